Context: an optimization exercise on an open-source flow, tuned for small area and a short achievable clock period. The choices shown serve that exercise and are no tape-out recipe. At most, simulation tests tie the RTL to the original design; equivalence was not proved. The runs stand in the order in which they began. Some may have run side by side, so a run need not build on the results above it, and the first need not be the original design. Not every run is shown, and edits may drop behaviour that the tests do not exercise. Function not checked in run 4: the RTL went through the layout flow alone.

===== flow/run.sh =====
#!/bin/bash
# synth_recipe.tcl (not shown) runs the flow's synth.tcl, then flattens the netlist and writes it again
# the make line also repeats each setting of config.mk as NAME=value (left out here)
make -C /OpenROAD-flow-scripts/flow DESIGN_CONFIG=/design/flow/config.mk WORK_HOME=/design/flow/orfs CLKGATE_MAP_FILE= SYNTH_SCRIPT=/design/flow/synth_recipe.tcl finish

===== flow/config.mk =====
export PLATFORM = sky130hd
export DESIGN_NAME = main32
export DESIGN_NICKNAME = main32
export VERILOG_FILES = /design/flow/design.v
export SDC_FILE = /design/flow/constraint.sdc
export NUM_CORES = 8
export LEC_CHECK = 0
export CAP_MARGIN = 20
export CORE_MARGIN = 2
export CORE_UTILIZATION = 30
export SLEW_MARGIN = 20

===== flow/constraint.sdc =====
create_clock -name core_clock -period 560.0 [get_ports {clk}]
set_input_delay 112.0000 -clock core_clock [delete_from_list [all_inputs] [get_ports {clk}]]
set_output_delay 112.0000 -clock core_clock [all_outputs]
set_load 0.01 [all_outputs]

===== flow/design.v =====
`timescale 1ns / 1ps
module select_term (
    input x,      
    input c,      
    output y      
);
assign y = c & x;
endmodule
module halfAdder(
    input A, B,
    output C, S
);
    xor G1 (S, A, B);
    and G2 (C, A, B);
endmodule
module fullAdder(
    input Ci, A, B,
    output Co, S
);
    wire w1, w2, w3;
    or (Co, w1, w3);
    halfAdder HA1 (
        .A(Ci),
        .B(A),
        .C(w1),
        .S(w2)
    );
    halfAdder HA2 (
        .A(w2),
        .B(B),
        .C(w3),
        .S(S)
    );
endmodule
module and32M(
    input [31:0] A,
    input B,
    output [31:0] Y
    );
    generate
        for (genvar i = 0; i < 32; i = i + 1) begin
            and (Y[i], A[i], B);
        end
    endgenerate
endmodule
module and32(
    input [31:0] A, B,
    output [31:0] Y
    );
    generate
        for (genvar i = 0; i < 32; i = i + 1) begin
            and N (Y[i], A[i], B[i]);
        end
    endgenerate
endmodule
module or32(
    input [31:0] A, B,
    output [31:0] Y
    );
    generate
        for (genvar i = 0; i < 32; i = i + 1) begin
            or N (Y[i], A[i], B[i]);
        end
    endgenerate
endmodule
module xor32(
    input [31:0] A, B,
    output [31:0] Y
    );
    generate
        for (genvar i = 0; i < 32; i = i + 1) begin
            xor N (Y[i], A[i], B[i]);
        end
    endgenerate
endmodule
module xor32A(
    input [31:0] A,
    input B,
    output [31:0] Y
    );
    generate
        for (genvar i = 0; i < 32; i = i + 1) begin
            xor N (Y[i], A[i], B);
        end
    endgenerate
endmodule
module not32(
    input [31:0] X,
    output [31:0] Y
    );
    generate
        for (genvar i = 0; i < 32; i = i + 1) begin
            not N (Y[i], X[i]);
        end
    endgenerate
endmodule
module negate32(
    input [31:0] X,
    output [31:0] Y
);
    wire [31:0] nx;
    not32 N32 (
        .X(X),
        .Y(nx)
    );
    add32 A32 (
        .A(nx),
        .B(32'h0000_0001),
        .Ci(32'h0000_0000),
        .S(Y)
    );
endmodule
module mux2_1_32(
    input [31:0] X0, X1,
    input select,
    output reg [31:0] Y
);
    always @(*) begin
        case (select)
            1'b0 : Y = X0;
            1'b1 : Y = X1;
        endcase
    end
endmodule
module mux4_1_32(
    input [31:0] X0, X1, X2, X3,
    input [1:0] select,
    output reg [31:0] Y
);
    always @(*) begin
        case (select)
            2'b00 : Y = X0;
            2'b01 : Y = X1;
            2'b10 : Y = X2;
            2'b11 : Y = X3;
        endcase
    end
endmodule
module mux8_1_32(
    input [31:0] X0, X1, X2, X3, X4, X5, X6, X7,
    input [2:0] select,
    output reg [31:0] Y
);
    always @(*) begin
        case (select)
            3'b000 : Y = X0;
            3'b001 : Y = X1;
            3'b010 : Y = X2;
            3'b011 : Y = X3;
            3'b100 : Y = X4;
            3'b101 : Y = X5;
            3'b110 : Y = X6;
            3'b111 : Y = X7;
        endcase
    end
endmodule
module mux16_1_32(
    input [511:0] X,
    input [3:0] select,
    input clk,
    output reg [31:0] Y
);
    always @(*) begin
        case (select)
            4'b0000 : Y <= X[31:0];
            4'b0001 : Y <= X[63:32];
            4'b0010 : Y <= X[95:64];
            4'b0011 : Y <= X[127:96];
            4'b0100 : Y <= X[159:128];
            4'b0101 : Y <= X[191:160];
            4'b0110 : Y <= X[223:192];
            4'b0111 : Y <= X[255:224];
            4'b1000 : Y <= X[287:256];
            4'b1001 : Y <= X[319:288];
            4'b1010 : Y <= X[351:320];
            4'b1011 : Y <= X[383:352];
            4'b1100 : Y <= X[415:384];
            4'b1101 : Y <= X[447:416];
            4'b1110 : Y <= X[479:448];
            4'b1111 : Y <= X[511:480];
        endcase
    end
endmodule
module mux2_1_4(
    input [3:0] X0, X1,
    input select,
    output reg [3:0] Y
);
    always @(*) begin
        case (select)
            1'b0 : Y = X0;
            1'b1 : Y = X1;
        endcase
    end
endmodule
module mux2_1_1(
    input X0, X1,
    input select,
    output reg Y
);
    always @(*) begin
        case (select)
            1'b0 : Y = X0;
            1'b1 : Y = X1;
        endcase
    end
endmodule
module decoder32(
    input [4:0] X,
    output [31:0] Y
);
    wire [4:0] n;
    not (n[0], X[0]);
    not (n[1], X[1]);
    not (n[2], X[2]);
    not (n[3], X[3]);
    not (n[4], X[4]);
    and (Y[00], n[4], n[3], n[2], n[1], n[0]);
    and (Y[01], n[4], n[3], n[2], n[1], X[0]);
    and (Y[02], n[4], n[3], n[2], X[1], n[0]);
    and (Y[03], n[4], n[3], n[2], X[1], X[0]);
    and (Y[04], n[4], n[3], X[2], n[1], n[0]);
    and (Y[05], n[4], n[3], X[2], n[1], X[0]);
    and (Y[06], n[4], n[3], X[2], X[1], n[0]);
    and (Y[07], n[4], n[3], X[2], X[1], X[0]);
    and (Y[08], n[4], X[3], n[2], n[1], n[0]);
    and (Y[09], n[4], X[3], n[2], n[1], X[0]);
    and (Y[10], n[4], X[3], n[2], X[1], n[0]);
    and (Y[11], n[4], X[3], n[2], X[1], X[0]);
    and (Y[12], n[4], X[3], X[2], n[1], n[0]);
    and (Y[13], n[4], X[3], X[2], n[1], X[0]);
    and (Y[14], n[4], X[3], X[2], X[1], n[0]);
    and (Y[15], n[4], X[3], X[2], X[1], X[0]);
    and (Y[16], X[4], n[3], n[2], n[1], n[0]);
    and (Y[17], X[4], n[3], n[2], n[1], X[0]);
    and (Y[18], X[4], n[3], n[2], X[1], n[0]);
    and (Y[19], X[4], n[3], n[2], X[1], X[0]);
    and (Y[20], X[4], n[3], X[2], n[1], n[0]);
    and (Y[21], X[4], n[3], X[2], n[1], X[0]);
    and (Y[22], X[4], n[3], X[2], X[1], n[0]);
    and (Y[23], X[4], n[3], X[2], X[1], X[0]);
    and (Y[24], X[4], X[3], n[2], n[1], n[0]);
    and (Y[25], X[4], X[3], n[2], n[1], X[0]);
    and (Y[26], X[4], X[3], n[2], X[1], n[0]);
    and (Y[27], X[4], X[3], n[2], X[1], X[0]);
    and (Y[28], X[4], X[3], X[2], n[1], n[0]);
    and (Y[29], X[4], X[3], X[2], n[1], X[0]);
    and (Y[30], X[4], X[3], X[2], X[1], n[0]);
    and (Y[31], X[4], X[3], X[2], X[1], X[0]);
endmodule
module decoder16(
    input [3:0] X,
    input enable,
    output [15:0] Y
);
    wire [3:0] n;
    not (n[0], X[0]);
    not (n[1], X[1]);
    not (n[2], X[2]);
    not (n[3], X[3]);
    and (Y[00], n[3], n[2], n[1], n[0], enable);
    and (Y[01], n[3], n[2], n[1], X[0], enable);
    and (Y[02], n[3], n[2], X[1], n[0], enable);
    and (Y[03], n[3], n[2], X[1], X[0], enable);
    and (Y[04], n[3], X[2], n[1], n[0], enable);
    and (Y[05], n[3], X[2], n[1], X[0], enable);
    and (Y[06], n[3], X[2], X[1], n[0], enable);
    and (Y[07], n[3], X[2], X[1], X[0], enable);
    and (Y[08], X[3], n[2], n[1], n[0], enable);
    and (Y[09], X[3], n[2], n[1], X[0], enable);
    and (Y[10], X[3], n[2], X[1], n[0], enable);
    and (Y[11], X[3], n[2], X[1], X[0], enable);
    and (Y[12], X[3], X[2], n[1], n[0], enable);
    and (Y[13], X[3], X[2], n[1], X[0], enable);
    and (Y[14], X[3], X[2], X[1], n[0], enable);
    and (Y[15], X[3], X[2], X[1], X[0], enable);
endmodule
module lShift(
    input [31:0] X,
    input [4:0] shiftAmt,
    input SR,  
    output [31:0] Y
);
    wire [31:0] controlSig;
    wire [1023:0] terms;  
    decoder32 d32 (
        .X (shiftAmt),
        .Y(controlSig)
    );
    generate
        for (genvar i = 0; i < 32; i = i + 1) begin  
            for (genvar j = 0; j < 32; j = j + 1) begin  
                if (j - i < 0) begin
                    wire muxConnect;
                    mux2_1_1 M (
                        .X0(1'b0),
                        .X1(X[j - i + 32]),
                        .select(SR),
                        .Y(muxConnect)
                    );
                    select_term tsb (
                        .x(muxConnect),
                        .y(terms[j*32 + i]),
                        .c(controlSig[i])
                    );
                end else begin
                    select_term tsb (
                        .x(X[j - i]),
                        .y(terms[j*32 + i]),
                        .c(controlSig[i])
                    );
                end
            end
        end
        for (genvar j = 0; j < 32; j = j + 1) begin
            assign Y[j] = |terms[j*32 +: 32];
        end
    endgenerate
endmodule
module rShift(
    input [31:0] X,
    input [4:0] shiftAmt,
    input SR,  
    input LA,  
    output [31:0] Y
);
    wire [31:0] controlSig;
    wire [1023:0] terms;  
    decoder32 d32 (
        .X (shiftAmt),
        .Y(controlSig)
    );
    generate
        for (genvar i = 0; i < 32; i = i + 1) begin  
            for (genvar j = 0; j < 32; j = j + 1) begin  
                if (j + i >= 32) begin
                    wire newBit, muxConnect;
                    mux2_1_1 M_LA (
                        .X0(1'b0),
                        .X1(X[31]),
                        .select(LA),
                        .Y(newBit)
                    );
                    mux2_1_1 M_SR (
                        .X0(newBit),
                        .X1(X[j + i - 32]),
                        .select(SR),
                        .Y(muxConnect)
                    );
                    select_term tsb (
                        .x(muxConnect),
                        .y(terms[j*32 + i]),
                        .c(controlSig[i])
                    );
                end else begin
                    select_term tsb (
                        .x(X[j + i]),
                        .y(terms[j*32 + i]),
                        .c(controlSig[i])
                    );
                end
            end
        end
        for (genvar j = 0; j < 32; j = j + 1) begin
            assign Y[j] = |terms[j*32 +: 32];
        end
    endgenerate
endmodule
`timescale 1ns / 1ps
module add32(      
    input [31:0] A, B,
    input Ci,
    output [31:0] S,
    output Co
);
    wire [31:0] cBus;
    assign Co = cBus[31];
    generate
        for (genvar i = 0; i < 32; i = i + 1) begin
            if (i == 0) begin
                fullAdder FAi (
                    .A(A[i]),
                    .B(B[i]),
                    .Ci(Ci),
                    .S(S[i]),
                    .Co(cBus[i])
                );
            end else begin
                fullAdder FAi (
                    .A(A[i]),
                    .B(B[i]),
                    .Ci(cBus[i-1]),
                    .S(S[i]),
                    .Co(cBus[i])
                );
            end
        end
    endgenerate
endmodule
module add4(      
    input [3:0] A, B,
    input Ci,
    output [3:0] S,
    output Co
);
    wire [3:0] cBus;
    assign Co = cBus[3];
    generate
        for (genvar i = 0; i < 4; i = i + 1) begin
            if (i == 0) begin
                fullAdder FAi (
                    .A(A[i]),
                    .B(B[i]),
                    .Ci(Ci),
                    .S(S[i]),
                    .Co(cBus[i])
                );
            end else begin
                fullAdder FAi (
                    .A(A[i]),
                    .B(B[i]),
                    .Ci(cBus[i-1]),
                    .S(S[i]),
                    .Co(cBus[i])
                );
            end
        end
    endgenerate
endmodule
module addSub32(       
    input [31:0] A, B,
    input control,  
    output [31:0] S,
    output Co
);
    wire [31:0] fB;  
    xor32A XA(
        .A(B),
        .B(control),
        .Y(fB)
    );
    add32 a32 (
        .Ci(control),
        .A(A),
        .B(fB),
        .S(S),
        .Co(Co)
    );
endmodule
`timescale 1ns / 1ps
module d_FF4(
    input [3:0] D,
    input clk,
    output reg [3:0] Q
    );
    always @(posedge clk) begin
        Q <= D;
    end
endmodule
module reg4(
    input [3:0] D,
    input clk, enable,
    output [3:0] Q
);
    wire [3:0] out, in;
    mux2_1_4 M1 (
        .X0(out),
        .X1(D),
        .select(enable),
        .Y(in)
    );
    d_FF4 R_main (
        .D(in),
        .clk(clk),
        .Q(out)
    );
    assign Q = out;
endmodule
module d_FF(
    input [31:0] D,
    input clk,
    output reg [31:0] Q
    );
    always @(posedge clk) begin
        Q <= D;
    end
endmodule
module reg32(
    input [31:0] D,
    input clk, enable,
    output [31:0] Q
);
    wire [31:0] out, in;
    mux2_1_32 M1 (
        .X0(out),
        .X1(D),
        .select(enable),
        .Y(in)
    );
    d_FF R_main (
        .D(in),
        .clk(clk),
        .Q(out)
    );
    assign Q = out;
endmodule
module regCell(
    input [31:0] D0, D1,
    input S0, S1, clk,
    output [31:0] Q
);
    wire enable;
    wire [31:0] writeData;
    assign enable = S0 ^ S1;
    mux2_1_32 M1(
        .X0(D0), .X1(D1),
        .select(S1),
        .Y(writeData)
    );
    reg32 R32 (
        .D(writeData),
        .clk(clk), .enable(enable),
        .Q(Q)
    );
endmodule
module regFile(
    input [31:0] inp0, inp1,
    input [4:0] inSelect0, inSelect1,  
    input [3:0] outSelect0, outSelect1, outSelect2,
    input clk,
    output [31:0] out0, out1, out2
);
    wire [15:0] S0Arr, S1Arr;
    wire [511:0] rFileStatus;
    decoder16 D1(
        .X(inSelect0[3:0]),
        .enable(inSelect0[4]),
        .Y(S0Arr)
    );
    decoder16 D2(
        .X(inSelect1[3:0]),
        .enable(inSelect1[4]),
        .Y(S1Arr)
    );
    generate
        for (genvar i = 0; i < 16; i = i + 1) begin
            regCell rC(
                .D0(inp0), 
                .D1(inp1),
                .S0(S0Arr[i]), 
                .S1(S1Arr[i]), 
                .clk(clk),
                .Q(rFileStatus[(i+1)*32 - 1:i*32])
            );
        end
    endgenerate
    mux16_1_32 M0(
        .X(rFileStatus),
        .select(outSelect0),
        .clk(clk),
        .Y(out0)
    );
    mux16_1_32 M1(
        .X(rFileStatus),
        .select(outSelect1),
        .clk(clk),
        .Y(out1)
    );
    mux16_1_32 M2(
        .X(rFileStatus),
        .select(outSelect2),
        .clk(clk),
        .Y(out2)
    );
endmodule
`timescale 1ns / 1ps
module multiplierBase(
    input [31:0] A, B,
    output [31:0] OH, OL
    );
    wire [31:0] prodArr [31:0];
    wire [30:0] carryBus;
    wire [31:0] sumArr [30:0];
    wire [64:0] finalProd;
    generate
        for (genvar i = 0; i < 32; i = i + 1) begin
            and32M G1 (
                .A(A),
                .B(B[i]),
                .Y(prodArr[i])
            );
        end
    endgenerate
    generate
        for (genvar i = 0; i < 31; i = i + 1) begin
            if (i == 0) begin
                add32 G2 (
                    .A({1'b0, prodArr[0][31:1]}),
                    .B(prodArr[1]),
                    .Ci(1'b0),
                    .S(sumArr[0]),
                    .Co(carryBus[0])
                );
            end else begin
                add32 G3 (
                    .A({carryBus[i-1], sumArr[i-1][31:1]}),
                    .B(prodArr[i+1]),
                    .Ci(1'b0),
                    .S(sumArr[i]),
                    .Co(carryBus[i])
                );
            end
        end
    endgenerate
    assign OL[0] = prodArr[0][0];
    assign OH = {carryBus[30] ,sumArr[30][31:1]};
    generate
        for (genvar i = 0; i < 31; i = i + 1) begin
            assign OL[i+1] = sumArr[i][0];
        end
    endgenerate
endmodule
module intMul(
    input [31:0] A, B,
    input us,  
    output [31:0] OH, OL
);
    wire xBit, fMux;
    xor G1 (xBit, A[31], B[31]);
    and G2 (fMux, xBit, us);
    wire [31:0] mag1, mag2;
    wire [31:0] oM1, oM2;
    wire muxA, muxB;
    assign muxA = A[31] & us;
    assign muxB = B[31] & us;
    negate32 N1 (
        .X(A),
        .Y(mag1)
    );
    negate32 N2 (
        .X(B),
        .Y(mag2)
    );
    mux2_1_32 M1 (
        .X0(A),
        .X1(mag1),
        .select(muxA),
        .Y(oM1)
    );
    mux2_1_32 M2 (
        .X0(B),
        .X1(mag2),
        .select(muxB),
        .Y(oM2)
    );
    wire [31:0] OHm, OLm;
    multiplierBase MB (
        .A(oM1),
        .B(oM2),
        .OH(OHm),
        .OL(OLm)
    );
    wire [31:0] OHn, OLn;
    not32 NT1 (
        .X(OHm),
        .Y(OHn)
    );
    not32 NT2 (
        .X(OLm),
        .Y(OLn)
    );
    wire [31:0] OHn2, OLn2;
    wire t;
    add32 A1 (
        .A(OLn),
        .B(32'h0000_0001),
        .Ci(1'b0),
        .S(OLn2),
        .Co(t)
    );
    add32 A2 (
        .A(OHn),
        .B(32'h0000_0000),
        .Ci(t),
        .S(OHn2)
    );
    mux2_1_32 M5 (
        .X0(OHm),
        .X1(OHn2),
        .select(fMux),
        .Y(OH)
    );
    mux2_1_32 M6 (
        .X0(OLm),
        .X1(OLn2),
        .select(fMux),
        .Y(OL)
    );
endmodule
`timescale 1ns / 1ps
module dividerCell(
    input nxtBit,
    input [31:0] prevAns, invDivider,
    output Q,
    output [31:0] R
    );
    wire [31:0] subRes;
    wire muxCont;
    wire temp;
    add32 S1 (
        .A({prevAns[30:0], nxtBit}),
        .B(invDivider),
        .Ci(1'b1),
        .S(subRes),
        .Co(temp)
    );
    mux2_1_32 M1 (
        .X0(subRes),
        .X1({prevAns[30:0], nxtBit}),
        .select(subRes[31]),
        .Y(R)
    );
    assign Q = ~subRes[31];
endmodule
module division(
    input [31:0] A, B, prevR,
    output [31:0] Q, R
);
    wire [31:0] invB;
    wire t;
    wire [31:0] subArr [31:0];
    generate
        for (genvar i = 0; i < 32; i = i + 1) begin
            not N (invB[i], B[i]);
        end
    endgenerate
    generate
        for (genvar i = 31; i >= 0; i = i - 1) begin
            if (i == 31) begin
                dividerCell dC1 (
                    .nxtBit(A[31]),
                    .prevAns(prevR),
                    .invDivider(invB),
                    .Q(Q[31]),
                    .R(subArr[31])
                );
            end else begin
                dividerCell dC2 (
                    .nxtBit(A[i]),
                    .prevAns(subArr[i+1]),
                    .invDivider(invB),
                    .Q(Q[i]),
                    .R(subArr[i])
                );
            end
        end
    endgenerate
    assign R = subArr[31];
endmodule
module intDiv(
    input [31:0] A, B,
    input us,
    output [31:0] Q, R
);
    wire fSign;
    xor G1 (fSign, A[31], B[31]);
    wire [31:0] absA, absB, negA, negB, baseQ, baseR;
    wire muxA, muxB;
    negate32 N1 (
        .X(A),
        .Y(negA)
    );
    negate32 N2 (
        .X(B),
        .Y(negB)
    );
    assign muxA = A[31] & us;
    assign muxB = B[31] & us;
    mux2_1_32 M1 (
        .X0(A),
        .X1(negA),
        .select(muxA),
        .Y(absA)
    );
    mux2_1_32 M2 (
        .X0(B),
        .X1(negB),
        .select(muxB),
        .Y(absB)
    );
    division DMain (
        .A(absA), 
        .B(absB), 
        .prevR(32'b0000_0000),
        .Q(baseQ),
        .R(baseR)
    ); 
    wire [31:0] negQ, negR;
    negate32 N3 (
        .X(baseQ),
        .Y(negQ)
    );
    negate32 N4 (
        .X(baseR),
        .Y(negR)
    );
    wire fMux;
    and (fMux, us, fSign);
    mux2_1_32 M5 (
        .X0(baseQ),
        .X1(negQ),
        .select(fMux),
        .Y(Q)
    );
    mux2_1_32 M6 (
        .X0(baseR),
        .X1(negR),
        .select(fMux),
        .Y(R)
    );
endmodule
`timescale 1ns / 1ps
module iJump (
    input jmpEnable, misc,  
    input [31:0] inst,
    input [3:0] flag,
    output [31:0] newPC,
    output jumpValid
);
    reg outMux;
    always @(*) begin
        case (inst[28:26])
            3'b000: outMux <= flag[3];
            3'b001: outMux <= ~flag[3];
            3'b010: outMux <= flag[1];
            3'b011: outMux <= ~flag[1];
            3'b100: outMux <= flag[0];
            3'b101: outMux <= flag[1] | flag[0];
            3'b110: outMux <= flag[2];
            3'b111: outMux <= flag[2] | flag[1];
        endcase
    end
    assign ucJmp = misc & ~(inst[28] | inst[27] | inst[26]);
    assign newPC = {16'h0000, inst[15:0]};
    assign jumpValid = (outMux & jmpEnable) | ucJmp;
endmodule
module opDecoder(
    input [31:0] inst,
    input clk,
    output [7:0] opType
);
    wire n2, n1, n0, i2, i1, i0;
    assign {i2, i1, i0} = inst[31:29];
    assign {n2, n1, n0} = {~i2, ~i1, ~i0};
    assign opType[0] = n2 & n1 & n0;
    assign opType[1] = n2 & n1 & i0;
    assign opType[2] = n2 & i1 & n0;
    assign opType[3] = n2 & i1 & i0;
    assign opType[4] = i2 & n1 & n0;
    assign opType[5] = i2 & n1 & i0;
    assign opType[6] = i2 & i1 & n0;
    assign opType[7] = i2 & i1 & i0;
endmodule
module Bin1 (
    input [31:0] R0, R1,
    input [2:0] spCode,
    output [31:0] res
);
    wire [31:0] a32, o32, x32, aox, neAox, naox, lastMux0;
    and32 A1 (
        .A(R0), .B(R1),
        .Y(a32)
    );
    or32 O1 (
        .A(R0), .B(R1),
        .Y(o32)
    );
    xor32 X1 (
        .A(R0), .B(R1),
        .Y(x32)
    );
    mux4_1_32 M1 (
        .X0(a32), .X1(o32), .X2(x32), .X3(R0),
        .select(spCode[1:0]),
        .Y(aox)
    );
    negate32 N1(
        .X(aox),
        .Y(neAox)
    );
    not32 N2 (
        .X(aox),
        .Y(naox)
    );
    mux2_1_32 M2 (
        .X0(aox), .X1(neAox),
        .select(spCode[1] & spCode[0]),
        .Y(lastMux0)
    );
    mux2_1_32 M3 (
        .X0(lastMux0), .X1(naox),
        .select(spCode[2]),
        .Y(res)
    );
endmodule
module Bin2 (
    input [31:0] R0, R1,  
    input [2:0] spCode,
    output [31:0] res
);
    wire [31:0] L, R;
    lShift LS(
        .X(R0),
        .shiftAmt(R1[4:0]),
        .SR(spCode[1]),  
        .Y(L)
    );
    rShift RS(
        .X(R0),
        .shiftAmt(R1[4:0]),
        .SR(spCode[1]),  
        .LA(spCode[0]),  
        .Y(R)
    );
    mux2_1_32 M1 (
        .X0(L), .X1(R),
        .select(spCode[2]),
        .Y(res)
   );
endmodule
module arithCmp (
    input [31:0] R0, R1,
    input [2:0] spCode,
    input cmp,
    output [31:0] Rd1, Rd2,
    output usMSB, sMSB
);
    wire ctrl, bit33;
    wire [31:0] addSubOut, mul1, mul0, divQ, divR, filteredR1;
    assign ctrl = spCode[1] | spCode[0] | cmp;
    addSub32 addSub(       
        .A(R0), .B(R1),
        .control(ctrl),  
        .S(addSubOut),
        .Co(bit33)
    );
    assign usMSB = ~bit33;
    assign sMSB = addSubOut[31];
    intMul multiplier(
        .A(R0), .B(R1),
        .us(spCode[2]),  
        .OH(mul1), .OL(mul0)
    );
    intDiv divider(
        .A(R0), .B(R1),
        .us(spCode[2]),
        .Q(divQ), .R(divR)
    );
    mux2_1_32 M1 (
        .X0(mul1), .X1(divR),
        .select(spCode[0]),
        .Y(Rd2)
    );
    mux4_1_32 M2(
        .X0(addSubOut), .X1(addSubOut), .X2(mul0), .X3(divQ),
        .select(spCode[1:0]),
        .Y(Rd1)
    );
endmodule
module writes(
    input [31:0] regVal,
    input [15:0] inVal,
    input [2:0] spCode,
    output [31:0] newVal
);
    mux2_1_32 M1 (
        .X0({regVal[31:16], inVal}), .X1({inVal, regVal[15:0]}),
        .select(spCode[0]),
        .Y(newVal)
    );
endmodule
module loadStore #(
    parameter addWidth = 8
) (
    input [31:0] memAddress, R1val, memReadVal,
    output [addWidth - 1:0] memReadAdd,
    output [31:0] R0val, memWriteVal,
    output [addWidth - 1:0] memWriteAdd
);
    assign memReadAdd = memAddress[addWidth-1:0];
    assign R0val = memReadVal;
    assign memWriteAdd = memAddress[addWidth-1:0];
    assign memWriteVal = R1val;
endmodule
module comparator(
    input [31:0] Rd1, Rd2,
    input [2:0] spCode, inst,
    input sMSB, usMSB,
    output [3:0] flag
);
    wire iM, finalV2, finalOR, MSBbit;
    wire v1, v2;
    assign iM = inst[2] & ~inst[1] & ~inst[0] & spCode[1] & ~spCode[0];
    assign isMul = iM;
    assign v1 = |Rd1;
    assign v2 = |Rd2;
    assign finalV2 = v2 & iM;
    assign finalOR = v1 | finalV2;
    assign flag[3] = ~finalOR;
    assign flag[1] = ~finalOR;
    mux2_1_1 M1 (
        .X0(sMSB), .X1(usMSB),
        .select(spCode[0]),
        .Y(MSBbit)
    );
    assign flag[2] = MSBbit;
    assign flag[0] = ~MSBbit;
endmodule
module main32 #(
    parameter ramDepth = 8
) (
    input rst, clk,
    input [3:0] rSelect,
    output [31:0] regOut, PCOut,
    output [3:0] flagOut,
    input [31:0] instIn,
    output [ramDepth-1:0] memAddr,
    output [31:0] memWData,
    output memWE,
    input [31:0] memRData
);
   wire [3:0] flag;  
   wire [31:0] inst;
   wire [7:0] hotInst;
   wire [31:0] setPC, readPC, nxtPC, incPC, jmpPC, writeB, readB;
   wire jmpValid, memWriteEnable, flagWriteEnable;
   wire [ramDepth-1:0] W_loc, R_loc;
   wire [3:0] newFlag;
   wire [31:0] regWData0, regWData1, R1Read, R2Read;
   wire [4:0] regWAdd1;
   wire [31:0] val1, val2;
   wire [31:0] bin1Out, bin2Out, arithOut1, arithOut2;
   wire [31:0] writesOut;
   wire [31:0] loadRegVal;
   wire sMSB, usMSB, regWrite1enable;
   assign PCOut = readPC;
   assign flagOut = flag;
   assign inst = instIn;
   assign readB = memRData;
   assign memAddr = R_loc;
   assign memWData = writeB;
   assign memWE = memWriteEnable;
   assign memWriteEnable = hotInst[5] & inst[28];  
   reg4 Flag (
        .D(newFlag),
        .clk(clk), .enable(flagWriteEnable),
        .Q(flag)
    );
   reg32 PC ( 
        .D(setPC),
        .clk(clk), 
        .enable(1'b1),
        .Q(readPC)
   );
   mux2_1_32 M1 (
        .X0(nxtPC), .X1(32'h0000_0000),
        .select(rst),
        .Y(setPC)
   );
   add32 INC_PC(
        .A(readPC), .B(32'h0000_0001),
        .Ci(1'b0),
        .S(incPC)
    );
   mux2_1_32 M2 (
        .X0(incPC), .X1(jmpPC),
        .select(jmpValid),
        .Y(nxtPC)
   );
   iJump JMP (
        .jmpEnable(hotInst[7]),
        .misc(hotInst[3]),
        .inst(inst),
        .flag(flag),
        .newPC(jmpPC),
        .jumpValid(jmpValid)
    );
    opDecoder OD (
        .inst(inst),
        .clk(clk),
        .opType(hotInst)
    );
    assign flagWriteEnable = hotInst[4] | hotInst[2] | hotInst[1] | hotInst[0];
    assign regWAdd1[4] = hotInst[4] & inst[27];  
    assign regWrite1enable = hotInst[0] | hotInst[1] | hotInst[4] | hotInst[6] | (hotInst[5] & ~inst[28]);
    assign regWData1 = arithOut2;
    add4 RPP (
        .A(inst[23:20]), .B(4'b0001),
        .Ci(1'b0),
        .S(regWAdd1[3:0])
    );
    regFile RF(
        .inp0(regWData0), .inp1(regWData1),
        .inSelect0({regWrite1enable, inst[23:20]}), .inSelect1(regWAdd1),  
        .outSelect0(inst[19:16]), .outSelect1(inst[15:12]), .outSelect2(rSelect),
        .clk(clk),
        .out0(R1Read), .out1(R2Read), .out2(regOut)
    );
    mux4_1_32 M3 (
        .X0(R2Read), .X1(R2Read), .X2({16'h0000, inst[15:0]}), .X3({24'h0000_00, inst[15:8]}),
        .select(inst[25:24]),
        .Y(val2)
    );
    mux4_1_32 M4 (
        .X0(R1Read), .X1({16'h0000, inst[15:0]}), .X2(R1Read), .X3({24'h0000_00, inst[7:0]}),
        .select(inst[25:24]),
        .Y(val1)
    );
    Bin1 binary1 (
        .R0(val1), .R1(val2),
        .spCode(inst[28:26]),
        .res(bin1Out)
    );
    Bin2 binary2 (
        .R0(val1), .R1(val2),
        .spCode(inst[28:26]),
        .res(bin2Out)
    );
    arithCmp AC (
        .R0(val1), .R1(val2),
        .spCode(inst[28:26]),
        .cmp(hotInst[2]),
        .Rd1(arithOut1), .Rd2(arithOut2),
        .usMSB(usMSB), .sMSB(sMSB)
    );
    comparator comp(
        .Rd1(regWData0), .Rd2(arithOut2),
        .spCode(inst[28:26]), .inst(inst[31:29]),
        .sMSB(sMSB), .usMSB(usMSB),
        .flag(newFlag)
    );
    mux8_1_32 R0_combined (
        .X0(bin1Out), .X1(bin2Out), .X2(32'h0000_0000), .X3(32'h0000_0000),
        .X4(arithOut1), .X5(loadRegVal), .X6(writesOut), .X7(32'h0000_0000),
        .select(inst[31:29]),
        .Y(regWData0)
    );
    writes W (
        .regVal(val1),
        .inVal(inst[15:0]),
        .spCode(inst[28:26]),
        .newVal(writesOut)
    );
    loadStore #(
        .addWidth(ramDepth)
    ) LS (
        .memAddress(val2), .R1val(val1), .memReadVal(readB),
        .memReadAdd(R_loc),
        .R0val(loadRegVal), .memWriteVal(writeB),
        .memWriteAdd(W_loc)
    );
endmodule

==> flow_metrics.py, run 1 <==
metrics = {
    "critical_path": {
        "path_buf_inv": 18,
        "worstSetupEndpoint": "Flag.R_main.Q[1]",
        "worst-path-stages": 825,
        "reg2reg_slack_ns": 127.70,
        "r2r_end": "Flag.R_main.Q[1]",
        "cp_slowest_cell": "mux4_2",
        "max_stage_delay_ns": 0.53,
        "cp_max_fo": 12,
        "r2r_start": "RF.genblk1[13].rC.R32.R_main.Q[1]",
        "arrival_ns": 544.87,
        "cp-startpoint": "instIn[19]",
        "end_kind": "register",
        "critPathMostFrequentCell": "fa_1",
        "rr_worst_depth": 1235,
        "worstSetupPathType": "in -> reg",
        "start_kind": "input pin",
        "crit_required_ns": 560.51,
        "critPathTopFamily": "adder cells",
    },
    "routing": {
        "dr.first_iter.drc_count": 19480,
        "post_drt_via_cell_ratio": 6.489,
        "vias": 117900,
        "wl_per_cell_um": 36.00,
        "wirelength_mm": 654.1,
        "firstDrtPassIters": 21,
        "postRouteAntennaNets": 0,
        "drcViolationCount": 0,
    },
    "grt": {
        "busiest_layer": "met2",
        "grt_max_degree": 96,
        "met3_usage_pct": 14.75,
        "overflow": 0,
        "grt_pass1_vias": 112900,
        "grtUsageTotal_pct": 33.64,
        "grt_pass1_wl_mm": 909.3,
        "met2_usage_pct": 46.59,
        "antenna_found_initial": 61,
        "use_met1_pct": 42.22,
    },
    "synth": {
        "ys_top_cells_by_count": "nor2_1, fa_1, nand2_1",
        "async_reset_ff_share_pct": 0,
        "synth_ff_type": "edfxtp_1",
        "synth_cells": 12860,
        "netlist_area_um2": 113200,
        "avgSynthCellArea_um2": 8.802,
        "ys_ff_latch": 547,
        "synth-edff-count": 515,
        "synth.distinct_cells": 111,
        "yosys.area.top_type": "fa_1",
        "seq_area_frac_synth_pct": 14.23,
        "yosysTopAreaCellShare_pct": 33.45,
        "yosysWarnings": 13,
        "synth.most_common_cell": "nor2_1",
        "synth_area_leaders": "fa_1, edfxtp_1, nor2_1, ha_1, nand2_1",
    },
    "sta": {
        "skew_ns": 0.03888,
        "tightest_slew_ns": 1.282,
        "period_minus_slack_ns": 544.35,
        "setup-violations-final": 0,
        "hold_ws_ns": 0.5736,
        "relSlewSlack_pct": 12.30,
        "maxSlewViolCount": 0,
        "finalHoldViolCount": 0,
        "fmax_mhz": 1.837,
        "period_share_pct": 97.21,
    },
    "floorplan": {
        "ios": 179,
        "coreArea_um2": 375500,
        "die_x_um": 618.2,
        "start_util_pct": 30.14,
        "dieArea_um2": 382200,
        "die_h_um": 618.2,
        "rows": 225,
    },
    "cells_and_area": {
        "area_growth_pct": 15.88,
        "instances_no_fill": 18170,
        "fillers": 38540,
        "drive_gt1_share_pct": 17.44,
        "final_cell_area_um2": 131200,
        "final_nets": 15500,
    },
    "place": {
        "io_buffers": 178,
        "placed_area_um2": 127300,
        "dp.cells": 17960,
        "place.gp.congestion": 1.095,
        "hpwl_mm": 455.9,
    },
    "clock_network": {
        "htree_levels": 3,
        "path_clk_slew_ns": 0.07,
        "clockRootBuffer": "clkbuf_16",
        "clock-sinks": 547,
        "clock_path_buffers": 3,
        "insertion_delay_ns": 0.67,
        "cts_buffers": 67,
        "cts_tree": "done",
    },
    "hold_path": {
        "hold_class": "reg -> reg",
        "hp-start": "PC.R_main.Q[0]",
        "holdPathEnd": "PC.R_main.Q[0]",
        "whs_path_depth": 1,
    },
    "run": {
        "max_cap_viol_count": 0,
    },
    "outcome": {
        "status": "finished clean",
    },
}
cell families after synthesis:
group,Yosys count,share of synthesized area [%]
AND/OR/NAND/NOR,4426,16.24
AO/OA/AOI/OAI,3230,19.10
adder cells (fa/ha/maj),2354,38.56
buffers and inverters,1741,6.072
flip-flops,547,14.23
multiplexers,436,4.792
XOR/XNOR,125,1.007
flip-flops by register name (all words and copies together), names as in the netlist:
name and flops:
RF.genblk1.rC.R32.R_main.Q 512, PC.R_main.Q 32, Flag.R_main.Q 3
repair_timing:
action | CTS | global route
resized for setup | 80 | 267
setup endpoints to repair | 216 | 513
setup buffers | 16 | 6
hold buffers | 0 | 0
pin swaps | 42 | 54
stage by stage:
stage,TNS (ns),utilization (%),setup WS [ns]
floorplan,-0.07611,-,-0.07611
finish,0,34.93,15.65
global placement,0,33.90,0.2055
detailed placement,-265.19,33.90,-3.950
global route,-0.06395,34.89,-0.06395
CTS,0,34.62,0.05360
layer usage:
layer | vias up | wire, um
met4 | 26 | 57300
met5 | - | 402
li1 | 45840 | -
met1 | 58690 | 241100
met2 | 10180 | 257500
met3 | 3168 | 97830
placed cells by master, fill, tap and decap left out, drive strengths merged, types with 184 or more instances in the layout:
master / synthesis / routed
a21oi: 811 / 811
a22oi: 544 / 544
buf: 246 / 1141
edfxtp: 515 / 515
fa: 1891 / 1891
ha: 463 / 463
inv: 546 / 546
mux2: 277 / 277
nand2: 1497 / 1497
nand4: 184 / 184
nor2: 2183 / 2183
o21ai: 392 / 392
o22ai: 535 / 535
final cells by class:
cell class	count	area (um2)	share of cell area, %
multi-input combinational	10570	93670	71.42
timing repair buffer	1319	10520	8.020
sequential	547	16110	12.28
clock buffer	80	1852	1.412
clock inverter	42	498.0	0.3797
inverter	566	2137	1.629
antenna	52	130.1	0.09921
tap	4994	6248	4.764
Power of run 1 is not shown: the default activity estimate is doubtful for this run.
==> inputs of run 2 (changes only) <==
==> flow/design.v (replaced) <==
module main32 (
    input rst, clk,
    input [3:0] rSelect,
    output [31:0] regOut, PCOut,
    output [3:0] flagOut,
    input [31:0] instIn,
    output [7:0] memAddr,
    output [31:0] memWData,
    output memWE,
    input [31:0] memRData
);
  wire [31:0] inst = instIn;
  wire [2:0] op = inst[31:29];
  wire [2:0] sp = inst[28:26];
  wire [1:0] ip = inst[25:24];
  wire [3:0] rd = inst[23:20];
  wire [3:0] ra = inst[19:16];
  wire [3:0] rb = inst[15:12];
  wire [15:0] imm = inst[15:0];
  wire isB0 = (op == 3'd0);
  wire isB1 = (op == 3'd1);
  wire isCMP = (op == 3'd2);
  wire isMISC = (op == 3'd3);
  wire isAR = (op == 3'd4);
  wire isLS = (op == 3'd5);
  wire isWR = (op == 3'd6);
  wire isJMP = (op == 3'd7);
  wire [511:0] rfq;
  wire [31:0] RA, RB;
  mc_rport u_ra (.q(rfq), .s(ra), .y(RA));
  mc_rport u_rb (.q(rfq), .s(rb), .y(RB));
  mc_rport u_ro (.q(rfq), .s(rSelect), .y(regOut));
  wire [31:0] A = (ip == 2'b01) ? {16'h0, imm} : (ip == 2'b11) ? {24'h0, inst[7:0]} : RA;
  wire [31:0] B = (ip == 2'b10) ? {16'h0, imm} : (ip == 2'b11) ? {24'h0, inst[15:8]} : RB;
  wire us = sp[2];
  wire [31:0] am, bm;
  wire isSRA = (sp == 3'b101);
  wire sgnA = isB1 ? isSRA : us;
  wire [31:0] bn;
  mc_cneg u_na (.x(A), .neg(isB0 | (sgnA & A[31])), .y(am));
  mc_cneg u_nb (.x(B), .neg(us & B[31]), .y(bn));
  wire fneg = isB1 ? (isSRA & A[31]) : (us & (A[31] ^ B[31]));
  wire [4:0] shn = B[4:0];
  wire [4:0] shk = sp[2] ? (5'd0 - shn) : shn;
  wire [31:0] shoh = 32'd1 << shk;
  assign bm = isB1 ? shoh : bn;
  wire cadd = (sp[1:0] != 2'b00) | isCMP;
  wire [31:0] S, b0res, b1res;
  wire co;
  mc_alu u_alu (.A(A), .B(B), .negA(am), .sp(sp), .cadd(cadd), .S(S), .b0res(b0res), .b1res(b1res), .co(co));
  wire div = sp[0] & isAR;
  wire [31:0] u = div ? ~bn : am;
  wire [31:0] sel, hy;
  wire [31:0] hx;
  wire [31:0] rr [0:31];
  mc_row0 u_row31 (.u(u), .lsb(div & am[31]), .div(div), .bi(bm[31]), .r(rr[31]), .sel(sel[31]), .y(hy[31]));
  assign hx[31] = 1'b0;
  genvar i;
  generate for (i = 30; i >= 0; i = i - 1) begin : ar
    mc_row u_row (.prev(rr[i+1]), .u(u), .lsb(div & am[i]), .div(div), .bi(bm[i]), .r(rr[i]), .sel(sel[i]), .y(hy[i]));
    assign hx[i] = rr[i+1][31];
  end endgenerate
  wire [31:0] qv = ~sel;
  wire [31:0] hsum;
  mc_hadd u_hadd (.x(hx), .y(hy), .s(hsum));
  wire [31:0] lo0 = div ? qv : rr[0];
  wire [31:0] lo;
  mc_cneg u_nlo (.x(lo0), .neg(fneg), .y(lo));
  wire lz = ~(|rr[0]);
  wire [31:0] hi0 = (div ? rr[31] : hsum) ^ {32{fneg}};
  wire [31:0] hi;
  mc_cinc u_nhi (.x(hi0), .inc(fneg & (div | lz)), .y(hi));
  reg [31:0] res;
  always @(*) case (op)
    3'd0: res = b0res;
    3'd1: res = (sp[2:1] == 2'b00) ? lo : sp[1] ? (lo | hi) : (shn == 5'd0) ? lo : hi;
    3'd4: res = sp[1] ? lo : S;
    3'd5: res = memRData;
    3'd6: res = sp[0] ? {imm, A[15:0]} : {A[31:16], imm};
    default: res = 32'h0;
  endcase
  wire zmul = ~(|A) | ~(|B);
  wire zdiv = ~(|qv);
  wire zres = ~(|res);
  wire nZ = isCMP ? 1'b1 : (isAR & sp[1]) ? (div ? zdiv : zmul) : zres;
  wire nLT = sp[0] ? ~co : S[31];
  wire fwe = isB0 | isB1 | isCMP | isAR;
  reg fZ, fLT;
  always @(posedge clk) if (fwe) begin fZ <= nZ; fLT <= nLT; end
  assign flagOut = {fZ, fLT, fZ, ~fLT};
  wire we0 = isB0 | isB1 | isAR | isWR | (isLS & ~inst[28]);
  wire we1 = isAR & sp[1];
  wire [3:0] rd1 = rd + 4'd1;
  wire [31:0] busE = rd[0] ? hi : res;
  wire [31:0] busO = rd[0] ? res : hi;
  genvar k;
  generate for (k = 0; k < 16; k = k + 1) begin : rf
    wire en = (we0 & (rd == k)) | (we1 & (rd1 == k));
    reg [31:0] q;
    always @(posedge clk) if (en) q <= (k % 2) ? busO : busE;
    assign rfq[k*32 +: 32] = q;
  end endgenerate
  assign memAddr = B[7:0];
  assign memWData = A;
  assign memWE = isLS & inst[28];
  reg [31:0] pc;
  wire jc = sp[2] ? ((sp[1] ? fLT : ~fLT) | (sp[0] & fZ)) : (fZ ^ sp[0]);
  wire jmp = (isJMP & jc) | (isMISC & (sp == 3'b000));
  always @(posedge clk) pc <= rst ? 32'h0 : jmp ? {16'h0, imm} : pc + 32'd1;
  assign PCOut = pc;
endmodule
module mc_cneg (
    input [31:0] x,
    input neg,
    output [31:0] y
);
  wire og1 = x[1] | x[0];
  wire og2 = x[3] | x[2];
  wire og3 = x[5] | x[4];
  wire og4 = x[7] | x[6];
  wire og5 = x[9] | x[8];
  wire og6 = x[11] | x[10];
  wire og7 = x[13] | x[12];
  wire og8 = x[15] | x[14];
  wire og9 = x[17] | x[16];
  wire og10 = x[19] | x[18];
  wire og11 = x[21] | x[20];
  wire og12 = x[23] | x[22];
  wire og13 = x[25] | x[24];
  wire og14 = x[27] | x[26];
  wire og15 = x[29] | x[28];
  wire og16 = og2 | og1;
  wire og17 = og4 | og3;
  wire og18 = og6 | og5;
  wire og19 = og8 | og7;
  wire og20 = og10 | og9;
  wire og21 = og12 | og11;
  wire og22 = og14 | og13;
  wire og23 = og17 | og16;
  wire og24 = og19 | og18;
  wire og25 = og21 | og20;
  wire og26 = og24 | og23;
  wire og27 = og25 | og26;
  wire og28 = og18 | og23;
  wire og29 = og20 | og26;
  wire og30 = og22 | og27;
  wire og31 = og3 | og16;
  wire og32 = og5 | og23;
  wire og33 = og7 | og28;
  wire og34 = og9 | og26;
  wire og35 = og11 | og29;
  wire og36 = og13 | og27;
  wire og37 = og15 | og30;
  wire og38 = x[2] | og1;
  wire og39 = x[4] | og16;
  wire og40 = x[6] | og31;
  wire og41 = x[8] | og23;
  wire og42 = x[10] | og32;
  wire og43 = x[12] | og28;
  wire og44 = x[14] | og33;
  wire og45 = x[16] | og26;
  wire og46 = x[18] | og34;
  wire og47 = x[20] | og29;
  wire og48 = x[22] | og35;
  wire og49 = x[24] | og27;
  wire og50 = x[26] | og36;
  wire og51 = x[28] | og30;
  wire og52 = x[30] | og37;
  assign y[0] = x[0];
  assign y[1] = x[1] ^ (neg & x[0]);
  assign y[2] = x[2] ^ (neg & og1);
  assign y[3] = x[3] ^ (neg & og38);
  assign y[4] = x[4] ^ (neg & og16);
  assign y[5] = x[5] ^ (neg & og39);
  assign y[6] = x[6] ^ (neg & og31);
  assign y[7] = x[7] ^ (neg & og40);
  assign y[8] = x[8] ^ (neg & og23);
  assign y[9] = x[9] ^ (neg & og41);
  assign y[10] = x[10] ^ (neg & og32);
  assign y[11] = x[11] ^ (neg & og42);
  assign y[12] = x[12] ^ (neg & og28);
  assign y[13] = x[13] ^ (neg & og43);
  assign y[14] = x[14] ^ (neg & og33);
  assign y[15] = x[15] ^ (neg & og44);
  assign y[16] = x[16] ^ (neg & og26);
  assign y[17] = x[17] ^ (neg & og45);
  assign y[18] = x[18] ^ (neg & og34);
  assign y[19] = x[19] ^ (neg & og46);
  assign y[20] = x[20] ^ (neg & og29);
  assign y[21] = x[21] ^ (neg & og47);
  assign y[22] = x[22] ^ (neg & og35);
  assign y[23] = x[23] ^ (neg & og48);
  assign y[24] = x[24] ^ (neg & og27);
  assign y[25] = x[25] ^ (neg & og49);
  assign y[26] = x[26] ^ (neg & og36);
  assign y[27] = x[27] ^ (neg & og50);
  assign y[28] = x[28] ^ (neg & og30);
  assign y[29] = x[29] ^ (neg & og51);
  assign y[30] = x[30] ^ (neg & og37);
  assign y[31] = x[31] ^ (neg & og52);
endmodule
module mc_cinc (
    input [31:0] x,
    input inc,
    output [31:0] y
);
  wire og53 = x[1] & x[0];
  wire og54 = x[3] & x[2];
  wire og55 = x[5] & x[4];
  wire og56 = x[7] & x[6];
  wire og57 = x[9] & x[8];
  wire og58 = x[11] & x[10];
  wire og59 = x[13] & x[12];
  wire og60 = x[15] & x[14];
  wire og61 = x[17] & x[16];
  wire og62 = x[19] & x[18];
  wire og63 = x[21] & x[20];
  wire og64 = x[23] & x[22];
  wire og65 = x[25] & x[24];
  wire og66 = x[27] & x[26];
  wire og67 = x[29] & x[28];
  wire og68 = og54 & og53;
  wire og69 = og56 & og55;
  wire og70 = og58 & og57;
  wire og71 = og60 & og59;
  wire og72 = og62 & og61;
  wire og73 = og64 & og63;
  wire og74 = og66 & og65;
  wire og75 = og69 & og68;
  wire og76 = og71 & og70;
  wire og77 = og73 & og72;
  wire og78 = og76 & og75;
  wire og79 = og77 & og78;
  wire og80 = og70 & og75;
  wire og81 = og72 & og78;
  wire og82 = og74 & og79;
  wire og83 = og55 & og68;
  wire og84 = og57 & og75;
  wire og85 = og59 & og80;
  wire og86 = og61 & og78;
  wire og87 = og63 & og81;
  wire og88 = og65 & og79;
  wire og89 = og67 & og82;
  wire og90 = x[2] & og53;
  wire og91 = x[4] & og68;
  wire og92 = x[6] & og83;
  wire og93 = x[8] & og75;
  wire og94 = x[10] & og84;
  wire og95 = x[12] & og80;
  wire og96 = x[14] & og85;
  wire og97 = x[16] & og78;
  wire og98 = x[18] & og86;
  wire og99 = x[20] & og81;
  wire og100 = x[22] & og87;
  wire og101 = x[24] & og79;
  wire og102 = x[26] & og88;
  wire og103 = x[28] & og82;
  wire og104 = x[30] & og89;
  assign y[0] = x[0] ^ inc;
  assign y[1] = x[1] ^ (inc & x[0]);
  assign y[2] = x[2] ^ (inc & og53);
  assign y[3] = x[3] ^ (inc & og90);
  assign y[4] = x[4] ^ (inc & og68);
  assign y[5] = x[5] ^ (inc & og91);
  assign y[6] = x[6] ^ (inc & og83);
  assign y[7] = x[7] ^ (inc & og92);
  assign y[8] = x[8] ^ (inc & og75);
  assign y[9] = x[9] ^ (inc & og93);
  assign y[10] = x[10] ^ (inc & og84);
  assign y[11] = x[11] ^ (inc & og94);
  assign y[12] = x[12] ^ (inc & og80);
  assign y[13] = x[13] ^ (inc & og95);
  assign y[14] = x[14] ^ (inc & og85);
  assign y[15] = x[15] ^ (inc & og96);
  assign y[16] = x[16] ^ (inc & og78);
  assign y[17] = x[17] ^ (inc & og97);
  assign y[18] = x[18] ^ (inc & og86);
  assign y[19] = x[19] ^ (inc & og98);
  assign y[20] = x[20] ^ (inc & og81);
  assign y[21] = x[21] ^ (inc & og99);
  assign y[22] = x[22] ^ (inc & og87);
  assign y[23] = x[23] ^ (inc & og100);
  assign y[24] = x[24] ^ (inc & og79);
  assign y[25] = x[25] ^ (inc & og101);
  assign y[26] = x[26] ^ (inc & og88);
  assign y[27] = x[27] ^ (inc & og102);
  assign y[28] = x[28] ^ (inc & og82);
  assign y[29] = x[29] ^ (inc & og103);
  assign y[30] = x[30] ^ (inc & og89);
  assign y[31] = x[31] ^ (inc & og104);
endmodule
module mc_rport (
    input [511:0] q,
    input [3:0] s,
    output [31:0] y
);
  assign y = q[s*32 +: 32];
endmodule
module mc_alu (
    input [31:0] A, B, negA,
    input [2:0] sp,
    input cadd,
    output [31:0] S, b0res, b1res,
    output co
);
  wire [31:0] Bx = B ^ {32{cadd}};
  wire [32:0] ads_c;
  wire [31:0] ads_s;
  assign ads_c[0] = cadd;
  assign ads_s[0] = A[0] ^ Bx[0] ^ ads_c[0];
  assign ads_c[1] = (A[0] & Bx[0]) | (A[0] & ads_c[0]) | (Bx[0] & ads_c[0]);
  assign ads_s[1] = A[1] ^ Bx[1] ^ ads_c[1];
  assign ads_c[2] = (A[1] & Bx[1]) | (A[1] & ads_c[1]) | (Bx[1] & ads_c[1]);
  assign ads_s[2] = A[2] ^ Bx[2] ^ ads_c[2];
  assign ads_c[3] = (A[2] & Bx[2]) | (A[2] & ads_c[2]) | (Bx[2] & ads_c[2]);
  assign ads_s[3] = A[3] ^ Bx[3] ^ ads_c[3];
  assign ads_c[4] = (A[3] & Bx[3]) | (A[3] & ads_c[3]) | (Bx[3] & ads_c[3]);
  assign ads_s[4] = A[4] ^ Bx[4] ^ ads_c[4];
  assign ads_c[5] = (A[4] & Bx[4]) | (A[4] & ads_c[4]) | (Bx[4] & ads_c[4]);
  assign ads_s[5] = A[5] ^ Bx[5] ^ ads_c[5];
  assign ads_c[6] = (A[5] & Bx[5]) | (A[5] & ads_c[5]) | (Bx[5] & ads_c[5]);
  assign ads_s[6] = A[6] ^ Bx[6] ^ ads_c[6];
  assign ads_c[7] = (A[6] & Bx[6]) | (A[6] & ads_c[6]) | (Bx[6] & ads_c[6]);
  assign ads_s[7] = A[7] ^ Bx[7] ^ ads_c[7];
  assign ads_c[8] = (A[7] & Bx[7]) | (A[7] & ads_c[7]) | (Bx[7] & ads_c[7]);
  assign ads_s[8] = A[8] ^ Bx[8] ^ ads_c[8];
  assign ads_c[9] = (A[8] & Bx[8]) | (A[8] & ads_c[8]) | (Bx[8] & ads_c[8]);
  assign ads_s[9] = A[9] ^ Bx[9] ^ ads_c[9];
  assign ads_c[10] = (A[9] & Bx[9]) | (A[9] & ads_c[9]) | (Bx[9] & ads_c[9]);
  assign ads_s[10] = A[10] ^ Bx[10] ^ ads_c[10];
  assign ads_c[11] = (A[10] & Bx[10]) | (A[10] & ads_c[10]) | (Bx[10] & ads_c[10]);
  assign ads_s[11] = A[11] ^ Bx[11] ^ ads_c[11];
  assign ads_c[12] = (A[11] & Bx[11]) | (A[11] & ads_c[11]) | (Bx[11] & ads_c[11]);
  assign ads_s[12] = A[12] ^ Bx[12] ^ ads_c[12];
  assign ads_c[13] = (A[12] & Bx[12]) | (A[12] & ads_c[12]) | (Bx[12] & ads_c[12]);
  assign ads_s[13] = A[13] ^ Bx[13] ^ ads_c[13];
  assign ads_c[14] = (A[13] & Bx[13]) | (A[13] & ads_c[13]) | (Bx[13] & ads_c[13]);
  assign ads_s[14] = A[14] ^ Bx[14] ^ ads_c[14];
  assign ads_c[15] = (A[14] & Bx[14]) | (A[14] & ads_c[14]) | (Bx[14] & ads_c[14]);
  assign ads_s[15] = A[15] ^ Bx[15] ^ ads_c[15];
  assign ads_c[16] = (A[15] & Bx[15]) | (A[15] & ads_c[15]) | (Bx[15] & ads_c[15]);
  assign ads_s[16] = A[16] ^ Bx[16] ^ ads_c[16];
  assign ads_c[17] = (A[16] & Bx[16]) | (A[16] & ads_c[16]) | (Bx[16] & ads_c[16]);
  assign ads_s[17] = A[17] ^ Bx[17] ^ ads_c[17];
  assign ads_c[18] = (A[17] & Bx[17]) | (A[17] & ads_c[17]) | (Bx[17] & ads_c[17]);
  assign ads_s[18] = A[18] ^ Bx[18] ^ ads_c[18];
  assign ads_c[19] = (A[18] & Bx[18]) | (A[18] & ads_c[18]) | (Bx[18] & ads_c[18]);
  assign ads_s[19] = A[19] ^ Bx[19] ^ ads_c[19];
  assign ads_c[20] = (A[19] & Bx[19]) | (A[19] & ads_c[19]) | (Bx[19] & ads_c[19]);
  assign ads_s[20] = A[20] ^ Bx[20] ^ ads_c[20];
  assign ads_c[21] = (A[20] & Bx[20]) | (A[20] & ads_c[20]) | (Bx[20] & ads_c[20]);
  assign ads_s[21] = A[21] ^ Bx[21] ^ ads_c[21];
  assign ads_c[22] = (A[21] & Bx[21]) | (A[21] & ads_c[21]) | (Bx[21] & ads_c[21]);
  assign ads_s[22] = A[22] ^ Bx[22] ^ ads_c[22];
  assign ads_c[23] = (A[22] & Bx[22]) | (A[22] & ads_c[22]) | (Bx[22] & ads_c[22]);
  assign ads_s[23] = A[23] ^ Bx[23] ^ ads_c[23];
  assign ads_c[24] = (A[23] & Bx[23]) | (A[23] & ads_c[23]) | (Bx[23] & ads_c[23]);
  assign ads_s[24] = A[24] ^ Bx[24] ^ ads_c[24];
  assign ads_c[25] = (A[24] & Bx[24]) | (A[24] & ads_c[24]) | (Bx[24] & ads_c[24]);
  assign ads_s[25] = A[25] ^ Bx[25] ^ ads_c[25];
  assign ads_c[26] = (A[25] & Bx[25]) | (A[25] & ads_c[25]) | (Bx[25] & ads_c[25]);
  assign ads_s[26] = A[26] ^ Bx[26] ^ ads_c[26];
  assign ads_c[27] = (A[26] & Bx[26]) | (A[26] & ads_c[26]) | (Bx[26] & ads_c[26]);
  assign ads_s[27] = A[27] ^ Bx[27] ^ ads_c[27];
  assign ads_c[28] = (A[27] & Bx[27]) | (A[27] & ads_c[27]) | (Bx[27] & ads_c[27]);
  assign ads_s[28] = A[28] ^ Bx[28] ^ ads_c[28];
  assign ads_c[29] = (A[28] & Bx[28]) | (A[28] & ads_c[28]) | (Bx[28] & ads_c[28]);
  assign ads_s[29] = A[29] ^ Bx[29] ^ ads_c[29];
  assign ads_c[30] = (A[29] & Bx[29]) | (A[29] & ads_c[29]) | (Bx[29] & ads_c[29]);
  assign ads_s[30] = A[30] ^ Bx[30] ^ ads_c[30];
  assign ads_c[31] = (A[30] & Bx[30]) | (A[30] & ads_c[30]) | (Bx[30] & ads_c[30]);
  assign ads_s[31] = A[31] ^ Bx[31] ^ ads_c[31];
  assign ads_c[32] = (A[31] & Bx[31]) | (A[31] & ads_c[31]) | (Bx[31] & ads_c[31]);
  assign S = ads_s;
  assign co = ads_c[32];
  reg [31:0] X0;
  always @(*) case (sp[1:0])
    2'b00: X0 = A & B;
    2'b01: X0 = A | B;
    2'b10: X0 = A ^ B;
    default: X0 = A;
  endcase
  assign b0res = sp[2] ? ~X0 : (sp[1:0] == 2'b11) ? negA : X0;
  assign b1res = 32'h0;
endmodule
module mc_row (
    input [31:0] prev, u,
    input lsb, div, bi,
    output [31:0] r,
    output sel, y
);
  wire [31:0] t = {prev[30:0], lsb};
  wire [31:0] a_g, a_p, a_s;
  assign a_p[0] = t[0] ^ u[0];
  assign a_g[0] = (t[0] & u[0]) | (a_p[0] & div);
  assign a_p[1] = t[1] ^ u[1];
  assign a_g[1] = t[1] & u[1];
  assign a_p[2] = t[2] ^ u[2];
  assign a_g[2] = t[2] & u[2];
  assign a_p[3] = t[3] ^ u[3];
  assign a_g[3] = t[3] & u[3];
  assign a_p[4] = t[4] ^ u[4];
  assign a_g[4] = t[4] & u[4];
  assign a_p[5] = t[5] ^ u[5];
  assign a_g[5] = t[5] & u[5];
  assign a_p[6] = t[6] ^ u[6];
  assign a_g[6] = t[6] & u[6];
  assign a_p[7] = t[7] ^ u[7];
  assign a_g[7] = t[7] & u[7];
  assign a_p[8] = t[8] ^ u[8];
  assign a_g[8] = t[8] & u[8];
  assign a_p[9] = t[9] ^ u[9];
  assign a_g[9] = t[9] & u[9];
  assign a_p[10] = t[10] ^ u[10];
  assign a_g[10] = t[10] & u[10];
  assign a_p[11] = t[11] ^ u[11];
  assign a_g[11] = t[11] & u[11];
  assign a_p[12] = t[12] ^ u[12];
  assign a_g[12] = t[12] & u[12];
  assign a_p[13] = t[13] ^ u[13];
  assign a_g[13] = t[13] & u[13];
  assign a_p[14] = t[14] ^ u[14];
  assign a_g[14] = t[14] & u[14];
  assign a_p[15] = t[15] ^ u[15];
  assign a_g[15] = t[15] & u[15];
  assign a_p[16] = t[16] ^ u[16];
  assign a_g[16] = t[16] & u[16];
  assign a_p[17] = t[17] ^ u[17];
  assign a_g[17] = t[17] & u[17];
  assign a_p[18] = t[18] ^ u[18];
  assign a_g[18] = t[18] & u[18];
  assign a_p[19] = t[19] ^ u[19];
  assign a_g[19] = t[19] & u[19];
  assign a_p[20] = t[20] ^ u[20];
  assign a_g[20] = t[20] & u[20];
  assign a_p[21] = t[21] ^ u[21];
  assign a_g[21] = t[21] & u[21];
  assign a_p[22] = t[22] ^ u[22];
  assign a_g[22] = t[22] & u[22];
  assign a_p[23] = t[23] ^ u[23];
  assign a_g[23] = t[23] & u[23];
  assign a_p[24] = t[24] ^ u[24];
  assign a_g[24] = t[24] & u[24];
  assign a_p[25] = t[25] ^ u[25];
  assign a_g[25] = t[25] & u[25];
  assign a_p[26] = t[26] ^ u[26];
  assign a_g[26] = t[26] & u[26];
  assign a_p[27] = t[27] ^ u[27];
  assign a_g[27] = t[27] & u[27];
  assign a_p[28] = t[28] ^ u[28];
  assign a_g[28] = t[28] & u[28];
  assign a_p[29] = t[29] ^ u[29];
  assign a_g[29] = t[29] & u[29];
  assign a_p[30] = t[30] ^ u[30];
  assign a_g[30] = t[30] & u[30];
  assign a_p[31] = t[31] ^ u[31];
  assign a_g[31] = t[31] & u[31];
  wire ag105 = a_g[1] | (a_p[1] & a_g[0]);
  wire ag106 = a_g[3] | (a_p[3] & a_g[2]);
  wire ap107 = a_p[3] & a_p[2];
  wire ag108 = a_g[5] | (a_p[5] & a_g[4]);
  wire ap109 = a_p[5] & a_p[4];
  wire ag110 = a_g[7] | (a_p[7] & a_g[6]);
  wire ap111 = a_p[7] & a_p[6];
  wire ag112 = a_g[9] | (a_p[9] & a_g[8]);
  wire ap113 = a_p[9] & a_p[8];
  wire ag114 = a_g[11] | (a_p[11] & a_g[10]);
  wire ap115 = a_p[11] & a_p[10];
  wire ag116 = a_g[13] | (a_p[13] & a_g[12]);
  wire ap117 = a_p[13] & a_p[12];
  wire ag118 = a_g[15] | (a_p[15] & a_g[14]);
  wire ap119 = a_p[15] & a_p[14];
  wire ag120 = a_g[17] | (a_p[17] & a_g[16]);
  wire ap121 = a_p[17] & a_p[16];
  wire ag122 = a_g[19] | (a_p[19] & a_g[18]);
  wire ap123 = a_p[19] & a_p[18];
  wire ag124 = a_g[21] | (a_p[21] & a_g[20]);
  wire ap125 = a_p[21] & a_p[20];
  wire ag126 = a_g[23] | (a_p[23] & a_g[22]);
  wire ap127 = a_p[23] & a_p[22];
  wire ag128 = a_g[25] | (a_p[25] & a_g[24]);
  wire ap129 = a_p[25] & a_p[24];
  wire ag130 = a_g[27] | (a_p[27] & a_g[26]);
  wire ap131 = a_p[27] & a_p[26];
  wire ag132 = a_g[29] | (a_p[29] & a_g[28]);
  wire ap133 = a_p[29] & a_p[28];
  wire ag134 = a_g[31] | (a_p[31] & a_g[30]);
  wire ap135 = a_p[31] & a_p[30];
  wire ag136 = ag106 | (ap107 & ag105);
  wire ag137 = ag110 | (ap111 & ag108);
  wire ap138 = ap111 & ap109;
  wire ag139 = ag114 | (ap115 & ag112);
  wire ap140 = ap115 & ap113;
  wire ag141 = ag118 | (ap119 & ag116);
  wire ap142 = ap119 & ap117;
  wire ag143 = ag122 | (ap123 & ag120);
  wire ap144 = ap123 & ap121;
  wire ag145 = ag126 | (ap127 & ag124);
  wire ap146 = ap127 & ap125;
  wire ag147 = ag130 | (ap131 & ag128);
  wire ap148 = ap131 & ap129;
  wire ag149 = ag134 | (ap135 & ag132);
  wire ap150 = ap135 & ap133;
  wire ag151 = ag137 | (ap138 & ag136);
  wire ag152 = ag141 | (ap142 & ag139);
  wire ap153 = ap142 & ap140;
  wire ag154 = ag145 | (ap146 & ag143);
  wire ap155 = ap146 & ap144;
  wire ag156 = ag149 | (ap150 & ag147);
  wire ap157 = ap150 & ap148;
  wire ag158 = ag152 | (ap153 & ag151);
  wire ag159 = ag156 | (ap157 & ag154);
  wire ap160 = ap157 & ap155;
  wire ag161 = ag159 | (ap160 & ag158);
  wire ag162 = ag154 | (ap155 & ag158);
  wire ag163 = ag139 | (ap140 & ag151);
  wire ag164 = ag143 | (ap144 & ag158);
  wire ag165 = ag147 | (ap148 & ag162);
  wire ag166 = ag108 | (ap109 & ag136);
  wire ag167 = ag112 | (ap113 & ag151);
  wire ag168 = ag116 | (ap117 & ag163);
  wire ag169 = ag120 | (ap121 & ag158);
  wire ag170 = ag124 | (ap125 & ag164);
  wire ag171 = ag128 | (ap129 & ag162);
  wire ag172 = ag132 | (ap133 & ag165);
  wire ag173 = a_g[2] | (a_p[2] & ag105);
  wire ag174 = a_g[4] | (a_p[4] & ag136);
  wire ag175 = a_g[6] | (a_p[6] & ag166);
  wire ag176 = a_g[8] | (a_p[8] & ag151);
  wire ag177 = a_g[10] | (a_p[10] & ag167);
  wire ag178 = a_g[12] | (a_p[12] & ag163);
  wire ag179 = a_g[14] | (a_p[14] & ag168);
  wire ag180 = a_g[16] | (a_p[16] & ag158);
  wire ag181 = a_g[18] | (a_p[18] & ag169);
  wire ag182 = a_g[20] | (a_p[20] & ag164);
  wire ag183 = a_g[22] | (a_p[22] & ag170);
  wire ag184 = a_g[24] | (a_p[24] & ag162);
  wire ag185 = a_g[26] | (a_p[26] & ag171);
  wire ag186 = a_g[28] | (a_p[28] & ag165);
  wire ag187 = a_g[30] | (a_p[30] & ag172);
  assign a_s[0] = a_p[0] ^ div;
  assign a_s[1] = a_p[1] ^ a_g[0];
  assign a_s[2] = a_p[2] ^ ag105;
  assign a_s[3] = a_p[3] ^ ag173;
  assign a_s[4] = a_p[4] ^ ag136;
  assign a_s[5] = a_p[5] ^ ag174;
  assign a_s[6] = a_p[6] ^ ag166;
  assign a_s[7] = a_p[7] ^ ag175;
  assign a_s[8] = a_p[8] ^ ag151;
  assign a_s[9] = a_p[9] ^ ag176;
  assign a_s[10] = a_p[10] ^ ag167;
  assign a_s[11] = a_p[11] ^ ag177;
  assign a_s[12] = a_p[12] ^ ag163;
  assign a_s[13] = a_p[13] ^ ag178;
  assign a_s[14] = a_p[14] ^ ag168;
  assign a_s[15] = a_p[15] ^ ag179;
  assign a_s[16] = a_p[16] ^ ag158;
  assign a_s[17] = a_p[17] ^ ag180;
  assign a_s[18] = a_p[18] ^ ag169;
  assign a_s[19] = a_p[19] ^ ag181;
  assign a_s[20] = a_p[20] ^ ag164;
  assign a_s[21] = a_p[21] ^ ag182;
  assign a_s[22] = a_p[22] ^ ag170;
  assign a_s[23] = a_p[23] ^ ag183;
  assign a_s[24] = a_p[24] ^ ag162;
  assign a_s[25] = a_p[25] ^ ag184;
  assign a_s[26] = a_p[26] ^ ag171;
  assign a_s[27] = a_p[27] ^ ag185;
  assign a_s[28] = a_p[28] ^ ag165;
  assign a_s[29] = a_p[29] ^ ag186;
  assign a_s[30] = a_p[30] ^ ag172;
  assign a_s[31] = a_p[31] ^ ag187;
  assign sel = div ? a_s[31] : ~bi;
  assign y = bi & ag161;
  assign r = sel ? t : a_s;
endmodule
module mc_row0 (
    input [31:0] u,
    input lsb, div, bi,
    output [31:0] r,
    output sel, y
);
  wire [31:0] t = {31'h0, lsb};
  wire [31:0] a_g, a_p, a_s;
  assign a_p[0] = t[0] ^ u[0];
  assign a_g[0] = (t[0] & u[0]) | (a_p[0] & div);
  assign a_p[1] = t[1] ^ u[1];
  assign a_g[1] = t[1] & u[1];
  assign a_p[2] = t[2] ^ u[2];
  assign a_g[2] = t[2] & u[2];
  assign a_p[3] = t[3] ^ u[3];
  assign a_g[3] = t[3] & u[3];
  assign a_p[4] = t[4] ^ u[4];
  assign a_g[4] = t[4] & u[4];
  assign a_p[5] = t[5] ^ u[5];
  assign a_g[5] = t[5] & u[5];
  assign a_p[6] = t[6] ^ u[6];
  assign a_g[6] = t[6] & u[6];
  assign a_p[7] = t[7] ^ u[7];
  assign a_g[7] = t[7] & u[7];
  assign a_p[8] = t[8] ^ u[8];
  assign a_g[8] = t[8] & u[8];
  assign a_p[9] = t[9] ^ u[9];
  assign a_g[9] = t[9] & u[9];
  assign a_p[10] = t[10] ^ u[10];
  assign a_g[10] = t[10] & u[10];
  assign a_p[11] = t[11] ^ u[11];
  assign a_g[11] = t[11] & u[11];
  assign a_p[12] = t[12] ^ u[12];
  assign a_g[12] = t[12] & u[12];
  assign a_p[13] = t[13] ^ u[13];
  assign a_g[13] = t[13] & u[13];
  assign a_p[14] = t[14] ^ u[14];
  assign a_g[14] = t[14] & u[14];
  assign a_p[15] = t[15] ^ u[15];
  assign a_g[15] = t[15] & u[15];
  assign a_p[16] = t[16] ^ u[16];
  assign a_g[16] = t[16] & u[16];
  assign a_p[17] = t[17] ^ u[17];
  assign a_g[17] = t[17] & u[17];
  assign a_p[18] = t[18] ^ u[18];
  assign a_g[18] = t[18] & u[18];
  assign a_p[19] = t[19] ^ u[19];
  assign a_g[19] = t[19] & u[19];
  assign a_p[20] = t[20] ^ u[20];
  assign a_g[20] = t[20] & u[20];
  assign a_p[21] = t[21] ^ u[21];
  assign a_g[21] = t[21] & u[21];
  assign a_p[22] = t[22] ^ u[22];
  assign a_g[22] = t[22] & u[22];
  assign a_p[23] = t[23] ^ u[23];
  assign a_g[23] = t[23] & u[23];
  assign a_p[24] = t[24] ^ u[24];
  assign a_g[24] = t[24] & u[24];
  assign a_p[25] = t[25] ^ u[25];
  assign a_g[25] = t[25] & u[25];
  assign a_p[26] = t[26] ^ u[26];
  assign a_g[26] = t[26] & u[26];
  assign a_p[27] = t[27] ^ u[27];
  assign a_g[27] = t[27] & u[27];
  assign a_p[28] = t[28] ^ u[28];
  assign a_g[28] = t[28] & u[28];
  assign a_p[29] = t[29] ^ u[29];
  assign a_g[29] = t[29] & u[29];
  assign a_p[30] = t[30] ^ u[30];
  assign a_g[30] = t[30] & u[30];
  assign a_p[31] = t[31] ^ u[31];
  assign a_g[31] = t[31] & u[31];
  wire ag188 = a_g[1] | (a_p[1] & a_g[0]);
  wire ag189 = a_g[3] | (a_p[3] & a_g[2]);
  wire ap190 = a_p[3] & a_p[2];
  wire ag191 = a_g[5] | (a_p[5] & a_g[4]);
  wire ap192 = a_p[5] & a_p[4];
  wire ag193 = a_g[7] | (a_p[7] & a_g[6]);
  wire ap194 = a_p[7] & a_p[6];
  wire ag195 = a_g[9] | (a_p[9] & a_g[8]);
  wire ap196 = a_p[9] & a_p[8];
  wire ag197 = a_g[11] | (a_p[11] & a_g[10]);
  wire ap198 = a_p[11] & a_p[10];
  wire ag199 = a_g[13] | (a_p[13] & a_g[12]);
  wire ap200 = a_p[13] & a_p[12];
  wire ag201 = a_g[15] | (a_p[15] & a_g[14]);
  wire ap202 = a_p[15] & a_p[14];
  wire ag203 = a_g[17] | (a_p[17] & a_g[16]);
  wire ap204 = a_p[17] & a_p[16];
  wire ag205 = a_g[19] | (a_p[19] & a_g[18]);
  wire ap206 = a_p[19] & a_p[18];
  wire ag207 = a_g[21] | (a_p[21] & a_g[20]);
  wire ap208 = a_p[21] & a_p[20];
  wire ag209 = a_g[23] | (a_p[23] & a_g[22]);
  wire ap210 = a_p[23] & a_p[22];
  wire ag211 = a_g[25] | (a_p[25] & a_g[24]);
  wire ap212 = a_p[25] & a_p[24];
  wire ag213 = a_g[27] | (a_p[27] & a_g[26]);
  wire ap214 = a_p[27] & a_p[26];
  wire ag215 = a_g[29] | (a_p[29] & a_g[28]);
  wire ap216 = a_p[29] & a_p[28];
  wire ag217 = a_g[31] | (a_p[31] & a_g[30]);
  wire ap218 = a_p[31] & a_p[30];
  wire ag219 = ag189 | (ap190 & ag188);
  wire ag220 = ag193 | (ap194 & ag191);
  wire ap221 = ap194 & ap192;
  wire ag222 = ag197 | (ap198 & ag195);
  wire ap223 = ap198 & ap196;
  wire ag224 = ag201 | (ap202 & ag199);
  wire ap225 = ap202 & ap200;
  wire ag226 = ag205 | (ap206 & ag203);
  wire ap227 = ap206 & ap204;
  wire ag228 = ag209 | (ap210 & ag207);
  wire ap229 = ap210 & ap208;
  wire ag230 = ag213 | (ap214 & ag211);
  wire ap231 = ap214 & ap212;
  wire ag232 = ag217 | (ap218 & ag215);
  wire ap233 = ap218 & ap216;
  wire ag234 = ag220 | (ap221 & ag219);
  wire ag235 = ag224 | (ap225 & ag222);
  wire ap236 = ap225 & ap223;
  wire ag237 = ag228 | (ap229 & ag226);
  wire ap238 = ap229 & ap227;
  wire ag239 = ag232 | (ap233 & ag230);
  wire ap240 = ap233 & ap231;
  wire ag241 = ag235 | (ap236 & ag234);
  wire ag242 = ag239 | (ap240 & ag237);
  wire ap243 = ap240 & ap238;
  wire ag244 = ag242 | (ap243 & ag241);
  wire ag245 = ag237 | (ap238 & ag241);
  wire ag246 = ag222 | (ap223 & ag234);
  wire ag247 = ag226 | (ap227 & ag241);
  wire ag248 = ag230 | (ap231 & ag245);
  wire ag249 = ag191 | (ap192 & ag219);
  wire ag250 = ag195 | (ap196 & ag234);
  wire ag251 = ag199 | (ap200 & ag246);
  wire ag252 = ag203 | (ap204 & ag241);
  wire ag253 = ag207 | (ap208 & ag247);
  wire ag254 = ag211 | (ap212 & ag245);
  wire ag255 = ag215 | (ap216 & ag248);
  wire ag256 = a_g[2] | (a_p[2] & ag188);
  wire ag257 = a_g[4] | (a_p[4] & ag219);
  wire ag258 = a_g[6] | (a_p[6] & ag249);
  wire ag259 = a_g[8] | (a_p[8] & ag234);
  wire ag260 = a_g[10] | (a_p[10] & ag250);
  wire ag261 = a_g[12] | (a_p[12] & ag246);
  wire ag262 = a_g[14] | (a_p[14] & ag251);
  wire ag263 = a_g[16] | (a_p[16] & ag241);
  wire ag264 = a_g[18] | (a_p[18] & ag252);
  wire ag265 = a_g[20] | (a_p[20] & ag247);
  wire ag266 = a_g[22] | (a_p[22] & ag253);
  wire ag267 = a_g[24] | (a_p[24] & ag245);
  wire ag268 = a_g[26] | (a_p[26] & ag254);
  wire ag269 = a_g[28] | (a_p[28] & ag248);
  wire ag270 = a_g[30] | (a_p[30] & ag255);
  assign a_s[0] = a_p[0] ^ div;
  assign a_s[1] = a_p[1] ^ a_g[0];
  assign a_s[2] = a_p[2] ^ ag188;
  assign a_s[3] = a_p[3] ^ ag256;
  assign a_s[4] = a_p[4] ^ ag219;
  assign a_s[5] = a_p[5] ^ ag257;
  assign a_s[6] = a_p[6] ^ ag249;
  assign a_s[7] = a_p[7] ^ ag258;
  assign a_s[8] = a_p[8] ^ ag234;
  assign a_s[9] = a_p[9] ^ ag259;
  assign a_s[10] = a_p[10] ^ ag250;
  assign a_s[11] = a_p[11] ^ ag260;
  assign a_s[12] = a_p[12] ^ ag246;
  assign a_s[13] = a_p[13] ^ ag261;
  assign a_s[14] = a_p[14] ^ ag251;
  assign a_s[15] = a_p[15] ^ ag262;
  assign a_s[16] = a_p[16] ^ ag241;
  assign a_s[17] = a_p[17] ^ ag263;
  assign a_s[18] = a_p[18] ^ ag252;
  assign a_s[19] = a_p[19] ^ ag264;
  assign a_s[20] = a_p[20] ^ ag247;
  assign a_s[21] = a_p[21] ^ ag265;
  assign a_s[22] = a_p[22] ^ ag253;
  assign a_s[23] = a_p[23] ^ ag266;
  assign a_s[24] = a_p[24] ^ ag245;
  assign a_s[25] = a_p[25] ^ ag267;
  assign a_s[26] = a_p[26] ^ ag254;
  assign a_s[27] = a_p[27] ^ ag268;
  assign a_s[28] = a_p[28] ^ ag248;
  assign a_s[29] = a_p[29] ^ ag269;
  assign a_s[30] = a_p[30] ^ ag255;
  assign a_s[31] = a_p[31] ^ ag270;
  assign sel = div ? a_s[31] : ~bi;
  assign y = bi & ag244;
  assign r = sel ? t : a_s;
endmodule
module mc_hadd (
    input [31:0] x, y,
    output [31:0] s
);
  wire [31:0] h_g, h_p, h_s;
  assign h_p[0] = x[0] ^ y[0];
  assign h_g[0] = x[0] & y[0];
  assign h_p[1] = x[1] ^ y[1];
  assign h_g[1] = x[1] & y[1];
  assign h_p[2] = x[2] ^ y[2];
  assign h_g[2] = x[2] & y[2];
  assign h_p[3] = x[3] ^ y[3];
  assign h_g[3] = x[3] & y[3];
  assign h_p[4] = x[4] ^ y[4];
  assign h_g[4] = x[4] & y[4];
  assign h_p[5] = x[5] ^ y[5];
  assign h_g[5] = x[5] & y[5];
  assign h_p[6] = x[6] ^ y[6];
  assign h_g[6] = x[6] & y[6];
  assign h_p[7] = x[7] ^ y[7];
  assign h_g[7] = x[7] & y[7];
  assign h_p[8] = x[8] ^ y[8];
  assign h_g[8] = x[8] & y[8];
  assign h_p[9] = x[9] ^ y[9];
  assign h_g[9] = x[9] & y[9];
  assign h_p[10] = x[10] ^ y[10];
  assign h_g[10] = x[10] & y[10];
  assign h_p[11] = x[11] ^ y[11];
  assign h_g[11] = x[11] & y[11];
  assign h_p[12] = x[12] ^ y[12];
  assign h_g[12] = x[12] & y[12];
  assign h_p[13] = x[13] ^ y[13];
  assign h_g[13] = x[13] & y[13];
  assign h_p[14] = x[14] ^ y[14];
  assign h_g[14] = x[14] & y[14];
  assign h_p[15] = x[15] ^ y[15];
  assign h_g[15] = x[15] & y[15];
  assign h_p[16] = x[16] ^ y[16];
  assign h_g[16] = x[16] & y[16];
  assign h_p[17] = x[17] ^ y[17];
  assign h_g[17] = x[17] & y[17];
  assign h_p[18] = x[18] ^ y[18];
  assign h_g[18] = x[18] & y[18];
  assign h_p[19] = x[19] ^ y[19];
  assign h_g[19] = x[19] & y[19];
  assign h_p[20] = x[20] ^ y[20];
  assign h_g[20] = x[20] & y[20];
  assign h_p[21] = x[21] ^ y[21];
  assign h_g[21] = x[21] & y[21];
  assign h_p[22] = x[22] ^ y[22];
  assign h_g[22] = x[22] & y[22];
  assign h_p[23] = x[23] ^ y[23];
  assign h_g[23] = x[23] & y[23];
  assign h_p[24] = x[24] ^ y[24];
  assign h_g[24] = x[24] & y[24];
  assign h_p[25] = x[25] ^ y[25];
  assign h_g[25] = x[25] & y[25];
  assign h_p[26] = x[26] ^ y[26];
  assign h_g[26] = x[26] & y[26];
  assign h_p[27] = x[27] ^ y[27];
  assign h_g[27] = x[27] & y[27];
  assign h_p[28] = x[28] ^ y[28];
  assign h_g[28] = x[28] & y[28];
  assign h_p[29] = x[29] ^ y[29];
  assign h_g[29] = x[29] & y[29];
  assign h_p[30] = x[30] ^ y[30];
  assign h_g[30] = x[30] & y[30];
  assign h_p[31] = x[31] ^ y[31];
  assign h_g[31] = x[31] & y[31];
  wire hg271 = h_g[1] | (h_p[1] & h_g[0]);
  wire hg272 = h_g[3] | (h_p[3] & h_g[2]);
  wire hp273 = h_p[3] & h_p[2];
  wire hg274 = h_g[5] | (h_p[5] & h_g[4]);
  wire hp275 = h_p[5] & h_p[4];
  wire hg276 = h_g[7] | (h_p[7] & h_g[6]);
  wire hp277 = h_p[7] & h_p[6];
  wire hg278 = h_g[9] | (h_p[9] & h_g[8]);
  wire hp279 = h_p[9] & h_p[8];
  wire hg280 = h_g[11] | (h_p[11] & h_g[10]);
  wire hp281 = h_p[11] & h_p[10];
  wire hg282 = h_g[13] | (h_p[13] & h_g[12]);
  wire hp283 = h_p[13] & h_p[12];
  wire hg284 = h_g[15] | (h_p[15] & h_g[14]);
  wire hp285 = h_p[15] & h_p[14];
  wire hg286 = h_g[17] | (h_p[17] & h_g[16]);
  wire hp287 = h_p[17] & h_p[16];
  wire hg288 = h_g[19] | (h_p[19] & h_g[18]);
  wire hp289 = h_p[19] & h_p[18];
  wire hg290 = h_g[21] | (h_p[21] & h_g[20]);
  wire hp291 = h_p[21] & h_p[20];
  wire hg292 = h_g[23] | (h_p[23] & h_g[22]);
  wire hp293 = h_p[23] & h_p[22];
  wire hg294 = h_g[25] | (h_p[25] & h_g[24]);
  wire hp295 = h_p[25] & h_p[24];
  wire hg296 = h_g[27] | (h_p[27] & h_g[26]);
  wire hp297 = h_p[27] & h_p[26];
  wire hg298 = h_g[29] | (h_p[29] & h_g[28]);
  wire hp299 = h_p[29] & h_p[28];
  wire hg300 = h_g[31] | (h_p[31] & h_g[30]);
  wire hp301 = h_p[31] & h_p[30];
  wire hg302 = hg272 | (hp273 & hg271);
  wire hg303 = hg276 | (hp277 & hg274);
  wire hp304 = hp277 & hp275;
  wire hg305 = hg280 | (hp281 & hg278);
  wire hp306 = hp281 & hp279;
  wire hg307 = hg284 | (hp285 & hg282);
  wire hp308 = hp285 & hp283;
  wire hg309 = hg288 | (hp289 & hg286);
  wire hp310 = hp289 & hp287;
  wire hg311 = hg292 | (hp293 & hg290);
  wire hp312 = hp293 & hp291;
  wire hg313 = hg296 | (hp297 & hg294);
  wire hp314 = hp297 & hp295;
  wire hg315 = hg300 | (hp301 & hg298);
  wire hp316 = hp301 & hp299;
  wire hg317 = hg303 | (hp304 & hg302);
  wire hg318 = hg307 | (hp308 & hg305);
  wire hp319 = hp308 & hp306;
  wire hg320 = hg311 | (hp312 & hg309);
  wire hp321 = hp312 & hp310;
  wire hg322 = hg315 | (hp316 & hg313);
  wire hp323 = hp316 & hp314;
  wire hg324 = hg318 | (hp319 & hg317);
  wire hg325 = hg322 | (hp323 & hg320);
  wire hp326 = hp323 & hp321;
  wire hg327 = hg325 | (hp326 & hg324);
  wire hg328 = hg320 | (hp321 & hg324);
  wire hg329 = hg305 | (hp306 & hg317);
  wire hg330 = hg309 | (hp310 & hg324);
  wire hg331 = hg313 | (hp314 & hg328);
  wire hg332 = hg274 | (hp275 & hg302);
  wire hg333 = hg278 | (hp279 & hg317);
  wire hg334 = hg282 | (hp283 & hg329);
  wire hg335 = hg286 | (hp287 & hg324);
  wire hg336 = hg290 | (hp291 & hg330);
  wire hg337 = hg294 | (hp295 & hg328);
  wire hg338 = hg298 | (hp299 & hg331);
  wire hg339 = h_g[2] | (h_p[2] & hg271);
  wire hg340 = h_g[4] | (h_p[4] & hg302);
  wire hg341 = h_g[6] | (h_p[6] & hg332);
  wire hg342 = h_g[8] | (h_p[8] & hg317);
  wire hg343 = h_g[10] | (h_p[10] & hg333);
  wire hg344 = h_g[12] | (h_p[12] & hg329);
  wire hg345 = h_g[14] | (h_p[14] & hg334);
  wire hg346 = h_g[16] | (h_p[16] & hg324);
  wire hg347 = h_g[18] | (h_p[18] & hg335);
  wire hg348 = h_g[20] | (h_p[20] & hg330);
  wire hg349 = h_g[22] | (h_p[22] & hg336);
  wire hg350 = h_g[24] | (h_p[24] & hg328);
  wire hg351 = h_g[26] | (h_p[26] & hg337);
  wire hg352 = h_g[28] | (h_p[28] & hg331);
  wire hg353 = h_g[30] | (h_p[30] & hg338);
  assign h_s[0] = h_p[0] ^ 1'b0;
  assign h_s[1] = h_p[1] ^ h_g[0];
  assign h_s[2] = h_p[2] ^ hg271;
  assign h_s[3] = h_p[3] ^ hg339;
  assign h_s[4] = h_p[4] ^ hg302;
  assign h_s[5] = h_p[5] ^ hg340;
  assign h_s[6] = h_p[6] ^ hg332;
  assign h_s[7] = h_p[7] ^ hg341;
  assign h_s[8] = h_p[8] ^ hg317;
  assign h_s[9] = h_p[9] ^ hg342;
  assign h_s[10] = h_p[10] ^ hg333;
  assign h_s[11] = h_p[11] ^ hg343;
  assign h_s[12] = h_p[12] ^ hg329;
  assign h_s[13] = h_p[13] ^ hg344;
  assign h_s[14] = h_p[14] ^ hg334;
  assign h_s[15] = h_p[15] ^ hg345;
  assign h_s[16] = h_p[16] ^ hg324;
  assign h_s[17] = h_p[17] ^ hg346;
  assign h_s[18] = h_p[18] ^ hg335;
  assign h_s[19] = h_p[19] ^ hg347;
  assign h_s[20] = h_p[20] ^ hg330;
  assign h_s[21] = h_p[21] ^ hg348;
  assign h_s[22] = h_p[22] ^ hg336;
  assign h_s[23] = h_p[23] ^ hg349;
  assign h_s[24] = h_p[24] ^ hg328;
  assign h_s[25] = h_p[25] ^ hg350;
  assign h_s[26] = h_p[26] ^ hg337;
  assign h_s[27] = h_p[27] ^ hg351;
  assign h_s[28] = h_p[28] ^ hg331;
  assign h_s[29] = h_p[29] ^ hg352;
  assign h_s[30] = h_p[30] ^ hg338;
  assign h_s[31] = h_p[31] ^ hg353;
  assign s = h_s;
endmodule
--- a/flow/config.mk
+++ b/flow/config.mk
@@ -10,2 +10,3 @@
 export CORE_UTILIZATION = 30
-export SLEW_MARGIN = 20
+export SLEW_MARGIN = 50
+export SYNTH_HIERARCHICAL = 1
==> run 2 against run 1 <==
- die area is 15% lower
- first-iteration DRC count shrank 48%
- routed wire length decreased by 41%
- register-to-register slack better by 320 ns
- clock-buffer cell count down 21
- worst setup slack improved by 320 ns
- synthesized cell count decreased by 14%
- critical endpoint is now memAddr[2]
- highest routed layer unchanged
==> flow_metrics.py, run 2 <==
metrics = {
    "outcome": {
        "status": "finished clean",
    },
    "critical_path": {
        "crit_required_ns": 448.00,
        "worstSetupPathType": "in -> out",
        "start_kind": "input pin",
        "end_kind": "output port",
        "arrival_ns": 115.86,
        "cp_max_fo": 21,
    },
    "routing": {
        "wl_per_cell_um": 24.87,
        "drcViolationCount": 0,
        "vias": 87390,
        "firstDrtPassIters": 7,
        "wirelength_mm": 382.8,
        "postRouteAntennaNets": 0,
        "post_drt_via_cell_ratio": 5.677,
        "dr.first_iter.drc_count": 10190,
    },
    "cells_and_area": {
        "largest_register_ffs": 512,
        "mostFrequentLayoutCells": "nand2_1, ha_1, a21oi_1",
        "area_growth_pct": 10.40,
        "drive_gt1_share_pct": 12.48,
        "top_register": "rf.q",
        "final_common_cell": "nand2_1",
        "top_regs": "rf.q (512), pc (32)",
        "final_nets": 12730,
        "fin_util_pct": 33.26,
    },
    "grt": {
        "overflow": 0,
        "grtUsageTotal_pct": 22.76,
        "antenna_found_initial": 28,
        "grt_max_degree": 66,
        "grt_pass1_wl_mm": 554.7,
        "grt_pass1_vias": 82320,
    },
    "clock_network": {
        "clock-sinks": 546,
        "insertion_delay_ns": 0.62,
        "path_clk_slew_ns": 0.06,
        "postCtsSetupBuffers": 0,
        "cts_buffers": 51,
        "clock_path_buffers": 3,
        "clockRootBuffer": "clkbuf_16",
        "htree_levels": 2,
        "cts-resized-gates": 0,
        "cts_hold_buf": 0,
        "cts_tree": "done",
    },
    "sta": {
        "setup-violations-final": 0,
        "rsz0062_at_grt": "no",
        "skew_ns": 0.02900,
        "maxSlewViolCount": 0,
        "period_share_pct": 40.69,
        "fmax_mhz": 4.389,
        "finalHoldViolCount": 0,
        "tightest_slew_ns": 0.8766,
        "relSlewSlack_pct": 41.56,
        "finalSetupTns_ns": 0,
        "period_minus_slack_ns": 227.86,
    },
    "synth": {
        "avgSynthCellArea_um2": 8.751,
        "yosysWarnings": 8,
        "synth_cells": 11050,
        "netlist_area_um2": 96660,
    },
    "place": {
        "hpwl_mm": 294.1,
        "io_buffers": 178,
        "place.gp.congestion": 0.9954,
    },
    "floorplan": {
        "dieArea_um2": 326800,
        "die_x_um": 571.6,
        "coreArea_um2": 320900,
        "rows": 208,
        "start_util_pct": 30.12,
        "die_h_um": 571.6,
        "ios": 179,
    },
    "run": {
        "max_cap_viol_count": 0,
    },
    "hold_path": {
        "hold_class": "reg -> reg",
    },
}
==> run 2: path summary, 6_finish.rpt <==
| check | slack [ns] | from | end | depth (start not counted) |
|---|---|---|---|---|
| worst max-delay path | 332.15 | instIn[15] | memAddr[2] | 10 |
| worst min-delay path | 0.51 | pc[31] | pc[31] | 2 |
| worst max register to register | 447.55 | rf[11].q[6] | rf[5].q[27] | 490 |
| worst min register to register | 0.51 | pc[31] | pc[31] | 2 |
==> run 2: critical path, stage by stage <==
cell and delay (ns):
clkdlybuf4s50_1 0.46, buf_4 0.34, and2_2 0.48, buf_4 0.50, a22oi_1 0.18, nand2_1 0.22
nor2_1 0.07, a21o_1 0.30, inv_1 0.49, clkdlybuf4s50_1 0.79
==> run 2: area by class of cell <==
cell class              count  area [um2]
repair buffers            456        4179
multi-input cells        9203       76340
diodes                     10       25.02
fillers                 33110      214200
well taps                4305        5386
flip-flops and latches    546       16080
inverters                 778        2928
clock buffers              59        1328
clock inverters            36       454.2
==> run 2: per-stage QoR <==
step,instances,hold WS (ns),setup slack [ns],cell area (um2)
2_1_floorplan,11050,0.5151,334.26,96660
3_3_place_gp,15270,0.4947,328.53,104000
3_5_place_dp,15280,0.5034,332.27,104600
4_1_cts,15380,0.5160,332.25,106400
5_1_grt,15380,0.5493,326.27,106700
6_report,15390,0.5095,332.15,106700
==> run 2: routing by layer <==
layer  vias up  GRT usage [%]  wire [um]
met4        18          11.73      23890
met5         -              0        123
met2      4353          35.44     167000
met1     42760          29.44     151500
met3       930          5.109      40290
li1      39330              -          -
Power of run 2 is left out: the tool's default activity adds up to more than one toggle a clock period on the data nets, which glitch-free logic cannot reach.
--- run 3: outline of the changes from run 2 ---
flow/design.v: 953 -> 1923 lines; modules unchanged: 2
  main32: edited, 111 -> 173 lines, not shown
  mc_dec16: new, 10 lines
  mc_sel16: new, 22 lines
  mc_sel17: new, 22 lines
  mc_sel18: new, 22 lines
  mc_rport: edited, 7 -> 12 lines
  mc_rporta: new, 43 lines
  mc_rportb: new, 43 lines, not shown
  mc_alu: edited, 87 -> 89 lines
  mc_rowp: new, 441 lines, not shown
  mc_rown: new, 446 lines, shown in part
  mc_rowf: new, 191 lines, not shown
  mc_hadd: edited, 186 -> 186 lines, not shown
  g_a21oi: new, 3 lines
  g_a222oi: new, 3 lines
  g_a22oi: new, 3 lines
  g_inv: new, 3 lines
  g_mux2i: new, 3 lines
  g_nand2: new, 3 lines
  g_nand3: new, 3 lines
  g_nor2: new, 3 lines
  g_o21ai: new, 3 lines
  g_o22ai: new, 3 lines
  g_or2: new, 3 lines
  g_xnor2: new, 3 lines
  g_xor2: new, 3 lines
  g_ha: new, 4 lines
  removed: mc_row, mc_row0
==> module mc_dec16 as of run 3 <==
module mc_dec16 (
    input [3:0] s,
    input en,
    output [15:0] oh
);
  genvar k;
  generate for (k = 0; k < 16; k = k + 1) begin : d
    assign oh[k] = en & (s == k);
  end endgenerate
endmodule
==> module mc_sel16 as of run 3 <==
module mc_sel16 (
    input [15:0] oh, d,
    output y
);
  wire w105;
  g_a222oi g106 (.a1(oh[0]), .a2(d[0]), .b1(oh[1]), .b2(d[1]), .c1(oh[2]), .c2(d[2]), .y(w105));
  wire w107;
  g_a222oi g108 (.a1(oh[3]), .a2(d[3]), .b1(oh[4]), .b2(d[4]), .c1(oh[5]), .c2(d[5]), .y(w107));
  wire w109;
  g_a222oi g110 (.a1(oh[6]), .a2(d[6]), .b1(oh[7]), .b2(d[7]), .c1(oh[8]), .c2(d[8]), .y(w109));
  wire w111;
  g_a222oi g112 (.a1(oh[9]), .a2(d[9]), .b1(oh[10]), .b2(d[10]), .c1(oh[11]), .c2(d[11]), .y(w111));
  wire w113;
  g_a222oi g114 (.a1(oh[12]), .a2(d[12]), .b1(oh[13]), .b2(d[13]), .c1(oh[14]), .c2(d[14]), .y(w113));
  wire w115;
  g_nand2 g116 (.a(oh[15]), .b(d[15]), .y(w115));
  wire w117;
  g_nand3 g118 (.a(w105), .b(w107), .c(w109), .y(w117));
  wire w119;
  g_nand3 g120 (.a(w111), .b(w113), .c(w115), .y(w119));
  g_or2 g121 (.a(w117), .b(w119), .y(y));
endmodule
==> module mc_sel17 as of run 3 <==
module mc_sel17 (
    input [16:0] oh, d,
    output y
);
  wire w122;
  g_a222oi g123 (.a1(oh[0]), .a2(d[0]), .b1(oh[1]), .b2(d[1]), .c1(oh[2]), .c2(d[2]), .y(w122));
  wire w124;
  g_a222oi g125 (.a1(oh[3]), .a2(d[3]), .b1(oh[4]), .b2(d[4]), .c1(oh[5]), .c2(d[5]), .y(w124));
  wire w126;
  g_a222oi g127 (.a1(oh[6]), .a2(d[6]), .b1(oh[7]), .b2(d[7]), .c1(oh[8]), .c2(d[8]), .y(w126));
  wire w128;
  g_a222oi g129 (.a1(oh[9]), .a2(d[9]), .b1(oh[10]), .b2(d[10]), .c1(oh[11]), .c2(d[11]), .y(w128));
  wire w130;
  g_a222oi g131 (.a1(oh[12]), .a2(d[12]), .b1(oh[13]), .b2(d[13]), .c1(oh[14]), .c2(d[14]), .y(w130));
  wire w132;
  g_a22oi g133 (.a1(oh[15]), .a2(d[15]), .b1(oh[16]), .b2(d[16]), .y(w132));
  wire w134;
  g_nand3 g135 (.a(w122), .b(w124), .c(w126), .y(w134));
  wire w136;
  g_nand3 g137 (.a(w128), .b(w130), .c(w132), .y(w136));
  g_or2 g138 (.a(w134), .b(w136), .y(y));
endmodule
==> module mc_sel18 as of run 3 <==
module mc_sel18 (
    input [17:0] oh, d,
    output y
);
  wire w139;
  g_a222oi g140 (.a1(oh[0]), .a2(d[0]), .b1(oh[1]), .b2(d[1]), .c1(oh[2]), .c2(d[2]), .y(w139));
  wire w141;
  g_a222oi g142 (.a1(oh[3]), .a2(d[3]), .b1(oh[4]), .b2(d[4]), .c1(oh[5]), .c2(d[5]), .y(w141));
  wire w143;
  g_a222oi g144 (.a1(oh[6]), .a2(d[6]), .b1(oh[7]), .b2(d[7]), .c1(oh[8]), .c2(d[8]), .y(w143));
  wire w145;
  g_a222oi g146 (.a1(oh[9]), .a2(d[9]), .b1(oh[10]), .b2(d[10]), .c1(oh[11]), .c2(d[11]), .y(w145));
  wire w147;
  g_a222oi g148 (.a1(oh[12]), .a2(d[12]), .b1(oh[13]), .b2(d[13]), .c1(oh[14]), .c2(d[14]), .y(w147));
  wire w149;
  g_a222oi g150 (.a1(oh[15]), .a2(d[15]), .b1(oh[16]), .b2(d[16]), .c1(oh[17]), .c2(d[17]), .y(w149));
  wire w151;
  g_nand3 g152 (.a(w139), .b(w141), .c(w143), .y(w151));
  wire w153;
  g_nand3 g154 (.a(w145), .b(w147), .c(w149), .y(w153));
  g_or2 g155 (.a(w151), .b(w153), .y(y));
endmodule
==> module mc_rport as of run 3 <==
module mc_rport (
    input [511:0] q,
    input [3:0] s,
    output [31:0] y
);
  wire [15:0] oh;
  mc_dec16 u_dec (.s(s), .en(1'b1), .oh(oh));
  genvar k;
  generate for (k = 0; k < 32; k = k + 1) begin : b
    mc_sel16 u_b (.oh(oh), .d({q[480+k], q[448+k], q[416+k], q[384+k], q[352+k], q[320+k], q[288+k], q[256+k], q[224+k], q[192+k], q[160+k], q[128+k], q[96+k], q[64+k], q[32+k], q[0+k]}), .y(y[k]));
  end endgenerate
endmodule
==> module mc_rporta as of run 3 <==
module mc_rporta (
    input [511:0] q,
    input [31:0] inst,
    output [31:0] y
);
  wire [1:0] ip = inst[25:24];
  wire [15:0] oh;
  mc_dec16 u_dec (.s(inst[19:16]), .en(~ip[0]), .oh(oh));
  wire xl = ip[0];
  wire xh = ip[0] & ~ip[1];
  mc_sel17 u_b0 (.oh({xl, oh}), .d({inst[0], q[480], q[448], q[416], q[384], q[352], q[320], q[288], q[256], q[224], q[192], q[160], q[128], q[96], q[64], q[32], q[0]}), .y(y[0]));
  mc_sel17 u_b1 (.oh({xl, oh}), .d({inst[1], q[481], q[449], q[417], q[385], q[353], q[321], q[289], q[257], q[225], q[193], q[161], q[129], q[97], q[65], q[33], q[1]}), .y(y[1]));
  mc_sel17 u_b2 (.oh({xl, oh}), .d({inst[2], q[482], q[450], q[418], q[386], q[354], q[322], q[290], q[258], q[226], q[194], q[162], q[130], q[98], q[66], q[34], q[2]}), .y(y[2]));
  mc_sel17 u_b3 (.oh({xl, oh}), .d({inst[3], q[483], q[451], q[419], q[387], q[355], q[323], q[291], q[259], q[227], q[195], q[163], q[131], q[99], q[67], q[35], q[3]}), .y(y[3]));
  mc_sel17 u_b4 (.oh({xl, oh}), .d({inst[4], q[484], q[452], q[420], q[388], q[356], q[324], q[292], q[260], q[228], q[196], q[164], q[132], q[100], q[68], q[36], q[4]}), .y(y[4]));
  mc_sel17 u_b5 (.oh({xl, oh}), .d({inst[5], q[485], q[453], q[421], q[389], q[357], q[325], q[293], q[261], q[229], q[197], q[165], q[133], q[101], q[69], q[37], q[5]}), .y(y[5]));
  mc_sel17 u_b6 (.oh({xl, oh}), .d({inst[6], q[486], q[454], q[422], q[390], q[358], q[326], q[294], q[262], q[230], q[198], q[166], q[134], q[102], q[70], q[38], q[6]}), .y(y[6]));
  mc_sel17 u_b7 (.oh({xl, oh}), .d({inst[7], q[487], q[455], q[423], q[391], q[359], q[327], q[295], q[263], q[231], q[199], q[167], q[135], q[103], q[71], q[39], q[7]}), .y(y[7]));
  mc_sel17 u_b8 (.oh({xh, oh}), .d({inst[8], q[488], q[456], q[424], q[392], q[360], q[328], q[296], q[264], q[232], q[200], q[168], q[136], q[104], q[72], q[40], q[8]}), .y(y[8]));
  mc_sel17 u_b9 (.oh({xh, oh}), .d({inst[9], q[489], q[457], q[425], q[393], q[361], q[329], q[297], q[265], q[233], q[201], q[169], q[137], q[105], q[73], q[41], q[9]}), .y(y[9]));
  mc_sel17 u_b10 (.oh({xh, oh}), .d({inst[10], q[490], q[458], q[426], q[394], q[362], q[330], q[298], q[266], q[234], q[202], q[170], q[138], q[106], q[74], q[42], q[10]}), .y(y[10]));
  mc_sel17 u_b11 (.oh({xh, oh}), .d({inst[11], q[491], q[459], q[427], q[395], q[363], q[331], q[299], q[267], q[235], q[203], q[171], q[139], q[107], q[75], q[43], q[11]}), .y(y[11]));
  mc_sel17 u_b12 (.oh({xh, oh}), .d({inst[12], q[492], q[460], q[428], q[396], q[364], q[332], q[300], q[268], q[236], q[204], q[172], q[140], q[108], q[76], q[44], q[12]}), .y(y[12]));
  mc_sel17 u_b13 (.oh({xh, oh}), .d({inst[13], q[493], q[461], q[429], q[397], q[365], q[333], q[301], q[269], q[237], q[205], q[173], q[141], q[109], q[77], q[45], q[13]}), .y(y[13]));
  mc_sel17 u_b14 (.oh({xh, oh}), .d({inst[14], q[494], q[462], q[430], q[398], q[366], q[334], q[302], q[270], q[238], q[206], q[174], q[142], q[110], q[78], q[46], q[14]}), .y(y[14]));
  mc_sel17 u_b15 (.oh({xh, oh}), .d({inst[15], q[495], q[463], q[431], q[399], q[367], q[335], q[303], q[271], q[239], q[207], q[175], q[143], q[111], q[79], q[47], q[15]}), .y(y[15]));
  mc_sel16 u_b16 (.oh(oh), .d({q[496], q[464], q[432], q[400], q[368], q[336], q[304], q[272], q[240], q[208], q[176], q[144], q[112], q[80], q[48], q[16]}), .y(y[16]));
  mc_sel16 u_b17 (.oh(oh), .d({q[497], q[465], q[433], q[401], q[369], q[337], q[305], q[273], q[241], q[209], q[177], q[145], q[113], q[81], q[49], q[17]}), .y(y[17]));
  mc_sel16 u_b18 (.oh(oh), .d({q[498], q[466], q[434], q[402], q[370], q[338], q[306], q[274], q[242], q[210], q[178], q[146], q[114], q[82], q[50], q[18]}), .y(y[18]));
  mc_sel16 u_b19 (.oh(oh), .d({q[499], q[467], q[435], q[403], q[371], q[339], q[307], q[275], q[243], q[211], q[179], q[147], q[115], q[83], q[51], q[19]}), .y(y[19]));
  mc_sel16 u_b20 (.oh(oh), .d({q[500], q[468], q[436], q[404], q[372], q[340], q[308], q[276], q[244], q[212], q[180], q[148], q[116], q[84], q[52], q[20]}), .y(y[20]));
  mc_sel16 u_b21 (.oh(oh), .d({q[501], q[469], q[437], q[405], q[373], q[341], q[309], q[277], q[245], q[213], q[181], q[149], q[117], q[85], q[53], q[21]}), .y(y[21]));
  mc_sel16 u_b22 (.oh(oh), .d({q[502], q[470], q[438], q[406], q[374], q[342], q[310], q[278], q[246], q[214], q[182], q[150], q[118], q[86], q[54], q[22]}), .y(y[22]));
  mc_sel16 u_b23 (.oh(oh), .d({q[503], q[471], q[439], q[407], q[375], q[343], q[311], q[279], q[247], q[215], q[183], q[151], q[119], q[87], q[55], q[23]}), .y(y[23]));
  mc_sel16 u_b24 (.oh(oh), .d({q[504], q[472], q[440], q[408], q[376], q[344], q[312], q[280], q[248], q[216], q[184], q[152], q[120], q[88], q[56], q[24]}), .y(y[24]));
  mc_sel16 u_b25 (.oh(oh), .d({q[505], q[473], q[441], q[409], q[377], q[345], q[313], q[281], q[249], q[217], q[185], q[153], q[121], q[89], q[57], q[25]}), .y(y[25]));
  mc_sel16 u_b26 (.oh(oh), .d({q[506], q[474], q[442], q[410], q[378], q[346], q[314], q[282], q[250], q[218], q[186], q[154], q[122], q[90], q[58], q[26]}), .y(y[26]));
  mc_sel16 u_b27 (.oh(oh), .d({q[507], q[475], q[443], q[411], q[379], q[347], q[315], q[283], q[251], q[219], q[187], q[155], q[123], q[91], q[59], q[27]}), .y(y[27]));
  mc_sel16 u_b28 (.oh(oh), .d({q[508], q[476], q[444], q[412], q[380], q[348], q[316], q[284], q[252], q[220], q[188], q[156], q[124], q[92], q[60], q[28]}), .y(y[28]));
  mc_sel16 u_b29 (.oh(oh), .d({q[509], q[477], q[445], q[413], q[381], q[349], q[317], q[285], q[253], q[221], q[189], q[157], q[125], q[93], q[61], q[29]}), .y(y[29]));
  mc_sel16 u_b30 (.oh(oh), .d({q[510], q[478], q[446], q[414], q[382], q[350], q[318], q[286], q[254], q[222], q[190], q[158], q[126], q[94], q[62], q[30]}), .y(y[30]));
  mc_sel16 u_b31 (.oh(oh), .d({q[511], q[479], q[447], q[415], q[383], q[351], q[319], q[287], q[255], q[223], q[191], q[159], q[127], q[95], q[63], q[31]}), .y(y[31]));
endmodule
==> module mc_alu, changes in run 3 <==
@@ -4,3 +4,3 @@
     input cadd,
-    output [31:0] S, b0res, b1res,
+    output [31:0] S, b0res,
     output co
@@ -77,11 +77,13 @@
   assign co = ads_c[32];
-  reg [31:0] X0;
-  always @(*) case (sp[1:0])
-    2'b00: X0 = A & B;
-    2'b01: X0 = A | B;
-    2'b10: X0 = A ^ B;
-    default: X0 = A;
-  endcase
-  assign b0res = sp[2] ? ~X0 : (sp[1:0] == 2'b11) ? negA : X0;
-  assign b1res = 32'h0;
+  wire isand = (sp[1:0] == 2'b00), isor = (sp[1:0] == 2'b01), isxor = (sp[1:0] == 2'b10);
+  wire k11 = ~isxor ^ sp[2];
+  wire k10 = ~isand ^ sp[2];
+  wire k01 = (isor | isxor) ^ sp[2];
+  wire k00 = sp[2];
+  wire neg = (sp == 3'b011);
+  genvar k;
+  generate for (k = 0; k < 32; k = k + 1) begin : b0
+    wire x = A[k] ? (B[k] ? k11 : k10) : (B[k] ? k01 : k00);
+    assign b0res[k] = neg ? negA[k] : x;
+  end endgenerate
 endmodule
==> module mc_rown as of run 3, first 61 of 446 lines <==
module mc_rown (
    input [31:0] t, u, un,
    input div, divn, nb, nbn, bi,
    output [31:0] r,
    output q, y
);
  wire w589;
  g_xnor2 g590 (.a(t[0]), .b(u[0]), .y(w589));
  wire w591;
  g_nor2 g592 (.a(t[0]), .b(un[0]), .y(w591));
  wire w593;
  g_xnor2 g594 (.a(t[1]), .b(u[1]), .y(w593));
  wire w595;
  g_nor2 g596 (.a(t[1]), .b(un[1]), .y(w595));
  wire w597;
  g_xnor2 g598 (.a(t[2]), .b(u[2]), .y(w597));
  wire w599;
  g_nor2 g600 (.a(t[2]), .b(un[2]), .y(w599));
  wire w601;
  g_xnor2 g602 (.a(t[3]), .b(u[3]), .y(w601));
  wire w603;
  g_nor2 g604 (.a(t[3]), .b(un[3]), .y(w603));
  wire w605;
  g_xnor2 g606 (.a(t[4]), .b(u[4]), .y(w605));
  wire w607;
  g_nor2 g608 (.a(t[4]), .b(un[4]), .y(w607));
  wire w609;
  g_xnor2 g610 (.a(t[5]), .b(u[5]), .y(w609));
  wire w611;
  g_nor2 g612 (.a(t[5]), .b(un[5]), .y(w611));
  wire w613;
  g_xnor2 g614 (.a(t[6]), .b(u[6]), .y(w613));
  wire w615;
  g_nor2 g616 (.a(t[6]), .b(un[6]), .y(w615));
  wire w617;
  g_xnor2 g618 (.a(t[7]), .b(u[7]), .y(w617));
  wire w619;
  g_nor2 g620 (.a(t[7]), .b(un[7]), .y(w619));
  wire w621;
  g_xnor2 g622 (.a(t[8]), .b(u[8]), .y(w621));
  wire w623;
  g_nor2 g624 (.a(t[8]), .b(un[8]), .y(w623));
  wire w625;
  g_xnor2 g626 (.a(t[9]), .b(u[9]), .y(w625));
  wire w627;
  g_nor2 g628 (.a(t[9]), .b(un[9]), .y(w627));
  wire w629;
  g_xnor2 g630 (.a(t[10]), .b(u[10]), .y(w629));
  wire w631;
  g_nor2 g632 (.a(t[10]), .b(un[10]), .y(w631));
  wire w633;
  g_xnor2 g634 (.a(t[11]), .b(u[11]), .y(w633));
  wire w635;
  g_nor2 g636 (.a(t[11]), .b(un[11]), .y(w635));
  wire w637;
  g_xnor2 g638 (.a(t[12]), .b(u[12]), .y(w637));
  wire w639;
  g_nor2 g640 (.a(t[12]), .b(un[12]), .y(w639));
  wire w641;
  g_xnor2 g642 (.a(t[13]), .b(u[13]), .y(w641));
  wire w643;
==> module g_a21oi as of run 3 <==
module g_a21oi (input a1, a2, b1, output y);
  assign y = ~((a1 & a2) | b1);
endmodule
==> module g_a222oi as of run 3 <==
module g_a222oi (input a1, a2, b1, b2, c1, c2, output y);
  assign y = ~((a1 & a2) | (b1 & b2) | (c1 & c2));
endmodule
==> module g_a22oi as of run 3 <==
module g_a22oi (input a1, a2, b1, b2, output y);
  assign y = ~((a1 & a2) | (b1 & b2));
endmodule
==> module g_inv as of run 3 <==
module g_inv (input a, output y);
  assign y = ~a;
endmodule
==> module g_mux2i as of run 3 <==
module g_mux2i (input a0, a1, s, output y);
  assign y = ~(s ? a1 : a0);
endmodule
==> module g_nand2 as of run 3 <==
module g_nand2 (input a, b, output y);
  assign y = ~(a & b);
endmodule
==> module g_nand3 as of run 3 <==
module g_nand3 (input a, b, c, output y);
  assign y = ~(a & b & c);
endmodule
==> module g_nor2 as of run 3 <==
module g_nor2 (input a, b, output y);
  assign y = ~(a | b);
endmodule
==> module g_o21ai as of run 3 <==
module g_o21ai (input a1, a2, b1, output y);
  assign y = ~((a1 | a2) & b1);
endmodule
==> module g_o22ai as of run 3 <==
module g_o22ai (input a1, a2, b1, b2, output y);
  assign y = ~((a1 | a2) & (b1 | b2));
endmodule
==> module g_or2 as of run 3 <==
module g_or2 (input a, b, output y);
  assign y = a | b;
endmodule
==> module g_xnor2 as of run 3 <==
module g_xnor2 (input a, b, output y);
  assign y = ~(a ^ b);
endmodule
==> module g_xor2 as of run 3 <==
module g_xor2 (input a, b, output y);
  assign y = a ^ b;
endmodule
==> module g_ha as of run 3 <==
module g_ha (input a, b, output s, c);
  assign s = a ^ b;
  assign c = a & b;
endmodule
--- a/flow/config.mk
+++ b/flow/config.mk
@@ -10,3 +10,3 @@
 export CORE_UTILIZATION = 30
-export SLEW_MARGIN = 50
+export SLEW_MARGIN = 20
 export SYNTH_HIERARCHICAL = 1
==> run 3 against run 2 <==
- flip-flop and latch count is the same
- cell count fell by 2.1%
- die area shrank 12%
- critical path depth fell by 3
- non-clock buffer count grew 40
- via count increased by 4.0%
- area after synthesis fell by 12%
- highest routed layer unchanged
- worst hold slack got worse by 0.038 ns
- largest cell class unchanged
- clock-buffer cell count fell by 3
- final area fell by 9.4%
- register-to-register slack got worse by 2.0 ns
- first-iteration DRC count grew 51%
==> flow_metrics.py, run 3 <==
metrics = {
    "outcome": {
        "status": "finished clean",
    },
    "critical_path": {
        "r2r_end": "rf[13].q[23]",
        "path_buf_inv": 2,
        "path_cells": "clkdlybuf4s50_1 > nand3b_1 > nor2_4 > a222oi_1 > nand3_1 > or2_1 > clkdlybuf4s50_1",
        "arrival_ns": 116.82,
        "reg2reg_slack_ns": 445.58,
        "cp_slowest_cell": "nor2_4",
        "max_stage_delay_ns": 1.13,
        "end_kind": "output port",
        "r2r_start": "rf[9].q[0]",
        "rr_worst_depth": 366,
        "cp_max_fo": 32,
        "crit_required_ns": 448.00,
        "worstSetupPathType": "in -> out",
        "worst-path-stages": 7,
        "critPathMostFrequentCell": "clkdlybuf4s50_1",
        "start_kind": "input pin",
        "critPathTopFamily": "simple AND/OR/NAND/NOR gates",
    },
    "clock_network": {
        "clock-sinks": 546,
        "htree_levels": 2,
        "path_clk_slew_ns": 0.07,
        "clock_path_buffers": 3,
        "cts_hold_buf": 0,
        "cts_buffers": 48,
        "postCtsSetupBuffers": 0,
        "clockRootBuffer": "clkbuf_16",
        "cts-resized-gates": 0,
        "cts_tree": "done",
        "insertion_delay_ns": 0.67,
    },
    "routing": {
        "post_drt_via_cell_ratio": 6.030,
        "vias": 90870,
        "dr_wl_met3_mm": 48.27,
        "wl_met1_mm": 151.2,
        "topRoutingLayerUsed": "met5",
        "drcViolationCount": 0,
        "firstDrtPassIters": 19,
        "postRouteAntennaNets": 0,
        "wl_per_cell_um": 25.85,
        "wirelength_mm": 389.6,
        "wl_met2_mm": 165.5,
        "dr.first_iter.drc_count": 15420,
    },
    "cells_and_area": {
        "final_cell_area_um2": 96710,
        "area_growth_pct": 13.22,
        "mostFrequentLayoutCells": "xnor2_1, nand2_1, mux2i_1",
        "top_regs": "rf.q (512), pc (32)",
        "top_register": "rf.q",
        "fillers": 29560,
        "largest_register_ffs": 512,
        "multi_input_area_um2": 67350,
        "regArea_um2": 16080,
        "final_common_cell": "xnor2_1",
        "drive_gt1_share_pct": 6.053,
        "final_nets": 11470,
    },
    "hold_path": {
        "whs_path_depth": 1,
        "hold_class": "reg -> reg",
        "holdPathEnd": "pc[0]",
        "hp-start": "pc[0]",
    },
    "sta": {
        "period_share_pct": 40.86,
        "setup-violations-final": 0,
        "rsz0062_at_grt": "no",
        "tightest_slew_ns": 1.362,
        "period_minus_slack_ns": 228.82,
        "relSlewSlack_pct": 8.996,
        "maxSlewViolCount": 0,
        "fmax_mhz": 4.370,
        "finalHoldViolCount": 0,
        "finalSetupTns_ns": 0,
        "skew_ns": 0.07607,
    },
    "grt": {
        "overflow": 0,
        "grtUsageTotal_pct": 25.52,
        "grt_pass1_wl_mm": 556.2,
        "grt_max_degree": 111,
        "grt_pass1_vias": 81380,
        "antenna_found_initial": 33,
    },
    "floorplan": {
        "rows": 195,
        "die_x_um": 537.6,
        "start_util_pct": 30.21,
        "coreArea_um2": 282800,
        "dieArea_um2": 289000,
        "die_h_um": 537.6,
        "ios": 179,
    },
    "synth": {
        "netlist_area_um2": 85420,
        "yosysWarnings": 8,
        "avgSynthCellArea_um2": 7.865,
        "synth_cells": 10860,
    },
    "place": {
        "io_buffers": 178,
        "place.gp.congestion": 1.028,
        "placed_area_um2": 94850,
        "hpwl_mm": 292.1,
    },
    "run": {
        "max_cap_viol_count": 0,
    },
}
==> run 3: how the worst max path moves through the flow <==
stage / from / end / slack, ns
3_5_place_dp: instIn[14] / memAddr[0] / 331.61
3_3_place_gp: instIn[14] / memAddr[0] / 331.56
5_1_grt: instIn[24] / rf[13].q[31] / 328.40
2_1_floorplan: instIn[25] / fZ / 315.15
6_report: instIn[14] / memAddr[0] / 331.18
4_1_cts: instIn[14] / memAddr[0] / 331.60
==> run 3: stage by stage <==
stage	instances	worst slack, ns	hold WS, ns	utilization, %
finish	15070	331.18	0.4714	34.20
global route	15050	328.40	0.5144	34.18
CTS	15040	331.60	0.4791	34.12
detailed placement	14950	331.61	0.4691	33.54
global placement	14950	331.56	0.4746	33.49
floorplan	10860	315.15	0.5100	-
==> run 3: area by class of cell <==
type | count | area share, %
multi-input combinational | 9491 | 69.64
sequential | 546 | 16.62
tap | 3743 | 4.842
timing repair buffer | 496 | 4.485
inverter | 680 | 2.644
clock buffer | 56 | 1.273
clock inverter | 31 | 0.4256
antenna | 27 | 0.06986
==> run 3: layer usage <==
| layer | GRT usage (%) | up-vias |
|---|---|---|
| met3 | 7.034 | 1157 |
| met1 | 32.31 | 42730 |
| met4 | 13.80 | 22 |
| met2 | 39.10 | 5765 |
| met5 | 0.3618 | - |
| li1 | - | 41200 |
Power of run 3 is left out for the same reason.
==> inputs of run 4 (changes only) <==
--- a/flow/design.v
+++ b/flow/design.v
@@ -909,148 +909,146 @@
   wire w442;
-  g_inv g443 (.a(w394), .y(w442));
+  g_o22ai g443 (.a1(w318), .a2(w320), .b1(w318), .b2(w422), .y(w442));
   wire w444;
-  g_o22ai g445 (.a1(w318), .a2(w320), .b1(w318), .b2(w442), .y(w444));
+  g_o22ai g445 (.a1(w326), .a2(w328), .b1(w326), .b2(w430), .y(w444));
   wire w446;
-  g_o22ai g447 (.a1(w326), .a2(w328), .b1(w326), .b2(w430), .y(w446));
+  g_inv g447 (.a(w424), .y(w446));
   wire w448;
-  g_inv g449 (.a(w424), .y(w448));
+  g_o22ai g449 (.a1(w334), .a2(w336), .b1(w334), .b2(w446), .y(w448));
   wire w450;
-  g_o22ai g451 (.a1(w334), .a2(w336), .b1(w334), .b2(w448), .y(w450));
+  g_o22ai g451 (.a1(w342), .a2(w344), .b1(w342), .b2(w432), .y(w450));
   wire w452;
-  g_o22ai g453 (.a1(w342), .a2(w344), .b1(w342), .b2(w432), .y(w452));
+  g_inv g453 (.a(w288), .y(w452));
   wire w454;
-  g_inv g455 (.a(w288), .y(w454));
+  g_o21ai g455 (.a1(w164), .a2(w452), .b1(w166), .y(w454));
   wire w456;
-  g_o21ai g457 (.a1(w164), .a2(w454), .b1(w166), .y(w456));
+  g_o21ai g457 (.a1(w172), .a2(w350), .b1(w174), .y(w456));
   wire w458;
-  g_o21ai g459 (.a1(w172), .a2(w350), .b1(w174), .y(w458));
+  g_o21ai g459 (.a1(w180), .a2(w436), .b1(w182), .y(w458));
   wire w460;
-  g_o21ai g461 (.a1(w180), .a2(w436), .b1(w182), .y(w460));
+  g_o21ai g461 (.a1(w188), .a2(w426), .b1(w190), .y(w460));
   wire w462;
-  g_inv g463 (.a(w380), .y(w462));
+  g_o21ai g463 (.a1(w196), .a2(w438), .b1(w198), .y(w462));
   wire w464;
-  g_o21ai g465 (.a1(w188), .a2(w462), .b1(w190), .y(w464));
+  g_inv g465 (.a(w428), .y(w464));
   wire w466;
-  g_o21ai g467 (.a1(w196), .a2(w438), .b1(w198), .y(w466));
+  g_o21ai g467 (.a1(w204), .a2(w464), .b1(w206), .y(w466));
   wire w468;
-  g_inv g469 (.a(w428), .y(w468));
+  g_o21ai g469 (.a1(w212), .a2(w440), .b1(w214), .y(w468));
   wire w470;
-  g_o21ai g471 (.a1(w204), .a2(w468), .b1(w206), .y(w470));
+  g_o21ai g471 (.a1(w220), .a2(w394), .b1(w222), .y(w470));
   wire w472;
-  g_o21ai g473 (.a1(w212), .a2(w440), .b1(w214), .y(w472));
+  g_o21ai g473 (.a1(w228), .a2(w442), .b1(w230), .y(w472));
   wire w474;
-  g_o21ai g475 (.a1(w220), .a2(w394), .b1(w222), .y(w474));
+  g_inv g475 (.a(w430), .y(w474));
   wire w476;
-  g_o21ai g477 (.a1(w228), .a2(w444), .b1(w230), .y(w476));
+  g_o21ai g477 (.a1(w236), .a2(w474), .b1(w238), .y(w476));
   wire w478;
-  g_inv g479 (.a(w430), .y(w478));
+  g_o21ai g479 (.a1(w244), .a2(w444), .b1(w246), .y(w478));
   wire w480;
-  g_o21ai g481 (.a1(w236), .a2(w478), .b1(w238), .y(w480));
+  g_o21ai g481 (.a1(w252), .a2(w424), .b1(w254), .y(w480));
   wire w482;
-  g_o21ai g483 (.a1(w244), .a2(w446), .b1(w246), .y(w482));
+  g_o21ai g483 (.a1(w260), .a2(w448), .b1(w262), .y(w482));
   wire w484;
-  g_o21ai g485 (.a1(w252), .a2(w424), .b1(w254), .y(w484));
+  g_inv g485 (.a(w432), .y(w484));
   wire w486;
-  g_o21ai g487 (.a1(w260), .a2(w450), .b1(w262), .y(w486));
+  g_o21ai g487 (.a1(w268), .a2(w484), .b1(w270), .y(w486));
   wire w488;
-  g_inv g489 (.a(w432), .y(w488));
+  g_xnor2 g489 (.a(w156), .b(div), .y(w488));
   wire w490;
-  g_o21ai g491 (.a1(w268), .a2(w488), .b1(w270), .y(w490));
+  g_xnor2 g491 (.a(w160), .b(w284), .y(w490));
   wire w492;
-  g_xnor2 g493 (.a(w156), .b(div), .y(w492));
+  g_xnor2 g493 (.a(w164), .b(w288), .y(w492));
   wire w494;
-  g_xnor2 g495 (.a(w160), .b(w284), .y(w494));
+  g_xnor2 g495 (.a(w168), .b(w454), .y(w494));
   wire w496;
-  g_xnor2 g497 (.a(w164), .b(w288), .y(w496));
+  g_xor2 g497 (.a(w172), .b(w350), .y(w496));
   wire w498;
-  g_xnor2 g499 (.a(w168), .b(w456), .y(w498));
+  g_xnor2 g499 (.a(w176), .b(w456), .y(w498));
   wire w500;
-  g_xor2 g501 (.a(w172), .b(w350), .y(w500));
+  g_xor2 g501 (.a(w180), .b(w436), .y(w500));
   wire w502;
-  g_xnor2 g503 (.a(w176), .b(w458), .y(w502));
+  g_xnor2 g503 (.a(w184), .b(w458), .y(w502));
   wire w504;
-  g_xor2 g505 (.a(w180), .b(w436), .y(w504));
+  g_xnor2 g505 (.a(w188), .b(w380), .y(w504));
   wire w506;
-  g_xnor2 g507 (.a(w184), .b(w460), .y(w506));
+  g_xnor2 g507 (.a(w192), .b(w460), .y(w506));
   wire w508;
-  g_xnor2 g509 (.a(w188), .b(w380), .y(w508));
+  g_xor2 g509 (.a(w196), .b(w438), .y(w508));
   wire w510;
-  g_xnor2 g511 (.a(w192), .b(w464), .y(w510));
+  g_xnor2 g511 (.a(w200), .b(w462), .y(w510));
   wire w512;
-  g_xor2 g513 (.a(w196), .b(w438), .y(w512));
+  g_xnor2 g513 (.a(w204), .b(w428), .y(w512));
   wire w514;
-  g_xnor2 g515 (.a(w200), .b(w466), .y(w514));
+  g_xnor2 g515 (.a(w208), .b(w466), .y(w514));
   wire w516;
-  g_xnor2 g517 (.a(w204), .b(w428), .y(w516));
+  g_xor2 g517 (.a(w212), .b(w440), .y(w516));
   wire w518;
-  g_xnor2 g519 (.a(w208), .b(w470), .y(w518));
+  g_xnor2 g519 (.a(w216), .b(w468), .y(w518));
   wire w520;
-  g_xor2 g521 (.a(w212), .b(w440), .y(w520));
+  g_xor2 g521 (.a(w220), .b(w394), .y(w520));
   wire w522;
-  g_xnor2 g523 (.a(w216), .b(w472), .y(w522));
+  g_xnor2 g523 (.a(w224), .b(w470), .y(w522));
   wire w524;
-  g_xor2 g525 (.a(w220), .b(w394), .y(w524));
+  g_xor2 g525 (.a(w228), .b(w442), .y(w524));
   wire w526;
-  g_xnor2 g527 (.a(w224), .b(w474), .y(w526));
+  g_xnor2 g527 (.a(w232), .b(w472), .y(w526));
   wire w528;
-  g_xor2 g529 (.a(w228), .b(w444), .y(w528));
+  g_xnor2 g529 (.a(w236), .b(w430), .y(w528));
   wire w530;
-  g_xnor2 g531 (.a(w232), .b(w476), .y(w530));
+  g_xnor2 g531 (.a(w240), .b(w476), .y(w530));
   wire w532;
-  g_xnor2 g533 (.a(w236), .b(w430), .y(w532));
+  g_xor2 g533 (.a(w244), .b(w444), .y(w532));
   wire w534;
-  g_xnor2 g535 (.a(w240), .b(w480), .y(w534));
+  g_xnor2 g535 (.a(w248), .b(w478), .y(w534));
   wire w536;
-  g_xor2 g537 (.a(w244), .b(w446), .y(w536));
+  g_xor2 g537 (.a(w252), .b(w424), .y(w536));
   wire w538;
-  g_xnor2 g539 (.a(w248), .b(w482), .y(w538));
+  g_xnor2 g539 (.a(w256), .b(w480), .y(w538));
   wire w540;
-  g_xor2 g541 (.a(w252), .b(w424), .y(w540));
+  g_xor2 g541 (.a(w260), .b(w448), .y(w540));
   wire w542;
-  g_xnor2 g543 (.a(w256), .b(w484), .y(w542));
+  g_xnor2 g543 (.a(w264), .b(w482), .y(w542));
   wire w544;
-  g_xor2 g545 (.a(w260), .b(w450), .y(w544));
+  g_xnor2 g545 (.a(w268), .b(w432), .y(w544));
   wire w546;
-  g_xnor2 g547 (.a(w264), .b(w486), .y(w546));
+  g_xnor2 g547 (.a(w272), .b(w486), .y(w546));
   wire w548;
-  g_xnor2 g549 (.a(w268), .b(w432), .y(w548));
+  g_xor2 g549 (.a(w276), .b(w450), .y(w548));
   wire w550;
-  g_xnor2 g551 (.a(w272), .b(w490), .y(w550));
-  wire w552;
-  g_xor2 g553 (.a(w276), .b(w452), .y(w552));
-  wire w554;
-  g_xnor2 g555 (.a(w280), .b(w420), .y(w554));
-  g_a21oi g556 (.a1(div), .a2(w554), .b1(nb), .y(q));
-  g_mux2i g557 (.a0(t[0]), .a1(w492), .s(q), .y(r[0]));
-  g_mux2i g558 (.a0(t[1]), .a1(w494), .s(q), .y(r[1]));
-  g_mux2i g559 (.a0(t[2]), .a1(w496), .s(q), .y(r[2]));
-  g_mux2i g560 (.a0(t[3]), .a1(w498), .s(q), .y(r[3]));
-  g_mux2i g561 (.a0(t[4]), .a1(w500), .s(q), .y(r[4]));
-  g_mux2i g562 (.a0(t[5]), .a1(w502), .s(q), .y(r[5]));
-  g_mux2i g563 (.a0(t[6]), .a1(w504), .s(q), .y(r[6]));
-  g_mux2i g564 (.a0(t[7]), .a1(w506), .s(q), .y(r[7]));
-  g_mux2i g565 (.a0(t[8]), .a1(w508), .s(q), .y(r[8]));
-  g_mux2i g566 (.a0(t[9]), .a1(w510), .s(q), .y(r[9]));
-  g_mux2i g567 (.a0(t[10]), .a1(w512), .s(q), .y(r[10]));
-  g_mux2i g568 (.a0(t[11]), .a1(w514), .s(q), .y(r[11]));
-  g_mux2i g569 (.a0(t[12]), .a1(w516), .s(q), .y(r[12]));
-  g_mux2i g570 (.a0(t[13]), .a1(w518), .s(q), .y(r[13]));
-  g_mux2i g571 (.a0(t[14]), .a1(w520), .s(q), .y(r[14]));
-  g_mux2i g572 (.a0(t[15]), .a1(w522), .s(q), .y(r[15]));
-  g_mux2i g573 (.a0(t[16]), .a1(w524), .s(q), .y(r[16]));
-  g_mux2i g574 (.a0(t[17]), .a1(w526), .s(q), .y(r[17]));
-  g_mux2i g575 (.a0(t[18]), .a1(w528), .s(q), .y(r[18]));
-  g_mux2i g576 (.a0(t[19]), .a1(w530), .s(q), .y(r[19]));
-  g_mux2i g577 (.a0(t[20]), .a1(w532), .s(q), .y(r[20]));
-  g_mux2i g578 (.a0(t[21]), .a1(w534), .s(q), .y(r[21]));
-  g_mux2i g579 (.a0(t[22]), .a1(w536), .s(q), .y(r[22]));
-  g_mux2i g580 (.a0(t[23]), .a1(w538), .s(q), .y(r[23]));
-  g_mux2i g581 (.a0(t[24]), .a1(w540), .s(q), .y(r[24]));
-  g_mux2i g582 (.a0(t[25]), .a1(w542), .s(q), .y(r[25]));
-  g_mux2i g583 (.a0(t[26]), .a1(w544), .s(q), .y(r[26]));
-  g_mux2i g584 (.a0(t[27]), .a1(w546), .s(q), .y(r[27]));
-  g_mux2i g585 (.a0(t[28]), .a1(w548), .s(q), .y(r[28]));
-  g_mux2i g586 (.a0(t[29]), .a1(w550), .s(q), .y(r[29]));
-  g_mux2i g587 (.a0(t[30]), .a1(w552), .s(q), .y(r[30]));
-  g_mux2i g588 (.a0(t[31]), .a1(w554), .s(q), .y(r[31]));
+  g_xnor2 g551 (.a(w280), .b(w420), .y(w550));
+  g_a21oi g552 (.a1(div), .a2(w550), .b1(nb), .y(q));
+  wire w553;
+  g_a21oi g554 (.a1(div), .a2(w550), .b1(nb), .y(w553));
+  g_mux2i g555 (.a0(t[0]), .a1(w488), .s(q), .y(r[0]));
+  g_mux2i g556 (.a0(t[1]), .a1(w490), .s(q), .y(r[1]));
+  g_mux2i g557 (.a0(t[2]), .a1(w492), .s(q), .y(r[2]));
+  g_mux2i g558 (.a0(t[3]), .a1(w494), .s(q), .y(r[3]));
+  g_mux2i g559 (.a0(t[4]), .a1(w496), .s(q), .y(r[4]));
+  g_mux2i g560 (.a0(t[5]), .a1(w498), .s(q), .y(r[5]));
+  g_mux2i g561 (.a0(t[6]), .a1(w500), .s(q), .y(r[6]));
+  g_mux2i g562 (.a0(t[7]), .a1(w502), .s(q), .y(r[7]));
+  g_mux2i g563 (.a0(t[8]), .a1(w504), .s(q), .y(r[8]));
+  g_mux2i g564 (.a0(t[9]), .a1(w506), .s(q), .y(r[9]));
+  g_mux2i g565 (.a0(t[10]), .a1(w508), .s(q), .y(r[10]));
+  g_mux2i g566 (.a0(t[11]), .a1(w510), .s(q), .y(r[11]));
+  g_mux2i g567 (.a0(t[12]), .a1(w512), .s(q), .y(r[12]));
+  g_mux2i g568 (.a0(t[13]), .a1(w514), .s(q), .y(r[13]));
+  g_mux2i g569 (.a0(t[14]), .a1(w516), .s(q), .y(r[14]));
+  g_mux2i g570 (.a0(t[15]), .a1(w518), .s(q), .y(r[15]));
+  g_mux2i g571 (.a0(t[16]), .a1(w520), .s(w553), .y(r[16]));
+  g_mux2i g572 (.a0(t[17]), .a1(w522), .s(w553), .y(r[17]));
+  g_mux2i g573 (.a0(t[18]), .a1(w524), .s(w553), .y(r[18]));
+  g_mux2i g574 (.a0(t[19]), .a1(w526), .s(w553), .y(r[19]));
+  g_mux2i g575 (.a0(t[20]), .a1(w528), .s(w553), .y(r[20]));
+  g_mux2i g576 (.a0(t[21]), .a1(w530), .s(w553), .y(r[21]));
+  g_mux2i g577 (.a0(t[22]), .a1(w532), .s(w553), .y(r[22]));
+  g_mux2i g578 (.a0(t[23]), .a1(w534), .s(w553), .y(r[23]));
+  g_mux2i g579 (.a0(t[24]), .a1(w536), .s(w553), .y(r[24]));
+  g_mux2i g580 (.a0(t[25]), .a1(w538), .s(w553), .y(r[25]));
+  g_mux2i g581 (.a0(t[26]), .a1(w540), .s(w553), .y(r[26]));
+  g_mux2i g582 (.a0(t[27]), .a1(w542), .s(w553), .y(r[27]));
+  g_mux2i g583 (.a0(t[28]), .a1(w544), .s(w553), .y(r[28]));
+  g_mux2i g584 (.a0(t[29]), .a1(w546), .s(w553), .y(r[29]));
+  g_mux2i g585 (.a0(t[30]), .a1(w548), .s(w553), .y(r[30]));
+  g_mux2i g586 (.a0(t[31]), .a1(w550), .s(w553), .y(r[31]));
   assign y = bi & w400;
@@ -1063,441 +1061,439 @@
 );
+  wire w587;
+  g_xnor2 g588 (.a(t[0]), .b(u[0]), .y(w587));
   wire w589;
-  g_xnor2 g590 (.a(t[0]), .b(u[0]), .y(w589));
+  g_nor2 g590 (.a(t[0]), .b(un[0]), .y(w589));
   wire w591;
-  g_nor2 g592 (.a(t[0]), .b(un[0]), .y(w591));
+  g_xnor2 g592 (.a(t[1]), .b(u[1]), .y(w591));
   wire w593;
-  g_xnor2 g594 (.a(t[1]), .b(u[1]), .y(w593));
+  g_nor2 g594 (.a(t[1]), .b(un[1]), .y(w593));
   wire w595;
-  g_nor2 g596 (.a(t[1]), .b(un[1]), .y(w595));
+  g_xnor2 g596 (.a(t[2]), .b(u[2]), .y(w595));
   wire w597;
-  g_xnor2 g598 (.a(t[2]), .b(u[2]), .y(w597));
+  g_nor2 g598 (.a(t[2]), .b(un[2]), .y(w597));
   wire w599;
-  g_nor2 g600 (.a(t[2]), .b(un[2]), .y(w599));
+  g_xnor2 g600 (.a(t[3]), .b(u[3]), .y(w599));
   wire w601;
-  g_xnor2 g602 (.a(t[3]), .b(u[3]), .y(w601));
+  g_nor2 g602 (.a(t[3]), .b(un[3]), .y(w601));
   wire w603;
-  g_nor2 g604 (.a(t[3]), .b(un[3]), .y(w603));
+  g_xnor2 g604 (.a(t[4]), .b(u[4]), .y(w603));
   wire w605;
-  g_xnor2 g606 (.a(t[4]), .b(u[4]), .y(w605));
+  g_nor2 g606 (.a(t[4]), .b(un[4]), .y(w605));
   wire w607;
-  g_nor2 g608 (.a(t[4]), .b(un[4]), .y(w607));
+  g_xnor2 g608 (.a(t[5]), .b(u[5]), .y(w607));
   wire w609;
-  g_xnor2 g610 (.a(t[5]), .b(u[5]), .y(w609));
+  g_nor2 g610 (.a(t[5]), .b(un[5]), .y(w609));
   wire w611;
-  g_nor2 g612 (.a(t[5]), .b(un[5]), .y(w611));
+  g_xnor2 g612 (.a(t[6]), .b(u[6]), .y(w611));
   wire w613;
-  g_xnor2 g614 (.a(t[6]), .b(u[6]), .y(w613));
+  g_nor2 g614 (.a(t[6]), .b(un[6]), .y(w613));
   wire w615;
-  g_nor2 g616 (.a(t[6]), .b(un[6]), .y(w615));
+  g_xnor2 g616 (.a(t[7]), .b(u[7]), .y(w615));
   wire w617;
-  g_xnor2 g618 (.a(t[7]), .b(u[7]), .y(w617));
+  g_nor2 g618 (.a(t[7]), .b(un[7]), .y(w617));
   wire w619;
-  g_nor2 g620 (.a(t[7]), .b(un[7]), .y(w619));
+  g_xnor2 g620 (.a(t[8]), .b(u[8]), .y(w619));
   wire w621;
-  g_xnor2 g622 (.a(t[8]), .b(u[8]), .y(w621));
+  g_nor2 g622 (.a(t[8]), .b(un[8]), .y(w621));
   wire w623;
-  g_nor2 g624 (.a(t[8]), .b(un[8]), .y(w623));
+  g_xnor2 g624 (.a(t[9]), .b(u[9]), .y(w623));
   wire w625;
-  g_xnor2 g626 (.a(t[9]), .b(u[9]), .y(w625));
+  g_nor2 g626 (.a(t[9]), .b(un[9]), .y(w625));
   wire w627;
-  g_nor2 g628 (.a(t[9]), .b(un[9]), .y(w627));
+  g_xnor2 g628 (.a(t[10]), .b(u[10]), .y(w627));
   wire w629;
-  g_xnor2 g630 (.a(t[10]), .b(u[10]), .y(w629));
+  g_nor2 g630 (.a(t[10]), .b(un[10]), .y(w629));
   wire w631;
-  g_nor2 g632 (.a(t[10]), .b(un[10]), .y(w631));
+  g_xnor2 g632 (.a(t[11]), .b(u[11]), .y(w631));
   wire w633;
-  g_xnor2 g634 (.a(t[11]), .b(u[11]), .y(w633));
+  g_nor2 g634 (.a(t[11]), .b(un[11]), .y(w633));
   wire w635;
-  g_nor2 g636 (.a(t[11]), .b(un[11]), .y(w635));
+  g_xnor2 g636 (.a(t[12]), .b(u[12]), .y(w635));
   wire w637;
-  g_xnor2 g638 (.a(t[12]), .b(u[12]), .y(w637));
+  g_nor2 g638 (.a(t[12]), .b(un[12]), .y(w637));
   wire w639;
-  g_nor2 g640 (.a(t[12]), .b(un[12]), .y(w639));
+  g_xnor2 g640 (.a(t[13]), .b(u[13]), .y(w639));
   wire w641;
-  g_xnor2 g642 (.a(t[13]), .b(u[13]), .y(w641));
+  g_nor2 g642 (.a(t[13]), .b(un[13]), .y(w641));
   wire w643;
-  g_nor2 g644 (.a(t[13]), .b(un[13]), .y(w643));
+  g_xnor2 g644 (.a(t[14]), .b(u[14]), .y(w643));
   wire w645;
-  g_xnor2 g646 (.a(t[14]), .b(u[14]), .y(w645));
+  g_nor2 g646 (.a(t[14]), .b(un[14]), .y(w645));
   wire w647;
-  g_nor2 g648 (.a(t[14]), .b(un[14]), .y(w647));
+  g_xnor2 g648 (.a(t[15]), .b(u[15]), .y(w647));
   wire w649;
-  g_xnor2 g650 (.a(t[15]), .b(u[15]), .y(w649));
+  g_nor2 g650 (.a(t[15]), .b(un[15]), .y(w649));
   wire w651;
-  g_nor2 g652 (.a(t[15]), .b(un[15]), .y(w651));
+  g_xnor2 g652 (.a(t[16]), .b(u[16]), .y(w651));
   wire w653;
-  g_xnor2 g654 (.a(t[16]), .b(u[16]), .y(w653));
+  g_nor2 g654 (.a(t[16]), .b(un[16]), .y(w653));
   wire w655;
-  g_nor2 g656 (.a(t[16]), .b(un[16]), .y(w655));
+  g_xnor2 g656 (.a(t[17]), .b(u[17]), .y(w655));
   wire w657;
-  g_xnor2 g658 (.a(t[17]), .b(u[17]), .y(w657));
+  g_nor2 g658 (.a(t[17]), .b(un[17]), .y(w657));
   wire w659;
-  g_nor2 g660 (.a(t[17]), .b(un[17]), .y(w659));
+  g_xnor2 g660 (.a(t[18]), .b(u[18]), .y(w659));
   wire w661;
-  g_xnor2 g662 (.a(t[18]), .b(u[18]), .y(w661));
+  g_nor2 g662 (.a(t[18]), .b(un[18]), .y(w661));
   wire w663;
-  g_nor2 g664 (.a(t[18]), .b(un[18]), .y(w663));
+  g_xnor2 g664 (.a(t[19]), .b(u[19]), .y(w663));
   wire w665;
-  g_xnor2 g666 (.a(t[19]), .b(u[19]), .y(w665));
+  g_nor2 g666 (.a(t[19]), .b(un[19]), .y(w665));
   wire w667;
-  g_nor2 g668 (.a(t[19]), .b(un[19]), .y(w667));
+  g_xnor2 g668 (.a(t[20]), .b(u[20]), .y(w667));
   wire w669;
-  g_xnor2 g670 (.a(t[20]), .b(u[20]), .y(w669));
+  g_nor2 g670 (.a(t[20]), .b(un[20]), .y(w669));
   wire w671;
-  g_nor2 g672 (.a(t[20]), .b(un[20]), .y(w671));
+  g_xnor2 g672 (.a(t[21]), .b(u[21]), .y(w671));
   wire w673;
-  g_xnor2 g674 (.a(t[21]), .b(u[21]), .y(w673));
+  g_nor2 g674 (.a(t[21]), .b(un[21]), .y(w673));
   wire w675;
-  g_nor2 g676 (.a(t[21]), .b(un[21]), .y(w675));
+  g_xnor2 g676 (.a(t[22]), .b(u[22]), .y(w675));
   wire w677;
-  g_xnor2 g678 (.a(t[22]), .b(u[22]), .y(w677));
+  g_nor2 g678 (.a(t[22]), .b(un[22]), .y(w677));
   wire w679;
-  g_nor2 g680 (.a(t[22]), .b(un[22]), .y(w679));
+  g_xnor2 g680 (.a(t[23]), .b(u[23]), .y(w679));
   wire w681;
-  g_xnor2 g682 (.a(t[23]), .b(u[23]), .y(w681));
+  g_nor2 g682 (.a(t[23]), .b(un[23]), .y(w681));
   wire w683;
-  g_nor2 g684 (.a(t[23]), .b(un[23]), .y(w683));
+  g_xnor2 g684 (.a(t[24]), .b(u[24]), .y(w683));
   wire w685;
-  g_xnor2 g686 (.a(t[24]), .b(u[24]), .y(w685));
+  g_nor2 g686 (.a(t[24]), .b(un[24]), .y(w685));
   wire w687;
-  g_nor2 g688 (.a(t[24]), .b(un[24]), .y(w687));
+  g_xnor2 g688 (.a(t[25]), .b(u[25]), .y(w687));
   wire w689;
-  g_xnor2 g690 (.a(t[25]), .b(u[25]), .y(w689));
+  g_nor2 g690 (.a(t[25]), .b(un[25]), .y(w689));
   wire w691;
-  g_nor2 g692 (.a(t[25]), .b(un[25]), .y(w691));
+  g_xnor2 g692 (.a(t[26]), .b(u[26]), .y(w691));
   wire w693;
-  g_xnor2 g694 (.a(t[26]), .b(u[26]), .y(w693));
+  g_nor2 g694 (.a(t[26]), .b(un[26]), .y(w693));
   wire w695;
-  g_nor2 g696 (.a(t[26]), .b(un[26]), .y(w695));
+  g_xnor2 g696 (.a(t[27]), .b(u[27]), .y(w695));
   wire w697;
-  g_xnor2 g698 (.a(t[27]), .b(u[27]), .y(w697));
+  g_nor2 g698 (.a(t[27]), .b(un[27]), .y(w697));
   wire w699;
-  g_nor2 g700 (.a(t[27]), .b(un[27]), .y(w699));
+  g_xnor2 g700 (.a(t[28]), .b(u[28]), .y(w699));
   wire w701;
-  g_xnor2 g702 (.a(t[28]), .b(u[28]), .y(w701));
+  g_nor2 g702 (.a(t[28]), .b(un[28]), .y(w701));
   wire w703;
-  g_nor2 g704 (.a(t[28]), .b(un[28]), .y(w703));
+  g_xnor2 g704 (.a(t[29]), .b(u[29]), .y(w703));
   wire w705;
-  g_xnor2 g706 (.a(t[29]), .b(u[29]), .y(w705));
+  g_nor2 g706 (.a(t[29]), .b(un[29]), .y(w705));
   wire w707;
-  g_nor2 g708 (.a(t[29]), .b(un[29]), .y(w707));
+  g_xnor2 g708 (.a(t[30]), .b(u[30]), .y(w707));
   wire w709;
-  g_xnor2 g710 (.a(t[30]), .b(u[30]), .y(w709));
+  g_nor2 g710 (.a(t[30]), .b(un[30]), .y(w709));
   wire w711;
-  g_nor2 g712 (.a(t[30]), .b(un[30]), .y(w711));
+  g_xnor2 g712 (.a(t[31]), .b(u[31]), .y(w711));
   wire w713;
-  g_xnor2 g714 (.a(t[31]), .b(u[31]), .y(w713));
+  g_nor2 g714 (.a(t[31]), .b(un[31]), .y(w713));
   wire w715;
-  g_nor2 g716 (.a(t[31]), .b(un[31]), .y(w715));
+  g_o22ai g716 (.a1(w589), .a2(w587), .b1(w589), .b2(div), .y(w715));
   wire w717;
-  g_o22ai g718 (.a1(w591), .a2(w589), .b1(w591), .b2(div), .y(w717));
+  g_inv g718 (.a(w715), .y(w717));
   wire w719;
-  g_inv g720 (.a(w717), .y(w719));
+  g_o22ai g720 (.a1(w593), .a2(w591), .b1(w593), .b2(w717), .y(w719));
   wire w721;
-  g_o22ai g722 (.a1(w595), .a2(w593), .b1(w595), .b2(w719), .y(w721));
+  g_o22ai g722 (.a1(w601), .a2(w599), .b1(w601), .b2(w597), .y(w721));
   wire w723;
-  g_o22ai g724 (.a1(w603), .a2(w601), .b1(w603), .b2(w599), .y(w723));
+  g_nand2 g724 (.a(w599), .b(w595), .y(w723));
   wire w725;
-  g_nand2 g726 (.a(w601), .b(w597), .y(w725));
+  g_o22ai g726 (.a1(w609), .a2(w607), .b1(w609), .b2(w605), .y(w725));
   wire w727;
-  g_o22ai g728 (.a1(w611), .a2(w609), .b1(w611), .b2(w607), .y(w727));
+  g_nand2 g728 (.a(w607), .b(w603), .y(w727));
   wire w729;
-  g_nand2 g730 (.a(w609), .b(w605), .y(w729));
+  g_o22ai g730 (.a1(w617), .a2(w615), .b1(w617), .b2(w613), .y(w729));
   wire w731;
-  g_o22ai g732 (.a1(w619), .a2(w617), .b1(w619), .b2(w615), .y(w731));
+  g_nand2 g732 (.a(w615), .b(w611), .y(w731));
   wire w733;
-  g_nand2 g734 (.a(w617), .b(w613), .y(w733));
+  g_o22ai g734 (.a1(w625), .a2(w623), .b1(w625), .b2(w621), .y(w733));
   wire w735;
-  g_o22ai g736 (.a1(w627), .a2(w625), .b1(w627), .b2(w623), .y(w735));
+  g_nand2 g736 (.a(w623), .b(w619), .y(w735));
   wire w737;
-  g_nand2 g738 (.a(w625), .b(w621), .y(w737));
+  g_o22ai g738 (.a1(w633), .a2(w631), .b1(w633), .b2(w629), .y(w737));
   wire w739;
-  g_o22ai g740 (.a1(w635), .a2(w633), .b1(w635), .b2(w631), .y(w739));
+  g_nand2 g740 (.a(w631), .b(w627), .y(w739));
   wire w741;
-  g_nand2 g742 (.a(w633), .b(w629), .y(w741));
+  g_o22ai g742 (.a1(w641), .a2(w639), .b1(w641), .b2(w637), .y(w741));
   wire w743;
-  g_o22ai g744 (.a1(w643), .a2(w641), .b1(w643), .b2(w639), .y(w743));
+  g_nand2 g744 (.a(w639), .b(w635), .y(w743));
   wire w745;
-  g_nand2 g746 (.a(w641), .b(w637), .y(w745));
+  g_o22ai g746 (.a1(w649), .a2(w647), .b1(w649), .b2(w645), .y(w745));
   wire w747;
-  g_o22ai g748 (.a1(w651), .a2(w649), .b1(w651), .b2(w647), .y(w747));
+  g_nand2 g748 (.a(w647), .b(w643), .y(w747));
   wire w749;
-  g_nand2 g750 (.a(w649), .b(w645), .y(w749));
+  g_o22ai g750 (.a1(w657), .a2(w655), .b1(w657), .b2(w653), .y(w749));
   wire w751;
-  g_o22ai g752 (.a1(w659), .a2(w657), .b1(w659), .b2(w655), .y(w751));
+  g_nand2 g752 (.a(w655), .b(w651), .y(w751));
   wire w753;
-  g_nand2 g754 (.a(w657), .b(w653), .y(w753));
+  g_o22ai g754 (.a1(w665), .a2(w663), .b1(w665), .b2(w661), .y(w753));
   wire w755;
-  g_o22ai g756 (.a1(w667), .a2(w665), .b1(w667), .b2(w663), .y(w755));
+  g_nand2 g756 (.a(w663), .b(w659), .y(w755));
   wire w757;
-  g_nand2 g758 (.a(w665), .b(w661), .y(w757));
+  g_o22ai g758 (.a1(w673), .a2(w671), .b1(w673), .b2(w669), .y(w757));
   wire w759;
-  g_o22ai g760 (.a1(w675), .a2(w673), .b1(w675), .b2(w671), .y(w759));
+  g_nand2 g760 (.a(w671), .b(w667), .y(w759));
   wire w761;
-  g_nand2 g762 (.a(w673), .b(w669), .y(w761));
+  g_o22ai g762 (.a1(w681), .a2(w679), .b1(w681), .b2(w677), .y(w761));
   wire w763;
-  g_o22ai g764 (.a1(w683), .a2(w681), .b1(w683), .b2(w679), .y(w763));
+  g_nand2 g764 (.a(w679), .b(w675), .y(w763));
   wire w765;
-  g_nand2 g766 (.a(w681), .b(w677), .y(w765));
+  g_o22ai g766 (.a1(w689), .a2(w687), .b1(w689), .b2(w685), .y(w765));
   wire w767;
-  g_o22ai g768 (.a1(w691), .a2(w689), .b1(w691), .b2(w687), .y(w767));
+  g_nand2 g768 (.a(w687), .b(w683), .y(w767));
   wire w769;
-  g_nand2 g770 (.a(w689), .b(w685), .y(w769));
+  g_o22ai g770 (.a1(w697), .a2(w695), .b1(w697), .b2(w693), .y(w769));
   wire w771;
-  g_o22ai g772 (.a1(w699), .a2(w697), .b1(w699), .b2(w695), .y(w771));
+  g_nand2 g772 (.a(w695), .b(w691), .y(w771));
   wire w773;
-  g_nand2 g774 (.a(w697), .b(w693), .y(w773));
+  g_o22ai g774 (.a1(w705), .a2(w703), .b1(w705), .b2(w701), .y(w773));
   wire w775;
-  g_o22ai g776 (.a1(w707), .a2(w705), .b1(w707), .b2(w703), .y(w775));
+  g_nand2 g776 (.a(w703), .b(w699), .y(w775));
   wire w777;
-  g_nand2 g778 (.a(w705), .b(w701), .y(w777));
+  g_o22ai g778 (.a1(w713), .a2(w711), .b1(w713), .b2(w709), .y(w777));
   wire w779;
-  g_o22ai g780 (.a1(w715), .a2(w713), .b1(w715), .b2(w711), .y(w779));
+  g_nand2 g780 (.a(w711), .b(w707), .y(w779));
   wire w781;
-  g_nand2 g782 (.a(w713), .b(w709), .y(w781));
+  g_o21ai g782 (.a1(w723), .a2(w719), .b1(w721), .y(w781));
   wire w783;
-  g_o21ai g784 (.a1(w725), .a2(w721), .b1(w723), .y(w783));
+  g_o21ai g784 (.a1(w731), .a2(w725), .b1(w729), .y(w783));
   wire w785;
-  g_o21ai g786 (.a1(w733), .a2(w727), .b1(w731), .y(w785));
+  g_nor2 g786 (.a(w731), .b(w727), .y(w785));
   wire w787;
-  g_nor2 g788 (.a(w733), .b(w729), .y(w787));
+  g_o21ai g788 (.a1(w739), .a2(w733), .b1(w737), .y(w787));
   wire w789;
-  g_o21ai g790 (.a1(w741), .a2(w735), .b1(w739), .y(w789));
+  g_nor2 g790 (.a(w739), .b(w735), .y(w789));
   wire w791;
-  g_nor2 g792 (.a(w741), .b(w737), .y(w791));
+  g_o21ai g792 (.a1(w747), .a2(w741), .b1(w745), .y(w791));
   wire w793;
-  g_o21ai g794 (.a1(w749), .a2(w743), .b1(w747), .y(w793));
+  g_nor2 g794 (.a(w747), .b(w743), .y(w793));
   wire w795;
-  g_nor2 g796 (.a(w749), .b(w745), .y(w795));
+  g_o21ai g796 (.a1(w755), .a2(w749), .b1(w753), .y(w795));
   wire w797;
-  g_o21ai g798 (.a1(w757), .a2(w751), .b1(w755), .y(w797));
+  g_nor2 g798 (.a(w755), .b(w751), .y(w797));
   wire w799;
-  g_nor2 g800 (.a(w757), .b(w753), .y(w799));
+  g_o21ai g800 (.a1(w763), .a2(w757), .b1(w761), .y(w799));
   wire w801;
-  g_o21ai g802 (.a1(w765), .a2(w759), .b1(w763), .y(w801));
+  g_nor2 g802 (.a(w763), .b(w759), .y(w801));
   wire w803;
-  g_nor2 g804 (.a(w765), .b(w761), .y(w803));
+  g_o21ai g804 (.a1(w771), .a2(w765), .b1(w769), .y(w803));
   wire w805;
-  g_o21ai g806 (.a1(w773), .a2(w767), .b1(w771), .y(w805));
+  g_nor2 g806 (.a(w771), .b(w767), .y(w805));
   wire w807;
-  g_nor2 g808 (.a(w773), .b(w769), .y(w807));
+  g_o21ai g808 (.a1(w779), .a2(w773), .b1(w777), .y(w807));
   wire w809;
-  g_o21ai g810 (.a1(w781), .a2(w775), .b1(w779), .y(w809));
+  g_nor2 g810 (.a(w779), .b(w775), .y(w809));
   wire w811;
-  g_nor2 g812 (.a(w781), .b(w777), .y(w811));
+  g_o22ai g812 (.a1(w783), .a2(w785), .b1(w783), .b2(w781), .y(w811));
   wire w813;
-  g_o22ai g814 (.a1(w785), .a2(w787), .b1(w785), .b2(w783), .y(w813));
+  g_o22ai g814 (.a1(w791), .a2(w793), .b1(w791), .b2(w787), .y(w813));
   wire w815;
-  g_o22ai g816 (.a1(w793), .a2(w795), .b1(w793), .b2(w789), .y(w815));
+  g_nand2 g816 (.a(w793), .b(w789), .y(w815));
   wire w817;
-  g_nand2 g818 (.a(w795), .b(w791), .y(w817));
+  g_o22ai g818 (.a1(w799), .a2(w801), .b1(w799), .b2(w795), .y(w817));
   wire w819;
-  g_o22ai g820 (.a1(w801), .a2(w803), .b1(w801), .b2(w797), .y(w819));
+  g_nand2 g820 (.a(w801), .b(w797), .y(w819));
   wire w821;
-  g_nand2 g822 (.a(w803), .b(w799), .y(w821));
+  g_o22ai g822 (.a1(w807), .a2(w809), .b1(w807), .b2(w803), .y(w821));
   wire w823;
-  g_o22ai g824 (.a1(w809), .a2(w811), .b1(w809), .b2(w805), .y(w823));
+  g_nand2 g824 (.a(w809), .b(w805), .y(w823));
   wire w825;
-  g_nand2 g826 (.a(w811), .b(w807), .y(w825));
+  g_o21ai g826 (.a1(w815), .a2(w811), .b1(w813), .y(w825));
   wire w827;
-  g_o21ai g828 (.a1(w817), .a2(w813), .b1(w815), .y(w827));
+  g_o21ai g828 (.a1(w823), .a2(w817), .b1(w821), .y(w827));
   wire w829;
-  g_o21ai g830 (.a1(w825), .a2(w819), .b1(w823), .y(w829));
+  g_nor2 g830 (.a(w823), .b(w819), .y(w829));
   wire w831;
-  g_nor2 g832 (.a(w825), .b(w821), .y(w831));
+  g_o22ai g832 (.a1(w827), .a2(w829), .b1(w827), .b2(w825), .y(w831));
   wire w833;
-  g_o22ai g834 (.a1(w829), .a2(w831), .b1(w829), .b2(w827), .y(w833));
+  g_inv g834 (.a(w773), .y(w833));
   wire w835;
-  g_inv g836 (.a(w775), .y(w835));
+  g_o22ai g836 (.a1(w709), .a2(w707), .b1(w709), .b2(w833), .y(w835));
   wire w837;
-  g_o22ai g838 (.a1(w711), .a2(w709), .b1(w711), .b2(w835), .y(w837));
+  g_inv g838 (.a(w775), .y(w837));
   wire w839;
-  g_inv g840 (.a(w777), .y(w839));
+  g_nand2 g840 (.a(w707), .b(w837), .y(w839));
   wire w841;
-  g_nand2 g842 (.a(w709), .b(w839), .y(w841));
+  g_inv g842 (.a(w803), .y(w841));
   wire w843;
-  g_inv g844 (.a(w805), .y(w843));
+  g_o21ai g844 (.a1(w839), .a2(w841), .b1(w835), .y(w843));
   wire w845;
-  g_o21ai g846 (.a1(w841), .a2(w843), .b1(w837), .y(w845));
+  g_inv g846 (.a(w839), .y(w845));
   wire w847;
-  g_inv g848 (.a(w841), .y(w847));
+  g_nand2 g848 (.a(w845), .b(w805), .y(w847));
   wire w849;
-  g_nand2 g850 (.a(w847), .b(w807), .y(w849));
+  g_inv g850 (.a(w843), .y(w849));
   wire w851;
-  g_inv g852 (.a(w845), .y(w851));
+  g_o21ai g852 (.a1(w847), .a2(w817), .b1(w849), .y(w851));
   wire w853;
-  g_o21ai g854 (.a1(w849), .a2(w819), .b1(w851), .y(w853));
+  g_nor2 g854 (.a(w847), .b(w819), .y(w853));
   wire w855;
-  g_nor2 g856 (.a(w849), .b(w821), .y(w855));
+  g_o22ai g856 (.a1(w851), .a2(w853), .b1(w851), .b2(w825), .y(w855));
   wire w857;
-  g_o22ai g858 (.a1(w853), .a2(w855), .b1(w853), .b2(w827), .y(w857));
+  g_inv g858 (.a(w825), .y(w857));
   wire w859;
-  g_inv g860 (.a(w827), .y(w859));
+  g_o21ai g860 (.a1(w819), .a2(w857), .b1(w817), .y(w859));
   wire w861;
-  g_o21ai g862 (.a1(w821), .a2(w859), .b1(w819), .y(w861));
+  g_inv g862 (.a(w811), .y(w861));
   wire w863;
-  g_inv g864 (.a(w813), .y(w863));
+  g_o22ai g864 (.a1(w787), .a2(w789), .b1(w787), .b2(w861), .y(w863));
   wire w865;
-  g_o22ai g866 (.a1(w789), .a2(w791), .b1(w789), .b2(w863), .y(w865));
+  g_o22ai g866 (.a1(w795), .a2(w797), .b1(w795), .b2(w825), .y(w865));
   wire w867;
-  g_o22ai g868 (.a1(w797), .a2(w799), .b1(w797), .b2(w827), .y(w867));
+  g_o22ai g868 (.a1(w803), .a2(w805), .b1(w803), .b2(w859), .y(w867));
   wire w869;
-  g_o22ai g870 (.a1(w805), .a2(w807), .b1(w805), .b2(w861), .y(w869));
+  g_inv g870 (.a(w781), .y(w869));
   wire w871;
-  g_inv g872 (.a(w783), .y(w871));
+  g_o21ai g872 (.a1(w727), .a2(w869), .b1(w725), .y(w871));
   wire w873;
-  g_o21ai g874 (.a1(w729), .a2(w871), .b1(w727), .y(w873));
+  g_o21ai g874 (.a1(w735), .a2(w811), .b1(w733), .y(w873));
   wire w875;
-  g_o21ai g876 (.a1(w737), .a2(w813), .b1(w735), .y(w875));
+  g_o21ai g876 (.a1(w743), .a2(w863), .b1(w741), .y(w875));
   wire w877;
-  g_o21ai g878 (.a1(w745), .a2(w865), .b1(w743), .y(w877));
+  g_o21ai g878 (.a1(w751), .a2(w857), .b1(w749), .y(w877));
   wire w879;
-  g_inv g880 (.a(w827), .y(w879));
+  g_o21ai g880 (.a1(w759), .a2(w865), .b1(w757), .y(w879));
   wire w881;
-  g_o21ai g882 (.a1(w753), .a2(w879), .b1(w751), .y(w881));
+  g_inv g882 (.a(w859), .y(w881));
   wire w883;
-  g_o21ai g884 (.a1(w761), .a2(w867), .b1(w759), .y(w883));
+  g_o21ai g884 (.a1(w767), .a2(w881), .b1(w765), .y(w883));
   wire w885;
-  g_inv g886 (.a(w861), .y(w885));
+  g_o21ai g886 (.a1(w775), .a2(w867), .b1(w773), .y(w885));
   wire w887;
-  g_o21ai g888 (.a1(w769), .a2(w885), .b1(w767), .y(w887));
+  g_inv g888 (.a(w719), .y(w887));
   wire w889;
-  g_o21ai g890 (.a1(w777), .a2(w869), .b1(w775), .y(w889));
+  g_o22ai g890 (.a1(w597), .a2(w595), .b1(w597), .b2(w887), .y(w889));
   wire w891;
-  g_inv g892 (.a(w721), .y(w891));
+  g_o22ai g892 (.a1(w605), .a2(w603), .b1(w605), .b2(w781), .y(w891));
   wire w893;
-  g_o22ai g894 (.a1(w599), .a2(w597), .b1(w599), .b2(w891), .y(w893));
+  g_o22ai g894 (.a1(w613), .a2(w611), .b1(w613), .b2(w871), .y(w893));
   wire w895;
-  g_o22ai g896 (.a1(w607), .a2(w605), .b1(w607), .b2(w783), .y(w895));
+  g_o22ai g896 (.a1(w621), .a2(w619), .b1(w621), .b2(w861), .y(w895));
   wire w897;
-  g_o22ai g898 (.a1(w615), .a2(w613), .b1(w615), .b2(w873), .y(w897));
+  g_o22ai g898 (.a1(w629), .a2(w627), .b1(w629), .b2(w873), .y(w897));
   wire w899;
-  g_inv g900 (.a(w813), .y(w899));
+  g_inv g900 (.a(w863), .y(w899));
   wire w901;
-  g_o22ai g902 (.a1(w623), .a2(w621), .b1(w623), .b2(w899), .y(w901));
+  g_o22ai g902 (.a1(w637), .a2(w635), .b1(w637), .b2(w899), .y(w901));
   wire w903;
-  g_o22ai g904 (.a1(w631), .a2(w629), .b1(w631), .b2(w875), .y(w903));
+  g_o22ai g904 (.a1(w645), .a2(w643), .b1(w645), .b2(w875), .y(w903));
   wire w905;
-  g_inv g906 (.a(w865), .y(w905));
+  g_o22ai g906 (.a1(w653), .a2(w651), .b1(w653), .b2(w825), .y(w905));
   wire w907;
-  g_o22ai g908 (.a1(w639), .a2(w637), .b1(w639), .b2(w905), .y(w907));
+  g_o22ai g908 (.a1(w661), .a2(w659), .b1(w661), .b2(w877), .y(w907));
   wire w909;
-  g_o22ai g910 (.a1(w647), .a2(w645), .b1(w647), .b2(w877), .y(w909));
+  g_inv g910 (.a(w865), .y(w909));
   wire w911;
-  g_o22ai g912 (.a1(w655), .a2(w653), .b1(w655), .b2(w827), .y(w911));
+  g_o22ai g912 (.a1(w669), .a2(w667), .b1(w669), .b2(w909), .y(w911));
   wire w913;
-  g_o22ai g914 (.a1(w663), .a2(w661), .b1(w663), .b2(w881), .y(w913));
+  g_o22ai g914 (.a1(w677), .a2(w675), .b1(w677), .b2(w879), .y(w913));
   wire w915;
-  g_inv g916 (.a(w867), .y(w915));
+  g_o22ai g916 (.a1(w685), .a2(w683), .b1(w685), .b2(w859), .y(w915));
   wire w917;
-  g_o22ai g918 (.a1(w671), .a2(w669), .b1(w671), .b2(w915), .y(w917));
+  g_o22ai g918 (.a1(w693), .a2(w691), .b1(w693), .b2(w883), .y(w917));
   wire w919;
-  g_o22ai g920 (.a1(w679), .a2(w677), .b1(w679), .b2(w883), .y(w919));
+  g_inv g920 (.a(w867), .y(w919));
   wire w921;
-  g_o22ai g922 (.a1(w687), .a2(w685), .b1(w687), .b2(w861), .y(w921));
+  g_o22ai g922 (.a1(w701), .a2(w699), .b1(w701), .b2(w919), .y(w921));
   wire w923;
-  g_o22ai g924 (.a1(w695), .a2(w693), .b1(w695), .b2(w887), .y(w923));
+  g_xnor2 g924 (.a(w587), .b(div), .y(w923));
   wire w925;
-  g_inv g926 (.a(w869), .y(w925));
+  g_xor2 g926 (.a(w591), .b(w715), .y(w925));
   wire w927;
-  g_o22ai g928 (.a1(w703), .a2(w701), .b1(w703), .b2(w925), .y(w927));
+  g_xor2 g928 (.a(w595), .b(w719), .y(w927));
   wire w929;
-  g_xnor2 g930 (.a(w589), .b(div), .y(w929));
+  g_xor2 g930 (.a(w599), .b(w889), .y(w929));
   wire w931;
-  g_xor2 g932 (.a(w593), .b(w717), .y(w931));
+  g_xnor2 g932 (.a(w603), .b(w781), .y(w931));
   wire w933;
-  g_xor2 g934 (.a(w597), .b(w721), .y(w933));
+  g_xor2 g934 (.a(w607), .b(w891), .y(w933));
   wire w935;
-  g_xor2 g936 (.a(w601), .b(w893), .y(w935));
+  g_xnor2 g936 (.a(w611), .b(w871), .y(w935));
   wire w937;
-  g_xnor2 g938 (.a(w605), .b(w783), .y(w937));
+  g_xor2 g938 (.a(w615), .b(w893), .y(w937));
   wire w939;
-  g_xor2 g940 (.a(w609), .b(w895), .y(w939));
+  g_xor2 g940 (.a(w619), .b(w811), .y(w939));
   wire w941;
-  g_xnor2 g942 (.a(w613), .b(w873), .y(w941));
+  g_xor2 g942 (.a(w623), .b(w895), .y(w941));
   wire w943;
-  g_xor2 g944 (.a(w617), .b(w897), .y(w943));
+  g_xnor2 g944 (.a(w627), .b(w873), .y(w943));
   wire w945;
-  g_xor2 g946 (.a(w621), .b(w813), .y(w945));
+  g_xor2 g946 (.a(w631), .b(w897), .y(w945));
   wire w947;
-  g_xor2 g948 (.a(w625), .b(w901), .y(w947));
+  g_xor2 g948 (.a(w635), .b(w863), .y(w947));
   wire w949;
-  g_xnor2 g950 (.a(w629), .b(w875), .y(w949));
+  g_xor2 g950 (.a(w639), .b(w901), .y(w949));
   wire w951;
-  g_xor2 g952 (.a(w633), .b(w903), .y(w951));
+  g_xnor2 g952 (.a(w643), .b(w875), .y(w951));
   wire w953;
-  g_xor2 g954 (.a(w637), .b(w865), .y(w953));
+  g_xor2 g954 (.a(w647), .b(w903), .y(w953));
   wire w955;
-  g_xor2 g956 (.a(w641), .b(w907), .y(w955));
+  g_xnor2 g956 (.a(w651), .b(w825), .y(w955));
   wire w957;
-  g_xnor2 g958 (.a(w645), .b(w877), .y(w957));
+  g_xor2 g958 (.a(w655), .b(w905), .y(w957));
   wire w959;
-  g_xor2 g960 (.a(w649), .b(w909), .y(w959));
+  g_xnor2 g960 (.a(w659), .b(w877), .y(w959));
   wire w961;
-  g_xnor2 g962 (.a(w653), .b(w827), .y(w961));
+  g_xor2 g962 (.a(w663), .b(w907), .y(w961));
   wire w963;
-  g_xor2 g964 (.a(w657), .b(w911), .y(w963));
+  g_xor2 g964 (.a(w667), .b(w865), .y(w963));
   wire w965;
-  g_xnor2 g966 (.a(w661), .b(w881), .y(w965));
+  g_xor2 g966 (.a(w671), .b(w911), .y(w965));
   wire w967;
-  g_xor2 g968 (.a(w665), .b(w913), .y(w967));
+  g_xnor2 g968 (.a(w675), .b(w879), .y(w967));
   wire w969;
-  g_xor2 g970 (.a(w669), .b(w867), .y(w969));
+  g_xor2 g970 (.a(w679), .b(w913), .y(w969));
   wire w971;
-  g_xor2 g972 (.a(w673), .b(w917), .y(w971));
+  g_xnor2 g972 (.a(w683), .b(w859), .y(w971));
   wire w973;
-  g_xnor2 g974 (.a(w677), .b(w883), .y(w973));
+  g_xor2 g974 (.a(w687), .b(w915), .y(w973));
   wire w975;
-  g_xor2 g976 (.a(w681), .b(w919), .y(w975));
+  g_xnor2 g976 (.a(w691), .b(w883), .y(w975));
   wire w977;
-  g_xnor2 g978 (.a(w685), .b(w861), .y(w977));
+  g_xor2 g978 (.a(w695), .b(w917), .y(w977));
   wire w979;
-  g_xor2 g980 (.a(w689), .b(w921), .y(w979));
+  g_xor2 g980 (.a(w699), .b(w867), .y(w979));
   wire w981;
-  g_xnor2 g982 (.a(w693), .b(w887), .y(w981));
+  g_xor2 g982 (.a(w703), .b(w921), .y(w981));
   wire w983;
-  g_xor2 g984 (.a(w697), .b(w923), .y(w983));
+  g_xnor2 g984 (.a(w707), .b(w885), .y(w983));
   wire w985;
-  g_xor2 g986 (.a(w701), .b(w869), .y(w985));
-  wire w987;
-  g_xor2 g988 (.a(w705), .b(w927), .y(w987));
-  wire w989;
-  g_xnor2 g990 (.a(w709), .b(w889), .y(w989));
-  wire w991;
-  g_xor2 g992 (.a(w713), .b(w857), .y(w991));
-  g_o21ai g993 (.a1(divn), .a2(w991), .b1(nbn), .y(seli));
+  g_xor2 g986 (.a(w711), .b(w855), .y(w985));
+  g_o21ai g987 (.a1(divn), .a2(w985), .b1(nbn), .y(seli));
+  wire w988;
+  g_o21ai g989 (.a1(divn), .a2(w985), .b1(nbn), .y(w988));
   assign q = ~seli;
-  g_mux2i g994 (.a0(w929), .a1(t[0]), .s(seli), .y(r[0]));
-  g_mux2i g995 (.a0(w931), .a1(t[1]), .s(seli), .y(r[1]));
-  g_mux2i g996 (.a0(w933), .a1(t[2]), .s(seli), .y(r[2]));
-  g_mux2i g997 (.a0(w935), .a1(t[3]), .s(seli), .y(r[3]));
-  g_mux2i g998 (.a0(w937), .a1(t[4]), .s(seli), .y(r[4]));
-  g_mux2i g999 (.a0(w939), .a1(t[5]), .s(seli), .y(r[5]));
-  g_mux2i g1000 (.a0(w941), .a1(t[6]), .s(seli), .y(r[6]));
-  g_mux2i g1001 (.a0(w943), .a1(t[7]), .s(seli), .y(r[7]));
-  g_mux2i g1002 (.a0(w945), .a1(t[8]), .s(seli), .y(r[8]));
-  g_mux2i g1003 (.a0(w947), .a1(t[9]), .s(seli), .y(r[9]));
-  g_mux2i g1004 (.a0(w949), .a1(t[10]), .s(seli), .y(r[10]));
-  g_mux2i g1005 (.a0(w951), .a1(t[11]), .s(seli), .y(r[11]));
-  g_mux2i g1006 (.a0(w953), .a1(t[12]), .s(seli), .y(r[12]));
-  g_mux2i g1007 (.a0(w955), .a1(t[13]), .s(seli), .y(r[13]));
-  g_mux2i g1008 (.a0(w957), .a1(t[14]), .s(seli), .y(r[14]));
-  g_mux2i g1009 (.a0(w959), .a1(t[15]), .s(seli), .y(r[15]));
-  g_mux2i g1010 (.a0(w961), .a1(t[16]), .s(seli), .y(r[16]));
-  g_mux2i g1011 (.a0(w963), .a1(t[17]), .s(seli), .y(r[17]));
-  g_mux2i g1012 (.a0(w965), .a1(t[18]), .s(seli), .y(r[18]));
-  g_mux2i g1013 (.a0(w967), .a1(t[19]), .s(seli), .y(r[19]));
-  g_mux2i g1014 (.a0(w969), .a1(t[20]), .s(seli), .y(r[20]));
-  g_mux2i g1015 (.a0(w971), .a1(t[21]), .s(seli), .y(r[21]));
-  g_mux2i g1016 (.a0(w973), .a1(t[22]), .s(seli), .y(r[22]));
-  g_mux2i g1017 (.a0(w975), .a1(t[23]), .s(seli), .y(r[23]));
-  g_mux2i g1018 (.a0(w977), .a1(t[24]), .s(seli), .y(r[24]));
-  g_mux2i g1019 (.a0(w979), .a1(t[25]), .s(seli), .y(r[25]));
-  g_mux2i g1020 (.a0(w981), .a1(t[26]), .s(seli), .y(r[26]));
-  g_mux2i g1021 (.a0(w983), .a1(t[27]), .s(seli), .y(r[27]));
-  g_mux2i g1022 (.a0(w985), .a1(t[28]), .s(seli), .y(r[28]));
-  g_mux2i g1023 (.a0(w987), .a1(t[29]), .s(seli), .y(r[29]));
-  g_mux2i g1024 (.a0(w989), .a1(t[30]), .s(seli), .y(r[30]));
-  g_mux2i g1025 (.a0(w991), .a1(t[31]), .s(seli), .y(r[31]));
-  assign y = bi & ~w833;
+  g_mux2i g990 (.a0(w923), .a1(t[0]), .s(seli), .y(r[0]));
+  g_mux2i g991 (.a0(w925), .a1(t[1]), .s(seli), .y(r[1]));
+  g_mux2i g992 (.a0(w927), .a1(t[2]), .s(seli), .y(r[2]));
+  g_mux2i g993 (.a0(w929), .a1(t[3]), .s(seli), .y(r[3]));
+  g_mux2i g994 (.a0(w931), .a1(t[4]), .s(seli), .y(r[4]));
+  g_mux2i g995 (.a0(w933), .a1(t[5]), .s(seli), .y(r[5]));
+  g_mux2i g996 (.a0(w935), .a1(t[6]), .s(seli), .y(r[6]));
+  g_mux2i g997 (.a0(w937), .a1(t[7]), .s(seli), .y(r[7]));
+  g_mux2i g998 (.a0(w939), .a1(t[8]), .s(seli), .y(r[8]));
+  g_mux2i g999 (.a0(w941), .a1(t[9]), .s(seli), .y(r[9]));
+  g_mux2i g1000 (.a0(w943), .a1(t[10]), .s(seli), .y(r[10]));
+  g_mux2i g1001 (.a0(w945), .a1(t[11]), .s(seli), .y(r[11]));
+  g_mux2i g1002 (.a0(w947), .a1(t[12]), .s(seli), .y(r[12]));
+  g_mux2i g1003 (.a0(w949), .a1(t[13]), .s(seli), .y(r[13]));
+  g_mux2i g1004 (.a0(w951), .a1(t[14]), .s(seli), .y(r[14]));
+  g_mux2i g1005 (.a0(w953), .a1(t[15]), .s(seli), .y(r[15]));
+  g_mux2i g1006 (.a0(w955), .a1(t[16]), .s(w988), .y(r[16]));
+  g_mux2i g1007 (.a0(w957), .a1(t[17]), .s(w988), .y(r[17]));
+  g_mux2i g1008 (.a0(w959), .a1(t[18]), .s(w988), .y(r[18]));
+  g_mux2i g1009 (.a0(w961), .a1(t[19]), .s(w988), .y(r[19]));
+  g_mux2i g1010 (.a0(w963), .a1(t[20]), .s(w988), .y(r[20]));
+  g_mux2i g1011 (.a0(w965), .a1(t[21]), .s(w988), .y(r[21]));
+  g_mux2i g1012 (.a0(w967), .a1(t[22]), .s(w988), .y(r[22]));
+  g_mux2i g1013 (.a0(w969), .a1(t[23]), .s(w988), .y(r[23]));
+  g_mux2i g1014 (.a0(w971), .a1(t[24]), .s(w988), .y(r[24]));
+  g_mux2i g1015 (.a0(w973), .a1(t[25]), .s(w988), .y(r[25]));
+  g_mux2i g1016 (.a0(w975), .a1(t[26]), .s(w988), .y(r[26]));
+  g_mux2i g1017 (.a0(w977), .a1(t[27]), .s(w988), .y(r[27]));
+  g_mux2i g1018 (.a0(w979), .a1(t[28]), .s(w988), .y(r[28]));
+  g_mux2i g1019 (.a0(w981), .a1(t[29]), .s(w988), .y(r[29]));
+  g_mux2i g1020 (.a0(w983), .a1(t[30]), .s(w988), .y(r[30]));
+  g_mux2i g1021 (.a0(w985), .a1(t[31]), .s(w988), .y(r[31]));
+  assign y = bi & ~w831;
 endmodule
@@ -1575,117 +1571,117 @@
   assign a_g[31] = t[31] & u[31];
-  wire ag1026 = a_g[1] | (a_p[1] & a_g[0]);
-  wire ag1027 = a_g[3] | (a_p[3] & a_g[2]);
-  wire ap1028 = a_p[3] & a_p[2];
-  wire ag1029 = a_g[5] | (a_p[5] & a_g[4]);
-  wire ap1030 = a_p[5] & a_p[4];
-  wire ag1031 = a_g[7] | (a_p[7] & a_g[6]);
-  wire ap1032 = a_p[7] & a_p[6];
-  wire ag1033 = a_g[9] | (a_p[9] & a_g[8]);
-  wire ap1034 = a_p[9] & a_p[8];
-  wire ag1035 = a_g[11] | (a_p[11] & a_g[10]);
-  wire ap1036 = a_p[11] & a_p[10];
-  wire ag1037 = a_g[13] | (a_p[13] & a_g[12]);
-  wire ap1038 = a_p[13] & a_p[12];
-  wire ag1039 = a_g[15] | (a_p[15] & a_g[14]);
-  wire ap1040 = a_p[15] & a_p[14];
-  wire ag1041 = a_g[17] | (a_p[17] & a_g[16]);
-  wire ap1042 = a_p[17] & a_p[16];
-  wire ag1043 = a_g[19] | (a_p[19] & a_g[18]);
-  wire ap1044 = a_p[19] & a_p[18];
-  wire ag1045 = a_g[21] | (a_p[21] & a_g[20]);
-  wire ap1046 = a_p[21] & a_p[20];
-  wire ag1047 = a_g[23] | (a_p[23] & a_g[22]);
-  wire ap1048 = a_p[23] & a_p[22];
-  wire ag1049 = a_g[25] | (a_p[25] & a_g[24]);
-  wire ap1050 = a_p[25] & a_p[24];
-  wire ag1051 = a_g[27] | (a_p[27] & a_g[26]);
-  wire ap1052 = a_p[27] & a_p[26];
-  wire ag1053 = a_g[29] | (a_p[29] & a_g[28]);
-  wire ap1054 = a_p[29] & a_p[28];
-  wire ag1055 = a_g[31] | (a_p[31] & a_g[30]);
-  wire ap1056 = a_p[31] & a_p[30];
-  wire ag1057 = ag1027 | (ap1028 & ag1026);
-  wire ag1058 = ag1031 | (ap1032 & ag1029);
-  wire ap1059 = ap1032 & ap1030;
-  wire ag1060 = ag1035 | (ap1036 & ag1033);
-  wire ap1061 = ap1036 & ap1034;
-  wire ag1062 = ag1039 | (ap1040 & ag1037);
-  wire ap1063 = ap1040 & ap1038;
-  wire ag1064 = ag1043 | (ap1044 & ag1041);
-  wire ap1065 = ap1044 & ap1042;
-  wire ag1066 = ag1047 | (ap1048 & ag1045);
-  wire ap1067 = ap1048 & ap1046;
-  wire ag1068 = ag1051 | (ap1052 & ag1049);
-  wire ap1069 = ap1052 & ap1050;
-  wire ag1070 = ag1055 | (ap1056 & ag1053);
-  wire ap1071 = ap1056 & ap1054;
-  wire ag1072 = ag1058 | (ap1059 & ag1057);
-  wire ag1073 = ag1062 | (ap1063 & ag1060);
-  wire ap1074 = ap1063 & ap1061;
-  wire ag1075 = ag1066 | (ap1067 & ag1064);
-  wire ap1076 = ap1067 & ap1065;
-  wire ag1077 = ag1070 | (ap1071 & ag1068);
-  wire ap1078 = ap1071 & ap1069;
-  wire ag1079 = ag1073 | (ap1074 & ag1072);
-  wire ag1080 = ag1077 | (ap1078 & ag1075);
-  wire ap1081 = ap1078 & ap1076;
-  wire ag1082 = ag1080 | (ap1081 & ag1079);
-  wire ag1083 = ag1075 | (ap1076 & ag1079);
-  wire ag1084 = ag1060 | (ap1061 & ag1072);
-  wire ag1085 = ag1064 | (ap1065 & ag1079);
-  wire ag1086 = ag1068 | (ap1069 & ag1083);
-  wire ag1087 = ag1029 | (ap1030 & ag1057);
-  wire ag1088 = ag1033 | (ap1034 & ag1072);
-  wire ag1089 = ag1037 | (ap1038 & ag1084);
-  wire ag1090 = ag1041 | (ap1042 & ag1079);
-  wire ag1091 = ag1045 | (ap1046 & ag1085);
-  wire ag1092 = ag1049 | (ap1050 & ag1083);
-  wire ag1093 = ag1053 | (ap1054 & ag1086);
-  wire ag1094 = a_g[2] | (a_p[2] & ag1026);
-  wire ag1095 = a_g[4] | (a_p[4] & ag1057);
-  wire ag1096 = a_g[6] | (a_p[6] & ag1087);
-  wire ag1097 = a_g[8] | (a_p[8] & ag1072);
-  wire ag1098 = a_g[10] | (a_p[10] & ag1088);
-  wire ag1099 = a_g[12] | (a_p[12] & ag1084);
-  wire ag1100 = a_g[14] | (a_p[14] & ag1089);
-  wire ag1101 = a_g[16] | (a_p[16] & ag1079);
-  wire ag1102 = a_g[18] | (a_p[18] & ag1090);
-  wire ag1103 = a_g[20] | (a_p[20] & ag1085);
-  wire ag1104 = a_g[22] | (a_p[22] & ag1091);
-  wire ag1105 = a_g[24] | (a_p[24] & ag1083);
-  wire ag1106 = a_g[26] | (a_p[26] & ag1092);
-  wire ag1107 = a_g[28] | (a_p[28] & ag1086);
-  wire ag1108 = a_g[30] | (a_p[30] & ag1093);
+  wire ag1022 = a_g[1] | (a_p[1] & a_g[0]);
+  wire ag1023 = a_g[3] | (a_p[3] & a_g[2]);
+  wire ap1024 = a_p[3] & a_p[2];
+  wire ag1025 = a_g[5] | (a_p[5] & a_g[4]);
+  wire ap1026 = a_p[5] & a_p[4];
+  wire ag1027 = a_g[7] | (a_p[7] & a_g[6]);
+  wire ap1028 = a_p[7] & a_p[6];
+  wire ag1029 = a_g[9] | (a_p[9] & a_g[8]);
+  wire ap1030 = a_p[9] & a_p[8];
+  wire ag1031 = a_g[11] | (a_p[11] & a_g[10]);
+  wire ap1032 = a_p[11] & a_p[10];
+  wire ag1033 = a_g[13] | (a_p[13] & a_g[12]);
+  wire ap1034 = a_p[13] & a_p[12];
+  wire ag1035 = a_g[15] | (a_p[15] & a_g[14]);
+  wire ap1036 = a_p[15] & a_p[14];
+  wire ag1037 = a_g[17] | (a_p[17] & a_g[16]);
+  wire ap1038 = a_p[17] & a_p[16];
+  wire ag1039 = a_g[19] | (a_p[19] & a_g[18]);
+  wire ap1040 = a_p[19] & a_p[18];
+  wire ag1041 = a_g[21] | (a_p[21] & a_g[20]);
+  wire ap1042 = a_p[21] & a_p[20];
+  wire ag1043 = a_g[23] | (a_p[23] & a_g[22]);
+  wire ap1044 = a_p[23] & a_p[22];
+  wire ag1045 = a_g[25] | (a_p[25] & a_g[24]);
+  wire ap1046 = a_p[25] & a_p[24];
+  wire ag1047 = a_g[27] | (a_p[27] & a_g[26]);
+  wire ap1048 = a_p[27] & a_p[26];
+  wire ag1049 = a_g[29] | (a_p[29] & a_g[28]);
+  wire ap1050 = a_p[29] & a_p[28];
+  wire ag1051 = a_g[31] | (a_p[31] & a_g[30]);
+  wire ap1052 = a_p[31] & a_p[30];
+  wire ag1053 = ag1023 | (ap1024 & ag1022);
+  wire ag1054 = ag1027 | (ap1028 & ag1025);
+  wire ap1055 = ap1028 & ap1026;
+  wire ag1056 = ag1031 | (ap1032 & ag1029);
+  wire ap1057 = ap1032 & ap1030;
+  wire ag1058 = ag1035 | (ap1036 & ag1033);
+  wire ap1059 = ap1036 & ap1034;
+  wire ag1060 = ag1039 | (ap1040 & ag1037);
+  wire ap1061 = ap1040 & ap1038;
+  wire ag1062 = ag1043 | (ap1044 & ag1041);
+  wire ap1063 = ap1044 & ap1042;
+  wire ag1064 = ag1047 | (ap1048 & ag1045);
+  wire ap1065 = ap1048 & ap1046;
+  wire ag1066 = ag1051 | (ap1052 & ag1049);
+  wire ap1067 = ap1052 & ap1050;
+  wire ag1068 = ag1054 | (ap1055 & ag1053);
+  wire ag1069 = ag1058 | (ap1059 & ag1056);
+  wire ap1070 = ap1059 & ap1057;
+  wire ag1071 = ag1062 | (ap1063 & ag1060);
+  wire ap1072 = ap1063 & ap1061;
+  wire ag1073 = ag1066 | (ap1067 & ag1064);
+  wire ap1074 = ap1067 & ap1065;
+  wire ag1075 = ag1069 | (ap1070 & ag1068);
+  wire ag1076 = ag1073 | (ap1074 & ag1071);
+  wire ap1077 = ap1074 & ap1072;
+  wire ag1078 = ag1076 | (ap1077 & ag1075);
+  wire ag1079 = ag1071 | (ap1072 & ag1075);
+  wire ag1080 = ag1056 | (ap1057 & ag1068);
+  wire ag1081 = ag1060 | (ap1061 & ag1075);
+  wire ag1082 = ag1064 | (ap1065 & ag1079);
+  wire ag1083 = ag1025 | (ap1026 & ag1053);
+  wire ag1084 = ag1029 | (ap1030 & ag1068);
+  wire ag1085 = ag1033 | (ap1034 & ag1080);
+  wire ag1086 = ag1037 | (ap1038 & ag1075);
+  wire ag1087 = ag1041 | (ap1042 & ag1081);
+  wire ag1088 = ag1045 | (ap1046 & ag1079);
+  wire ag1089 = ag1049 | (ap1050 & ag1082);
+  wire ag1090 = a_g[2] | (a_p[2] & ag1022);
+  wire ag1091 = a_g[4] | (a_p[4] & ag1053);
+  wire ag1092 = a_g[6] | (a_p[6] & ag1083);
+  wire ag1093 = a_g[8] | (a_p[8] & ag1068);
+  wire ag1094 = a_g[10] | (a_p[10] & ag1084);
+  wire ag1095 = a_g[12] | (a_p[12] & ag1080);
+  wire ag1096 = a_g[14] | (a_p[14] & ag1085);
+  wire ag1097 = a_g[16] | (a_p[16] & ag1075);
+  wire ag1098 = a_g[18] | (a_p[18] & ag1086);
+  wire ag1099 = a_g[20] | (a_p[20] & ag1081);
+  wire ag1100 = a_g[22] | (a_p[22] & ag1087);
+  wire ag1101 = a_g[24] | (a_p[24] & ag1079);
+  wire ag1102 = a_g[26] | (a_p[26] & ag1088);
+  wire ag1103 = a_g[28] | (a_p[28] & ag1082);
+  wire ag1104 = a_g[30] | (a_p[30] & ag1089);
   assign a_s[0] = a_p[0] ^ div;
   assign a_s[1] = a_p[1] ^ a_g[0];
-  assign a_s[2] = a_p[2] ^ ag1026;
-  assign a_s[3] = a_p[3] ^ ag1094;
-  assign a_s[4] = a_p[4] ^ ag1057;
-  assign a_s[5] = a_p[5] ^ ag1095;
-  assign a_s[6] = a_p[6] ^ ag1087;
-  assign a_s[7] = a_p[7] ^ ag1096;
-  assign a_s[8] = a_p[8] ^ ag1072;
-  assign a_s[9] = a_p[9] ^ ag1097;
-  assign a_s[10] = a_p[10] ^ ag1088;
-  assign a_s[11] = a_p[11] ^ ag1098;
-  assign a_s[12] = a_p[12] ^ ag1084;
-  assign a_s[13] = a_p[13] ^ ag1099;
-  assign a_s[14] = a_p[14] ^ ag1089;
-  assign a_s[15] = a_p[15] ^ ag1100;
-  assign a_s[16] = a_p[16] ^ ag1079;
-  assign a_s[17] = a_p[17] ^ ag1101;
-  assign a_s[18] = a_p[18] ^ ag1090;
-  assign a_s[19] = a_p[19] ^ ag1102;
-  assign a_s[20] = a_p[20] ^ ag1085;
-  assign a_s[21] = a_p[21] ^ ag1103;
-  assign a_s[22] = a_p[22] ^ ag1091;
-  assign a_s[23] = a_p[23] ^ ag1104;
-  assign a_s[24] = a_p[24] ^ ag1083;
-  assign a_s[25] = a_p[25] ^ ag1105;
-  assign a_s[26] = a_p[26] ^ ag1092;
-  assign a_s[27] = a_p[27] ^ ag1106;
-  assign a_s[28] = a_p[28] ^ ag1086;
-  assign a_s[29] = a_p[29] ^ ag1107;
-  assign a_s[30] = a_p[30] ^ ag1093;
-  assign a_s[31] = a_p[31] ^ ag1108;
+  assign a_s[2] = a_p[2] ^ ag1022;
+  assign a_s[3] = a_p[3] ^ ag1090;
+  assign a_s[4] = a_p[4] ^ ag1053;
+  assign a_s[5] = a_p[5] ^ ag1091;
+  assign a_s[6] = a_p[6] ^ ag1083;
+  assign a_s[7] = a_p[7] ^ ag1092;
+  assign a_s[8] = a_p[8] ^ ag1068;
+  assign a_s[9] = a_p[9] ^ ag1093;
+  assign a_s[10] = a_p[10] ^ ag1084;
+  assign a_s[11] = a_p[11] ^ ag1094;
+  assign a_s[12] = a_p[12] ^ ag1080;
+  assign a_s[13] = a_p[13] ^ ag1095;
+  assign a_s[14] = a_p[14] ^ ag1085;
+  assign a_s[15] = a_p[15] ^ ag1096;
+  assign a_s[16] = a_p[16] ^ ag1075;
+  assign a_s[17] = a_p[17] ^ ag1097;
+  assign a_s[18] = a_p[18] ^ ag1086;
+  assign a_s[19] = a_p[19] ^ ag1098;
+  assign a_s[20] = a_p[20] ^ ag1081;
+  assign a_s[21] = a_p[21] ^ ag1099;
+  assign a_s[22] = a_p[22] ^ ag1087;
+  assign a_s[23] = a_p[23] ^ ag1100;
+  assign a_s[24] = a_p[24] ^ ag1079;
+  assign a_s[25] = a_p[25] ^ ag1101;
+  assign a_s[26] = a_p[26] ^ ag1088;
+  assign a_s[27] = a_p[27] ^ ag1102;
+  assign a_s[28] = a_p[28] ^ ag1082;
+  assign a_s[29] = a_p[29] ^ ag1103;
+  assign a_s[30] = a_p[30] ^ ag1089;
+  assign a_s[31] = a_p[31] ^ ag1104;
   wire sel = (div & a_s[31]) | nb;
@@ -1763,117 +1759,117 @@
   assign h_g[31] = x[31] & y[31];
-  wire hg1109 = h_g[1] | (h_p[1] & h_g[0]);
-  wire hg1110 = h_g[3] | (h_p[3] & h_g[2]);
-  wire hp1111 = h_p[3] & h_p[2];
-  wire hg1112 = h_g[5] | (h_p[5] & h_g[4]);
-  wire hp1113 = h_p[5] & h_p[4];
-  wire hg1114 = h_g[7] | (h_p[7] & h_g[6]);
-  wire hp1115 = h_p[7] & h_p[6];
-  wire hg1116 = h_g[9] | (h_p[9] & h_g[8]);
-  wire hp1117 = h_p[9] & h_p[8];
-  wire hg1118 = h_g[11] | (h_p[11] & h_g[10]);
-  wire hp1119 = h_p[11] & h_p[10];
-  wire hg1120 = h_g[13] | (h_p[13] & h_g[12]);
-  wire hp1121 = h_p[13] & h_p[12];
-  wire hg1122 = h_g[15] | (h_p[15] & h_g[14]);
-  wire hp1123 = h_p[15] & h_p[14];
-  wire hg1124 = h_g[17] | (h_p[17] & h_g[16]);
-  wire hp1125 = h_p[17] & h_p[16];
-  wire hg1126 = h_g[19] | (h_p[19] & h_g[18]);
-  wire hp1127 = h_p[19] & h_p[18];
-  wire hg1128 = h_g[21] | (h_p[21] & h_g[20]);
-  wire hp1129 = h_p[21] & h_p[20];
-  wire hg1130 = h_g[23] | (h_p[23] & h_g[22]);
-  wire hp1131 = h_p[23] & h_p[22];
-  wire hg1132 = h_g[25] | (h_p[25] & h_g[24]);
-  wire hp1133 = h_p[25] & h_p[24];
-  wire hg1134 = h_g[27] | (h_p[27] & h_g[26]);
-  wire hp1135 = h_p[27] & h_p[26];
-  wire hg1136 = h_g[29] | (h_p[29] & h_g[28]);
-  wire hp1137 = h_p[29] & h_p[28];
-  wire hg1138 = h_g[31] | (h_p[31] & h_g[30]);
-  wire hp1139 = h_p[31] & h_p[30];
-  wire hg1140 = hg1110 | (hp1111 & hg1109);
-  wire hg1141 = hg1114 | (hp1115 & hg1112);
-  wire hp1142 = hp1115 & hp1113;
-  wire hg1143 = hg1118 | (hp1119 & hg1116);
-  wire hp1144 = hp1119 & hp1117;
-  wire hg1145 = hg1122 | (hp1123 & hg1120);
-  wire hp1146 = hp1123 & hp1121;
-  wire hg1147 = hg1126 | (hp1127 & hg1124);
-  wire hp1148 = hp1127 & hp1125;
-  wire hg1149 = hg1130 | (hp1131 & hg1128);
-  wire hp1150 = hp1131 & hp1129;
-  wire hg1151 = hg1134 | (hp1135 & hg1132);
-  wire hp1152 = hp1135 & hp1133;
-  wire hg1153 = hg1138 | (hp1139 & hg1136);
-  wire hp1154 = hp1139 & hp1137;
-  wire hg1155 = hg1141 | (hp1142 & hg1140);
-  wire hg1156 = hg1145 | (hp1146 & hg1143);
-  wire hp1157 = hp1146 & hp1144;
-  wire hg1158 = hg1149 | (hp1150 & hg1147);
-  wire hp1159 = hp1150 & hp1148;
-  wire hg1160 = hg1153 | (hp1154 & hg1151);
-  wire hp1161 = hp1154 & hp1152;
-  wire hg1162 = hg1156 | (hp1157 & hg1155);
-  wire hg1163 = hg1160 | (hp1161 & hg1158);
-  wire hp1164 = hp1161 & hp1159;
-  wire hg1165 = hg1163 | (hp1164 & hg1162);
-  wire hg1166 = hg1158 | (hp1159 & hg1162);
-  wire hg1167 = hg1143 | (hp1144 & hg1155);
-  wire hg1168 = hg1147 | (hp1148 & hg1162);
-  wire hg1169 = hg1151 | (hp1152 & hg1166);
-  wire hg1170 = hg1112 | (hp1113 & hg1140);
-  wire hg1171 = hg1116 | (hp1117 & hg1155);
-  wire hg1172 = hg1120 | (hp1121 & hg1167);
-  wire hg1173 = hg1124 | (hp1125 & hg1162);
-  wire hg1174 = hg1128 | (hp1129 & hg1168);
-  wire hg1175 = hg1132 | (hp1133 & hg1166);
-  wire hg1176 = hg1136 | (hp1137 & hg1169);
-  wire hg1177 = h_g[2] | (h_p[2] & hg1109);
-  wire hg1178 = h_g[4] | (h_p[4] & hg1140);
-  wire hg1179 = h_g[6] | (h_p[6] & hg1170);
-  wire hg1180 = h_g[8] | (h_p[8] & hg1155);
-  wire hg1181 = h_g[10] | (h_p[10] & hg1171);
-  wire hg1182 = h_g[12] | (h_p[12] & hg1167);
-  wire hg1183 = h_g[14] | (h_p[14] & hg1172);
-  wire hg1184 = h_g[16] | (h_p[16] & hg1162);
-  wire hg1185 = h_g[18] | (h_p[18] & hg1173);
-  wire hg1186 = h_g[20] | (h_p[20] & hg1168);
-  wire hg1187 = h_g[22] | (h_p[22] & hg1174);
-  wire hg1188 = h_g[24] | (h_p[24] & hg1166);
-  wire hg1189 = h_g[26] | (h_p[26] & hg1175);
-  wire hg1190 = h_g[28] | (h_p[28] & hg1169);
-  wire hg1191 = h_g[30] | (h_p[30] & hg1176);
+  wire hg1105 = h_g[1] | (h_p[1] & h_g[0]);
+  wire hg1106 = h_g[3] | (h_p[3] & h_g[2]);
+  wire hp1107 = h_p[3] & h_p[2];
+  wire hg1108 = h_g[5] | (h_p[5] & h_g[4]);
+  wire hp1109 = h_p[5] & h_p[4];
+  wire hg1110 = h_g[7] | (h_p[7] & h_g[6]);
+  wire hp1111 = h_p[7] & h_p[6];
+  wire hg1112 = h_g[9] | (h_p[9] & h_g[8]);
+  wire hp1113 = h_p[9] & h_p[8];
+  wire hg1114 = h_g[11] | (h_p[11] & h_g[10]);
+  wire hp1115 = h_p[11] & h_p[10];
+  wire hg1116 = h_g[13] | (h_p[13] & h_g[12]);
+  wire hp1117 = h_p[13] & h_p[12];
+  wire hg1118 = h_g[15] | (h_p[15] & h_g[14]);
+  wire hp1119 = h_p[15] & h_p[14];
+  wire hg1120 = h_g[17] | (h_p[17] & h_g[16]);
+  wire hp1121 = h_p[17] & h_p[16];
+  wire hg1122 = h_g[19] | (h_p[19] & h_g[18]);
+  wire hp1123 = h_p[19] & h_p[18];
+  wire hg1124 = h_g[21] | (h_p[21] & h_g[20]);
+  wire hp1125 = h_p[21] & h_p[20];
+  wire hg1126 = h_g[23] | (h_p[23] & h_g[22]);
+  wire hp1127 = h_p[23] & h_p[22];
+  wire hg1128 = h_g[25] | (h_p[25] & h_g[24]);
+  wire hp1129 = h_p[25] & h_p[24];
+  wire hg1130 = h_g[27] | (h_p[27] & h_g[26]);
+  wire hp1131 = h_p[27] & h_p[26];
+  wire hg1132 = h_g[29] | (h_p[29] & h_g[28]);
+  wire hp1133 = h_p[29] & h_p[28];
+  wire hg1134 = h_g[31] | (h_p[31] & h_g[30]);
+  wire hp1135 = h_p[31] & h_p[30];
+  wire hg1136 = hg1106 | (hp1107 & hg1105);
+  wire hg1137 = hg1110 | (hp1111 & hg1108);
+  wire hp1138 = hp1111 & hp1109;
+  wire hg1139 = hg1114 | (hp1115 & hg1112);
+  wire hp1140 = hp1115 & hp1113;
+  wire hg1141 = hg1118 | (hp1119 & hg1116);
+  wire hp1142 = hp1119 & hp1117;
+  wire hg1143 = hg1122 | (hp1123 & hg1120);
+  wire hp1144 = hp1123 & hp1121;
+  wire hg1145 = hg1126 | (hp1127 & hg1124);
+  wire hp1146 = hp1127 & hp1125;
+  wire hg1147 = hg1130 | (hp1131 & hg1128);
+  wire hp1148 = hp1131 & hp1129;
+  wire hg1149 = hg1134 | (hp1135 & hg1132);
+  wire hp1150 = hp1135 & hp1133;
+  wire hg1151 = hg1137 | (hp1138 & hg1136);
+  wire hg1152 = hg1141 | (hp1142 & hg1139);
+  wire hp1153 = hp1142 & hp1140;
+  wire hg1154 = hg1145 | (hp1146 & hg1143);
+  wire hp1155 = hp1146 & hp1144;
+  wire hg1156 = hg1149 | (hp1150 & hg1147);
+  wire hp1157 = hp1150 & hp1148;
+  wire hg1158 = hg1152 | (hp1153 & hg1151);
+  wire hg1159 = hg1156 | (hp1157 & hg1154);
+  wire hp1160 = hp1157 & hp1155;
+  wire hg1161 = hg1159 | (hp1160 & hg1158);
+  wire hg1162 = hg1154 | (hp1155 & hg1158);
+  wire hg1163 = hg1139 | (hp1140 & hg1151);
+  wire hg1164 = hg1143 | (hp1144 & hg1158);
+  wire hg1165 = hg1147 | (hp1148 & hg1162);
+  wire hg1166 = hg1108 | (hp1109 & hg1136);
+  wire hg1167 = hg1112 | (hp1113 & hg1151);
+  wire hg1168 = hg1116 | (hp1117 & hg1163);
+  wire hg1169 = hg1120 | (hp1121 & hg1158);
+  wire hg1170 = hg1124 | (hp1125 & hg1164);
+  wire hg1171 = hg1128 | (hp1129 & hg1162);
+  wire hg1172 = hg1132 | (hp1133 & hg1165);
+  wire hg1173 = h_g[2] | (h_p[2] & hg1105);
+  wire hg1174 = h_g[4] | (h_p[4] & hg1136);
+  wire hg1175 = h_g[6] | (h_p[6] & hg1166);
+  wire hg1176 = h_g[8] | (h_p[8] & hg1151);
+  wire hg1177 = h_g[10] | (h_p[10] & hg1167);
+  wire hg1178 = h_g[12] | (h_p[12] & hg1163);
+  wire hg1179 = h_g[14] | (h_p[14] & hg1168);
+  wire hg1180 = h_g[16] | (h_p[16] & hg1158);
+  wire hg1181 = h_g[18] | (h_p[18] & hg1169);
+  wire hg1182 = h_g[20] | (h_p[20] & hg1164);
+  wire hg1183 = h_g[22] | (h_p[22] & hg1170);
+  wire hg1184 = h_g[24] | (h_p[24] & hg1162);
+  wire hg1185 = h_g[26] | (h_p[26] & hg1171);
+  wire hg1186 = h_g[28] | (h_p[28] & hg1165);
+  wire hg1187 = h_g[30] | (h_p[30] & hg1172);
   assign h_s[0] = h_p[0] ^ 1'b0;
   assign h_s[1] = h_p[1] ^ h_g[0];
-  assign h_s[2] = h_p[2] ^ hg1109;
-  assign h_s[3] = h_p[3] ^ hg1177;
-  assign h_s[4] = h_p[4] ^ hg1140;
-  assign h_s[5] = h_p[5] ^ hg1178;
-  assign h_s[6] = h_p[6] ^ hg1170;
-  assign h_s[7] = h_p[7] ^ hg1179;
-  assign h_s[8] = h_p[8] ^ hg1155;
-  assign h_s[9] = h_p[9] ^ hg1180;
-  assign h_s[10] = h_p[10] ^ hg1171;
-  assign h_s[11] = h_p[11] ^ hg1181;
-  assign h_s[12] = h_p[12] ^ hg1167;
-  assign h_s[13] = h_p[13] ^ hg1182;
-  assign h_s[14] = h_p[14] ^ hg1172;
-  assign h_s[15] = h_p[15] ^ hg1183;
-  assign h_s[16] = h_p[16] ^ hg1162;
-  assign h_s[17] = h_p[17] ^ hg1184;
-  assign h_s[18] = h_p[18] ^ hg1173;
-  assign h_s[19] = h_p[19] ^ hg1185;
-  assign h_s[20] = h_p[20] ^ hg1168;
-  assign h_s[21] = h_p[21] ^ hg1186;
-  assign h_s[22] = h_p[22] ^ hg1174;
-  assign h_s[23] = h_p[23] ^ hg1187;
-  assign h_s[24] = h_p[24] ^ hg1166;
-  assign h_s[25] = h_p[25] ^ hg1188;
-  assign h_s[26] = h_p[26] ^ hg1175;
-  assign h_s[27] = h_p[27] ^ hg1189;
-  assign h_s[28] = h_p[28] ^ hg1169;
-  assign h_s[29] = h_p[29] ^ hg1190;
-  assign h_s[30] = h_p[30] ^ hg1176;
-  assign h_s[31] = h_p[31] ^ hg1191;
+  assign h_s[2] = h_p[2] ^ hg1105;
+  assign h_s[3] = h_p[3] ^ hg1173;
+  assign h_s[4] = h_p[4] ^ hg1136;
+  assign h_s[5] = h_p[5] ^ hg1174;
+  assign h_s[6] = h_p[6] ^ hg1166;
+  assign h_s[7] = h_p[7] ^ hg1175;
+  assign h_s[8] = h_p[8] ^ hg1151;
+  assign h_s[9] = h_p[9] ^ hg1176;
+  assign h_s[10] = h_p[10] ^ hg1167;
+  assign h_s[11] = h_p[11] ^ hg1177;
+  assign h_s[12] = h_p[12] ^ hg1163;
+  assign h_s[13] = h_p[13] ^ hg1178;
+  assign h_s[14] = h_p[14] ^ hg1168;
+  assign h_s[15] = h_p[15] ^ hg1179;
+  assign h_s[16] = h_p[16] ^ hg1158;
+  assign h_s[17] = h_p[17] ^ hg1180;
+  assign h_s[18] = h_p[18] ^ hg1169;
+  assign h_s[19] = h_p[19] ^ hg1181;
+  assign h_s[20] = h_p[20] ^ hg1164;
+  assign h_s[21] = h_p[21] ^ hg1182;
+  assign h_s[22] = h_p[22] ^ hg1170;
+  assign h_s[23] = h_p[23] ^ hg1183;
+  assign h_s[24] = h_p[24] ^ hg1162;
+  assign h_s[25] = h_p[25] ^ hg1184;
+  assign h_s[26] = h_p[26] ^ hg1171;
+  assign h_s[27] = h_p[27] ^ hg1185;
+  assign h_s[28] = h_p[28] ^ hg1165;
+  assign h_s[29] = h_p[29] ^ hg1186;
+  assign h_s[30] = h_p[30] ^ hg1172;
+  assign h_s[31] = h_p[31] ^ hg1187;
   assign s = h_s;
==> flow/flow/run.sh (new file) <==
#!/bin/bash
# Own layout flow: the standard synthesis, then the standard ORFS layout with the
# port buffers set to buf_2 (the default picks the weakest buffer, a delay cell).
set -euo pipefail
bash standard.sh synth > synth.log 2>&1
bash standard.sh "BUFFER_PORTS_ARGS=-buffer_cell sky130_fd_sc_hd__buf_2" finish > layout.log 2>&1
==> flow/standard.sh (new file) <==
#!/bin/bash
# synth_recipe.tcl (not shown) runs the flow's synth.tcl, then flattens the netlist and writes it again
# the make line also repeats each setting of config.mk as NAME=value (left out here)
make -C /OpenROAD-flow-scripts/flow DESIGN_CONFIG=/design/flow/config.mk WORK_HOME=/design/flow/orfs CLKGATE_MAP_FILE= SYNTH_SCRIPT=/design/flow/synth_recipe.tcl "${@:-finish}"
removed: flow/run.sh
==> run 4 against run 3 <==
- register-to-register slack improved by 8.1 ns
- via count fell by 0.91%
- critical path depth rose by 1
- area after synthesis barely moved
- final area fell by 0.85%
- still clean on timing, DRC and antenna
- first-iteration DRC count fell by 1.3%
- non-clock buffer count rose by 17
- die area barely moved
- cell count fell by 0.12%
- flip-flop and latch count did not move
- global-route usage rose by 0.40 points
- clock-buffer cell count rose by 2
- critical path type unchanged
==> flow_metrics.py, run 4 <==
metrics = {
    "hold_path": {
        "hold_class": "reg -> reg",
    },
    "cells_and_area": {
        "largest_register_ffs": 512,
        "fin_util_pct": 33.91,
        "area_growth_pct": 12.28,
        "mostFrequentLayoutCells": "xnor2_1, nand2_1, mux2i_1",
        "final_common_cell": "xnor2_1",
        "top_register": "rf.q",
        "drive_gt1_share_pct": 8.226,
        "top_regs": "rf.q (512), pc (32)",
        "final_nets": 11460,
    },
    "floorplan": {
        "coreArea_um2": 282800,
        "start_util_pct": 30.20,
        "die_x_um": 537.5,
        "die_h_um": 537.5,
        "rows": 195,
        "ios": 179,
        "dieArea_um2": 288900,
    },
    "grt": {
        "grtUsageTotal_pct": 25.92,
        "met3_usage_pct": 8.501,
        "grt_pass1_wl_mm": 559.3,
        "use_met1_pct": 32.62,
        "antenna_found_initial": 29,
        "met2_usage_pct": 39.18,
        "overflow": 0,
        "grt_max_degree": 87,
        "busiest_layer": "met2",
        "grt_pass1_vias": 81660,
    },
    "sta": {
        "rsz0062_at_grt": "no",
        "period_minus_slack_ns": 227.70,
        "finalHoldViolCount": 0,
        "setup-violations-final": 0,
        "finalSetupTns_ns": 0,
        "period_share_pct": 40.66,
        "maxSlewViolCount": 0,
        "skew_ns": 0.05230,
        "tightest_slew_ns": 1.265,
        "hold_ws_ns": 0.5070,
        "layout_setup_ws_ns": 332.30,
        "relSlewSlack_pct": 15.05,
        "fmax_mhz": 4.392,
    },
    "outcome": {
        "status": "finished clean",
    },
    "place": {
        "place_ws_ns": 332.72,
        "io_buffers": 178,
        "place.gp.congestion": 1.043,
        "hpwl_mm": 296.5,
    },
    "clock_network": {
        "cts_hold_buf": 0,
        "cts_buffers": 52,
        "clock_path_buffers": 3,
        "cts_tree": "done",
        "clock-sinks": 546,
        "path_clk_slew_ns": 0.07,
        "insertion_delay_ns": 0.67,
        "htree_levels": 2,
        "postCtsSetupBuffers": 0,
        "cts-resized-gates": 0,
        "clockRootBuffer": "clkbuf_16",
    },
    "routing": {
        "vias": 90050,
        "drcViolationCount": 0,
        "wirelength_mm": 395.5,
        "post_drt_via_cell_ratio": 5.982,
        "dr.first_iter.drc_count": 15220,
        "postRouteAntennaNets": 0,
        "wl_per_cell_um": 26.28,
        "firstDrtPassIters": 21,
    },
    "synth": {
        "netlist_area_um2": 85400,
        "avgSynthCellArea_um2": 7.886,
        "yosysWarnings": 8,
        "synth_cells": 10830,
    },
    "critical_path": {
        "crit_required_ns": 448.00,
        "cp_max_fo": 22,
        "path_cells": "buf_2 > nand3_1 > nor3_2 > buf_4 > a222oi_1 > nand3_1 > or2_1 > buf_2",
        "start_kind": "input pin",
        "end_kind": "output port",
        "arrival_ns": 115.70,
        "max_stage_delay_ns": 0.96,
        "reg2reg_slack_ns": 453.69,
        "cp_slowest_cell": "nor3_2",
        "worstSetupPathType": "in -> out",
    },
    "run": {
        "max_cap_viol_count": 0,
    },
}
## run 4: layer usage
layer	vias to the layer above	share of wire, %
met5	-	0.15
met4	30	6.1
met3	1112	12
met2	5178	42
met1	42440	40
li1	41290	-
## run 4: metrics by stage
step	cell area, um2	std cells
floorplan	85410	10830
global placement	93950	14940
detailed placement	94000	14940
CTS	95710	15030
global route	95860	15040
finish	95890	15050
## run 4: layout make-up
cell class | count | area (um2)
tap | 3743 | 4683
fill | 29660 | 186900
clock buffer | 58 | 1358
timing repair buffer | 513 | 3503
multi-input combinational | 9522 | 67540
inverter | 618 | 2327
sequential | 546 | 16080
clock inverter | 37 | 357.8
antenna | 15 | 37.54
## run 4: worst paths after layout
kind | cells past startpoint | end | from
hold reg to reg | 1 | pc[0] | pc[0]
setup reg to reg | 372 | fZ | rf[3].q[2]
hold / removal | 1 | pc[0] | pc[0]
setup / recovery | 8 | memAddr[4] | instIn[15]
## run 4: worst max-delay path: cells and delay by family
family / cells / cell delay (ns)
compound gates: 1 / 0.18
simple gates: 4 / 2.33
buf+inv: 3 / 1.17
Power of run 4 is left out for the same reason.
==> inputs of run 5 (changes only) <==
--- a/flow/design.v
+++ b/flow/design.v
@@ -1021,34 +1021,38 @@
   g_a21oi g554 (.a1(div), .a2(w550), .b1(nb), .y(w553));
-  g_mux2i g555 (.a0(t[0]), .a1(w488), .s(q), .y(r[0]));
-  g_mux2i g556 (.a0(t[1]), .a1(w490), .s(q), .y(r[1]));
-  g_mux2i g557 (.a0(t[2]), .a1(w492), .s(q), .y(r[2]));
-  g_mux2i g558 (.a0(t[3]), .a1(w494), .s(q), .y(r[3]));
-  g_mux2i g559 (.a0(t[4]), .a1(w496), .s(q), .y(r[4]));
-  g_mux2i g560 (.a0(t[5]), .a1(w498), .s(q), .y(r[5]));
-  g_mux2i g561 (.a0(t[6]), .a1(w500), .s(q), .y(r[6]));
-  g_mux2i g562 (.a0(t[7]), .a1(w502), .s(q), .y(r[7]));
-  g_mux2i g563 (.a0(t[8]), .a1(w504), .s(q), .y(r[8]));
-  g_mux2i g564 (.a0(t[9]), .a1(w506), .s(q), .y(r[9]));
-  g_mux2i g565 (.a0(t[10]), .a1(w508), .s(q), .y(r[10]));
-  g_mux2i g566 (.a0(t[11]), .a1(w510), .s(q), .y(r[11]));
-  g_mux2i g567 (.a0(t[12]), .a1(w512), .s(q), .y(r[12]));
-  g_mux2i g568 (.a0(t[13]), .a1(w514), .s(q), .y(r[13]));
-  g_mux2i g569 (.a0(t[14]), .a1(w516), .s(q), .y(r[14]));
-  g_mux2i g570 (.a0(t[15]), .a1(w518), .s(q), .y(r[15]));
-  g_mux2i g571 (.a0(t[16]), .a1(w520), .s(w553), .y(r[16]));
-  g_mux2i g572 (.a0(t[17]), .a1(w522), .s(w553), .y(r[17]));
-  g_mux2i g573 (.a0(t[18]), .a1(w524), .s(w553), .y(r[18]));
-  g_mux2i g574 (.a0(t[19]), .a1(w526), .s(w553), .y(r[19]));
-  g_mux2i g575 (.a0(t[20]), .a1(w528), .s(w553), .y(r[20]));
-  g_mux2i g576 (.a0(t[21]), .a1(w530), .s(w553), .y(r[21]));
-  g_mux2i g577 (.a0(t[22]), .a1(w532), .s(w553), .y(r[22]));
-  g_mux2i g578 (.a0(t[23]), .a1(w534), .s(w553), .y(r[23]));
-  g_mux2i g579 (.a0(t[24]), .a1(w536), .s(w553), .y(r[24]));
-  g_mux2i g580 (.a0(t[25]), .a1(w538), .s(w553), .y(r[25]));
-  g_mux2i g581 (.a0(t[26]), .a1(w540), .s(w553), .y(r[26]));
-  g_mux2i g582 (.a0(t[27]), .a1(w542), .s(w553), .y(r[27]));
-  g_mux2i g583 (.a0(t[28]), .a1(w544), .s(w553), .y(r[28]));
-  g_mux2i g584 (.a0(t[29]), .a1(w546), .s(w553), .y(r[29]));
-  g_mux2i g585 (.a0(t[30]), .a1(w548), .s(w553), .y(r[30]));
-  g_mux2i g586 (.a0(t[31]), .a1(w550), .s(w553), .y(r[31]));
+  wire w555;
+  g_a21o g556 (.a1(div), .a2(w550), .b1(nb), .y(w555));
+  wire w557;
+  g_a21o g558 (.a1(div), .a2(w550), .b1(nb), .y(w557));
+  g_o22ai g559 (.a1(q), .a2(t[0]), .b1(w555), .b2(w488), .y(r[0]));
+  g_o22ai g560 (.a1(q), .a2(t[1]), .b1(w555), .b2(w490), .y(r[1]));
+  g_o22ai g561 (.a1(q), .a2(t[2]), .b1(w555), .b2(w492), .y(r[2]));
+  g_o22ai g562 (.a1(q), .a2(t[3]), .b1(w555), .b2(w494), .y(r[3]));
+  g_o22ai g563 (.a1(q), .a2(t[4]), .b1(w555), .b2(w496), .y(r[4]));
+  g_o22ai g564 (.a1(q), .a2(t[5]), .b1(w555), .b2(w498), .y(r[5]));
+  g_o22ai g565 (.a1(q), .a2(t[6]), .b1(w555), .b2(w500), .y(r[6]));
+  g_o22ai g566 (.a1(q), .a2(t[7]), .b1(w555), .b2(w502), .y(r[7]));
+  g_o22ai g567 (.a1(q), .a2(t[8]), .b1(w555), .b2(w504), .y(r[8]));
+  g_o22ai g568 (.a1(q), .a2(t[9]), .b1(w555), .b2(w506), .y(r[9]));
+  g_o22ai g569 (.a1(q), .a2(t[10]), .b1(w555), .b2(w508), .y(r[10]));
+  g_o22ai g570 (.a1(q), .a2(t[11]), .b1(w555), .b2(w510), .y(r[11]));
+  g_o22ai g571 (.a1(q), .a2(t[12]), .b1(w555), .b2(w512), .y(r[12]));
+  g_o22ai g572 (.a1(q), .a2(t[13]), .b1(w555), .b2(w514), .y(r[13]));
+  g_o22ai g573 (.a1(q), .a2(t[14]), .b1(w555), .b2(w516), .y(r[14]));
+  g_o22ai g574 (.a1(q), .a2(t[15]), .b1(w555), .b2(w518), .y(r[15]));
+  g_o22ai g575 (.a1(w553), .a2(t[16]), .b1(w557), .b2(w520), .y(r[16]));
+  g_o22ai g576 (.a1(w553), .a2(t[17]), .b1(w557), .b2(w522), .y(r[17]));
+  g_o22ai g577 (.a1(w553), .a2(t[18]), .b1(w557), .b2(w524), .y(r[18]));
+  g_o22ai g578 (.a1(w553), .a2(t[19]), .b1(w557), .b2(w526), .y(r[19]));
+  g_o22ai g579 (.a1(w553), .a2(t[20]), .b1(w557), .b2(w528), .y(r[20]));
+  g_o22ai g580 (.a1(w553), .a2(t[21]), .b1(w557), .b2(w530), .y(r[21]));
+  g_o22ai g581 (.a1(w553), .a2(t[22]), .b1(w557), .b2(w532), .y(r[22]));
+  g_o22ai g582 (.a1(w553), .a2(t[23]), .b1(w557), .b2(w534), .y(r[23]));
+  g_o22ai g583 (.a1(w553), .a2(t[24]), .b1(w557), .b2(w536), .y(r[24]));
+  g_o22ai g584 (.a1(w553), .a2(t[25]), .b1(w557), .b2(w538), .y(r[25]));
+  g_o22ai g585 (.a1(w553), .a2(t[26]), .b1(w557), .b2(w540), .y(r[26]));
+  g_o22ai g586 (.a1(w553), .a2(t[27]), .b1(w557), .b2(w542), .y(r[27]));
+  g_o22ai g587 (.a1(w553), .a2(t[28]), .b1(w557), .b2(w544), .y(r[28]));
+  g_o22ai g588 (.a1(w553), .a2(t[29]), .b1(w557), .b2(w546), .y(r[29]));
+  g_o22ai g589 (.a1(w553), .a2(t[30]), .b1(w557), .b2(w548), .y(r[30]));
+  g_o22ai g590 (.a1(w553), .a2(t[31]), .b1(w557), .b2(w550), .y(r[31]));
   assign y = bi & w400;
@@ -1061,264 +1065,260 @@
 );
-  wire w587;
-  g_xnor2 g588 (.a(t[0]), .b(u[0]), .y(w587));
-  wire w589;
-  g_nor2 g590 (.a(t[0]), .b(un[0]), .y(w589));
   wire w591;
-  g_xnor2 g592 (.a(t[1]), .b(u[1]), .y(w591));
+  g_xnor2 g592 (.a(t[0]), .b(u[0]), .y(w591));
   wire w593;
-  g_nor2 g594 (.a(t[1]), .b(un[1]), .y(w593));
+  g_nor2 g594 (.a(t[0]), .b(un[0]), .y(w593));
   wire w595;
-  g_xnor2 g596 (.a(t[2]), .b(u[2]), .y(w595));
+  g_xnor2 g596 (.a(t[1]), .b(u[1]), .y(w595));
   wire w597;
-  g_nor2 g598 (.a(t[2]), .b(un[2]), .y(w597));
+  g_nor2 g598 (.a(t[1]), .b(un[1]), .y(w597));
   wire w599;
-  g_xnor2 g600 (.a(t[3]), .b(u[3]), .y(w599));
+  g_xnor2 g600 (.a(t[2]), .b(u[2]), .y(w599));
   wire w601;
-  g_nor2 g602 (.a(t[3]), .b(un[3]), .y(w601));
+  g_nor2 g602 (.a(t[2]), .b(un[2]), .y(w601));
   wire w603;
-  g_xnor2 g604 (.a(t[4]), .b(u[4]), .y(w603));
+  g_xnor2 g604 (.a(t[3]), .b(u[3]), .y(w603));
   wire w605;
-  g_nor2 g606 (.a(t[4]), .b(un[4]), .y(w605));
+  g_nor2 g606 (.a(t[3]), .b(un[3]), .y(w605));
   wire w607;
-  g_xnor2 g608 (.a(t[5]), .b(u[5]), .y(w607));
+  g_xnor2 g608 (.a(t[4]), .b(u[4]), .y(w607));
   wire w609;
-  g_nor2 g610 (.a(t[5]), .b(un[5]), .y(w609));
+  g_nor2 g610 (.a(t[4]), .b(un[4]), .y(w609));
   wire w611;
-  g_xnor2 g612 (.a(t[6]), .b(u[6]), .y(w611));
+  g_xnor2 g612 (.a(t[5]), .b(u[5]), .y(w611));
   wire w613;
-  g_nor2 g614 (.a(t[6]), .b(un[6]), .y(w613));
+  g_nor2 g614 (.a(t[5]), .b(un[5]), .y(w613));
   wire w615;
-  g_xnor2 g616 (.a(t[7]), .b(u[7]), .y(w615));
+  g_xnor2 g616 (.a(t[6]), .b(u[6]), .y(w615));
   wire w617;
-  g_nor2 g618 (.a(t[7]), .b(un[7]), .y(w617));
+  g_nor2 g618 (.a(t[6]), .b(un[6]), .y(w617));
   wire w619;
-  g_xnor2 g620 (.a(t[8]), .b(u[8]), .y(w619));
+  g_xnor2 g620 (.a(t[7]), .b(u[7]), .y(w619));
   wire w621;
-  g_nor2 g622 (.a(t[8]), .b(un[8]), .y(w621));
+  g_nor2 g622 (.a(t[7]), .b(un[7]), .y(w621));
   wire w623;
-  g_xnor2 g624 (.a(t[9]), .b(u[9]), .y(w623));
+  g_xnor2 g624 (.a(t[8]), .b(u[8]), .y(w623));
   wire w625;
-  g_nor2 g626 (.a(t[9]), .b(un[9]), .y(w625));
+  g_nor2 g626 (.a(t[8]), .b(un[8]), .y(w625));
   wire w627;
-  g_xnor2 g628 (.a(t[10]), .b(u[10]), .y(w627));
+  g_xnor2 g628 (.a(t[9]), .b(u[9]), .y(w627));
   wire w629;
-  g_nor2 g630 (.a(t[10]), .b(un[10]), .y(w629));
+  g_nor2 g630 (.a(t[9]), .b(un[9]), .y(w629));
   wire w631;
-  g_xnor2 g632 (.a(t[11]), .b(u[11]), .y(w631));
+  g_xnor2 g632 (.a(t[10]), .b(u[10]), .y(w631));
   wire w633;
-  g_nor2 g634 (.a(t[11]), .b(un[11]), .y(w633));
+  g_nor2 g634 (.a(t[10]), .b(un[10]), .y(w633));
   wire w635;
-  g_xnor2 g636 (.a(t[12]), .b(u[12]), .y(w635));
+  g_xnor2 g636 (.a(t[11]), .b(u[11]), .y(w635));
   wire w637;
-  g_nor2 g638 (.a(t[12]), .b(un[12]), .y(w637));
+  g_nor2 g638 (.a(t[11]), .b(un[11]), .y(w637));
   wire w639;
-  g_xnor2 g640 (.a(t[13]), .b(u[13]), .y(w639));
+  g_xnor2 g640 (.a(t[12]), .b(u[12]), .y(w639));
   wire w641;
-  g_nor2 g642 (.a(t[13]), .b(un[13]), .y(w641));
+  g_nor2 g642 (.a(t[12]), .b(un[12]), .y(w641));
   wire w643;
-  g_xnor2 g644 (.a(t[14]), .b(u[14]), .y(w643));
+  g_xnor2 g644 (.a(t[13]), .b(u[13]), .y(w643));
   wire w645;
-  g_nor2 g646 (.a(t[14]), .b(un[14]), .y(w645));
+  g_nor2 g646 (.a(t[13]), .b(un[13]), .y(w645));
   wire w647;
-  g_xnor2 g648 (.a(t[15]), .b(u[15]), .y(w647));
+  g_xnor2 g648 (.a(t[14]), .b(u[14]), .y(w647));
   wire w649;
-  g_nor2 g650 (.a(t[15]), .b(un[15]), .y(w649));
+  g_nor2 g650 (.a(t[14]), .b(un[14]), .y(w649));
   wire w651;
-  g_xnor2 g652 (.a(t[16]), .b(u[16]), .y(w651));
+  g_xnor2 g652 (.a(t[15]), .b(u[15]), .y(w651));
   wire w653;
-  g_nor2 g654 (.a(t[16]), .b(un[16]), .y(w653));
+  g_nor2 g654 (.a(t[15]), .b(un[15]), .y(w653));
   wire w655;
-  g_xnor2 g656 (.a(t[17]), .b(u[17]), .y(w655));
+  g_xnor2 g656 (.a(t[16]), .b(u[16]), .y(w655));
   wire w657;
-  g_nor2 g658 (.a(t[17]), .b(un[17]), .y(w657));
+  g_nor2 g658 (.a(t[16]), .b(un[16]), .y(w657));
   wire w659;
-  g_xnor2 g660 (.a(t[18]), .b(u[18]), .y(w659));
+  g_xnor2 g660 (.a(t[17]), .b(u[17]), .y(w659));
   wire w661;
-  g_nor2 g662 (.a(t[18]), .b(un[18]), .y(w661));
+  g_nor2 g662 (.a(t[17]), .b(un[17]), .y(w661));
   wire w663;
-  g_xnor2 g664 (.a(t[19]), .b(u[19]), .y(w663));
+  g_xnor2 g664 (.a(t[18]), .b(u[18]), .y(w663));
   wire w665;
-  g_nor2 g666 (.a(t[19]), .b(un[19]), .y(w665));
+  g_nor2 g666 (.a(t[18]), .b(un[18]), .y(w665));
   wire w667;
-  g_xnor2 g668 (.a(t[20]), .b(u[20]), .y(w667));
+  g_xnor2 g668 (.a(t[19]), .b(u[19]), .y(w667));
   wire w669;
-  g_nor2 g670 (.a(t[20]), .b(un[20]), .y(w669));
+  g_nor2 g670 (.a(t[19]), .b(un[19]), .y(w669));
   wire w671;
-  g_xnor2 g672 (.a(t[21]), .b(u[21]), .y(w671));
+  g_xnor2 g672 (.a(t[20]), .b(u[20]), .y(w671));
   wire w673;
-  g_nor2 g674 (.a(t[21]), .b(un[21]), .y(w673));
+  g_nor2 g674 (.a(t[20]), .b(un[20]), .y(w673));
   wire w675;
-  g_xnor2 g676 (.a(t[22]), .b(u[22]), .y(w675));
+  g_xnor2 g676 (.a(t[21]), .b(u[21]), .y(w675));
   wire w677;
-  g_nor2 g678 (.a(t[22]), .b(un[22]), .y(w677));
+  g_nor2 g678 (.a(t[21]), .b(un[21]), .y(w677));
   wire w679;
-  g_xnor2 g680 (.a(t[23]), .b(u[23]), .y(w679));
+  g_xnor2 g680 (.a(t[22]), .b(u[22]), .y(w679));
   wire w681;
-  g_nor2 g682 (.a(t[23]), .b(un[23]), .y(w681));
+  g_nor2 g682 (.a(t[22]), .b(un[22]), .y(w681));
   wire w683;
-  g_xnor2 g684 (.a(t[24]), .b(u[24]), .y(w683));
+  g_xnor2 g684 (.a(t[23]), .b(u[23]), .y(w683));
   wire w685;
-  g_nor2 g686 (.a(t[24]), .b(un[24]), .y(w685));
+  g_nor2 g686 (.a(t[23]), .b(un[23]), .y(w685));
   wire w687;
-  g_xnor2 g688 (.a(t[25]), .b(u[25]), .y(w687));
+  g_xnor2 g688 (.a(t[24]), .b(u[24]), .y(w687));
   wire w689;
-  g_nor2 g690 (.a(t[25]), .b(un[25]), .y(w689));
+  g_nor2 g690 (.a(t[24]), .b(un[24]), .y(w689));
   wire w691;
-  g_xnor2 g692 (.a(t[26]), .b(u[26]), .y(w691));
+  g_xnor2 g692 (.a(t[25]), .b(u[25]), .y(w691));
   wire w693;
-  g_nor2 g694 (.a(t[26]), .b(un[26]), .y(w693));
+  g_nor2 g694 (.a(t[25]), .b(un[25]), .y(w693));
   wire w695;
-  g_xnor2 g696 (.a(t[27]), .b(u[27]), .y(w695));
+  g_xnor2 g696 (.a(t[26]), .b(u[26]), .y(w695));
   wire w697;
-  g_nor2 g698 (.a(t[27]), .b(un[27]), .y(w697));
+  g_nor2 g698 (.a(t[26]), .b(un[26]), .y(w697));
   wire w699;
-  g_xnor2 g700 (.a(t[28]), .b(u[28]), .y(w699));
+  g_xnor2 g700 (.a(t[27]), .b(u[27]), .y(w699));
   wire w701;
-  g_nor2 g702 (.a(t[28]), .b(un[28]), .y(w701));
+  g_nor2 g702 (.a(t[27]), .b(un[27]), .y(w701));
   wire w703;
-  g_xnor2 g704 (.a(t[29]), .b(u[29]), .y(w703));
+  g_xnor2 g704 (.a(t[28]), .b(u[28]), .y(w703));
   wire w705;
-  g_nor2 g706 (.a(t[29]), .b(un[29]), .y(w705));
+  g_nor2 g706 (.a(t[28]), .b(un[28]), .y(w705));
   wire w707;
-  g_xnor2 g708 (.a(t[30]), .b(u[30]), .y(w707));
+  g_xnor2 g708 (.a(t[29]), .b(u[29]), .y(w707));
   wire w709;
-  g_nor2 g710 (.a(t[30]), .b(un[30]), .y(w709));
+  g_nor2 g710 (.a(t[29]), .b(un[29]), .y(w709));
   wire w711;
-  g_xnor2 g712 (.a(t[31]), .b(u[31]), .y(w711));
+  g_xnor2 g712 (.a(t[30]), .b(u[30]), .y(w711));
   wire w713;
-  g_nor2 g714 (.a(t[31]), .b(un[31]), .y(w713));
+  g_nor2 g714 (.a(t[30]), .b(un[30]), .y(w713));
   wire w715;
-  g_o22ai g716 (.a1(w589), .a2(w587), .b1(w589), .b2(div), .y(w715));
+  g_xnor2 g716 (.a(t[31]), .b(u[31]), .y(w715));
   wire w717;
-  g_inv g718 (.a(w715), .y(w717));
+  g_nor2 g718 (.a(t[31]), .b(un[31]), .y(w717));
   wire w719;
-  g_o22ai g720 (.a1(w593), .a2(w591), .b1(w593), .b2(w717), .y(w719));
+  g_o22ai g720 (.a1(w593), .a2(w591), .b1(w593), .b2(div), .y(w719));
   wire w721;
-  g_o22ai g722 (.a1(w601), .a2(w599), .b1(w601), .b2(w597), .y(w721));
+  g_inv g722 (.a(w719), .y(w721));
   wire w723;
-  g_nand2 g724 (.a(w599), .b(w595), .y(w723));
+  g_o22ai g724 (.a1(w597), .a2(w595), .b1(w597), .b2(w721), .y(w723));
   wire w725;
-  g_o22ai g726 (.a1(w609), .a2(w607), .b1(w609), .b2(w605), .y(w725));
+  g_o22ai g726 (.a1(w605), .a2(w603), .b1(w605), .b2(w601), .y(w725));
   wire w727;
-  g_nand2 g728 (.a(w607), .b(w603), .y(w727));
+  g_nand2 g728 (.a(w603), .b(w599), .y(w727));
   wire w729;
-  g_o22ai g730 (.a1(w617), .a2(w615), .b1(w617), .b2(w613), .y(w729));
+  g_o22ai g730 (.a1(w613), .a2(w611), .b1(w613), .b2(w609), .y(w729));
   wire w731;
-  g_nand2 g732 (.a(w615), .b(w611), .y(w731));
+  g_nand2 g732 (.a(w611), .b(w607), .y(w731));
   wire w733;
-  g_o22ai g734 (.a1(w625), .a2(w623), .b1(w625), .b2(w621), .y(w733));
+  g_o22ai g734 (.a1(w621), .a2(w619), .b1(w621), .b2(w617), .y(w733));
   wire w735;
-  g_nand2 g736 (.a(w623), .b(w619), .y(w735));
+  g_nand2 g736 (.a(w619), .b(w615), .y(w735));
   wire w737;
-  g_o22ai g738 (.a1(w633), .a2(w631), .b1(w633), .b2(w629), .y(w737));
+  g_o22ai g738 (.a1(w629), .a2(w627), .b1(w629), .b2(w625), .y(w737));
   wire w739;
-  g_nand2 g740 (.a(w631), .b(w627), .y(w739));
+  g_nand2 g740 (.a(w627), .b(w623), .y(w739));
   wire w741;
-  g_o22ai g742 (.a1(w641), .a2(w639), .b1(w641), .b2(w637), .y(w741));
+  g_o22ai g742 (.a1(w637), .a2(w635), .b1(w637), .b2(w633), .y(w741));
   wire w743;
-  g_nand2 g744 (.a(w639), .b(w635), .y(w743));
+  g_nand2 g744 (.a(w635), .b(w631), .y(w743));
   wire w745;
-  g_o22ai g746 (.a1(w649), .a2(w647), .b1(w649), .b2(w645), .y(w745));
+  g_o22ai g746 (.a1(w645), .a2(w643), .b1(w645), .b2(w641), .y(w745));
   wire w747;
-  g_nand2 g748 (.a(w647), .b(w643), .y(w747));
+  g_nand2 g748 (.a(w643), .b(w639), .y(w747));
   wire w749;
-  g_o22ai g750 (.a1(w657), .a2(w655), .b1(w657), .b2(w653), .y(w749));
+  g_o22ai g750 (.a1(w653), .a2(w651), .b1(w653), .b2(w649), .y(w749));
   wire w751;
-  g_nand2 g752 (.a(w655), .b(w651), .y(w751));
+  g_nand2 g752 (.a(w651), .b(w647), .y(w751));
   wire w753;
-  g_o22ai g754 (.a1(w665), .a2(w663), .b1(w665), .b2(w661), .y(w753));
+  g_o22ai g754 (.a1(w661), .a2(w659), .b1(w661), .b2(w657), .y(w753));
   wire w755;
-  g_nand2 g756 (.a(w663), .b(w659), .y(w755));
+  g_nand2 g756 (.a(w659), .b(w655), .y(w755));
   wire w757;
-  g_o22ai g758 (.a1(w673), .a2(w671), .b1(w673), .b2(w669), .y(w757));
+  g_o22ai g758 (.a1(w669), .a2(w667), .b1(w669), .b2(w665), .y(w757));
   wire w759;
-  g_nand2 g760 (.a(w671), .b(w667), .y(w759));
+  g_nand2 g760 (.a(w667), .b(w663), .y(w759));
   wire w761;
-  g_o22ai g762 (.a1(w681), .a2(w679), .b1(w681), .b2(w677), .y(w761));
+  g_o22ai g762 (.a1(w677), .a2(w675), .b1(w677), .b2(w673), .y(w761));
   wire w763;
-  g_nand2 g764 (.a(w679), .b(w675), .y(w763));
+  g_nand2 g764 (.a(w675), .b(w671), .y(w763));
   wire w765;
-  g_o22ai g766 (.a1(w689), .a2(w687), .b1(w689), .b2(w685), .y(w765));
+  g_o22ai g766 (.a1(w685), .a2(w683), .b1(w685), .b2(w681), .y(w765));
   wire w767;
-  g_nand2 g768 (.a(w687), .b(w683), .y(w767));
+  g_nand2 g768 (.a(w683), .b(w679), .y(w767));
   wire w769;
-  g_o22ai g770 (.a1(w697), .a2(w695), .b1(w697), .b2(w693), .y(w769));
+  g_o22ai g770 (.a1(w693), .a2(w691), .b1(w693), .b2(w689), .y(w769));
   wire w771;
-  g_nand2 g772 (.a(w695), .b(w691), .y(w771));
+  g_nand2 g772 (.a(w691), .b(w687), .y(w771));
   wire w773;
-  g_o22ai g774 (.a1(w705), .a2(w703), .b1(w705), .b2(w701), .y(w773));
+  g_o22ai g774 (.a1(w701), .a2(w699), .b1(w701), .b2(w697), .y(w773));
   wire w775;
-  g_nand2 g776 (.a(w703), .b(w699), .y(w775));
+  g_nand2 g776 (.a(w699), .b(w695), .y(w775));
   wire w777;
-  g_o22ai g778 (.a1(w713), .a2(w711), .b1(w713), .b2(w709), .y(w777));
+  g_o22ai g778 (.a1(w709), .a2(w707), .b1(w709), .b2(w705), .y(w777));
   wire w779;
-  g_nand2 g780 (.a(w711), .b(w707), .y(w779));
+  g_nand2 g780 (.a(w707), .b(w703), .y(w779));
   wire w781;
-  g_o21ai g782 (.a1(w723), .a2(w719), .b1(w721), .y(w781));
+  g_o22ai g782 (.a1(w717), .a2(w715), .b1(w717), .b2(w713), .y(w781));
   wire w783;
-  g_o21ai g784 (.a1(w731), .a2(w725), .b1(w729), .y(w783));
+  g_nand2 g784 (.a(w715), .b(w711), .y(w783));
   wire w785;
-  g_nor2 g786 (.a(w731), .b(w727), .y(w785));
+  g_o21ai g786 (.a1(w727), .a2(w723), .b1(w725), .y(w785));
   wire w787;
-  g_o21ai g788 (.a1(w739), .a2(w733), .b1(w737), .y(w787));
+  g_o21ai g788 (.a1(w735), .a2(w729), .b1(w733), .y(w787));
   wire w789;
-  g_nor2 g790 (.a(w739), .b(w735), .y(w789));
+  g_nor2 g790 (.a(w735), .b(w731), .y(w789));
   wire w791;
-  g_o21ai g792 (.a1(w747), .a2(w741), .b1(w745), .y(w791));
+  g_o21ai g792 (.a1(w743), .a2(w737), .b1(w741), .y(w791));
   wire w793;
-  g_nor2 g794 (.a(w747), .b(w743), .y(w793));
+  g_nor2 g794 (.a(w743), .b(w739), .y(w793));
   wire w795;
-  g_o21ai g796 (.a1(w755), .a2(w749), .b1(w753), .y(w795));
+  g_o21ai g796 (.a1(w751), .a2(w745), .b1(w749), .y(w795));
   wire w797;
-  g_nor2 g798 (.a(w755), .b(w751), .y(w797));
+  g_nor2 g798 (.a(w751), .b(w747), .y(w797));
   wire w799;
-  g_o21ai g800 (.a1(w763), .a2(w757), .b1(w761), .y(w799));
+  g_o21ai g800 (.a1(w759), .a2(w753), .b1(w757), .y(w799));
   wire w801;
-  g_nor2 g802 (.a(w763), .b(w759), .y(w801));
+  g_nor2 g802 (.a(w759), .b(w755), .y(w801));
   wire w803;
-  g_o21ai g804 (.a1(w771), .a2(w765), .b1(w769), .y(w803));
+  g_o21ai g804 (.a1(w767), .a2(w761), .b1(w765), .y(w803));
   wire w805;
-  g_nor2 g806 (.a(w771), .b(w767), .y(w805));
+  g_nor2 g806 (.a(w767), .b(w763), .y(w805));
   wire w807;
-  g_o21ai g808 (.a1(w779), .a2(w773), .b1(w777), .y(w807));
+  g_o21ai g808 (.a1(w775), .a2(w769), .b1(w773), .y(w807));
   wire w809;
-  g_nor2 g810 (.a(w779), .b(w775), .y(w809));
+  g_nor2 g810 (.a(w775), .b(w771), .y(w809));
   wire w811;
-  g_o22ai g812 (.a1(w783), .a2(w785), .b1(w783), .b2(w781), .y(w811));
+  g_o21ai g812 (.a1(w783), .a2(w777), .b1(w781), .y(w811));
   wire w813;
-  g_o22ai g814 (.a1(w791), .a2(w793), .b1(w791), .b2(w787), .y(w813));
+  g_nor2 g814 (.a(w783), .b(w779), .y(w813));
   wire w815;
-  g_nand2 g816 (.a(w793), .b(w789), .y(w815));
+  g_o22ai g816 (.a1(w787), .a2(w789), .b1(w787), .b2(w785), .y(w815));
   wire w817;
-  g_o22ai g818 (.a1(w799), .a2(w801), .b1(w799), .b2(w795), .y(w817));
+  g_o22ai g818 (.a1(w795), .a2(w797), .b1(w795), .b2(w791), .y(w817));
   wire w819;
-  g_nand2 g820 (.a(w801), .b(w797), .y(w819));
+  g_nand2 g820 (.a(w797), .b(w793), .y(w819));
   wire w821;
-  g_o22ai g822 (.a1(w807), .a2(w809), .b1(w807), .b2(w803), .y(w821));
+  g_o22ai g822 (.a1(w803), .a2(w805), .b1(w803), .b2(w799), .y(w821));
   wire w823;
-  g_nand2 g824 (.a(w809), .b(w805), .y(w823));
+  g_nand2 g824 (.a(w805), .b(w801), .y(w823));
   wire w825;
-  g_o21ai g826 (.a1(w815), .a2(w811), .b1(w813), .y(w825));
+  g_o22ai g826 (.a1(w811), .a2(w813), .b1(w811), .b2(w807), .y(w825));
   wire w827;
-  g_o21ai g828 (.a1(w823), .a2(w817), .b1(w821), .y(w827));
+  g_nand2 g828 (.a(w813), .b(w809), .y(w827));
   wire w829;
-  g_nor2 g830 (.a(w823), .b(w819), .y(w829));
+  g_o21ai g830 (.a1(w819), .a2(w815), .b1(w817), .y(w829));
   wire w831;
-  g_o22ai g832 (.a1(w827), .a2(w829), .b1(w827), .b2(w825), .y(w831));
+  g_o21ai g832 (.a1(w827), .a2(w821), .b1(w825), .y(w831));
   wire w833;
-  g_inv g834 (.a(w773), .y(w833));
+  g_nor2 g834 (.a(w827), .b(w823), .y(w833));
   wire w835;
-  g_o22ai g836 (.a1(w709), .a2(w707), .b1(w709), .b2(w833), .y(w835));
+  g_o22ai g836 (.a1(w831), .a2(w833), .b1(w831), .b2(w829), .y(w835));
   wire w837;
-  g_inv g838 (.a(w775), .y(w837));
+  g_inv g838 (.a(w777), .y(w837));
   wire w839;
-  g_nand2 g840 (.a(w707), .b(w837), .y(w839));
+  g_o22ai g840 (.a1(w713), .a2(w711), .b1(w713), .b2(w837), .y(w839));
   wire w841;
-  g_inv g842 (.a(w803), .y(w841));
+  g_inv g842 (.a(w779), .y(w841));
   wire w843;
-  g_o21ai g844 (.a1(w839), .a2(w841), .b1(w835), .y(w843));
+  g_nand2 g844 (.a(w711), .b(w841), .y(w843));
   wire w845;
-  g_inv g846 (.a(w839), .y(w845));
+  g_inv g846 (.a(w807), .y(w845));
   wire w847;
-  g_nand2 g848 (.a(w845), .b(w805), .y(w847));
+  g_o21ai g848 (.a1(w843), .a2(w845), .b1(w839), .y(w847));
   wire w849;
@@ -1326,174 +1326,180 @@
   wire w851;
-  g_o21ai g852 (.a1(w847), .a2(w817), .b1(w849), .y(w851));
+  g_nand2 g852 (.a(w849), .b(w809), .y(w851));
   wire w853;
-  g_nor2 g854 (.a(w847), .b(w819), .y(w853));
+  g_inv g854 (.a(w847), .y(w853));
   wire w855;
-  g_o22ai g856 (.a1(w851), .a2(w853), .b1(w851), .b2(w825), .y(w855));
+  g_o21ai g856 (.a1(w851), .a2(w821), .b1(w853), .y(w855));
   wire w857;
-  g_inv g858 (.a(w825), .y(w857));
+  g_nor2 g858 (.a(w851), .b(w823), .y(w857));
   wire w859;
-  g_o21ai g860 (.a1(w819), .a2(w857), .b1(w817), .y(w859));
+  g_o22ai g860 (.a1(w855), .a2(w857), .b1(w855), .b2(w829), .y(w859));
   wire w861;
-  g_inv g862 (.a(w811), .y(w861));
+  g_inv g862 (.a(w829), .y(w861));
   wire w863;
-  g_o22ai g864 (.a1(w787), .a2(w789), .b1(w787), .b2(w861), .y(w863));
+  g_o21ai g864 (.a1(w823), .a2(w861), .b1(w821), .y(w863));
   wire w865;
-  g_o22ai g866 (.a1(w795), .a2(w797), .b1(w795), .b2(w825), .y(w865));
+  g_inv g866 (.a(w815), .y(w865));
   wire w867;
-  g_o22ai g868 (.a1(w803), .a2(w805), .b1(w803), .b2(w859), .y(w867));
+  g_o22ai g868 (.a1(w791), .a2(w793), .b1(w791), .b2(w865), .y(w867));
   wire w869;
-  g_inv g870 (.a(w781), .y(w869));
+  g_o22ai g870 (.a1(w799), .a2(w801), .b1(w799), .b2(w829), .y(w869));
   wire w871;
-  g_o21ai g872 (.a1(w727), .a2(w869), .b1(w725), .y(w871));
+  g_o22ai g872 (.a1(w807), .a2(w809), .b1(w807), .b2(w863), .y(w871));
   wire w873;
-  g_o21ai g874 (.a1(w735), .a2(w811), .b1(w733), .y(w873));
+  g_inv g874 (.a(w785), .y(w873));
   wire w875;
-  g_o21ai g876 (.a1(w743), .a2(w863), .b1(w741), .y(w875));
+  g_o21ai g876 (.a1(w731), .a2(w873), .b1(w729), .y(w875));
   wire w877;
-  g_o21ai g878 (.a1(w751), .a2(w857), .b1(w749), .y(w877));
+  g_o21ai g878 (.a1(w739), .a2(w815), .b1(w737), .y(w877));
   wire w879;
-  g_o21ai g880 (.a1(w759), .a2(w865), .b1(w757), .y(w879));
+  g_o21ai g880 (.a1(w747), .a2(w867), .b1(w745), .y(w879));
   wire w881;
-  g_inv g882 (.a(w859), .y(w881));
+  g_o21ai g882 (.a1(w755), .a2(w861), .b1(w753), .y(w881));
   wire w883;
-  g_o21ai g884 (.a1(w767), .a2(w881), .b1(w765), .y(w883));
+  g_o21ai g884 (.a1(w763), .a2(w869), .b1(w761), .y(w883));
   wire w885;
-  g_o21ai g886 (.a1(w775), .a2(w867), .b1(w773), .y(w885));
+  g_inv g886 (.a(w863), .y(w885));
   wire w887;
-  g_inv g888 (.a(w719), .y(w887));
+  g_o21ai g888 (.a1(w771), .a2(w885), .b1(w769), .y(w887));
   wire w889;
-  g_o22ai g890 (.a1(w597), .a2(w595), .b1(w597), .b2(w887), .y(w889));
+  g_o21ai g890 (.a1(w779), .a2(w871), .b1(w777), .y(w889));
   wire w891;
-  g_o22ai g892 (.a1(w605), .a2(w603), .b1(w605), .b2(w781), .y(w891));
+  g_inv g892 (.a(w723), .y(w891));
   wire w893;
-  g_o22ai g894 (.a1(w613), .a2(w611), .b1(w613), .b2(w871), .y(w893));
+  g_o22ai g894 (.a1(w601), .a2(w599), .b1(w601), .b2(w891), .y(w893));
   wire w895;
-  g_o22ai g896 (.a1(w621), .a2(w619), .b1(w621), .b2(w861), .y(w895));
+  g_o22ai g896 (.a1(w609), .a2(w607), .b1(w609), .b2(w785), .y(w895));
   wire w897;
-  g_o22ai g898 (.a1(w629), .a2(w627), .b1(w629), .b2(w873), .y(w897));
+  g_o22ai g898 (.a1(w617), .a2(w615), .b1(w617), .b2(w875), .y(w897));
   wire w899;
-  g_inv g900 (.a(w863), .y(w899));
+  g_o22ai g900 (.a1(w625), .a2(w623), .b1(w625), .b2(w865), .y(w899));
   wire w901;
-  g_o22ai g902 (.a1(w637), .a2(w635), .b1(w637), .b2(w899), .y(w901));
+  g_o22ai g902 (.a1(w633), .a2(w631), .b1(w633), .b2(w877), .y(w901));
   wire w903;
-  g_o22ai g904 (.a1(w645), .a2(w643), .b1(w645), .b2(w875), .y(w903));
+  g_inv g904 (.a(w867), .y(w903));
   wire w905;
-  g_o22ai g906 (.a1(w653), .a2(w651), .b1(w653), .b2(w825), .y(w905));
+  g_o22ai g906 (.a1(w641), .a2(w639), .b1(w641), .b2(w903), .y(w905));
   wire w907;
-  g_o22ai g908 (.a1(w661), .a2(w659), .b1(w661), .b2(w877), .y(w907));
+  g_o22ai g908 (.a1(w649), .a2(w647), .b1(w649), .b2(w879), .y(w907));
   wire w909;
-  g_inv g910 (.a(w865), .y(w909));
+  g_o22ai g910 (.a1(w657), .a2(w655), .b1(w657), .b2(w829), .y(w909));
   wire w911;
-  g_o22ai g912 (.a1(w669), .a2(w667), .b1(w669), .b2(w909), .y(w911));
+  g_o22ai g912 (.a1(w665), .a2(w663), .b1(w665), .b2(w881), .y(w911));
   wire w913;
-  g_o22ai g914 (.a1(w677), .a2(w675), .b1(w677), .b2(w879), .y(w913));
+  g_inv g914 (.a(w869), .y(w913));
   wire w915;
-  g_o22ai g916 (.a1(w685), .a2(w683), .b1(w685), .b2(w859), .y(w915));
+  g_o22ai g916 (.a1(w673), .a2(w671), .b1(w673), .b2(w913), .y(w915));
   wire w917;
-  g_o22ai g918 (.a1(w693), .a2(w691), .b1(w693), .b2(w883), .y(w917));
+  g_o22ai g918 (.a1(w681), .a2(w679), .b1(w681), .b2(w883), .y(w917));
   wire w919;
-  g_inv g920 (.a(w867), .y(w919));
+  g_o22ai g920 (.a1(w689), .a2(w687), .b1(w689), .b2(w863), .y(w919));
   wire w921;
-  g_o22ai g922 (.a1(w701), .a2(w699), .b1(w701), .b2(w919), .y(w921));
+  g_o22ai g922 (.a1(w697), .a2(w695), .b1(w697), .b2(w887), .y(w921));
   wire w923;
-  g_xnor2 g924 (.a(w587), .b(div), .y(w923));
+  g_inv g924 (.a(w871), .y(w923));
   wire w925;
-  g_xor2 g926 (.a(w591), .b(w715), .y(w925));
+  g_o22ai g926 (.a1(w705), .a2(w703), .b1(w705), .b2(w923), .y(w925));
   wire w927;
-  g_xor2 g928 (.a(w595), .b(w719), .y(w927));
+  g_xnor2 g928 (.a(w591), .b(div), .y(w927));
   wire w929;
-  g_xor2 g930 (.a(w599), .b(w889), .y(w929));
+  g_xor2 g930 (.a(w595), .b(w719), .y(w929));
   wire w931;
-  g_xnor2 g932 (.a(w603), .b(w781), .y(w931));
+  g_xor2 g932 (.a(w599), .b(w723), .y(w931));
   wire w933;
-  g_xor2 g934 (.a(w607), .b(w891), .y(w933));
+  g_xor2 g934 (.a(w603), .b(w893), .y(w933));
   wire w935;
-  g_xnor2 g936 (.a(w611), .b(w871), .y(w935));
+  g_xnor2 g936 (.a(w607), .b(w785), .y(w935));
   wire w937;
-  g_xor2 g938 (.a(w615), .b(w893), .y(w937));
+  g_xor2 g938 (.a(w611), .b(w895), .y(w937));
   wire w939;
-  g_xor2 g940 (.a(w619), .b(w811), .y(w939));
+  g_xnor2 g940 (.a(w615), .b(w875), .y(w939));
   wire w941;
-  g_xor2 g942 (.a(w623), .b(w895), .y(w941));
+  g_xor2 g942 (.a(w619), .b(w897), .y(w941));
   wire w943;
-  g_xnor2 g944 (.a(w627), .b(w873), .y(w943));
+  g_xor2 g944 (.a(w623), .b(w815), .y(w943));
   wire w945;
-  g_xor2 g946 (.a(w631), .b(w897), .y(w945));
+  g_xor2 g946 (.a(w627), .b(w899), .y(w945));
   wire w947;
-  g_xor2 g948 (.a(w635), .b(w863), .y(w947));
+  g_xnor2 g948 (.a(w631), .b(w877), .y(w947));
   wire w949;
-  g_xor2 g950 (.a(w639), .b(w901), .y(w949));
+  g_xor2 g950 (.a(w635), .b(w901), .y(w949));
   wire w951;
-  g_xnor2 g952 (.a(w643), .b(w875), .y(w951));
+  g_xor2 g952 (.a(w639), .b(w867), .y(w951));
   wire w953;
-  g_xor2 g954 (.a(w647), .b(w903), .y(w953));
+  g_xor2 g954 (.a(w643), .b(w905), .y(w953));
   wire w955;
-  g_xnor2 g956 (.a(w651), .b(w825), .y(w955));
+  g_xnor2 g956 (.a(w647), .b(w879), .y(w955));
   wire w957;
-  g_xor2 g958 (.a(w655), .b(w905), .y(w957));
+  g_xor2 g958 (.a(w651), .b(w907), .y(w957));
   wire w959;
-  g_xnor2 g960 (.a(w659), .b(w877), .y(w959));
+  g_xnor2 g960 (.a(w655), .b(w829), .y(w959));
   wire w961;
-  g_xor2 g962 (.a(w663), .b(w907), .y(w961));
+  g_xor2 g962 (.a(w659), .b(w909), .y(w961));
   wire w963;
-  g_xor2 g964 (.a(w667), .b(w865), .y(w963));
+  g_xnor2 g964 (.a(w663), .b(w881), .y(w963));
   wire w965;
-  g_xor2 g966 (.a(w671), .b(w911), .y(w965));
+  g_xor2 g966 (.a(w667), .b(w911), .y(w965));
   wire w967;
-  g_xnor2 g968 (.a(w675), .b(w879), .y(w967));
+  g_xor2 g968 (.a(w671), .b(w869), .y(w967));
   wire w969;
-  g_xor2 g970 (.a(w679), .b(w913), .y(w969));
+  g_xor2 g970 (.a(w675), .b(w915), .y(w969));
   wire w971;
-  g_xnor2 g972 (.a(w683), .b(w859), .y(w971));
+  g_xnor2 g972 (.a(w679), .b(w883), .y(w971));
   wire w973;
-  g_xor2 g974 (.a(w687), .b(w915), .y(w973));
+  g_xor2 g974 (.a(w683), .b(w917), .y(w973));
   wire w975;
-  g_xnor2 g976 (.a(w691), .b(w883), .y(w975));
+  g_xnor2 g976 (.a(w687), .b(w863), .y(w975));
   wire w977;
-  g_xor2 g978 (.a(w695), .b(w917), .y(w977));
+  g_xor2 g978 (.a(w691), .b(w919), .y(w977));
   wire w979;
-  g_xor2 g980 (.a(w699), .b(w867), .y(w979));
+  g_xnor2 g980 (.a(w695), .b(w887), .y(w979));
   wire w981;
-  g_xor2 g982 (.a(w703), .b(w921), .y(w981));
+  g_xor2 g982 (.a(w699), .b(w921), .y(w981));
   wire w983;
-  g_xnor2 g984 (.a(w707), .b(w885), .y(w983));
+  g_xor2 g984 (.a(w703), .b(w871), .y(w983));
   wire w985;
-  g_xor2 g986 (.a(w711), .b(w855), .y(w985));
-  g_o21ai g987 (.a1(divn), .a2(w985), .b1(nbn), .y(seli));
-  wire w988;
-  g_o21ai g989 (.a1(divn), .a2(w985), .b1(nbn), .y(w988));
-  assign q = ~seli;
-  g_mux2i g990 (.a0(w923), .a1(t[0]), .s(seli), .y(r[0]));
-  g_mux2i g991 (.a0(w925), .a1(t[1]), .s(seli), .y(r[1]));
-  g_mux2i g992 (.a0(w927), .a1(t[2]), .s(seli), .y(r[2]));
-  g_mux2i g993 (.a0(w929), .a1(t[3]), .s(seli), .y(r[3]));
-  g_mux2i g994 (.a0(w931), .a1(t[4]), .s(seli), .y(r[4]));
-  g_mux2i g995 (.a0(w933), .a1(t[5]), .s(seli), .y(r[5]));
-  g_mux2i g996 (.a0(w935), .a1(t[6]), .s(seli), .y(r[6]));
-  g_mux2i g997 (.a0(w937), .a1(t[7]), .s(seli), .y(r[7]));
-  g_mux2i g998 (.a0(w939), .a1(t[8]), .s(seli), .y(r[8]));
-  g_mux2i g999 (.a0(w941), .a1(t[9]), .s(seli), .y(r[9]));
-  g_mux2i g1000 (.a0(w943), .a1(t[10]), .s(seli), .y(r[10]));
-  g_mux2i g1001 (.a0(w945), .a1(t[11]), .s(seli), .y(r[11]));
-  g_mux2i g1002 (.a0(w947), .a1(t[12]), .s(seli), .y(r[12]));
-  g_mux2i g1003 (.a0(w949), .a1(t[13]), .s(seli), .y(r[13]));
-  g_mux2i g1004 (.a0(w951), .a1(t[14]), .s(seli), .y(r[14]));
-  g_mux2i g1005 (.a0(w953), .a1(t[15]), .s(seli), .y(r[15]));
-  g_mux2i g1006 (.a0(w955), .a1(t[16]), .s(w988), .y(r[16]));
-  g_mux2i g1007 (.a0(w957), .a1(t[17]), .s(w988), .y(r[17]));
-  g_mux2i g1008 (.a0(w959), .a1(t[18]), .s(w988), .y(r[18]));
-  g_mux2i g1009 (.a0(w961), .a1(t[19]), .s(w988), .y(r[19]));
-  g_mux2i g1010 (.a0(w963), .a1(t[20]), .s(w988), .y(r[20]));
-  g_mux2i g1011 (.a0(w965), .a1(t[21]), .s(w988), .y(r[21]));
-  g_mux2i g1012 (.a0(w967), .a1(t[22]), .s(w988), .y(r[22]));
-  g_mux2i g1013 (.a0(w969), .a1(t[23]), .s(w988), .y(r[23]));
-  g_mux2i g1014 (.a0(w971), .a1(t[24]), .s(w988), .y(r[24]));
-  g_mux2i g1015 (.a0(w973), .a1(t[25]), .s(w988), .y(r[25]));
-  g_mux2i g1016 (.a0(w975), .a1(t[26]), .s(w988), .y(r[26]));
-  g_mux2i g1017 (.a0(w977), .a1(t[27]), .s(w988), .y(r[27]));
-  g_mux2i g1018 (.a0(w979), .a1(t[28]), .s(w988), .y(r[28]));
-  g_mux2i g1019 (.a0(w981), .a1(t[29]), .s(w988), .y(r[29]));
-  g_mux2i g1020 (.a0(w983), .a1(t[30]), .s(w988), .y(r[30]));
-  g_mux2i g1021 (.a0(w985), .a1(t[31]), .s(w988), .y(r[31]));
-  assign y = bi & ~w831;
+  g_xor2 g986 (.a(w707), .b(w925), .y(w985));
+  wire w987;
+  g_xnor2 g988 (.a(w711), .b(w889), .y(w987));
+  wire w989;
+  g_xor2 g990 (.a(w715), .b(w859), .y(w989));
+  g_o21ai g991 (.a1(divn), .a2(w989), .b1(nbn), .y(seli));
+  wire w992;
+  g_o21ai g993 (.a1(divn), .a2(w989), .b1(nbn), .y(w992));
+  g_o21a g994 (.a1(divn), .a2(w989), .b1(nbn), .y(q));
+  wire w995;
+  g_o21a g996 (.a1(divn), .a2(w989), .b1(nbn), .y(w995));
+  g_o22ai g997 (.a1(q), .a2(t[0]), .b1(seli), .b2(w927), .y(r[0]));
+  g_o22ai g998 (.a1(q), .a2(t[1]), .b1(seli), .b2(w929), .y(r[1]));
+  g_o22ai g999 (.a1(q), .a2(t[2]), .b1(seli), .b2(w931), .y(r[2]));
+  g_o22ai g1000 (.a1(q), .a2(t[3]), .b1(seli), .b2(w933), .y(r[3]));
+  g_o22ai g1001 (.a1(q), .a2(t[4]), .b1(seli), .b2(w935), .y(r[4]));
+  g_o22ai g1002 (.a1(q), .a2(t[5]), .b1(seli), .b2(w937), .y(r[5]));
+  g_o22ai g1003 (.a1(q), .a2(t[6]), .b1(seli), .b2(w939), .y(r[6]));
+  g_o22ai g1004 (.a1(q), .a2(t[7]), .b1(seli), .b2(w941), .y(r[7]));
+  g_o22ai g1005 (.a1(q), .a2(t[8]), .b1(seli), .b2(w943), .y(r[8]));
+  g_o22ai g1006 (.a1(q), .a2(t[9]), .b1(seli), .b2(w945), .y(r[9]));
+  g_o22ai g1007 (.a1(q), .a2(t[10]), .b1(seli), .b2(w947), .y(r[10]));
+  g_o22ai g1008 (.a1(q), .a2(t[11]), .b1(seli), .b2(w949), .y(r[11]));
+  g_o22ai g1009 (.a1(q), .a2(t[12]), .b1(seli), .b2(w951), .y(r[12]));
+  g_o22ai g1010 (.a1(q), .a2(t[13]), .b1(seli), .b2(w953), .y(r[13]));
+  g_o22ai g1011 (.a1(q), .a2(t[14]), .b1(seli), .b2(w955), .y(r[14]));
+  g_o22ai g1012 (.a1(q), .a2(t[15]), .b1(seli), .b2(w957), .y(r[15]));
+  g_o22ai g1013 (.a1(w995), .a2(t[16]), .b1(w992), .b2(w959), .y(r[16]));
+  g_o22ai g1014 (.a1(w995), .a2(t[17]), .b1(w992), .b2(w961), .y(r[17]));
+  g_o22ai g1015 (.a1(w995), .a2(t[18]), .b1(w992), .b2(w963), .y(r[18]));
+  g_o22ai g1016 (.a1(w995), .a2(t[19]), .b1(w992), .b2(w965), .y(r[19]));
+  g_o22ai g1017 (.a1(w995), .a2(t[20]), .b1(w992), .b2(w967), .y(r[20]));
+  g_o22ai g1018 (.a1(w995), .a2(t[21]), .b1(w992), .b2(w969), .y(r[21]));
+  g_o22ai g1019 (.a1(w995), .a2(t[22]), .b1(w992), .b2(w971), .y(r[22]));
+  g_o22ai g1020 (.a1(w995), .a2(t[23]), .b1(w992), .b2(w973), .y(r[23]));
+  g_o22ai g1021 (.a1(w995), .a2(t[24]), .b1(w992), .b2(w975), .y(r[24]));
+  g_o22ai g1022 (.a1(w995), .a2(t[25]), .b1(w992), .b2(w977), .y(r[25]));
+  g_o22ai g1023 (.a1(w995), .a2(t[26]), .b1(w992), .b2(w979), .y(r[26]));
+  g_o22ai g1024 (.a1(w995), .a2(t[27]), .b1(w992), .b2(w981), .y(r[27]));
+  g_o22ai g1025 (.a1(w995), .a2(t[28]), .b1(w992), .b2(w983), .y(r[28]));
+  g_o22ai g1026 (.a1(w995), .a2(t[29]), .b1(w992), .b2(w985), .y(r[29]));
+  g_o22ai g1027 (.a1(w995), .a2(t[30]), .b1(w992), .b2(w987), .y(r[30]));
+  g_o22ai g1028 (.a1(w995), .a2(t[31]), .b1(w992), .b2(w989), .y(r[31]));
+  assign y = bi & ~w835;
 endmodule
@@ -1571,117 +1577,117 @@
   assign a_g[31] = t[31] & u[31];
-  wire ag1022 = a_g[1] | (a_p[1] & a_g[0]);
-  wire ag1023 = a_g[3] | (a_p[3] & a_g[2]);
-  wire ap1024 = a_p[3] & a_p[2];
-  wire ag1025 = a_g[5] | (a_p[5] & a_g[4]);
-  wire ap1026 = a_p[5] & a_p[4];
-  wire ag1027 = a_g[7] | (a_p[7] & a_g[6]);
-  wire ap1028 = a_p[7] & a_p[6];
-  wire ag1029 = a_g[9] | (a_p[9] & a_g[8]);
-  wire ap1030 = a_p[9] & a_p[8];
-  wire ag1031 = a_g[11] | (a_p[11] & a_g[10]);
-  wire ap1032 = a_p[11] & a_p[10];
-  wire ag1033 = a_g[13] | (a_p[13] & a_g[12]);
-  wire ap1034 = a_p[13] & a_p[12];
-  wire ag1035 = a_g[15] | (a_p[15] & a_g[14]);
-  wire ap1036 = a_p[15] & a_p[14];
-  wire ag1037 = a_g[17] | (a_p[17] & a_g[16]);
-  wire ap1038 = a_p[17] & a_p[16];
-  wire ag1039 = a_g[19] | (a_p[19] & a_g[18]);
-  wire ap1040 = a_p[19] & a_p[18];
-  wire ag1041 = a_g[21] | (a_p[21] & a_g[20]);
-  wire ap1042 = a_p[21] & a_p[20];
-  wire ag1043 = a_g[23] | (a_p[23] & a_g[22]);
-  wire ap1044 = a_p[23] & a_p[22];
-  wire ag1045 = a_g[25] | (a_p[25] & a_g[24]);
-  wire ap1046 = a_p[25] & a_p[24];
-  wire ag1047 = a_g[27] | (a_p[27] & a_g[26]);
-  wire ap1048 = a_p[27] & a_p[26];
-  wire ag1049 = a_g[29] | (a_p[29] & a_g[28]);
-  wire ap1050 = a_p[29] & a_p[28];
-  wire ag1051 = a_g[31] | (a_p[31] & a_g[30]);
-  wire ap1052 = a_p[31] & a_p[30];
-  wire ag1053 = ag1023 | (ap1024 & ag1022);
-  wire ag1054 = ag1027 | (ap1028 & ag1025);
-  wire ap1055 = ap1028 & ap1026;
-  wire ag1056 = ag1031 | (ap1032 & ag1029);
-  wire ap1057 = ap1032 & ap1030;
-  wire ag1058 = ag1035 | (ap1036 & ag1033);
-  wire ap1059 = ap1036 & ap1034;
-  wire ag1060 = ag1039 | (ap1040 & ag1037);
-  wire ap1061 = ap1040 & ap1038;
-  wire ag1062 = ag1043 | (ap1044 & ag1041);
-  wire ap1063 = ap1044 & ap1042;
-  wire ag1064 = ag1047 | (ap1048 & ag1045);
-  wire ap1065 = ap1048 & ap1046;
-  wire ag1066 = ag1051 | (ap1052 & ag1049);
-  wire ap1067 = ap1052 & ap1050;
-  wire ag1068 = ag1054 | (ap1055 & ag1053);
-  wire ag1069 = ag1058 | (ap1059 & ag1056);
-  wire ap1070 = ap1059 & ap1057;
-  wire ag1071 = ag1062 | (ap1063 & ag1060);
-  wire ap1072 = ap1063 & ap1061;
-  wire ag1073 = ag1066 | (ap1067 & ag1064);
-  wire ap1074 = ap1067 & ap1065;
-  wire ag1075 = ag1069 | (ap1070 & ag1068);
-  wire ag1076 = ag1073 | (ap1074 & ag1071);
-  wire ap1077 = ap1074 & ap1072;
-  wire ag1078 = ag1076 | (ap1077 & ag1075);
-  wire ag1079 = ag1071 | (ap1072 & ag1075);
-  wire ag1080 = ag1056 | (ap1057 & ag1068);
-  wire ag1081 = ag1060 | (ap1061 & ag1075);
-  wire ag1082 = ag1064 | (ap1065 & ag1079);
-  wire ag1083 = ag1025 | (ap1026 & ag1053);
-  wire ag1084 = ag1029 | (ap1030 & ag1068);
-  wire ag1085 = ag1033 | (ap1034 & ag1080);
-  wire ag1086 = ag1037 | (ap1038 & ag1075);
-  wire ag1087 = ag1041 | (ap1042 & ag1081);
-  wire ag1088 = ag1045 | (ap1046 & ag1079);
-  wire ag1089 = ag1049 | (ap1050 & ag1082);
-  wire ag1090 = a_g[2] | (a_p[2] & ag1022);
-  wire ag1091 = a_g[4] | (a_p[4] & ag1053);
-  wire ag1092 = a_g[6] | (a_p[6] & ag1083);
-  wire ag1093 = a_g[8] | (a_p[8] & ag1068);
-  wire ag1094 = a_g[10] | (a_p[10] & ag1084);
-  wire ag1095 = a_g[12] | (a_p[12] & ag1080);
-  wire ag1096 = a_g[14] | (a_p[14] & ag1085);
-  wire ag1097 = a_g[16] | (a_p[16] & ag1075);
-  wire ag1098 = a_g[18] | (a_p[18] & ag1086);
-  wire ag1099 = a_g[20] | (a_p[20] & ag1081);
-  wire ag1100 = a_g[22] | (a_p[22] & ag1087);
-  wire ag1101 = a_g[24] | (a_p[24] & ag1079);
-  wire ag1102 = a_g[26] | (a_p[26] & ag1088);
-  wire ag1103 = a_g[28] | (a_p[28] & ag1082);
-  wire ag1104 = a_g[30] | (a_p[30] & ag1089);
+  wire ag1029 = a_g[1] | (a_p[1] & a_g[0]);
+  wire ag1030 = a_g[3] | (a_p[3] & a_g[2]);
+  wire ap1031 = a_p[3] & a_p[2];
+  wire ag1032 = a_g[5] | (a_p[5] & a_g[4]);
+  wire ap1033 = a_p[5] & a_p[4];
+  wire ag1034 = a_g[7] | (a_p[7] & a_g[6]);
+  wire ap1035 = a_p[7] & a_p[6];
+  wire ag1036 = a_g[9] | (a_p[9] & a_g[8]);
+  wire ap1037 = a_p[9] & a_p[8];
+  wire ag1038 = a_g[11] | (a_p[11] & a_g[10]);
+  wire ap1039 = a_p[11] & a_p[10];
+  wire ag1040 = a_g[13] | (a_p[13] & a_g[12]);
+  wire ap1041 = a_p[13] & a_p[12];
+  wire ag1042 = a_g[15] | (a_p[15] & a_g[14]);
+  wire ap1043 = a_p[15] & a_p[14];
+  wire ag1044 = a_g[17] | (a_p[17] & a_g[16]);
+  wire ap1045 = a_p[17] & a_p[16];
+  wire ag1046 = a_g[19] | (a_p[19] & a_g[18]);
+  wire ap1047 = a_p[19] & a_p[18];
+  wire ag1048 = a_g[21] | (a_p[21] & a_g[20]);
+  wire ap1049 = a_p[21] & a_p[20];
+  wire ag1050 = a_g[23] | (a_p[23] & a_g[22]);
+  wire ap1051 = a_p[23] & a_p[22];
+  wire ag1052 = a_g[25] | (a_p[25] & a_g[24]);
+  wire ap1053 = a_p[25] & a_p[24];
+  wire ag1054 = a_g[27] | (a_p[27] & a_g[26]);
+  wire ap1055 = a_p[27] & a_p[26];
+  wire ag1056 = a_g[29] | (a_p[29] & a_g[28]);
+  wire ap1057 = a_p[29] & a_p[28];
+  wire ag1058 = a_g[31] | (a_p[31] & a_g[30]);
+  wire ap1059 = a_p[31] & a_p[30];
+  wire ag1060 = ag1030 | (ap1031 & ag1029);
+  wire ag1061 = ag1034 | (ap1035 & ag1032);
+  wire ap1062 = ap1035 & ap1033;
+  wire ag1063 = ag1038 | (ap1039 & ag1036);
+  wire ap1064 = ap1039 & ap1037;
+  wire ag1065 = ag1042 | (ap1043 & ag1040);
+  wire ap1066 = ap1043 & ap1041;
+  wire ag1067 = ag1046 | (ap1047 & ag1044);
+  wire ap1068 = ap1047 & ap1045;
+  wire ag1069 = ag1050 | (ap1051 & ag1048);
+  wire ap1070 = ap1051 & ap1049;
+  wire ag1071 = ag1054 | (ap1055 & ag1052);
+  wire ap1072 = ap1055 & ap1053;
+  wire ag1073 = ag1058 | (ap1059 & ag1056);
+  wire ap1074 = ap1059 & ap1057;
+  wire ag1075 = ag1061 | (ap1062 & ag1060);
+  wire ag1076 = ag1065 | (ap1066 & ag1063);
+  wire ap1077 = ap1066 & ap1064;
+  wire ag1078 = ag1069 | (ap1070 & ag1067);
+  wire ap1079 = ap1070 & ap1068;
+  wire ag1080 = ag1073 | (ap1074 & ag1071);
+  wire ap1081 = ap1074 & ap1072;
+  wire ag1082 = ag1076 | (ap1077 & ag1075);
+  wire ag1083 = ag1080 | (ap1081 & ag1078);
+  wire ap1084 = ap1081 & ap1079;
+  wire ag1085 = ag1083 | (ap1084 & ag1082);
+  wire ag1086 = ag1078 | (ap1079 & ag1082);
+  wire ag1087 = ag1063 | (ap1064 & ag1075);
+  wire ag1088 = ag1067 | (ap1068 & ag1082);
+  wire ag1089 = ag1071 | (ap1072 & ag1086);
+  wire ag1090 = ag1032 | (ap1033 & ag1060);
+  wire ag1091 = ag1036 | (ap1037 & ag1075);
+  wire ag1092 = ag1040 | (ap1041 & ag1087);
+  wire ag1093 = ag1044 | (ap1045 & ag1082);
+  wire ag1094 = ag1048 | (ap1049 & ag1088);
+  wire ag1095 = ag1052 | (ap1053 & ag1086);
+  wire ag1096 = ag1056 | (ap1057 & ag1089);
+  wire ag1097 = a_g[2] | (a_p[2] & ag1029);
+  wire ag1098 = a_g[4] | (a_p[4] & ag1060);
+  wire ag1099 = a_g[6] | (a_p[6] & ag1090);
+  wire ag1100 = a_g[8] | (a_p[8] & ag1075);
+  wire ag1101 = a_g[10] | (a_p[10] & ag1091);
+  wire ag1102 = a_g[12] | (a_p[12] & ag1087);
+  wire ag1103 = a_g[14] | (a_p[14] & ag1092);
+  wire ag1104 = a_g[16] | (a_p[16] & ag1082);
+  wire ag1105 = a_g[18] | (a_p[18] & ag1093);
+  wire ag1106 = a_g[20] | (a_p[20] & ag1088);
+  wire ag1107 = a_g[22] | (a_p[22] & ag1094);
+  wire ag1108 = a_g[24] | (a_p[24] & ag1086);
+  wire ag1109 = a_g[26] | (a_p[26] & ag1095);
+  wire ag1110 = a_g[28] | (a_p[28] & ag1089);
+  wire ag1111 = a_g[30] | (a_p[30] & ag1096);
   assign a_s[0] = a_p[0] ^ div;
   assign a_s[1] = a_p[1] ^ a_g[0];
-  assign a_s[2] = a_p[2] ^ ag1022;
-  assign a_s[3] = a_p[3] ^ ag1090;
-  assign a_s[4] = a_p[4] ^ ag1053;
-  assign a_s[5] = a_p[5] ^ ag1091;
-  assign a_s[6] = a_p[6] ^ ag1083;
-  assign a_s[7] = a_p[7] ^ ag1092;
-  assign a_s[8] = a_p[8] ^ ag1068;
-  assign a_s[9] = a_p[9] ^ ag1093;
-  assign a_s[10] = a_p[10] ^ ag1084;
-  assign a_s[11] = a_p[11] ^ ag1094;
-  assign a_s[12] = a_p[12] ^ ag1080;
-  assign a_s[13] = a_p[13] ^ ag1095;
-  assign a_s[14] = a_p[14] ^ ag1085;
-  assign a_s[15] = a_p[15] ^ ag1096;
-  assign a_s[16] = a_p[16] ^ ag1075;
-  assign a_s[17] = a_p[17] ^ ag1097;
-  assign a_s[18] = a_p[18] ^ ag1086;
-  assign a_s[19] = a_p[19] ^ ag1098;
-  assign a_s[20] = a_p[20] ^ ag1081;
-  assign a_s[21] = a_p[21] ^ ag1099;
-  assign a_s[22] = a_p[22] ^ ag1087;
-  assign a_s[23] = a_p[23] ^ ag1100;
-  assign a_s[24] = a_p[24] ^ ag1079;
-  assign a_s[25] = a_p[25] ^ ag1101;
-  assign a_s[26] = a_p[26] ^ ag1088;
-  assign a_s[27] = a_p[27] ^ ag1102;
-  assign a_s[28] = a_p[28] ^ ag1082;
-  assign a_s[29] = a_p[29] ^ ag1103;
-  assign a_s[30] = a_p[30] ^ ag1089;
-  assign a_s[31] = a_p[31] ^ ag1104;
+  assign a_s[2] = a_p[2] ^ ag1029;
+  assign a_s[3] = a_p[3] ^ ag1097;
+  assign a_s[4] = a_p[4] ^ ag1060;
+  assign a_s[5] = a_p[5] ^ ag1098;
+  assign a_s[6] = a_p[6] ^ ag1090;
+  assign a_s[7] = a_p[7] ^ ag1099;
+  assign a_s[8] = a_p[8] ^ ag1075;
+  assign a_s[9] = a_p[9] ^ ag1100;
+  assign a_s[10] = a_p[10] ^ ag1091;
+  assign a_s[11] = a_p[11] ^ ag1101;
+  assign a_s[12] = a_p[12] ^ ag1087;
+  assign a_s[13] = a_p[13] ^ ag1102;
+  assign a_s[14] = a_p[14] ^ ag1092;
+  assign a_s[15] = a_p[15] ^ ag1103;
+  assign a_s[16] = a_p[16] ^ ag1082;
+  assign a_s[17] = a_p[17] ^ ag1104;
+  assign a_s[18] = a_p[18] ^ ag1093;
+  assign a_s[19] = a_p[19] ^ ag1105;
+  assign a_s[20] = a_p[20] ^ ag1088;
+  assign a_s[21] = a_p[21] ^ ag1106;
+  assign a_s[22] = a_p[22] ^ ag1094;
+  assign a_s[23] = a_p[23] ^ ag1107;
+  assign a_s[24] = a_p[24] ^ ag1086;
+  assign a_s[25] = a_p[25] ^ ag1108;
+  assign a_s[26] = a_p[26] ^ ag1095;
+  assign a_s[27] = a_p[27] ^ ag1109;
+  assign a_s[28] = a_p[28] ^ ag1089;
+  assign a_s[29] = a_p[29] ^ ag1110;
+  assign a_s[30] = a_p[30] ^ ag1096;
+  assign a_s[31] = a_p[31] ^ ag1111;
   wire sel = (div & a_s[31]) | nb;
@@ -1759,119 +1765,122 @@
   assign h_g[31] = x[31] & y[31];
-  wire hg1105 = h_g[1] | (h_p[1] & h_g[0]);
-  wire hg1106 = h_g[3] | (h_p[3] & h_g[2]);
-  wire hp1107 = h_p[3] & h_p[2];
-  wire hg1108 = h_g[5] | (h_p[5] & h_g[4]);
-  wire hp1109 = h_p[5] & h_p[4];
-  wire hg1110 = h_g[7] | (h_p[7] & h_g[6]);
-  wire hp1111 = h_p[7] & h_p[6];
-  wire hg1112 = h_g[9] | (h_p[9] & h_g[8]);
-  wire hp1113 = h_p[9] & h_p[8];
-  wire hg1114 = h_g[11] | (h_p[11] & h_g[10]);
-  wire hp1115 = h_p[11] & h_p[10];
-  wire hg1116 = h_g[13] | (h_p[13] & h_g[12]);
-  wire hp1117 = h_p[13] & h_p[12];
-  wire hg1118 = h_g[15] | (h_p[15] & h_g[14]);
-  wire hp1119 = h_p[15] & h_p[14];
-  wire hg1120 = h_g[17] | (h_p[17] & h_g[16]);
-  wire hp1121 = h_p[17] & h_p[16];
-  wire hg1122 = h_g[19] | (h_p[19] & h_g[18]);
-  wire hp1123 = h_p[19] & h_p[18];
-  wire hg1124 = h_g[21] | (h_p[21] & h_g[20]);
-  wire hp1125 = h_p[21] & h_p[20];
-  wire hg1126 = h_g[23] | (h_p[23] & h_g[22]);
-  wire hp1127 = h_p[23] & h_p[22];
-  wire hg1128 = h_g[25] | (h_p[25] & h_g[24]);
-  wire hp1129 = h_p[25] & h_p[24];
-  wire hg1130 = h_g[27] | (h_p[27] & h_g[26]);
-  wire hp1131 = h_p[27] & h_p[26];
-  wire hg1132 = h_g[29] | (h_p[29] & h_g[28]);
-  wire hp1133 = h_p[29] & h_p[28];
-  wire hg1134 = h_g[31] | (h_p[31] & h_g[30]);
-  wire hp1135 = h_p[31] & h_p[30];
-  wire hg1136 = hg1106 | (hp1107 & hg1105);
-  wire hg1137 = hg1110 | (hp1111 & hg1108);
-  wire hp1138 = hp1111 & hp1109;
-  wire hg1139 = hg1114 | (hp1115 & hg1112);
-  wire hp1140 = hp1115 & hp1113;
-  wire hg1141 = hg1118 | (hp1119 & hg1116);
-  wire hp1142 = hp1119 & hp1117;
-  wire hg1143 = hg1122 | (hp1123 & hg1120);
-  wire hp1144 = hp1123 & hp1121;
-  wire hg1145 = hg1126 | (hp1127 & hg1124);
-  wire hp1146 = hp1127 & hp1125;
-  wire hg1147 = hg1130 | (hp1131 & hg1128);
-  wire hp1148 = hp1131 & hp1129;
-  wire hg1149 = hg1134 | (hp1135 & hg1132);
-  wire hp1150 = hp1135 & hp1133;
-  wire hg1151 = hg1137 | (hp1138 & hg1136);
-  wire hg1152 = hg1141 | (hp1142 & hg1139);
-  wire hp1153 = hp1142 & hp1140;
-  wire hg1154 = hg1145 | (hp1146 & hg1143);
-  wire hp1155 = hp1146 & hp1144;
-  wire hg1156 = hg1149 | (hp1150 & hg1147);
-  wire hp1157 = hp1150 & hp1148;
-  wire hg1158 = hg1152 | (hp1153 & hg1151);
-  wire hg1159 = hg1156 | (hp1157 & hg1154);
-  wire hp1160 = hp1157 & hp1155;
-  wire hg1161 = hg1159 | (hp1160 & hg1158);
-  wire hg1162 = hg1154 | (hp1155 & hg1158);
-  wire hg1163 = hg1139 | (hp1140 & hg1151);
-  wire hg1164 = hg1143 | (hp1144 & hg1158);
-  wire hg1165 = hg1147 | (hp1148 & hg1162);
-  wire hg1166 = hg1108 | (hp1109 & hg1136);
-  wire hg1167 = hg1112 | (hp1113 & hg1151);
-  wire hg1168 = hg1116 | (hp1117 & hg1163);
-  wire hg1169 = hg1120 | (hp1121 & hg1158);
-  wire hg1170 = hg1124 | (hp1125 & hg1164);
-  wire hg1171 = hg1128 | (hp1129 & hg1162);
-  wire hg1172 = hg1132 | (hp1133 & hg1165);
-  wire hg1173 = h_g[2] | (h_p[2] & hg1105);
-  wire hg1174 = h_g[4] | (h_p[4] & hg1136);
-  wire hg1175 = h_g[6] | (h_p[6] & hg1166);
-  wire hg1176 = h_g[8] | (h_p[8] & hg1151);
-  wire hg1177 = h_g[10] | (h_p[10] & hg1167);
-  wire hg1178 = h_g[12] | (h_p[12] & hg1163);
-  wire hg1179 = h_g[14] | (h_p[14] & hg1168);
-  wire hg1180 = h_g[16] | (h_p[16] & hg1158);
-  wire hg1181 = h_g[18] | (h_p[18] & hg1169);
-  wire hg1182 = h_g[20] | (h_p[20] & hg1164);
-  wire hg1183 = h_g[22] | (h_p[22] & hg1170);
-  wire hg1184 = h_g[24] | (h_p[24] & hg1162);
-  wire hg1185 = h_g[26] | (h_p[26] & hg1171);
-  wire hg1186 = h_g[28] | (h_p[28] & hg1165);
-  wire hg1187 = h_g[30] | (h_p[30] & hg1172);
+  wire hg1112 = h_g[1] | (h_p[1] & h_g[0]);
+  wire hg1113 = h_g[3] | (h_p[3] & h_g[2]);
+  wire hp1114 = h_p[3] & h_p[2];
+  wire hg1115 = h_g[5] | (h_p[5] & h_g[4]);
+  wire hp1116 = h_p[5] & h_p[4];
+  wire hg1117 = h_g[7] | (h_p[7] & h_g[6]);
+  wire hp1118 = h_p[7] & h_p[6];
+  wire hg1119 = h_g[9] | (h_p[9] & h_g[8]);
+  wire hp1120 = h_p[9] & h_p[8];
+  wire hg1121 = h_g[11] | (h_p[11] & h_g[10]);
+  wire hp1122 = h_p[11] & h_p[10];
+  wire hg1123 = h_g[13] | (h_p[13] & h_g[12]);
+  wire hp1124 = h_p[13] & h_p[12];
+  wire hg1125 = h_g[15] | (h_p[15] & h_g[14]);
+  wire hp1126 = h_p[15] & h_p[14];
+  wire hg1127 = h_g[17] | (h_p[17] & h_g[16]);
+  wire hp1128 = h_p[17] & h_p[16];
+  wire hg1129 = h_g[19] | (h_p[19] & h_g[18]);
+  wire hp1130 = h_p[19] & h_p[18];
+  wire hg1131 = h_g[21] | (h_p[21] & h_g[20]);
+  wire hp1132 = h_p[21] & h_p[20];
+  wire hg1133 = h_g[23] | (h_p[23] & h_g[22]);
+  wire hp1134 = h_p[23] & h_p[22];
+  wire hg1135 = h_g[25] | (h_p[25] & h_g[24]);
+  wire hp1136 = h_p[25] & h_p[24];
+  wire hg1137 = h_g[27] | (h_p[27] & h_g[26]);
+  wire hp1138 = h_p[27] & h_p[26];
+  wire hg1139 = h_g[29] | (h_p[29] & h_g[28]);
+  wire hp1140 = h_p[29] & h_p[28];
+  wire hg1141 = h_g[31] | (h_p[31] & h_g[30]);
+  wire hp1142 = h_p[31] & h_p[30];
+  wire hg1143 = hg1113 | (hp1114 & hg1112);
+  wire hg1144 = hg1117 | (hp1118 & hg1115);
+  wire hp1145 = hp1118 & hp1116;
+  wire hg1146 = hg1121 | (hp1122 & hg1119);
+  wire hp1147 = hp1122 & hp1120;
+  wire hg1148 = hg1125 | (hp1126 & hg1123);
+  wire hp1149 = hp1126 & hp1124;
+  wire hg1150 = hg1129 | (hp1130 & hg1127);
+  wire hp1151 = hp1130 & hp1128;
+  wire hg1152 = hg1133 | (hp1134 & hg1131);
+  wire hp1153 = hp1134 & hp1132;
+  wire hg1154 = hg1137 | (hp1138 & hg1135);
+  wire hp1155 = hp1138 & hp1136;
+  wire hg1156 = hg1141 | (hp1142 & hg1139);
+  wire hp1157 = hp1142 & hp1140;
+  wire hg1158 = hg1144 | (hp1145 & hg1143);
+  wire hg1159 = hg1148 | (hp1149 & hg1146);
+  wire hp1160 = hp1149 & hp1147;
+  wire hg1161 = hg1152 | (hp1153 & hg1150);
+  wire hp1162 = hp1153 & hp1151;
+  wire hg1163 = hg1156 | (hp1157 & hg1154);
+  wire hp1164 = hp1157 & hp1155;
+  wire hg1165 = hg1159 | (hp1160 & hg1158);
+  wire hg1166 = hg1163 | (hp1164 & hg1161);
+  wire hp1167 = hp1164 & hp1162;
+  wire hg1168 = hg1166 | (hp1167 & hg1165);
+  wire hg1169 = hg1161 | (hp1162 & hg1165);
+  wire hg1170 = hg1146 | (hp1147 & hg1158);
+  wire hg1171 = hg1150 | (hp1151 & hg1165);
+  wire hg1172 = hg1154 | (hp1155 & hg1169);
+  wire hg1173 = hg1115 | (hp1116 & hg1143);
+  wire hg1174 = hg1119 | (hp1120 & hg1158);
+  wire hg1175 = hg1123 | (hp1124 & hg1170);
+  wire hg1176 = hg1127 | (hp1128 & hg1165);
+  wire hg1177 = hg1131 | (hp1132 & hg1171);
+  wire hg1178 = hg1135 | (hp1136 & hg1169);
+  wire hg1179 = hg1139 | (hp1140 & hg1172);
+  wire hg1180 = h_g[2] | (h_p[2] & hg1112);
+  wire hg1181 = h_g[4] | (h_p[4] & hg1143);
+  wire hg1182 = h_g[6] | (h_p[6] & hg1173);
+  wire hg1183 = h_g[8] | (h_p[8] & hg1158);
+  wire hg1184 = h_g[10] | (h_p[10] & hg1174);
+  wire hg1185 = h_g[12] | (h_p[12] & hg1170);
+  wire hg1186 = h_g[14] | (h_p[14] & hg1175);
+  wire hg1187 = h_g[16] | (h_p[16] & hg1165);
+  wire hg1188 = h_g[18] | (h_p[18] & hg1176);
+  wire hg1189 = h_g[20] | (h_p[20] & hg1171);
+  wire hg1190 = h_g[22] | (h_p[22] & hg1177);
+  wire hg1191 = h_g[24] | (h_p[24] & hg1169);
+  wire hg1192 = h_g[26] | (h_p[26] & hg1178);
+  wire hg1193 = h_g[28] | (h_p[28] & hg1172);
+  wire hg1194 = h_g[30] | (h_p[30] & hg1179);
   assign h_s[0] = h_p[0] ^ 1'b0;
   assign h_s[1] = h_p[1] ^ h_g[0];
-  assign h_s[2] = h_p[2] ^ hg1105;
-  assign h_s[3] = h_p[3] ^ hg1173;
-  assign h_s[4] = h_p[4] ^ hg1136;
-  assign h_s[5] = h_p[5] ^ hg1174;
-  assign h_s[6] = h_p[6] ^ hg1166;
-  assign h_s[7] = h_p[7] ^ hg1175;
-  assign h_s[8] = h_p[8] ^ hg1151;
-  assign h_s[9] = h_p[9] ^ hg1176;
-  assign h_s[10] = h_p[10] ^ hg1167;
-  assign h_s[11] = h_p[11] ^ hg1177;
-  assign h_s[12] = h_p[12] ^ hg1163;
-  assign h_s[13] = h_p[13] ^ hg1178;
-  assign h_s[14] = h_p[14] ^ hg1168;
-  assign h_s[15] = h_p[15] ^ hg1179;
-  assign h_s[16] = h_p[16] ^ hg1158;
-  assign h_s[17] = h_p[17] ^ hg1180;
-  assign h_s[18] = h_p[18] ^ hg1169;
-  assign h_s[19] = h_p[19] ^ hg1181;
-  assign h_s[20] = h_p[20] ^ hg1164;
-  assign h_s[21] = h_p[21] ^ hg1182;
-  assign h_s[22] = h_p[22] ^ hg1170;
-  assign h_s[23] = h_p[23] ^ hg1183;
-  assign h_s[24] = h_p[24] ^ hg1162;
-  assign h_s[25] = h_p[25] ^ hg1184;
-  assign h_s[26] = h_p[26] ^ hg1171;
-  assign h_s[27] = h_p[27] ^ hg1185;
-  assign h_s[28] = h_p[28] ^ hg1165;
-  assign h_s[29] = h_p[29] ^ hg1186;
-  assign h_s[30] = h_p[30] ^ hg1172;
-  assign h_s[31] = h_p[31] ^ hg1187;
+  assign h_s[2] = h_p[2] ^ hg1112;
+  assign h_s[3] = h_p[3] ^ hg1180;
+  assign h_s[4] = h_p[4] ^ hg1143;
+  assign h_s[5] = h_p[5] ^ hg1181;
+  assign h_s[6] = h_p[6] ^ hg1173;
+  assign h_s[7] = h_p[7] ^ hg1182;
+  assign h_s[8] = h_p[8] ^ hg1158;
+  assign h_s[9] = h_p[9] ^ hg1183;
+  assign h_s[10] = h_p[10] ^ hg1174;
+  assign h_s[11] = h_p[11] ^ hg1184;
+  assign h_s[12] = h_p[12] ^ hg1170;
+  assign h_s[13] = h_p[13] ^ hg1185;
+  assign h_s[14] = h_p[14] ^ hg1175;
+  assign h_s[15] = h_p[15] ^ hg1186;
+  assign h_s[16] = h_p[16] ^ hg1165;
+  assign h_s[17] = h_p[17] ^ hg1187;
+  assign h_s[18] = h_p[18] ^ hg1176;
+  assign h_s[19] = h_p[19] ^ hg1188;
+  assign h_s[20] = h_p[20] ^ hg1171;
+  assign h_s[21] = h_p[21] ^ hg1189;
+  assign h_s[22] = h_p[22] ^ hg1177;
+  assign h_s[23] = h_p[23] ^ hg1190;
+  assign h_s[24] = h_p[24] ^ hg1169;
+  assign h_s[25] = h_p[25] ^ hg1191;
+  assign h_s[26] = h_p[26] ^ hg1178;
+  assign h_s[27] = h_p[27] ^ hg1192;
+  assign h_s[28] = h_p[28] ^ hg1172;
+  assign h_s[29] = h_p[29] ^ hg1193;
+  assign h_s[30] = h_p[30] ^ hg1179;
+  assign h_s[31] = h_p[31] ^ hg1194;
   assign s = h_s;
 endmodule
+module g_a21o (input a1, a2, b1, output y);
+  assign y = (a1 & a2) | b1;
+endmodule
 module g_a21oi (input a1, a2, b1, output y);
@@ -1888,5 +1897,2 @@
 endmodule
-module g_mux2i (input a0, a1, s, output y);
-  assign y = ~(s ? a1 : a0);
-endmodule
 module g_nand2 (input a, b, output y);
@@ -1900,2 +1906,5 @@
 endmodule
+module g_o21a (input a1, a2, b1, output y);
+  assign y = (a1 | a2) & b1;
+endmodule
 module g_o21ai (input a1, a2, b1, output y);
==> run 5 against run 4 <==
- die area decreased by 3.8%
- first-iteration DRC count increased by 19%
- final area decreased by 4.4%
- utilization decreased by 0.33 points
- still clean
- critical path type unchanged
- non-clock buffer count decreased by 24
==> flow_metrics.py, run 5 <==
metrics = {
    "routing": {
        "wirelength_mm": 381.3,
        "drcViolationCount": 0,
        "wl_per_cell_um": 25.55,
        "postRouteAntennaNets": 0,
        "dr.first_iter.drc_count": 18060,
        "firstDrtPassIters": 22,
        "vias": 93210,
        "post_drt_via_cell_ratio": 6.247,
    },
    "critical_path": {
        "crit_required_ns": 448.00,
        "end_kind": "output port",
        "max_stage_delay_ns": 0.79,
        "critPathMostFrequentCell": "buf_2",
        "rr_worst_depth": 362,
        "critPathTopFamily": "simple AND/OR/NAND/NOR gates",
        "path_buf_inv": 4,
        "r2r_end": "fZ",
        "cp_slowest_cell": "or2_1",
        "path_cells": "buf_2 > inv_1 > or3b_4 > nor3_4 > buf_4 > a222oi_1 > nand3_1 > or2_1 > buf_2",
        "reg2reg_slack_ns": 448.84,
        "start_kind": "input pin",
        "worst-path-stages": 9,
        "arrival_ns": 115.19,
        "r2r_start": "rf[0].q[7]",
        "worstSetupPathType": "in -> out",
        "cp_max_fo": 32,
    },
    "grt": {
        "grt_pass1_wl_mm": 547.0,
        "overflow": 0,
        "grt_pass1_vias": 83480,
        "grt_max_degree": 108,
        "grtUsageTotal_pct": 25.61,
        "antenna_found_initial": 34,
    },
    "sta": {
        "finalHoldViolCount": 0,
        "period_minus_slack_ns": 227.19,
        "relSlewSlack_pct": 8.177,
        "setup-violations-final": 0,
        "tightest_slew_ns": 1.339,
        "fmax_mhz": 4.402,
        "period_share_pct": 40.57,
        "finalSetupTns_ns": 0,
        "skew_ns": 0.04617,
        "maxSlewViolCount": 0,
        "rsz0062_at_grt": "no",
    },
    "floorplan": {
        "die_h_um": 527.1,
        "coreArea_um2": 272900,
        "ios": 179,
        "dieArea_um2": 277800,
        "start_util_pct": 30.08,
        "rows": 192,
        "die_x_um": 527.1,
    },
    "clock_network": {
        "cts_tree": "done",
        "clock_path_buffers": 3,
        "insertion_delay_ns": 0.63,
        "cts_hold_buf": 0,
        "cts-resized-gates": 0,
        "postCtsSetupBuffers": 0,
        "cts_buffers": 46,
        "clockRootBuffer": "clkbuf_16",
        "htree_levels": 2,
        "path_clk_slew_ns": 0.07,
        "clock-sinks": 546,
    },
    "synth": {
        "avgSynthCellArea_um2": 7.546,
        "netlist_area_um2": 82090,
        "yosysWarnings": 8,
        "synth_cells": 10880,
    },
    "place": {
        "hpwl_mm": 276.5,
        "io_buffers": 178,
        "placed_area_um2": 90020,
        "place.gp.congestion": 1.011,
        "dp.cells": 14810,
    },
    "cells_and_area": {
        "instances_no_fill": 14920,
        "area_growth_pct": 11.62,
        "top_register": "rf.q",
        "mostFrequentLayoutCells": "o22ai_1, xnor2_1, nand2_1",
        "fin_util_pct": 33.58,
        "drive_gt1_share_pct": 7.446,
        "multi_input_area_um2": 63960,
        "final_cell_area_um2": 91630,
        "fillers": 28880,
        "regArea_um2": 16080,
        "largest_register_ffs": 512,
        "final_common_cell": "o22ai_1",
        "final_nets": 11470,
        "top_regs": "rf.q (512), pc (32)",
    },
    "hold_path": {
        "hp-start": "pc[31]",
        "holdPathEnd": "pc[31]",
        "whs_path_depth": 2,
        "hold_class": "reg -> reg",
    },
    "outcome": {
        "status": "finished clean",
    },
    "run": {
        "max_cap_viol_count": 0,
    },
}
==> run 5: worst max path at each step <==
stage | from | endpoint | slack, ns
global route | instIn[24] | fZ | 332.47
CTS | instIn[24] | memWData[7] | 333.03
detailed placement | instIn[24] | memWData[7] | 333.03
global placement | instIn[24] | memWData[7] | 333.06
floorplan | instIn[25] | memAddr[1] | 333.30
finish | instIn[24] | memWData[7] | 332.81
==> run 5: layer usage <==
layer | wire (um) | part of all wire (%) | global-route usage (%)
met2 | 158900 | 42 | 38.96
met1 | 146400 | 38 | 32.00
met5 | 767 | 0.20 | 1.229
met3 | 50800 | 13 | 8.539
met4 | 24480 | 6.4 | 12.91
==> run 5: layout make-up <==
class	instances	share of cell area [%]
timing repair buffer	489	3.556
clock inverter	33	0.3509
tap	3589	4.901
sequential	546	17.54
multi-input combinational	9585	69.80
antenna	25	0.06827
clock buffer	51	1.300
inverter	604	2.482
==> run 5: stage by stage <==
step	setup WS, ns	hold WS (ns)
floorplan	333.30	0.5100
global placement	333.06	0.5563
detailed placement	333.03	0.5668
CTS	333.03	0.5830
global route	332.47	0.6102
finish	332.81	0.5774
==> run 5: worst min-delay path, cell delays in order, from the launching register on <==
cell and delay, ns:
dfxtp_1 0.32, xor2_1 0.11, and2_1 0.12
Power of run 5 is left out for the same reason.
## Run 6: large edit since run 5, in outline
flow/design.v: 1928 -> 1955 lines; modules unchanged: 19
  main32: edited, 173 -> 173 lines
  mc_rport: edited, 12 -> 40 lines
  mc_rporta: edited, 43 -> 43 lines
  mc_rportb: edited, 43 -> 43 lines, not shown
  mc_alu: edited, 89 -> 89 lines
  mc_rowp: edited, 443 -> 445 lines, not shown
  mc_rown: edited, 446 -> 449 lines, shown in part
  mc_rowf: edited, 191 -> 191 lines, not shown
  mc_hadd: edited, 186 -> 186 lines, not shown
  removed: g_a21o, g_o21a
==> module main32, changes in run 6 <==
@@ -130,3 +130,3 @@
   always @(*) case (op)
-    3'd0: res = b0res;
+    3'd0: res = (sp == 3'b011) ? am : b0res;
     3'd1: res = (sp[2:1] == 2'b00) ? lo : sp[1] ? (lo | hi) : (shn == 5'd0) ? lo : hi;
==> module mc_rport as of run 6 <==
module mc_rport (
    input [511:0] q,
    input [3:0] s,
    output [31:0] y
);
  wire [15:0] oh0;
  mc_dec16 u_dec0 (.s(s), .en(1'b1), .oh(oh0));
  mc_sel16 u_b0 (.oh(oh0), .d({q[480], q[448], q[416], q[384], q[352], q[320], q[288], q[256], q[224], q[192], q[160], q[128], q[96], q[64], q[32], q[0]}), .y(y[0]));
  mc_sel16 u_b1 (.oh(oh0), .d({q[481], q[449], q[417], q[385], q[353], q[321], q[289], q[257], q[225], q[193], q[161], q[129], q[97], q[65], q[33], q[1]}), .y(y[1]));
  mc_sel16 u_b2 (.oh(oh0), .d({q[482], q[450], q[418], q[386], q[354], q[322], q[290], q[258], q[226], q[194], q[162], q[130], q[98], q[66], q[34], q[2]}), .y(y[2]));
  mc_sel16 u_b3 (.oh(oh0), .d({q[483], q[451], q[419], q[387], q[355], q[323], q[291], q[259], q[227], q[195], q[163], q[131], q[99], q[67], q[35], q[3]}), .y(y[3]));
  mc_sel16 u_b4 (.oh(oh0), .d({q[484], q[452], q[420], q[388], q[356], q[324], q[292], q[260], q[228], q[196], q[164], q[132], q[100], q[68], q[36], q[4]}), .y(y[4]));
  mc_sel16 u_b5 (.oh(oh0), .d({q[485], q[453], q[421], q[389], q[357], q[325], q[293], q[261], q[229], q[197], q[165], q[133], q[101], q[69], q[37], q[5]}), .y(y[5]));
  mc_sel16 u_b6 (.oh(oh0), .d({q[486], q[454], q[422], q[390], q[358], q[326], q[294], q[262], q[230], q[198], q[166], q[134], q[102], q[70], q[38], q[6]}), .y(y[6]));
  mc_sel16 u_b7 (.oh(oh0), .d({q[487], q[455], q[423], q[391], q[359], q[327], q[295], q[263], q[231], q[199], q[167], q[135], q[103], q[71], q[39], q[7]}), .y(y[7]));
  mc_sel16 u_b8 (.oh(oh0), .d({q[488], q[456], q[424], q[392], q[360], q[328], q[296], q[264], q[232], q[200], q[168], q[136], q[104], q[72], q[40], q[8]}), .y(y[8]));
  mc_sel16 u_b9 (.oh(oh0), .d({q[489], q[457], q[425], q[393], q[361], q[329], q[297], q[265], q[233], q[201], q[169], q[137], q[105], q[73], q[41], q[9]}), .y(y[9]));
  mc_sel16 u_b10 (.oh(oh0), .d({q[490], q[458], q[426], q[394], q[362], q[330], q[298], q[266], q[234], q[202], q[170], q[138], q[106], q[74], q[42], q[10]}), .y(y[10]));
  mc_sel16 u_b11 (.oh(oh0), .d({q[491], q[459], q[427], q[395], q[363], q[331], q[299], q[267], q[235], q[203], q[171], q[139], q[107], q[75], q[43], q[11]}), .y(y[11]));
  mc_sel16 u_b12 (.oh(oh0), .d({q[492], q[460], q[428], q[396], q[364], q[332], q[300], q[268], q[236], q[204], q[172], q[140], q[108], q[76], q[44], q[12]}), .y(y[12]));
  mc_sel16 u_b13 (.oh(oh0), .d({q[493], q[461], q[429], q[397], q[365], q[333], q[301], q[269], q[237], q[205], q[173], q[141], q[109], q[77], q[45], q[13]}), .y(y[13]));
  mc_sel16 u_b14 (.oh(oh0), .d({q[494], q[462], q[430], q[398], q[366], q[334], q[302], q[270], q[238], q[206], q[174], q[142], q[110], q[78], q[46], q[14]}), .y(y[14]));
  mc_sel16 u_b15 (.oh(oh0), .d({q[495], q[463], q[431], q[399], q[367], q[335], q[303], q[271], q[239], q[207], q[175], q[143], q[111], q[79], q[47], q[15]}), .y(y[15]));
  mc_sel16 u_b16 (.oh(oh0), .d({q[496], q[464], q[432], q[400], q[368], q[336], q[304], q[272], q[240], q[208], q[176], q[144], q[112], q[80], q[48], q[16]}), .y(y[16]));
  mc_sel16 u_b17 (.oh(oh0), .d({q[497], q[465], q[433], q[401], q[369], q[337], q[305], q[273], q[241], q[209], q[177], q[145], q[113], q[81], q[49], q[17]}), .y(y[17]));
  mc_sel16 u_b18 (.oh(oh0), .d({q[498], q[466], q[434], q[402], q[370], q[338], q[306], q[274], q[242], q[210], q[178], q[146], q[114], q[82], q[50], q[18]}), .y(y[18]));
  mc_sel16 u_b19 (.oh(oh0), .d({q[499], q[467], q[435], q[403], q[371], q[339], q[307], q[275], q[243], q[211], q[179], q[147], q[115], q[83], q[51], q[19]}), .y(y[19]));
  mc_sel16 u_b20 (.oh(oh0), .d({q[500], q[468], q[436], q[404], q[372], q[340], q[308], q[276], q[244], q[212], q[180], q[148], q[116], q[84], q[52], q[20]}), .y(y[20]));
  mc_sel16 u_b21 (.oh(oh0), .d({q[501], q[469], q[437], q[405], q[373], q[341], q[309], q[277], q[245], q[213], q[181], q[149], q[117], q[85], q[53], q[21]}), .y(y[21]));
  mc_sel16 u_b22 (.oh(oh0), .d({q[502], q[470], q[438], q[406], q[374], q[342], q[310], q[278], q[246], q[214], q[182], q[150], q[118], q[86], q[54], q[22]}), .y(y[22]));
  mc_sel16 u_b23 (.oh(oh0), .d({q[503], q[471], q[439], q[407], q[375], q[343], q[311], q[279], q[247], q[215], q[183], q[151], q[119], q[87], q[55], q[23]}), .y(y[23]));
  mc_sel16 u_b24 (.oh(oh0), .d({q[504], q[472], q[440], q[408], q[376], q[344], q[312], q[280], q[248], q[216], q[184], q[152], q[120], q[88], q[56], q[24]}), .y(y[24]));
  mc_sel16 u_b25 (.oh(oh0), .d({q[505], q[473], q[441], q[409], q[377], q[345], q[313], q[281], q[249], q[217], q[185], q[153], q[121], q[89], q[57], q[25]}), .y(y[25]));
  mc_sel16 u_b26 (.oh(oh0), .d({q[506], q[474], q[442], q[410], q[378], q[346], q[314], q[282], q[250], q[218], q[186], q[154], q[122], q[90], q[58], q[26]}), .y(y[26]));
  mc_sel16 u_b27 (.oh(oh0), .d({q[507], q[475], q[443], q[411], q[379], q[347], q[315], q[283], q[251], q[219], q[187], q[155], q[123], q[91], q[59], q[27]}), .y(y[27]));
  mc_sel16 u_b28 (.oh(oh0), .d({q[508], q[476], q[444], q[412], q[380], q[348], q[316], q[284], q[252], q[220], q[188], q[156], q[124], q[92], q[60], q[28]}), .y(y[28]));
  mc_sel16 u_b29 (.oh(oh0), .d({q[509], q[477], q[445], q[413], q[381], q[349], q[317], q[285], q[253], q[221], q[189], q[157], q[125], q[93], q[61], q[29]}), .y(y[29]));
  mc_sel16 u_b30 (.oh(oh0), .d({q[510], q[478], q[446], q[414], q[382], q[350], q[318], q[286], q[254], q[222], q[190], q[158], q[126], q[94], q[62], q[30]}), .y(y[30]));
  mc_sel16 u_b31 (.oh(oh0), .d({q[511], q[479], q[447], q[415], q[383], q[351], q[319], q[287], q[255], q[223], q[191], q[159], q[127], q[95], q[63], q[31]}), .y(y[31]));
endmodule
==> module mc_rporta as of run 6 <==
module mc_rporta (
    input [511:0] q,
    input [31:0] inst,
    output [31:0] y
);
  wire [1:0] ip = inst[25:24];
  wire [15:0] oh0;
  mc_dec16 u_dec0 (.s(inst[19:16]), .en(~ip[0]), .oh(oh0));
  wire xl = ip[0];
  wire xh = ip[0] & ~ip[1];
  mc_sel17 u_b0 (.oh({xl, oh0}), .d({inst[0], q[480], q[448], q[416], q[384], q[352], q[320], q[288], q[256], q[224], q[192], q[160], q[128], q[96], q[64], q[32], q[0]}), .y(y[0]));
  mc_sel17 u_b1 (.oh({xl, oh0}), .d({inst[1], q[481], q[449], q[417], q[385], q[353], q[321], q[289], q[257], q[225], q[193], q[161], q[129], q[97], q[65], q[33], q[1]}), .y(y[1]));
  mc_sel17 u_b2 (.oh({xl, oh0}), .d({inst[2], q[482], q[450], q[418], q[386], q[354], q[322], q[290], q[258], q[226], q[194], q[162], q[130], q[98], q[66], q[34], q[2]}), .y(y[2]));
  mc_sel17 u_b3 (.oh({xl, oh0}), .d({inst[3], q[483], q[451], q[419], q[387], q[355], q[323], q[291], q[259], q[227], q[195], q[163], q[131], q[99], q[67], q[35], q[3]}), .y(y[3]));
  mc_sel17 u_b4 (.oh({xl, oh0}), .d({inst[4], q[484], q[452], q[420], q[388], q[356], q[324], q[292], q[260], q[228], q[196], q[164], q[132], q[100], q[68], q[36], q[4]}), .y(y[4]));
  mc_sel17 u_b5 (.oh({xl, oh0}), .d({inst[5], q[485], q[453], q[421], q[389], q[357], q[325], q[293], q[261], q[229], q[197], q[165], q[133], q[101], q[69], q[37], q[5]}), .y(y[5]));
  mc_sel17 u_b6 (.oh({xl, oh0}), .d({inst[6], q[486], q[454], q[422], q[390], q[358], q[326], q[294], q[262], q[230], q[198], q[166], q[134], q[102], q[70], q[38], q[6]}), .y(y[6]));
  mc_sel17 u_b7 (.oh({xl, oh0}), .d({inst[7], q[487], q[455], q[423], q[391], q[359], q[327], q[295], q[263], q[231], q[199], q[167], q[135], q[103], q[71], q[39], q[7]}), .y(y[7]));
  mc_sel17 u_b8 (.oh({xh, oh0}), .d({inst[8], q[488], q[456], q[424], q[392], q[360], q[328], q[296], q[264], q[232], q[200], q[168], q[136], q[104], q[72], q[40], q[8]}), .y(y[8]));
  mc_sel17 u_b9 (.oh({xh, oh0}), .d({inst[9], q[489], q[457], q[425], q[393], q[361], q[329], q[297], q[265], q[233], q[201], q[169], q[137], q[105], q[73], q[41], q[9]}), .y(y[9]));
  mc_sel17 u_b10 (.oh({xh, oh0}), .d({inst[10], q[490], q[458], q[426], q[394], q[362], q[330], q[298], q[266], q[234], q[202], q[170], q[138], q[106], q[74], q[42], q[10]}), .y(y[10]));
  mc_sel17 u_b11 (.oh({xh, oh0}), .d({inst[11], q[491], q[459], q[427], q[395], q[363], q[331], q[299], q[267], q[235], q[203], q[171], q[139], q[107], q[75], q[43], q[11]}), .y(y[11]));
  mc_sel17 u_b12 (.oh({xh, oh0}), .d({inst[12], q[492], q[460], q[428], q[396], q[364], q[332], q[300], q[268], q[236], q[204], q[172], q[140], q[108], q[76], q[44], q[12]}), .y(y[12]));
  mc_sel17 u_b13 (.oh({xh, oh0}), .d({inst[13], q[493], q[461], q[429], q[397], q[365], q[333], q[301], q[269], q[237], q[205], q[173], q[141], q[109], q[77], q[45], q[13]}), .y(y[13]));
  mc_sel17 u_b14 (.oh({xh, oh0}), .d({inst[14], q[494], q[462], q[430], q[398], q[366], q[334], q[302], q[270], q[238], q[206], q[174], q[142], q[110], q[78], q[46], q[14]}), .y(y[14]));
  mc_sel17 u_b15 (.oh({xh, oh0}), .d({inst[15], q[495], q[463], q[431], q[399], q[367], q[335], q[303], q[271], q[239], q[207], q[175], q[143], q[111], q[79], q[47], q[15]}), .y(y[15]));
  mc_sel16 u_b16 (.oh(oh0), .d({q[496], q[464], q[432], q[400], q[368], q[336], q[304], q[272], q[240], q[208], q[176], q[144], q[112], q[80], q[48], q[16]}), .y(y[16]));
  mc_sel16 u_b17 (.oh(oh0), .d({q[497], q[465], q[433], q[401], q[369], q[337], q[305], q[273], q[241], q[209], q[177], q[145], q[113], q[81], q[49], q[17]}), .y(y[17]));
  mc_sel16 u_b18 (.oh(oh0), .d({q[498], q[466], q[434], q[402], q[370], q[338], q[306], q[274], q[242], q[210], q[178], q[146], q[114], q[82], q[50], q[18]}), .y(y[18]));
  mc_sel16 u_b19 (.oh(oh0), .d({q[499], q[467], q[435], q[403], q[371], q[339], q[307], q[275], q[243], q[211], q[179], q[147], q[115], q[83], q[51], q[19]}), .y(y[19]));
  mc_sel16 u_b20 (.oh(oh0), .d({q[500], q[468], q[436], q[404], q[372], q[340], q[308], q[276], q[244], q[212], q[180], q[148], q[116], q[84], q[52], q[20]}), .y(y[20]));
  mc_sel16 u_b21 (.oh(oh0), .d({q[501], q[469], q[437], q[405], q[373], q[341], q[309], q[277], q[245], q[213], q[181], q[149], q[117], q[85], q[53], q[21]}), .y(y[21]));
  mc_sel16 u_b22 (.oh(oh0), .d({q[502], q[470], q[438], q[406], q[374], q[342], q[310], q[278], q[246], q[214], q[182], q[150], q[118], q[86], q[54], q[22]}), .y(y[22]));
  mc_sel16 u_b23 (.oh(oh0), .d({q[503], q[471], q[439], q[407], q[375], q[343], q[311], q[279], q[247], q[215], q[183], q[151], q[119], q[87], q[55], q[23]}), .y(y[23]));
  mc_sel16 u_b24 (.oh(oh0), .d({q[504], q[472], q[440], q[408], q[376], q[344], q[312], q[280], q[248], q[216], q[184], q[152], q[120], q[88], q[56], q[24]}), .y(y[24]));
  mc_sel16 u_b25 (.oh(oh0), .d({q[505], q[473], q[441], q[409], q[377], q[345], q[313], q[281], q[249], q[217], q[185], q[153], q[121], q[89], q[57], q[25]}), .y(y[25]));
  mc_sel16 u_b26 (.oh(oh0), .d({q[506], q[474], q[442], q[410], q[378], q[346], q[314], q[282], q[250], q[218], q[186], q[154], q[122], q[90], q[58], q[26]}), .y(y[26]));
  mc_sel16 u_b27 (.oh(oh0), .d({q[507], q[475], q[443], q[411], q[379], q[347], q[315], q[283], q[251], q[219], q[187], q[155], q[123], q[91], q[59], q[27]}), .y(y[27]));
  mc_sel16 u_b28 (.oh(oh0), .d({q[508], q[476], q[444], q[412], q[380], q[348], q[316], q[284], q[252], q[220], q[188], q[156], q[124], q[92], q[60], q[28]}), .y(y[28]));
  mc_sel16 u_b29 (.oh(oh0), .d({q[509], q[477], q[445], q[413], q[381], q[349], q[317], q[285], q[253], q[221], q[189], q[157], q[125], q[93], q[61], q[29]}), .y(y[29]));
  mc_sel16 u_b30 (.oh(oh0), .d({q[510], q[478], q[446], q[414], q[382], q[350], q[318], q[286], q[254], q[222], q[190], q[158], q[126], q[94], q[62], q[30]}), .y(y[30]));
  mc_sel16 u_b31 (.oh(oh0), .d({q[511], q[479], q[447], q[415], q[383], q[351], q[319], q[287], q[255], q[223], q[191], q[159], q[127], q[95], q[63], q[31]}), .y(y[31]));
endmodule
==> module mc_alu, changes in run 6 <==
@@ -77,12 +77,12 @@
   assign co = ads_c[32];
-  wire isand = (sp[1:0] == 2'b00), isor = (sp[1:0] == 2'b01), isxor = (sp[1:0] == 2'b10);
-  wire k11 = ~isxor ^ sp[2];
-  wire k10 = ~isand ^ sp[2];
-  wire k01 = (isor | isxor) ^ sp[2];
-  wire k00 = sp[2];
-  wire neg = (sp == 3'b011);
+  wire cand = (sp[1:0] == 2'b00) | (sp[1:0] == 2'b01);
+  wire cxor = sp[1] ^ sp[0];
+  wire cpass = (sp[1:0] == 2'b11);
+  wire nsp2 = ~sp[2];
   genvar k;
   generate for (k = 0; k < 32; k = k + 1) begin : b0
-    wire x = A[k] ? (B[k] ? k11 : k10) : (B[k] ? k01 : k00);
-    assign b0res[k] = neg ? negA[k] : x;
+    wire hg, hp, xn;
+    g_ha u_h (.a(A[k]), .b(B[k]), .s(hp), .c(hg));
+    g_a222oi u_x (.a1(hg), .a2(cand), .b1(hp), .b2(cxor), .c1(A[k]), .c2(cpass), .y(xn));
+    g_xor2 u_o (.a(xn), .b(nsp2), .y(b0res[k]));
   end endgenerate
==> module mc_rown, changes in run 6, first 57 of 653 lines <==
@@ -6,4 +6,2 @@
 );
-  wire w591;
-  g_xnor2 g592 (.a(t[0]), .b(u[0]), .y(w591));
   wire w593;
@@ -11,3 +9,3 @@
   wire w595;
-  g_xnor2 g596 (.a(t[1]), .b(u[1]), .y(w595));
+  g_o22ai g596 (.a1(t[0]), .a2(w593), .b1(un[0]), .b2(w593), .y(w595));
   wire w597;
@@ -15,3 +13,3 @@
   wire w599;
-  g_xnor2 g600 (.a(t[2]), .b(u[2]), .y(w599));
+  g_o22ai g600 (.a1(t[1]), .a2(w597), .b1(un[1]), .b2(w597), .y(w599));
   wire w601;
@@ -19,3 +17,3 @@
   wire w603;
-  g_xnor2 g604 (.a(t[3]), .b(u[3]), .y(w603));
+  g_o22ai g604 (.a1(t[2]), .a2(w601), .b1(un[2]), .b2(w601), .y(w603));
   wire w605;
@@ -23,3 +21,3 @@
   wire w607;
-  g_xnor2 g608 (.a(t[4]), .b(u[4]), .y(w607));
+  g_o22ai g608 (.a1(t[3]), .a2(w605), .b1(un[3]), .b2(w605), .y(w607));
   wire w609;
@@ -27,3 +25,3 @@
   wire w611;
-  g_xnor2 g612 (.a(t[5]), .b(u[5]), .y(w611));
+  g_o22ai g612 (.a1(t[4]), .a2(w609), .b1(un[4]), .b2(w609), .y(w611));
   wire w613;
@@ -31,3 +29,3 @@
   wire w615;
-  g_xnor2 g616 (.a(t[6]), .b(u[6]), .y(w615));
+  g_o22ai g616 (.a1(t[5]), .a2(w613), .b1(un[5]), .b2(w613), .y(w615));
   wire w617;
@@ -35,3 +33,3 @@
   wire w619;
-  g_xnor2 g620 (.a(t[7]), .b(u[7]), .y(w619));
+  g_o22ai g620 (.a1(t[6]), .a2(w617), .b1(un[6]), .b2(w617), .y(w619));
   wire w621;
@@ -39,3 +37,3 @@
   wire w623;
-  g_xnor2 g624 (.a(t[8]), .b(u[8]), .y(w623));
+  g_o22ai g624 (.a1(t[7]), .a2(w621), .b1(un[7]), .b2(w621), .y(w623));
   wire w625;
@@ -43,3 +41,3 @@
   wire w627;
-  g_xnor2 g628 (.a(t[9]), .b(u[9]), .y(w627));
+  g_o22ai g628 (.a1(t[8]), .a2(w625), .b1(un[8]), .b2(w625), .y(w627));
   wire w629;
@@ -47,3 +45,3 @@
   wire w631;
-  g_xnor2 g632 (.a(t[10]), .b(u[10]), .y(w631));
+  g_o22ai g632 (.a1(t[9]), .a2(w629), .b1(un[9]), .b2(w629), .y(w631));
   wire w633;
@@ -51,3 +49,3 @@
   wire w635;
==> run 6 against run 5 <==
- synthesized cell count down 0.27%
- global-route usage up 5.6 points
- sequential share of layout area up 0.50 points
- via count up 3.2%
- highest routed layer unchanged
- area after synthesis down 3.7%
- routed wire length up 16%
- utilization up 0.39 points
- clock-buffer cell count up 8
- critical endpoint is now memAddr[5]
- first-iteration DRC count down 1.2%
- critical path depth down 1
- still clean on timing, DRC and antenna
==> flow_metrics.py, run 6 <==
metrics = {
    "outcome": {
        "status": "finished clean",
    },
    "cells_and_area": {
        "largest_register_ffs": 512,
        "top_regs": "rf.q (512), pc (32)",
        "final_nets": 11540,
        "final_common_cell": "o22ai_1",
        "area_growth_pct": 12.64,
        "top_register": "rf.q",
        "drive_gt1_share_pct": 8.179,
        "mostFrequentLayoutCells": "o22ai_1, o21ai_1, nand2_1",
    },
    "synth": {
        "yosysWarnings": 7,
        "ys_top_cells_by_count": "o22ai_1, o21ai_1, nand2_1",
        "synth_cells": 10850,
        "synth_ff_type": "edfxtp_1",
        "netlist_area_um2": 79080,
        "avgSynthCellArea_um2": 7.289,
        "synth-edff-count": 514,
        "ys_ff_latch": 546,
        "synth_area_leaders": "edfxtp_1, o22ai_1, o21ai_1, xnor2_1, a222oi_1",
        "synth.most_common_cell": "o22ai_1",
        "seq_area_frac_synth_pct": 20.33,
        "synth.distinct_cells": 92,
        "yosys.area.top_type": "edfxtp_1",
        "yosysTopAreaCellShare_pct": 19.52,
        "async_reset_ff_share_pct": 0,
    },
    "sta": {
        "tightest_slew_ns": 1.412,
        "setup-violations-final": 0,
        "fmax_mhz": 4.399,
        "skew_ns": 0.05544,
        "period_share_pct": 40.60,
        "relSlewSlack_pct": 5.895,
        "finalSetupTns_ns": 0,
        "layout_setup_ws_ns": 332.65,
        "maxSlewViolCount": 0,
        "period_minus_slack_ns": 227.35,
        "rsz0062_at_grt": "no",
        "finalHoldViolCount": 0,
    },
    "floorplan": {
        "dieArea_um2": 267700,
        "rows": 188,
        "die_x_um": 517.4,
        "start_util_pct": 30.15,
        "coreArea_um2": 262300,
        "ios": 179,
        "die_h_um": 517.4,
    },
    "routing": {
        "drcViolationCount": 0,
        "vias": 96150,
        "dr.first_iter.drc_count": 17840,
        "post_drt_via_cell_ratio": 6.463,
        "postRouteAntennaNets": 0,
        "firstDrtPassIters": 22,
        "wirelength_mm": 442.7,
        "wl_per_cell_um": 29.75,
    },
    "grt": {
        "grt_pass1_wl_mm": 610.3,
        "busiest_layer": "met2",
        "grt_max_degree": 89,
        "antenna_found_initial": 36,
        "grtUsageTotal_pct": 31.23,
        "met2_usage_pct": 47.21,
        "overflow": 0,
        "use_met1_pct": 39.41,
        "grt_pass1_vias": 82810,
        "met3_usage_pct": 9.870,
    },
    "place": {
        "hpwl_mm": 330.5,
        "place.gp.congestion": 1.053,
        "place_ws_ns": 332.75,
        "io_buffers": 178,
    },
    "clock_network": {
        "clock_path_buffers": 3,
        "cts_hold_buf": 0,
        "clock-sinks": 546,
        "htree_levels": 2,
        "postCtsSetupBuffers": 0,
        "clockRootBuffer": "clkbuf_16",
        "cts_tree": "done",
        "cts_buffers": 53,
        "insertion_delay_ns": 0.66,
        "cts-resized-gates": 0,
        "path_clk_slew_ns": 0.06,
    },
    "critical_path": {
        "start_kind": "input pin",
        "worstSetupPathType": "in -> out",
        "cp-startpoint": "instIn[14]",
        "cp_max_fo": 20,
        "end_kind": "output port",
        "crit_required_ns": 448.00,
        "arrival_ns": 115.35,
        "r2r_start": "rf[6].q[4]",
    },
    "hold_path": {
        "hold_class": "reg -> reg",
        "hp-start": "pc[31]",
    },
    "run": {
        "max_cap_viol_count": 0,
    },
}
## run 6: modules after synthesis (local to each module, per instance), a selection
module / flip-flops and latches / area, um2 / times used / cells
mc_rport: 0 / 3.754 / 1 / 1
mc_rowf: 0 / 734.5 / 1 / 106
g_nor2: 0 / 3.754 / 919 / 1
mc_cneg: 0 / 708.2 / 3 / 91
g_o22ai: 0 / 6.256 / 2391 / 1
mc_rowp: 0 / 13.76 / 16 / 1
mc_rown: 0 / 13.76 / 15 / 1
g_xor2: 0 / 8.758 / 523 / 1
mc_hadd: 0 / 1334 / 1 / 144
g_ha: 0 / 12.51 / 32 / 1
mc_rporta: 0 / 17.52 / 1 / 2
g_a222oi: 0 / 10.01 / 520 / 1
mc_cinc: 0 / 659.4 / 1 / 91
g_inv: 0 / 3.754 / 402 / 1
## run 6: final timing paths
kind | cells past startpoint | slack [ns] | to
worst min-delay path | 2 | 0.53 | pc[31]
worst min register to register | 2 | 0.53 | pc[31]
worst max register to register | 388 | 456.13 | rf[5].q[25]
worst max-delay path | 8 | 332.65 | memAddr[5]
## run 6: layer usage
layer  routed length, um  part of all wire, %
met5                 446                 0.10
met3               55400                   13
met2              184600                   42
met4               28740                  6.5
met1              173500                   39
## run 6: kinds of logic after synthesis
logic type	after synthesis	synth area share [%]
buffers and inverters	736	3.742
AND/OR/NAND/NOR	3006	16.66
AO/OA/AOI/OAI	4946	39.86
multiplexers	170	2.187
XOR/XNOR	1279	14.17
other	2	0.009497
adder cells (fa/ha/maj)	164	3.050
flip-flops	546	20.33
## run 6: area by class of cell
class                   instances  area (um2)
inverters                     612        2305
well taps                    3515        4398
diodes                         16       40.04
flip-flops and latches        546       16080
clock inverters                37       369.1
clock buffers                  59        1370
fillers                     27980      173200
repair buffers                521        3505
multi-input cells            9571       61010
## run 6: critical path: stages
cell and delay [ns]:
buf_2 0.35, nand3_1 0.37, nor3_2 0.90, buf_4 0.48, a222oi_1 0.17, nand3_1 0.21
or2_1 0.51, buf_2 0.31
## run 6: per-stage QoR
stage | utilization (%) | hold WS [ns] | instance area, um2 | cells
3_3_place_gp | 33.23 | 0.5113 | 87160 | 14760
6_report | 33.96 | 0.5310 | 89080 | 14880
5_1_grt | 33.95 | 0.5516 | 89050 | 14870
2_1_floorplan | - | 0.5426 | 79100 | 10850
4_1_cts | 33.92 | 0.5277 | 88960 | 14860
3_5_place_dp | 33.25 | 0.5147 | 87220 | 14760
Power of run 6 is left out for the same reason.
==> run 7: too many edits to list; what changed since run 6 <==
flow/design.v: 1955 -> 2688 lines; modules unchanged: 18
  main32: edited, 173 -> 244 lines
  mc_cneg: edited, 90 -> 227 lines, not shown
  mc_cincn: new, 227 lines, not shown
  mc_cinc: edited, 90 -> 227 lines, not shown
  mc_sel16: edited, 22 -> 22 lines
  mc_sel17: edited, 22 -> 22 lines
  mc_sel18: edited, 22 -> 22 lines
  mc_rowp: edited, 445 -> 445 lines, not shown
  mc_rown: edited, 449 -> 449 lines, shown in part
  mc_rowf: edited, 191 -> 191 lines, not shown
  mc_hadd: edited, 186 -> 347 lines, not shown
==> module main32, changes in run 7 <==
@@ -127,3 +127,5 @@
   wire [31:0] hi;
-  mc_cinc u_nhi (.x(hi0), .inc(fneg & (div | lz)), .y(hi));
+  wire [31:0] hin;
+  mc_cincn u_nhi (.x(hi0), .inc(fneg & (div | lz)), .yn(hin));
+  assign hi = ~hin;
   reg [31:0] res;
@@ -137,6 +139,10 @@
   endcase
-  wire zmul = ~(|A) | ~(|B);
+  wire zA = ~(|A);
+  wire zmul = zA | ~(|B);
   wire zdiv = ~(|qv);
-  wire zres = ~(|res);
-  wire nZ = isCMP ? 1'b1 : (isAR & sp[1]) ? (div ? zdiv : zmul) : zres;
+  wire zS = ~(|S);
+  wire zB0 = (sp == 3'b011) ? zA : ~(|b0res);
+  wire zXY = ~(|hx) & ~(|hy);
+  wire zB1 = (sp[2:1] == 2'b00) ? lz : sp[1] ? zA : (shn == 5'd0) ? zA : (~(sp[0] & A[31]) & zXY);
+  wire nZ = isCMP ? 1'b1 : isAR ? (sp[1] ? (div ? zdiv : zmul) : zS) : isB0 ? zB0 : zB1;
   wire nLT = sp[0] ? ~co : S[31];
@@ -149,4 +155,69 @@
   wire [3:0] rd1 = rd + 4'd1;
-  wire [31:0] busE = rd[0] ? hi : res;
-  wire [31:0] busO = rd[0] ? res : hi;
+  wire [31:0] resn = ~res;
+  wire rd0n = ~rd[0];
+  wire [31:0] busE, busO;
+  g_o22ai g1 (.a1(rd[0]), .a2(resn[0]), .b1(rd0n), .b2(hin[0]), .y(busE[0]));
+  g_o22ai g2 (.a1(rd0n), .a2(resn[0]), .b1(rd[0]), .b2(hin[0]), .y(busO[0]));
+  g_o22ai g3 (.a1(rd[0]), .a2(resn[1]), .b1(rd0n), .b2(hin[1]), .y(busE[1]));
+  g_o22ai g4 (.a1(rd0n), .a2(resn[1]), .b1(rd[0]), .b2(hin[1]), .y(busO[1]));
+  g_o22ai g5 (.a1(rd[0]), .a2(resn[2]), .b1(rd0n), .b2(hin[2]), .y(busE[2]));
+  g_o22ai g6 (.a1(rd0n), .a2(resn[2]), .b1(rd[0]), .b2(hin[2]), .y(busO[2]));
+  g_o22ai g7 (.a1(rd[0]), .a2(resn[3]), .b1(rd0n), .b2(hin[3]), .y(busE[3]));
+  g_o22ai g8 (.a1(rd0n), .a2(resn[3]), .b1(rd[0]), .b2(hin[3]), .y(busO[3]));
+  g_o22ai g9 (.a1(rd[0]), .a2(resn[4]), .b1(rd0n), .b2(hin[4]), .y(busE[4]));
+  g_o22ai g10 (.a1(rd0n), .a2(resn[4]), .b1(rd[0]), .b2(hin[4]), .y(busO[4]));
+  g_o22ai g11 (.a1(rd[0]), .a2(resn[5]), .b1(rd0n), .b2(hin[5]), .y(busE[5]));
+  g_o22ai g12 (.a1(rd0n), .a2(resn[5]), .b1(rd[0]), .b2(hin[5]), .y(busO[5]));
+  g_o22ai g13 (.a1(rd[0]), .a2(resn[6]), .b1(rd0n), .b2(hin[6]), .y(busE[6]));
+  g_o22ai g14 (.a1(rd0n), .a2(resn[6]), .b1(rd[0]), .b2(hin[6]), .y(busO[6]));
+  g_o22ai g15 (.a1(rd[0]), .a2(resn[7]), .b1(rd0n), .b2(hin[7]), .y(busE[7]));
+  g_o22ai g16 (.a1(rd0n), .a2(resn[7]), .b1(rd[0]), .b2(hin[7]), .y(busO[7]));
+  g_o22ai g17 (.a1(rd[0]), .a2(resn[8]), .b1(rd0n), .b2(hin[8]), .y(busE[8]));
+  g_o22ai g18 (.a1(rd0n), .a2(resn[8]), .b1(rd[0]), .b2(hin[8]), .y(busO[8]));
+  g_o22ai g19 (.a1(rd[0]), .a2(resn[9]), .b1(rd0n), .b2(hin[9]), .y(busE[9]));
+  g_o22ai g20 (.a1(rd0n), .a2(resn[9]), .b1(rd[0]), .b2(hin[9]), .y(busO[9]));
+  g_o22ai g21 (.a1(rd[0]), .a2(resn[10]), .b1(rd0n), .b2(hin[10]), .y(busE[10]));
+  g_o22ai g22 (.a1(rd0n), .a2(resn[10]), .b1(rd[0]), .b2(hin[10]), .y(busO[10]));
+  g_o22ai g23 (.a1(rd[0]), .a2(resn[11]), .b1(rd0n), .b2(hin[11]), .y(busE[11]));
+  g_o22ai g24 (.a1(rd0n), .a2(resn[11]), .b1(rd[0]), .b2(hin[11]), .y(busO[11]));
+  g_o22ai g25 (.a1(rd[0]), .a2(resn[12]), .b1(rd0n), .b2(hin[12]), .y(busE[12]));
+  g_o22ai g26 (.a1(rd0n), .a2(resn[12]), .b1(rd[0]), .b2(hin[12]), .y(busO[12]));
+  g_o22ai g27 (.a1(rd[0]), .a2(resn[13]), .b1(rd0n), .b2(hin[13]), .y(busE[13]));
+  g_o22ai g28 (.a1(rd0n), .a2(resn[13]), .b1(rd[0]), .b2(hin[13]), .y(busO[13]));
+  g_o22ai g29 (.a1(rd[0]), .a2(resn[14]), .b1(rd0n), .b2(hin[14]), .y(busE[14]));
+  g_o22ai g30 (.a1(rd0n), .a2(resn[14]), .b1(rd[0]), .b2(hin[14]), .y(busO[14]));
+  g_o22ai g31 (.a1(rd[0]), .a2(resn[15]), .b1(rd0n), .b2(hin[15]), .y(busE[15]));
+  g_o22ai g32 (.a1(rd0n), .a2(resn[15]), .b1(rd[0]), .b2(hin[15]), .y(busO[15]));
+  g_o22ai g33 (.a1(rd[0]), .a2(resn[16]), .b1(rd0n), .b2(hin[16]), .y(busE[16]));
+  g_o22ai g34 (.a1(rd0n), .a2(resn[16]), .b1(rd[0]), .b2(hin[16]), .y(busO[16]));
+  g_o22ai g35 (.a1(rd[0]), .a2(resn[17]), .b1(rd0n), .b2(hin[17]), .y(busE[17]));
+  g_o22ai g36 (.a1(rd0n), .a2(resn[17]), .b1(rd[0]), .b2(hin[17]), .y(busO[17]));
+  g_o22ai g37 (.a1(rd[0]), .a2(resn[18]), .b1(rd0n), .b2(hin[18]), .y(busE[18]));
+  g_o22ai g38 (.a1(rd0n), .a2(resn[18]), .b1(rd[0]), .b2(hin[18]), .y(busO[18]));
+  g_o22ai g39 (.a1(rd[0]), .a2(resn[19]), .b1(rd0n), .b2(hin[19]), .y(busE[19]));
+  g_o22ai g40 (.a1(rd0n), .a2(resn[19]), .b1(rd[0]), .b2(hin[19]), .y(busO[19]));
+  g_o22ai g41 (.a1(rd[0]), .a2(resn[20]), .b1(rd0n), .b2(hin[20]), .y(busE[20]));
+  g_o22ai g42 (.a1(rd0n), .a2(resn[20]), .b1(rd[0]), .b2(hin[20]), .y(busO[20]));
+  g_o22ai g43 (.a1(rd[0]), .a2(resn[21]), .b1(rd0n), .b2(hin[21]), .y(busE[21]));
+  g_o22ai g44 (.a1(rd0n), .a2(resn[21]), .b1(rd[0]), .b2(hin[21]), .y(busO[21]));
+  g_o22ai g45 (.a1(rd[0]), .a2(resn[22]), .b1(rd0n), .b2(hin[22]), .y(busE[22]));
+  g_o22ai g46 (.a1(rd0n), .a2(resn[22]), .b1(rd[0]), .b2(hin[22]), .y(busO[22]));
+  g_o22ai g47 (.a1(rd[0]), .a2(resn[23]), .b1(rd0n), .b2(hin[23]), .y(busE[23]));
+  g_o22ai g48 (.a1(rd0n), .a2(resn[23]), .b1(rd[0]), .b2(hin[23]), .y(busO[23]));
+  g_o22ai g49 (.a1(rd[0]), .a2(resn[24]), .b1(rd0n), .b2(hin[24]), .y(busE[24]));
+  g_o22ai g50 (.a1(rd0n), .a2(resn[24]), .b1(rd[0]), .b2(hin[24]), .y(busO[24]));
+  g_o22ai g51 (.a1(rd[0]), .a2(resn[25]), .b1(rd0n), .b2(hin[25]), .y(busE[25]));
+  g_o22ai g52 (.a1(rd0n), .a2(resn[25]), .b1(rd[0]), .b2(hin[25]), .y(busO[25]));
+  g_o22ai g53 (.a1(rd[0]), .a2(resn[26]), .b1(rd0n), .b2(hin[26]), .y(busE[26]));
+  g_o22ai g54 (.a1(rd0n), .a2(resn[26]), .b1(rd[0]), .b2(hin[26]), .y(busO[26]));
+  g_o22ai g55 (.a1(rd[0]), .a2(resn[27]), .b1(rd0n), .b2(hin[27]), .y(busE[27]));
+  g_o22ai g56 (.a1(rd0n), .a2(resn[27]), .b1(rd[0]), .b2(hin[27]), .y(busO[27]));
+  g_o22ai g57 (.a1(rd[0]), .a2(resn[28]), .b1(rd0n), .b2(hin[28]), .y(busE[28]));
+  g_o22ai g58 (.a1(rd0n), .a2(resn[28]), .b1(rd[0]), .b2(hin[28]), .y(busO[28]));
+  g_o22ai g59 (.a1(rd[0]), .a2(resn[29]), .b1(rd0n), .b2(hin[29]), .y(busE[29]));
+  g_o22ai g60 (.a1(rd0n), .a2(resn[29]), .b1(rd[0]), .b2(hin[29]), .y(busO[29]));
+  g_o22ai g61 (.a1(rd[0]), .a2(resn[30]), .b1(rd0n), .b2(hin[30]), .y(busE[30]));
+  g_o22ai g62 (.a1(rd0n), .a2(resn[30]), .b1(rd[0]), .b2(hin[30]), .y(busO[30]));
+  g_o22ai g63 (.a1(rd[0]), .a2(resn[31]), .b1(rd0n), .b2(hin[31]), .y(busE[31]));
+  g_o22ai g64 (.a1(rd0n), .a2(resn[31]), .b1(rd[0]), .b2(hin[31]), .y(busO[31]));
   genvar k;
==> module mc_sel16 as of run 7 <==
module mc_sel16 (
    input [15:0] oh, d,
    output y
);
  wire w722;
  g_a222oi g723 (.a1(oh[0]), .a2(d[0]), .b1(oh[1]), .b2(d[1]), .c1(oh[2]), .c2(d[2]), .y(w722));
  wire w724;
  g_a222oi g725 (.a1(oh[3]), .a2(d[3]), .b1(oh[4]), .b2(d[4]), .c1(oh[5]), .c2(d[5]), .y(w724));
  wire w726;
  g_a222oi g727 (.a1(oh[6]), .a2(d[6]), .b1(oh[7]), .b2(d[7]), .c1(oh[8]), .c2(d[8]), .y(w726));
  wire w728;
  g_a222oi g729 (.a1(oh[9]), .a2(d[9]), .b1(oh[10]), .b2(d[10]), .c1(oh[11]), .c2(d[11]), .y(w728));
  wire w730;
  g_a222oi g731 (.a1(oh[12]), .a2(d[12]), .b1(oh[13]), .b2(d[13]), .c1(oh[14]), .c2(d[14]), .y(w730));
  wire w732;
  g_nand2 g733 (.a(oh[15]), .b(d[15]), .y(w732));
  wire w734;
  g_nand3 g735 (.a(w722), .b(w724), .c(w726), .y(w734));
  wire w736;
  g_nand3 g737 (.a(w728), .b(w730), .c(w732), .y(w736));
  g_or2 g738 (.a(w734), .b(w736), .y(y));
endmodule
==> module mc_sel17 as of run 7 <==
module mc_sel17 (
    input [16:0] oh, d,
    output y
);
  wire w739;
  g_a222oi g740 (.a1(oh[0]), .a2(d[0]), .b1(oh[1]), .b2(d[1]), .c1(oh[2]), .c2(d[2]), .y(w739));
  wire w741;
  g_a222oi g742 (.a1(oh[3]), .a2(d[3]), .b1(oh[4]), .b2(d[4]), .c1(oh[5]), .c2(d[5]), .y(w741));
  wire w743;
  g_a222oi g744 (.a1(oh[6]), .a2(d[6]), .b1(oh[7]), .b2(d[7]), .c1(oh[8]), .c2(d[8]), .y(w743));
  wire w745;
  g_a222oi g746 (.a1(oh[9]), .a2(d[9]), .b1(oh[10]), .b2(d[10]), .c1(oh[11]), .c2(d[11]), .y(w745));
  wire w747;
  g_a222oi g748 (.a1(oh[12]), .a2(d[12]), .b1(oh[13]), .b2(d[13]), .c1(oh[14]), .c2(d[14]), .y(w747));
  wire w749;
  g_a22oi g750 (.a1(oh[15]), .a2(d[15]), .b1(oh[16]), .b2(d[16]), .y(w749));
  wire w751;
  g_nand3 g752 (.a(w739), .b(w741), .c(w743), .y(w751));
  wire w753;
  g_nand3 g754 (.a(w745), .b(w747), .c(w749), .y(w753));
  g_or2 g755 (.a(w751), .b(w753), .y(y));
endmodule
==> module mc_sel18 as of run 7 <==
module mc_sel18 (
    input [17:0] oh, d,
    output y
);
  wire w756;
  g_a222oi g757 (.a1(oh[0]), .a2(d[0]), .b1(oh[1]), .b2(d[1]), .c1(oh[2]), .c2(d[2]), .y(w756));
  wire w758;
  g_a222oi g759 (.a1(oh[3]), .a2(d[3]), .b1(oh[4]), .b2(d[4]), .c1(oh[5]), .c2(d[5]), .y(w758));
  wire w760;
  g_a222oi g761 (.a1(oh[6]), .a2(d[6]), .b1(oh[7]), .b2(d[7]), .c1(oh[8]), .c2(d[8]), .y(w760));
  wire w762;
  g_a222oi g763 (.a1(oh[9]), .a2(d[9]), .b1(oh[10]), .b2(d[10]), .c1(oh[11]), .c2(d[11]), .y(w762));
  wire w764;
  g_a222oi g765 (.a1(oh[12]), .a2(d[12]), .b1(oh[13]), .b2(d[13]), .c1(oh[14]), .c2(d[14]), .y(w764));
  wire w766;
  g_a222oi g767 (.a1(oh[15]), .a2(d[15]), .b1(oh[16]), .b2(d[16]), .c1(oh[17]), .c2(d[17]), .y(w766));
  wire w768;
  g_nand3 g769 (.a(w756), .b(w758), .c(w760), .y(w768));
  wire w770;
  g_nand3 g771 (.a(w762), .b(w764), .c(w766), .y(w770));
  g_or2 g772 (.a(w768), .b(w770), .y(y));
endmodule
==> module mc_rown as of run 7, first 49 of 449 lines <==
module mc_rown (
    input [31:0] t, u, un,
    input div, divn, nb, nbn, bi,
    output [31:0] r,
    output q, y
);
  wire w1210;
  g_nor2 g1211 (.a(t[0]), .b(un[0]), .y(w1210));
  wire w1212;
  g_o22ai g1213 (.a1(t[0]), .a2(w1210), .b1(un[0]), .b2(w1210), .y(w1212));
  wire w1214;
  g_nor2 g1215 (.a(t[1]), .b(un[1]), .y(w1214));
  wire w1216;
  g_o22ai g1217 (.a1(t[1]), .a2(w1214), .b1(un[1]), .b2(w1214), .y(w1216));
  wire w1218;
  g_nor2 g1219 (.a(t[2]), .b(un[2]), .y(w1218));
  wire w1220;
  g_o22ai g1221 (.a1(t[2]), .a2(w1218), .b1(un[2]), .b2(w1218), .y(w1220));
  wire w1222;
  g_nor2 g1223 (.a(t[3]), .b(un[3]), .y(w1222));
  wire w1224;
  g_o22ai g1225 (.a1(t[3]), .a2(w1222), .b1(un[3]), .b2(w1222), .y(w1224));
  wire w1226;
  g_nor2 g1227 (.a(t[4]), .b(un[4]), .y(w1226));
  wire w1228;
  g_o22ai g1229 (.a1(t[4]), .a2(w1226), .b1(un[4]), .b2(w1226), .y(w1228));
  wire w1230;
  g_nor2 g1231 (.a(t[5]), .b(un[5]), .y(w1230));
  wire w1232;
  g_o22ai g1233 (.a1(t[5]), .a2(w1230), .b1(un[5]), .b2(w1230), .y(w1232));
  wire w1234;
  g_nor2 g1235 (.a(t[6]), .b(un[6]), .y(w1234));
  wire w1236;
  g_o22ai g1237 (.a1(t[6]), .a2(w1234), .b1(un[6]), .b2(w1234), .y(w1236));
  wire w1238;
  g_nor2 g1239 (.a(t[7]), .b(un[7]), .y(w1238));
  wire w1240;
  g_o22ai g1241 (.a1(t[7]), .a2(w1238), .b1(un[7]), .b2(w1238), .y(w1240));
  wire w1242;
  g_nor2 g1243 (.a(t[8]), .b(un[8]), .y(w1242));
  wire w1244;
  g_o22ai g1245 (.a1(t[8]), .a2(w1242), .b1(un[8]), .b2(w1242), .y(w1244));
  wire w1246;
  g_nor2 g1247 (.a(t[9]), .b(un[9]), .y(w1246));
  wire w1248;
  g_o22ai g1249 (.a1(t[9]), .a2(w1246), .b1(un[9]), .b2(w1246), .y(w1248));
  wire w1250;
  g_nor2 g1251 (.a(t[10]), .b(un[10]), .y(w1250));
  wire w1252;
==> run 7 against run 6 <==
- still clean
- final area decreased by 1.2%
- register-to-register slack got worse by 3.0 ns
- clock skew decreased by 0.016 ns
- die area decreased by 0.87%
- critical path type unchanged
==> flow_metrics.py, run 7 <==
metrics = {
    "grt": {
        "antenna_found_initial": 34,
        "met2_usage_pct": 42.48,
        "grt_pass1_vias": 82780,
        "grtUsageTotal_pct": 28.22,
        "grt_pass1_wl_mm": 561.2,
        "use_met1_pct": 35.63,
        "grt_max_degree": 87,
        "met3_usage_pct": 9.536,
        "busiest_layer": "met2",
        "overflow": 0,
    },
    "place": {
        "place.gp.congestion": 1.041,
        "hpwl_mm": 300.7,
        "io_buffers": 178,
    },
    "critical_path": {
        "start_kind": "input pin",
        "arrival_ns": 115.39,
        "crit_required_ns": 448.00,
        "path_buf_inv": 2,
        "max_stage_delay_ns": 0.97,
        "cp-startpoint": "instIn[12]",
        "worst-path-stages": 7,
        "r2r_start": "rf[6].q[1]",
        "rr_worst_depth": 411,
        "r2r_end": "rf[0].q[31]",
        "cp_slowest_cell": "nor2_4",
        "worstSetupEndpoint": "memAddr[0]",
        "critPathMostFrequentCell": "buf_2",
        "worstSetupPathType": "in -> out",
        "reg2reg_slack_ns": 453.10,
        "path_cells": "buf_2 > nand2_1 > nor2_4 > a222oi_1 > nand3_1 > or2_1 > buf_2",
        "cp_max_fo": 32,
        "critPathTopFamily": "simple AND/OR/NAND/NOR gates",
        "end_kind": "output port",
    },
    "routing": {
        "drcViolationCount": 0,
        "postRouteAntennaNets": 0,
        "dr.first_iter.drc_count": 17120,
        "post_drt_via_cell_ratio": 6.387,
        "wl_per_cell_um": 26.77,
        "firstDrtPassIters": 31,
        "vias": 95100,
        "wirelength_mm": 398.6,
    },
    "cells_and_area": {
        "final_nets": 11620,
        "fin_util_pct": 33.87,
        "top_regs": "rf.q (512), pc (32)",
        "top_register": "rf.q",
        "mostFrequentLayoutCells": "o22ai_1, o21ai_1, nand2_1",
        "final_common_cell": "o22ai_1",
        "largest_register_ffs": 512,
        "fillers": 27660,
        "area_growth_pct": 12.23,
        "drive_gt1_share_pct": 7.251,
    },
    "clock_network": {
        "cts-resized-gates": 0,
        "cts_buffers": 54,
        "postCtsSetupBuffers": 0,
        "cts_hold_buf": 0,
        "insertion_delay_ns": 0.67,
        "clock-sinks": 546,
        "htree_levels": 2,
        "path_clk_slew_ns": 0.07,
        "clockRootBuffer": "clkbuf_16",
        "clock_path_buffers": 3,
        "cts_tree": "done",
    },
    "sta": {
        "finalHoldViolCount": 0,
        "tightest_slew_ns": 1.348,
        "period_minus_slack_ns": 227.39,
        "finalSetupTns_ns": 0,
        "setup-violations-final": 0,
        "fmax_mhz": 4.398,
        "relSlewSlack_pct": 9.374,
        "rsz0062_at_grt": "no",
        "period_share_pct": 40.61,
        "skew_ns": 0.03948,
        "maxSlewViolCount": 0,
    },
    "synth": {
        "yosys.area.top_type": "o22ai_1",
        "seq_area_frac_synth_pct": 20.51,
        "ys_ff_latch": 546,
        "yosysTopAreaCellShare_pct": 19.98,
        "netlist_area_um2": 78390,
        "async_reset_ff_share_pct": 0,
        "synth.most_common_cell": "o22ai_1",
        "synth_ff_type": "edfxtp_1",
        "synth-edff-count": 514,
        "avgSynthCellArea_um2": 7.129,
        "synth_cells": 11000,
        "synth.distinct_cells": 69,
        "ys_top_cells_by_count": "o22ai_1, o21ai_1, nor2_1",
        "yosysWarnings": 7,
        "synth_area_leaders": "o22ai_1, edfxtp_1, o21ai_1, xor2_1, xnor2_1",
    },
    "hold_path": {
        "whs_path_depth": 1,
        "hold_class": "reg -> reg",
    },
    "floorplan": {
        "die_h_um": 515.2,
        "ios": 179,
        "rows": 187,
        "dieArea_um2": 265400,
        "coreArea_um2": 259700,
        "die_x_um": 515.2,
        "start_util_pct": 30.18,
    },
    "outcome": {
        "status": "finished clean",
    },
    "run": {
        "max_cap_viol_count": 0,
    },
}
-- run 7: changes by cell type after synthesis, sizes merged, moves of 25 or more --
cell,change
nor2,+186
o21ai,+32
xnor2,-46
xor2,+62
o22ai,+92
o31ai,-26
ha,-30
nand2,+136
o41ai,-25
a32o,+30
-- run 7: worst min-delay path by stage --
| stage | from | endpoint | slack (ns) |
|---|---|---|---|
| floorplan | pc[0] | pc[0] | 0.51 |
| global placement | pc[0] | pc[0] | 0.47 |
| detailed placement | pc[0] | pc[0] | 0.48 |
| CTS | pc[0] | pc[0] | 0.48 |
| global route | pc[0] | pc[0] | 0.50 |
| finish | pc[0] | pc[0] | 0.48 |
-- run 7: Yosys stat by module (local to each module, per instance), a selection --
module / cells inside / flip-flops and latches / cell area, um2 / times used
main32: 1626 / 546 / 22900 / 1
mc_alu: 133 / 0 / 1246 / 1
mc_rportb: 3 / 0 / 20.02 / 1
mc_rporta: 2 / 0 / 17.52 / 1
mc_rown: 1 / 0 / 13.76 / 15
mc_rowp: 1 / 0 / 13.76 / 16
g_a22oi: 1 / 0 / 12.51 / 24
mc_cincn: 2 / 0 / 12.51 / 1
g_ha: 1 / 0 / 12.51 / 32
g_a222oi: 1 / 0 / 10.01 / 520
g_a21oi: 1 / 0 / 8.758 / 62
g_o22ai: 1 / 0 / 6.256 / 2471
g_or2: 1 / 0 / 6.256 / 96
g_nand3: 1 / 0 / 5.005 / 192
mc_hadd: 1 / 0 / 3.754 / 1
g_nand2: 1 / 0 / 3.754 / 1184
-- run 7: per-stage QoR --
step	setup slack (ns)	instances	hold slack [ns]	instance area [um2]
finish	332.61	14890	0.4815	87970
global route	332.69	14880	0.5047	87950
CTS	332.89	14880	0.4848	87890
detailed placement	332.90	14780	0.4755	86080
global placement	332.94	14780	0.4688	86060
floorplan	333.38	11000	0.5100	78410
-- run 7: area by class of cell --
cell class,instances,area (um2),share of cell area (%)
antenna,11,27.53,0.03129
clock buffer,60,1374,1.562
clock inverter,40,439.2,0.4992
inverter,612,2305,2.620
multi-input combinational,9742,60380,68.63
sequential,546,16080,18.27
tap,3402,4257,4.839
timing repair buffer,475,3118,3.544
-- run 7: per-layer routing --
metal / up-vias / routed length, um
met5: - / 1058
met4: 52 / 23590
met3: 1123 / 51840
met2: 5703 / 165200
met1: 43820 / 156900
li1: 44390 / -
-- run 7: worst reg2reg max path, delay by kind of cell, from the launching register on --
family | cells | cell delay, ns
xor gates and xnor gates | 35 | 9.60
and+or+nand+nor | 59 | 12.41
muxes | 1 | 0.24
buffers and inverters | 60 | 14.69
AOI/OAI and AO/OA | 253 | 68.39
adders and majority gates | 3 | 0.76
DFF | 1 | 0.44
-- run 7: cells by family (layout without fill, tap and decap cells) --
family	after synthesis	in the layout	share of synthesized area [%]
buffers and inverters	714	1187	3.665
adders and majority gates	118	118	2.190
and+or+nand+nor	3227	3227	17.43
xor gates and xnor gates	1295	1295	14.47
AOI/OAI and AO/OA	4948	4948	39.86
DFF	546	546	20.51
muxes	146	146	1.868
other	2	19	0.009581
Power of run 7 is left out for the same reason.
## Run 8: large edit since run 7, in outline
flow/design.v: 2688 -> 2676 lines; modules unchanged: 25
  mc_rowp: edited, 445 -> 441 lines
  mc_rown: edited, 449 -> 441 lines, shown in part
  mc_rowf: edited, 191 -> 191 lines
  mc_hadd: edited, 347 -> 347 lines, not shown
==> module mc_rowp, changes in run 8 <==
@@ -406,39 +406,35 @@
   wire w1172;
-  g_a21oi g1173 (.a1(div), .a2(w1167), .b1(nb), .y(w1172));
-  wire w1174;
-  g_o21ai g1175 (.a1(divn), .a2(w1169), .b1(nbn), .y(w1174));
-  wire w1176;
-  g_o21ai g1177 (.a1(divn), .a2(w1169), .b1(nbn), .y(w1176));
-  g_o22ai g1178 (.a1(q), .a2(t[0]), .b1(w1174), .b2(w1105), .y(r[0]));
-  g_o22ai g1179 (.a1(q), .a2(t[1]), .b1(w1174), .b2(w1107), .y(r[1]));
-  g_o22ai g1180 (.a1(q), .a2(t[2]), .b1(w1174), .b2(w1109), .y(r[2]));
-  g_o22ai g1181 (.a1(q), .a2(t[3]), .b1(w1174), .b2(w1111), .y(r[3]));
-  g_o22ai g1182 (.a1(q), .a2(t[4]), .b1(w1174), .b2(w1113), .y(r[4]));
-  g_o22ai g1183 (.a1(q), .a2(t[5]), .b1(w1174), .b2(w1115), .y(r[5]));
-  g_o22ai g1184 (.a1(q), .a2(t[6]), .b1(w1174), .b2(w1117), .y(r[6]));
-  g_o22ai g1185 (.a1(q), .a2(t[7]), .b1(w1174), .b2(w1119), .y(r[7]));
-  g_o22ai g1186 (.a1(q), .a2(t[8]), .b1(w1174), .b2(w1121), .y(r[8]));
-  g_o22ai g1187 (.a1(q), .a2(t[9]), .b1(w1174), .b2(w1123), .y(r[9]));
-  g_o22ai g1188 (.a1(q), .a2(t[10]), .b1(w1174), .b2(w1125), .y(r[10]));
-  g_o22ai g1189 (.a1(q), .a2(t[11]), .b1(w1174), .b2(w1127), .y(r[11]));
-  g_o22ai g1190 (.a1(q), .a2(t[12]), .b1(w1174), .b2(w1129), .y(r[12]));
-  g_o22ai g1191 (.a1(q), .a2(t[13]), .b1(w1174), .b2(w1131), .y(r[13]));
-  g_o22ai g1192 (.a1(q), .a2(t[14]), .b1(w1174), .b2(w1133), .y(r[14]));
-  g_o22ai g1193 (.a1(q), .a2(t[15]), .b1(w1174), .b2(w1135), .y(r[15]));
-  g_o22ai g1194 (.a1(w1172), .a2(t[16]), .b1(w1176), .b2(w1137), .y(r[16]));
-  g_o22ai g1195 (.a1(w1172), .a2(t[17]), .b1(w1176), .b2(w1139), .y(r[17]));
-  g_o22ai g1196 (.a1(w1172), .a2(t[18]), .b1(w1176), .b2(w1141), .y(r[18]));
-  g_o22ai g1197 (.a1(w1172), .a2(t[19]), .b1(w1176), .b2(w1143), .y(r[19]));
-  g_o22ai g1198 (.a1(w1172), .a2(t[20]), .b1(w1176), .b2(w1145), .y(r[20]));
-  g_o22ai g1199 (.a1(w1172), .a2(t[21]), .b1(w1176), .b2(w1147), .y(r[21]));
-  g_o22ai g1200 (.a1(w1172), .a2(t[22]), .b1(w1176), .b2(w1149), .y(r[22]));
-  g_o22ai g1201 (.a1(w1172), .a2(t[23]), .b1(w1176), .b2(w1151), .y(r[23]));
-  g_o22ai g1202 (.a1(w1172), .a2(t[24]), .b1(w1176), .b2(w1153), .y(r[24]));
-  g_o22ai g1203 (.a1(w1172), .a2(t[25]), .b1(w1176), .b2(w1155), .y(r[25]));
-  g_o22ai g1204 (.a1(w1172), .a2(t[26]), .b1(w1176), .b2(w1157), .y(r[26]));
-  g_o22ai g1205 (.a1(w1172), .a2(t[27]), .b1(w1176), .b2(w1159), .y(r[27]));
-  g_o22ai g1206 (.a1(w1172), .a2(t[28]), .b1(w1176), .b2(w1161), .y(r[28]));
-  g_o22ai g1207 (.a1(w1172), .a2(t[29]), .b1(w1176), .b2(w1163), .y(r[29]));
-  g_o22ai g1208 (.a1(w1172), .a2(t[30]), .b1(w1176), .b2(w1165), .y(r[30]));
-  g_o22ai g1209 (.a1(w1172), .a2(t[31]), .b1(w1176), .b2(w1167), .y(r[31]));
+  g_o21ai g1173 (.a1(divn), .a2(w1169), .b1(nbn), .y(w1172));
+  g_o22ai g1174 (.a1(q), .a2(t[0]), .b1(w1172), .b2(w1105), .y(r[0]));
+  g_o22ai g1175 (.a1(q), .a2(t[1]), .b1(w1172), .b2(w1107), .y(r[1]));
+  g_o22ai g1176 (.a1(q), .a2(t[2]), .b1(w1172), .b2(w1109), .y(r[2]));
+  g_o22ai g1177 (.a1(q), .a2(t[3]), .b1(w1172), .b2(w1111), .y(r[3]));
+  g_o22ai g1178 (.a1(q), .a2(t[4]), .b1(w1172), .b2(w1113), .y(r[4]));
+  g_o22ai g1179 (.a1(q), .a2(t[5]), .b1(w1172), .b2(w1115), .y(r[5]));
+  g_o22ai g1180 (.a1(q), .a2(t[6]), .b1(w1172), .b2(w1117), .y(r[6]));
+  g_o22ai g1181 (.a1(q), .a2(t[7]), .b1(w1172), .b2(w1119), .y(r[7]));
+  g_o22ai g1182 (.a1(q), .a2(t[8]), .b1(w1172), .b2(w1121), .y(r[8]));
+  g_o22ai g1183 (.a1(q), .a2(t[9]), .b1(w1172), .b2(w1123), .y(r[9]));
+  g_o22ai g1184 (.a1(q), .a2(t[10]), .b1(w1172), .b2(w1125), .y(r[10]));
+  g_o22ai g1185 (.a1(q), .a2(t[11]), .b1(w1172), .b2(w1127), .y(r[11]));
+  g_o22ai g1186 (.a1(q), .a2(t[12]), .b1(w1172), .b2(w1129), .y(r[12]));
+  g_o22ai g1187 (.a1(q), .a2(t[13]), .b1(w1172), .b2(w1131), .y(r[13]));
+  g_o22ai g1188 (.a1(q), .a2(t[14]), .b1(w1172), .b2(w1133), .y(r[14]));
+  g_o22ai g1189 (.a1(q), .a2(t[15]), .b1(w1172), .b2(w1135), .y(r[15]));
+  g_o22ai g1190 (.a1(q), .a2(t[16]), .b1(w1172), .b2(w1137), .y(r[16]));
+  g_o22ai g1191 (.a1(q), .a2(t[17]), .b1(w1172), .b2(w1139), .y(r[17]));
+  g_o22ai g1192 (.a1(q), .a2(t[18]), .b1(w1172), .b2(w1141), .y(r[18]));
+  g_o22ai g1193 (.a1(q), .a2(t[19]), .b1(w1172), .b2(w1143), .y(r[19]));
+  g_o22ai g1194 (.a1(q), .a2(t[20]), .b1(w1172), .b2(w1145), .y(r[20]));
+  g_o22ai g1195 (.a1(q), .a2(t[21]), .b1(w1172), .b2(w1147), .y(r[21]));
+  g_o22ai g1196 (.a1(q), .a2(t[22]), .b1(w1172), .b2(w1149), .y(r[22]));
+  g_o22ai g1197 (.a1(q), .a2(t[23]), .b1(w1172), .b2(w1151), .y(r[23]));
+  g_o22ai g1198 (.a1(q), .a2(t[24]), .b1(w1172), .b2(w1153), .y(r[24]));
+  g_o22ai g1199 (.a1(q), .a2(t[25]), .b1(w1172), .b2(w1155), .y(r[25]));
+  g_o22ai g1200 (.a1(q), .a2(t[26]), .b1(w1172), .b2(w1157), .y(r[26]));
+  g_o22ai g1201 (.a1(q), .a2(t[27]), .b1(w1172), .b2(w1159), .y(r[27]));
+  g_o22ai g1202 (.a1(q), .a2(t[28]), .b1(w1172), .b2(w1161), .y(r[28]));
+  g_o22ai g1203 (.a1(q), .a2(t[29]), .b1(w1172), .b2(w1163), .y(r[29]));
+  g_o22ai g1204 (.a1(q), .a2(t[30]), .b1(w1172), .b2(w1165), .y(r[30]));
+  g_o22ai g1205 (.a1(q), .a2(t[31]), .b1(w1172), .b2(w1167), .y(r[31]));
   assign y = ~nb & w1017;
==> module mc_rown, changes in run 8, first 41 of 682 lines <==
@@ -6,444 +6,436 @@
 );
+  wire w1206;
+  g_nand2 g1207 (.a(t[0]), .b(un[0]), .y(w1206));
+  wire w1208;
+  g_o21ai g1209 (.a1(t[0]), .a2(un[0]), .b1(w1206), .y(w1208));
   wire w1210;
-  g_nor2 g1211 (.a(t[0]), .b(un[0]), .y(w1210));
+  g_nand2 g1211 (.a(t[1]), .b(un[1]), .y(w1210));
   wire w1212;
-  g_o22ai g1213 (.a1(t[0]), .a2(w1210), .b1(un[0]), .b2(w1210), .y(w1212));
+  g_o21ai g1213 (.a1(t[1]), .a2(un[1]), .b1(w1210), .y(w1212));
   wire w1214;
-  g_nor2 g1215 (.a(t[1]), .b(un[1]), .y(w1214));
+  g_nand2 g1215 (.a(t[2]), .b(un[2]), .y(w1214));
   wire w1216;
-  g_o22ai g1217 (.a1(t[1]), .a2(w1214), .b1(un[1]), .b2(w1214), .y(w1216));
+  g_o21ai g1217 (.a1(t[2]), .a2(un[2]), .b1(w1214), .y(w1216));
   wire w1218;
-  g_nor2 g1219 (.a(t[2]), .b(un[2]), .y(w1218));
+  g_nand2 g1219 (.a(t[3]), .b(un[3]), .y(w1218));
   wire w1220;
-  g_o22ai g1221 (.a1(t[2]), .a2(w1218), .b1(un[2]), .b2(w1218), .y(w1220));
+  g_o21ai g1221 (.a1(t[3]), .a2(un[3]), .b1(w1218), .y(w1220));
   wire w1222;
-  g_nor2 g1223 (.a(t[3]), .b(un[3]), .y(w1222));
+  g_nand2 g1223 (.a(t[4]), .b(un[4]), .y(w1222));
   wire w1224;
-  g_o22ai g1225 (.a1(t[3]), .a2(w1222), .b1(un[3]), .b2(w1222), .y(w1224));
+  g_o21ai g1225 (.a1(t[4]), .a2(un[4]), .b1(w1222), .y(w1224));
   wire w1226;
-  g_nor2 g1227 (.a(t[4]), .b(un[4]), .y(w1226));
+  g_nand2 g1227 (.a(t[5]), .b(un[5]), .y(w1226));
   wire w1228;
-  g_o22ai g1229 (.a1(t[4]), .a2(w1226), .b1(un[4]), .b2(w1226), .y(w1228));
+  g_o21ai g1229 (.a1(t[5]), .a2(un[5]), .b1(w1226), .y(w1228));
   wire w1230;
-  g_nor2 g1231 (.a(t[5]), .b(un[5]), .y(w1230));
+  g_nand2 g1231 (.a(t[6]), .b(un[6]), .y(w1230));
   wire w1232;
-  g_o22ai g1233 (.a1(t[5]), .a2(w1230), .b1(un[5]), .b2(w1230), .y(w1232));
==> module mc_rowf as of run 8 <==
module mc_rowf (
    input [31:0] u,
    input lsb, div, nb,
    output [31:0] r,
    output q
);
  wire [31:0] t = {31'h0, lsb};
  wire [31:0] a_g, a_p, a_s;
  assign a_p[0] = t[0] ^ u[0];
  assign a_g[0] = (t[0] & u[0]) | (a_p[0] & div);
  assign a_p[1] = t[1] ^ u[1];
  assign a_g[1] = t[1] & u[1];
  assign a_p[2] = t[2] ^ u[2];
  assign a_g[2] = t[2] & u[2];
  assign a_p[3] = t[3] ^ u[3];
  assign a_g[3] = t[3] & u[3];
  assign a_p[4] = t[4] ^ u[4];
  assign a_g[4] = t[4] & u[4];
  assign a_p[5] = t[5] ^ u[5];
  assign a_g[5] = t[5] & u[5];
  assign a_p[6] = t[6] ^ u[6];
  assign a_g[6] = t[6] & u[6];
  assign a_p[7] = t[7] ^ u[7];
  assign a_g[7] = t[7] & u[7];
  assign a_p[8] = t[8] ^ u[8];
  assign a_g[8] = t[8] & u[8];
  assign a_p[9] = t[9] ^ u[9];
  assign a_g[9] = t[9] & u[9];
  assign a_p[10] = t[10] ^ u[10];
  assign a_g[10] = t[10] & u[10];
  assign a_p[11] = t[11] ^ u[11];
  assign a_g[11] = t[11] & u[11];
  assign a_p[12] = t[12] ^ u[12];
  assign a_g[12] = t[12] & u[12];
  assign a_p[13] = t[13] ^ u[13];
  assign a_g[13] = t[13] & u[13];
  assign a_p[14] = t[14] ^ u[14];
  assign a_g[14] = t[14] & u[14];
  assign a_p[15] = t[15] ^ u[15];
  assign a_g[15] = t[15] & u[15];
  assign a_p[16] = t[16] ^ u[16];
  assign a_g[16] = t[16] & u[16];
  assign a_p[17] = t[17] ^ u[17];
  assign a_g[17] = t[17] & u[17];
  assign a_p[18] = t[18] ^ u[18];
  assign a_g[18] = t[18] & u[18];
  assign a_p[19] = t[19] ^ u[19];
  assign a_g[19] = t[19] & u[19];
  assign a_p[20] = t[20] ^ u[20];
  assign a_g[20] = t[20] & u[20];
  assign a_p[21] = t[21] ^ u[21];
  assign a_g[21] = t[21] & u[21];
  assign a_p[22] = t[22] ^ u[22];
  assign a_g[22] = t[22] & u[22];
  assign a_p[23] = t[23] ^ u[23];
  assign a_g[23] = t[23] & u[23];
  assign a_p[24] = t[24] ^ u[24];
  assign a_g[24] = t[24] & u[24];
  assign a_p[25] = t[25] ^ u[25];
  assign a_g[25] = t[25] & u[25];
  assign a_p[26] = t[26] ^ u[26];
  assign a_g[26] = t[26] & u[26];
  assign a_p[27] = t[27] ^ u[27];
  assign a_g[27] = t[27] & u[27];
  assign a_p[28] = t[28] ^ u[28];
  assign a_g[28] = t[28] & u[28];
  assign a_p[29] = t[29] ^ u[29];
  assign a_g[29] = t[29] & u[29];
  assign a_p[30] = t[30] ^ u[30];
  assign a_g[30] = t[30] & u[30];
  assign a_p[31] = t[31] ^ u[31];
  assign a_g[31] = t[31] & u[31];
  wire ag1639 = a_g[1] | (a_p[1] & a_g[0]);
  wire ag1640 = a_g[3] | (a_p[3] & a_g[2]);
  wire ap1641 = a_p[3] & a_p[2];
  wire ag1642 = a_g[5] | (a_p[5] & a_g[4]);
  wire ap1643 = a_p[5] & a_p[4];
  wire ag1644 = a_g[7] | (a_p[7] & a_g[6]);
  wire ap1645 = a_p[7] & a_p[6];
  wire ag1646 = a_g[9] | (a_p[9] & a_g[8]);
  wire ap1647 = a_p[9] & a_p[8];
  wire ag1648 = a_g[11] | (a_p[11] & a_g[10]);
  wire ap1649 = a_p[11] & a_p[10];
  wire ag1650 = a_g[13] | (a_p[13] & a_g[12]);
  wire ap1651 = a_p[13] & a_p[12];
  wire ag1652 = a_g[15] | (a_p[15] & a_g[14]);
  wire ap1653 = a_p[15] & a_p[14];
  wire ag1654 = a_g[17] | (a_p[17] & a_g[16]);
  wire ap1655 = a_p[17] & a_p[16];
  wire ag1656 = a_g[19] | (a_p[19] & a_g[18]);
  wire ap1657 = a_p[19] & a_p[18];
  wire ag1658 = a_g[21] | (a_p[21] & a_g[20]);
  wire ap1659 = a_p[21] & a_p[20];
  wire ag1660 = a_g[23] | (a_p[23] & a_g[22]);
  wire ap1661 = a_p[23] & a_p[22];
  wire ag1662 = a_g[25] | (a_p[25] & a_g[24]);
  wire ap1663 = a_p[25] & a_p[24];
  wire ag1664 = a_g[27] | (a_p[27] & a_g[26]);
  wire ap1665 = a_p[27] & a_p[26];
  wire ag1666 = a_g[29] | (a_p[29] & a_g[28]);
  wire ap1667 = a_p[29] & a_p[28];
  wire ag1668 = a_g[31] | (a_p[31] & a_g[30]);
  wire ap1669 = a_p[31] & a_p[30];
  wire ag1670 = ag1640 | (ap1641 & ag1639);
  wire ag1671 = ag1644 | (ap1645 & ag1642);
  wire ap1672 = ap1645 & ap1643;
  wire ag1673 = ag1648 | (ap1649 & ag1646);
  wire ap1674 = ap1649 & ap1647;
  wire ag1675 = ag1652 | (ap1653 & ag1650);
  wire ap1676 = ap1653 & ap1651;
  wire ag1677 = ag1656 | (ap1657 & ag1654);
  wire ap1678 = ap1657 & ap1655;
  wire ag1679 = ag1660 | (ap1661 & ag1658);
  wire ap1680 = ap1661 & ap1659;
  wire ag1681 = ag1664 | (ap1665 & ag1662);
  wire ap1682 = ap1665 & ap1663;
  wire ag1683 = ag1668 | (ap1669 & ag1666);
  wire ap1684 = ap1669 & ap1667;
  wire ag1685 = ag1671 | (ap1672 & ag1670);
  wire ag1686 = ag1675 | (ap1676 & ag1673);
  wire ap1687 = ap1676 & ap1674;
  wire ag1688 = ag1679 | (ap1680 & ag1677);
  wire ap1689 = ap1680 & ap1678;
  wire ag1690 = ag1683 | (ap1684 & ag1681);
  wire ap1691 = ap1684 & ap1682;
  wire ag1692 = ag1686 | (ap1687 & ag1685);
  wire ag1693 = ag1690 | (ap1691 & ag1688);
  wire ap1694 = ap1691 & ap1689;
  wire ag1695 = ag1693 | (ap1694 & ag1692);
  wire ag1696 = ag1688 | (ap1689 & ag1692);
  wire ag1697 = ag1673 | (ap1674 & ag1685);
  wire ag1698 = ag1677 | (ap1678 & ag1692);
  wire ag1699 = ag1681 | (ap1682 & ag1696);
  wire ag1700 = ag1642 | (ap1643 & ag1670);
  wire ag1701 = ag1646 | (ap1647 & ag1685);
  wire ag1702 = ag1650 | (ap1651 & ag1697);
  wire ag1703 = ag1654 | (ap1655 & ag1692);
  wire ag1704 = ag1658 | (ap1659 & ag1698);
  wire ag1705 = ag1662 | (ap1663 & ag1696);
  wire ag1706 = ag1666 | (ap1667 & ag1699);
  wire ag1707 = a_g[2] | (a_p[2] & ag1639);
  wire ag1708 = a_g[4] | (a_p[4] & ag1670);
  wire ag1709 = a_g[6] | (a_p[6] & ag1700);
  wire ag1710 = a_g[8] | (a_p[8] & ag1685);
  wire ag1711 = a_g[10] | (a_p[10] & ag1701);
  wire ag1712 = a_g[12] | (a_p[12] & ag1697);
  wire ag1713 = a_g[14] | (a_p[14] & ag1702);
  wire ag1714 = a_g[16] | (a_p[16] & ag1692);
  wire ag1715 = a_g[18] | (a_p[18] & ag1703);
  wire ag1716 = a_g[20] | (a_p[20] & ag1698);
  wire ag1717 = a_g[22] | (a_p[22] & ag1704);
  wire ag1718 = a_g[24] | (a_p[24] & ag1696);
  wire ag1719 = a_g[26] | (a_p[26] & ag1705);
  wire ag1720 = a_g[28] | (a_p[28] & ag1699);
  wire ag1721 = a_g[30] | (a_p[30] & ag1706);
  assign a_s[0] = a_p[0] ^ div;
  assign a_s[1] = a_p[1] ^ a_g[0];
  assign a_s[2] = a_p[2] ^ ag1639;
  assign a_s[3] = a_p[3] ^ ag1707;
  assign a_s[4] = a_p[4] ^ ag1670;
  assign a_s[5] = a_p[5] ^ ag1708;
  assign a_s[6] = a_p[6] ^ ag1700;
  assign a_s[7] = a_p[7] ^ ag1709;
  assign a_s[8] = a_p[8] ^ ag1685;
  assign a_s[9] = a_p[9] ^ ag1710;
  assign a_s[10] = a_p[10] ^ ag1701;
  assign a_s[11] = a_p[11] ^ ag1711;
  assign a_s[12] = a_p[12] ^ ag1697;
  assign a_s[13] = a_p[13] ^ ag1712;
  assign a_s[14] = a_p[14] ^ ag1702;
  assign a_s[15] = a_p[15] ^ ag1713;
  assign a_s[16] = a_p[16] ^ ag1692;
  assign a_s[17] = a_p[17] ^ ag1714;
  assign a_s[18] = a_p[18] ^ ag1703;
  assign a_s[19] = a_p[19] ^ ag1715;
  assign a_s[20] = a_p[20] ^ ag1698;
  assign a_s[21] = a_p[21] ^ ag1716;
  assign a_s[22] = a_p[22] ^ ag1704;
  assign a_s[23] = a_p[23] ^ ag1717;
  assign a_s[24] = a_p[24] ^ ag1696;
  assign a_s[25] = a_p[25] ^ ag1718;
  assign a_s[26] = a_p[26] ^ ag1705;
  assign a_s[27] = a_p[27] ^ ag1719;
  assign a_s[28] = a_p[28] ^ ag1699;
  assign a_s[29] = a_p[29] ^ ag1720;
  assign a_s[30] = a_p[30] ^ ag1706;
  assign a_s[31] = a_p[31] ^ ag1721;
  wire sel = (div & a_s[31]) | nb;
  assign q = ~sel;
  assign r = sel ? t : a_s;
endmodule
==> flow/flow/run.sh (replaced) <==
#!/bin/bash
# Own layout flow: the standard synthesis, then the standard ORFS layout with
#  - the port buffers set to buf_2 (the default picks the weakest buffer, a delay cell),
#  - ORFS's repair_timing (after CTS and after global routing) allowed to upsize gates
#    (no buffering) on paths with less than 332.5 ns of slack at the 560 ns clock.
# Each tool's full output goes to its own log here (synth.log, layout.log) and to
# ORFS's logs under orfs/logs/.
set -euo pipefail
bash standard.sh synth > synth.log 2>&1
bash standard.sh "BUFFER_PORTS_ARGS=-buffer_cell sky130_fd_sc_hd__buf_2" \
  SETUP_SLACK_MARGIN=332.5 SETUP_MOVE_SEQUENCE=sizeup,swap finish > layout.log 2>&1
==> run 8 against run 7 <==
- critical path type unchanged
- non-clock buffer count down 17
- register-to-register slack worse by 1.1 ns
- fmax is essentially flat
- synthesized cell count decreased by 0.84%
- critical path depth rose by 2
- critical endpoint is now memWData[16]
- flip-flop and latch count did not move
- final area fell by 1.9%
- still clean
- die area decreased by 2.0%
- clock skew decreased by 0.0024 ns
- routed wire length rose by 7.2%
==> flow_metrics.py, run 8 <==
metrics = {
    "outcome": {
        "status": "finished clean",
    },
    "grt": {
        "grt_pass1_vias": 79340,
        "grt_max_degree": 87,
        "antenna_found_initial": 26,
        "grtUsageTotal_pct": 30.83,
        "overflow": 0,
        "grt_pass1_wl_mm": 587.7,
    },
    "sta": {
        "setup-violations-final": 0,
        "period_share_pct": 40.58,
        "period_minus_slack_ns": 227.27,
        "skew_ns": 0.03711,
        "finalSetupTns_ns": 0,
        "rsz0062_at_grt": "no",
        "relSlewSlack_pct": 8.088,
        "fmax_mhz": 4.400,
        "finalHoldViolCount": 0,
        "tightest_slew_ns": 1.379,
        "maxSlewViolCount": 0,
    },
    "floorplan": {
        "die_h_um": 510.1,
        "rows": 185,
        "die_x_um": 510.1,
        "start_util_pct": 30.20,
        "dieArea_um2": 260200,
        "coreArea_um2": 254400,
        "ios": 179,
    },
    "synth": {
        "synth_ff_type": "edfxtp_1",
        "synth_area_leaders": "edfxtp_1, o21ai_1, o22ai_1, xnor2_1, nand2_1",
        "seq_area_frac_synth_pct": 20.92,
        "avgSynthCellArea_um2": 7.046,
        "async_reset_ff_share_pct": 0,
        "yosysWarnings": 7,
        "synth.distinct_cells": 69,
        "yosys.area.top_type": "edfxtp_1",
        "yosysTopAreaCellShare_pct": 20.09,
        "netlist_area_um2": 76830,
        "synth.most_common_cell": "o21ai_1",
        "ys_top_cells_by_count": "o21ai_1, o22ai_1, nand2_1",
        "synth-edff-count": 514,
        "ys_ff_latch": 546,
        "synth_cells": 10900,
    },
    "critical_path": {
        "crit_required_ns": 448.00,
        "end_kind": "output port",
        "r2r_start": "rf[12].q[0]",
        "arrival_ns": 115.27,
        "r2r_end": "rf[1].q[6]",
        "start_kind": "input pin",
        "cp_max_fo": 22,
        "reg2reg_slack_ns": 451.99,
        "rr_worst_depth": 372,
        "worstSetupPathType": "in -> out",
    },
    "routing": {
        "wirelength_mm": 427.4,
        "postRouteAntennaNets": 0,
        "dr.first_iter.drc_count": 20040,
        "post_drt_via_cell_ratio": 6.445,
        "firstDrtPassIters": 23,
        "vias": 94950,
        "drcViolationCount": 0,
        "wl_per_cell_um": 29.01,
    },
    "clock_network": {
        "cts_buffers": 47,
        "clock_path_buffers": 3,
        "htree_levels": 2,
        "clock-sinks": 546,
        "path_clk_slew_ns": 0.07,
        "cts-resized-gates": 0,
        "cts_hold_buf": 0,
        "cts_tree": "done",
        "clockRootBuffer": "clkbuf_16",
        "insertion_delay_ns": 0.64,
        "postCtsSetupBuffers": 0,
    },
    "place": {
        "place.gp.congestion": 1.055,
        "io_buffers": 178,
        "hpwl_mm": 315.6,
    },
    "cells_and_area": {
        "top_regs": "rf.q (512), pc (32)",
        "mostFrequentLayoutCells": "o21ai_1, o22ai_1, nand2_1",
        "top_register": "rf.q",
        "final_common_cell": "o21ai_1",
        "largest_register_ffs": 512,
        "final_nets": 11500,
        "drive_gt1_share_pct": 7.064,
        "fillers": 27070,
        "area_growth_pct": 12.29,
    },
    "hold_path": {
        "hold_class": "reg -> reg",
        "hp-start": "pc[0]",
        "whs_path_depth": 1,
        "holdPathEnd": "pc[0]",
    },
    "run": {
        "max_cap_viol_count": 0,
    },
}
[run 8: worst max-delay path: stages]
cell,delay [ns]
buf_2,0.23
inv_1,0.16
nand3b_1,0.30
nor3_2,0.91
buf_4,0.50
a222oi_1,0.11
nand3_1,0.16
or2_1,0.59
buf_2,0.26
[run 8: worst max path at each step]
stage	slack [ns]	from	end
after floorplan	333.38	instIn[24]	memWData[31]
after global placement	332.90	instIn[24]	memWData[16]
after detailed placement	332.93	instIn[24]	memWData[17]
after CTS	332.92	instIn[24]	memWData[17]
after global routing	332.84	instIn[24]	memWData[16]
final	332.73	instIn[24]	memWData[16]
[run 8: cell families after synthesis]
| logic type | Yosys count | synth area share (%) |
|---|---|---|
| AO/OA/AOI/OAI | 4886 | 38.79 |
| adder cells (fa/ha/maj) | 118 | 2.234 |
| other | 2 | 0.009774 |
| buffers and inverters | 684 | 3.592 |
| XOR/XNOR | 1295 | 14.76 |
| AND/OR/NAND/NOR | 3227 | 17.79 |
| flip-flops | 546 | 20.92 |
| multiplexers | 146 | 1.905 |
[run 8: stage by stage]
| stage | instances | hold WS (ns) | setup slack, ns | util, % | area [um2] |
|---|---|---|---|---|---|
| 2_1_floorplan | 10910 | 0.5100 | 333.38 | - | 76860 |
| 3_3_place_gp | 14630 | 0.4768 | 332.90 | 33.25 | 84590 |
| 3_5_place_dp | 14630 | 0.4761 | 332.93 | 33.25 | 84590 |
| 4_1_cts | 14720 | 0.4860 | 332.92 | 33.89 | 86210 |
| 5_1_grt | 14720 | 0.5098 | 332.84 | 33.91 | 86260 |
| 6_report | 14730 | 0.4806 | 332.73 | 33.92 | 86280 |
[run 8: layer usage]
layer | global-route usage [%] | part of all wire (%)
met1 | 40.92 | 39
met2 | 44.08 | 40
met3 | 10.63 | 15
met4 | 14.70 | 5.9
met5 | 2.083 | 0.20
[run 8: layout make-up]
class | count | area, um2 | share of cell area (%)
Antenna cell | 13 | 32.53 | 0.03770
Clock buffer | 56 | 1231 | 1.427
Clock inverter | 32 | 385.4 | 0.4466
Inverter | 582 | 2193 | 2.542
Multi-Input combinational cell | 9680 | 59150 | 68.55
Sequential cell | 546 | 16080 | 18.63
Tap cell | 3366 | 4212 | 4.881
Timing Repair Buffer | 458 | 3005 | 3.483
[run 8: per-module statistics from Yosys, one instance, submodules excluded, excerpt]
module / copies in the design / flops+latches / cell area [um2] / cells
g_a21oi: 31 / 0 / 8.758 / 1
g_a222oi: 520 / 0 / 10.01 / 1
g_a22oi: 24 / 0 / 12.51 / 1
g_ha: 32 / 0 / 12.51 / 1
g_nand3: 192 / 0 / 5.005 / 1
g_nor2: 827 / 0 / 3.754 / 1
g_o22ai: 1661 / 0 / 6.256 / 1
g_or2: 96 / 0 / 6.256 / 1
mc_cincn: 1 / 0 / 12.51 / 2
mc_cneg: 3 / 0 / 11.26 / 2
mc_rowp: 16 / 0 / 13.76 / 1
mc_rport: 1 / 0 / 3.754 / 1
mc_rporta: 1 / 0 / 17.52 / 2
mc_rportb: 1 / 0 / 20.02 / 3
Power of run 8 is left out for the same reason.
==> inputs of run 9 (changes only) <==
--- a/flow/config.mk
+++ b/flow/config.mk
@@ -10,2 +10,4 @@
 export CORE_UTILIZATION = 30
+export CTS_CLUSTER_DIAMETER = 60
+export CTS_CLUSTER_SIZE = 25
 export SLEW_MARGIN = 20
==> run 9 against run 8 <==
- sequential share of layout area up 0.12 points
- first-iteration DRC count down 0.71%
- final area down 0.64%
- clock-buffer cell count down 20
- fmax about the same
- critical path depth unchanged
- global-route usage down 0.10 points
- die area unchanged
- worst setup slack worse by 0.031 ns
- via count about the same
- area after synthesis unchanged
==> flow_metrics.py, run 9 <==
metrics = {
    "floorplan": {
        "die_x_um": 510.1,
        "coreArea_um2": 254400,
        "rows": 185,
        "ios": 179,
        "die_h_um": 510.1,
        "dieArea_um2": 260200,
        "start_util_pct": 30.20,
    },
    "cells_and_area": {
        "drive_gt1_share_pct": 6.839,
        "final_common_cell": "o21ai_1",
        "largest_register_ffs": 512,
        "final_nets": 11490,
        "top_regs": "rf.q (512), pc (32)",
        "mostFrequentLayoutCells": "o21ai_1, o22ai_1, nand2_1",
        "top_register": "rf.q",
        "area_growth_pct": 11.58,
    },
    "clock_network": {
        "clock_path_buffers": 3,
        "postCtsSetupBuffers": 0,
        "cts-resized-gates": 0,
        "cts_tree": "done",
        "clock-sinks": 546,
        "path_clk_slew_ns": 0.09,
        "cts_buffers": 31,
        "cts_hold_buf": 0,
        "clockRootBuffer": "clkbuf_16",
        "insertion_delay_ns": 0.69,
        "htree_levels": 1,
    },
    "synth": {
        "async_reset_ff_share_pct": 0,
        "synth.most_common_cell": "o21ai_1",
        "seq_area_frac_synth_pct": 20.92,
        "netlist_area_um2": 76830,
        "synth_area_leaders": "edfxtp_1, o21ai_1, o22ai_1, xnor2_1, nand2_1",
        "ys_top_cells_by_count": "o21ai_1, o22ai_1, nand2_1",
        "yosysWarnings": 7,
        "synth.distinct_cells": 69,
        "synth_cells": 10900,
        "ys_ff_latch": 546,
        "synth-edff-count": 514,
        "synth_ff_type": "edfxtp_1",
        "avgSynthCellArea_um2": 7.046,
        "yosys.area.top_type": "edfxtp_1",
        "yosysTopAreaCellShare_pct": 20.09,
    },
    "sta": {
        "hold_ws_ns": 0.4851,
        "period_share_pct": 40.59,
        "relSlewSlack_pct": 11.92,
        "maxSlewViolCount": 0,
        "skew_ns": 0.02748,
        "setup-violations-final": 0,
        "finalSetupTns_ns": 0,
        "tightest_slew_ns": 1.321,
        "period_minus_slack_ns": 227.31,
        "finalHoldViolCount": 0,
        "rsz0062_at_grt": "no",
        "fmax_mhz": 4.399,
    },
    "hold_path": {
        "hold_class": "reg -> reg",
        "whs_path_depth": 1,
    },
    "grt": {
        "antenna_found_initial": 35,
        "grt_pass1_wl_mm": 586.6,
        "grt_max_degree": 87,
        "overflow": 0,
        "grt_pass1_vias": 79050,
        "grtUsageTotal_pct": 30.73,
    },
    "place": {
        "io_buffers": 178,
        "place.gp.congestion": 1.055,
        "hpwl_mm": 315.6,
    },
    "critical_path": {
        "critPathTopFamily": "simple AND/OR/NAND/NOR gates",
        "path_cells": "buf_2 > inv_1 > nand3b_1 > nor3_2 > buf_4 > a222oi_1 > nand3_1 > or2_1 > buf_2",
        "arrival_ns": 115.31,
        "cp_max_fo": 22,
        "crit_required_ns": 448.00,
        "worstSetupPathType": "in -> out",
        "max_stage_delay_ns": 0.90,
        "path_buf_inv": 4,
        "start_kind": "input pin",
        "end_kind": "output port",
        "critPathMostFrequentCell": "buf_2",
        "worst-path-stages": 9,
        "rr_worst_depth": 372,
        "cp_slowest_cell": "nor3_2",
    },
    "routing": {
        "postRouteAntennaNets": 0,
        "dr.first_iter.drc_count": 19900,
        "drcViolationCount": 0,
        "firstDrtPassIters": 23,
        "vias": 95040,
        "post_drt_via_cell_ratio": 6.464,
        "wl_per_cell_um": 29.03,
        "wirelength_mm": 426.8,
    },
    "run": {
        "max_cap_viol_count": 0,
    },
    "outcome": {
        "status": "finished clean",
    },
}
-- run 9: cell types whose count changed in the layout (fill, tap and decap cells not counted), sizes merged --
| cell | change |
|---|---|
| clkbuf | -21 |
| clkinv | -8 |
| diode | +7 |
| bufinv | -4 |
| clkinvlp | -2 |
| inv | -1 |
-- run 9: layout make-up --
class                      count  area [um2]
clock inverter                17       255.2
clock buffer                  36       794.5
fill                       27120      168700
timing repair buffer         457        2998
sequential                   546       16080
multi-input combinational   9680       59150
inverter                     582        2193
antenna                       20       50.05
tap                         3366        4212
-- run 9: path summary, 6_finish.rpt --
kind	slack (ns)	from	endpoint
worst max-delay path	332.69	instIn[24]	memWData[16]
worst min-delay path	0.49	pc[0]	pc[0]
worst max register to register	452.07	rf[14].q[0]	rf[11].q[19]
worst min register to register	0.49	pc[0]	pc[0]
-- run 9: per-module statistics from Yosys, one instance, submodules excluded, excerpt --
module / times used / flops+latches
g_o21ai: 2393 / 0
g_or2: 96 / 0
g_nor2: 827 / 0
main32: 1 / 546
g_a222oi: 520 / 0
mc_alu: 1 / 0
mc_dec16: 3 / 0
mc_rporta: 1 / 0
mc_cincn: 1 / 0
g_nand2: 1514 / 0
mc_rportb: 1 / 0
g_ha: 32 / 0
mc_rowp: 16 / 0
g_a21oi: 31 / 0
g_nand3: 192 / 0
g_o22ai: 1661 / 0
-- run 9: kinds of logic after synthesis --
logic type,share of synthesized area [%]
AO/OA/AOI/OAI,38.79
adder cells (fa/ha/maj),2.234
flip-flops,20.92
multiplexers,1.905
other,0.009774
XOR/XNOR,14.76
AND/OR/NAND/NOR,17.79
buffers and inverters,3.592
-- run 9: stage by stage --
stage	area [um2]	setup WS (ns)	util, %	std cells
after floorplan	76860	333.38	-	10910
after global placement	84590	332.90	33.25	14630
after detailed placement	84590	332.93	33.25	14630
after CTS	85640	332.92	33.67	14680
after global routing	85690	332.84	33.68	14690
final	85730	332.69	33.70	14700
-- run 9: routing by layer --
layer / routed length (um) / global-route usage [%]
met1: 169200 / 41.16
met2: 170600 / 44.23
met3: 61600 / 10.08
met4: 24660 / 13.97
met5: 849 / 1.535
-- run 9: worst reg2reg max path: cells and delay by family, from the launching register on --
kind / cells / cell delay (ns)
AO/OA/AOI/OAI: 246 / 77.19
XOR/XNOR: 34 / 7.87
AND/OR/NAND/NOR: 50 / 9.38
adder cells (fa/ha/maj): 3 / 0.80
buffers and inverters: 39 / 11.65
flip-flops: 1 / 0.65
Power of run 9 is left out for the same reason.
==> run 10: too many edits to list; what changed since run 9 <==
flow/design.v: 2676 -> 2682 lines; modules unchanged: 21
  mc_sel17: edited, 22 -> 24 lines
  mc_sel18: edited, 22 -> 22 lines
  mc_alu: edited, 89 -> 87 lines
  mc_rowp: edited, 441 -> 441 lines, not shown
  mc_rown: edited, 441 -> 441 lines, shown in part
  mc_rowf: edited, 191 -> 191 lines
  mc_hadd: edited, 347 -> 347 lines, not shown
  g_and2: new, 3 lines
  g_mux4: new, 3 lines
  g_nand4: new, 3 lines
  removed: g_a22oi
==> module mc_sel17, changes in run 10 <==
@@ -15,8 +15,10 @@
   wire w749;
-  g_a22oi g750 (.a1(oh[15]), .a2(d[15]), .b1(oh[16]), .b2(d[16]), .y(w749));
+  g_nand2 g750 (.a(oh[15]), .b(d[15]), .y(w749));
   wire w751;
-  g_nand3 g752 (.a(w739), .b(w741), .c(w743), .y(w751));
+  g_nand2 g752 (.a(oh[16]), .b(d[16]), .y(w751));
   wire w753;
-  g_nand3 g754 (.a(w745), .b(w747), .c(w749), .y(w753));
-  g_or2 g755 (.a(w751), .b(w753), .y(y));
+  g_nand4 g754 (.a(w739), .b(w741), .c(w743), .d(w745), .y(w753));
+  wire w755;
+  g_nand3 g756 (.a(w747), .b(w749), .c(w751), .y(w755));
+  g_or2 g757 (.a(w753), .b(w755), .y(y));
 endmodule
==> module mc_sel18 as of run 10 <==
module mc_sel18 (
    input [17:0] oh, d,
    output y
);
  wire w758;
  g_a222oi g759 (.a1(oh[0]), .a2(d[0]), .b1(oh[1]), .b2(d[1]), .c1(oh[2]), .c2(d[2]), .y(w758));
  wire w760;
  g_a222oi g761 (.a1(oh[3]), .a2(d[3]), .b1(oh[4]), .b2(d[4]), .c1(oh[5]), .c2(d[5]), .y(w760));
  wire w762;
  g_a222oi g763 (.a1(oh[6]), .a2(d[6]), .b1(oh[7]), .b2(d[7]), .c1(oh[8]), .c2(d[8]), .y(w762));
  wire w764;
  g_a222oi g765 (.a1(oh[9]), .a2(d[9]), .b1(oh[10]), .b2(d[10]), .c1(oh[11]), .c2(d[11]), .y(w764));
  wire w766;
  g_a222oi g767 (.a1(oh[12]), .a2(d[12]), .b1(oh[13]), .b2(d[13]), .c1(oh[14]), .c2(d[14]), .y(w766));
  wire w768;
  g_a222oi g769 (.a1(oh[15]), .a2(d[15]), .b1(oh[16]), .b2(d[16]), .c1(oh[17]), .c2(d[17]), .y(w768));
  wire w770;
  g_nand3 g771 (.a(w758), .b(w760), .c(w762), .y(w770));
  wire w772;
  g_nand3 g773 (.a(w764), .b(w766), .c(w768), .y(w772));
  g_or2 g774 (.a(w770), .b(w772), .y(y));
endmodule
==> module mc_alu, changes in run 10 <==
@@ -77,12 +77,10 @@
   assign co = ads_c[32];
-  wire cand = (sp[1:0] == 2'b00) | (sp[1:0] == 2'b01);
-  wire cxor = sp[1] ^ sp[0];
-  wire cpass = (sp[1:0] == 2'b11);
-  wire nsp2 = ~sp[2];
+  wire isand = (sp[1:0] == 2'b00), isor = (sp[1:0] == 2'b01), isxor = (sp[1:0] == 2'b10);
+  wire k11 = ~isxor ^ sp[2];
+  wire k10 = ~isand ^ sp[2];
+  wire k01 = (isor | isxor) ^ sp[2];
+  wire k00 = sp[2];
   genvar k;
   generate for (k = 0; k < 32; k = k + 1) begin : b0
-    wire hg, hp, xn;
-    g_ha u_h (.a(A[k]), .b(B[k]), .s(hp), .c(hg));
-    g_a222oi u_x (.a1(hg), .a2(cand), .b1(hp), .b2(cxor), .c1(A[k]), .c2(cpass), .y(xn));
-    g_xor2 u_o (.a(xn), .b(nsp2), .y(b0res[k]));
+    g_mux4 u_x (.a0(k00), .a1(k01), .a2(k10), .a3(k11), .s0(B[k]), .s1(A[k]), .y(b0res[k]));
   end endgenerate
==> module mc_rown as of run 10, first 53 of 441 lines <==
module mc_rown (
    input [31:0] t, u, un,
    input div, divn, nb, nbn, bi,
    output [31:0] r,
    output q, y
);
  wire w1209;
  g_nand2 g1210 (.a(t[0]), .b(un[0]), .y(w1209));
  wire w1211;
  g_o21ai g1212 (.a1(t[0]), .a2(un[0]), .b1(w1209), .y(w1211));
  wire w1213;
  g_nand2 g1214 (.a(t[1]), .b(un[1]), .y(w1213));
  wire w1215;
  g_o21ai g1216 (.a1(t[1]), .a2(un[1]), .b1(w1213), .y(w1215));
  wire w1217;
  g_nand2 g1218 (.a(t[2]), .b(un[2]), .y(w1217));
  wire w1219;
  g_o21ai g1220 (.a1(t[2]), .a2(un[2]), .b1(w1217), .y(w1219));
  wire w1221;
  g_nand2 g1222 (.a(t[3]), .b(un[3]), .y(w1221));
  wire w1223;
  g_o21ai g1224 (.a1(t[3]), .a2(un[3]), .b1(w1221), .y(w1223));
  wire w1225;
  g_nand2 g1226 (.a(t[4]), .b(un[4]), .y(w1225));
  wire w1227;
  g_o21ai g1228 (.a1(t[4]), .a2(un[4]), .b1(w1225), .y(w1227));
  wire w1229;
  g_nand2 g1230 (.a(t[5]), .b(un[5]), .y(w1229));
  wire w1231;
  g_o21ai g1232 (.a1(t[5]), .a2(un[5]), .b1(w1229), .y(w1231));
  wire w1233;
  g_nand2 g1234 (.a(t[6]), .b(un[6]), .y(w1233));
  wire w1235;
  g_o21ai g1236 (.a1(t[6]), .a2(un[6]), .b1(w1233), .y(w1235));
  wire w1237;
  g_nand2 g1238 (.a(t[7]), .b(un[7]), .y(w1237));
  wire w1239;
  g_o21ai g1240 (.a1(t[7]), .a2(un[7]), .b1(w1237), .y(w1239));
  wire w1241;
  g_nand2 g1242 (.a(t[8]), .b(un[8]), .y(w1241));
  wire w1243;
  g_o21ai g1244 (.a1(t[8]), .a2(un[8]), .b1(w1241), .y(w1243));
  wire w1245;
  g_nand2 g1246 (.a(t[9]), .b(un[9]), .y(w1245));
  wire w1247;
  g_o21ai g1248 (.a1(t[9]), .a2(un[9]), .b1(w1245), .y(w1247));
  wire w1249;
  g_nand2 g1250 (.a(t[10]), .b(un[10]), .y(w1249));
  wire w1251;
  g_o21ai g1252 (.a1(t[10]), .a2(un[10]), .b1(w1249), .y(w1251));
  wire w1253;
  g_nand2 g1254 (.a(t[11]), .b(un[11]), .y(w1253));
  wire w1255;
==> module mc_rowf as of run 10 <==
module mc_rowf (
    input [31:0] u,
    input lsb, div, nb,
    output [31:0] r,
    output q
);
  wire [31:0] t = {31'h0, lsb};
  wire [31:0] a_g, a_p, a_s;
  assign a_p[0] = t[0] ^ u[0];
  assign a_g[0] = (t[0] & u[0]) | (a_p[0] & div);
  assign a_p[1] = t[1] ^ u[1];
  assign a_g[1] = t[1] & u[1];
  assign a_p[2] = t[2] ^ u[2];
  assign a_g[2] = t[2] & u[2];
  assign a_p[3] = t[3] ^ u[3];
  assign a_g[3] = t[3] & u[3];
  assign a_p[4] = t[4] ^ u[4];
  assign a_g[4] = t[4] & u[4];
  assign a_p[5] = t[5] ^ u[5];
  assign a_g[5] = t[5] & u[5];
  assign a_p[6] = t[6] ^ u[6];
  assign a_g[6] = t[6] & u[6];
  assign a_p[7] = t[7] ^ u[7];
  assign a_g[7] = t[7] & u[7];
  assign a_p[8] = t[8] ^ u[8];
  assign a_g[8] = t[8] & u[8];
  assign a_p[9] = t[9] ^ u[9];
  assign a_g[9] = t[9] & u[9];
  assign a_p[10] = t[10] ^ u[10];
  assign a_g[10] = t[10] & u[10];
  assign a_p[11] = t[11] ^ u[11];
  assign a_g[11] = t[11] & u[11];
  assign a_p[12] = t[12] ^ u[12];
  assign a_g[12] = t[12] & u[12];
  assign a_p[13] = t[13] ^ u[13];
  assign a_g[13] = t[13] & u[13];
  assign a_p[14] = t[14] ^ u[14];
  assign a_g[14] = t[14] & u[14];
  assign a_p[15] = t[15] ^ u[15];
  assign a_g[15] = t[15] & u[15];
  assign a_p[16] = t[16] ^ u[16];
  assign a_g[16] = t[16] & u[16];
  assign a_p[17] = t[17] ^ u[17];
  assign a_g[17] = t[17] & u[17];
  assign a_p[18] = t[18] ^ u[18];
  assign a_g[18] = t[18] & u[18];
  assign a_p[19] = t[19] ^ u[19];
  assign a_g[19] = t[19] & u[19];
  assign a_p[20] = t[20] ^ u[20];
  assign a_g[20] = t[20] & u[20];
  assign a_p[21] = t[21] ^ u[21];
  assign a_g[21] = t[21] & u[21];
  assign a_p[22] = t[22] ^ u[22];
  assign a_g[22] = t[22] & u[22];
  assign a_p[23] = t[23] ^ u[23];
  assign a_g[23] = t[23] & u[23];
  assign a_p[24] = t[24] ^ u[24];
  assign a_g[24] = t[24] & u[24];
  assign a_p[25] = t[25] ^ u[25];
  assign a_g[25] = t[25] & u[25];
  assign a_p[26] = t[26] ^ u[26];
  assign a_g[26] = t[26] & u[26];
  assign a_p[27] = t[27] ^ u[27];
  assign a_g[27] = t[27] & u[27];
  assign a_p[28] = t[28] ^ u[28];
  assign a_g[28] = t[28] & u[28];
  assign a_p[29] = t[29] ^ u[29];
  assign a_g[29] = t[29] & u[29];
  assign a_p[30] = t[30] ^ u[30];
  assign a_g[30] = t[30] & u[30];
  assign a_p[31] = t[31] ^ u[31];
  assign a_g[31] = t[31] & u[31];
  wire ag1643 = a_g[1] | (a_p[1] & a_g[0]);
  wire ag1644 = a_g[3] | (a_p[3] & a_g[2]);
  wire ap1645 = a_p[3] & a_p[2];
  wire ag1646 = a_g[5] | (a_p[5] & a_g[4]);
  wire ap1647 = a_p[5] & a_p[4];
  wire ag1648 = a_g[7] | (a_p[7] & a_g[6]);
  wire ap1649 = a_p[7] & a_p[6];
  wire ag1650 = a_g[9] | (a_p[9] & a_g[8]);
  wire ap1651 = a_p[9] & a_p[8];
  wire ag1652 = a_g[11] | (a_p[11] & a_g[10]);
  wire ap1653 = a_p[11] & a_p[10];
  wire ag1654 = a_g[13] | (a_p[13] & a_g[12]);
  wire ap1655 = a_p[13] & a_p[12];
  wire ag1656 = a_g[15] | (a_p[15] & a_g[14]);
  wire ap1657 = a_p[15] & a_p[14];
  wire ag1658 = a_g[17] | (a_p[17] & a_g[16]);
  wire ap1659 = a_p[17] & a_p[16];
  wire ag1660 = a_g[19] | (a_p[19] & a_g[18]);
  wire ap1661 = a_p[19] & a_p[18];
  wire ag1662 = a_g[21] | (a_p[21] & a_g[20]);
  wire ap1663 = a_p[21] & a_p[20];
  wire ag1664 = a_g[23] | (a_p[23] & a_g[22]);
  wire ap1665 = a_p[23] & a_p[22];
  wire ag1666 = a_g[25] | (a_p[25] & a_g[24]);
  wire ap1667 = a_p[25] & a_p[24];
  wire ag1668 = a_g[27] | (a_p[27] & a_g[26]);
  wire ap1669 = a_p[27] & a_p[26];
  wire ag1670 = a_g[29] | (a_p[29] & a_g[28]);
  wire ap1671 = a_p[29] & a_p[28];
  wire ag1672 = a_g[31] | (a_p[31] & a_g[30]);
  wire ap1673 = a_p[31] & a_p[30];
  wire ag1674 = ag1644 | (ap1645 & ag1643);
  wire ag1675 = ag1648 | (ap1649 & ag1646);
  wire ap1676 = ap1649 & ap1647;
  wire ag1677 = ag1652 | (ap1653 & ag1650);
  wire ap1678 = ap1653 & ap1651;
  wire ag1679 = ag1656 | (ap1657 & ag1654);
  wire ap1680 = ap1657 & ap1655;
  wire ag1681 = ag1660 | (ap1661 & ag1658);
  wire ap1682 = ap1661 & ap1659;
  wire ag1683 = ag1664 | (ap1665 & ag1662);
  wire ap1684 = ap1665 & ap1663;
  wire ag1685 = ag1668 | (ap1669 & ag1666);
  wire ap1686 = ap1669 & ap1667;
  wire ag1687 = ag1672 | (ap1673 & ag1670);
  wire ap1688 = ap1673 & ap1671;
  wire ag1689 = ag1675 | (ap1676 & ag1674);
  wire ag1690 = ag1679 | (ap1680 & ag1677);
  wire ap1691 = ap1680 & ap1678;
  wire ag1692 = ag1683 | (ap1684 & ag1681);
  wire ap1693 = ap1684 & ap1682;
  wire ag1694 = ag1687 | (ap1688 & ag1685);
  wire ap1695 = ap1688 & ap1686;
  wire ag1696 = ag1690 | (ap1691 & ag1689);
  wire ag1697 = ag1694 | (ap1695 & ag1692);
  wire ap1698 = ap1695 & ap1693;
  wire ag1699 = ag1697 | (ap1698 & ag1696);
  wire ag1700 = ag1692 | (ap1693 & ag1696);
  wire ag1701 = ag1677 | (ap1678 & ag1689);
  wire ag1702 = ag1681 | (ap1682 & ag1696);
  wire ag1703 = ag1685 | (ap1686 & ag1700);
  wire ag1704 = ag1646 | (ap1647 & ag1674);
  wire ag1705 = ag1650 | (ap1651 & ag1689);
  wire ag1706 = ag1654 | (ap1655 & ag1701);
  wire ag1707 = ag1658 | (ap1659 & ag1696);
  wire ag1708 = ag1662 | (ap1663 & ag1702);
  wire ag1709 = ag1666 | (ap1667 & ag1700);
  wire ag1710 = ag1670 | (ap1671 & ag1703);
  wire ag1711 = a_g[2] | (a_p[2] & ag1643);
  wire ag1712 = a_g[4] | (a_p[4] & ag1674);
  wire ag1713 = a_g[6] | (a_p[6] & ag1704);
  wire ag1714 = a_g[8] | (a_p[8] & ag1689);
  wire ag1715 = a_g[10] | (a_p[10] & ag1705);
  wire ag1716 = a_g[12] | (a_p[12] & ag1701);
  wire ag1717 = a_g[14] | (a_p[14] & ag1706);
  wire ag1718 = a_g[16] | (a_p[16] & ag1696);
  wire ag1719 = a_g[18] | (a_p[18] & ag1707);
  wire ag1720 = a_g[20] | (a_p[20] & ag1702);
  wire ag1721 = a_g[22] | (a_p[22] & ag1708);
  wire ag1722 = a_g[24] | (a_p[24] & ag1700);
  wire ag1723 = a_g[26] | (a_p[26] & ag1709);
  wire ag1724 = a_g[28] | (a_p[28] & ag1703);
  wire ag1725 = a_g[30] | (a_p[30] & ag1710);
  assign a_s[0] = a_p[0] ^ div;
  assign a_s[1] = a_p[1] ^ a_g[0];
  assign a_s[2] = a_p[2] ^ ag1643;
  assign a_s[3] = a_p[3] ^ ag1711;
  assign a_s[4] = a_p[4] ^ ag1674;
  assign a_s[5] = a_p[5] ^ ag1712;
  assign a_s[6] = a_p[6] ^ ag1704;
  assign a_s[7] = a_p[7] ^ ag1713;
  assign a_s[8] = a_p[8] ^ ag1689;
  assign a_s[9] = a_p[9] ^ ag1714;
  assign a_s[10] = a_p[10] ^ ag1705;
  assign a_s[11] = a_p[11] ^ ag1715;
  assign a_s[12] = a_p[12] ^ ag1701;
  assign a_s[13] = a_p[13] ^ ag1716;
  assign a_s[14] = a_p[14] ^ ag1706;
  assign a_s[15] = a_p[15] ^ ag1717;
  assign a_s[16] = a_p[16] ^ ag1696;
  assign a_s[17] = a_p[17] ^ ag1718;
  assign a_s[18] = a_p[18] ^ ag1707;
  assign a_s[19] = a_p[19] ^ ag1719;
  assign a_s[20] = a_p[20] ^ ag1702;
  assign a_s[21] = a_p[21] ^ ag1720;
  assign a_s[22] = a_p[22] ^ ag1708;
  assign a_s[23] = a_p[23] ^ ag1721;
  assign a_s[24] = a_p[24] ^ ag1700;
  assign a_s[25] = a_p[25] ^ ag1722;
  assign a_s[26] = a_p[26] ^ ag1709;
  assign a_s[27] = a_p[27] ^ ag1723;
  assign a_s[28] = a_p[28] ^ ag1703;
  assign a_s[29] = a_p[29] ^ ag1724;
  assign a_s[30] = a_p[30] ^ ag1710;
  assign a_s[31] = a_p[31] ^ ag1725;
  wire sel = (div & a_s[31]) | nb;
  assign q = ~sel;
  assign r = sel ? t : a_s;
endmodule
==> module g_and2 as of run 10 <==
module g_and2 (input a, b, output y);
  assign y = a & b;
endmodule
==> module g_mux4 as of run 10 <==
module g_mux4 (input a0, a1, a2, a3, s0, s1, output y);
  assign y = s1 ? (s0 ? a3 : a2) : (s0 ? a1 : a0);
endmodule
==> module g_nand4 as of run 10 <==
module g_nand4 (input a, b, c, d, output y);
  assign y = ~(a & b & c & d);
endmodule
==> flow/flow/run.sh (replaced) <==
#!/bin/bash
# Own layout flow: the standard synthesis, then the standard ORFS layout with
#  - the port buffers set to buf_2 (the default picks the weakest buffer, a delay cell),
#  - ORFS's repair_timing (after CTS and after global routing) allowed to upsize gates only
#    (no buffering, no pin swaps) on paths with less than 333.2 ns of slack at the 560 ns clock.
# Each tool's full output goes to its own log here (synth.log, layout.log) and to
# ORFS's logs under orfs/logs/.
set -euo pipefail
bash standard.sh synth > synth.log 2>&1
bash standard.sh "BUFFER_PORTS_ARGS=-buffer_cell sky130_fd_sc_hd__buf_2" \
  SETUP_SLACK_MARGIN=333.2 SETUP_MOVE_SEQUENCE=sizeup SKIP_PIN_SWAP=1 finish > layout.log 2>&1
--- a/flow/config.mk
+++ b/flow/config.mk
@@ -8,2 +8,3 @@
 export CAP_MARGIN = 20
+export CELL_PAD_IN_SITES_DETAIL_PLACEMENT = 1
 export CORE_MARGIN = 2
==> run 10 against run 9 <==
- still clean
- cell count about the same
- first-iteration DRC count down 13%
- synthesized cell count fell by 0.37%
- die area decreased by 0.82%
- global-route usage up 2.6 points
- sequential share of layout area barely moved
- via count up 4.1%
==> flow_metrics.py, run 10 <==
metrics = {
    "routing": {
        "firstDrtPassIters": 23,
        "wl_per_cell_um": 31.01,
        "vias": 98950,
        "postRouteAntennaNets": 0,
        "wirelength_mm": 455.9,
        "post_drt_via_cell_ratio": 6.731,
        "drcViolationCount": 0,
        "dr.first_iter.drc_count": 17310,
    },
    "cells_and_area": {
        "final_common_cell": "o21ai_1",
        "mostFrequentLayoutCells": "o21ai_1, nand2_1, o22ai_1",
        "area_growth_pct": 12.45,
        "top_register": "rf.q",
        "final_nets": 11440,
        "largest_register_ffs": 512,
        "fillers": 32060,
        "drive_gt1_share_pct": 7.149,
        "fin_util_pct": 33.84,
        "top_regs": "rf.q (512), pc (32)",
    },
    "synth": {
        "async_reset_ff_share_pct": 0,
        "avgSynthCellArea_um2": 7.014,
        "ys_top_cells_by_count": "o21ai_1, nand2_1, o22ai_1",
        "seq_area_frac_synth_pct": 21.10,
        "synth_ff_type": "edfxtp_1",
        "synth_cells": 10860,
        "netlist_area_um2": 76200,
        "ys_ff_latch": 546,
        "yosysTopAreaCellShare_pct": 20.26,
        "yosysWarnings": 7,
        "synth-edff-count": 514,
        "synth_area_leaders": "edfxtp_1, o21ai_1, o22ai_1, xnor2_1, nand2_1",
        "synth.distinct_cells": 69,
        "yosys.area.top_type": "edfxtp_1",
        "synth.most_common_cell": "o21ai_1",
    },
    "grt": {
        "grt_pass1_wl_mm": 640.0,
        "overflow": 0,
        "grt_pass1_vias": 91440,
        "grtUsageTotal_pct": 33.35,
        "grt_max_degree": 88,
        "antenna_found_initial": 41,
    },
    "clock_network": {
        "cts_tree": "done",
        "htree_levels": 2,
        "clock_path_buffers": 3,
        "clockRootBuffer": "clkbuf_16",
        "cts_buffers": 37,
        "path_clk_slew_ns": 0.10,
        "insertion_delay_ns": 0.63,
        "clock-sinks": 546,
    },
    "hold_path": {
        "hold_class": "reg -> reg",
    },
    "sta": {
        "finalHoldViolCount": 0,
        "rsz0062_at_grt": "no",
        "skew_ns": 0.04180,
        "maxSlewViolCount": 0,
        "relSlewSlack_pct": 7.552,
        "setup-violations-final": 0,
        "fmax_mhz": 4.407,
        "finalSetupTns_ns": 0,
        "period_minus_slack_ns": 226.89,
        "period_share_pct": 40.52,
        "tightest_slew_ns": 1.383,
    },
    "floorplan": {
        "die_x_um": 508.0,
        "dieArea_um2": 258000,
        "ios": 179,
        "coreArea_um2": 253200,
        "rows": 185,
        "die_h_um": 508.0,
        "start_util_pct": 30.09,
    },
    "place": {
        "place.gp.congestion": 1.087,
        "hpwl_mm": 336.3,
        "io_buffers": 178,
    },
    "critical_path": {
        "cp_slowest_cell": "nor2_4",
        "crit_required_ns": 448.00,
        "arrival_ns": 114.89,
        "start_kind": "input pin",
        "max_stage_delay_ns": 1.11,
        "path_cells": "buf_2 > nand3b_1 > nor2_4 > a222oi_1 > nand3_1 > or2_2 > buf_2",
        "worstSetupPathType": "in -> out",
        "cp_max_fo": 32,
        "critPathMostFrequentCell": "buf_2",
        "end_kind": "output port",
    },
    "outcome": {
        "status": "finished clean",
    },
    "run": {
        "max_cap_viol_count": 0,
    },
}
==> run 10: what timing repair did <==
| action | in CTS | in global routing |
|---|---|---|
| cloned | 0 | 0 |
| hold buffers | 0 | 0 |
| setup endpoints to repair | 6 | 7 |
| gates resized for setup | 6 | 8 |
| buffers inserted | 0 | 0 |
==> run 10: final timing paths <==
kind / startpoint / to / cells past startpoint / slack [ns]
max: instIn[14] / memAddr[4] / 7 / 333.11
min: pc[0] / pc[0] / 1 / 0.58
max reg2reg: rf[9].q[0] / rf[11].q[30] / 396 / 451.74
min reg2reg: pc[0] / pc[0] / 1 / 0.58
==> run 10: layout make-up <==
type	count	area [um2]	share of cell area [%]
Timing Repair Buffer	474	3181	3.712
Multi-Input combinational cell	9641	58670	68.47
Inverter	581	2188	2.554
Antenna cell	32	80.08	0.09345
Clock buffer	40	937.1	1.094
Clock inverter	21	345.3	0.4030
Tap cell	3366	4212	4.915
Sequential cell	546	16080	18.76
==> run 10: layer usage <==
layer / share of wire [%] / global-route usage (%) / vias up
li1: - / - / 42810
met2: 40 / 48.02 / 6724
met5: 0.30 / 2.537 / -
met3: 14 / 13.36 / 1682
met4: 7.1 / 19.73 / 48
met1: 39 / 41.39 / 47690
==> run 10: through the flow <==
step | worst slack [ns] | cells | cell area (um2) | hold WS (ns)
final | 333.11 | 14700 | 85690 | 0.5825
after global routing | 333.25 | 14680 | 85630 | 0.5992
after CTS | 333.17 | 14670 | 85480 | 0.5745
after detailed placement | 332.98 | 14600 | 84200 | 0.5586
after global placement | 332.95 | 14600 | 84170 | 0.5510
after floorplan | 333.39 | 10870 | 76220 | 0.5100
==> run 10: Yosys stat by module, one instance, submodules excluded, a selection <==
module | times used | cells | cell area, um2 | flip-flops and latches
g_o22ai | 1661 | 1 | 6.256 | 0
mc_cneg | 3 | 2 | 11.26 | 0
mc_dec16 | 3 | 23 | 117.6 | 0
g_o21ai | 2393 | 1 | 5.005 | 0
mc_rportb | 1 | 3 | 20.02 | 0
g_xor2 | 444 | 1 | 8.758 | 0
==> run 10: kinds of logic (layout without fill, tap and decap cells) <==
group                      Yosys count  count (layout)  synth area share [%]
AOI/OAI and AO/OA                 4830            4830                 38.30
xor gates and xnor gates          1266            1266                 14.55
adders and majority gates           85              85                 1.711
buffers and inverters              683            1116                 3.617
DFF                                546             546                 21.10
muxes                              178             178                 2.867
other                                2              40              0.009856
and+or+nand+nor                   3274            3274                 17.85
==> run 10: worst max-delay path, delay by kind of cell <==
| family | cells | cell delay, ns |
|---|---|---|
| AO/OA/AOI/OAI | 1 | 0.31 |
| AND/OR/NAND/NOR | 4 | 2.14 |
| buffers and inverters | 2 | 0.42 |
Power of run 10 is left out for the same reason.

[re-timing with driven ports]
Ports are ideal in the flow. The routed layouts listed here were re-timed in OpenROAD. Step 1: set_driving_cell puts a clkbuf_16 on clk and a buf_2 on each other input, an assumption about the parent block. Step 2 moves the port delays by t, midway between the first and last clock arrival at a register: inputs arrive t later, outputs are due t later. That takes back most of the time a late clock gives input paths. Slacks: ideal / step 1 / step 2; pairs: ideal / step 1.
run | t (ns) | setup slack, ns | latest minus earliest clock arrival (ns) | slew at the worst register clock pin (ns) | pins driven straight from the clock port
run 1 | 0.732 | 15.648 / 15.641 / 14.909 | 0.039 / 0.038 | 0.07 / 0.07 | 1
run 2 | 0.659 | 332.145 / 332.119 / 332.119 | 0.029 / 0.029 | 0.07 / 0.07 | 1
run 3 | 0.709 | 331.176 / 331.138 / 331.138 | 0.076 / 0.076 | 0.10 / 0.10 | 1
run 4 | 0.712 | 332.302 / 332.281 / 332.281 | 0.052 / 0.052 | 0.08 / 0.08 | 1
run 5 | 0.664 | 332.811 / 332.791 / 332.791 | 0.046 / 0.046 | 0.08 / 0.08 | 1
run 6 | 0.702 | 332.652 / 332.630 / 332.630 | 0.056 / 0.055 | 0.08 / 0.08 | 1
run 7 | 0.720 | 332.610 / 332.582 / 332.582 | 0.039 / 0.039 | 0.08 / 0.08 | 1
run 8 | 0.691 | 332.725 / 332.691 / 332.691 | 0.037 / 0.037 | 0.09 / 0.09 | 1
run 9 | 0.748 | 332.694 / 332.658 / 332.658 | 0.028 / 0.028 | 0.10 / 0.10 | 1
run 10 | 0.680 | 333.105 / 333.081 / 333.081 | 0.042 / 0.041 | 0.11 / 0.11 | 1
After both steps setup and hold are still met in every run listed. The setup slack of run 1, which loses most, moves by -0.007 ns with the drivers and by -0.739 ns with both steps.
